From an optimization exercise on the open Yosys and OpenROAD flow, aimed at small area, a short achievable clock period and few clock cycles; shortcuts taken in it are not production practice. RTL that was checked went through simulation tests only; none was proved equivalent to the original. Runs are listed by start time; runs that overlapped did not see each other's results, and the first one shown may already differ from the original design. Some runs may be left out. An edit can pass the tests and still lose a function that they never use. Only the layout flow was run in runs 1, 3, 9, 10, 12, 16 to 19, 24 to 26 and 41; the RTL was not checked for function there. Power is estimated from default activity; no workload was simulated.

==> flow/design.v <==
module k_rom (
    input  logic [5:0] kSel,
    output logic [31:0] kBus
);
    always_comb begin
        case (kSel)
                00: kBus = 32'h428a2f98;
                01: kBus = 32'h71374491;
                02: kBus = 32'hb5c0fbcf;
                03: kBus = 32'he9b5dba5;
                04: kBus = 32'h3956c25b;
                05: kBus = 32'h59f111f1;
                06: kBus = 32'h923f82a4;
                07: kBus = 32'hab1c5ed5;
                08: kBus = 32'hd807aa98;
                09: kBus = 32'h12835b01;
                10: kBus = 32'h243185be;
                11: kBus = 32'h550c7dc3;
                12: kBus = 32'h72be5d74;
                13: kBus = 32'h80deb1fe;
                14: kBus = 32'h9bdc06a7;
                15: kBus = 32'hc19bf174;
                16: kBus = 32'he49b69c1;
                17: kBus = 32'hefbe4786;
                18: kBus = 32'h0fc19dc6;
                19: kBus = 32'h240ca1cc;
                20: kBus = 32'h2de92c6f;
                21: kBus = 32'h4a7484aa;
                22: kBus = 32'h5cb0a9dc;
                23: kBus = 32'h76f988da;
                24: kBus = 32'h983e5152;
                25: kBus = 32'ha831c66d;
                26: kBus = 32'hb00327c8;
                27: kBus = 32'hbf597fc7;
                28: kBus = 32'hc6e00bf3;
                29: kBus = 32'hd5a79147;
                30: kBus = 32'h06ca6351;
                31: kBus = 32'h14292967;
                32: kBus = 32'h27b70a85;
                33: kBus = 32'h2e1b2138;
                34: kBus = 32'h4d2c6dfc;
                35: kBus = 32'h53380d13;
                36: kBus = 32'h650a7354;
                37: kBus = 32'h766a0abb;
                38: kBus = 32'h81c2c92e;
                39: kBus = 32'h92722c85;
                40: kBus = 32'ha2bfe8a1;
                41: kBus = 32'ha81a664b;
                42: kBus = 32'hc24b8b70;
                43: kBus = 32'hc76c51a3;
                44: kBus = 32'hd192e819;
                45: kBus = 32'hd6990624;
                46: kBus = 32'hf40e3585;
                47: kBus = 32'h106aa070;
                48: kBus = 32'h19a4c116;
                49: kBus = 32'h1e376c08;
                50: kBus = 32'h2748774c;
                51: kBus = 32'h34b0bcb5;
                52: kBus = 32'h391c0cb3;
                53: kBus = 32'h4ed8aa4a;
                54: kBus = 32'h5b9cca4f;
                55: kBus = 32'h682e6ff3;
                56: kBus = 32'h748f82ee;
                57: kBus = 32'h78a5636f;
                58: kBus = 32'h84c87814;
                59: kBus = 32'h8cc70208;
                60: kBus = 32'h90befffa;
                61: kBus = 32'ha4506ceb;
                62: kBus = 32'hbef9a3f7;
                63: kBus = 32'hc67178f2;
            default: kBus = 32'h00000000;
        endcase
    end
endmodule: k_rom
module w_ram_half (
    input  logic        clk,
    input  logic        we,
    input  logic [4:0]  waddr,
    input  logic [31:0] wdata,
    input  logic [4:0]  raddr1,
    output logic [31:0] rdata1,
    input  logic [4:0]  raddr2,
    output logic [31:0] rdata2
);
    logic [31:0] mem [0:31];
    always_ff @(posedge clk) begin
        if (we) begin
            mem[waddr] <= wdata;
        end
    end
    assign rdata1 = mem[raddr1];  
    assign rdata2 = mem[raddr2];  
endmodule
module msg_ram (
    input  logic        clk,
    input  logic        we,
    input  logic [9:0]  waddr,
    input  logic [7:0]  wdata,
    input  logic [7:0]  raddr,
    output logic [31:0] rdata
);
    logic [7:0] mem [0:255]; 
    logic [7:0] raddr_aligned;
    always_ff @(posedge clk) begin
        if (we) begin
            mem[waddr[7:0]] <= wdata;
        end
    end
    assign raddr_aligned = {raddr[5:0], 2'b00};  
    assign rdata = {mem[raddr_aligned], mem[raddr_aligned+1], mem[raddr_aligned+2], mem[raddr_aligned+3]};
endmodule: msg_ram
module compression_loop_parity (
    input  logic        clk,             
    input  logic        rst_n,           
    input  logic        enable,          
    input  logic        start,           
    input  logic [31:0] word_data,       
    input  logic        word_valid,      
    output logic        busy,             
    output logic        req_word,        
    output logic        load_done,       
    input  logic [255:0]    prev_hash,
    input  logic            hash_ack,        
    output logic [255:0]    hash_out,       
    output logic            hash_valid      
);
    typedef enum logic [3:0] {
        IDLE,
        LOAD_SCHEDULE,
        EXTEND_SCHEDULE,
        COMPRESS,
        FINALIZE
    } state_t;
    state_t state, next_state;
    logic [5:0] kSel;
    logic [31:0] kBus;
    k_rom k (
        .kSel(kSel),
        .kBus(kBus)
    );
    logic [4:0] write_addr_e;      
    logic [31:0] write_data_e;      
    logic [4:0] read_addr1_e;       
    logic [31:0] read_data1_e;      
    logic [4:0] read_addr2_e;       
    logic [31:0] read_data2_e;      
    logic enable_write_e;          
    w_ram_half w_e (
        .clk(clk),
        .we(enable_write_e),
        .waddr(write_addr_e),
        .wdata((state == LOAD_SCHEDULE) ? word_data : write_data_e),
        .raddr1(read_addr1_e),
        .rdata1(read_data1_e),
        .raddr2(read_addr2_e),
        .rdata2(read_data2_e)
    );
    logic [4:0] write_addr_o;      
    logic [31:0] write_data_o;      
    logic [4:0] read_addr1_o;       
    logic [31:0] read_data1_o;      
    logic [4:0] read_addr2_o;       
    logic [31:0] read_data2_o;      
    logic enable_write_o;          
    w_ram_half w_o (
        .clk(clk),
        .we(enable_write_o),
        .waddr(write_addr_o),
        .wdata((state == LOAD_SCHEDULE) ? word_data : write_data_o),
        .raddr1(read_addr1_o),
        .rdata1(read_data1_o),
        .raddr2(read_addr2_o),
        .rdata2(read_data2_o)
    );
    logic [31:0] a, b, c, d, e, f, g, h;
    logic [31:0] h0, h1, h2, h3, h4, h5, h6, h7;  
    logic [6:0]  schedule_counter;
    logic [6:0]  round_counter;
    logic [2:0]  extend_phase;
    logic [31:0] temp1, temp2;
    logic [31:0] extend_W [0:3];     
    logic hash_saved;  
    logic delay_save;  
    function automatic logic [31:0] ch(input logic [31:0] x, input logic [31:0] y, input logic [31:0] z);
        ch = (x & y) ^ (~x & z);
    endfunction
    function automatic logic [31:0] maj(input logic [31:0] x, input logic [31:0] y, input logic [31:0] z);
        maj = (x & y) ^ (x & z) ^ (y & z);
    endfunction
    function automatic logic [31:0] sigma0(input logic [31:0] x);
        sigma0 = {x[1:0], x[31:2]} ^ {x[12:0], x[31:13]} ^ {x[21:0], x[31:22]};
    endfunction
    function automatic logic [31:0] sigma1(input logic [31:0] x);
        sigma1 = {x[5:0], x[31:6]} ^ {x[10:0], x[31:11]} ^ {x[24:0], x[31:25]};
    endfunction
    function automatic logic [31:0] sigma_0(input logic [31:0] x);
        sigma_0 = {x[6:0], x[31:7]} ^ {x[17:0], x[31:18]} ^ (x >> 3);
    endfunction
    function automatic logic [31:0] sigma_1(input logic [31:0] x);
        sigma_1 = {x[16:0], x[31:17]} ^ {x[18:0], x[31:19]} ^ (x >> 10);
    endfunction
    always_ff @(posedge clk or negedge rst_n) begin
        if (!rst_n) begin
            state <= IDLE;
            busy <= 1'b0;
            hash_valid <= 1'b0;
            schedule_counter <= 7'b0;
            round_counter <= 7'b0;
            kSel <= 6'b0;
            extend_phase <= 3'b0;
            hash_out <= 256'b0; 
            hash_saved <= 1'b0;
            delay_save <= 1'b0;
            h0 <= 32'b0;
            h1 <= 32'b0;
            h2 <= 32'b0;
            h3 <= 32'b0;
            h4 <= 32'b0;
            h5 <= 32'b0;
            h6 <= 32'b0;
            h7 <= 32'b0;
            a <= 32'b0;
            b <= 32'b0;
            c <= 32'b0;
            d <= 32'b0;
            e <= 32'b0;
            f <= 32'b0;
            g <= 32'b0;
            h <= 32'b0;
        end else begin
            state <= next_state;
            case (state)
                IDLE: begin
                    if (start) begin
                        busy <= 1'b1;
                        hash_valid <= 1'b0;
                        schedule_counter <= 7'b0;
                        round_counter <= 7'b0;
                        kSel <= 6'b0;
                        extend_phase <= 3'b0;
                        hash_out <= 256'b0;
                        hash_saved <= 1'b0; 
                        delay_save <= 1'b0;
                    end
                end
                LOAD_SCHEDULE: begin
                    if (schedule_counter < 16) begin    
                        delay_save <= 1'b1;
                        if (word_valid && delay_save) begin
                            schedule_counter <= schedule_counter + 1;
                        end
                    end 
                end
                EXTEND_SCHEDULE: begin
                    delay_save <= 1'b0;  
                    extend_phase <= extend_phase + 1;
                    case (extend_phase)
                        0: begin
                            if (schedule_counter[0] == 1'b0) begin
                                extend_W[0] <= read_data1_e;
                                extend_W[1] <= read_data1_o;
                                extend_W[2] <= read_data2_o;
                                extend_W[3] <= read_data2_e;
                            end else begin
                                extend_W[0] <= read_data1_o;
                                extend_W[1] <= read_data1_e;
                                extend_W[2] <= read_data2_e;
                                extend_W[3] <= read_data2_o;
                            end 
                        end
                        1: begin
                            schedule_counter <= schedule_counter + 1;
                            extend_phase <= 3'b0;
                        end
                    endcase
                end
                COMPRESS: begin
                    if (hash_ack == 1'b1 && hash_saved == 1'b0) begin
                        h0 <= prev_hash[255:224];
                        h1 <= prev_hash[223:192];
                        h2 <= prev_hash[191:160];
                        h3 <= prev_hash[159:128];
                        h4 <= prev_hash[127:96];
                        h5 <= prev_hash[95:64];
                        h6 <= prev_hash[63:32];
                        h7 <= prev_hash[31:0];
                        hash_saved <= 1'b1;
                    end else if (hash_saved == 1'b1) begin
                        if (round_counter == 0) begin
                            a <= h0;
                            b <= h1;
                            c <= h2;
                            d <= h3;
                            e <= h4;
                            f <= h5;
                            g <= h6;
                            h <= h7;
                            round_counter <= round_counter + 1;
                        end else if (round_counter >= 65) begin
                            busy <= 1'b0;
                        end else begin                      
                            if (round_counter <= 64) begin
                                h <= g;
                                g <= f;
                                f <= e;
                                e <= d + temp1;
                                d <= c;
                                c <= b;
                                b <= a;
                                a <= temp1 + temp2;
                                kSel <= kSel + 1;
                            end
                            round_counter <= round_counter + 1;
                        end
                    end
                end
                FINALIZE: begin
                    hash_out <= {h0+a, h1+b, h2+c, h3+d, h4+e, h5+f, h6+g, h7+h};
                    hash_valid <= 1'b1;
                    busy <= 1'b0;
                end
                default: begin
                    state <= IDLE;
                end
            endcase
        end
    end
    assign load_done = (state == LOAD_SCHEDULE && schedule_counter >= 16) ? 1'b1 : 1'b0;
    assign req_word = (state == LOAD_SCHEDULE && schedule_counter < 16) ? 1'b1 : 1'b0;
    always_comb begin
        temp1 = 32'b0;
        temp2 = 32'b0;
        if (state == COMPRESS) begin
            if (round_counter[0] == 1'b1) begin
                temp1 = h + sigma1(e) + ch(e, f, g) + kBus + read_data1_e;
                temp2 = sigma0(a) + maj(a, b, c);
            end else begin
                temp1 = h + sigma1(e) + ch(e, f, g) + kBus + read_data1_o;
                temp2 = sigma0(a) + maj(a, b, c);
            end
        end
    end
    always_comb begin
        enable_write_e = 1'b0;
        write_data_e = 32'b0;
        write_addr_e = 5'b0;
        read_addr1_e = 5'b0;
        read_addr2_e = 5'b0;
        enable_write_o = 1'b0;
        write_data_o = 32'b0;
        write_addr_o = 5'b0;
        read_addr1_o = 5'b0;
        read_addr2_o = 5'b0;
        if (state == LOAD_SCHEDULE) begin
            if (word_valid && delay_save) begin
                if (schedule_counter[0] == 1'b0) begin
                    enable_write_e = 1'b1;
                    write_data_e = word_data;
                    write_addr_e = {2'b00, schedule_counter[3:1]};
                end else begin
                    enable_write_o = 1'b1;
                    write_data_o = word_data;
                    write_addr_o = {2'b00, schedule_counter[3:1]};
                end
            end
        end else if (state == EXTEND_SCHEDULE) begin
            case (extend_phase)
                0: begin
                    if (schedule_counter[0] == 1'b0) begin
                        read_addr1_e = schedule_counter[5:1]-1; 
                        read_addr1_o = schedule_counter[5:1]-4;
                        read_addr2_o = schedule_counter[5:1]-8; 
                        read_addr2_e = schedule_counter[5:1]-8;  
                    end else begin
                        read_addr1_o = schedule_counter[5:1]-1; 
                        read_addr1_e = schedule_counter[5:1]-3;
                        read_addr2_e = schedule_counter[5:1]-7; 
                        read_addr2_o = schedule_counter[5:1]-8;  
                    end
                end
                1: begin
                    if (schedule_counter[0] == 1'b0) begin
                        enable_write_e = 1'b1;
                        write_data_e = sigma_1(extend_W[0]) + extend_W[1] + sigma_0(extend_W[2]) + extend_W[3];
                        write_addr_e = schedule_counter[5:1];
                    end else begin
                        enable_write_o = 1'b1;
                        write_data_o = sigma_1(extend_W[0]) + extend_W[1] + sigma_0(extend_W[2]) + extend_W[3];
                        write_addr_o = schedule_counter[5:1];
                    end
                end
                default: begin
                    read_addr1_e = 5'b0;
                    read_addr1_o = 5'b0;
                    read_addr2_e = 5'b0;
                    read_addr2_o = 5'b0;
                end
            endcase
        end else if (state == COMPRESS) begin
            if (round_counter[0] == 1'b1) begin
                read_addr1_e = round_counter[5:1];
            end else begin
                read_addr1_o = round_counter[5:1] - 1;
            end
        end
    end
    always_comb begin
        next_state = state;
        case (state)
            IDLE: begin
                if (start && enable) next_state = LOAD_SCHEDULE;
            end
            LOAD_SCHEDULE: begin
                if (schedule_counter == 16) next_state = EXTEND_SCHEDULE;
            end
            EXTEND_SCHEDULE: begin
                if (schedule_counter == 64) next_state = COMPRESS;
            end
            COMPRESS: begin
                if (round_counter == 65) next_state = FINALIZE;  
            end
            FINALIZE: begin
                next_state = IDLE;
            end
            default: begin
                next_state = IDLE;  
            end
        endcase
    end
endmodule
module message_controller (
    input  logic        clk,             
    input  logic        rst_n,           
    input  logic [7:0]  data_in,         
    input  logic        data_valid,      
    input  logic        end_of_file,     
    input  logic        busy,            
    input  logic [3:0]  word_address,    
    input  logic        req_word,        
    input  logic        cont,            
    input  logic        enable,          
    output logic [31:0] word_data,       
    output logic        word_valid,      
    output logic [3:0]  num_blocks,      
    output logic        ready,           
    output logic        done             
);
    typedef enum {
        IDLE,
        RECEIVE,
        PADDING,
        LENGTH_APPEND,
        CALCULATE_BLOCKS,
        READY,
        PROVIDE_DATA
    } state_t;
    state_t state, next_state;
    logic [12:0]    bit_count;          
    logic [12:0]    temp_msgLen;        
    logic [9:0]     byte_count;         
    logic           padding_phase;      
    logic [2:0]     length_phase;       
    logic [3:0]     block_section;      
    logic [7:0] write_data;        
    logic [7:0] read_addr;          
    logic [31:0] read_data;         
    logic enable_write;          
    logic delay_out;
    msg_ram memory_buffer (
        .clk(clk),
        .we(enable_write),
        .waddr(byte_count),
        .wdata(write_data),
        .raddr(read_addr),
        .rdata(read_data)
    );
    always_ff @(posedge clk or negedge rst_n) begin
        if (!rst_n) begin
            state <= IDLE;
            bit_count <= 13'b0;
            temp_msgLen <= 13'b0;
            byte_count <= 10'b0;
            padding_phase <= 1'b0;
            length_phase <= 3'b0;
            num_blocks <= 4'b0;
            done <= 1'b0;
            block_section <= 4'b0;
            word_valid <= 1'b0;
        end else begin
            state <= next_state;
            case (state)
                IDLE: begin
                    bit_count <= 13'b0;
                    temp_msgLen <= 13'b0;
                    byte_count <= 10'b0;
                    padding_phase <= 1'b0;
                    length_phase <= 3'b0;
                    num_blocks <= 4'b0;
                    done <= 1'b0;
                    block_section <= 4'b0;
                    word_valid <= 1'b0;
                end
                RECEIVE: begin
                    if (data_valid) begin
                        bit_count <= bit_count + 8;
                        byte_count <= byte_count + 1;
                    end
                end
                PADDING: begin
                    if (padding_phase == 0) begin
                        bit_count <= bit_count + 8;
                        byte_count <= byte_count + 1;
                        padding_phase <= 1;
                        temp_msgLen <= bit_count;
                    end else begin
                        if ((byte_count % 64) != 56) begin
                            bit_count <= bit_count + 8;
                            byte_count <= byte_count + 1;
                        end
                    end
                end
                LENGTH_APPEND: begin
                    bit_count <= bit_count + 8;
                    byte_count <= byte_count + 1;
                    length_phase <= length_phase + 1;
                end
                CALCULATE_BLOCKS: begin
                    num_blocks <= (byte_count >> 6) - 1;
                end
                READY: begin
                    done <= 1'b1;
                    padding_phase <= 1'b0;
                    block_section <= 4'b0;
                end
                PROVIDE_DATA: begin
                    word_valid <= 1'b0;
                    delay_out <= 1'b0;
                    if (req_word) begin
                        if (delay_out) begin
                            block_section <= (block_section <= 4'b1111) ? block_section + 1 : block_section;
                        end
                        delay_out <= 1'b1;
                        word_valid <= req_word;
                    end 
                end
            endcase
        end
    end
    assign ready = (state == IDLE) && !busy;
    always_comb begin
        enable_write = 1'b0;
        write_data = 8'b0;
        word_data = 32'b0;
        read_addr = 8'b0;
        case (state)
            RECEIVE: begin
                enable_write = 1'b1;
                write_data = data_in;
            end
            PADDING: begin
                enable_write = 1'b1;
                if (padding_phase == 0)
                    write_data = 8'h80;
                else
                    write_data = 8'h00;
                end
            LENGTH_APPEND: begin
                enable_write = 1'b1;
                if (length_phase == 6)
                    write_data = {3'b000, temp_msgLen[12:8]};
                else if (length_phase == 7)
                    write_data = temp_msgLen[7:0];      
                else
                    write_data = 8'h00;
            end
            PROVIDE_DATA: begin
                read_addr = {word_address[3:0], block_section};
                if (word_valid) begin
                    word_data = read_data;
                end 
            end
        endcase
    end
    always_comb begin
        next_state = state;
        case (state)
            IDLE: begin
                if (data_valid && enable) next_state = RECEIVE;
                if (end_of_file) next_state = PADDING;
            end
            RECEIVE: begin
                if (end_of_file) next_state = PADDING;
            end
            PADDING: begin
                if (padding_phase > 0 && (byte_count % 64) == 56)
                    next_state = LENGTH_APPEND;
            end
            LENGTH_APPEND: begin
                if (length_phase == 7) next_state = CALCULATE_BLOCKS;
            end
            CALCULATE_BLOCKS: begin
                next_state = READY;
            end
            READY: begin
                if (!busy) next_state = PROVIDE_DATA;
            end
            PROVIDE_DATA: begin
                if ((block_section >= 4'b1111) && done && !req_word) begin
                    if (cont) begin
                        next_state = READY;
                    end else begin
                        next_state = IDLE;
                    end
                end 
            end
        endcase
    end
endmodule
module sha256_reduced 
#(
    parameter num_loops = 4  
)
(
    input  logic        clk,
    input  logic        rst_n,           
    input  logic        enable,          
    input  logic [7:0]  data_in,         
    input  logic        data_valid,      
    input  logic        end_of_file,     
    output logic        ready,           
    output logic [31:0] hash_out,       
    output logic        hash_valid       
);
    logic [3:0]     num_blocks;         
    logic [3:0]     block_count;        
    logic [255:0]   internal_hash;      
    logic           hash_ready;         
    logic [2:0]     hash_counter;       
    logic           mc_done;            
    logic           compression_busy;   
    logic [31:0]    word_data;          
    logic           word_valid;         
    logic [3:0]     word_address;       
    logic           req_word;           
    logic [num_loops-1:0]   cl_start;                
    logic [num_loops-1:0]   cl_compression_busy;                 
    logic                   cl_req_word [num_loops];             
    logic                   cl_load_done [num_loops];             
    logic [num_loops-1:0]   cl_hash_ack;                         
    logic [255:0]           cl_internal_hash [num_loops];        
    logic [255:0]           cl_hash_out [num_loops];             
    logic [255:0]           cl_output_hash;                      
    logic                   cl_hash_valid [num_loops];           
    logic          cont;                 
    logic [3:0] cl_block_count;          
    logic [num_loops-1:0] cl_select;     
    logic cl_init_hash;                  
    logic cl_finalize;                 
    message_controller mc (
        .clk(clk),
        .rst_n(rst_n),
        .data_in(data_in),
        .data_valid(data_valid),
        .end_of_file(end_of_file),
        .busy(compression_busy),
        .word_address(word_address),
        .req_word(req_word),
        .cont(cont),
        .word_data(word_data),
        .word_valid(word_valid),
        .num_blocks(num_blocks),
        .ready(ready),
        .done(mc_done),
        .enable(enable)
    );
    genvar i;
    generate
        for (i = 0; i < num_loops; i++) begin : compression_loop
            compression_loop_parity cl (
                .clk(clk),
                .rst_n(rst_n),
                .enable(enable),
                .start(cl_start[i]),
                .word_data(word_data),
                .word_valid(word_valid),
                .busy(cl_compression_busy[i]),
                .req_word(cl_req_word[i]),
                .load_done(cl_load_done[i]),
                .prev_hash(cl_internal_hash[i]),
                .hash_ack(cl_hash_ack[i]),
                .hash_out(cl_hash_out[i]),
                .hash_valid(cl_hash_valid[i])
            );
        end
    endgenerate
    typedef enum {
        IDLE,
        ITERATE,
        SINGLE,
        FINALIZE
    } state_t;
    state_t state;
    task automatic clSequence(input logic [1:0] select);
        if (compression_busy || cl_finalize) begin
            cl_start <= 4'b0;  
        end else begin
            cl_start <= 4'b0001 << select;  
        end
        if (cl_load_done[select] && cl_block_count != block_count) begin
            cl_select <= {cl_select[num_loops-2:0], cl_select[num_loops-1]};  
            cl_block_count <= cl_block_count + 1;  
        end else if (cl_hash_valid[0]) begin
            cl_init_hash <= 1'b1;  
        end 
        if (cl_block_count == block_count && cl_compression_busy == 4'b0) begin
            cl_finalize <= 1'b1;  
            cl_start <= 4'b0;
        end else begin
            cl_finalize <= 1'b0;  
        end
    endtask
    always_ff @(posedge clk or negedge rst_n) begin
        if (!rst_n) begin
            state <= IDLE;
            cl_block_count <= 4'b0;  
            cl_start <= 4'b0;  
            cl_select <= 4'b1;  
            hash_ready <= 1'b0;  
            cl_init_hash <= 1'b0;  
            cl_finalize <= 1'b0;  
            block_count <= 4'b0;  
            internal_hash <= 256'h6a09e667bb67ae853c6ef372a54ff53a510e527f9b05688c1f83d9ab5be0cd19;  
        end else begin
            case (state)
                IDLE: begin
                    state <= IDLE;
                    cl_block_count <= 4'b0;  
                    cl_start <= 4'b0;  
                    cl_select <= 4'b1;  
                    hash_ready <= 1'b0;  
                    cl_init_hash <= 1'b0;  
                    cl_finalize <= 1'b0;  
                    block_count <= num_blocks;  
                    internal_hash <= 256'h6a09e667bb67ae853c6ef372a54ff53a510e527f9b05688c1f83d9ab5be0cd19;  
                    if (enable && mc_done && block_count != 4'b0) begin
                        state <= ITERATE;                                
                    end else if (enable && mc_done && block_count == 4'b0) begin
                        state <= SINGLE;  
                        block_count <= 4'b1;  
                    end else begin
                        state <= IDLE;  
                    end
                end
                ITERATE: begin
                    if (cl_finalize) begin
                        state <= FINALIZE;
                        case (cl_select)
                            4'b0001: internal_hash <= cl_internal_hash[1];  
                            4'b0010: internal_hash <= cl_internal_hash[2];  
                            4'b0100: internal_hash <= cl_internal_hash[3];  
                            4'b1000: internal_hash <= cl_internal_hash[0];  
                            default: cl_start <= 4'b0;  
                        endcase
                    end else if (cl_block_count <= block_count) begin
                        if (cl_compression_busy == 4'b1111 && cl_load_done[num_loops-1] == 1'b1 && cl_block_count != block_count) begin
                            cl_select <= 4'b1;
                            cl_start <= 4'b0;
                            cl_block_count <= cl_block_count + 1;  
                        end else begin
                            case (cl_select)
                                4'b0001: clSequence(2'b00);  
                                4'b0010: clSequence(2'b01);
                                4'b0100: clSequence(2'b10);
                                4'b1000: clSequence(2'b11);
                                default: cl_start <= 4'b0;  
                            endcase
                        end
                    end 
                end
                SINGLE: begin
                    if (cl_finalize) begin
                        state <= FINALIZE;
                        internal_hash <= cl_internal_hash[1];  
                    end else begin
                        cl_start <= 4'b0001;  
                        cl_select <= 4'b0001;  
                        if (cl_load_done[0] && cl_block_count != block_count) begin
                            cl_block_count <= cl_block_count + 1;  
                        end
                        if (cl_block_count == block_count && cl_compression_busy == 4'b0) begin
                            cl_finalize <= 1'b1;  
                            cl_start <= 4'b0;
                        end else begin
                            cl_finalize <= 1'b0;  
                        end
                    end
                end
                FINALIZE: begin
                    hash_ready <= 1'b1;  
                    if (hash_counter == 3'b111) begin
                        state <= IDLE;  
                    end 
                end
                default: state <= IDLE;  
            endcase
        end   
    end
    always_comb begin
        word_address = cl_block_count;
        case (cl_select)
            4'b0001: begin
                req_word = cl_req_word[0];
            end
            4'b0010: begin
                req_word = cl_req_word[1];
            end
            4'b0100: begin
                req_word = cl_req_word[2];
            end
            4'b1000: begin
                req_word = cl_req_word[3];
            end
            default: begin
                word_address = 4'b0;  
                req_word = 1'b0;  
            end
        endcase
    end
    always_comb begin
        cl_internal_hash[0] = (cl_init_hash) ? cl_output_hash : internal_hash;
        cl_hash_ack[0] = (cl_init_hash) ? cl_hash_valid[num_loops-1] : 1'b1;  
        for (int j = 1; j < num_loops; j++) begin
            cl_internal_hash[j] = cl_hash_out[j-1];
            cl_hash_ack[j] = cl_hash_valid[j-1];
        end
    end
    assign cl_output_hash = cl_hash_out[num_loops-1];
    assign compression_busy = &cl_compression_busy;
    assign cont = ((cl_block_count < block_count) ? 1'b1 : 1'b0);  
    always_ff @(posedge clk or negedge rst_n) begin
        if (!rst_n) begin
            hash_counter <= 3'b0;
        end else if (hash_valid) begin
            if (hash_counter < 3'b111) begin
                hash_counter <= hash_counter + 1;
            end 
        end else begin
            hash_counter <= 3'b0;  
        end   
    end
    assign hash_valid = (hash_counter <= 3'b111 && enable && hash_ready) ? 1'b1 : 1'b0;
    assign hash_out = hash_valid ? internal_hash[255 - 32*hash_counter -: 32] : 32'b0;
endmodule
==> flow/run.sh <==
#!/bin/bash
# synth_recipe.tcl (not shown) runs the flow's synth.tcl, then flattens the netlist and writes it again
# the make line also repeats each setting of config.mk as NAME=value (left out here)
make -C /OpenROAD-flow-scripts/flow DESIGN_CONFIG=/design/flow/config.mk WORK_HOME=/design/flow/orfs CLKGATE_MAP_FILE= SYNTH_SCRIPT=/design/flow/synth_recipe.tcl finish
==> flow/config.mk <==
export PLATFORM = sky130hd
export DESIGN_NAME = sha256_reduced
export DESIGN_NICKNAME = sha256_reduced
export VERILOG_FILES = /design/flow/design.v
export SDC_FILE = /design/flow/constraint.sdc
export NUM_CORES = 8
export LEC_CHECK = 0
export CAP_MARGIN = 20
export CORE_MARGIN = 2
export CORE_UTILIZATION = 40
export SLEW_MARGIN = 20
export SYNTH_MEMORY_MAX_BITS = 4096
==> flow/constraint.sdc <==
create_clock -name core_clock -period 15.0 [get_ports {clk}]
set_input_delay 3.0000 -clock core_clock [delete_from_list [all_inputs] [get_ports {clk}]]
set_output_delay 3.0000 -clock core_clock [all_outputs]
set_load 0.01 [all_outputs]
==> results of run 1 <==
## logic make-up (layout without fill, tap and decap cells)
family / count (synthesis) / count (layout) / share of synthesized area
adder cells (fa/ha/maj): 2548 / 2548 / 0.0464
other: 0 / 566 / 0
AND/OR/NAND/NOR: 24900 / 24900 / 0.139
multiplexers: 4411 / 4411 / 0.0814
AO/OA/AOI/OAI: 15600 / 15600 / 0.136
XOR/XNOR: 2559 / 2559 / 0.0293
flip-flops: 14300 / 14300 / 0.537
buffers and inverters: 6434 / 5931 / 0.0316
## cell usage after synthesis, drive strengths merged, types with 220 or more instances
| library cell | instances | area share |
|---|---|---|
| dfrtp | 3383 | 0.11 |
| o21ai | 3507 | 0.023 |
| xor2 | 669 | 0.0077 |
| a31oi | 1947 | 0.016 |
| fa | 544 | 0.014 |
| inv | 1077 | 0.0053 |
| edfxtp | 10800 | 0.42 |
| mux2 | 1592 | 0.023 |
| o221ai | 342 | 0.0039 |
| a221oi | 542 | 0.0062 |
| o22ai | 555 | 0.0045 |
| nor3 | 852 | 0.0056 |
| o211ai | 771 | 0.0076 |
| nand3 | 3052 | 0.020 |
| a211oi | 1395 | 0.014 |
| nand2 | 13300 | 0.065 |
| nor2 | 4685 | 0.023 |
| a21o | 393 | 0.0039 |
| o21bai | 336 | 0.0033 |
| ha | 1829 | 0.030 |
| and2 | 659 | 0.0054 |
| a311oi | 1646 | 0.019 |
| mux2i | 1526 | 0.020 |
| clkbuf | 4757 | 0.023 |
| a21oi | 2632 | 0.017 |
| mux4 | 1293 | 0.038 |
| o21a | 220 | 0.0022 |
| and3 | 1064 | 0.0087 |
| buf | 582 | 0.0029 |
| xnor2 | 1888 | 0.022 |
| nand2b | 365 | 0.0030 |
## sequential cells by signal (all words and copies together), names as in the netlist, 256 cells and up
name,count
compression_loop.cl.w_e.mem,4096
compression_loop.cl.w_o.mem,4096
mc.memory_buffer.mem,2048
compression_loop.cl.hash_out,1024
compression_loop.cl.extend_W,512
internal_hash,256
## metrics by stage
step	utilization	total power [W]	instances
after global placement	0.418	0.0776	92800
after floorplan	-	0.0653	70700
final	0.447	0.118	96300
after detailed placement	0.419	0.0777	92800
after CTS	0.445	0.117	95700
after global routing	0.446	0.121	96000
## path summary, 6_finish.rpt
check | from | to | slack, ps
worst max register to register | compression_loop[0].cl.schedule_counter[0] | compression_loop[0].cl.a[31] | 2290
worst max-delay path | compression_loop[0].cl.schedule_counter[0] | compression_loop[0].cl.a[31] | 2290
min in group asynchronous | rst_n | compression_loop[3].cl.schedule_counter[1] | 1560
worst min-delay path | compression_loop[3].cl.hash_out[159] | compression_loop[3].cl.hash_out[159] | 480
max in group asynchronous | rst_n | compression_loop[1].cl.b[26] | 9310
worst min register to register | compression_loop[3].cl.hash_out[159] | compression_loop[3].cl.hash_out[159] | 480
## metal layers
metal | share of wire | vias up
li1 | - | 259000
met1 | 0.38 | 306000
met2 | 0.41 | 40800
met3 | 0.14 | 8110
met4 | 0.073 | 140
met5 | 0.00047 | -
## tightest hold or removal path, stage by stage, from the launching register on
cell and delay, ps:
dfrtp_1 340, nand2_1 40, o21ai_0 60
## area by class of cell
class / count / share of cell area
clock inverters: 859 / 0.0100
well taps: 25500 / 0.0374
repair buffers: 1958 / 0.0198
flip-flops and latches: 14300 / 0.482
multi-input cells: 50000 / 0.394
inverters: 1095 / 0.00484
diodes: 566 / 0.00166
clock buffers: 2019 / 0.0501
## power groups by stage
stage                     combinational [W]  clock (W)  sequential [W]
after global routing                 0.0341     0.0414          0.0460
after global placement               0.0310          0          0.0466
after CTS                            0.0312     0.0399          0.0458
final                                0.0325     0.0397          0.0460
after detailed placement             0.0311          0          0.0466
after floorplan                      0.0199          0          0.0454
==> impl_metrics.ini, run 1 <==
[detailed_routing]
dr.pass1.iters = 13
num_vias = 615000
ant_nets = 0
dr.first_iter.drc_count = 91200
drt-vias-per-instance = 6.39
avgRoutedWirePerCell_um = 33.7
drcViolationCount = 0
wl_mm = 3240

[cts]
clock-root-buffer = clkbuf_16
cts_sinks = 14300
htreeDepth = 7
cts_tree = yes
cts_buffers = 1580
ctsHoldBuffers = 0
cts_resized = 0
post_cts_buffers = 0
clock_latency_ps = 1490
clk_transition_reported_paths_ps = 70
clock_path_buffers = 6

[worst_setup_path]
path_buf_inv = 2
cp-start-kind = register
path_max_fanout = 62
crit_arrival_ps = 13980
reg2reg_depth = 40
critPathSlowestCell = dfrtp_4
required_ps = 16270
path_class = register to register
max_stage_delay_ps = 930
crit_family = compound AO/OA/AOI/OAI gates
crit_path_end_kind = register
cp.depth = 40
crit_path_frequent_cell = a21oi_1

[final_layout]
layout.cells.most_common = nand2_1
final_cell_mix = nand2_1, edfxtp_1, nor2_1, dfrtp_1, o21ai_0
area_growth_pct = 11.4
design_area_mm2 = 0.853
seq_area_mm2 = 0.411
drive_above_1_share = 0.120
multiInputGateArea_mm2 = 0.336
fin_nets = 71300
n_fill_cell = 175000

[floorplan]
io_pins = 47
dieArea_mm2 = 1.93
num_rows = 508
die_y_mm = 1.39
initial_utilization = 0.401
fp.dieW_mm = 1.39
core_area_mm2 = 1.91

[logic_synthesis]
synth.distinct_cells = 125
yosys_register_bits = 14300
synth_ff_type = edfxtp_1
syn_area_per_cell_um2 = 10.8
async_reset_ff_frac = 0.247
synth-edff-count = 10800
yosysWarnings = 13
synth_area_mm2 = 0.766
synthCells = 70700
seq_area_frac_synth = 0.537
syn_nets = 73100

[grt]
grt_busiest_layer = met2
antenna_found_initial = 287
overflow = 0
globalRouteMet1Util = 0.422
grt_pass1_vias = 567000
grt_start_max_net_pins = 201
met2_usage = 0.451
grt.total_usage = 0.323
grt_pass1_wl_mm = 4460
grtUsageMet3 = 0.119

[sta]
hold_ws_ps = 478
rsz0062_at_grt = false
finalSetupViolCount = 0
period_needed_ps = 12710
fin_tns_setup_ps = 0
clock-skew-final_ps = 147
clock.fmax_mhz = 78.6
slew-limit-headroom = 0.0553
hold_viol_final = 0
worst_slew_pin_slew_ps = 1410
setup_slack_ps = 2290
post-route-period-util = 0.848
drv_slew = 0

[place]
placed_area_mm2 = 0.800
dp_slack_ps = 2700
hpwl_mm = 2100
portBuffers = 46
place_congestion = 1.06

[power_and_ir_drop]
powerDensity_mw_per_mm2 = 139
swShare = 0.349
leakage_nw = 315
p_sw_w = 0.0412
clockPowerShare = 0.336
combPwrFrac = 0.275
ir_worst_vdd_v = 0.000423
seqPwrFrac = 0.389
power.internal_w = 0.0769

[run_status]
status = no timing/DRC/antenna violations

[hold_path]
hold_class = register to register
holdPathStages = 2

[run]
drv_cap = 0
==> inputs of run 2 (changes only) <==
==> flow/design.v (replaced) <==
module k_rom (
    input  logic [5:0] kSel,
    output logic [31:0] kBus
);
    always_comb begin
        case (kSel)
                00: kBus = 32'h428a2f98;
                01: kBus = 32'h71374491;
                02: kBus = 32'hb5c0fbcf;
                03: kBus = 32'he9b5dba5;
                04: kBus = 32'h3956c25b;
                05: kBus = 32'h59f111f1;
                06: kBus = 32'h923f82a4;
                07: kBus = 32'hab1c5ed5;
                08: kBus = 32'hd807aa98;
                09: kBus = 32'h12835b01;
                10: kBus = 32'h243185be;
                11: kBus = 32'h550c7dc3;
                12: kBus = 32'h72be5d74;
                13: kBus = 32'h80deb1fe;
                14: kBus = 32'h9bdc06a7;
                15: kBus = 32'hc19bf174;
                16: kBus = 32'he49b69c1;
                17: kBus = 32'hefbe4786;
                18: kBus = 32'h0fc19dc6;
                19: kBus = 32'h240ca1cc;
                20: kBus = 32'h2de92c6f;
                21: kBus = 32'h4a7484aa;
                22: kBus = 32'h5cb0a9dc;
                23: kBus = 32'h76f988da;
                24: kBus = 32'h983e5152;
                25: kBus = 32'ha831c66d;
                26: kBus = 32'hb00327c8;
                27: kBus = 32'hbf597fc7;
                28: kBus = 32'hc6e00bf3;
                29: kBus = 32'hd5a79147;
                30: kBus = 32'h06ca6351;
                31: kBus = 32'h14292967;
                32: kBus = 32'h27b70a85;
                33: kBus = 32'h2e1b2138;
                34: kBus = 32'h4d2c6dfc;
                35: kBus = 32'h53380d13;
                36: kBus = 32'h650a7354;
                37: kBus = 32'h766a0abb;
                38: kBus = 32'h81c2c92e;
                39: kBus = 32'h92722c85;
                40: kBus = 32'ha2bfe8a1;
                41: kBus = 32'ha81a664b;
                42: kBus = 32'hc24b8b70;
                43: kBus = 32'hc76c51a3;
                44: kBus = 32'hd192e819;
                45: kBus = 32'hd6990624;
                46: kBus = 32'hf40e3585;
                47: kBus = 32'h106aa070;
                48: kBus = 32'h19a4c116;
                49: kBus = 32'h1e376c08;
                50: kBus = 32'h2748774c;
                51: kBus = 32'h34b0bcb5;
                52: kBus = 32'h391c0cb3;
                53: kBus = 32'h4ed8aa4a;
                54: kBus = 32'h5b9cca4f;
                55: kBus = 32'h682e6ff3;
                56: kBus = 32'h748f82ee;
                57: kBus = 32'h78a5636f;
                58: kBus = 32'h84c87814;
                59: kBus = 32'h8cc70208;
                60: kBus = 32'h90befffa;
                61: kBus = 32'ha4506ceb;
                62: kBus = 32'hbef9a3f7;
                63: kBus = 32'hc67178f2;
            default: kBus = 32'h00000000;
        endcase
    end
endmodule: k_rom
module sha256_reduced (
    input  logic        clk,
    input  logic        rst_n,
    input  logic        enable,
    input  logic [7:0]  data_in,
    input  logic        data_valid,
    input  logic        end_of_file,
    output logic        ready,
    output logic [31:0] hash_out,
    output logic        hash_valid
);
    localparam int FD = 13;    
    function automatic logic [31:0] rotr(input logic [31:0] x, input int n);
        rotr = (x >> n) | (x << (32 - n));
    endfunction
    function automatic logic [31:0] bsig0(input logic [31:0] x);
        bsig0 = rotr(x, 2) ^ rotr(x, 13) ^ rotr(x, 22);
    endfunction
    function automatic logic [31:0] bsig1(input logic [31:0] x);
        bsig1 = rotr(x, 6) ^ rotr(x, 11) ^ rotr(x, 25);
    endfunction
    function automatic logic [31:0] ssig0(input logic [31:0] x);
        ssig0 = rotr(x, 7) ^ rotr(x, 18) ^ (x >> 3);
    endfunction
    function automatic logic [31:0] ssig1(input logic [31:0] x);
        ssig1 = rotr(x, 17) ^ rotr(x, 19) ^ (x >> 10);
    endfunction
    logic        started;     
    logic        rx;          
    logic        eof_done;    
    logic        pad80;       
    logic [1:0]  bc;          
    logic [7:0]  nbytes;      
    logic [23:0] asm_q;
    assign ready = ~started;
    wire start  = ~started & data_valid & enable;
    wire byte_v = rx & data_valid;
    wire push   = byte_v & ((bc == 2'd3) | end_of_file);
    logic [31:0] wdata;
    always_comb begin
        case (bc)
            2'd0:    wdata = {data_in, 8'h80, 16'h0000};
            2'd1:    wdata = {asm_q[7:0], data_in, 8'h80, 8'h00};
            2'd2:    wdata = {asm_q[15:0], data_in, 8'h80};
            default: wdata = {asm_q, data_in};
        endcase
    end
    always_ff @(posedge clk) begin
        if (byte_v) asm_q <= {asm_q[15:0], data_in};
    end
    logic [FD-1:0][31:0] fq;
    logic [FD-1:0]       occ;      
    logic                fne;      
    logic                pop;
    always_ff @(posedge clk) begin
        if (push) fq <= {fq[FD-2:0], wdata};
    end
    logic [31:0] fhead;
    always_comb begin
        fhead = '0;
        for (int i = 0; i < FD; i++) fhead |= fq[i] & {32{occ[i]}};
    end
    always_ff @(posedge clk or negedge rst_n) begin
        if (!rst_n) begin
            occ <= '0;
            fne <= 1'b0;
        end else if (push & ~pop) begin
            occ <= {occ[FD-2:0], ~fne};
            fne <= 1'b1;
        end else if (pop & ~push) begin
            occ <= {1'b0, occ[FD-1:1]};
            fne <= ~occ[0];
        end
    end
    localparam logic [1:0] P_IDLE = 2'd0, P_RUN = 2'd1, P_OUT = 2'd2, P_DONE = 2'd3;
    logic [1:0]  ph;
    logic [6:0]  st;
    logic        zero_op;    
    logic        pad14;      
    logic        lastblk;    
    logic [31:0] a, b, c, d, e, f, g, h;
    logic [31:0] dl;         
    logic [3:0][31:0] xa, xe;   
    logic [15:0][31:0] w;
    logic [7:0]  osel;
    wire run     = (ph == P_RUN);
    wire srcm    = (st <= 7'd14) | (st == 7'd64);
    wire needm   = (st <= 7'd14) | ((st == 7'd64) & ~lastblk);
    wire adv     = run & ~(needm & ~fne & ~eof_done);
    wire ffstep  = adv & ((st >= 7'd62) | (st == 7'd0));
    wire bound   = (st == 7'd0);
    assign pop = adv & srcm & fne;
    logic [31:0] padword;
    always_comb begin
        if (pad80)                       padword = 32'h80000000;
        else if ((st == 7'd14) & pad14)  padword = {21'b0, nbytes, 3'b000};
        else                             padword = 32'h0;
    end
    wire [31:0] mval = fne ? fhead : padword;
    wire [31:0] wsch = ssig1(w[14]) + w[9] + ssig0(w[1]) + w[0];
    wire [31:0] wnew = srcm ? mval : wsch;
    logic [31:0] kbus;
    k_rom krom (.kSel(st[5:0]), .kBus(kbus));
    wire [31:0] ch  = (e & f) ^ (~e & g);
    wire [31:0] maj = (a & b) ^ (a & c) ^ (b & c);
    wire [31:0] t1  = dl + bsig1(e) + ch;
    wire [31:0] t2  = bsig0(a) + maj;
    wire [31:0] an  = t1 + t2;
    wire [31:0] en  = d + t1;
    wire [31:0] suma = xa[0] + (zero_op ? 32'h0 : a);
    wire [31:0] sume = xe[0] + (zero_op ? 32'h0 : e);
    wire [31:0] hsrc = bound ? xe[1] : g;
    always_ff @(posedge clk) begin
        if (adv) begin
            w  <= {wnew, w[15:1]};
            dl <= hsrc + kbus + w[15];
            if (bound) begin
                a <= suma;  b <= xa[3]; c <= xa[2]; d <= xa[1];
                e <= sume;  f <= xe[3]; g <= xe[2]; h <= xe[1];
            end else begin
                a <= an;    b <= a;     c <= b;     d <= c;
                e <= en;    f <= e;     g <= f;     h <= g;
            end
        end
    end
    always_ff @(posedge clk or negedge rst_n) begin
        if (!rst_n) begin
            xa <= {32'h3c6ef372, 32'ha54ff53a, 32'h6a09e667, 32'hbb67ae85};
            xe <= {32'h1f83d9ab, 32'h5be0cd19, 32'h510e527f, 32'h9b05688c};
        end else if (ffstep) begin
            xa <= {suma, xa[3:1]};
            xe <= {sume, xe[3:1]};
        end
    end
    always_ff @(posedge clk or negedge rst_n) begin
        if (!rst_n) begin
            started    <= 1'b0;
            rx         <= 1'b0;
            eof_done   <= 1'b0;
            pad80      <= 1'b0;
            bc         <= 2'd0;
            nbytes     <= 8'd0;
            ph         <= P_IDLE;
            st         <= 7'd0;
            zero_op    <= 1'b0;
            pad14      <= 1'b0;
            lastblk    <= 1'b0;
            osel       <= 8'd0;
            hash_valid <= 1'b0;
        end else begin
            if (start) begin
                started <= 1'b1;
                ph      <= P_RUN;
                st      <= 7'd64;
                zero_op <= 1'b1;
                if (end_of_file) begin
                    eof_done <= 1'b1;
                    pad80    <= 1'b1;
                end else begin
                    rx <= 1'b1;
                end
            end
            if (byte_v) begin
                bc     <= bc + 2'd1;
                nbytes <= nbytes + 8'd1;
                if (end_of_file) begin
                    rx       <= 1'b0;
                    eof_done <= 1'b1;
                    pad80    <= (bc == 2'd3);
                end
            end
            if (adv) begin
                st <= (st == 7'd64) ? 7'd0 : st + 7'd1;
                if (srcm & ~fne & pad80) pad80 <= 1'b0;
                if (st == 7'd13) pad14 <= ~fne & ~pad80;
                if ((st == 7'd14) & ~fne & pad14) lastblk <= 1'b1;
                if (bound) begin
                    zero_op <= 1'b0;
                    if (lastblk) begin
                        ph         <= P_OUT;
                        osel       <= 8'd1;
                        hash_valid <= 1'b1;
                    end
                end
            end
            if (ph == P_OUT) begin
                osel <= {osel[6:0], 1'b0};
                if (osel[7]) begin
                    ph         <= P_DONE;
                    hash_valid <= 1'b0;
                end
            end
        end
    end
    always_comb begin
        hash_out = ({32{osel[0]}} & a) | ({32{osel[1]}} & b) |
                   ({32{osel[2]}} & c) | ({32{osel[3]}} & d) |
                   ({32{osel[4]}} & e) | ({32{osel[5]}} & f) |
                   ({32{osel[6]}} & g) | ({32{osel[7]}} & h);
    end
endmodule
==> run 2 against run 1 <==
- routed wire length is 93% lower
- clock skew shrank 84 ps
- hold slack got worse by 80 ps
- critical path depth shrank 18
- die area is 90% lower
- synthesized cell count down 91%
- critical endpoint is now dl[31]
- highest routed layer unchanged
==> impl_metrics.ini, run 2 <==
[grt]
grt_pass1_vias = 49000
grt_start_max_net_pins = 195
overflow = 0
grt.total_usage = 0.229
antenna_found_initial = 6
grt_pass1_wl_mm = 335

[floorplan]
die_y_um = 444
fp.dieW_um = 444
num_rows = 161
initial_utilization = 0.402
dieArea_mm2 = 0.197
io_pins = 47
core_area_mm2 = 0.192

[logic_synthesis]
synth-edff-count = 1240
yosysWarnings = 2
yosysTopAreaCell = edfxtp_1
synth.distinct_cells = 91
synth_ff_type = edfxtp_1
synth_common_cells = edfxtp_1, nand2_1, inv_1
seq_area_frac_synth = 0.582
syn_area_per_cell_um2 = 12.3
synth_area_mm2 = 0.0774
synth_top_area_share = 0.481
yosys_register_bits = 1545
syn_nets = 6693
synth_most_common_cell = edfxtp_1
synthTopCellsByArea = edfxtp_1, dfrtp_1, dfstp_2
synthCells = 6282
async_reset_ff_frac = 0.197

[sta]
worst_slew_pin_slew_ps = 1240
fin_tns_setup_ps = 0
slew-limit-headroom = 0.162
finalSetupViolCount = 0
post-route-period-util = 0.517
rsz0062_at_grt = false
drv_slew = 0
clock.fmax_mhz = 129
clock-skew-final_ps = 62.7
period_needed_ps = 7750
hold_viol_final = 0

[run_status]
status = no timing/DRC/antenna violations

[final_layout]
area_growth_pct = 11.1
final_cell_mix = edfxtp_1, nand2_1, inv_1, o21ai_0, xnor2_1
layout.cells.most_common = edfxtp_1
fin_nets = 6637
regMostFlops = w
largest_reg_flops = 512
design_area_mm2 = 0.0860
n_fill_cell = 17400
top_regs = w (512), fq (416)
drive_above_1_share = 0.121

[detailed_routing]
ant_nets = 0
dr.first_iter.drc_count = 5890
avgRoutedWirePerCell_um = 25.6
drt-vias-per-instance = 5.72
num_vias = 50800
dr.pass1.iters = 6
wl_mm = 228
drcViolationCount = 0

[place]
hpwl_mm = 159
placed_area_mm2 = 0.0803
portBuffers = 46
place_congestion = 0.943

[worst_setup_path]
cp-start-kind = register
path_max_fanout = 104
reg2reg_depth = 22
crit_arrival_ps = 8350
crit_path_end_kind = register
required_ps = 15600
path_class = register to register

[cts]
ctsHoldBuffers = 0
clock_path_buffers = 3
post_cts_buffers = 0
clock-root-buffer = clkbuf_16
cts_resized = 0
cts_tree = yes
cts_buffers = 166
clk_transition_reported_paths_ps = 60
cts_sinks = 1545
htreeDepth = 4
clock_latency_ps = 860

[hold_path]
holdPathStages = 0
hold_class = register to register

[run]
drv_cap = 0
==> run 2: logic make-up (layout without fill, tap and decap cells) <==
kind of cell | count (synthesis) | after routing | share of synthesized area
AO/OA/AOI/OAI | 1386 | 1386 | 0.120
XOR/XNOR | 446 | 446 | 0.0505
adder cells (fa/ha/maj) | 400 | 400 | 0.0802
buffers and inverters | 763 | 849 | 0.0380
flip-flops | 1545 | 1545 | 0.582
multiplexers | 324 | 324 | 0.0471
other | 0 | 1 | 0
AND/OR/NAND/NOR | 1418 | 1418 | 0.0821
==> run 2: worst paths after layout <==
check | startpoint | endpoint | slack (ps)
max | st[0] | dl[31] | 7250
min | w[389] | w[357] | 400
min in group asynchronous | rst_n | xa[126] | 2080
max in group asynchronous | rst_n | xe[71] | 10780
max reg2reg | st[0] | dl[31] | 7250
min reg2reg | w[389] | w[357] | 400
==> run 2: per-layer routing <==
layer | wire, um | global-route usage | vias to the layer above
met5 | 13 | 0 | -
met4 | 5470 | 0.0595 | 2
met3 | 18400 | 0.0425 | 346
met2 | 101000 | 0.342 | 2049
met1 | 103000 | 0.341 | 25800
li1 | - | - | 22700
==> run 2: stage by stage <==
stage                     std cells  utilization  worst slack (ps)  hold slack [ps]
final                          8895        0.447              7250              399
after global routing           8894        0.447              6730              414
after CTS                      8894        0.447              7340              404
after detailed placement       8584        0.418              7340              405
after global placement         8584        0.418              7360              400
after floorplan                6282            -              2510              400
==> run 2: area by class of cell <==
cell class                 count  area [um^2]  area share
clock inverter                91         1170      0.0136
clock buffer                 219         4450      0.0518
tap                         2526         3160      0.0368
sequential                  1545        45000       0.524
multi-input combinational   3974        29500       0.343
antenna                        1         2.50   0.0000291
timing repair buffer         127         1120      0.0131
inverter                     412         1550      0.0181
==> run 2: critical path, stage by stage, from the launching register on <==
cell and delay, ps:
dfrtp_1 690, clkinv_1 440, ha_1 660, nand2_1 330
nor4_2 210, buf_4 640, buf_12 480, mux2i_1 400
fa_1 470, inv_1 70, ha_1 180, inv_1 70
fa_1 460, nor2b_1 120, o21ai_0 100, a21boi_0 410
o21a_1 240, a311oi_1 210, nor3_1 410, nor3_1 130
o41ai_1 360, a21oi_1 130, xnor2_1 130
Testbench counts for the RTL of run 2, summed over its fixed seeds: cycles 20,321.
Power of run 2 is not shown: default switching activity piles up to over one toggle a cycle in this logic, so the estimate is an artifact.
==> inputs of run 3 (changes only) <==
--- a/flow/design.v
+++ b/flow/design.v
@@ -85,3 +85,4 @@
 );
-    localparam int FD = 13;    
+    localparam int FD = 14;    
+    localparam int TH = 12;    
     function automatic logic [31:0] rotr(input logic [31:0] x, input int n);
@@ -101,2 +102,22 @@
     endfunction
+    function automatic logic [31:0] csum(input logic [31:0] x, input logic [31:0] y, input logic [31:0] z);
+        csum = x ^ y ^ z;
+    endfunction
+    function automatic logic [31:0] ccar(input logic [31:0] x, input logic [31:0] y, input logic [31:0] z);
+        ccar = {((x[30:0] & y[30:0]) | (x[30:0] & z[30:0]) | (y[30:0] & z[30:0])), 1'b0};
+    endfunction
+    logic       iv, ie, ien;
+    logic [7:0] id;
+    always_ff @(posedge clk or negedge rst_n) begin
+        if (!rst_n) begin
+            iv  <= 1'b0;
+            ie  <= 1'b0;
+            ien <= 1'b0;
+        end else begin
+            iv  <= data_valid;
+            ie  <= end_of_file;
+            ien <= enable;
+        end
+    end
+    always_ff @(posedge clk) id <= data_in;
     logic        started;     
@@ -109,5 +130,5 @@
     assign ready = ~started;
-    wire start  = ~started & data_valid & enable;
-    wire byte_v = rx & data_valid;
-    wire push   = byte_v & ((bc == 2'd3) | end_of_file);
+    wire start  = ~started & iv & ien;
+    wire byte_v = rx & iv;
+    wire push   = byte_v & ((bc == 2'd3) | ie);
     logic [31:0] wdata;
@@ -115,6 +136,6 @@
         case (bc)
-            2'd0:    wdata = {data_in, 8'h80, 16'h0000};
-            2'd1:    wdata = {asm_q[7:0], data_in, 8'h80, 8'h00};
-            2'd2:    wdata = {asm_q[15:0], data_in, 8'h80};
-            default: wdata = {asm_q, data_in};
+            2'd0:    wdata = {id, 8'h80, 16'h0000};
+            2'd1:    wdata = {asm_q[7:0], id, 8'h80, 8'h00};
+            2'd2:    wdata = {asm_q[15:0], id, 8'h80};
+            default: wdata = {asm_q, id};
         endcase
@@ -122,3 +143,3 @@
     always_ff @(posedge clk) begin
-        if (byte_v) asm_q <= {asm_q[15:0], data_in};
+        if (byte_v) asm_q <= {asm_q[15:0], id};
     end
@@ -151,2 +172,6 @@
     logic [6:0]  st;
+    logic        bnd;        
+    logic        srcm;       
+    logic        nm;         
+    logic        ffq;        
     logic        zero_op;    
@@ -154,3 +179,5 @@
     logic        lastblk;    
+    logic [1:0]  stl;        
     logic [31:0] a, b, c, d, e, f, g, h;
+    logic [31:0] kq;         
     logic [31:0] dl;         
@@ -159,9 +186,14 @@
     logic [7:0]  osel;
-    wire run     = (ph == P_RUN);
-    wire srcm    = (st <= 7'd14) | (st == 7'd64);
-    wire needm   = (st <= 7'd14) | ((st == 7'd64) & ~lastblk);
-    wire adv     = run & ~(needm & ~fne & ~eof_done);
-    wire ffstep  = adv & ((st >= 7'd62) | (st == 7'd0));
-    wire bound   = (st == 7'd0);
+    logic [31:0] hout;
+    logic        hv;
+    wire run      = (ph == P_RUN);
+    wire avail    = fne | eof_done;
+    wire stalling = (stl != 2'd0);
+    wire stall    = stalling | (run & nm & ~avail);
+    wire adv      = run & ~stall;
+    wire ffstep   = adv & ffq;
+    wire ld_r     = adv & ~bnd;
+    wire ld_b     = adv & bnd;
     assign pop = adv & srcm & fne;
+    wire [6:0] st_next = (st == 7'd64) ? 7'd0 : st + 7'd1;
     logic [31:0] padword;
@@ -173,33 +205,62 @@
     wire [31:0] mval = fne ? fhead : padword;
-    wire [31:0] wsch = ssig1(w[14]) + w[9] + ssig0(w[1]) + w[0];
+    wire [31:0] ws1  = ssig1(w[14]);
+    wire [31:0] ws0  = ssig0(w[1]);
+    wire [31:0] wx1  = csum(ws1, w[9], ws0);
+    wire [31:0] wy1  = ccar(ws1, w[9], ws0);
+    wire [31:0] wx2  = csum(wx1, wy1, w[0]);
+    wire [31:0] wy2  = ccar(wx1, wy1, w[0]);
+    wire [31:0] wsch = wx2 + wy2;
     wire [31:0] wnew = srcm ? mval : wsch;
-    logic [31:0] kbus;
-    k_rom krom (.kSel(st[5:0]), .kBus(kbus));
-    wire [31:0] ch  = (e & f) ^ (~e & g);
-    wire [31:0] maj = (a & b) ^ (a & c) ^ (b & c);
-    wire [31:0] t1  = dl + bsig1(e) + ch;
-    wire [31:0] t2  = bsig0(a) + maj;
-    wire [31:0] an  = t1 + t2;
-    wire [31:0] en  = d + t1;
-    wire [31:0] suma = xa[0] + (zero_op ? 32'h0 : a);
-    wire [31:0] sume = xe[0] + (zero_op ? 32'h0 : e);
-    wire [31:0] hsrc = bound ? xe[1] : g;
+    logic [31:0] knext;
+    k_rom krom (.kSel(st_next[5:0]), .kBus(knext));
+    wire [31:0] s1  = bsig1(e);
+    wire [31:0] s0  = bsig0(a);
+    wire [31:0] ch  = (e & f) | (~e & g);
+    wire [31:0] maj = (a & b) | (c & (a | b));
+    wire [31:0] ax1 = csum(dl, ch, maj);
+    wire [31:0] ay1 = ccar(dl, ch, maj);
+    wire [31:0] ax2 = csum(ax1, ay1, s0);
+    wire [31:0] ay2 = ccar(ax1, ay1, s0);
+    wire [31:0] ax3 = csum(ax2, ay2, s1);
+    wire [31:0] ay3 = ccar(ax2, ay2, s1);
+    wire [31:0] an  = ax3 + ay3;
+    wire [31:0] ex1 = csum(dl, ch, s1);
+    wire [31:0] ey1 = ccar(dl, ch, s1);
+    wire [31:0] ex2 = csum(ex1, ey1, d);
+    wire [31:0] ey2 = ccar(ex1, ey1, d);
+    wire [31:0] en  = ex2 + ey2;
+    wire [31:0] hsrc = bnd ? xe[1] : g;
+    wire [31:0] px1  = csum(hsrc, kq, w[15]);
+    wire [31:0] py1  = ccar(hsrc, kq, w[15]);
+    logic [31:0] iva, ive;
+    always_comb begin
+        case (st)
+            7'd62:   begin iva = 32'ha54ff53a; ive = 32'h5be0cd19; end
+            7'd63:   begin iva = 32'h3c6ef372; ive = 32'h1f83d9ab; end
+            7'd64:   begin iva = 32'hbb67ae85; ive = 32'h9b05688c; end
+            default: begin iva = 32'h6a09e667; ive = 32'h510e527f; end
+        endcase
+    end
+    wire [31:0] suma = zero_op ? iva : xa[0] + a;
+    wire [31:0] sume = zero_op ? ive : xe[0] + e;
+    wire [31:0] a_alt = ld_b ? suma : d;
+    wire [31:0] e_alt = ld_b ? sume : h;
     always_ff @(posedge clk) begin
+        w <= {(adv ? wnew  : w[12]), w[15:13],
+              (adv ? w[12] : w[8]),  w[11:9],
+              (adv ? w[8]  : w[4]),  w[7:5],
+              (adv ? w[4]  : w[0]),  w[3:1]};
+        a <= ld_r ? an : a_alt;
+        b <= ld_b ? xa[3] : a;
+        c <= ld_b ? xa[2] : b;
+        d <= ld_b ? xa[1] : c;
+        e <= ld_r ? en : e_alt;
+        f <= ld_b ? xe[3] : e;
+        g <= ld_b ? xe[2] : f;
+        h <= ld_b ? xe[1] : g;
         if (adv) begin
-            w  <= {wnew, w[15:1]};
-            dl <= hsrc + kbus + w[15];
-            if (bound) begin
-                a <= suma;  b <= xa[3]; c <= xa[2]; d <= xa[1];
-                e <= sume;  f <= xe[3]; g <= xe[2]; h <= xe[1];
-            end else begin
-                a <= an;    b <= a;     c <= b;     d <= c;
-                e <= en;    f <= e;     g <= f;     h <= g;
-            end
+            kq  <= knext;
+            dl  <= px1 + py1;
         end
-    end
-    always_ff @(posedge clk or negedge rst_n) begin
-        if (!rst_n) begin
-            xa <= {32'h3c6ef372, 32'ha54ff53a, 32'h6a09e667, 32'hbb67ae85};
-            xe <= {32'h1f83d9ab, 32'h5be0cd19, 32'h510e527f, 32'h9b05688c};
-        end else if (ffstep) begin
+        if (ffstep) begin
             xa <= {suma, xa[3:1]};
@@ -208,17 +269,29 @@
     end
+    always_ff @(posedge clk) begin
+        hout <= ({32{osel[0] | osel[2]}} & a) | ({32{osel[1] | osel[3]}} & c) |
+                ({32{osel[4] | osel[6]}} & e) | ({32{osel[5] | osel[7]}} & g);
+    end
+    assign hash_out   = hout;
+    assign hash_valid = hv;
+    wire thr = |occ[FD-1:TH-1];
     always_ff @(posedge clk or negedge rst_n) begin
         if (!rst_n) begin
-            started    <= 1'b0;
-            rx         <= 1'b0;
-            eof_done   <= 1'b0;
-            pad80      <= 1'b0;
-            bc         <= 2'd0;
-            nbytes     <= 8'd0;
-            ph         <= P_IDLE;
-            st         <= 7'd0;
-            zero_op    <= 1'b0;
-            pad14      <= 1'b0;
-            lastblk    <= 1'b0;
-            osel       <= 8'd0;
-            hash_valid <= 1'b0;
+            started  <= 1'b0;
+            rx       <= 1'b0;
+            eof_done <= 1'b0;
+            pad80    <= 1'b0;
+            bc       <= 2'd0;
+            nbytes   <= 8'd0;
+            ph       <= P_IDLE;
+            st       <= 7'd0;
+            bnd      <= 1'b0;
+            srcm     <= 1'b0;
+            nm       <= 1'b0;
+            ffq      <= 1'b0;
+            zero_op  <= 1'b0;
+            pad14    <= 1'b0;
+            lastblk  <= 1'b0;
+            stl      <= 2'd0;
+            osel     <= 8'd0;
+            hv       <= 1'b0;
         end else begin
@@ -226,6 +299,3 @@
                 started <= 1'b1;
-                ph      <= P_RUN;
-                st      <= 7'd64;
-                zero_op <= 1'b1;
-                if (end_of_file) begin
+                if (ie) begin
                     eof_done <= 1'b1;
@@ -239,3 +309,3 @@
                 nbytes <= nbytes + 8'd1;
-                if (end_of_file) begin
+                if (ie) begin
                     rx       <= 1'b0;
@@ -245,4 +315,18 @@
             end
+            if ((ph == P_IDLE) & started & (thr | eof_done)) begin
+                ph      <= P_RUN;
+                st      <= 7'd62;
+                bnd     <= 1'b0;
+                srcm    <= 1'b0;
+                nm      <= 1'b0;
+                ffq     <= 1'b1;
+                zero_op <= 1'b1;
+            end
+            stl <= stall ? stl + 2'd1 : 2'd0;
             if (adv) begin
-                st <= (st == 7'd64) ? 7'd0 : st + 7'd1;
+                st   <= st_next;
+                bnd  <= (st_next == 7'd0);
+                srcm <= (st_next <= 7'd14) | (st_next == 7'd64);
+                nm   <= (st_next <= 7'd14) | ((st_next == 7'd64) & ~lastblk);
+                ffq  <= (st_next >= 7'd62) | (st_next == 7'd0);
                 if (srcm & ~fne & pad80) pad80 <= 1'b0;
@@ -250,8 +334,7 @@
                 if ((st == 7'd14) & ~fne & pad14) lastblk <= 1'b1;
-                if (bound) begin
+                if (bnd) begin
                     zero_op <= 1'b0;
                     if (lastblk) begin
-                        ph         <= P_OUT;
-                        osel       <= 8'd1;
-                        hash_valid <= 1'b1;
+                        ph   <= P_OUT;
+                        osel <= 8'd1;
                     end
@@ -261,15 +344,7 @@
                 osel <= {osel[6:0], 1'b0};
-                if (osel[7]) begin
-                    ph         <= P_DONE;
-                    hash_valid <= 1'b0;
-                end
+                if (osel[7]) ph <= P_DONE;
             end
+            hv <= |osel;
         end
     end
-    always_comb begin
-        hash_out = ({32{osel[0]}} & a) | ({32{osel[1]}} & b) |
-                   ({32{osel[2]}} & c) | ({32{osel[3]}} & d) |
-                   ({32{osel[4]}} & e) | ({32{osel[5]}} & f) |
-                   ({32{osel[6]}} & g) | ({32{osel[7]}} & h);
-    end
 endmodule
==> run 3 against run 2 <==
- still clean on timing, DRC and antenna
- via count fell by 2.6%
- hold slack got worse by 89 ps
- clock skew rose by 5.2 ps
- die area fell by 5.8%
- critical path type unchanged
- critical endpoint is now a[31]
- largest cell class unchanged
==> impl_metrics.ini, run 3 <==
[sta]
period_needed_ps = 5810
hold_viol_final = 0
clock.fmax_mhz = 172
finalSetupViolCount = 0
clock-skew-final_ps = 67.8
rsz0062_at_grt = false
fin_tns_setup_ps = 0
setup_slack_ps = 9190
post-route-period-util = 0.387
hold_ws_ps = 309
worst_slew_pin_slew_ps = 1260
drv_slew = 0
slew-limit-headroom = 0.159

[floorplan]
initial_utilization = 0.403
fp.dieW_um = 431
die_y_um = 431
dieArea_mm2 = 0.186
io_pins = 47
core_area_mm2 = 0.181
num_rows = 156

[final_layout]
fin_nets = 6857
drive_above_1_share = 0.0675
regMostFlops = w
largest_reg_flops = 512
final_util = 0.451
top_regs = w (512), fq (448)
area_growth_pct = 12.1
final_cell_mix = nand2_1, dfxtp_1, edfxtp_1, o21ai_0, xnor2_1
layout.cells.most_common = nand2_1

[worst_setup_path]
cp-start-kind = register
required_ps = 15640
crit_path_end_kind = register
path_class = register to register
crit_arrival_ps = 6450
path_max_fanout = 7

[grt]
grt_start_max_net_pins = 223
antenna_found_initial = 3
grt.total_usage = 0.233
overflow = 0
grt_pass1_vias = 48000
grt_pass1_wl_mm = 322

[cts]
cts_sinks = 1659
clock_path_buffers = 3
post_cts_buffers = 0
ctsHoldBuffers = 0
clock-root-buffer = clkbuf_16
clk_transition_reported_paths_ps = 60
htreeDepth = 4
cts_tree = yes
cts_resized = 0
clock_latency_ps = 830
cts_buffers = 171

[detailed_routing]
dr.pass1.iters = 6
avgRoutedWirePerCell_um = 24.6
drcViolationCount = 0
drt-vias-per-instance = 5.56
dr.first_iter.drc_count = 5192
wl_mm = 219
ant_nets = 0
num_vias = 49500

[place]
dp_slack_ps = 9280
portBuffers = 46
hpwl_mm = 156
place_congestion = 0.979

[logic_synthesis]
seq_area_frac_synth = 0.568
synth_top_area_share = 0.326
synth_most_common_cell = nand2_1
async_reset_ff_frac = 0.0356
yosysTopAreaCell = edfxtp_1
synth_area_mm2 = 0.0729
synth.distinct_cells = 95
yosys_register_bits = 1659
synth_common_cells = nand2_1, dfxtp_1, edfxtp_1
synth-edff-count = 792
syn_nets = 6904
syn_area_per_cell_um2 = 11.3
yosysWarnings = 2
synth_ff_type = dfxtp_1
synthCells = 6427
synthTopCellsByArea = edfxtp_1, dfxtp_1, fa_1

[hold_path]
hold_class = register to register

[run]
drv_cap = 0

[run_status]
status = no timing/DRC/antenna violations
==> run 3: critical path: stages (launching register included) <==
cell and delay [ps]:
dfxtp_1 550, mux2i_1 350, inv_1 100, fa_1 370, inv_1 90, fa_1 440, fa_1 520, inv_1 50
ha_1 230, inv_1 90, fa_1 190, nor2b_1 70, o31a_1 280, o31ai_1 450, a31oi_1 300, o21ai_0 580
a31oi_1 330, o21ai_0 310, xnor2_1 110, mux2i_1 150, o21ai_1 70
==> run 3: cell families (layout without fill, tap and decap cells) <==
family                     after synthesis  count (layout)  synth area share
AOI/OAI and AO/OA                     1425            1425             0.131
xor gates and xnor gates               417             417            0.0501
adders and majority gates              467             467             0.106
buffers and inverters                  589             692            0.0305
DFF                                   1659            1659             0.568
muxes                                   93              93            0.0135
other                                    0               3                 0
and+or+nand+nor                       1777            1777             0.101
==> run 3: path summary, 6_finish.rpt <==
| path | slack, ps | cells past startpoint | endpoint | from |
|---|---|---|---|---|
| min | 310 | 0 | w[387] | w[419] |
| max | 9190 | 20 | a[31] | e[0] |
| max reg2reg | 9190 | 20 | a[31] | e[0] |
| min reg2reg | 310 | 0 | w[387] | w[419] |
| max in group asynchronous | 11800 | 2 | bnd | rst_n |
| min in group asynchronous | 1980 | 1 | ie | rst_n |
==> run 3: routing by layer <==
layer / global-route usage / wire length [um] / share of wire / vias up
li1: - / - / - / 22600
met1: 0.320 / 94600 / 0.43 / 24600
met2: 0.369 / 101000 / 0.46 / 1924
met3: 0.0338 / 14300 / 0.065 / 378
met4: 0.0961 / 9520 / 0.043 / 2
met5: 0 / 13 / 0.000059 / -
==> run 3: area by class of cell <==
type,count,area [um^2]
multi-input cells,4179,29400
flip-flops and latches,1659,41400
well taps,2370,2970
clock inverters,89,1040
inverters,244,923
diodes,3,7.51
repair buffers,125,1120
fillers,16500,99300
clock buffers,234,4800
==> run 3: stage by stage <==
| step | cell area, um^2 | std cells |
|---|---|---|
| after floorplan | 72900 | 6427 |
| after global placement | 75800 | 8575 |
| after detailed placement | 75800 | 8575 |
| after CTS | 81600 | 8898 |
| after global routing | 81700 | 8900 |
| final | 81700 | 8903 |
Power of run 3 is left out for the same reason.
==> inputs of run 4 (changes only) <==
--- a/flow/design.v
+++ b/flow/design.v
@@ -86,3 +86,3 @@
     localparam int FD = 14;    
-    localparam int TH = 12;    
+    localparam int NB = 46;    
     function automatic logic [31:0] rotr(input logic [31:0] x, input int n);
@@ -185,3 +185,3 @@
     logic [15:0][31:0] w;
-    logic [7:0]  osel;
+    logic [7:1]  osel;
     logic [31:0] hout;
@@ -269,5 +269,7 @@
     end
+    wire fin = ld_b & lastblk;
     always_ff @(posedge clk) begin
-        hout <= ({32{osel[0] | osel[2]}} & a) | ({32{osel[1] | osel[3]}} & c) |
-                ({32{osel[4] | osel[6]}} & e) | ({32{osel[5] | osel[7]}} & g);
+        hout <= ({32{fin}} & suma) |
+                ({32{osel[1] | osel[3]}} & b) | ({32{osel[2]}} & d) |
+                ({32{osel[4] | osel[6]}} & h) | ({32{osel[5] | osel[7]}} & f);
     end
@@ -275,3 +277,3 @@
     assign hash_valid = hv;
-    wire thr = |occ[FD-1:TH-1];
+    wire thr = (nbytes >= 8'(NB));
     always_ff @(posedge clk or negedge rst_n) begin
@@ -294,3 +296,3 @@
             stl      <= 2'd0;
-            osel     <= 8'd0;
+            osel     <= 7'd0;
             hv       <= 1'b0;
@@ -336,13 +338,8 @@
                     zero_op <= 1'b0;
-                    if (lastblk) begin
-                        ph   <= P_OUT;
-                        osel <= 8'd1;
-                    end
+                    if (lastblk) ph <= P_OUT;
                 end
             end
-            if (ph == P_OUT) begin
-                osel <= {osel[6:0], 1'b0};
-                if (osel[7]) ph <= P_DONE;
-            end
-            hv <= |osel;
+            osel <= {osel[6:1], fin};
+            if (osel[7]) ph <= P_DONE;
+            hv <= fin | (|osel);
         end
==> flow/flow/run.sh (new file) <==
#!/bin/bash
# Standard synthesis, then the standard flow's own layout with a larger setup margin for
# timing repair, so that repair keeps working past the constraint's period.
set -euo pipefail
bash standard.sh synth > synth.log 2>&1
bash standard.sh SETUP_SLACK_MARGIN=10.4 TNS_END_PERCENT=100 finish > layout.log 2>&1
==> flow/standard.sh (new file) <==
#!/bin/bash
# synth_recipe.tcl (not shown) runs the flow's synth.tcl, then flattens the netlist and writes it again
# the make line also repeats each setting of config.mk as NAME=value (left out here)
make -C /OpenROAD-flow-scripts/flow DESIGN_CONFIG=/design/flow/config.mk WORK_HOME=/design/flow/orfs CLKGATE_MAP_FILE= SYNTH_SCRIPT=/design/flow/synth_recipe.tcl "${@:-finish}"
removed: flow/run.sh
==> run 4 against run 3 <==
- hold slack about the same
- routed wire length grew 1.5%
- clock-buffer cell count shrank 11
- first-iteration DRC count up 12%
- maximum frequency increased by 23%
- highest routed layer unchanged
- sequential share of layout area fell by 0.85 points
- setup slack better by 1100 ps
- cell count increased by 0.84%
- final area rose by 2.1%
==> impl_metrics.ini, run 4 <==
[run_status]
status = no timing/DRC/antenna violations

[worst_setup_path]
path_buf_inv = 1
max_stage_delay_ps = 550
crit_family = compound AO/OA/AOI/OAI gates
critPathSlowestCell = fa_2
path_max_fanout = 5
path_cells = mux2i_4 -> fa_1 -> fa_2 -> fa_1 -> inv_2 -> ha_4 -> a211o_1 -> a21o_1 -> o2111a_2 -> nor2_4 -> a221oi_4 -> a221oi_2 -> a22oi_1 -> a21oi_1 -> a31oi_1 -> a2111oi_1
crit_path_frequent_cell = fa_1
crit_path_end_kind = register
crit_arrival_ps = 5410
required_ps = 15680
path_class = register to register
cp-start-kind = register
cp.depth = 16
critPathLaunch = e[2]
reg2reg_depth = 16
reg2reg_slack_ps = 10270
r2r_start = e[2]

[hold_path]
hp-start = w[382]
holdPathStages = 0
hold_class = register to register

[run]
drv_cap = 0

[sta]
finalSetupViolCount = 0
drv_slew = 0
rsz0062_at_grt = true
hold_viol_final = 0
clock-skew-final_ps = 58.6
period_needed_ps = 4730
slew-limit-headroom = 0.202
worst_slew_pin_slew_ps = 1200
clock.fmax_mhz = 211
fin_tns_setup_ps = 0
post-route-period-util = 0.316

[place]
place_congestion = 0.977
portBuffers = 46
hpwl_mm = 155

[logic_synthesis]
yosys_register_bits = 1658
synth-edff-count = 792
synth_area_mm2 = 0.0732
synth_top_area_share = 0.325
yosysWarnings = 2
synth_common_cells = nand2_1, dfxtp_1, edfxtp_1
synth_most_common_cell = nand2_1
syn_nets = 6940
synthCells = 6464
synth.distinct_cells = 94
synthTopCellsByArea = edfxtp_1, dfxtp_1, fa_1
async_reset_ff_frac = 0.0350
yosysTopAreaCell = edfxtp_1
seq_area_frac_synth = 0.566
syn_area_per_cell_um2 = 11.3
synth_ff_type = dfxtp_1

[detailed_routing]
dr.pass1.iters = 6
ant_nets = 0
wl_mm = 223
num_vias = 50700
dr.first_iter.drc_count = 5824
drt-vias-per-instance = 5.65
avgRoutedWirePerCell_um = 24.8
drcViolationCount = 0

[floorplan]
io_pins = 47
num_rows = 156
die_y_um = 432
initial_utilization = 0.404
dieArea_mm2 = 0.186
fp.dieW_um = 432
core_area_mm2 = 0.181

[cts]
cts_buffers = 173
cts_sinks = 1658
clock_latency_ps = 830
htreeDepth = 4
clk_transition_reported_paths_ps = 70
clock-root-buffer = clkbuf_16
clock_path_buffers = 3
cts_tree = yes
ctsHoldBuffers = 0

[final_layout]
area_growth_pct = 14.0
seq_area_mm2 = 0.0416
fin_nets = 6935
multiInputGateArea_mm2 = 0.0304
largest_reg_flops = 512
drive_above_1_share = 0.106
top_regs = w (512), fq (448)
layout.cells.most_common = nand2_1
n_fill_cell = 16400
regMostFlops = w
final_cell_mix = nand2_1, edfxtp_1, dfxtp_1, o21ai_0, a21oi_1

[grt]
grt_start_max_net_pins = 221
grt.total_usage = 0.235
overflow = 0
antenna_found_initial = 2
grt_pass1_wl_mm = 326
grt_pass1_vias = 48600
[run 4: cells by family after synthesis]
kind of cell | after synthesis | synth area share
simple gates | 1771 | 0.0998
flops | 1658 | 0.566
compound gates | 1444 | 0.133
buf+inv | 609 | 0.0316
fa+ha+maj | 466 | 0.105
xor+xnor | 420 | 0.0503
mux | 96 | 0.0143
[run 4: metrics by stage]
| step | area [um^2] | worst slack [ps] | util | cells | hold slack [ps] |
|---|---|---|---|---|---|
| detailed placement | 75900 | 9430 | 0.419 | 8590 | 312 |
| global route | 83400 | 10130 | 0.460 | 8975 | 311 |
| floorplan | 73300 | 6190 | - | 6464 | 310 |
| CTS | 82600 | 10230 | 0.455 | 8940 | 305 |
| finish | 83400 | 10270 | 0.460 | 8978 | 309 |
| global placement | 75900 | 9460 | 0.419 | 8590 | 310 |
[run 4: path summary, 6_finish.rpt]
| path | endpoint |
|---|---|
| worst min-delay path | w[350] |
| worst min register to register | w[350] |
| max in group asynchronous | bnd |
| worst max-delay path | a[30] |
| worst max register to register | a[30] |
| min in group asynchronous | bc[0] |
[run 4: timing repair]
action / in CTS / in global routing
resized for setup: 207 / 141
endpoints found under the setup margin: 168 / 184
cloned: 0 / 1
pin swaps: 32 / 60
buffers inserted: 29 / 33
[run 4: layer usage]
| metal | part of all wire | up-vias | track usage |
|---|---|---|---|
| li1 | - | 22800 | - |
| met1 | 0.44 | 25200 | 0.335 |
| met5 | 0.000040 | - | 0 |
| met2 | 0.44 | 2298 | 0.360 |
| met4 | 0.037 | 2 | 0.0816 |
| met3 | 0.084 | 407 | 0.0418 |
[run 4: final cells by class]
cell class / count / area share
Inverter: 252 / 0.0115
Clock inverter: 98 / 0.0137
Antenna cell: 3 / 0.0000900
Timing Repair Buffer: 176 / 0.0183
Tap cell: 2370 / 0.0356
Sequential cell: 1658 / 0.499
Multi-Input combinational cell: 4198 / 0.365
Clock buffer: 223 / 0.0575
Testbench counts for the RTL of run 4, summed over its fixed seeds: cycles 20,631.
Power of run 4 is left out for the same reason.
==> inputs of run 5 (changes only) <==
==> flow/run.sh (new file) <==
#!/bin/bash
# synth_recipe.tcl (not shown) runs the flow's synth.tcl, then flattens the netlist and writes it again
# the make line also repeats each setting of config.mk as NAME=value (left out here)
make -C /OpenROAD-flow-scripts/flow DESIGN_CONFIG=/design/flow/config.mk WORK_HOME=/design/flow/orfs CLKGATE_MAP_FILE= SYNTH_SCRIPT=/design/flow/synth_recipe.tcl finish
removed: flow/flow/run.sh
removed: flow/standard.sh
==> run 5 against run 4 <==
- still clean on timing, DRC and antenna
- non-clock buffer count shrank 61
- sequential cell count unchanged
- utilization is 0.91 points lower
- routed wire length is 0.15% lower
- clock-buffer cell count grew 23
- synthesized area is the same
- critical path type unchanged
- largest cell class unchanged
==> impl_metrics.ini, run 5 <==
[sta]
hold_viol_final = 0
drv_slew = 0
period_needed_ps = 5750
finalSetupViolCount = 0
worst_slew_pin_slew_ps = 1150
post-route-period-util = 0.383
slew-limit-headroom = 0.230
rsz0062_at_grt = false
clock-skew-final_ps = 80.9
fin_tns_setup_ps = 0
clock.fmax_mhz = 174

[logic_synthesis]
async_reset_ff_frac = 0.0350
synth_ff_type = dfxtp_1
synth_common_cells = nand2_1, dfxtp_1, edfxtp_1
synth_most_common_cell = nand2_1
syn_area_per_cell_um2 = 11.3
seq_area_frac_synth = 0.566
synth-edff-count = 792
yosys_register_bits = 1658
synth_area_mm2 = 0.0732
synth_top_area_share = 0.325
synthCells = 6464
yosysTopAreaCell = edfxtp_1
yosysWarnings = 2
syn_nets = 6940
synthTopCellsByArea = edfxtp_1, dfxtp_1, fa_1
synth.distinct_cells = 94

[worst_setup_path]
crit_family = adder cells
crit_path_frequent_cell = fa_1
reg2reg_slack_ps = 9250
required_ps = 15680
r2r_end = a[31]
critPathSlowestCell = dfxtp_1
max_stage_delay_ps = 550
cp-start-kind = register
path_max_fanout = 6
crit_arrival_ps = 6430
path_cells = mux2i_1 -> fa_1 -> fa_1 -> fa_1 -> inv_1 -> ha_1 -> inv_1 -> fa_1 -> nor2b_1 -> o31a_1 -> o221ai_1 -> a21oi_1 -> nor3_1 -> o21ai_0 -> a41oi_1 -> xnor2_1 -> nor3_1 -> a221o_1
path_class = register to register
path_buf_inv = 2
reg2reg_depth = 18
r2r_start = e[1]
crit_path_end_kind = register

[final_layout]
seq_area_mm2 = 0.0414
top_regs = w (512), fq (448)
drive_above_1_share = 0.0655
largest_reg_flops = 512
fin_nets = 6873
n_fill_cell = 16600
layout.cells.most_common = nand2_1
area_growth_pct = 11.7
regMostFlops = w
multiInputGateArea_mm2 = 0.0296
final_cell_mix = nand2_1, dfxtp_1, edfxtp_1, o21ai_0, a21oi_1

[cts]
ctsHoldBuffers = 0
post_cts_buffers = 0
cts_buffers = 173
cts_tree = yes
clock-root-buffer = clkbuf_16
clk_transition_reported_paths_ps = 60
htreeDepth = 4
clock_path_buffers = 3
clock_latency_ps = 850
cts_resized = 0
cts_sinks = 1658

[detailed_routing]
dr.pass1.iters = 6
wl_mm = 222
dr.first_iter.drc_count = 5268
num_vias = 49500
drcViolationCount = 0
drt-vias-per-instance = 5.55
ant_nets = 0
avgRoutedWirePerCell_um = 24.9

[run]
drv_cap = 0

[hold_path]
hold_end = w[330]
holdPathStages = 0
hp-start = w[362]
hold_class = register to register

[place]
portBuffers = 46
hpwl_mm = 158
place_congestion = 0.954

[grt]
overflow = 0
grt_pass1_wl_mm = 327
grt.total_usage = 0.237
grt_start_max_net_pins = 196
antenna_found_initial = 6
grt_pass1_vias = 48300

[floorplan]
core_area_mm2 = 0.181
io_pins = 47
initial_utilization = 0.404
num_rows = 156
fp.dieW_um = 432
dieArea_mm2 = 0.186
die_y_um = 432

[run_status]
status = no timing/DRC/antenna violations
[run 5: cell type report]
| cell class | instances | area share |
|---|---|---|
| diodes | 3 | 0.0000918 |
| clock buffers | 246 | 0.0594 |
| clock inverters | 82 | 0.0120 |
| inverters | 252 | 0.0117 |
| multi-input cells | 4197 | 0.362 |
| flip-flops and latches | 1658 | 0.507 |
| well taps | 2370 | 0.0363 |
| repair buffers | 115 | 0.0124 |
[run 5: metrics by stage]
step | cells | area [um^2] | hold WS, ps | setup WS (ps) | util
after floorplan | 6464 | 73200 | 310 | 210 | -
after global placement | 8590 | 75900 | 310 | 9460 | 0.418
after detailed placement | 8591 | 75900 | 312 | 9360 | 0.418
after CTS | 8919 | 81700 | 301 | 9290 | 0.451
after global routing | 8920 | 81700 | 303 | 9000 | 0.451
final | 8923 | 81700 | 291 | 9250 | 0.451
[run 5: worst register-to-register path, stage by stage, from the launching register on]
cell      delay, ps
dfxtp_1         550
mux2i_1         410
fa_1            510
fa_1            530
fa_1            440
inv_1            70
ha_1            200
inv_1            80
fa_1            440
nor2b_1         230
o31a_1          230
o221ai_1        290
a21oi_1         410
nor3_1          180
o21ai_0         340
a41oi_1         190
xnor2_1         180
nor3_1           60
a221o_1         280
[run 5: how the worst max path moves through the flow]
stage / from / end / cells after the start / slack (ps)
detailed placement: e[1] / a[31] / 18 / 9360
floorplan: bc[0] / occ[10] / 10 / 210
global route: e[1] / a[31] / 18 / 9000
CTS: e[1] / a[31] / 18 / 9290
global placement: e[0] / a[31] / 20 / 9460
finish: e[1] / a[31] / 18 / 9250
[run 5: per-layer routing]
| metal | up-vias | GRT usage | wire length, um | share of wire |
|---|---|---|---|---|
| met5 | - | 0 | 37 | 0.00017 |
| met4 | 6 | 0.0809 | 7550 | 0.034 |
| li1 | 22700 | - | - | - |
| met2 | 1982 | 0.361 | 99000 | 0.45 |
| met1 | 24500 | 0.342 | 99500 | 0.45 |
| met3 | 351 | 0.0381 | 16100 | 0.073 |
[run 5: kinds of logic after synthesis]
kind of cell    Yosys count  synth area share
compound gates         1444             0.133
xor+xnor                420            0.0503
fa+ha+maj               466             0.105
buf+inv                 609            0.0316
flops                  1658             0.566
mux                      96            0.0143
simple gates           1771            0.0998
Power of run 5 is left out for the same reason.
==> inputs of run 6 (changes only) <==
==> flow/flow/run.sh (new file) <==
#!/bin/bash
# Standard synthesis, then the standard flow's own layout with a larger setup margin for
# timing repair, so that repair keeps working past the constraint's period.
set -euo pipefail
bash standard.sh synth > synth.log 2>&1
bash standard.sh SETUP_SLACK_MARGIN=10.4 TNS_END_PERCENT=100 finish > layout.log 2>&1
==> flow/standard.sh (new file) <==
#!/bin/bash
# synth_recipe.tcl (not shown) runs the flow's synth.tcl, then flattens the netlist and writes it again
# the make line also repeats each setting of config.mk as NAME=value (left out here)
make -C /OpenROAD-flow-scripts/flow DESIGN_CONFIG=/design/flow/config.mk WORK_HOME=/design/flow/orfs CLKGATE_MAP_FILE= SYNTH_SCRIPT=/design/flow/synth_recipe.tcl "${@:-finish}"
--- a/flow/config.mk
+++ b/flow/config.mk
@@ -9,3 +9,5 @@
 export CORE_MARGIN = 2
-export CORE_UTILIZATION = 40
+export CORE_UTILIZATION = 55
+export CTS_CLUSTER_DIAMETER = 100
+export CTS_CLUSTER_SIZE = 25
 export SLEW_MARGIN = 20
removed: flow/run.sh
==> run 6 against run 5 <==
- still clean on timing, DRC and antenna
- sequential cell count unchanged
- cell count decreased by 8.2%
- hold slack improved by 32 ps
- setup slack improved by 1100 ps
- maximum frequency increased by 25%
- clock skew decreased by 19 ps
- synthesized cell count unchanged
- utilization increased by 15 points
- sequential share of layout area increased by 1.7 points
- largest cell class unchanged
==> impl_metrics.ini, run 6 <==
[run_status]
status = no timing/DRC/antenna violations

[detailed_routing]
num_vias = 49500
drt-vias-per-instance = 6.04
avgRoutedWirePerCell_um = 26.8
ant_nets = 0
wl_mm = 219
dr.pass1.iters = 8
drcViolationCount = 0
dr.first_iter.drc_count = 5227

[worst_setup_path]
path_class = register to register
path_max_fanout = 3
required_ps = 15600
crit_family = adder cells
path_buf_inv = 2
cp-start-kind = register
cp.depth = 18
critPathSlowestCell = fa_2
max_stage_delay_ps = 550
crit_arrival_ps = 5210
path_cells = mux2i_4 -> fa_1 -> fa_2 -> fa_1 -> inv_1 -> ha_2 -> inv_2 -> fa_2 -> nor2b_4 -> o31a_1 -> o221ai_4 -> a21oi_4 -> nor3_4 -> o21ai_2 -> a41oi_2 -> xnor2_1 -> nor3_1 -> a221o_1
crit_path_end_kind = register
reg2reg_slack_ps = 10390
reg2reg_depth = 18

[sta]
hold_viol_final = 0
post-route-period-util = 0.307
finalSetupViolCount = 0
drv_slew = 0
hold_ws_ps = 323
clock-skew-final_ps = 61.6
worst_slew_pin_slew_ps = 1080
setup_slack_ps = 10390
period_needed_ps = 4610
rsz0062_at_grt = true
slew-limit-headroom = 0.274
fin_tns_setup_ps = 0
clock.fmax_mhz = 217

[floorplan]
initial_utilization = 0.555
fp.dieW_um = 369
core_area_mm2 = 0.132
num_rows = 133
dieArea_mm2 = 0.136
io_pins = 47
die_y_um = 369

[cts]
clk_transition_reported_paths_ps = 100
clock_latency_ps = 750
cts_sinks = 1658
cts_buffers = 79
clock_path_buffers = 3
htreeDepth = 3
ctsHoldBuffers = 0
cts_tree = yes
clock-root-buffer = clkbuf_16

[hold_path]
hold_class = register to register
holdPathStages = 0

[final_layout]
largest_reg_flops = 512
regMostFlops = w
top_regs = w (512), fq (448)
final_cell_mix = nand2_1, edfxtp_1, dfxtp_1, o21ai_0, a21oi_1
design_area_mm2 = 0.0795
drive_above_1_share = 0.0867
layout.cells.most_common = nand2_1
fin_nets = 6855
area_growth_pct = 8.59

[logic_synthesis]
seq_area_frac_synth = 0.566
syn_nets = 6940
syn_area_per_cell_um2 = 11.3
yosysTopAreaCell = edfxtp_1
yosys_register_bits = 1658
synthCells = 6464
async_reset_ff_frac = 0.0350
synth_most_common_cell = nand2_1
synth_top_area_share = 0.325
synth.distinct_cells = 94
synth_common_cells = nand2_1, dfxtp_1, edfxtp_1
synth-edff-count = 792
synth_ff_type = dfxtp_1
yosysWarnings = 2
synth_area_mm2 = 0.0732
synthTopCellsByArea = edfxtp_1, dfxtp_1, fa_1

[grt]
grt_pass1_wl_mm = 320
grt.total_usage = 0.320
antenna_found_initial = 0
grt_start_max_net_pins = 181
overflow = 0
grt_pass1_vias = 47900

[place]
portBuffers = 46
dp_slack_ps = 9330
hpwl_mm = 157
place_congestion = 0.986
placed_area_mm2 = 0.0752

[run]
drv_cap = 0
## run 6: cell families (layout without fill, tap and decap cells)
group | Yosys count | in the layout | share of synthesized area
simple gates | 1771 | 1771 | 0.0998
fa+ha+maj | 466 | 466 | 0.105
mux | 96 | 96 | 0.0143
buf+inv | 609 | 580 | 0.0316
xor+xnor | 420 | 420 | 0.0503
flops | 1658 | 1658 | 0.566
compound gates | 1444 | 1444 | 0.133
other cells | 0 | 3 | 0
## run 6: layout make-up
cell class	count	area [um^2]
well taps	1755	2200
clock buffers	122	2170
inverters	252	956
diodes	3	7.51
clock inverters	15	284
flip-flops and latches	1658	41600
multi-input cells	4197	30600
repair buffers	191	1620
fillers	10800	52300
## run 6: what timing repair did
item                       CTS  global route
pin swaps                   46            46
buffers inserted            37            34
setup endpoints to repair  107            43
resized for setup          262           113
## run 6: worst reg2reg max path, cell delays in order (launching register included)
cell and delay (ps):
dfxtp_4 380, mux2i_4 290, fa_1 480, fa_2 550, fa_1 390, inv_1 80, ha_2 190, inv_2 40
fa_2 370, nor2b_4 140, o31a_1 230, o221ai_4 200, a21oi_4 260, nor3_4 70, o21ai_2 170, a41oi_2 120
xnor2_1 170, nor3_1 60, a221o_1 270
## run 6: layer usage
metal  share of wire  global-route usage
met1            0.41               0.424
met2            0.48               0.535
met3           0.057              0.0323
met4           0.052               0.139
met5               0                   0
## run 6: worst paths after layout
kind                         from  endpoint
setup / recovery             e[1]     a[31]
hold / removal             w[210]    w[178]
setup reg to reg             e[1]     a[31]
hold reg to reg            w[210]    w[178]
max in group asynchronous   rst_n       bnd
min in group asynchronous   rst_n     bc[0]
## run 6: per-stage QoR
stage          instances   util
6_report            8193  0.603
5_1_grt             8190  0.603
4_1_cts             8155  0.597
3_5_place_dp        7981  0.570
3_3_place_gp        7981  0.570
2_1_floorplan       6464      -
Power of run 6 is left out for the same reason.
==> inputs of run 7 (changes only) <==
--- a/flow/design.v
+++ b/flow/design.v
@@ -108,2 +108,27 @@
     endfunction
+    function automatic logic [63:0] comp42(input logic [31:0] x1, input logic [31:0] x2,
+                                           input logic [31:0] x3, input logic [31:0] x4);
+        logic [31:0] p, t, co, ss, cc;
+        p  = x1 ^ x2;
+        t  = p ^ (x3 ^ x4);
+        co = {(p[30:0] & x3[30:0]) | (~p[30:0] & x1[30:0]), 1'b0};
+        ss = t ^ co;
+        cc = {(t[30:0] & co[30:0]) | (~t[30:0] & x4[30:0]), 1'b0};
+        comp42 = {ss, cc};
+    endfunction
+    function automatic logic [31:0] skadd(input logic [31:0] x, input logic [31:0] y);
+        logic [31:0] gg, pp, g2, p2;
+        gg = x & y; pp = x ^ y;
+        for (int k = 1; k < 32; k = k * 2) begin
+            g2 = gg; p2 = pp;
+            for (int i = 0; i < 32; i++) begin
+                if ((i / k) % 2 == 1) begin
+                    g2[i] = gg[i] | (pp[i] & gg[(i / k) * k - 1]);
+                    p2[i] = pp[i] & pp[(i / k) * k - 1];
+                end
+            end
+            gg = g2; pp = p2;
+        end
+        skadd = (x ^ y) ^ {gg[30:0], 1'b0};
+    endfunction
     logic       iv, ie, ien;
@@ -129,3 +154,4 @@
     logic [23:0] asm_q;
-    assign ready = ~started;
+    logic        nrdy;        
+    assign ready = ~nrdy;
     wire start  = ~started & iv & ien;
@@ -207,10 +233,7 @@
     wire [31:0] ws0  = ssig0(w[1]);
-    wire [31:0] wx1  = csum(ws1, w[9], ws0);
-    wire [31:0] wy1  = ccar(ws1, w[9], ws0);
-    wire [31:0] wx2  = csum(wx1, wy1, w[0]);
-    wire [31:0] wy2  = ccar(wx1, wy1, w[0]);
-    wire [31:0] wsch = wx2 + wy2;
+    wire [63:0] wc   = comp42(w[9], w[0], ws0, ws1);
+    wire [31:0] wsch = wc[63:32] + wc[31:0];
     wire [31:0] wnew = srcm ? mval : wsch;
     logic [31:0] knext;
-    k_rom krom (.kSel(st_next[5:0]), .kBus(knext));
+    k_rom krom (.kSel(adv ? st_next[5:0] : st[5:0]), .kBus(knext));
     wire [31:0] s1  = bsig1(e);
@@ -219,14 +242,8 @@
     wire [31:0] maj = (a & b) | (c & (a | b));
-    wire [31:0] ax1 = csum(dl, ch, maj);
-    wire [31:0] ay1 = ccar(dl, ch, maj);
-    wire [31:0] ax2 = csum(ax1, ay1, s0);
-    wire [31:0] ay2 = ccar(ax1, ay1, s0);
-    wire [31:0] ax3 = csum(ax2, ay2, s1);
-    wire [31:0] ay3 = ccar(ax2, ay2, s1);
-    wire [31:0] an  = ax3 + ay3;
-    wire [31:0] ex1 = csum(dl, ch, s1);
-    wire [31:0] ey1 = ccar(dl, ch, s1);
-    wire [31:0] ex2 = csum(ex1, ey1, d);
-    wire [31:0] ey2 = ccar(ex1, ey1, d);
-    wire [31:0] en  = ex2 + ey2;
+    wire [63:0] ac  = comp42(dl, maj, ch, s0);
+    wire [31:0] ax3 = csum(ac[63:32], ac[31:0], s1);
+    wire [31:0] ay3 = ccar(ac[63:32], ac[31:0], s1);
+    wire [31:0] an  = skadd(ax3, ay3);
+    wire [63:0] ec  = comp42(dl, d, ch, s1);
+    wire [31:0] en  = skadd(ec[63:32], ec[31:0]);
     wire [31:0] hsrc = bnd ? xe[1] : g;
@@ -260,4 +277,4 @@
         h <= ld_b ? xe[1] : g;
+        kq <= knext;
         if (adv) begin
-            kq  <= knext;
             dl  <= px1 + py1;
@@ -281,2 +298,3 @@
             started  <= 1'b0;
+            nrdy     <= 1'b0;
             rx       <= 1'b0;
@@ -301,2 +319,3 @@
                 started <= 1'b1;
+                nrdy    <= 1'b1;
                 if (ie) begin
==> flow/flow/run.sh (replaced) <==
#!/bin/bash
# Standard synthesis, then the standard flow's own layout with two changes: timing repair
# gets a larger setup margin, so that it keeps working past the constraint's
# period, and the port buffers are plain buffers (sky130_fd_sc_hd__buf_2)
# instead of the delay cells that buffer_ports picks by default.
set -euo pipefail
bash standard.sh synth > synth.log 2>&1
bash standard.sh SETUP_SLACK_MARGIN=10.7 TNS_END_PERCENT=100 \
  "BUFFER_PORTS_ARGS=-buffer_cell sky130_fd_sc_hd__buf_2" finish > layout.log 2>&1
--- a/flow/config.mk
+++ b/flow/config.mk
@@ -12,2 +12,3 @@
 export CTS_CLUSTER_SIZE = 25
+export GPL_TIMING_DRIVEN = 1
 export SLEW_MARGIN = 20
==> run 7 against run 6 <==
- sequential share of layout area shrank 0.83 points
- non-clock buffer count increased by 5
- critical path type unchanged
- still clean
- critical path depth rose by 3
- routed wire length up 1.4%
- critical endpoint is now a[17]
- utilization decreased by 0.27 points
- cell count increased by 3.9%
- maximum frequency up 2.6%
- via count rose by 3.7%
==> impl_metrics.ini, run 7 <==
[final_layout]
fin_nets = 6984
layout.cells.most_common = nand2_1
drive_above_1_share = 0.0979
n_fill_cell = 11100
final_util = 0.600
regMostFlops = w
largest_reg_flops = 512
area_growth_pct = 8.44
top_regs = w (512), fq (448)
final_cell_mix = nand2_1, dfxtp_1, edfxtp_1, xnor2_1, nor2_1

[floorplan]
core_area_mm2 = 0.133
io_pins = 47
dieArea_mm2 = 0.137
initial_utilization = 0.553
num_rows = 134
fp.dieW_um = 370
die_y_um = 370

[cts]
cts_sinks = 1658
cts_tree = yes
clock_path_buffers = 3
clock_latency_ps = 760
cts_buffers = 79
clock-root-buffer = clkbuf_16
clk_transition_reported_paths_ps = 110
htreeDepth = 3

[logic_synthesis]
synth-edff-count = 760
async_reset_ff_frac = 0.0350
yosysWarnings = 2
synth_most_common_cell = nand2_1
synthTopCellsByArea = edfxtp_1, dfxtp_1, nand2_1
yosysTopAreaCell = edfxtp_1
seq_area_frac_synth = 0.557
synth_top_area_share = 0.309
synth_common_cells = nand2_1, dfxtp_1, edfxtp_1
synthCells = 6762
synth_ff_type = dfxtp_1
synth.distinct_cells = 102
yosys_register_bits = 1658
synth_area_mm2 = 0.0738
syn_area_per_cell_um2 = 10.9
syn_nets = 7059

[detailed_routing]
avgRoutedWirePerCell_um = 26.1
drt-vias-per-instance = 6.02
ant_nets = 0
drcViolationCount = 0
num_vias = 51300
dr.pass1.iters = 6
dr.first_iter.drc_count = 5521
wl_mm = 222

[grt]
globalRouteMet1Util = 0.437
grt_pass1_wl_mm = 324
antenna_found_initial = 3
grt.total_usage = 0.319
grt_start_max_net_pins = 203
grt_busiest_layer = met2
grt_pass1_vias = 48600
grtUsageMet3 = 0.0410
met2_usage = 0.513
overflow = 0

[sta]
rsz0062_at_grt = true
post-route-period-util = 0.299
worst_slew_pin_slew_ps = 1120
slew-limit-headroom = 0.252
period_needed_ps = 4490
hold_ws_ps = 307
clock.fmax_mhz = 223
drv_slew = 0
clock-skew-final_ps = 39.1
fin_tns_setup_ps = 0
finalSetupViolCount = 0
hold_viol_final = 0

[worst_setup_path]
path_max_fanout = 3
path_class = register to register
max_stage_delay_ps = 460
cp-start-kind = register
crit_path_end_kind = register
crit_arrival_ps = 5110
critPathLaunch = e[3]
crit_path_frequent_cell = xor2_1
r2r_start = e[3]
path_cells = mux2_4 -> xor2_2 -> xor2_1 -> xnor2_1 -> xor2_1 -> fa_1 -> inv_2 -> ha_4 -> a21oi_4 -> a211o_1 -> nand2_1 -> o21bai_1 -> nand3b_1 -> a21oi_2 -> o21bai_1 -> a21o_1 -> fa_2 -> xor2_1 -> nor2_1 -> a211oi_2 -> a21o_1
required_ps = 15620
critPathSlowestCell = fa_1

[place]
place_congestion = 0.985
hpwl_mm = 157
portBuffers = 46

[run]
drv_cap = 0

[hold_path]
hold_class = register to register
hp-start = w[75]

[run_status]
status = no timing/DRC/antenna violations
run 7: what timing repair did:
item,4_1_cts,5_1_grt
hold buffers,0,0
buffers inserted,57,20
gates resized for setup,252,120
pin swaps,62,44
setup endpoints to repair,162,285
cloned,3,1
run 7: final cells by class:
| class | count | area (um^2) | area share |
|---|---|---|---|
| Multi-Input combinational cell | 4575 | 32000 | 0.400 |
| Antenna cell | 2 | 5.00 | 0.0000626 |
| Clock inverter | 14 | 249 | 0.00311 |
| Clock buffer | 120 | 2130 | 0.0266 |
| Sequential cell | 1658 | 41200 | 0.516 |
| Tap cell | 1768 | 2210 | 0.0277 |
| Inverter | 177 | 682 | 0.00852 |
| Timing Repair Buffer | 196 | 1510 | 0.0189 |
run 7: final timing paths:
kind | endpoint | slack (ps) | depth (start not counted)
worst max-delay path | a[17] | 10510 | 21
worst max register to register | a[17] | 10510 | 21
max in group asynchronous | bnd | 11790 | 1
worst min register to register | w[43] | 310 | 0
worst min-delay path | w[43] | 310 | 0
min in group asynchronous | iv | 2390 | 1
run 7: worst max-delay path: cells and delay by family (launching register included):
| kind | cells | cell delay, ps |
|---|---|---|
| AO/OA/AOI/OAI | 8 | 1220 |
| adder cells (fa/ha/maj) | 3 | 1020 |
| XOR/XNOR | 5 | 1010 |
| flip-flops | 1 | 360 |
| AND/OR/NAND/NOR | 3 | 360 |
| multiplexers | 1 | 320 |
| buffers and inverters | 1 | 80 |
run 7: routing by layer:
metal	wire length (um)	up-vias
met1	94600	25200
met4	11200	2
met5	12	-
met3	13800	403
met2	102000	1972
li1	-	23600
run 7: logic make-up after synthesis:
family	synth area share
buf+inv	0.0284
xor+xnor	0.0890
flops	0.557
mux	0.0149
compound gates	0.128
simple gates	0.111
fa+ha+maj	0.0720
run 7: through the flow:
| stage | cells | setup slack [ps] | instance area (um^2) |
|---|---|---|---|
| floorplan | 6762 | 6190 | 73900 |
| global placement | 8293 | 9890 | 75500 |
| detailed placement | 8293 | 9840 | 75500 |
| CTS | 8487 | 10570 | 79300 |
| global route | 8508 | 10300 | 80000 |
| finish | 8510 | 10510 | 80000 |
Testbench counts for the RTL of run 7, summed over its fixed seeds: cycles 20,631.
Power of run 7 is left out for the same reason.
==> inputs of run 8 (changes only) <==
--- a/flow/flow/run.sh
+++ b/flow/flow/run.sh
@@ -7,3 +7,3 @@
 bash standard.sh synth > synth.log 2>&1
-bash standard.sh SETUP_SLACK_MARGIN=10.7 TNS_END_PERCENT=100 \
+bash standard.sh SETUP_SLACK_MARGIN=11.0 TNS_END_PERCENT=100 \
   "BUFFER_PORTS_ARGS=-buffer_cell sky130_fd_sc_hd__buf_2" finish > layout.log 2>&1
--- a/flow/config.mk
+++ b/flow/config.mk
@@ -12,3 +12,2 @@
 export CTS_CLUSTER_SIZE = 25
-export GPL_TIMING_DRIVEN = 1
 export SLEW_MARGIN = 20
==> run 8 against run 7 <==
- highest routed layer is now met4
- first-iteration DRC count rose by 1.0%
- hold slack worse by 1.2 ps
- synthesized area unchanged
- routed wire length is 1.1% higher
==> impl_metrics.ini, run 8 <==
[run_status]
status = no timing/DRC/antenna violations

[floorplan]
initial_utilization = 0.553
io_pins = 47
core_area_mm2 = 0.133
num_rows = 134
die_y_um = 370
dieArea_mm2 = 0.137
fp.dieW_um = 370

[sta]
slew-limit-headroom = 0.253
post-route-period-util = 0.298
finalSetupViolCount = 0
rsz0062_at_grt = true
fin_tns_setup_ps = 0
clock-skew-final_ps = 39.0
period_needed_ps = 4460
worst_slew_pin_slew_ps = 1120
hold_ws_ps = 306
hold_viol_final = 0
drv_slew = 0
clock.fmax_mhz = 224

[cts]
cts_buffers = 79
clock_path_buffers = 3
cts_tree = yes
ctsHoldBuffers = 0
clock_latency_ps = 760
cts_sinks = 1658
clk_transition_reported_paths_ps = 110
htreeDepth = 3
clock-root-buffer = clkbuf_16

[logic_synthesis]
synth.distinct_cells = 102
yosys_register_bits = 1658
seq_area_frac_synth = 0.557
syn_area_per_cell_um2 = 10.9
synth_common_cells = nand2_1, dfxtp_1, edfxtp_1
syn_nets = 7059
async_reset_ff_frac = 0.0350
synth_ff_type = dfxtp_1
synth-edff-count = 760
yosysWarnings = 2
synthTopCellsByArea = edfxtp_1, dfxtp_1, nand2_1
synth_most_common_cell = nand2_1
synth_top_area_share = 0.309
synthCells = 6762
synth_area_mm2 = 0.0738
yosysTopAreaCell = edfxtp_1

[detailed_routing]
wl_mm = 225
drt-met1-wl_mm = 95.3
dr.first_iter.drc_count = 5576
topRoutingLayerUsed = met4
drcViolationCount = 0
ant_nets = 0
drt-vias-per-instance = 6.03
avgRoutedWirePerCell_um = 26.3
dr.pass1.iters = 6
route.met2.wl_mm = 104
num_vias = 51600
wl_met3_mm = 14.1

[run]
drv_cap = 0

[final_layout]
drive_above_1_share = 0.125
area_growth_pct = 10.4
largest_reg_flops = 512
layout.cells.most_common = nand2_1
regMostFlops = w
n_fill_cell = 11000
fin_nets = 7030
top_regs = w (512), fq (448)
final_cell_mix = nand2_1, edfxtp_1, dfxtp_1, xnor2_1, nor2_1
num_antenna_cells = 0

[grt]
antenna_found_initial = 3
grt_pass1_vias = 48900
overflow = 0
grt.total_usage = 0.321
grt_pass1_wl_mm = 326
grt_start_max_net_pins = 203

[worst_setup_path]
required_ps = 15620
path_class = register to register
crit_arrival_ps = 5090
cp-start-kind = register
crit_path_end_kind = register
path_max_fanout = 3

[place]
hpwl_mm = 157
place_congestion = 0.985
portBuffers = 46

[hold_path]
hold_class = register to register
-- run 8: critical path, stage by stage (launching register included) --
cell and delay [ps]:
dfxtp_4 360, mux2_4 340, xor2_4 170, xor2_2 170
xnor2_1 230, xor2_1 130, fa_1 560, inv_2 50
ha_4 250, a21oi_4 130, a211o_1 240, nand2_2 110
o21bai_4 160, nand3b_1 130, a21oi_2 170, o21bai_1 100
a21o_1 200, fa_2 350, xor2_1 150, nor2_1 120
a211oi_2 60, a21o_1 160
-- run 8: final timing paths --
kind                        from    end  slack, ps  cells past startpoint
setup / recovery            e[3]  a[17]      10540                     21
hold reg to reg            w[75]  w[43]        310                      0
max in group asynchronous  rst_n    bnd      11790                      1
setup reg to reg            e[3]  a[17]      10540                     21
hold / removal             w[75]  w[43]        310                      0
min in group asynchronous  rst_n     iv       2390                      1
-- run 8: cells by family after synthesis --
kind of cell,count (synthesis),share of synthesized area
adders and majority gates,405,0.0720
DFF,1658,0.557
xor gates and xnor gates,717,0.0890
buffers and inverters,532,0.0284
muxes,102,0.0149
AOI/OAI and AO/OA,1396,0.128
and+or+nand+nor,1952,0.111
-- run 8: area by class of cell --
| cell class | instances | area [um^2] | share of cell area |
|---|---|---|---|
| Clock buffer | 120 | 2130 | 0.0262 |
| Clock inverter | 14 | 249 | 0.00306 |
| Inverter | 177 | 689 | 0.00847 |
| Multi-Input combinational cell | 4576 | 32800 | 0.403 |
| Sequential cell | 1658 | 41300 | 0.507 |
| Tap cell | 1768 | 2210 | 0.0272 |
| Timing Repair Buffer | 241 | 2070 | 0.0254 |
-- run 8: routing by layer --
layer | global-route usage | vias up
met5 | 0 | -
li1 | - | 23700
met4 | 0.138 | 0
met2 | 0.517 | 2000
met3 | 0.0408 | 408
met1 | 0.438 | 25500
-- run 8: stage by stage --
stage	std cells	cell area (um^2)	worst slack, ps	utilization
after floorplan	6762	73900	6190	-
after global placement	8293	75500	9890	0.566
after detailed placement	8293	75500	9840	0.566
after CTS	8515	80100	10580	0.601
after global routing	8554	81400	10300	0.611
final	8554	81400	10540	0.611
-- run 8: repair_timing --
item,4_1_cts,5_1_grt
pin swaps,94,77
resized for setup,386,207
gates cloned,4,4
setup buffers,84,35
setup endpoints to repair,459,510
Power of run 8 is left out for the same reason.
==> inputs of run 9 (changes only) <==
--- a/flow/design.v
+++ b/flow/design.v
@@ -224,2 +224,13 @@
     wire [6:0] st_next = (st == 7'd64) ? 7'd0 : st + 7'd1;
+    logic       ldr_q, ldb_q;
+    wire        init_go  = (ph == P_IDLE) & started & (thr | eof_done);
+    wire        fin      = ld_b & lastblk;
+    wire        run_n    = init_go | (run & ~fin);
+    wire [1:0]  stl_n    = stall ? stl + 2'd1 : 2'd0;
+    wire        nm_n     = init_go ? 1'b0 :
+                           adv ? ((st_next <= 7'd14) | ((st_next == 7'd64) & ~lastblk)) : nm;
+    wire        bnd_n    = init_go ? 1'b0 : adv ? (st_next == 7'd0) : bnd;
+    wire        fne_n    = (push & ~pop) ? 1'b1 : (pop & ~push) ? ~occ[0] : fne;
+    wire        eofd_n   = eof_done | (start & ie) | (byte_v & ie);
+    wire        adv_n    = run_n & (stl_n == 2'd0) & ~(nm_n & ~fne_n & ~eofd_n);
     logic [31:0] padword;
@@ -242,5 +253,10 @@
     wire [31:0] maj = (a & b) | (c & (a | b));
-    wire [63:0] ac  = comp42(dl, maj, ch, s0);
-    wire [31:0] ax3 = csum(ac[63:32], ac[31:0], s1);
-    wire [31:0] ay3 = ccar(ac[63:32], ac[31:0], s1);
+    wire [31:0] adl  = ldr_q ? dl : (ldb_q ? (zero_op ? iva : xa[0]) : d);
+    wire [31:0] amaj = ldr_q ? maj : ((ldb_q & ~zero_op) ? a : 32'h0);
+    wire [31:0] ach  = ch & {32{ldr_q}};
+    wire [31:0] as0  = s0 & {32{ldr_q}};
+    wire [31:0] as1  = s1 & {32{ldr_q}};
+    wire [63:0] ac  = comp42(adl, amaj, ach, as0);
+    wire [31:0] ax3 = csum(ac[63:32], ac[31:0], as1);
+    wire [31:0] ay3 = ccar(ac[63:32], ac[31:0], as1);
     wire [31:0] an  = skadd(ax3, ay3);
@@ -262,3 +278,2 @@
     wire [31:0] sume = zero_op ? ive : xe[0] + e;
-    wire [31:0] a_alt = ld_b ? suma : d;
     wire [31:0] e_alt = ld_b ? sume : h;
@@ -269,3 +284,3 @@
               (adv ? w[4]  : w[0]),  w[3:1]};
-        a <= ld_r ? an : a_alt;
+        a <= an;
         b <= ld_b ? xa[3] : a;
@@ -286,3 +301,2 @@
     end
-    wire fin = ld_b & lastblk;
     always_ff @(posedge clk) begin
@@ -314,2 +328,4 @@
             stl      <= 2'd0;
+            ldr_q    <= 1'b0;
+            ldb_q    <= 1'b0;
             osel     <= 7'd0;
@@ -336,3 +352,3 @@
             end
-            if ((ph == P_IDLE) & started & (thr | eof_done)) begin
+            if (init_go) begin
                 ph      <= P_RUN;
@@ -345,3 +361,5 @@
             end
-            stl <= stall ? stl + 2'd1 : 2'd0;
+            stl <= stl_n;
+            ldr_q <= adv_n & ~bnd_n;
+            ldb_q <= adv_n & bnd_n;
             if (adv) begin
--- a/flow/flow/run.sh
+++ b/flow/flow/run.sh
@@ -7,3 +7,3 @@
 bash standard.sh synth > synth.log 2>&1
-bash standard.sh SETUP_SLACK_MARGIN=11.0 TNS_END_PERCENT=100 \
+bash standard.sh SETUP_SLACK_MARGIN=10.7 TNS_END_PERCENT=100 \
   "BUFFER_PORTS_ARGS=-buffer_cell sky130_fd_sc_hd__buf_2" finish > layout.log 2>&1
==> run 9 against run 8 <==
- cell count up 1.5%
- critical path depth up 1
- synthesized cell count up 2.0%
- critical path type unchanged
- still clean
- register-to-register slack worse by 920 ps
==> impl_metrics.ini, run 9 <==
[run_status]
status = no timing/DRC/antenna violations

[sta]
worst_slew_pin_slew_ps = 1120
clock.fmax_mhz = 186
hold_viol_final = 0
slew-limit-headroom = 0.252
clock-skew-final_ps = 45.6
hold_ws_ps = 315
rsz0062_at_grt = true
finalSetupViolCount = 0
fin_tns_setup_ps = 0
post-route-period-util = 0.359
period_needed_ps = 5380
drv_slew = 0

[logic_synthesis]
synth_area_mm2 = 0.0750
synthTopCellsByArea = edfxtp_1, dfxtp_1, nand2_1
yosysWarnings = 2
syn_area_per_cell_um2 = 10.9
seq_area_frac_synth = 0.548
synth_common_cells = nand2_1, dfxtp_1, edfxtp_1
yosys_register_bits = 1660
synth.distinct_cells = 101
synth_most_common_cell = nand2_1
synth-edff-count = 760
synth_ff_type = dfxtp_1
async_reset_ff_frac = 0.0361
yosysTopAreaCell = edfxtp_1
synthCells = 6896
syn_nets = 7198
synth_top_area_share = 0.304

[detailed_routing]
dr.first_iter.drc_count = 5707
avgRoutedWirePerCell_um = 26.6
dr.pass1.iters = 7
num_vias = 52700
wl_mm = 231
drt-vias-per-instance = 6.07
ant_nets = 0
drcViolationCount = 0

[final_layout]
regMostFlops = w
final_cell_mix = nand2_1, dfxtp_1, edfxtp_1, xnor2_1, o21ai_0
largest_reg_flops = 512
n_fill_cell = 11200
design_area_mm2 = 0.0819
drive_above_1_share = 0.101
fin_nets = 7143
top_regs = w (512), fq (448)
layout.cells.most_common = nand2_1
area_growth_pct = 9.09
final_util = 0.604

[cts]
cts_tree = yes
clock-root-buffer = clkbuf_16
cts_buffers = 79
htreeDepth = 3
clock_latency_ps = 760
clk_transition_reported_paths_ps = 110
clock_path_buffers = 3
cts_sinks = 1660

[hold_path]
hold_class = register to register
hp-start = w[423]

[grt]
grt_pass1_vias = 50000
grt_start_max_net_pins = 195
antenna_found_initial = 7
grt_pass1_wl_mm = 336
overflow = 0
grt.total_usage = 0.323

[worst_setup_path]
path_class = register to register
cp-start-kind = register
critPathLaunch = st[1]
crit_arrival_ps = 6050
r2r_start = st[1]
crit_path_end_kind = register
path_max_fanout = 8
required_ps = 15670

[place]
place_congestion = 0.997
portBuffers = 46
hpwl_mm = 162
placed_area_mm2 = 0.0770

[floorplan]
io_pins = 47
num_rows = 135
initial_utilization = 0.554
dieArea_mm2 = 0.139
core_area_mm2 = 0.135
die_y_um = 373
fp.dieW_um = 373

[run]
drv_cap = 0
run 9: worst max-delay path, stage by stage (launching register included):
cell,delay [ps]
dfrtp_2,480
inv_2,110
ha_4,140
nand4bb_4,150
or3_4,550
a311oi_2,320
or3_1,160
and2_4,150
nor2_2,40
maj3_2,320
a22o_1,230
fa_1,610
ha_4,230
a211oi_4,240
o21a_2,220
o21ai_4,100
a21oi_4,260
o21ai_4,100
a21oi_4,190
o21ai_2,90
or3_4,350
a31oi_4,160
xnor2_1,120
run 9: worst paths after layout:
check / slack [ps] / end / depth (start not counted)
max: 9620 / a[31] / 22
min: 320 / w[391] / 0
max reg2reg: 9620 / a[31] / 22
min reg2reg: 320 / w[391] / 0
max in group asynchronous: 11700 / ldr_q / 2
min in group asynchronous: 2110 / ie / 1
run 9: area by class of cell:
class / instances / area, um^2 / area share
Tap cell: 1781 / 2230 / 0.0272
Timing Repair Buffer: 237 / 2040 / 0.0249
Inverter: 136 / 524 / 0.00640
Clock buffer: 123 / 2170 / 0.0265
Clock inverter: 17 / 292 / 0.00356
Multi-Input combinational cell: 4727 / 33400 / 0.408
Sequential cell: 1660 / 41200 / 0.504
Antenna cell: 5 / 12.5 / 0.000153
run 9: cell families (layout without fill, tap and decap cells):
| group | count (synthesis) | count (layout) | synth area share |
|---|---|---|---|
| xor gates and xnor gates | 748 | 748 | 0.0910 |
| AOI/OAI and AO/OA | 1476 | 1476 | 0.133 |
| buffers and inverters | 509 | 513 | 0.0269 |
| DFF | 1660 | 1660 | 0.548 |
| other | 0 | 5 | 0 |
| adders and majority gates | 441 | 441 | 0.0758 |
| muxes | 116 | 116 | 0.0166 |
| and+or+nand+nor | 1946 | 1946 | 0.108 |
run 9: metrics by stage:
| stage | std cells | worst slack [ps] |
|---|---|---|
| 2_1_floorplan | 6896 | 6390 |
| 3_3_place_gp | 8437 | 8270 |
| 3_5_place_dp | 8437 | 8080 |
| 4_1_cts | 8654 | 9670 |
| 5_1_grt | 8685 | 9440 |
| 6_report | 8686 | 9620 |
run 9: what timing repair did:
action                                  in CTS  in global routing
hold buffers                                 0                  0
pin swaps                                   62                 65
setup buffers                               74                 25
endpoints found under the setup margin     285                272
gates cloned                                 3                  2
gates resized for setup                    223                 96
endpoints found under the hold margin        0                  0
run 9: per-layer routing:
metal,global-route usage,vias up,routed length [um]
met4,0.149,0,12300
li1,-,24300,-
met3,0.0376,470,14800
met5,0,-,0
met1,0.435,25800,96100
met2,0.526,2156,108000
Power of run 9 is left out for the same reason.
==> inputs of run 10 (changes only) <==
--- a/flow/design.v
+++ b/flow/design.v
@@ -253,3 +253,3 @@
     wire [31:0] maj = (a & b) | (c & (a | b));
-    wire [31:0] adl  = ldr_q ? dl : (ldb_q ? (zero_op ? iva : xa[0]) : d);
+    wire [31:0] adl  = ldr_q ? dl : (ldb_q ? (zero_op ? 32'h6a09e667 : xa[0]) : d);
     wire [31:0] amaj = ldr_q ? maj : ((ldb_q & ~zero_op) ? a : 32'h0);
==> run 10 against run 9 <==
- hold slack got worse by 3.8 ps
- clock skew increased by 9.4 ps
- die area decreased by 0.92%
- setup slack improved by 570 ps
- via count decreased by 0.71%
- cell count decreased by 1.0%
- critical path depth decreased by 3
- synthesized area decreased by 0.93%
- sequential share of layout area about the same
- critical path type unchanged
- critical endpoint is now a[30]
- largest cell class unchanged
==> impl_metrics.ini, run 10 <==
[floorplan]
core_area_mm2 = 0.134
initial_utilization = 0.556
dieArea_mm2 = 0.138
num_rows = 134
fp.dieW_um = 372
die_y_um = 372
io_pins = 47

[final_layout]
largest_reg_flops = 512
final_cell_mix = nand2_1, dfxtp_1, edfxtp_1, xnor2_1, nor2_1
drive_above_1_share = 0.112
n_fill_cell = 11000
regMostFlops = w
area_growth_pct = 10.1
top_regs = w (512), fq (448)
layout.cells.most_common = nand2_1
design_area_mm2 = 0.0819
final_util = 0.612
fin_nets = 7066

[logic_synthesis]
synth.distinct_cells = 87
synthCells = 6783
synth-edff-count = 760
synth_common_cells = nand2_1, dfxtp_1, edfxtp_1
synthTopCellsByArea = edfxtp_1, dfxtp_1, nand2_1
synth_area_mm2 = 0.0744
syn_area_per_cell_um2 = 11.0
yosysWarnings = 2
synth_ff_type = dfxtp_1
async_reset_ff_frac = 0.0361
yosys_register_bits = 1660
synth_most_common_cell = nand2_1
yosysTopAreaCell = edfxtp_1
syn_nets = 7084
seq_area_frac_synth = 0.553
synth_top_area_share = 0.307

[hold_path]
hold_class = register to register
hold_end = w[387]
hp-start = w[419]
holdPathStages = 0

[worst_setup_path]
max_stage_delay_ps = 730
path_cells = xor2_1 -> xnor2_1 -> xnor2_1 -> nand2_1 -> xnor2_1 -> xnor2_1 -> fa_1 -> inv_1 -> ha_1 -> and3_4 -> and3_4 -> nand3_4 -> a2111oi_4 -> o21ai_2 -> nor2_2 -> o41ai_2 -> o21bai_1 -> buf_4 -> xor2_1
r2r_start = a[10]
crit_path_end_kind = register
required_ps = 15650
cp-start-kind = register
crit_path_frequent_cell = xnor2_1
r2r_end = a[30]
reg2reg_slack_ps = 10190
crit_family = XOR/XNOR gates
path_max_fanout = 7
crit_arrival_ps = 5460
reg2reg_depth = 19
path_buf_inv = 2
path_class = register to register
critPathSlowestCell = dfxtp_1

[detailed_routing]
drcViolationCount = 0
avgRoutedWirePerCell_um = 26.8
ant_nets = 0
dr.first_iter.drc_count = 5776
drt-vias-per-instance = 6.09
dr.pass1.iters = 9
num_vias = 52400
wl_mm = 231

[sta]
worst_slew_pin_slew_ps = 1160
setup_slack_ps = 10190
clock.fmax_mhz = 208
period_needed_ps = 4810
fin_tns_setup_ps = 0
drv_slew = 0
slew-limit-headroom = 0.220
clock-skew-final_ps = 55.0
hold_viol_final = 0
post-route-period-util = 0.320
finalSetupViolCount = 0
rsz0062_at_grt = true

[grt]
grt.total_usage = 0.327
met2_usage = 0.526
grt_pass1_wl_mm = 333
grtUsageMet3 = 0.0398
grt_busiest_layer = met2
grt_start_max_net_pins = 96
antenna_found_initial = 7
globalRouteMet1Util = 0.448
grt_pass1_vias = 49400
overflow = 0

[cts]
cts_tree = yes
clock_latency_ps = 740
clock_path_buffers = 3
cts_buffers = 79
clock-root-buffer = clkbuf_16
ctsHoldBuffers = 0
cts_sinks = 1660
htreeDepth = 3
clk_transition_reported_paths_ps = 100

[place]
dp_slack_ps = 9220
placed_area_mm2 = 0.0763
hpwl_mm = 162
place_congestion = 0.986
portBuffers = 46

[run]
drv_cap = 0

[run_status]
status = no timing/DRC/antenna violations
==> run 10: final cells by class <==
type | count | area [um^2] | area share
Sequential cell | 1660 | 41300 | 0.504
Multi-Input combinational cell | 4641 | 33000 | 0.403
Timing Repair Buffer | 270 | 2460 | 0.0301
Tap cell | 1768 | 2210 | 0.0270
Clock buffer | 126 | 2180 | 0.0267
Inverter | 113 | 457 | 0.00558
Clock inverter | 16 | 264 | 0.00323
Antenna cell | 2 | 5.00 | 0.0000611
==> run 10: repair_timing <==
action,CTS,global route
setup endpoints to repair,180,105
buffers inserted,91,50
resized for setup,263,149
gates cloned,10,2
endpoints found under the hold margin,0,0
pin swaps,73,88
==> run 10: cells by family after synthesis <==
logic type,share of synthesized area
AOI/OAI and AO/OA,0.129
adders and majority gates,0.0762
xor gates and xnor gates,0.0955
DFF,0.553
and+or+nand+nor,0.109
muxes,0.0130
buffers and inverters,0.0248
==> run 10: worst max path at each step <==
stage / endpoint / cells after the start / from
after floorplan: ldb_q / 10 / bc[1]
after global placement: a[31] / 19 / ldr_q
after detailed placement: a[31] / 19 / ldr_q
after global routing: a[30] / 23 / ldb_q
final: a[30] / 19 / a[10]
after CTS: a[31] / 23 / ldb_q
==> run 10: per-stage QoR <==
stage          cells  hold WS, ps
2_1_floorplan   6783          310
3_3_place_gp    8299          310
3_5_place_dp    8299          312
4_1_cts         8542          303
5_1_grt         8594          313
6_report        8596          312
==> run 10: layer usage <==
layer | wire, um | part of all wire | vias to the layer above
li1 | - | - | 24000
met1 | 97500 | 0.42 | 25800
met2 | 106000 | 0.46 | 2157
met3 | 15700 | 0.068 | 468
met4 | 11800 | 0.051 | 2
met5 | 13 | 0.000056 | -
Power of run 10 is left out for the same reason.
==> inputs of run 11 (changes only) <==
--- a/flow/design.v
+++ b/flow/design.v
@@ -224,13 +224,2 @@
     wire [6:0] st_next = (st == 7'd64) ? 7'd0 : st + 7'd1;
-    logic       ldr_q, ldb_q;
-    wire        init_go  = (ph == P_IDLE) & started & (thr | eof_done);
-    wire        fin      = ld_b & lastblk;
-    wire        run_n    = init_go | (run & ~fin);
-    wire [1:0]  stl_n    = stall ? stl + 2'd1 : 2'd0;
-    wire        nm_n     = init_go ? 1'b0 :
-                           adv ? ((st_next <= 7'd14) | ((st_next == 7'd64) & ~lastblk)) : nm;
-    wire        bnd_n    = init_go ? 1'b0 : adv ? (st_next == 7'd0) : bnd;
-    wire        fne_n    = (push & ~pop) ? 1'b1 : (pop & ~push) ? ~occ[0] : fne;
-    wire        eofd_n   = eof_done | (start & ie) | (byte_v & ie);
-    wire        adv_n    = run_n & (stl_n == 2'd0) & ~(nm_n & ~fne_n & ~eofd_n);
     logic [31:0] padword;
@@ -253,10 +242,5 @@
     wire [31:0] maj = (a & b) | (c & (a | b));
-    wire [31:0] adl  = ldr_q ? dl : (ldb_q ? (zero_op ? 32'h6a09e667 : xa[0]) : d);
-    wire [31:0] amaj = ldr_q ? maj : ((ldb_q & ~zero_op) ? a : 32'h0);
-    wire [31:0] ach  = ch & {32{ldr_q}};
-    wire [31:0] as0  = s0 & {32{ldr_q}};
-    wire [31:0] as1  = s1 & {32{ldr_q}};
-    wire [63:0] ac  = comp42(adl, amaj, ach, as0);
-    wire [31:0] ax3 = csum(ac[63:32], ac[31:0], as1);
-    wire [31:0] ay3 = ccar(ac[63:32], ac[31:0], as1);
+    wire [63:0] ac  = comp42(dl, maj, ch, s0);
+    wire [31:0] ax3 = csum(ac[63:32], ac[31:0], s1);
+    wire [31:0] ay3 = ccar(ac[63:32], ac[31:0], s1);
     wire [31:0] an  = skadd(ax3, ay3);
@@ -278,2 +262,3 @@
     wire [31:0] sume = zero_op ? ive : xe[0] + e;
+    wire [31:0] a_alt = ld_b ? suma : d;
     wire [31:0] e_alt = ld_b ? sume : h;
@@ -284,3 +269,3 @@
               (adv ? w[4]  : w[0]),  w[3:1]};
-        a <= an;
+        a <= ld_r ? an : a_alt;
         b <= ld_b ? xa[3] : a;
@@ -301,2 +286,3 @@
     end
+    wire fin = ld_b & lastblk;
     always_ff @(posedge clk) begin
@@ -328,4 +314,2 @@
             stl      <= 2'd0;
-            ldr_q    <= 1'b0;
-            ldb_q    <= 1'b0;
             osel     <= 7'd0;
@@ -352,3 +336,3 @@
             end
-            if (init_go) begin
+            if ((ph == P_IDLE) & started & (thr | eof_done)) begin
                 ph      <= P_RUN;
@@ -361,5 +345,3 @@
             end
-            stl <= stl_n;
-            ldr_q <= adv_n & ~bnd_n;
-            ldb_q <= adv_n & bnd_n;
+            stl <= stall ? stl + 2'd1 : 2'd0;
             if (adv) begin
==> run 11 against run 10 <==
- first-iteration DRC count is 4.4% lower
- cell count is 1.0% lower
- critical path depth is 2 higher
- clock-buffer cell count is 6 lower
- critical path type unchanged
- still clean on timing, DRC and antenna
- hold slack worse by 4.4 ps
- final area is 2.3% lower
==> impl_metrics.ini, run 11 <==
[run]
drv_cap = 0

[sta]
finalSetupViolCount = 0
period_needed_ps = 4490
fin_tns_setup_ps = 0
clock-skew-final_ps = 39.1
clock.fmax_mhz = 223
drv_slew = 0
rsz0062_at_grt = true
worst_slew_pin_slew_ps = 1120
post-route-period-util = 0.299
hold_viol_final = 0
slew-limit-headroom = 0.252

[floorplan]
initial_utilization = 0.553
die_y_um = 370
dieArea_mm2 = 0.137
core_area_mm2 = 0.133
io_pins = 47
num_rows = 134
fp.dieW_um = 370

[logic_synthesis]
async_reset_ff_frac = 0.0350
yosysTopAreaCell = edfxtp_1
synth_top_area_share = 0.309
syn_nets = 7059
syn_area_per_cell_um2 = 10.9
yosysWarnings = 2
synthTopCellsByArea = edfxtp_1, dfxtp_1, nand2_1
synth_common_cells = nand2_1, dfxtp_1, edfxtp_1
synthCells = 6762
seq_area_frac_synth = 0.557
yosys_register_bits = 1658
synth_ff_type = dfxtp_1
synth_area_mm2 = 0.0738
synth.distinct_cells = 102
synth-edff-count = 760
synth_most_common_cell = nand2_1

[grt]
grt_pass1_wl_mm = 324
antenna_found_initial = 3
grt.total_usage = 0.319
grt_pass1_vias = 48600
overflow = 0
grt_start_max_net_pins = 203

[final_layout]
multiInputGateArea_mm2 = 0.0320
n_fill_cell = 11100
area_growth_pct = 8.44
regMostFlops = w
seq_area_mm2 = 0.0412
largest_reg_flops = 512
final_cell_mix = nand2_1, dfxtp_1, edfxtp_1, xnor2_1, nor2_1
top_regs = w (512), fq (448)
fin_nets = 6984
drive_above_1_share = 0.0979
layout.cells.most_common = nand2_1

[worst_setup_path]
crit_path_end_kind = register
path_max_fanout = 3
r2r_end = a[17]
r2r_start = e[3]
crit_end = a[17]
reg2reg_depth = 21
critPathLaunch = e[3]
crit_arrival_ps = 5110
reg2reg_slack_ps = 10510
path_class = register to register
required_ps = 15620
cp-start-kind = register

[place]
portBuffers = 46
place_congestion = 0.985
hpwl_mm = 157

[detailed_routing]
drt-vias-per-instance = 6.02
wl_mm = 222
num_vias = 51300
dr.pass1.iters = 6
drcViolationCount = 0
dr.first_iter.drc_count = 5521
ant_nets = 0
avgRoutedWirePerCell_um = 26.1

[cts]
clock_latency_ps = 760
clk_transition_reported_paths_ps = 110
cts_buffers = 79
htreeDepth = 3
clock_path_buffers = 3
clock-root-buffer = clkbuf_16
cts_tree = yes
cts_sinks = 1658

[hold_path]
hold_class = register to register

[run_status]
status = no timing/DRC/antenna violations
-- run 11: area by class of cell --
class,instances,share of cell area
flip-flops and latches,1658,0.516
multi-input cells,4575,0.400
well taps,1768,0.0277
clock buffers,120,0.0266
repair buffers,196,0.0189
inverters,177,0.00852
clock inverters,14,0.00311
diodes,2,0.0000626
-- run 11: kinds of logic after synthesis --
group | synth area share
compound gates | 0.128
simple gates | 0.111
buf+inv | 0.0284
flops | 0.557
fa+ha+maj | 0.0720
xor+xnor | 0.0890
mux | 0.0149
-- run 11: worst min path at each step --
stage            from      to  slack, ps  cells after the start
6_report        w[75]   w[43]        310                      0
5_1_grt         w[75]   w[43]        320                      0
4_1_cts         w[75]   w[43]        310                      0
3_5_place_dp   w[244]  w[212]        310                      0
3_3_place_gp   w[432]  w[400]        310                      0
2_1_floorplan  w[160]  w[128]        310                      0
-- run 11: worst max-delay path: stages (launching register included) --
cell and delay, ps:
dfxtp_4 360, mux2_4 320, xor2_2 180, xor2_1 280
xnor2_1 180, xor2_1 220, fa_1 460, inv_2 80
ha_4 220, a21oi_4 130, a211o_1 220, nand2_1 90
o21bai_1 180, nand3b_1 140, a21oi_2 190, o21bai_1 100
a21o_1 180, fa_2 340, xor2_1 150, nor2_1 130
a211oi_2 50, a21o_1 170
-- run 11: metal layers --
layer / part of all wire / vias to the layer above / GRT usage
met1: 0.43 / 25200 / 0.437
li1: - / 23600 / -
met2: 0.46 / 1972 / 0.513
met4: 0.051 / 2 / 0.137
met5: 0.000054 / - / 0
met3: 0.062 / 403 / 0.0410
-- run 11: metrics by stage --
step / area (um^2) / utilization / hold slack (ps) / std cells / setup WS (ps)
3_3_place_gp: 75500 / 0.566 / 310 / 8293 / 9890
6_report: 80000 / 0.600 / 307 / 8510 / 10510
4_1_cts: 79300 / 0.595 / 313 / 8487 / 10570
3_5_place_dp: 75500 / 0.566 / 312 / 8293 / 9840
2_1_floorplan: 73900 / - / 310 / 6762 / 6190
5_1_grt: 80000 / 0.600 / 325 / 8508 / 10300
-- run 11: timing repair --
| item | 4_1_cts | 5_1_grt |
|---|---|---|
| cloned | 3 | 1 |
| setup buffers | 57 | 20 |
| hold buffers | 0 | 0 |
| resized for setup | 252 | 120 |
| pin swaps | 62 | 44 |
| endpoints found under the setup margin | 162 | 285 |
Testbench counts for the RTL of run 11, summed over its fixed seeds: cycles 20,631.
Power of run 11 is left out for the same reason.
==> inputs of run 12 (changes only) <==
--- a/flow/design.v
+++ b/flow/design.v
@@ -86,3 +86,3 @@
     localparam int FD = 14;    
-    localparam int NB = 46;    
+    localparam int NB = 45;    
     function automatic logic [31:0] rotr(input logic [31:0] x, input int n);
@@ -133,16 +133,6 @@
     endfunction
-    logic       iv, ie, ien;
-    logic [7:0] id;
-    always_ff @(posedge clk or negedge rst_n) begin
-        if (!rst_n) begin
-            iv  <= 1'b0;
-            ie  <= 1'b0;
-            ien <= 1'b0;
-        end else begin
-            iv  <= data_valid;
-            ie  <= end_of_file;
-            ien <= enable;
-        end
-    end
-    always_ff @(posedge clk) id <= data_in;
+    wire       iv  = data_valid;
+    wire       ie  = end_of_file;
+    wire       ien = enable;
+    wire [7:0] id  = data_in;
     logic        started;     
@@ -158,3 +148,5 @@
     wire byte_v = rx & iv;
-    wire push   = byte_v & ((bc == 2'd3) | ie);
+    wire wrd    = byte_v & ((bc == 2'd3) | ie);    
+    logic byp;                                      
+    wire push   = wrd & ~byp;                       
     logic [31:0] wdata;
@@ -215,3 +207,3 @@
     wire run      = (ph == P_RUN);
-    wire avail    = fne | eof_done;
+    wire avail    = fne | eof_done | wrd;
     wire stalling = (stl != 2'd0);
@@ -223,2 +215,3 @@
     assign pop = adv & srcm & fne;
+    assign byp = adv & srcm & ~fne & wrd;
     wire [6:0] st_next = (st == 7'd64) ? 7'd0 : st + 7'd1;
@@ -230,3 +223,3 @@
     end
-    wire [31:0] mval = fne ? fhead : padword;
+    wire [31:0] mval = fne ? fhead : wrd ? wdata : padword;
     wire [31:0] ws1  = ssig1(w[14]);
@@ -352,5 +345,5 @@
                 ffq  <= (st_next >= 7'd62) | (st_next == 7'd0);
-                if (srcm & ~fne & pad80) pad80 <= 1'b0;
-                if (st == 7'd13) pad14 <= ~fne & ~pad80;
-                if ((st == 7'd14) & ~fne & pad14) lastblk <= 1'b1;
+                if (srcm & ~fne & ~wrd & pad80) pad80 <= 1'b0;
+                if (st == 7'd13) pad14 <= ~fne & ~wrd & ~pad80;
+                if ((st == 7'd14) & ~fne & ~wrd & pad14) lastblk <= 1'b1;
                 if (bnd) begin
==> run 12 against run 11 <==
- non-clock buffer count increased by 600
- via count is 11% higher
- synthesized cell count fell by 0.16%
- clock skew increased by 26 ps
- clock-buffer cell count is 2 higher
- sequential share of layout area is 7.9 points lower
- sequential cell count decreased by 11
- largest cell class unchanged
==> impl_metrics.ini, run 12 <==
[place]
portBuffers = 46
place_congestion = 0.930
hpwl_mm = 156

[hold_path]
hold_end = w[135]
hold_class = register to register
hp-start = w[167]
holdPathStages = 0

[sta]
fin_tns_setup_ps = 0
hold_viol_final = 0
clock-skew-final_ps = 65.0
clock.fmax_mhz = 195
finalSetupViolCount = 0
drv_slew = 0
worst_slew_pin_slew_ps = 1060
period_needed_ps = 5140
rsz0062_at_grt = true
post-route-period-util = 0.343
slew-limit-headroom = 0.289

[detailed_routing]
drcViolationCount = 0
num_vias = 57100
dr.first_iter.drc_count = 6830
ant_nets = 0
avgRoutedWirePerCell_um = 29.7
wl_mm = 270
drt-vias-per-instance = 6.27
dr.pass1.iters = 6

[grt]
overflow = 0
grt.total_usage = 0.379
grt_pass1_wl_mm = 375
grt_start_max_net_pins = 71
antenna_found_initial = 5
grt_pass1_vias = 54100

[final_layout]
n_fill_cell = 9416
seq_area_mm2 = 0.0410
largest_reg_flops = 512
layout.cells.most_common = nand2_1
regMostFlops = w
top_regs = w (512), fq (448)
final_cell_mix = nand2_1, edfxtp_1, dfxtp_1, xnor2_1, nor2_1
multiInputGateArea_mm2 = 0.0346
area_growth_pct = 27.8
drive_above_1_share = 0.237
fin_nets = 7578

[logic_synthesis]
synth_most_common_cell = nand2_1
synth_top_area_share = 0.310
yosysWarnings = 2
async_reset_ff_frac = 0.0334
yosysTopAreaCell = edfxtp_1
synth.distinct_cells = 96
syn_nets = 7049
synthTopCellsByArea = edfxtp_1, dfxtp_1, nand2_1
synthCells = 6751
syn_area_per_cell_um2 = 10.9
synth_ff_type = dfxtp_1
synth_area_mm2 = 0.0735
synth_common_cells = nand2_1, dfxtp_1, edfxtp_1
synth-edff-count = 760
yosys_register_bits = 1647
seq_area_frac_synth = 0.556

[floorplan]
core_area_mm2 = 0.133
dieArea_mm2 = 0.137
initial_utilization = 0.552
num_rows = 134
io_pins = 47
fp.dieW_um = 370
die_y_um = 370

[cts]
cts_tree = yes
clock_path_buffers = 3
cts_sinks = 1647
clock-root-buffer = clkbuf_16
cts_buffers = 78
htreeDepth = 3
clock_latency_ps = 760
clk_transition_reported_paths_ps = 100

[worst_setup_path]
cp-start-kind = input pin
path_class = input pin to register
path_max_fanout = 11
r2r_end = a[28]
required_ps = 15630
crit_path_end_kind = register
crit_arrival_ps = 5770
r2r_start = f[13]
reg2reg_slack_ps = 10370
reg2reg_depth = 21

[run_status]
status = no timing/DRC/antenna violations

[run]
drv_cap = 0
-- run 12: cell types whose count changed after synthesis, moves of 9 or more --
cell and change:
o31ai_1 -11, a22o_1 +9, inv_1 -14, o311ai_0 +10
o21ai_0 +25, nand2b_1 +19, a21oi_1 +12, a211oi_1 -16
nor2_1 -11, o21a_1 +15, nand2_1 -9
-- run 12: kinds of logic (layout without fill, tap and decap cells) --
logic type	Yosys count	in the layout	synth area share
AO/OA/AOI/OAI	1410	1410	0.129
other	0	2	0
adder cells (fa/ha/maj)	400	400	0.0716
multiplexers	102	102	0.0150
AND/OR/NAND/NOR	1957	1963	0.112
buffers and inverters	516	1095	0.0274
flip-flops	1647	1647	0.556
XOR/XNOR	719	719	0.0895
-- run 12: worst max path at each step --
stage                   end  slack, ps        start
floorplan               fne       1770  end_of_file
global placement    xa[125]       7660   data_valid
detailed placement  xa[124]       7580   data_valid
CTS                  kq[10]       9970  end_of_file
global route         kq[16]       9770  end_of_file
finish               kq[16]       9860  end_of_file
-- run 12: per-stage QoR --
step	setup WS [ps]	instance area (um^2)	util	instances	hold slack, ps
finish	9860	94000	0.706	9106	306
global route	9770	93900	0.706	9104	313
CTS	9970	90400	0.679	8956	307
detailed placement	7580	75400	0.566	8296	312
global placement	7660	75400	0.566	8295	310
floorplan	1770	73600	-	6751	310
-- run 12: layer usage --
layer / vias up / part of all wire / GRT usage
li1: 25000 / - / -
met1: 28000 / 0.37 / 0.470
met2: 3200 / 0.46 / 0.615
met3: 923 / 0.083 / 0.0585
met4: 4 / 0.087 / 0.254
met5: - / 0.000081 / 0
-- run 12: worst max-delay path, stage by stage --
cell and delay (ps):
buf_8 100, o211a_4 270, o311ai_4 350, buf_6 180
buf_12 100, buf_16 100, buf_4 110, or2_4 180
xor2_4 90, buf_4 190, clkbuf_16 180, nor2_2 400
o221ai_1 240, o21ai_1 170, a31oi_1 70
-- run 12: cell type report --
| type | instances | area share |
|---|---|---|
| timing repair inverter | 3 | 0.000280 |
| inverter | 160 | 0.00706 |
| antenna | 2 | 0.0000533 |
| sequential | 1647 | 0.437 |
| timing repair buffer | 796 | 0.139 |
| clock buffer | 122 | 0.0228 |
| clock inverter | 14 | 0.00245 |
| tap | 1768 | 0.0235 |
| multi-input combinational | 4594 | 0.369 |
-- run 12: repair_timing --
action                                  in CTS  in global routing
gates cloned                               196                 31
endpoints found under the setup margin    1162               1137
pin swaps                                  284                188
endpoints found under the hold margin        0                  0
gates resized for setup                   1148                485
buffers inserted                           328                117
hold buffers                                 0                  0
Power of run 12 is left out for the same reason.
==> inputs of run 13 (changes only) <==
--- a/flow/design.v
+++ b/flow/design.v
@@ -86,3 +86,3 @@
     localparam int FD = 14;    
-    localparam int NB = 45;    
+    localparam int NB = 46;    
     function automatic logic [31:0] rotr(input logic [31:0] x, input int n);
@@ -133,6 +133,16 @@
     endfunction
-    wire       iv  = data_valid;
-    wire       ie  = end_of_file;
-    wire       ien = enable;
-    wire [7:0] id  = data_in;
+    logic       iv, ie, ien;
+    logic [7:0] id;
+    always_ff @(posedge clk or negedge rst_n) begin
+        if (!rst_n) begin
+            iv  <= 1'b0;
+            ie  <= 1'b0;
+            ien <= 1'b0;
+        end else begin
+            iv  <= data_valid;
+            ie  <= end_of_file;
+            ien <= enable;
+        end
+    end
+    always_ff @(posedge clk) id <= data_in;
     logic        started;     
@@ -148,5 +158,3 @@
     wire byte_v = rx & iv;
-    wire wrd    = byte_v & ((bc == 2'd3) | ie);    
-    logic byp;                                      
-    wire push   = wrd & ~byp;                       
+    wire push   = byte_v & ((bc == 2'd3) | ie);
     logic [31:0] wdata;
@@ -207,3 +215,3 @@
     wire run      = (ph == P_RUN);
-    wire avail    = fne | eof_done | wrd;
+    wire avail    = fne | eof_done;
     wire stalling = (stl != 2'd0);
@@ -215,3 +223,2 @@
     assign pop = adv & srcm & fne;
-    assign byp = adv & srcm & ~fne & wrd;
     wire [6:0] st_next = (st == 7'd64) ? 7'd0 : st + 7'd1;
@@ -223,3 +230,3 @@
     end
-    wire [31:0] mval = fne ? fhead : wrd ? wdata : padword;
+    wire [31:0] mval = fne ? fhead : padword;
     wire [31:0] ws1  = ssig1(w[14]);
@@ -345,5 +352,5 @@
                 ffq  <= (st_next >= 7'd62) | (st_next == 7'd0);
-                if (srcm & ~fne & ~wrd & pad80) pad80 <= 1'b0;
-                if (st == 7'd13) pad14 <= ~fne & ~wrd & ~pad80;
-                if ((st == 7'd14) & ~fne & ~wrd & pad14) lastblk <= 1'b1;
+                if (srcm & ~fne & pad80) pad80 <= 1'b0;
+                if (st == 7'd13) pad14 <= ~fne & ~pad80;
+                if ((st == 7'd14) & ~fne & pad14) lastblk <= 1'b1;
                 if (bnd) begin
--- a/flow/config.mk
+++ b/flow/config.mk
@@ -9,3 +9,3 @@
 export CORE_MARGIN = 2
-export CORE_UTILIZATION = 55
+export CORE_UTILIZATION = 65
 export CTS_CLUSTER_DIAMETER = 100
==> run 13 against run 12 <==
- setup slack better by 630 ps
- first-iteration DRC count down 4.5%
- clock skew down 25 ps
- die area down 15%
- final area down 16%
- still clean
- critical endpoint is now a[15]
- synthesized area up 0.34%
==> impl_metrics.ini, run 13 <==
[run_status]
status = no timing/DRC/antenna violations

[sta]
hold_viol_final = 0
worst_slew_pin_slew_ps = 1120
period_needed_ps = 4510
post-route-period-util = 0.301
slew-limit-headroom = 0.248
clock-skew-final_ps = 40.4
hold_ws_ps = 313
fin_tns_setup_ps = 0
rsz0062_at_grt = true
clock.fmax_mhz = 222
drv_slew = 0
finalSetupViolCount = 0

[logic_synthesis]
synth.distinct_cells = 102
synth-edff-count = 760
synth_common_cells = nand2_1, dfxtp_1, edfxtp_1
synth_most_common_cell = nand2_1
yosysTopAreaCell = edfxtp_1
synth_ff_type = dfxtp_1
yosysWarnings = 2
seq_area_frac_synth = 0.557
synthTopCellsByArea = edfxtp_1, dfxtp_1, nand2_1
synthCells = 6762
syn_area_per_cell_um2 = 10.9
syn_nets = 7059
synth_top_area_share = 0.309
yosys_register_bits = 1658
synth_area_mm2 = 0.0738
async_reset_ff_frac = 0.0350

[detailed_routing]
num_vias = 52200
avgRoutedWirePerCell_um = 26.3
dr.pass1.iters = 8
drcViolationCount = 0
wl_mm = 217
ant_nets = 0
drt-vias-per-instance = 6.34
dr.first_iter.drc_count = 6523

[floorplan]
core_area_mm2 = 0.112
dieArea_mm2 = 0.116
fp.dieW_um = 341
num_rows = 123
die_y_um = 341
initial_utilization = 0.656
io_pins = 47

[grt]
antenna_found_initial = 6
overflow = 0
grt.total_usage = 0.367
grt_busiest_layer = met2
grt_pass1_vias = 49300
met2_usage = 0.572
grtUsageMet3 = 0.0553
grt_pass1_wl_mm = 317
grt_start_max_net_pins = 182
globalRouteMet1Util = 0.499

[final_layout]
regMostFlops = w
layout.cells.most_common = nand2_1
final_cell_count_no_fill = 8226
fin_nets = 6965
drive_above_1_share = 0.0911
top_regs = w (512), fq (448)
largest_reg_flops = 512
area_growth_pct = 7.60
final_util = 0.706
final_cell_mix = nand2_1, dfxtp_1, edfxtp_1, xnor2_1, nor2_1

[place]
place_inst = 8018
hpwl_mm = 150
portBuffers = 46
place_congestion = 0.995

[worst_setup_path]
path_max_fanout = 6
crit_path_end_kind = register
cp-start-kind = register
crit_arrival_ps = 5110
path_class = register to register
required_ps = 15600

[cts]
clock_path_buffers = 3
cts_tree = yes
cts_sinks = 1658
clk_transition_reported_paths_ps = 110
htreeDepth = 3
cts_buffers = 78
clock_latency_ps = 730
clock-root-buffer = clkbuf_16
ctsHoldBuffers = 0

[hold_path]
hold_class = register to register

[run]
drv_cap = 0
-- run 13: cell count changes after synthesis, sizes merged, moves of 13 or more --
cell	before	now
nand2b	45	26
a211oi	31	48
o21ai	335	319
inv	159	174
o21a	48	33
o31ai	15	28
-- run 13: cell families after synthesis --
logic type	count (synthesis)	synth area share
mux	102	0.0149
compound gates	1396	0.128
fa+ha+maj	405	0.0720
buf+inv	532	0.0284
flops	1658	0.557
xor+xnor	717	0.0890
simple gates	1952	0.111
-- run 13: metal layers --
metal	vias up	wire (um)
met1	25500	86000
met3	527	19100
li1	23600	-
met4	0	13900
met2	2587	97700
met5	-	0
-- run 13: critical path: stages (launching register included) --
cell and delay (ps):
dfxtp_1 750, xnor2_2 260, xnor2_1 260, xor2_1 220, fa_1 460, inv_2 90
ha_4 220, a21oi_4 120, a211o_1 240, nand2_1 90, o21bai_1 190, nand3b_1 150
a21oi_2 200, o21bai_2 80, buf_4 140, buf_6 110, buf_6 100, buf_6 100
buf_6 100, xor2_2 140, a221o_1 320
-- run 13: final timing paths --
kind                          end  slack, ps   start  cells past startpoint
min reg2reg                w[409]        310  w[441]                      0
min                        w[409]        310  w[441]                      0
min in group asynchronous   bc[0]       2100   rst_n                      1
max in group asynchronous     bnd      11660   rst_n                      2
max reg2reg                 a[15]      10490   a[25]                     20
max                         a[15]      10490   a[25]                     20
-- run 13: layout make-up --
cell class	count	area, um^2
Fill cell	8073	33100
Inverter	177	677
Tap cell	1500	1880
Multi-Input combinational cell	4574	31700
Antenna cell	5	12.5
Sequential cell	1658	41200
Clock inverter	11	204
Clock buffer	122	2180
Timing Repair Buffer	179	1460
-- run 13: through the flow --
stage                     area [um^2]  setup slack, ps
after CTS                       78700            10560
final                           79400            10490
after detailed placement        75100             9820
after global routing            79400            10300
after global placement          75100             9890
after floorplan                 73900             6190
-- run 13: what timing repair did --
action	CTS	global route
setup endpoints to repair	282	143
resized for setup	222	107
setup buffers	52	13
hold endpoints to repair	0	0
cloned	3	2
pin swaps	54	41
Testbench counts for the RTL of run 13, summed over its fixed seeds: cycles 20,631.
Power of run 13 is left out for the same reason.
==> inputs of run 14 (changes only) <==
--- a/flow/design.v
+++ b/flow/design.v
@@ -86,3 +86,3 @@
     localparam int FD = 14;    
-    localparam int NB = 46;    
+    localparam int NB = 45;    
     function automatic logic [31:0] rotr(input logic [31:0] x, input int n);
@@ -158,3 +158,5 @@
     wire byte_v = rx & iv;
-    wire push   = byte_v & ((bc == 2'd3) | ie);
+    wire wrd    = byte_v & ((bc == 2'd3) | ie);    
+    logic byp;                                      
+    wire push   = wrd & ~byp;                       
     logic [31:0] wdata;
@@ -215,3 +217,3 @@
     wire run      = (ph == P_RUN);
-    wire avail    = fne | eof_done;
+    wire avail    = fne | eof_done | wrd;
     wire stalling = (stl != 2'd0);
@@ -223,2 +225,3 @@
     assign pop = adv & srcm & fne;
+    assign byp = adv & srcm & ~fne & wrd;
     wire [6:0] st_next = (st == 7'd64) ? 7'd0 : st + 7'd1;
@@ -230,3 +233,3 @@
     end
-    wire [31:0] mval = fne ? fhead : padword;
+    wire [31:0] mval = fne ? fhead : wrd ? wdata : padword;
     wire [31:0] ws1  = ssig1(w[14]);
@@ -352,5 +355,5 @@
                 ffq  <= (st_next >= 7'd62) | (st_next == 7'd0);
-                if (srcm & ~fne & pad80) pad80 <= 1'b0;
-                if (st == 7'd13) pad14 <= ~fne & ~pad80;
-                if ((st == 7'd14) & ~fne & pad14) lastblk <= 1'b1;
+                if (srcm & ~fne & ~wrd & pad80) pad80 <= 1'b0;
+                if (st == 7'd13) pad14 <= ~fne & ~wrd & ~pad80;
+                if ((st == 7'd14) & ~fne & ~wrd & pad14) lastblk <= 1'b1;
                 if (bnd) begin
--- a/flow/config.mk
+++ b/flow/config.mk
@@ -9,3 +9,3 @@
 export CORE_MARGIN = 2
-export CORE_UTILIZATION = 65
+export CORE_UTILIZATION = 55
 export CTS_CLUSTER_DIAMETER = 100
==> run 14 against run 13 <==
- still clean
- synthesized cell count shrank 0.37%
- critical path type is now register to output pin
- sequential cell count is the same
- maximum frequency grew 0.32%
- critical path depth shrank 18
- hold slack lost 0.80 ps
- die area grew 18%
==> impl_metrics.ini, run 14 <==
[grt]
grt_pass1_vias = 48800
grt.total_usage = 0.330
overflow = 0
grt_start_max_net_pins = 200
grt_pass1_wl_mm = 332
antenna_found_initial = 3

[logic_synthesis]
yosys_register_bits = 1658
synth.distinct_cells = 95
synth_top_area_share = 0.310
synth_most_common_cell = nand2_1
yosysWarnings = 2
syn_area_per_cell_um2 = 10.9
synth_ff_type = dfxtp_1
synthCells = 6737
yosysTopAreaCell = edfxtp_1
synthTopCellsByArea = edfxtp_1, dfxtp_1, nand2_1
synth_area_mm2 = 0.0735
seq_area_frac_synth = 0.559
synth-edff-count = 760
synth_common_cells = nand2_1, dfxtp_1, edfxtp_1
async_reset_ff_frac = 0.0350
syn_nets = 7035

[place]
portBuffers = 46
hpwl_mm = 161
place_congestion = 0.994

[sta]
slew-limit-headroom = 0.193
period_needed_ps = 4500
rsz0062_at_grt = true
finalSetupViolCount = 0
clock.fmax_mhz = 222
drv_slew = 0
clock-skew-final_ps = 51.9
fin_tns_setup_ps = 0
hold_viol_final = 0
worst_slew_pin_slew_ps = 1210
post-route-period-util = 0.300

[hold_path]
hold_class = register to register

[cts]
clock-root-buffer = clkbuf_16
clk_transition_reported_paths_ps = 100
cts_sinks = 1658
htreeDepth = 3
cts_buffers = 78
cts_tree = yes
clock_latency_ps = 760
ctsHoldBuffers = 0
clock_path_buffers = 3

[detailed_routing]
num_vias = 51700
avgRoutedWirePerCell_um = 27.1
wl_mm = 230
dr.first_iter.drc_count = 5353
ant_nets = 0
drcViolationCount = 0
drt-vias-per-instance = 6.09
dr.pass1.iters = 6

[floorplan]
dieArea_mm2 = 0.137
num_rows = 134
fp.dieW_um = 370
core_area_mm2 = 0.133
die_y_um = 370
initial_utilization = 0.552
io_pins = 47

[final_layout]
largest_reg_flops = 512
layout.cells.most_common = nand2_1
fin_nets = 6964
top_regs = w (512), fq (448)
regMostFlops = w
final_cell_mix = nand2_1, edfxtp_1, dfxtp_1, xnor2_1, nor2_1
drive_above_1_share = 0.108
area_growth_pct = 9.01

[worst_setup_path]
critPathSlowestCell = dfrtp_1
crit_arrival_ps = 1500
path_max_fanout = 2
path_cells = clkinvlp_4 -> buf_6
cp-start-kind = register
required_ps = 12000
max_stage_delay_ps = 400
crit_path_end_kind = output pin
path_class = register to output pin

[run]
drv_cap = 0

[run_status]
status = no timing/DRC/antenna violations
==> run 14: cell count changes in the layout (fill, tap and decap cells not counted), sizes merged, moves of 16 or more <==
| cell | change |
|---|---|
| a211oi | -17 |
| buf | +24 |
| nor2 | -24 |
| nand2 | -18 |
| nand3 | +24 |
| a21o | +16 |
==> run 14: cells by family after synthesis <==
family	Yosys count	share of synthesized area
compound gates	1400	0.127
xor+xnor	723	0.0902
fa+ha+maj	400	0.0716
buf+inv	518	0.0274
flops	1658	0.559
mux	97	0.0141
simple gates	1941	0.110
==> run 14: routing by layer <==
metal | global-route usage | vias to the layer above | part of all wire
met5 | 0 | - | 0
met4 | 0.164 | 0 | 0.059
met3 | 0.0369 | 415 | 0.060
met2 | 0.525 | 2000 | 0.46
met1 | 0.450 | 25700 | 0.42
li1 | - | 23500 | -
==> run 14: final timing paths <==
path / cells after the start / slack, ps / startpoint / endpoint
setup / recovery: 2 / 10500 / nrdy / ready
hold / removal: 0 / 310 / w[82] / w[50]
setup reg to reg: 18 / 10600 / e[10] / a[31]
hold reg to reg: 0 / 310 / w[82] / w[50]
max in group asynchronous: 2 / 11790 / rst_n / bnd
min in group asynchronous: 2 / 2420 / rst_n / ien
==> run 14: final cells by class <==
class	count	area, um^2
flip-flops and latches	1658	41300
multi-input cells	4561	31900
repair buffers	204	1710
clock inverters	13	225
diodes	1	2.50
well taps	1768	2210
fillers	11100	53000
clock buffers	117	2120
inverters	163	634
==> run 14: critical path: cells and delay by family, from the launching register on <==
family	cells	cell delay, ps
flip-flops	1	400
buffers and inverters	2	350
==> run 14: stage by stage <==
stage / instance area (um^2) / util / cells / setup WS (ps) / hold WS [ps]
final: 80100 / 0.602 / 8485 / 10500 / 312
after global placement: 75300 / 0.566 / 8268 / 9610 / 310
after floorplan: 73700 / - / 6737 / 4120 / 310
after detailed placement: 75300 / 0.566 / 8268 / 9680 / 312
after global routing: 80100 / 0.602 / 8484 / 10470 / 325
after CTS: 78900 / 0.593 / 8445 / 10480 / 315
==> run 14: repair_timing <==
action / CTS / global route
resized for setup: 245 / 229
hold endpoints to repair: 0 / 0
pin swaps: 17 / 58
setup buffers: 45 / 38
cloned: 2 / 1
endpoints found under the setup margin: 698 / 172
Testbench counts for the RTL of run 14, summed over its fixed seeds: cycles 20,554.
Power of run 14 is left out for the same reason.
==> inputs of run 15 (changes only) <==
--- a/flow/config.mk
+++ b/flow/config.mk
@@ -9,3 +9,3 @@
 export CORE_MARGIN = 2
-export CORE_UTILIZATION = 55
+export CORE_UTILIZATION = 65
 export CTS_CLUSTER_DIAMETER = 100
==> run 15 against run 14 <==
- sequential share of layout area is 0.11 points higher
- setup slack better by 100 ps
- synthesized cell count stayed put
- global-route usage is 3.0 points higher
- non-clock buffer count is 4 higher
- highest routed layer is now met5
- maximum frequency is 2.3% higher
- cell count is 3.0% lower
- clock-buffer cell count is 11 higher
- first-iteration DRC count is 13% higher
- via count is 0.78% higher
- final area is 0.24% lower
==> impl_metrics.ini, run 15 <==
[floorplan]
io_pins = 47
initial_utilization = 0.654
dieArea_mm2 = 0.116
num_rows = 123
core_area_mm2 = 0.112
die_y_um = 340
fp.dieW_um = 340

[sta]
post-route-period-util = 0.293
period_needed_ps = 4400
rsz0062_at_grt = true
clock-skew-final_ps = 37.4
fin_tns_setup_ps = 0
finalSetupViolCount = 0
slew-limit-headroom = 0.266
setup_slack_ps = 10600
clock.fmax_mhz = 227
hold_viol_final = 0
worst_slew_pin_slew_ps = 1100
drv_slew = 0

[worst_setup_path]
cp-start-kind = register
crit_family = flip-flops
max_stage_delay_ps = 400
required_ps = 12000
crit_path_end_kind = output pin
crit_arrival_ps = 1400
path_buf_inv = 2
critPathSlowestCell = dfrtp_1
path_cells = clkinvlp_4 -> buf_6
path_max_fanout = 2
path_class = register to output pin

[cts]
cts_tree = yes
clock-root-buffer = clkbuf_16
htreeDepth = 3
ctsHoldBuffers = 0
clk_transition_reported_paths_ps = 110
clock_latency_ps = 700
cts_buffers = 79
clock_path_buffers = 3
cts_sinks = 1658

[detailed_routing]
wl_mm = 214
drcViolationCount = 0
avgRoutedWirePerCell_um = 26.0
ant_nets = 0
drt-vias-per-instance = 6.33
dr.pass1.iters = 9
dr.first_iter.drc_count = 6042
num_vias = 52100

[logic_synthesis]
muxShareOfSynthArea = 0.0141
synth_ff_type = dfxtp_1
synth-xor-area-share = 0.0902
synthTopCellsByArea = edfxtp_1, dfxtp_1, nand2_1
synth_top_area_share = 0.310
synth_fa_ha_area_frac = 0.0716
async_reset_ff_frac = 0.0350
yosysWarnings = 2
synthSimpleGateAreaFrac = 0.110
syn_area_per_cell_um2 = 10.9
synth_top_family_by_area = compound AO/OA/AOI/OAI gates
yosysTopAreaCell = edfxtp_1
seq_area_frac_synth = 0.559
synth.distinct_cells = 95
syn_nets = 7035
synth_common_cells = nand2_1, dfxtp_1, edfxtp_1
synth_area_mm2 = 0.0735
synth-compound-area-share = 0.127
synth-edff-count = 760
synthCells = 6737
synth_most_common_cell = nand2_1
yosys_register_bits = 1658

[final_layout]
seq_area_mm2 = 0.0413
drive_above_1_share = 0.107
top_regs = w (512), fq (448)
n_fill_cell = 8097
layout.cells.most_common = nand2_1
regMostFlops = w
fin_nets = 6970
final_cell_count_no_fill = 8232
final_cell_mix = nand2_1, edfxtp_1, dfxtp_1, xnor2_1
multiInputGateArea_mm2 = 0.0320
area_growth_pct = 8.74
largest_reg_flops = 512

[run_status]
status = no timing/DRC/antenna violations

[run]
drv_cap = 0

[grt]
overflow = 0
grt.total_usage = 0.360
grt_start_max_net_pins = 213
grt_pass1_vias = 49200
grt_pass1_wl_mm = 313
antenna_found_initial = 4

[place]
place_inst = 7998
place_congestion = 0.965
dp_slack_ps = 8990
portBuffers = 46
hpwl_mm = 150

[hold_path]
hold_class = register to register
[run 15: cell counts after synthesis]
No cell type changed its count.
[run 15: repair_timing]
item	CTS	global route
setup buffers	53	36
gates cloned	2	2
resized for setup	245	240
setup endpoints to repair	835	520
pin swaps	29	73
[run 15: final timing paths]
check / end / cells after the start / from / slack [ps]
hold / removal: w[60] / 0 / w[92] / 310
setup reg to reg: a[30] / 18 / a[7] / 10610
min in group asynchronous: iv / 1 / rst_n / 2230
setup / recovery: ready / 2 / nrdy / 10600
max in group asynchronous: bnd / 2 / rst_n / 11530
hold reg to reg: w[60] / 0 / w[92] / 310
[run 15: layer usage]
layer	GRT usage	wire (um)	vias to the layer above
met1	0.476	83800	25400
met3	0.0398	16500	572
met5	0	24	-
li1	-	-	23600
met4	0.206	14500	4
met2	0.581	99400	2563
[run 15: layout make-up]
class | instances | share of cell area
multi-input cells | 4562 | 0.400
repair buffers | 208 | 0.0225
clock buffers | 128 | 0.0276
inverters | 163 | 0.00800
diodes | 2 | 0.0000626
well taps | 1500 | 0.0235
clock inverters | 11 | 0.00177
flip-flops and latches | 1658 | 0.516
[run 15: cells by family after synthesis]
family,Yosys count
simple gates,1941
fa+ha+maj,400
compound gates,1400
buf+inv,518
xor+xnor,723
flops,1658
mux,97
[run 15: per-stage QoR]
step	utilization	hold WS (ps)	cell area (um^2)
after CTS	0.700	325	78700
final	0.712	312	79900
after global placement	0.667	310	74900
after detailed placement	0.667	312	74900
after global routing	0.711	331	79900
after floorplan	-	310	73700
Power of run 15 is left out for the same reason.
==> inputs of run 16 (changes only) <==
--- a/flow/design.v
+++ b/flow/design.v
@@ -209,3 +209,2 @@
     logic [31:0] a, b, c, d, e, f, g, h;
-    logic [31:0] kq;         
     logic [31:0] dl;         
@@ -239,4 +238,4 @@
     wire [31:0] wnew = srcm ? mval : wsch;
-    logic [31:0] knext;
-    k_rom krom (.kSel(adv ? st_next[5:0] : st[5:0]), .kBus(knext));
+    logic [31:0] kq;         
+    k_rom krom (.kSel(st[5:0]), .kBus(kq));
     wire [31:0] s1  = bsig1(e);
@@ -280,3 +279,2 @@
         h <= ld_b ? xe[1] : g;
-        kq <= knext;
         if (adv) begin
==> run 16 against run 15 <==
- maximum frequency is 14% lower
- register-to-register slack worse by 730 ps
- clock skew is 37 ps higher
- synthesized area is 0.55% lower
- critical endpoint is now dl[29]
==> impl_metrics.ini, run 16 <==
[detailed_routing]
drcViolationCount = 0
wl_met3_mm = 27.5
ant_nets = 0
route.met2.wl_mm = 94.5
drt-met1-wl_mm = 90.5
avgRoutedWirePerCell_um = 26.6
wl_mm = 223
dr.first_iter.drc_count = 7575
topRoutingLayerUsed = met5
drt-vias-per-instance = 6.42
dr.pass1.iters = 8
num_vias = 53700

[grt]
antenna_found_initial = 14
grt.total_usage = 0.378
grt_start_max_net_pins = 218
overflow = 0
grt_pass1_wl_mm = 325
grt_pass1_vias = 49700

[sta]
hold_viol_final = 0
clock-skew-final_ps = 74.5
clock.fmax_mhz = 195
fin_tns_setup_ps = 0
post-route-period-util = 0.341
finalSetupViolCount = 0
slew-limit-headroom = 0.222
worst_slew_pin_slew_ps = 1170
rsz0062_at_grt = true
period_needed_ps = 5120
drv_slew = 0

[worst_setup_path]
reg2reg_depth = 24
required_ps = 15490
crit_arrival_ps = 5610
critPathLaunch = st[0]
path_class = register to register
r2r_start = st[0]
crit_path_end_kind = register
path_max_fanout = 7
cp-start-kind = register

[hold_path]
holdPathStages = 0
hold_class = register to register
hp-start = w[67]

[cts]
cts_tree = yes
ctsHoldBuffers = 0
clk_transition_reported_paths_ps = 100
cts_buffers = 76
htreeDepth = 3
clock_path_buffers = 3
cts_sinks = 1626
clock_latency_ps = 730
clock-root-buffer = clkbuf_16

[logic_synthesis]
synth-edff-count = 760
synthTopCellsByArea = edfxtp_1, dfxtp_1, nand2_1
seq_area_frac_synth = 0.553
yosys_register_bits = 1626
syn_area_per_cell_um2 = 10.7
synth_top_area_share = 0.312
synth_common_cells = nand2_1, dfxtp_1, edfxtp_1
synth.distinct_cells = 84
yosysTopAreaCell = edfxtp_1
yosysWarnings = 2
synth_area_mm2 = 0.0731
synth_most_common_cell = nand2_1
syn_nets = 7115
synthCells = 6819
async_reset_ff_frac = 0.0357
synth_ff_type = dfxtp_1

[final_layout]
final_cell_mix = nand2_1, edfxtp_1, dfxtp_1, xnor2_1, nor2_1
seq_area_mm2 = 0.0406
multiInputGateArea_mm2 = 0.0322
n_fill_cell = 8021
largest_reg_flops = 512
layout.cells.most_common = nand2_1
area_growth_pct = 10.0
fin_nets = 7104
regMostFlops = w
drive_above_1_share = 0.110
top_regs = w (512), fq (448)

[floorplan]
io_pins = 47
dieArea_mm2 = 0.115
initial_utilization = 0.653
die_y_um = 339
core_area_mm2 = 0.112
num_rows = 123
fp.dieW_um = 339

[place]
hpwl_mm = 153
place_congestion = 0.961
portBuffers = 46

[run]
drv_cap = 0

[run_status]
status = no timing/DRC/antenna violations
[run 16: layout make-up]
class	instances	area share
diodes	8	0.000249
clock buffers	115	0.0257
clock inverters	13	0.00286
inverters	251	0.0123
multi-input cells	4599	0.401
flip-flops and latches	1626	0.505
well taps	1500	0.0233
repair buffers	254	0.0299
[run 16: critical path, stage by stage, from the launching register on]
cell	delay, ps
dfrtp_1	400
buf_12	160
inv_16	50
buf_12	120
ha_4	170
buf_12	140
nor2_4	140
nor2_4	70
nor2_2	120
a31oi_2	50
a211oi_2	270
a311oi_2	90
fa_1	590
inv_2	50
fa_2	350
nor2b_1	110
o21a_1	200
o21ai_4	90
a211oi_4	310
a31oi_2	150
o31a_1	310
o311a_4	410
o41ai_2	300
a21oi_1	120
xnor2_1	130
[run 16: per-layer routing]
layer / up-vias / global-route usage
met5: - / 0
met4: 12 / 0.148
met3: 534 / 0.0790
met2: 3235 / 0.549
met1: 26100 / 0.557
li1: 23800 / -
[run 16: final timing paths]
kind	endpoint	slack [ps]
setup / recovery	dl[29]	9880
hold / removal	w[35]	310
setup reg to reg	dl[29]	9880
hold reg to reg	w[35]	310
max in group asynchronous	occ[4]	11950
min in group asynchronous	st[1]	2360
[run 16: cells by family after synthesis]
| family | count (synthesis) | share of synthesized area |
|---|---|---|
| xor gates and xnor gates | 716 | 0.0895 |
| AOI/OAI and AO/OA | 1417 | 0.128 |
| adders and majority gates | 388 | 0.0703 |
| muxes | 103 | 0.0152 |
| and+or+nand+nor | 1973 | 0.112 |
| buffers and inverters | 596 | 0.0308 |
| DFF | 1626 | 0.553 |
[run 16: what timing repair did]
item                       in CTS  in global routing
pin swaps                      81                 74
resized for setup             328                168
setup endpoints to repair     631                250
setup buffers                  97                 40
gates cloned                    9                  0
[run 16: through the flow]
stage          cell area (um^2)  setup slack, ps  hold WS [ps]   util  instances
2_1_floorplan             73400             4350           310      -       6819
3_3_place_gp              74600             8890           309  0.666       8084
3_5_place_dp              74600             8720           312  0.666       8084
4_1_cts                   79300             9980           299  0.708       8318
5_1_grt                   80400             9700           317  0.718       8358
6_report                  80400             9880           308  0.718       8366
Power of run 16 is left out for the same reason.
==> inputs of run 17 (changes only) <==
--- a/flow/design.v
+++ b/flow/design.v
@@ -244,6 +244,6 @@
     wire [31:0] maj = (a & b) | (c & (a | b));
-    wire [63:0] ac  = comp42(dl, maj, ch, s0);
-    wire [31:0] ax3 = csum(ac[63:32], ac[31:0], s1);
-    wire [31:0] ay3 = ccar(ac[63:32], ac[31:0], s1);
-    wire [31:0] an  = skadd(ax3, ay3);
+    wire [31:0] ax1 = csum(dl, maj, ch);
+    wire [31:0] ay1 = ccar(dl, maj, ch);
+    wire [63:0] ac  = comp42(ax1, ay1, s0, s1);
+    wire [31:0] an  = skadd(ac[63:32], ac[31:0]);
     wire [63:0] ec  = comp42(dl, d, ch, s1);
==> run 17 against run 16 <==
- hold slack better by 6.9 ps
- synthesized area up 0.51%
- cell count about the same
- critical path depth down 4
- setup slack worse by 2.5 ps
- first-iteration DRC count down 8.8%
- routed wire length up 0.54%
- non-clock buffer count up 4
- sequential share of layout area down 0.17 points
- global-route usage up 0.061 points
- critical path type unchanged
- largest cell class unchanged
==> impl_metrics.ini, run 17 <==
[run_status]
status = no timing/DRC/antenna violations

[sta]
clock-skew-final_ps = 43.2
clock.fmax_mhz = 195
period_needed_ps = 5120
setup_slack_ps = 9880
drv_slew = 0
worst_slew_pin_slew_ps = 1140
rsz0062_at_grt = true
fin_tns_setup_ps = 0
slew-limit-headroom = 0.236
post-route-period-util = 0.342
hold_viol_final = 0
finalSetupViolCount = 0

[detailed_routing]
dr.first_iter.drc_count = 6906
avgRoutedWirePerCell_um = 26.7
num_vias = 53800
topRoutingLayerUsed = met5
drcViolationCount = 0
drt-met1-wl_mm = 93.4
wl_met3_mm = 26.5
wl_mm = 224
dr.pass1.iters = 6
drt-vias-per-instance = 6.43
ant_nets = 0
route.met2.wl_mm = 95.5

[grt]
grt.total_usage = 0.378
grt_pass1_vias = 50000
grt_start_max_net_pins = 168
antenna_found_initial = 12
grt_pass1_wl_mm = 326
overflow = 0

[cts]
clock_latency_ps = 720
cts_sinks = 1626
clock_path_buffers = 3
cts_tree = yes
htreeDepth = 3
clk_transition_reported_paths_ps = 90
ctsHoldBuffers = 0
clock-root-buffer = clkbuf_16
cts_buffers = 77

[logic_synthesis]
syn_nets = 7120
synth_area_mm2 = 0.0735
async_reset_ff_frac = 0.0357
synth_most_common_cell = nand2_1
synth.distinct_cells = 91
synth_ff_type = dfxtp_1
yosysWarnings = 2
synth-edff-count = 760
yosys_register_bits = 1626
synth_top_area_share = 0.311
seq_area_frac_synth = 0.550
yosysTopAreaCell = edfxtp_1
synth_common_cells = nand2_1, dfxtp_1, edfxtp_1
synthTopCellsByArea = edfxtp_1, dfxtp_1, nand2_1
synthCells = 6824
syn_area_per_cell_um2 = 10.8

[final_layout]
final_cell_mix = nand2_1, edfxtp_1, dfxtp_1, xnor2_1, o21ai_0
top_regs = w (512), fq (448)
fin_nets = 7115
layout.cells.most_common = nand2_1
drive_above_1_share = 0.111
largest_reg_flops = 512
area_growth_pct = 9.94
design_area_mm2 = 0.0808
regMostFlops = w

[worst_setup_path]
max_stage_delay_ps = 480
path_class = register to register
path_cells = buf_12 -> buf_4 -> ha_4 -> buf_4 -> nor2_2 -> o21ai_0 -> a211oi_2 -> a21oi_1 -> fa_1 -> ha_4 -> o21a_1 -> o21ai_1 -> a21oi_2 -> o211ai_1 -> a21oi_2 -> a21oi_4 -> o211ai_1 -> buf_4 -> a2111o_1 -> o211ai_1
crit_arrival_ps = 5680
r2r_end = dl[31]
r2r_start = st[1]
cp.depth = 20
path_buf_inv = 4
crit_family = compound AO/OA/AOI/OAI gates
critPathLaunch = st[1]
crit_path_end_kind = register
path_max_fanout = 9
cp-start-kind = register
reg2reg_slack_ps = 9880
critPathSlowestCell = a211oi_2
reg2reg_depth = 20
crit_end = dl[31]
required_ps = 15560

[floorplan]
die_y_um = 340
fp.dieW_um = 340
num_rows = 123
dieArea_mm2 = 0.116
io_pins = 47
initial_utilization = 0.654
core_area_mm2 = 0.112

[place]
hpwl_mm = 154
place_congestion = 1.00
dp_slack_ps = 8330
placed_area_mm2 = 0.0749
portBuffers = 46

[hold_path]
hold_class = register to register

[run]
drv_cap = 0
[run 17: cell count changes in the layout (fill, tap and decap cells not counted), moves of 20 or more]
cell and delta:
a21o_1 +41, nand2_1 +28, nor2_1 -54, o21ai_1 +20
xnor2_1 +66
[run 17: stage by stage]
step / utilization / hold slack (ps) / instances
3_5_place_dp: 0.667 / 312 / 8098
2_1_floorplan: - / 310 / 6824
3_3_place_gp: 0.667 / 310 / 8097
6_report: 0.719 / 315 / 8371
4_1_cts: 0.709 / 321 / 8315
5_1_grt: 0.719 / 313 / 8370
[run 17: metal layers]
layer | track usage | up-vias
met1 | 0.563 | 26500
met4 | 0.122 | 4
met2 | 0.551 | 3001
met5 | 0 | -
li1 | - | 23900
met3 | 0.0856 | 441
[run 17: final cells by class]
class	instances	area, um^2
timing repair buffer	258	2380
multi-input combinational	4612	32600
clock buffer	114	2070
timing repair inverter	1	8.76
inverter	243	952
clock inverter	16	241
tap	1500	1880
fill	7957	31600
sequential	1626	40600
antenna	1	2.50
[run 17: cells by family (layout without fill, tap and decap cells)]
family                   count (synthesis)  count (layout)  synth area share
AND/OR/NAND/NOR                       1913            1915             0.109
flip-flops                            1626            1626             0.550
AO/OA/AOI/OAI                         1425            1425             0.129
XOR/XNOR                               778             778            0.0957
buffers and inverters                  588             632            0.0304
adder cells (fa/ha/maj)                393             393            0.0708
multiplexers                           101             101            0.0148
other                                    0               1                 0
[run 17: worst register-to-register path, delay by kind of cell (launching register included)]
kind	cells	cell delay, ps
buf+inv	4	680
fa+ha+maj	3	970
flops	1	440
simple gates	1	350
compound gates	12	2550
[run 17: worst min-delay path by stage]
stage / start / end / slack, ps / cells after the start
after floorplan: w[160] / w[128] / 310 / 0
after global placement: w[429] / w[397] / 310 / 0
after detailed placement: w[186] / w[154] / 310 / 0
after CTS: w[339] / w[307] / 320 / 0
after global routing: w[339] / w[307] / 310 / 0
final: w[339] / w[307] / 310 / 0
[run 17: timing repair]
action                                  in CTS  in global routing
gates resized for setup                    421                156
setup buffers                               76                 55
endpoints found under the setup margin     787                131
cloned                                      11                  0
pin swaps                                  100                 90
Power of run 17 is left out for the same reason.
==> inputs of run 18 (changes only) <==
--- a/flow/design.v
+++ b/flow/design.v
@@ -209,2 +209,3 @@
     logic [31:0] a, b, c, d, e, f, g, h;
+    logic [31:0] kq;         
     logic [31:0] dl;         
@@ -238,4 +239,4 @@
     wire [31:0] wnew = srcm ? mval : wsch;
-    logic [31:0] kq;         
-    k_rom krom (.kSel(st[5:0]), .kBus(kq));
+    logic [31:0] knext;
+    k_rom krom (.kSel(adv ? st_next[5:0] : st[5:0]), .kBus(knext));
     wire [31:0] s1  = bsig1(e);
@@ -279,2 +280,3 @@
         h <= ld_b ? xe[1] : g;
+        kq <= knext;
         if (adv) begin
==> run 18 against run 17 <==
- now fails the layout checks on slew limit
- hold slack gained 5.3 ps
- final area is 0.18% lower
- first-iteration DRC count down 3.8%
- cell count down 0.25%
- maximum frequency increased by 10%
- via count down 0.49%
- synthesized area rose by 0.98%
- critical path type unchanged
- largest cell class unchanged
==> impl_metrics.ini, run 18 <==
[final_layout]
n_fill_cell = 7974
top_regs = w (512), fq (448)
multiInputGateArea_mm2 = 0.0325
area_growth_pct = 8.68
final_cell_mix = nand2_1, dfxtp_1, edfxtp_1, xnor2_1, o21ai_0
seq_area_mm2 = 0.0413
fin_nets = 7085
largest_reg_flops = 512
drive_above_1_share = 0.0969
layout.cells.most_common = nand2_1
regMostFlops = w

[floorplan]
core_area_mm2 = 0.113
initial_utilization = 0.658
io_pins = 47
fp.dieW_um = 342
dieArea_mm2 = 0.117
num_rows = 123
die_y_um = 342

[logic_synthesis]
synth.distinct_cells = 99
yosysTopAreaCell = edfxtp_1
syn_area_per_cell_um2 = 10.9
synth_top_family_by_area = compound AO/OA/AOI/OAI gates
async_reset_ff_frac = 0.0350
synth_area_mm2 = 0.0742
yosysWarnings = 2
syn_nets = 7118
synthTopCellsByArea = edfxtp_1, dfxtp_1, nand2_1
yosys_register_bits = 1658
synth_top_area_share = 0.308
synthCells = 6820
synth-edff-count = 760
seq_area_frac_synth = 0.554
synthSimpleGateAreaFrac = 0.107
synth-xor-area-share = 0.0942
synth_ff_type = dfxtp_1
synth_fa_ha_area_frac = 0.0713
synth-compound-area-share = 0.131
muxShareOfSynthArea = 0.0154
synth_most_common_cell = nand2_1
synth_common_cells = nand2_1, dfxtp_1, edfxtp_1

[detailed_routing]
wl_mm = 224
avgRoutedWirePerCell_um = 26.8
drcViolationCount = 0
num_vias = 53600
drt-vias-per-instance = 6.42
dr.first_iter.drc_count = 6646
ant_nets = 0
dr.pass1.iters = 9

[worst_setup_path]
path_class = register to register
crit_arrival_ps = 5230
crit_path_end_kind = register
required_ps = 15580
path_max_fanout = 5
cp-start-kind = register

[grt]
antenna_found_initial = 9
grt_pass1_wl_mm = 328
grt_start_max_net_pins = 209
grt.total_usage = 0.378
grt_pass1_vias = 50400
overflow = 0

[sta]
post-route-period-util = 0.310
hold_viol_final = 0
clock-skew-final_ps = 36.7
period_needed_ps = 4650
worst_slew_pin_slew_ps = 1890
hold_ws_ps = 320
finalSetupViolCount = 0
fin_tns_setup_ps = 0
clock.fmax_mhz = 215
slew-limit-headroom = -0.258
rsz0062_at_grt = true
drv_slew = 129

[hold_path]
hold_class = register to register

[cts]
clock_latency_ps = 710
clock-root-buffer = clkbuf_16
cts_buffers = 78
cts_sinks = 1658
clk_transition_reported_paths_ps = 100
cts_tree = yes
htreeDepth = 3
ctsHoldBuffers = 0
clock_path_buffers = 3

[run_status]
so.violations = slew limit
status = failed layout checks

[run]
drv_cap = 0

[place]
hpwl_mm = 156
portBuffers = 46
place_congestion = 1.04
run 18: cell types whose count changed after synthesis, moves of 28 or more:
cell and change:
o21ai_1 -28, a21oi_1 -33, o21ai_0 +39, dfxtp_1 +32, inv_1 -67
run 18: final cells by class:
class,instances,share of cell area
antenna,5,0.000155
clock buffer,130,0.0277
clock inverter,8,0.00183
inverter,178,0.00875
multi-input combinational,4633,0.403
sequential,1658,0.512
tap,1500,0.0233
timing repair buffer,238,0.0240
run 18: worst max-delay path, cell delays in order (launching register included):
cell       delay, ps
dfxtp_4          380
mux2i_4          280
fa_2             520
xnor2_2          220
xnor2_2          160
xor2_1           200
xor2_1           220
inv_1             60
ha_1             270
o211ai_1          90
o211a_1          310
o2bb2ai_4        270
nand4_1          300
a21oi_2          320
o2111a_1         260
nor3_1            70
nor3_1           210
mux2i_1          120
a221o_1          260
run 18: what timing repair did:
action | 4_1_cts | 5_1_grt
buffers inserted | 63 | 44
pin swaps | 51 | 74
endpoints found under the setup margin | 528 | 100
gates resized for setup | 232 | 160
cloned | 3 | 1
run 18: metal layers:
metal | up-vias | track usage | wire length [um]
met5 | - | 0 | 22
met4 | 4 | 0.171 | 12300
met3 | 549 | 0.0821 | 25700
met2 | 2999 | 0.553 | 95300
met1 | 26100 | 0.543 | 90800
li1 | 24000 | - | -
run 18: kinds of logic after synthesis:
logic type | count (synthesis)
AOI/OAI and AO/OA | 1448
xor gates and xnor gates | 755
adders and majority gates | 402
buffers and inverters | 529
DFF | 1658
muxes | 108
and+or+nand+nor | 1920
run 18: final timing paths:
| kind | start | endpoint | slack (ps) | cells after the start |
|---|---|---|---|---|
| max reg2reg | e[4] | a[31] | 10350 | 18 |
| min in group asynchronous | rst_n | ien | 2510 | 2 |
| min | w[215] | w[183] | 320 | 0 |
| max in group asynchronous | rst_n | bnd | 11720 | 2 |
| max | e[4] | a[31] | 10350 | 18 |
| min reg2reg | w[215] | w[183] | 320 | 0 |
run 18: metrics by stage:
stage	instance area, um^2	setup WS (ps)	utilization	std cells
final	80600	10350	0.715	8350
after global routing	80600	10220	0.715	8345
after CTS	79600	10520	0.706	8300
after detailed placement	75800	9500	0.672	8096
after global placement	75800	9610	0.672	8096
after floorplan	74400	4490	-	6820
Power of run 18 is left out for the same reason.
==> inputs of run 19 (changes only) <==
--- a/flow/design.v
+++ b/flow/design.v
@@ -154,4 +154,4 @@
     logic [23:0] asm_q;
-    logic        nrdy;        
-    assign ready = ~nrdy;
+    logic        rdy_q;       
+    assign ready = rdy_q;
     wire start  = ~started & iv & ien;
@@ -297,2 +297,6 @@
     assign hash_valid = hv;
+    always_ff @(posedge clk) begin
+        rdy_q <= ~(started | start);
+        hv    <= fin | (|osel);
+    end
     wire thr = (nbytes >= 8'(NB));
@@ -301,3 +305,2 @@
             started  <= 1'b0;
-            nrdy     <= 1'b0;
             rx       <= 1'b0;
@@ -318,3 +321,2 @@
             osel     <= 7'd0;
-            hv       <= 1'b0;
         end else begin
@@ -322,3 +324,2 @@
                 started <= 1'b1;
-                nrdy    <= 1'b1;
                 if (ie) begin
@@ -365,3 +366,2 @@
             if (osel[7]) ph <= P_DONE;
-            hv <= fin | (|osel);
         end
==> run 19 against run 18 <==
- the run now finishes clean
- cell count decreased by 1.1%
- maximum frequency increased by 2.0%
- sequential share of layout area increased by 0.80 points
- hold slack about the same
- routed wire length decreased by 4.7%
- clock skew increased by 6.9 ps
- final area decreased by 1.6%
- synthesized cell count decreased by 0.21%
- non-clock buffer count decreased by 61
- setup slack improved by 90 ps
- first-iteration DRC count decreased by 13%
- utilization decreased by 1.1 points
- critical path type unchanged
==> impl_metrics.ini, run 19 <==
[run_status]
status = no timing/DRC/antenna violations

[detailed_routing]
wl_mm = 213
drcViolationCount = 0
drt-vias-per-instance = 6.34
avgRoutedWirePerCell_um = 25.8
num_vias = 52400
ant_nets = 0
dr.pass1.iters = 8
dr.first_iter.drc_count = 5773

[logic_synthesis]
synthCells = 6806
synth-xor-area-share = 0.0954
synth_most_common_cell = nand2_1
async_reset_ff_frac = 0.0344
yosys_register_bits = 1659
yosysTopAreaCell = edfxtp_1
synth_top_area_share = 0.308
seq_area_frac_synth = 0.555
muxShareOfSynthArea = 0.0143
synth_area_mm2 = 0.0740
synth.distinct_cells = 86
syn_nets = 7104
synthSimpleGateAreaFrac = 0.107
synth_top_family_by_area = compound AO/OA/AOI/OAI gates
synth-compound-area-share = 0.129
synth_ff_type = dfxtp_1
synth_common_cells = nand2_1, dfxtp_1, edfxtp_1
synth_fa_ha_area_frac = 0.0716
synth-edff-count = 760
synthTopCellsByArea = edfxtp_1, dfxtp_1, nand2_1
yosysWarnings = 2
syn_area_per_cell_um2 = 10.9

[place]
portBuffers = 46
hpwl_mm = 150
place_congestion = 0.977

[grt]
grt.total_usage = 0.360
grt_pass1_vias = 49200
grt_pass1_wl_mm = 313
grt_start_max_net_pins = 218
antenna_found_initial = 4
overflow = 0

[final_layout]
n_fill_cell = 8339
largest_reg_flops = 512
multiInputGateArea_mm2 = 0.0318
area_growth_pct = 7.21
seq_area_mm2 = 0.0412
drive_above_1_share = 0.0786
regMostFlops = w
layout.cells.most_common = nand2_1
fin_nets = 7005
final_cell_mix = nand2_1, dfxtp_1, edfxtp_1, xnor2_1, o21ai_0
top_regs = w (512), fq (448)

[floorplan]
die_y_um = 341
core_area_mm2 = 0.113
dieArea_mm2 = 0.117
num_rows = 123
initial_utilization = 0.657
io_pins = 47
fp.dieW_um = 341

[sta]
hold_viol_final = 0
worst_slew_pin_slew_ps = 1210
period_needed_ps = 4560
finalSetupViolCount = 0
fin_tns_setup_ps = 0
clock.fmax_mhz = 219
slew-limit-headroom = 0.195
drv_slew = 0
post-route-period-util = 0.304
clock-skew-final_ps = 43.6
rsz0062_at_grt = true

[cts]
ctsHoldBuffers = 0
clock-root-buffer = clkbuf_16
clock_path_buffers = 3
clk_transition_reported_paths_ps = 100
clock_latency_ps = 720
cts_tree = yes
htreeDepth = 3
cts_buffers = 77
cts_sinks = 1659

[worst_setup_path]
critPathSlowestCell = fa_1
path_max_fanout = 5
cp-start-kind = register
required_ps = 15610
crit_path_end_kind = register
max_stage_delay_ps = 500
path_class = register to register
crit_arrival_ps = 5170
path_cells = mux2i_4 -> fa_1 -> xnor2_2 -> xnor2_2 -> xor2_1 -> xor2_1 -> inv_1 -> ha_4 -> and3_4 -> a2111o_1 -> nor4_4 -> o21ai_4 -> a21o_1 -> fa_2 -> nor3b_2 -> a221o_1

[run]
drv_cap = 0

[hold_path]
hold_class = register to register
[run 19: changes by cell type in the layout (fill, tap and decap cells not counted), moves of 14 or more]
cell / change
a21oi_1: +35
a31oi_1: -14
buf_4: -53
dfxtp_4: -14
nand2_1: -14
nor2b_1: -15
xnor2_1: +20
[run 19: repair_timing]
item | in CTS | in global routing
pin swaps | 41 | 43
gates resized for setup | 182 | 93
cloned | 4 | 2
setup endpoints to repair | 593 | 118
setup buffers | 32 | 21
[run 19: critical path: cells and delay by family (launching register included)]
family          cells  cell delay (ps)
compound gates      4             1150
buf+inv             1              110
flops               1              370
xor+xnor            4              820
mux                 1              270
fa+ha+maj           3             1150
simple gates        3              580
[run 19: path summary, 6_finish.rpt]
check                            start  endpoint  slack [ps]  cells after the start
worst max-delay path              e[4]     a[16]       10440                     16
worst min-delay path            w[430]    w[398]         320                      0
worst max register to register    e[4]     a[16]       10440                     16
worst min register to register  w[430]    w[398]         320                      0
max in group asynchronous        rst_n       bnd       11820                      2
min in group asynchronous        rst_n     bc[1]        2430                      2
[run 19: metal layers]
layer | routed length [um] | vias up | GRT usage
met3 | 17600 | 572 | 0.0424
met1 | 84400 | 25400 | 0.488
li1 | - | 23700 | -
met4 | 14000 | 4 | 0.190
met5 | 26 | - | 0
met2 | 97500 | 2664 | 0.575
[run 19: cells by family after synthesis]
family                     count (synthesis)
DFF                                     1659
and+or+nand+nor                         1909
buffers and inverters                    536
muxes                                    101
AOI/OAI and AO/OA                       1431
adders and majority gates                403
xor gates and xnor gates                 767
[run 19: stage by stage]
step,util,area [um^2],worst slack (ps),std cells,hold WS [ps]
5_1_grt,0.704,79300,10280,8256,321
6_report,0.704,79300,10440,8261,320
3_5_place_dp,0.670,75400,9650,8068,312
4_1_cts,0.699,78700,10460,8232,305
3_3_place_gp,0.670,75400,9710,8068,310
2_1_floorplan,-,74200,4250,6806,310
[run 19: layout make-up]
type / count / area share
well taps: 1500 / 0.0237
repair buffers: 177 / 0.0178
multi-input cells: 4613 / 0.401
diodes: 5 / 0.000158
clock inverters: 11 / 0.00240
clock buffers: 117 / 0.0266
inverters: 179 / 0.00863
flip-flops and latches: 1659 / 0.520
Power of run 19 is left out for the same reason.
==> inputs of run 20 (changes only) <==
--- a/flow/design.v
+++ b/flow/design.v
@@ -154,4 +154,4 @@
     logic [23:0] asm_q;
-    logic        rdy_q;       
-    assign ready = rdy_q;
+    logic        nrdy;        
+    assign ready = ~nrdy;
     wire start  = ~started & iv & ien;
@@ -245,6 +245,6 @@
     wire [31:0] maj = (a & b) | (c & (a | b));
-    wire [31:0] ax1 = csum(dl, maj, ch);
-    wire [31:0] ay1 = ccar(dl, maj, ch);
-    wire [63:0] ac  = comp42(ax1, ay1, s0, s1);
-    wire [31:0] an  = skadd(ac[63:32], ac[31:0]);
+    wire [63:0] ac  = comp42(dl, maj, ch, s0);
+    wire [31:0] ax3 = csum(ac[63:32], ac[31:0], s1);
+    wire [31:0] ay3 = ccar(ac[63:32], ac[31:0], s1);
+    wire [31:0] an  = skadd(ax3, ay3);
     wire [63:0] ec  = comp42(dl, d, ch, s1);
@@ -297,6 +297,2 @@
     assign hash_valid = hv;
-    always_ff @(posedge clk) begin
-        rdy_q <= ~(started | start);
-        hv    <= fin | (|osel);
-    end
     wire thr = (nbytes >= 8'(NB));
@@ -305,2 +301,3 @@
             started  <= 1'b0;
+            nrdy     <= 1'b0;
             rx       <= 1'b0;
@@ -321,2 +318,3 @@
             osel     <= 7'd0;
+            hv       <= 1'b0;
         end else begin
@@ -324,2 +322,3 @@
                 started <= 1'b1;
+                nrdy    <= 1'b1;
                 if (ie) begin
@@ -366,2 +365,3 @@
             if (osel[7]) ph <= P_DONE;
+            hv <= fin | (|osel);
         end
--- a/flow/flow/run.sh
+++ b/flow/flow/run.sh
@@ -7,3 +7,3 @@
 bash standard.sh synth > synth.log 2>&1
-bash standard.sh SETUP_SLACK_MARGIN=10.7 TNS_END_PERCENT=100 \
+bash standard.sh SETUP_SLACK_MARGIN=10.7 TNS_END_PERCENT=100 SKIP_BUFFER_REMOVAL=1 \
   "BUFFER_PORTS_ARGS=-buffer_cell sky130_fd_sc_hd__buf_2" finish > layout.log 2>&1
==> run 20 against run 19 <==
- register-to-register slack improved by 170 ps
- first-iteration DRC count increased by 4.7%
- synthesized area decreased by 0.67%
- maximum frequency increased by 3.7%
- sequential share of layout area decreased by 0.34 points
- largest cell class unchanged
==> impl_metrics.ini, run 20 <==
[worst_setup_path]
path_cells = clkinvlp_4 -> buf_6
cp-start-kind = register
critPathSlowestCell = dfrtp_1
max_stage_delay_ps = 400
required_ps = 12000
crit_path_end_kind = output pin
crit_family = flip-flops
reg2reg_depth = 18
path_class = register to output pin
path_max_fanout = 2
path_buf_inv = 2
crit_arrival_ps = 1400
cp.depth = 2

[logic_synthesis]
yosys_register_bits = 1658
synth_area_mm2 = 0.0735
synth-edff-count = 760
yosysTopAreaCell = edfxtp_1
synthCells = 6737
synth_most_common_cell = nand2_1
synth.distinct_cells = 95
synthTopCellsByArea = edfxtp_1, dfxtp_1, nand2_1
synth_common_cells = nand2_1, dfxtp_1, edfxtp_1
seq_area_frac_synth = 0.559
syn_area_per_cell_um2 = 10.9
synth_top_area_share = 0.310
async_reset_ff_frac = 0.0350
yosysWarnings = 2
syn_nets = 7035
synth_ff_type = dfxtp_1

[place]
place_congestion = 0.965
portBuffers = 46
hpwl_mm = 150

[cts]
clock_latency_ps = 700
cts_tree = yes
htreeDepth = 3
clock_path_buffers = 3
cts_buffers = 79
clk_transition_reported_paths_ps = 110
cts_sinks = 1658
clock-root-buffer = clkbuf_16

[floorplan]
core_area_mm2 = 0.112
dieArea_mm2 = 0.116
initial_utilization = 0.654
die_y_um = 340
io_pins = 47
num_rows = 123
fp.dieW_um = 340

[grt]
grt_pass1_vias = 49200
grt.total_usage = 0.360
overflow = 0
antenna_found_initial = 4
grt_pass1_wl_mm = 313
grt_start_max_net_pins = 213

[detailed_routing]
drt-vias-per-instance = 6.33
num_vias = 52100
avgRoutedWirePerCell_um = 26.0
dr.pass1.iters = 9
drcViolationCount = 0
dr.first_iter.drc_count = 6042
ant_nets = 0
wl_mm = 214

[sta]
slew-limit-headroom = 0.266
finalSetupViolCount = 0
period_needed_ps = 4400
hold_viol_final = 0
fin_tns_setup_ps = 0
clock.fmax_mhz = 227
drv_slew = 0
worst_slew_pin_slew_ps = 1100
rsz0062_at_grt = true
post-route-period-util = 0.293
clock-skew-final_ps = 37.4

[final_layout]
fin_nets = 6970
n_fill_cell = 8097
area_growth_pct = 8.74
drive_above_1_share = 0.107
final_cell_mix = nand2_1, edfxtp_1, dfxtp_1, xnor2_1
layout.cells.most_common = nand2_1
regMostFlops = w
top_regs = w (512), fq (448)
largest_reg_flops = 512

[hold_path]
holdPathStages = 0
hold_class = register to register

[run]
drv_cap = 0

[run_status]
status = no timing/DRC/antenna violations
[run 20: kinds of logic after synthesis]
| group | Yosys count | synth area share |
|---|---|---|
| compound gates | 1400 | 0.127 |
| mux | 97 | 0.0141 |
| buf+inv | 518 | 0.0274 |
| flops | 1658 | 0.559 |
| fa+ha+maj | 400 | 0.0716 |
| xor+xnor | 723 | 0.0902 |
| simple gates | 1941 | 0.110 |
[run 20: metrics by stage]
stage	hold slack (ps)	util	worst slack (ps)	instances	instance area, um^2
floorplan	310	-	4120	6737	73700
global placement	310	0.667	9120	7998	74900
detailed placement	312	0.667	8990	7998	74900
CTS	325	0.700	10580	8192	78700
global route	331	0.711	10550	8230	79900
finish	312	0.712	10600	8232	79900
[run 20: layout make-up]
cell class / count / area (um^2) / area share
flip-flops and latches: 1658 / 41300 / 0.516
multi-input cells: 4562 / 32000 / 0.400
well taps: 1500 / 1880 / 0.0235
clock buffers: 128 / 2210 / 0.0276
clock inverters: 11 / 141 / 0.00177
repair buffers: 208 / 1800 / 0.0225
diodes: 2 / 5.00 / 0.0000626
inverters: 163 / 639 / 0.00800
[run 20: repair_timing]
item / CTS / global route
resized for setup: 245 / 240
hold buffers: 0 / 0
setup buffers: 53 / 36
hold endpoints to repair: 0 / 0
gates cloned: 2 / 2
pin swaps: 29 / 73
endpoints found under the setup margin: 835 / 520
[run 20: worst register-to-register path: cells and delay by family, from the launching register on]
family                   cells  cell delay, ps
AO/OA/AOI/OAI                7            1350
buffers and inverters        2             260
flip-flops                   1             420
adder cells (fa/ha/maj)      2             630
XOR/XNOR                     5            1270
AND/OR/NAND/NOR              2             390
[run 20: layer usage]
| metal | vias up | share of wire | global-route usage | wire length [um] |
|---|---|---|---|---|
| li1 | 23600 | - | - | - |
| met1 | 25400 | 0.39 | 0.476 | 83800 |
| met2 | 2563 | 0.46 | 0.581 | 99400 |
| met3 | 572 | 0.077 | 0.0398 | 16500 |
| met4 | 4 | 0.068 | 0.206 | 14500 |
| met5 | - | 0.00011 | 0 | 24 |
[run 20: path summary, 6_finish.rpt]
| check | start | slack (ps) | endpoint |
|---|---|---|---|
| setup / recovery | nrdy | 10600 | ready |
| hold / removal | w[92] | 310 | w[60] |
| setup reg to reg | a[7] | 10610 | a[30] |
| hold reg to reg | w[92] | 310 | w[60] |
| max in group asynchronous | rst_n | 11530 | bnd |
| min in group asynchronous | rst_n | 2230 | iv |
Testbench counts for the RTL of run 20, summed over its fixed seeds: cycles 20,554.
Power of run 20 is left out for the same reason.
==> inputs of run 21 (changes only) <==
--- a/flow/design.v
+++ b/flow/design.v
@@ -154,4 +154,4 @@
     logic [23:0] asm_q;
-    logic        nrdy;        
-    assign ready = ~nrdy;
+    logic        rdy_q;       
+    assign ready = rdy_q;
     wire start  = ~started & iv & ien;
@@ -297,2 +297,6 @@
     assign hash_valid = hv;
+    always_ff @(posedge clk) begin
+        rdy_q <= ~(started | start);
+        hv    <= fin | (|osel);
+    end
     wire thr = (nbytes >= 8'(NB));
@@ -301,3 +305,2 @@
             started  <= 1'b0;
-            nrdy     <= 1'b0;
             rx       <= 1'b0;
@@ -318,3 +321,2 @@
             osel     <= 7'd0;
-            hv       <= 1'b0;
         end else begin
@@ -322,3 +324,2 @@
                 started <= 1'b1;
-                nrdy    <= 1'b1;
                 if (ie) begin
@@ -365,3 +366,2 @@
             if (osel[7]) ph <= P_DONE;
-            hv <= fin | (|osel);
         end
--- a/flow/flow/run.sh
+++ b/flow/flow/run.sh
@@ -7,3 +7,3 @@
 bash standard.sh synth > synth.log 2>&1
-bash standard.sh SETUP_SLACK_MARGIN=10.7 TNS_END_PERCENT=100 SKIP_BUFFER_REMOVAL=1 \
+bash standard.sh SETUP_SLACK_MARGIN=10.7 TNS_END_PERCENT=100 \
   "BUFFER_PORTS_ARGS=-buffer_cell sky130_fd_sc_hd__buf_2" finish > layout.log 2>&1
==> run 21 against run 20 <==
- clock-buffer cell count down 8
- sequential cell count rose by 1
- via count grew 1.2%
- synthesized area rose by 0.48%
- final area hardly changed
- first-iteration DRC count shrank 0.91%
- register-to-register slack improved by 60 ps
- synthesized cell count is 1.5% higher
- die area rose by 0.47%
- setup slack better by 75 ps
- hold slack improved by 12 ps
- critical endpoint is now a[29]
- largest cell class unchanged
==> impl_metrics.ini, run 21 <==
[run_status]
status = no timing/DRC/antenna violations

[logic_synthesis]
syn_area_per_cell_um2 = 10.8
async_reset_ff_frac = 0.0344
synth_common_cells = nand2_1, dfxtp_1, edfxtp_1
synth_most_common_cell = nand2_1
synth.distinct_cells = 95
yosysTopAreaCell = edfxtp_1
syn_nets = 7133
synth_area_mm2 = 0.0739
synth_top_area_share = 0.309
synthTopCellsByArea = edfxtp_1, dfxtp_1, nand2_1
seq_area_frac_synth = 0.557
yosys_register_bits = 1659
yosysWarnings = 2
synthCells = 6835
synth-edff-count = 760
synth_ff_type = dfxtp_1

[hold_path]
hold_class = register to register
holdPathStages = 0
hp-start = w[331]
hold_end = w[299]

[sta]
clock-skew-final_ps = 34.2
post-route-period-util = 0.288
drv_slew = 0
finalSetupViolCount = 0
worst_slew_pin_slew_ps = 1160
fin_tns_setup_ps = 0
slew-limit-headroom = 0.222
hold_viol_final = 0
hold_ws_ps = 324
period_needed_ps = 4330
clock.fmax_mhz = 231
rsz0062_at_grt = true

[detailed_routing]
avgRoutedWirePerCell_um = 25.8
num_vias = 52700
drcViolationCount = 0
drt-vias-per-instance = 6.33
dr.pass1.iters = 6
dr.first_iter.drc_count = 5987
ant_nets = 0
wl_mm = 214

[cts]
cts_buffers = 77
clock_latency_ps = 720
cts_tree = yes
cts_sinks = 1659
ctsHoldBuffers = 0
htreeDepth = 3
clk_transition_reported_paths_ps = 100
clock-root-buffer = clkbuf_16
clock_path_buffers = 3

[place]
hpwl_mm = 150
portBuffers = 46
place_congestion = 0.966

[worst_setup_path]
path_max_fanout = 3
crit_path_end_kind = register
path_buf_inv = 1
max_stage_delay_ps = 520
crit_family = compound AO/OA/AOI/OAI gates
reg2reg_slack_ps = 10670
path_class = register to register
required_ps = 15590
r2r_end = a[29]
cp-start-kind = register
critPathSlowestCell = fa_2
path_cells = buf_6 -> mux2_4 -> maj3_2 -> xnor2_1 -> xnor2_1 -> fa_2 -> ha_4 -> o21ai_2 -> o211ai_1 -> nand2_1 -> o21ai_4 -> o211ai_1 -> nand2b_1 -> a21oi_2 -> xor2_1 -> nor3_1 -> a221o_1
crit_arrival_ps = 4920
reg2reg_depth = 17
r2r_start = e[3]

[grt]
grt_pass1_wl_mm = 313
antenna_found_initial = 2
overflow = 0
grt.total_usage = 0.361
grt_pass1_vias = 49300
grt_start_max_net_pins = 190

[floorplan]
io_pins = 47
dieArea_mm2 = 0.116
num_rows = 123
die_y_um = 341
initial_utilization = 0.656
fp.dieW_um = 341
core_area_mm2 = 0.113

[final_layout]
seq_area_mm2 = 0.0413
top_regs = w (512), fq (448)
layout.cells.most_common = nand2_1
multiInputGateArea_mm2 = 0.0323
drive_above_1_share = 0.102
area_growth_pct = 8.32
fin_nets = 7064
final_cell_mix = nand2_1, dfxtp_1, edfxtp_1, xnor2_1, nor2_1
regMostFlops = w
largest_reg_flops = 512
n_fill_cell = 8230

[run]
drv_cap = 0
-- run 21: final cells by class --
cell class / instances / share of cell area
flip-flops and latches: 1659 / 0.516
multi-input cells: 4662 / 0.404
clock buffers: 120 / 0.0265
well taps: 1500 / 0.0235
repair buffers: 208 / 0.0202
inverters: 158 / 0.00783
clock inverters: 12 / 0.00191
diodes: 2 / 0.0000626
-- run 21: what timing repair did --
item                                    4_1_cts  5_1_grt
gates cloned                                  2        1
endpoints found under the setup margin      748      267
pin swaps                                    26       77
resized for setup                           204      233
buffers inserted                             34       60
-- run 21: worst max-delay path by stage --
stage,startpoint,endpoint,slack (ps),cells after the start
4_1_cts,e[12],a[29],10640,17
3_5_place_dp,bc[1],fq[289],9020,10
5_1_grt,w[468],w[503],10590,14
6_report,e[3],a[29],10670,17
2_1_floorplan,bc[1],fne,4340,13
3_3_place_gp,bc[1],fq[289],9110,10
-- run 21: metrics by stage --
step,setup WS (ps),cells,area [um^2],util
detailed placement,9020,8090,75200,0.667
global route,10590,8319,80000,0.710
floorplan,4340,6835,74000,-
finish,10670,8321,80000,0.710
global placement,9110,8090,75200,0.667
CTS,10640,8258,78500,0.697
-- run 21: routing by layer --
metal,vias up,track usage,wire (um)
li1,23900,-,-
met1,25600,0.489,85200
met2,2723,0.569,97000
met3,488,0.0458,18100
met4,2,0.197,14000
met5,-,0,15
-- run 21: kinds of logic after synthesis --
family                   after synthesis  share of synthesized area
flip-flops                          1659                      0.557
AO/OA/AOI/OAI                       1437                      0.129
AND/OR/NAND/NOR                     2011                      0.114
XOR/XNOR                             718                     0.0888
multiplexers                          95                     0.0138
buffers and inverters                516                     0.0270
adder cells (fa/ha/maj)              399                     0.0711
Testbench counts for the RTL of run 21, summed over its fixed seeds: cycles 20,554.
Power of run 21 is left out for the same reason.
==> inputs of run 22 (changes only) <==
--- a/flow/flow/run.sh
+++ b/flow/flow/run.sh
@@ -7,3 +7,3 @@
 bash standard.sh synth > synth.log 2>&1
-bash standard.sh SETUP_SLACK_MARGIN=10.7 TNS_END_PERCENT=100 \
+bash standard.sh SETUP_SLACK_MARGIN=10.9 TNS_END_PERCENT=100 \
   "BUFFER_PORTS_ARGS=-buffer_cell sky130_fd_sc_hd__buf_2" finish > layout.log 2>&1
==> run 22 against run 21 <==
- final area is 1.6% higher
- setup slack better by 19 ps
- synthesized area stayed put
==> impl_metrics.ini, run 22 <==
[logic_synthesis]
synthTopCellsByArea = edfxtp_1, dfxtp_1, nand2_1
synth-edff-count = 760
syn_area_per_cell_um2 = 10.8
yosys_register_bits = 1659
seq_area_frac_synth = 0.557
synth_common_cells = nand2_1, dfxtp_1, edfxtp_1
async_reset_ff_frac = 0.0344
synth_ff_type = dfxtp_1
synth_most_common_cell = nand2_1
yosysWarnings = 2
synth_area_mm2 = 0.0739
synth.distinct_cells = 95
synth_top_area_share = 0.309
synthCells = 6835
syn_nets = 7133
yosysTopAreaCell = edfxtp_1

[sta]
clock.fmax_mhz = 232
post-route-period-util = 0.287
worst_slew_pin_slew_ps = 1140
fin_tns_setup_ps = 0
hold_viol_final = 0
drv_slew = 0
hold_ws_ps = 322
finalSetupViolCount = 0
slew-limit-headroom = 0.241
rsz0062_at_grt = true
setup_slack_ps = 10690
period_needed_ps = 4310
clock-skew-final_ps = 30.8

[detailed_routing]
topRoutingLayerUsed = met5
wl_mm = 217
drt-vias-per-instance = 6.34
dr.first_iter.drc_count = 6201
num_vias = 52900
route.met2.wl_mm = 98.5
wl_met3_mm = 18.8
avgRoutedWirePerCell_um = 26.0
ant_nets = 0
dr.pass1.iters = 6
drcViolationCount = 0
drt-met1-wl_mm = 85.2

[grt]
grt_pass1_vias = 49700
grt.total_usage = 0.365
grt_pass1_wl_mm = 316
grt_start_max_net_pins = 190
antenna_found_initial = 2
overflow = 0

[place]
hpwl_mm = 150
portBuffers = 46
dp_slack_ps = 9020
place_congestion = 0.966
place_inst = 8090

[worst_setup_path]
path_cells = buf_4 -> xnor2_1 -> xor2_1 -> xnor2_1 -> fa_1 -> inv_2 -> ha_4 -> nand4_1 -> nor4_4 -> buf_4 -> nand3b_1 -> o21ai_4 -> buf_12 -> o211ai_1 -> nand2b_1 -> a21oi_2 -> xor2_1 -> nor3_1 -> a221o_1
path_max_fanout = 5
required_ps = 15600
crit_path_end_kind = register
cp-start-kind = register
reg2reg_depth = 19
crit_arrival_ps = 4900
critPathSlowestCell = fa_1
path_class = register to register
max_stage_delay_ps = 560

[cts]
clock_latency_ps = 720
clock-root-buffer = clkbuf_16
cts_buffers = 77
cts_tree = yes
htreeDepth = 3
cts_sinks = 1659
clk_transition_reported_paths_ps = 100
clock_path_buffers = 3

[floorplan]
dieArea_mm2 = 0.116
initial_utilization = 0.656
core_area_mm2 = 0.113
die_y_um = 341
num_rows = 123
fp.dieW_um = 341
io_pins = 47

[final_layout]
drive_above_1_share = 0.127
top_regs = w (512), fq (448)
final_cell_mix = nand2_1, edfxtp_1, dfxtp_1, xnor2_1, nor2_1
layout.cells.most_common = nand2_1
largest_reg_flops = 512
fin_nets = 7088
regMostFlops = w
final_cell_count_no_fill = 8345
area_growth_pct = 10.0

[run_status]
status = no timing/DRC/antenna violations

[run]
drv_cap = 0

[hold_path]
holdPathStages = 0
hold_class = register to register
-- run 22: cell counts after synthesis --
No cell type changed its count.
-- run 22: critical path, delay by kind of cell, from the launching register on --
family	cells	cell delay (ps)
xor gates and xnor gates	4	770
adders and majority gates	2	830
and+or+nand+nor	5	810
AOI/OAI and AO/OA	4	610
DFF	1	510
buffers and inverters	4	660
-- run 22: layout make-up --
class,instances,area (um^2)
repair buffers,231,2000
fillers,7969,31400
flip-flops and latches,1659,41400
inverters,158,638
diodes,2,5.00
clock buffers,120,2120
well taps,1500,1880
multi-input cells,4663,33100
clock inverters,12,153
-- run 22: metrics by stage --
stage,utilization,area [um^2]
4_1_cts,0.706,79600
3_3_place_gp,0.667,75200
2_1_floorplan,-,74000
5_1_grt,0.721,81200
6_report,0.721,81300
3_5_place_dp,0.667,75200
-- run 22: routing by layer --
layer  up-vias  global-route usage
li1      23900                   -
met4         2               0.195
met5         -                   0
met3       546              0.0469
met2      2688               0.578
met1     25800               0.493
-- run 22: logic make-up (layout without fill, tap and decap cells) --
group,count (synthesis),after routing,synth area share
AO/OA/AOI/OAI,1437,1437,0.129
buffers and inverters,516,521,0.0270
other,0,2,0
multiplexers,95,95,0.0138
adder cells (fa/ha/maj),399,399,0.0711
AND/OR/NAND/NOR,2011,2014,0.114
flip-flops,1659,1659,0.557
XOR/XNOR,718,718,0.0888
-- run 22: worst paths after layout --
kind	startpoint	end	slack [ps]
worst min-delay path	w[88]	w[56]	320
worst max register to register	a[25]	a[29]	10690
worst max-delay path	a[25]	a[29]	10690
worst min register to register	w[88]	w[56]	320
max in group asynchronous	rst_n	bnd	11830
min in group asynchronous	rst_n	ien	2460
-- run 22: repair_timing --
| item | CTS | global route |
|---|---|---|
| gates resized for setup | 385 | 306 |
| hold buffers | 0 | 0 |
| cloned | 4 | 0 |
| setup buffers | 71 | 46 |
| pin swaps | 64 | 103 |
| setup endpoints to repair | 939 | 238 |
Power of run 22 is left out for the same reason.
==> inputs of run 23 (changes only) <==
--- a/flow/flow/run.sh
+++ b/flow/flow/run.sh
@@ -7,3 +7,3 @@
 bash standard.sh synth > synth.log 2>&1
-bash standard.sh SETUP_SLACK_MARGIN=10.9 TNS_END_PERCENT=100 \
+bash standard.sh SETUP_SLACK_MARGIN=10.7 TNS_END_PERCENT=100 \
   "BUFFER_PORTS_ARGS=-buffer_cell sky130_fd_sc_hd__buf_2" finish > layout.log 2>&1
--- a/flow/config.mk
+++ b/flow/config.mk
@@ -9,3 +9,3 @@
 export CORE_MARGIN = 2
-export CORE_UTILIZATION = 65
+export CORE_UTILIZATION = 70
 export CTS_CLUSTER_DIAMETER = 100
==> run 23 against run 22 <==
- still clean on timing, DRC and antenna
- global-route usage up 3.0 points
- synthesized area did not move
- synthesized cell count is the same
- non-clock buffer count shrank 21
- hold slack worse by 1.0 ps
- critical path type unchanged
- largest cell class unchanged
==> impl_metrics.ini, run 23 <==
[worst_setup_path]
path_max_fanout = 6
reg2reg_slack_ps = 10500
required_ps = 15600
critPathLaunch = a[19]
crit_arrival_ps = 5090
cp-start-kind = register
path_class = register to register
crit_path_end_kind = register
reg2reg_depth = 17
crit_end = a[31]
r2r_start = a[19]
r2r_end = a[31]

[place]
place_congestion = 0.988
portBuffers = 46
hpwl_mm = 149

[final_layout]
regMostFlops = w
area_growth_pct = 8.68
final_util = 0.765
largest_reg_flops = 512
drive_above_1_share = 0.108
final_cell_mix = nand2_1, edfxtp_1, dfxtp_1, xnor2_1, nor2_1
fin_nets = 7066
top_regs = w (512), fq (448)
layout.cells.most_common = nand2_1

[grt]
overflow = 0
grt.total_usage = 0.394
grt_start_max_net_pins = 169
grt_pass1_wl_mm = 317
antenna_found_initial = 4
grt_pass1_vias = 50800

[floorplan]
dieArea_mm2 = 0.108
num_rows = 119
initial_utilization = 0.704
die_y_um = 329
fp.dieW_um = 329
io_pins = 47
core_area_mm2 = 0.105

[cts]
clock_latency_ps = 710
clock_path_buffers = 3
htreeDepth = 3
clk_transition_reported_paths_ps = 110
cts_tree = yes
cts_sinks = 1659
cts_buffers = 77
ctsHoldBuffers = 0
clock-root-buffer = clkbuf_16

[sta]
finalSetupViolCount = 0
clock-skew-final_ps = 39.4
slew-limit-headroom = 0.156
clock.fmax_mhz = 222
rsz0062_at_grt = true
worst_slew_pin_slew_ps = 1270
fin_tns_setup_ps = 0
post-route-period-util = 0.300
hold_viol_final = 0
drv_slew = 0
period_needed_ps = 4500

[logic_synthesis]
yosysTopAreaCell = edfxtp_1
synth_common_cells = nand2_1, dfxtp_1, edfxtp_1
synthCells = 6835
seq_area_frac_synth = 0.557
synth-edff-count = 760
synth_ff_type = dfxtp_1
synth_area_mm2 = 0.0739
synth_most_common_cell = nand2_1
synth.distinct_cells = 95
syn_nets = 7133
async_reset_ff_frac = 0.0344
synth_top_area_share = 0.309
synthTopCellsByArea = edfxtp_1, dfxtp_1, nand2_1
syn_area_per_cell_um2 = 10.8
yosysWarnings = 2
yosys_register_bits = 1659

[run_status]
status = no timing/DRC/antenna violations

[detailed_routing]
avgRoutedWirePerCell_um = 26.6
dr.pass1.iters = 10
wl_mm = 219
num_vias = 53800
ant_nets = 0
dr.first_iter.drc_count = 7415
drcViolationCount = 0
drt-vias-per-instance = 6.55

[hold_path]
hold_class = register to register
holdPathStages = 0

[run]
drv_cap = 0
run 23: how the worst min path moves through the flow:
stage / from / to / slack [ps]
floorplan: w[160] / w[128] / 310
global placement: w[438] / w[406] / 310
detailed placement: w[187] / w[155] / 310
CTS: w[209] / w[177] / 320
global route: w[360] / w[328] / 320
finish: w[376] / w[344] / 320
run 23: final cells by class:
| type | count | area (um^2) |
|---|---|---|
| Antenna cell | 2 | 5.00 |
| Clock buffer | 122 | 2150 |
| Clock inverter | 8 | 100 |
| Fill cell | 6628 | 24700 |
| Inverter | 158 | 604 |
| Multi-Input combinational cell | 4662 | 32600 |
| Sequential cell | 1659 | 41300 |
| Tap cell | 1391 | 1740 |
| Timing Repair Buffer | 210 | 1780 |
run 23: repair_timing:
action	CTS	global route
pin swaps	37	83
gates resized for setup	218	273
endpoints found under the setup margin	454	175
buffers inserted	49	53
gates cloned	6	0
run 23: metrics by stage:
stage	hold slack (ps)	setup slack, ps	area (um^2)	cells
2_1_floorplan	310	4340	74000	6835
3_3_place_gp	310	9290	75000	7972
3_5_place_dp	312	9180	75000	7972
4_1_cts	317	10590	78700	8157
5_1_grt	321	10430	80300	8210
6_report	321	10500	80300	8212
run 23: routing by layer:
layer	vias to the layer above	routed length [um]	track usage
met5	-	27	0
met4	4	18000	0.270
met3	720	21000	0.0639
met2	3086	97800	0.607
met1	26100	81700	0.517
li1	23900	-	-
run 23: cell families (layout without fill, tap and decap cells):
family / Yosys count / in the layout / synth area share
adders and majority gates: 399 / 399 / 0.0711
xor gates and xnor gates: 718 / 718 / 0.0888
and+or+nand+nor: 2011 / 2013 / 0.114
AOI/OAI and AO/OA: 1437 / 1437 / 0.129
buffers and inverters: 516 / 498 / 0.0270
DFF: 1659 / 1659 / 0.557
other: 0 / 2 / 0
muxes: 95 / 95 / 0.0138
run 23: worst max-delay path: stages (launching register included):
cell      delay [ps]
dfxtp_4          400
maj3_2           370
maj3_2           370
xnor2_2          230
xnor2_2          150
fa_2             460
ha_1             330
nand4_1          220
nor4_4           320
buf_4            200
nand2_4           60
o21ai_4          270
o211ai_1         200
buf_4            180
a21oi_4          140
a21oi_2           70
xnor2_1          120
o31ai_1          270
Power of run 23 is left out for the same reason.
==> inputs of run 24 (changes only) <==
--- a/flow/design.v
+++ b/flow/design.v
@@ -227,2 +227,17 @@
     wire [6:0] st_next = (st == 7'd64) ? 7'd0 : st + 7'd1;
+    logic       advq, ldrq, ldbq, ffsq;
+    wire        init_go = (ph == P_IDLE) & started & (thr | eof_done);
+    wire        fin     = ld_b & lastblk;
+    wire        run_n   = init_go | (run & ~fin);
+    wire [1:0]  stl_n   = stall ? stl + 2'd1 : 2'd0;
+    wire        nm_n    = init_go ? 1'b0 :
+                          adv ? ((st_next <= 7'd14) | ((st_next == 7'd64) & ~lastblk)) : nm;
+    wire        bnd_n   = init_go ? 1'b0 : adv ? (st_next == 7'd0) : bnd;
+    wire        ffq_n   = init_go ? 1'b1 : adv ? ((st_next >= 7'd62) | (st_next == 7'd0)) : ffq;
+    wire        fne_n   = (push & ~pop) ? 1'b1 : (pop & ~push) ? ~occ[0] : fne;
+    wire        eofd_n  = eof_done | (start & ie) | (byte_v & ie);
+    wire        rx_n    = (start & ~ie) | (rx & ~(byte_v & ie));
+    wire [1:0]  bc_n    = byte_v ? bc + 2'd1 : bc;
+    wire        wrd_n   = rx_n & data_valid & ((bc_n == 2'd3) | end_of_file);
+    wire        adv_n   = run_n & (stl_n == 2'd0) & ~(nm_n & ~fne_n & ~eofd_n & ~wrd_n);
     logic [31:0] padword;
@@ -265,22 +280,22 @@
     wire [31:0] sume = zero_op ? ive : xe[0] + e;
-    wire [31:0] a_alt = ld_b ? suma : d;
-    wire [31:0] e_alt = ld_b ? sume : h;
+    wire [31:0] a_alt = ldbq ? suma : d;
+    wire [31:0] e_alt = ldbq ? sume : h;
     always_ff @(posedge clk) begin
-        w <= {(adv ? wnew  : w[12]), w[15:13],
-              (adv ? w[12] : w[8]),  w[11:9],
-              (adv ? w[8]  : w[4]),  w[7:5],
-              (adv ? w[4]  : w[0]),  w[3:1]};
-        a <= ld_r ? an : a_alt;
-        b <= ld_b ? xa[3] : a;
-        c <= ld_b ? xa[2] : b;
-        d <= ld_b ? xa[1] : c;
-        e <= ld_r ? en : e_alt;
-        f <= ld_b ? xe[3] : e;
-        g <= ld_b ? xe[2] : f;
-        h <= ld_b ? xe[1] : g;
+        w <= {(advq ? wnew  : w[12]), w[15:13],
+              (advq ? w[12] : w[8]),  w[11:9],
+              (advq ? w[8]  : w[4]),  w[7:5],
+              (advq ? w[4]  : w[0]),  w[3:1]};
+        a <= ldrq ? an : a_alt;
+        b <= ldbq ? xa[3] : a;
+        c <= ldbq ? xa[2] : b;
+        d <= ldbq ? xa[1] : c;
+        e <= ldrq ? en : e_alt;
+        f <= ldbq ? xe[3] : e;
+        g <= ldbq ? xe[2] : f;
+        h <= ldbq ? xe[1] : g;
         kq <= knext;
-        if (adv) begin
+        if (advq) begin
             dl  <= px1 + py1;
         end
-        if (ffstep) begin
+        if (ffsq) begin
             xa <= {suma, xa[3:1]};
@@ -289,3 +304,2 @@
     end
-    wire fin = ld_b & lastblk;
     always_ff @(posedge clk) begin
@@ -320,2 +334,6 @@
             stl      <= 2'd0;
+            advq     <= 1'b0;
+            ldrq     <= 1'b0;
+            ldbq     <= 1'b0;
+            ffsq     <= 1'b0;
             osel     <= 7'd0;
@@ -340,3 +358,3 @@
             end
-            if ((ph == P_IDLE) & started & (thr | eof_done)) begin
+            if (init_go) begin
                 ph      <= P_RUN;
@@ -349,3 +367,7 @@
             end
-            stl <= stall ? stl + 2'd1 : 2'd0;
+            stl  <= stl_n;
+            advq <= adv_n;
+            ldrq <= adv_n & ~bnd_n;
+            ldbq <= adv_n & bnd_n;
+            ffsq <= adv_n & ffq_n;
             if (adv) begin
--- a/flow/config.mk
+++ b/flow/config.mk
@@ -9,3 +9,3 @@
 export CORE_MARGIN = 2
-export CORE_UTILIZATION = 70
+export CORE_UTILIZATION = 65
 export CTS_CLUSTER_DIAMETER = 100
==> run 24 against run 23 <==
- clock skew grew 1.5 ps
- routed wire length shrank 5.1%
- highest routed layer unchanged
- critical endpoint unchanged
- utilization shrank 5.6 points
- synthesized area shrank 0.35%
- cell count shrank 6.7%
- critical path depth grew 1
- non-clock buffer count shrank 7
- largest cell class unchanged
- maximum frequency grew 1.6%
- final area shrank 0.77%
- still clean
- synthesized cell count shrank 10%
- sequential cell count grew 4
- global-route usage shrank 4.3 points
==> impl_metrics.ini, run 24 <==
[run_status]
status = no timing/DRC/antenna violations

[final_layout]
fin_nets = 6408
drive_above_1_share = 0.154
layout.cells.most_common = dfxtp_1
design_area_mm2 = 0.0797
final_cell_count_no_fill = 7662
final_cell_mix = dfxtp_1, edfxtp_1, xnor2_1, nand2_1, nor2_1
area_growth_pct = 8.22
top_regs = w (512), fq (448)
n_fill_cell = 7929
regMostFlops = w
largest_reg_flops = 512

[sta]
clock-skew-final_ps = 40.9
clock.fmax_mhz = 226
drv_slew = 0
finalSetupViolCount = 0
worst_slew_pin_slew_ps = 1120
slew-limit-headroom = 0.253
hold_viol_final = 0
post-route-period-util = 0.295
period_needed_ps = 4430
fin_tns_setup_ps = 0
rsz0062_at_grt = true

[worst_setup_path]
r2r_start = f[1]
r2r_end = a[31]
crit_arrival_ps = 4970
path_class = register to register
path_max_fanout = 3
reg2reg_depth = 18
required_ps = 15540
cp-start-kind = register
crit_path_end_kind = register
reg2reg_slack_ps = 10570

[floorplan]
initial_utilization = 0.655
io_pins = 47
die_y_um = 340
dieArea_mm2 = 0.116
core_area_mm2 = 0.112
num_rows = 123
fp.dieW_um = 340

[logic_synthesis]
syn_area_per_cell_um2 = 12.0
synth-edff-count = 760
synthTopCellsByArea = edfxtp_1, dfxtp_1, xnor2_1
synth_area_mm2 = 0.0736
synth.distinct_cells = 95
yosysTopAreaCell = edfxtp_1
yosys_register_bits = 1663
syn_nets = 6443
seq_area_frac_synth = 0.560
async_reset_ff_frac = 0.0367
synth_ff_type = dfxtp_1
synthCells = 6144
synth_most_common_cell = dfxtp_1
synth_top_area_share = 0.310
synth_common_cells = dfxtp_1, edfxtp_1, xnor2_1
yosysWarnings = 2

[cts]
clock-root-buffer = clkbuf_16
ctsHoldBuffers = 0
htreeDepth = 3
cts_tree = yes
clock_latency_ps = 720
clk_transition_reported_paths_ps = 100
clock_path_buffers = 3
cts_sinks = 1663
cts_buffers = 78

[hold_path]
hold_end = w[53]
hold_class = register to register
hp-start = w[85]
holdPathStages = 0

[detailed_routing]
num_vias = 49000
drt-vias-per-instance = 6.40
dr.first_iter.drc_count = 5348
dr.pass1.iters = 7
drcViolationCount = 0
ant_nets = 0
avgRoutedWirePerCell_um = 27.1
wl_mm = 207

[place]
portBuffers = 46
place_congestion = 0.983
placed_area_mm2 = 0.0751
hpwl_mm = 148
place_inst = 7442

[grt]
grt_start_max_net_pins = 99
grt_pass1_wl_mm = 304
grt_pass1_vias = 46800
overflow = 0
antenna_found_initial = 2
grt.total_usage = 0.352

[run]
drv_cap = 0
## run 24: cell count changes in the layout (fill, tap and decap cells not counted), moves of 10 or more
cell / change
a21o_1: -19
a21oi_1: -35
a21oi_2: -11
buf_4: +11
inv_1: +10
mux2_2: +291
mux2i_1: +18
nand2_1: -911
nand3_1: +19
nand4_1: -11
o211ai_1: +20
o21a_1: +10
o21ai_0: -21
xnor2_1: +20
## run 24: through the flow
| step | util | setup slack, ps | hold WS [ps] |
|---|---|---|---|
| detailed placement | 0.669 | 9090 | 312 |
| finish | 0.709 | 10570 | 314 |
| global placement | 0.669 | 9220 | 309 |
| CTS | 0.703 | 10670 | 318 |
| global route | 0.709 | 10380 | 324 |
| floorplan | - | 5330 | 310 |
## run 24: layout make-up
cell class / instances / area (um^2) / share of cell area
clock buffer: 119 / 2130 / 0.0267
tap: 1500 / 1880 / 0.0236
clock inverter: 12 / 205 / 0.00258
multi-input combinational: 3992 / 31900 / 0.400
inverter: 169 / 644 / 0.00809
sequential: 1663 / 41400 / 0.520
timing repair inverter: 2 / 12.5 / 0.000157
antenna: 2 / 5.00 / 0.0000628
timing repair buffer: 203 / 1520 / 0.0191
## run 24: layer usage
| layer | global-route usage | share of wire |
|---|---|---|
| met3 | 0.0470 | 0.074 |
| met1 | 0.475 | 0.40 |
| met5 | 0 | 0.000043 |
| met2 | 0.555 | 0.46 |
| met4 | 0.194 | 0.067 |
## run 24: how the worst max path moves through the flow
| stage | cells after the start | end | start |
|---|---|---|---|
| finish | 18 | a[31] | f[1] |
| global route | 18 | a[28] | e[3] |
| CTS | 18 | a[31] | e[13] |
| detailed placement | 9 | fq[369] | bc[1] |
| global placement | 9 | fq[337] | bc[1] |
| floorplan | 17 | ldrq | bc[1] |
## run 24: timing repair
item | CTS | global route
gates cloned | 2 | 1
gates resized for setup | 259 | 122
setup buffers | 59 | 25
endpoints found under the setup margin | 437 | 144
pin swaps | 62 | 44
## run 24: worst max-delay path, cell delays in order (launching register included)
cell and delay, ps:
dfxtp_2 360, and2_4 170, nor3_4 270, nor2_4 70, xnor2_2 150, maj3_2 320, fa_1 520, inv_1 80
ha_4 270, a211oi_2 70, o211a_1 300, or4b_4 620, a21oi_4 210, nand4b_1 190, and2_4 190, a211oi_4 60
o21bai_1 170, xnor2_1 130, a22oi_1 90
## run 24: kinds of logic (layout without fill, tap and decap cells)
group / Yosys count / after routing / share of synthesized area
buffers and inverters: 489 / 505 / 0.0258
DFF: 1663 / 1663 / 0.560
and+or+nand+nor: 1085 / 1085 / 0.0664
muxes: 399 / 399 / 0.0600
other: 0 / 2 / 0
AOI/OAI and AO/OA: 1382 / 1382 / 0.126
adders and majority gates: 400 / 400 / 0.0716
xor gates and xnor gates: 726 / 726 / 0.0904
Power of run 24 is left out for the same reason.
==> inputs of run 25 (changes only) <==
--- a/flow/config.mk
+++ b/flow/config.mk
@@ -9,3 +9,3 @@
 export CORE_MARGIN = 2
-export CORE_UTILIZATION = 65
+export CORE_UTILIZATION = 55
 export CTS_CLUSTER_DIAMETER = 100
==> run 25 against run 24 <==
- sequential cell count is the same
- critical path depth is the same
- final area grew 0.87%
- still clean on timing, DRC and antenna
- clock skew shrank 5.6 ps
- via count shrank 1.3%
- largest cell class unchanged
- synthesized area is the same
- first-iteration DRC count shrank 7.5%
- setup slack gained 5.9 ps
- routed wire length grew 4.4%
- non-clock buffer count grew 15
==> impl_metrics.ini, run 25 <==
[final_layout]
fin_nets = 6422
top_regs = w (512), fq (448)
final_cell_mix = edfxtp_1, dfxtp_1, xnor2_1, nand2_1, mux2_2
layout.cells.most_common = edfxtp_1
drive_above_1_share = 0.164
largest_reg_flops = 512
area_growth_pct = 9.16
design_area_mm2 = 0.0803
regMostFlops = w

[worst_setup_path]
crit_end = a[30]
path_class = register to register
r2r_start = e[13]
path_max_fanout = 3
crit_arrival_ps = 5040
critPathLaunch = e[13]
crit_path_end_kind = register
cp-start-kind = register
reg2reg_depth = 18
r2r_end = a[30]
reg2reg_slack_ps = 10580
required_ps = 15620

[sta]
clock-skew-final_ps = 35.3
worst_slew_pin_slew_ps = 1120
clock.fmax_mhz = 226
rsz0062_at_grt = true
drv_slew = 0
hold_viol_final = 0
post-route-period-util = 0.295
finalSetupViolCount = 0
period_needed_ps = 4420
slew-limit-headroom = 0.250
fin_tns_setup_ps = 0

[logic_synthesis]
synth_area_mm2 = 0.0736
synth-edff-count = 760
synth_common_cells = dfxtp_1, edfxtp_1, xnor2_1
synth_top_family_by_area = compound AO/OA/AOI/OAI gates
synthCells = 6144
synthSimpleGateAreaFrac = 0.0664
async_reset_ff_frac = 0.0367
synth-xor-area-share = 0.0904
synth_top_area_share = 0.310
synth_fa_ha_area_frac = 0.0716
synth-compound-area-share = 0.126
seq_area_frac_synth = 0.560
muxShareOfSynthArea = 0.0600
synth.distinct_cells = 95
syn_area_per_cell_um2 = 12.0
syn_nets = 6443
synth_ff_type = dfxtp_1
yosys_register_bits = 1663
yosysTopAreaCell = edfxtp_1
synthTopCellsByArea = edfxtp_1, dfxtp_1, xnor2_1
synth_most_common_cell = dfxtp_1
yosysWarnings = 2

[floorplan]
num_rows = 134
die_y_um = 370
core_area_mm2 = 0.133
io_pins = 47
fp.dieW_um = 370
dieArea_mm2 = 0.137
initial_utilization = 0.553

[place]
portBuffers = 46
place_congestion = 0.980
placed_area_mm2 = 0.0755
hpwl_mm = 156

[detailed_routing]
avgRoutedWirePerCell_um = 27.3
dr.pass1.iters = 8
dr.first_iter.drc_count = 4948
drt-vias-per-instance = 6.09
ant_nets = 0
drcViolationCount = 0
wl_mm = 217
num_vias = 48400

[cts]
htreeDepth = 3
clock_latency_ps = 730
clock_path_buffers = 3
clk_transition_reported_paths_ps = 110
cts_buffers = 78
clock-root-buffer = clkbuf_16
cts_tree = yes
cts_sinks = 1663

[hold_path]
hold_class = register to register

[grt]
grt_pass1_wl_mm = 314
antenna_found_initial = 7
overflow = 0
grt_start_max_net_pins = 88
grt_pass1_vias = 46000
grt.total_usage = 0.311

[run]
drv_cap = 0

[run_status]
status = no timing/DRC/antenna violations
-- run 25: cell counts after synthesis --
Identical to the previous run, type by type.
-- run 25: repair_timing --
item / CTS / global route
hold endpoints to repair: 0 / 0
gates cloned: 1 / 1
hold buffers: 0 / 0
pin swaps: 66 / 52
setup endpoints to repair: 255 / 220
gates resized for setup: 274 / 165
buffers inserted: 55 / 37
-- run 25: final cells by class --
cell class,count,area (um^2)
Antenna cell,2,5.00
Clock buffer,117,2180
Clock inverter,12,160
Fill cell,10900,52800
Inverter,169,647
Multi-Input combinational cell,3993,32100
Sequential cell,1663,41400
Tap cell,1768,2210
Timing Repair Buffer,218,1660
-- run 25: how the worst min path moves through the flow --
stage	startpoint	cells past startpoint	to
after floorplan	w[160]	0	w[128]
after global placement	w[122]	0	w[90]
after detailed placement	w[180]	0	w[148]
after CTS	w[446]	0	w[414]
after global routing	w[434]	0	w[402]
final	w[439]	0	w[407]
-- run 25: logic make-up after synthesis --
group                      count (synthesis)
AOI/OAI and AO/OA                       1382
and+or+nand+nor                         1085
buffers and inverters                    489
muxes                                    399
adders and majority gates                400
DFF                                     1663
xor gates and xnor gates                 726
-- run 25: per-layer routing --
metal,vias up,wire (um),track usage
li1,22200,-,-
met1,24000,93500,0.436
met2,1780,99000,0.489
met3,397,12400,0.0341
met4,2,11600,0.143
met5,-,11,0
-- run 25: metrics by stage --
stage	std cells	hold WS, ps	setup slack, ps	utilization
6_report	7942	314	10580	0.604
5_1_grt	7940	322	10420	0.604
4_1_cts	7901	318	10630	0.596
3_5_place_dp	7716	312	9880	0.567
3_3_place_gp	7716	310	9920	0.567
2_1_floorplan	6144	310	5330	-
-- run 25: worst max-delay path, stage by stage (launching register included) --
cell and delay [ps]:
dfxtp_4 360, mux2_4 320, and2_4 190, nor2_4 110, xnor2_2 90, maj3_2 310
fa_1 520, inv_2 50, ha_4 250, and4_4 230, nand4_1 130, or4b_4 610
a21oi_4 220, nand4b_1 200, and2_4 200, a211oi_4 60, buf_4 140, xnor2_2 120
a22oi_1 210
Power of run 25 is left out for the same reason.
==> inputs of run 26 (changes only) <==
--- a/flow/config.mk
+++ b/flow/config.mk
@@ -9,3 +9,3 @@
 export CORE_MARGIN = 2
-export CORE_UTILIZATION = 55
+export CORE_UTILIZATION = 60
 export CTS_CLUSTER_DIAMETER = 100
==> run 26 against run 25 <==
- still clean on timing, DRC and antenna
- first-iteration DRC count rose by 7.9%
- synthesized area did not move
- non-clock buffer count fell by 18
- register-to-register slack improved by 20 ps
- critical path depth rose by 1
- routed wire length fell by 1.8%
- clock-buffer cell count rose by 1
- cell count fell by 2.0%
- critical path type unchanged
- largest cell class unchanged
==> impl_metrics.ini, run 26 <==
[final_layout]
design_area_mm2 = 0.0798
top_regs = w (512), fq (448)
drive_above_1_share = 0.157
fin_nets = 6404
regMostFlops = w
layout.cells.most_common = edfxtp_1
final_cell_mix = edfxtp_1, dfxtp_1, xnor2_1, nand2_1, nor2_1
area_growth_pct = 8.46
largest_reg_flops = 512

[floorplan]
dieArea_mm2 = 0.125
initial_utilization = 0.605
fp.dieW_um = 354
die_y_um = 354
io_pins = 47
core_area_mm2 = 0.122
num_rows = 128

[cts]
cts_tree = yes
clock_path_buffers = 3
htreeDepth = 3
cts_sinks = 1663
cts_buffers = 78
clock_latency_ps = 730
clk_transition_reported_paths_ps = 100
clock-root-buffer = clkbuf_16

[logic_synthesis]
seq_area_frac_synth = 0.560
synthCells = 6144
yosysWarnings = 2
synthTopCellsByArea = edfxtp_1, dfxtp_1, xnor2_1
synth.distinct_cells = 95
yosys_register_bits = 1663
synth_common_cells = dfxtp_1, edfxtp_1, xnor2_1
synth_top_area_share = 0.310
synth_most_common_cell = dfxtp_1
synth_area_mm2 = 0.0736
yosysTopAreaCell = edfxtp_1
syn_nets = 6443
async_reset_ff_frac = 0.0367
syn_area_per_cell_um2 = 12.0
synth-edff-count = 760
synth_ff_type = dfxtp_1

[worst_setup_path]
crit_arrival_ps = 4940
required_ps = 15540
cp-start-kind = register
reg2reg_depth = 19
path_max_fanout = 4
path_class = register to register
crit_path_end_kind = register

[grt]
grt_start_max_net_pins = 168
grt_pass1_wl_mm = 308
grt.total_usage = 0.331
overflow = 0
grt_pass1_vias = 46200
antenna_found_initial = 5

[sta]
slew-limit-headroom = 0.238
post-route-period-util = 0.294
fin_tns_setup_ps = 0
hold_viol_final = 0
clock.fmax_mhz = 227
rsz0062_at_grt = true
period_needed_ps = 4400
clock-skew-final_ps = 46.0
drv_slew = 0
worst_slew_pin_slew_ps = 1140
finalSetupViolCount = 0

[place]
placed_area_mm2 = 0.0753
portBuffers = 46
hpwl_mm = 151
place_congestion = 0.949

[detailed_routing]
drcViolationCount = 0
avgRoutedWirePerCell_um = 27.3
drt-vias-per-instance = 6.25
num_vias = 48600
wl_mm = 213
ant_nets = 0
dr.pass1.iters = 6
dr.first_iter.drc_count = 5339

[run]
drv_cap = 0

[hold_path]
hold_class = register to register
holdPathStages = 0

[run_status]
status = no timing/DRC/antenna violations
-- run 26: cell counts after synthesis --
Identical to the previous run, type by type.
-- run 26: final cells by class --
| type | count | area [um^2] |
|---|---|---|
| repair inverters | 1 | 5.00 |
| inverters | 169 | 641 |
| diodes | 2 | 5.00 |
| clock buffers | 118 | 2120 |
| clock inverters | 14 | 234 |
| multi-input cells | 3992 | 31900 |
| well taps | 1625 | 2030 |
| flip-flops and latches | 1663 | 41400 |
| fillers | 9305 | 41900 |
| repair buffers | 200 | 1490 |
-- run 26: worst paths after layout --
| kind | start | endpoint | slack, ps |
|---|---|---|---|
| max in group asynchronous | rst_n | ldbq | 11800 |
| worst max-delay path | e[3] | a[29] | 10600 |
| min in group asynchronous | rst_n | osel[6] | 2450 |
| worst min register to register | w[90] | w[58] | 310 |
| worst min-delay path | w[90] | w[58] | 310 |
| worst max register to register | e[3] | a[29] | 10600 |
-- run 26: timing repair --
item | in CTS | in global routing
buffers inserted | 55 | 33
hold buffers | 0 | 0
gates cloned | 2 | 0
resized for setup | 258 | 134
endpoints found under the setup margin | 444 | 227
pin swaps | 69 | 57
-- run 26: logic make-up after synthesis --
group | Yosys count | synth area share
DFF | 1663 | 0.560
muxes | 399 | 0.0600
and+or+nand+nor | 1085 | 0.0664
xor gates and xnor gates | 726 | 0.0904
adders and majority gates | 400 | 0.0716
AOI/OAI and AO/OA | 1382 | 0.126
buffers and inverters | 489 | 0.0258
-- run 26: layer usage --
metal	GRT usage	wire length, um
met1	0.455	88600
met3	0.0348	13500
met5	0	13
met2	0.532	98700
met4	0.156	11800
-- run 26: through the flow --
stage          worst slack [ps]  hold WS, ps  instances   util
4_1_cts                   10680          319       7749  0.649
5_1_grt                   10390          325       7782  0.656
6_report                  10600          309       7784  0.656
3_5_place_dp               9830          312       7560  0.618
2_1_floorplan              5330          310       6144      -
3_3_place_gp               9970          310       7560  0.618
-- run 26: worst max-delay path, stage by stage (launching register included) --
cell      delay [ps]
dfxtp_4          380
and2_4           170
o21a_2           250
nor2_4           150
xor2_2           200
buf_4            150
xnor2_2           60
fa_1             520
inv_2             50
ha_4             260
o211ai_1          90
o211a_1          290
or4b_4           630
a21oi_4          170
nand4b_1         180
and2_4           190
a21o_1           130
a31oi_1          100
xor2_1           170
o21ai_0           80
Power of run 26 is left out for the same reason.
==> inputs of run 27 (changes only) <==
==> flow/design.v: back to that of run 21 <==
--- a/flow/config.mk
+++ b/flow/config.mk
@@ -7,8 +7,8 @@
 export LEC_CHECK = 0
-export CAP_MARGIN = 20
+export CAP_MARGIN = 5
 export CORE_MARGIN = 2
-export CORE_UTILIZATION = 60
+export CORE_UTILIZATION = 65
 export CTS_CLUSTER_DIAMETER = 100
 export CTS_CLUSTER_SIZE = 25
-export SLEW_MARGIN = 20
+export SLEW_MARGIN = 5
 export SYNTH_MEMORY_MAX_BITS = 4096
==> run 27 against run 26 <==
- sequential cell count down 4
- routed wire length increased by 0.81%
- die area shrank 7.3%
- first-iteration DRC count up 12%
- still clean on timing, DRC and antenna
- global-route usage increased by 2.9 points
- non-clock buffer count rose by 8
- clock skew down 12 ps
- highest routed layer unchanged
- synthesized cell count increased by 11%
- utilization rose by 5.4 points
==> impl_metrics.ini, run 27 <==
[run]
drv_cap = 0

[sta]
fin_tns_setup_ps = 0
worst_slew_pin_slew_ps = 1160
finalSetupViolCount = 0
drv_slew = 0
clock-skew-final_ps = 34.2
post-route-period-util = 0.288
rsz0062_at_grt = true
hold_viol_final = 0
clock.fmax_mhz = 231
slew-limit-headroom = 0.222
period_needed_ps = 4330

[logic_synthesis]
synth-edff-count = 760
yosysWarnings = 2
yosys_register_bits = 1659
syn_area_per_cell_um2 = 10.8
syn_nets = 7133
synthTopCellsByArea = edfxtp_1, dfxtp_1, nand2_1
synth_common_cells = nand2_1, dfxtp_1, edfxtp_1
synth_top_area_share = 0.309
synth_area_mm2 = 0.0739
synth.distinct_cells = 95
async_reset_ff_frac = 0.0344
synth_most_common_cell = nand2_1
synthCells = 6835
synth_ff_type = dfxtp_1
yosysTopAreaCell = edfxtp_1
seq_area_frac_synth = 0.557

[final_layout]
drive_above_1_share = 0.102
area_growth_pct = 8.32
multiInputGateArea_mm2 = 0.0323
fin_nets = 7064
layout.cells.most_common = nand2_1
final_cell_mix = nand2_1, dfxtp_1, edfxtp_1, xnor2_1, nor2_1
seq_area_mm2 = 0.0413
regMostFlops = w
largest_reg_flops = 512
n_fill_cell = 8230
top_regs = w (512), fq (448)

[place]
portBuffers = 46
hpwl_mm = 150
place_congestion = 0.966

[cts]
htreeDepth = 3
clock-root-buffer = clkbuf_16
clock_latency_ps = 720
clock_path_buffers = 3
cts_sinks = 1659
cts_buffers = 77
clk_transition_reported_paths_ps = 100
cts_tree = yes

[worst_setup_path]
required_ps = 15590
reg2reg_depth = 17
reg2reg_slack_ps = 10670
max_stage_delay_ps = 520
cp-start-kind = register
path_buf_inv = 1
critPathSlowestCell = fa_2
cp.depth = 17
crit_arrival_ps = 4920
r2r_start = e[3]
path_cells = buf_6 -> mux2_4 -> maj3_2 -> xnor2_1 -> xnor2_1 -> fa_2 -> ha_4 -> o21ai_2 -> o211ai_1 -> nand2_1 -> o21ai_4 -> o211ai_1 -> nand2b_1 -> a21oi_2 -> xor2_1 -> nor3_1 -> a221o_1
crit_family = compound AO/OA/AOI/OAI gates
crit_path_end_kind = register
r2r_end = a[29]
critPathLaunch = e[3]
crit_end = a[29]
path_max_fanout = 3
path_class = register to register

[detailed_routing]
wl_mm = 214
drt-vias-per-instance = 6.33
drcViolationCount = 0
num_vias = 52700
dr.first_iter.drc_count = 5987
avgRoutedWirePerCell_um = 25.8
ant_nets = 0
dr.pass1.iters = 6

[floorplan]
dieArea_mm2 = 0.116
die_y_um = 341
initial_utilization = 0.656
fp.dieW_um = 341
num_rows = 123
io_pins = 47
core_area_mm2 = 0.113

[grt]
grt_pass1_vias = 49300
grt_start_max_net_pins = 190
grt.total_usage = 0.361
antenna_found_initial = 2
overflow = 0
grt_pass1_wl_mm = 313

[run_status]
status = no timing/DRC/antenna violations

[hold_path]
hold_class = register to register
holdPathStages = 0
run 27: cell types whose count changed in the layout (fill, tap and decap cells not counted), moves of 11 or more:
cell	previous run	this run
a21o_1	56	76
a21oi_1	251	293
dfxtp_1	753	770
dfxtp_2	60	45
mux2_2	327	36
mux2i_1	60	43
nand2_1	352	1263
nand3_1	100	80
nand4_1	34	45
o211ai_1	57	37
o21ai_0	281	308
xnor2_1	433	414
run 27: logic make-up after synthesis:
family,count (synthesis),share of synthesized area
flops,1659,0.557
fa+ha+maj,399,0.0711
mux,95,0.0138
compound gates,1437,0.129
buf+inv,516,0.0270
xor+xnor,718,0.0888
simple gates,2011,0.114
run 27: worst min path at each step:
stage	from	endpoint	slack, ps
5_1_grt	w[422]	w[390]	320
3_5_place_dp	w[169]	w[137]	310
6_report	w[331]	w[299]	320
3_3_place_gp	w[170]	w[138]	310
4_1_cts	w[422]	w[390]	320
2_1_floorplan	w[160]	w[128]	310
run 27: worst register-to-register path: stages, from the launching register on:
cell,delay [ps]
dfxtp_2,330
buf_6,110
mux2_4,350
maj3_2,360
xnor2_1,150
xnor2_1,290
fa_2,520
ha_4,290
o21ai_2,50
o211ai_1,330
nand2_1,190
o21ai_4,330
o211ai_1,220
nand2b_1,150
a21oi_2,70
xor2_1,150
nor3_1,60
a221o_1,280
run 27: layout make-up:
cell class | count | area share
sequential | 1659 | 0.516
multi-input combinational | 4662 | 0.404
clock buffer | 120 | 0.0265
tap | 1500 | 0.0235
timing repair buffer | 208 | 0.0202
inverter | 158 | 0.00783
clock inverter | 12 | 0.00191
antenna | 2 | 0.0000626
run 27: what timing repair did:
action                                  4_1_cts  5_1_grt
gates cloned                                  2        1
resized for setup                           204      233
pin swaps                                    26       77
endpoints found under the setup margin      748      267
hold buffers                                  0        0
buffers inserted                             34       60
run 27: metrics by stage:
step	util	hold slack (ps)	std cells	worst slack, ps	area, um^2
floorplan	-	310	6835	4340	74000
CTS	0.697	325	8258	10640	78500
global placement	0.667	310	8090	9110	75200
detailed placement	0.667	312	8090	9020	75200
global route	0.710	323	8319	10590	80000
finish	0.710	324	8321	10670	80000
run 27: metal layers:
metal	share of wire	wire (um)	GRT usage
met1	0.40	85200	0.489
met2	0.45	97000	0.569
met3	0.084	18100	0.0458
met4	0.065	14000	0.197
met5	0.000070	15	0
Testbench counts for the RTL of run 27, summed over its fixed seeds: cycles 20,554.
Power of run 27 is left out for the same reason.
==> inputs of run 28 (changes only) <==
--- a/flow/config.mk
+++ b/flow/config.mk
@@ -7,8 +7,9 @@
 export LEC_CHECK = 0
-export CAP_MARGIN = 5
+export CAP_MARGIN = 20
 export CORE_MARGIN = 2
 export CORE_UTILIZATION = 65
-export CTS_CLUSTER_DIAMETER = 100
-export CTS_CLUSTER_SIZE = 25
-export SLEW_MARGIN = 5
+export CTS_BUF_LIST = sky130_fd_sc_hd__clkbuf_8 sky130_fd_sc_hd__clkbuf_16
+export CTS_CLUSTER_DIAMETER = 80
+export CTS_CLUSTER_SIZE = 20
+export SLEW_MARGIN = 20
 export SYNTH_MEMORY_MAX_BITS = 4096
==> run 28 against run 27 <==
- setup slack worse by 25 ps
- first-iteration DRC count up 2.4%
- sequential cell count is the same
- synthesized area unchanged
- via count up 0.54%
- routed wire length rose by 0.59%
- global-route usage increased by 0.34 points
- critical path depth grew 1
==> impl_metrics.ini, run 28 <==
[worst_setup_path]
reg2reg_slack_ps = 10650
path_class = register to register
required_ps = 15580
path_max_fanout = 3
reg2reg_depth = 18
r2r_start = e[1]
crit_path_end_kind = register
r2r_end = a[17]
cp-start-kind = register
crit_arrival_ps = 4930

[hold_path]
holdPathStages = 0
hold_class = register to register
hp-start = w[89]
hold_end = w[57]

[sta]
hold_viol_final = 0
drv_slew = 0
period_needed_ps = 4350
slew-limit-headroom = 0.168
worst_slew_pin_slew_ps = 1250
fin_tns_setup_ps = 0
clock.fmax_mhz = 230
finalSetupViolCount = 0
clock-skew-final_ps = 58.6
post-route-period-util = 0.290
rsz0062_at_grt = true

[place]
hpwl_mm = 150
place_congestion = 0.966
portBuffers = 46

[floorplan]
initial_utilization = 0.656
fp.dieW_um = 341
num_rows = 123
die_y_um = 341
dieArea_mm2 = 0.116
io_pins = 47
core_area_mm2 = 0.113

[cts]
clock-root-buffer = clkbuf_16
htreeDepth = 3
clock_path_buffers = 3
cts_sinks = 1659
cts_tree = yes
cts_buffers = 95
clock_latency_ps = 750
clk_transition_reported_paths_ps = 90

[detailed_routing]
dr.first_iter.drc_count = 6130
wl_mm = 216
drcViolationCount = 0
dr.pass1.iters = 8
num_vias = 53000
avgRoutedWirePerCell_um = 25.8
drt-vias-per-instance = 6.34
ant_nets = 0

[final_layout]
area_growth_pct = 9.25
final_cell_mix = nand2_1, dfxtp_1, edfxtp_1, xnor2_1, nor2_1
drive_above_1_share = 0.106
regMostFlops = w
fin_nets = 7083
top_regs = w (512), fq (448)
layout.cells.most_common = nand2_1
largest_reg_flops = 512
n_fill_cell = 8067

[logic_synthesis]
yosysWarnings = 2
async_reset_ff_frac = 0.0344
synthCells = 6835
seq_area_frac_synth = 0.557
syn_nets = 7133
syn_area_per_cell_um2 = 10.8
synthTopCellsByArea = edfxtp_1, dfxtp_1, nand2_1
synth_top_area_share = 0.309
synth_most_common_cell = nand2_1
synth_area_mm2 = 0.0739
synth-edff-count = 760
synth_ff_type = dfxtp_1
synth.distinct_cells = 95
yosys_register_bits = 1659
yosysTopAreaCell = edfxtp_1
synth_common_cells = nand2_1, dfxtp_1, edfxtp_1

[grt]
antenna_found_initial = 1
grtUsageMet3 = 0.0516
grt_pass1_wl_mm = 316
grt.total_usage = 0.364
globalRouteMet1Util = 0.490
grt_start_max_net_pins = 190
grt_busiest_layer = met2
grt_pass1_vias = 49800
overflow = 0
met2_usage = 0.574

[run_status]
status = no timing/DRC/antenna violations

[run]
drv_cap = 0
run 28: stage by stage:
stage / util / hold slack, ps / area [um^2] / setup slack, ps / instances
finish: 0.716 / 313 / 80700 / 10650 / 8352
global placement: 0.667 / 310 / 75200 / 9110 / 8090
global route: 0.716 / 318 / 80700 / 10530 / 8349
detailed placement: 0.667 / 312 / 75200 / 9020 / 8090
floorplan: - / 310 / 74000 / 4340 / 6835
CTS: 0.705 / 318 / 79400 / 10630 / 8304
run 28: cell type report:
type,instances,area (um^2),area share
tap,1500,1880,0.0233
multi-input combinational,4663,32400,0.402
inverter,158,629,0.00780
antenna,3,7.51,0.0000930
sequential,1659,41300,0.512
timing repair buffer,208,1630,0.0202
clock buffer,98,2430,0.0301
clock inverter,63,415,0.00515
run 28: worst max-delay path by stage:
stage,startpoint,endpoint,slack [ps]
detailed placement,bc[1],fq[289],9020
global route,a[9],a[23],10530
global placement,bc[1],fq[289],9110
floorplan,bc[1],fne,4340
CTS,e[25],a[29],10630
finish,e[1],a[17],10650
run 28: what timing repair did:
action / 4_1_cts / 5_1_grt
gates resized for setup: 236 / 218
cloned: 3 / 1
pin swaps: 39 / 83
hold buffers: 0 / 0
buffers inserted: 50 / 44
endpoints found under the setup margin: 738 / 195
run 28: routing by layer:
layer / part of all wire / vias up
li1: - / 23900
met3: 0.080 / 521
met4: 0.066 / 0
met2: 0.45 / 2590
met5: 0 / -
met1: 0.40 / 25900
run 28: cells by family (layout without fill, tap and decap cells):
kind of cell | count (synthesis) | after routing | share of synthesized area
simple gates | 2011 | 2014 | 0.114
flops | 1659 | 1659 | 0.557
compound gates | 1437 | 1437 | 0.129
xor+xnor | 718 | 718 | 0.0888
buf+inv | 516 | 527 | 0.0270
fa+ha+maj | 399 | 399 | 0.0711
mux | 95 | 95 | 0.0138
other cells | 0 | 3 | 0
run 28: critical path, stage by stage, from the launching register on:
cell,delay (ps)
dfxtp_4,370
and2_4,150
o21a_1,200
nor2_2,150
buf_6,130
xnor2_4,60
maj3_2,320
fa_1,590
inv_2,60
ha_4,250
a211oi_4,240
o211ai_1,200
a21oi_2,310
o21ai_4,130
a21o_1,230
fa_2,340
xnor2_1,140
nor3_1,60
a221o_1,280
Power of run 28 is left out for the same reason.
==> inputs of run 29 (changes only) <==
--- a/flow/design.v
+++ b/flow/design.v
@@ -299,3 +299,6 @@
         rdy_q <= ~(started | start);
-        hv    <= fin | (|osel);
+    end
+    always_ff @(posedge clk or negedge rst_n) begin
+        if (!rst_n) hv <= 1'b0;
+        else        hv <= fin | (|osel);
     end
--- a/flow/config.mk
+++ b/flow/config.mk
@@ -10,5 +10,4 @@
 export CORE_UTILIZATION = 65
-export CTS_BUF_LIST = sky130_fd_sc_hd__clkbuf_8 sky130_fd_sc_hd__clkbuf_16
-export CTS_CLUSTER_DIAMETER = 80
-export CTS_CLUSTER_SIZE = 20
+export CTS_CLUSTER_DIAMETER = 100
+export CTS_CLUSTER_SIZE = 25
 export SLEW_MARGIN = 20
==> run 29 against run 28 <==
- final area down 0.59%
- critical path depth grew 1
- hold slack gained 1.0 ps
- largest cell class unchanged
- clock-buffer cell count grew 20
- setup slack hardly changed
- highest routed layer is now met5
- non-clock buffer count shrank 1
- via count is 0.28% higher
==> impl_metrics.ini, run 29 <==
[run_status]
status = no timing/DRC/antenna violations

[logic_synthesis]
synth_common_cells = nand2_1, dfxtp_1, edfxtp_1
syn_nets = 7133
async_reset_ff_frac = 0.0350
synth_ff_type = dfxtp_1
seq_area_frac_synth = 0.557
synth-edff-count = 760
yosysTopAreaCell = edfxtp_1
yosysWarnings = 2
syn_area_per_cell_um2 = 10.8
synthTopCellsByArea = edfxtp_1, dfxtp_1, nand2_1
synth_most_common_cell = nand2_1
synth_area_mm2 = 0.0739
yosys_register_bits = 1659
synth_top_area_share = 0.309
synthCells = 6835
synth.distinct_cells = 95

[final_layout]
design_area_mm2 = 0.0802
multiInputGateArea_mm2 = 0.0324
fin_nets = 7066
n_fill_cell = 8051
final_cell_mix = nand2_1, edfxtp_1, dfxtp_1, xnor2_1, nor2_1
top_regs = w (512), fq (448)
layout.cells.most_common = nand2_1
area_growth_pct = 8.60
regMostFlops = w
largest_reg_flops = 512
drive_above_1_share = 0.104
seq_area_mm2 = 0.0413

[run]
drv_cap = 0

[sta]
clock-skew-final_ps = 41.4
worst_slew_pin_slew_ps = 1100
post-route-period-util = 0.290
drv_slew = 0
rsz0062_at_grt = true
finalSetupViolCount = 0
period_needed_ps = 4350
slew-limit-headroom = 0.264
hold_ws_ps = 314
fin_tns_setup_ps = 0
clock.fmax_mhz = 230
hold_viol_final = 0

[place]
placed_area_mm2 = 0.0752
hpwl_mm = 154
place_congestion = 0.978
portBuffers = 46

[detailed_routing]
wl_mm = 221
num_vias = 53100
dr.first_iter.drc_count = 6655
ant_nets = 0
drcViolationCount = 0
avgRoutedWirePerCell_um = 26.6
drt-vias-per-instance = 6.39
dr.pass1.iters = 6

[cts]
cts_tree = yes
ctsHoldBuffers = 0
clock_latency_ps = 730
cts_sinks = 1659
clock_path_buffers = 3
cts_buffers = 78
htreeDepth = 3
clock-root-buffer = clkbuf_16
clk_transition_reported_paths_ps = 110

[floorplan]
io_pins = 47
dieArea_mm2 = 0.116
die_y_um = 341
core_area_mm2 = 0.113
initial_utilization = 0.656
num_rows = 123
fp.dieW_um = 341

[worst_setup_path]
required_ps = 15600
crit_path_end_kind = register
path_max_fanout = 4
crit_arrival_ps = 4950
path_class = register to register
cp-start-kind = register

[grt]
grt_pass1_vias = 49700
grt_pass1_wl_mm = 321
antenna_found_initial = 3
overflow = 0
grt_start_max_net_pins = 98
grt.total_usage = 0.372

[hold_path]
hold_class = register to register
## run 29: cell types whose count changed after synthesis, sizes merged
cell	delta
buf	-1
clkbuf	+1
dfxtp	-1
dfrtp	+1
## run 29: critical path, stage by stage (launching register included)
cell and delay, ps:
dfxtp_4 380, and2_4 150, nor3_4 290, nor2_4 70
xnor2_2 150, maj3_2 310, fa_1 590, inv_2 60
ha_4 230, a211oi_4 240, o211ai_1 230, nand2_1 200
o21ai_4 80, buf_12 140, o211ai_1 300, nand2b_1 160
a21oi_2 170, xor2_1 150, nor3_1 60, a221o_1 280
## run 29: area by class of cell
class	instances	area share
diodes	2	0.0000624
clock buffers	118	0.0265
clock inverters	11	0.00223
inverters	158	0.00780
multi-input cells	4664	0.404
flip-flops and latches	1659	0.515
well taps	1500	0.0234
repair buffers	207	0.0208
## run 29: per-stage QoR
| stage | utilization | worst slack, ps | instances |
|---|---|---|---|
| floorplan | - | 4340 | 6835 |
| global placement | 0.668 | 9030 | 8095 |
| detailed placement | 0.668 | 8970 | 8095 |
| CTS | 0.700 | 10610 | 8271 |
| global route | 0.712 | 10510 | 8317 |
| finish | 0.712 | 10650 | 8319 |
## run 29: logic make-up (layout without fill, tap and decap cells)
group | Yosys count | in the layout | share of synthesized area
and+or+nand+nor | 2011 | 2015 | 0.114
DFF | 1659 | 1659 | 0.557
AOI/OAI and AO/OA | 1437 | 1437 | 0.129
xor gates and xnor gates | 718 | 718 | 0.0888
buffers and inverters | 516 | 494 | 0.0269
adders and majority gates | 399 | 399 | 0.0711
muxes | 95 | 95 | 0.0138
other | 0 | 2 | 0
## run 29: worst paths after layout
path / depth (start not counted) / slack (ps) / startpoint / end
worst max-delay path: 19 / 10650 / e[1] / a[29]
worst min-delay path: 0 / 310 / w[416] / w[384]
worst max register to register: 19 / 10650 / e[1] / a[29]
worst min register to register: 0 / 310 / w[416] / w[384]
max in group asynchronous: 2 / 11700 / rst_n / osel[2]
min in group asynchronous: 2 / 2510 / rst_n / bc[1]
## run 29: repair_timing
action,4_1_cts,5_1_grt
gates resized for setup,241,219
pin swaps,36,71
buffers inserted,42,44
gates cloned,5,2
setup endpoints to repair,806,155
## run 29: per-layer routing
layer | GRT usage | share of wire | up-vias
met3 | 0.0512 | 0.086 | 549
met2 | 0.582 | 0.46 | 2751
met5 | 0 | 0.00021 | -
met1 | 0.502 | 0.39 | 25900
li1 | - | - | 23900
met4 | 0.209 | 0.068 | 6
Testbench counts for the RTL of run 29, summed over its fixed seeds: cycles 20,554.
Power of run 29 is left out for the same reason.
==> inputs of run 30 (changes only) <==
--- a/flow/config.mk
+++ b/flow/config.mk
@@ -12,2 +12,3 @@
 export CTS_CLUSTER_SIZE = 25
+export PLACE_DENSITY = 0.8
 export SLEW_MARGIN = 20
==> run 30 against run 29 <==
- still clean
- hold slack lost 8.0 ps
- critical path depth fell by 4
- clock-buffer cell count is 13 higher
- synthesized area stayed put
- cell count is essentially flat
- first-iteration DRC count fell by 5.3%
- utilization shrank 0.16 points
- global-route usage decreased by 1.7 points
==> impl_metrics.ini, run 30 <==
[run_status]
status = no timing/DRC/antenna violations

[final_layout]
fin_nets = 7059
layout.cells.most_common = nand2_1
area_growth_pct = 8.36
drive_above_1_share = 0.0993
seq_area_mm2 = 0.0413
multiInputGateArea_mm2 = 0.0323
final_cell_count_no_fill = 8321
regMostFlops = w
final_cell_mix = nand2_1, dfxtp_1, edfxtp_1, xnor2_1, nor2_1
n_fill_cell = 7900
top_regs = w (512), fq (448)
largest_reg_flops = 512

[sta]
clock.fmax_mhz = 231
drv_slew = 0
slew-limit-headroom = 0.283
fin_tns_setup_ps = 0
hold_viol_final = 0
period_needed_ps = 4330
post-route-period-util = 0.289
rsz0062_at_grt = true
worst_slew_pin_slew_ps = 1080
clock-skew-final_ps = 36.4
finalSetupViolCount = 0

[place]
place_inst = 8090
portBuffers = 46
place_congestion = 0.964
hpwl_mm = 147

[worst_setup_path]
path_max_fanout = 6
path_class = register to register
path_buf_inv = 2
crit_path_frequent_cell = a21o_1
crit_family = compound AO/OA/AOI/OAI gates
critPathSlowestCell = dfrtp_4
r2r_end = dl[28]
reg2reg_slack_ps = 10670
r2r_start = bnd
crit_path_end_kind = register
max_stage_delay_ps = 570
crit_arrival_ps = 4790
required_ps = 15450
path_cells = buf_16 -> buf_4 -> mux2_2 -> fa_2 -> ha_2 -> a21o_1 -> a21o_1 -> a211oi_2 -> a21bo_2 -> a222oi_1 -> a31oi_2 -> o31a_1 -> a21o_1 -> a21oi_2 -> xnor2_1
cp-start-kind = register
reg2reg_depth = 15

[logic_synthesis]
seq_area_frac_synth = 0.557
synthCells = 6835
synth_common_cells = nand2_1, dfxtp_1, edfxtp_1
synthTopCellsByArea = edfxtp_1, dfxtp_1, nand2_1
yosysTopAreaCell = edfxtp_1
syn_nets = 7133
synth-edff-count = 760
synth_ff_type = dfxtp_1
synth_top_area_share = 0.309
synth_most_common_cell = nand2_1
syn_area_per_cell_um2 = 10.8
async_reset_ff_frac = 0.0350
yosys_register_bits = 1659
synth_area_mm2 = 0.0739
yosysWarnings = 2
synth.distinct_cells = 95

[grt]
met2_usage = 0.558
grt_start_max_net_pins = 220
grt_pass1_wl_mm = 311
antenna_found_initial = 4
overflow = 0
grtUsageMet3 = 0.0501
globalRouteMet1Util = 0.464
grt_pass1_vias = 50500
grt_busiest_layer = met2
grt.total_usage = 0.354

[hold_path]
hp-start = w[162]
hold_class = register to register
hold_end = w[130]
holdPathStages = 0

[cts]
clock_path_buffers = 3
clock_latency_ps = 710
clock-root-buffer = clkbuf_16
cts_tree = yes
cts_sinks = 1659
cts_buffers = 78
clk_transition_reported_paths_ps = 90
htreeDepth = 3

[floorplan]
io_pins = 47
die_y_um = 341
initial_utilization = 0.656
core_area_mm2 = 0.113
dieArea_mm2 = 0.116
fp.dieW_um = 341
num_rows = 123

[detailed_routing]
drt-vias-per-instance = 6.38
avgRoutedWirePerCell_um = 25.4
dr.pass1.iters = 13
num_vias = 53100
ant_nets = 0
wl_mm = 211
drcViolationCount = 0
dr.first_iter.drc_count = 6302

[run]
drv_cap = 0
-- run 30: cell types whose count changed in the layout (fill, tap and decap cells not counted), sizes merged --
cell / change
xor2: +1
clkbuf: +15
buf: -9
and2: -2
inv: -1
clkinvlp: -1
bufbuf: +1
clkinv: -2
-- run 30: kinds of logic (layout without fill, tap and decap cells) --
family,Yosys count,after routing,share of synthesized area
multiplexers,95,95,0.0138
adder cells (fa/ha/maj),399,399,0.0711
AND/OR/NAND/NOR,2011,2013,0.114
AO/OA/AOI/OAI,1437,1437,0.129
flip-flops,1659,1659,0.557
other,0,2,0
buffers and inverters,516,497,0.0269
XOR/XNOR,718,719,0.0888
-- run 30: per-stage QoR --
| stage | setup slack [ps] | util | hold WS [ps] | area (um^2) |
|---|---|---|---|---|
| after floorplan | 4340 | - | 310 | 74000 |
| after global placement | 9140 | 0.668 | 309 | 75200 |
| after detailed placement | 8970 | 0.668 | 312 | 75200 |
| after CTS | 10600 | 0.698 | 317 | 78600 |
| after global routing | 10550 | 0.710 | 320 | 80000 |
| final | 10670 | 0.711 | 306 | 80000 |
-- run 30: worst max path at each step --
stage / start / end / cells past startpoint
after global placement: bc[1] / fq[215] / 10
after detailed placement: bc[1] / fq[183] / 10
final: bnd / dl[28] / 15
after floorplan: bc[1] / fne / 13
after global routing: e[21] / a[29] / 18
after CTS: e[22] / a[29] / 17
-- run 30: layout make-up --
cell class	instances	share of cell area
Sequential cell	1659	0.516
Multi-Input combinational cell	4663	0.404
Clock buffer	131	0.0275
Tap cell	1500	0.0234
Timing Repair Buffer	201	0.0206
Inverter	158	0.00766
Clock inverter	7	0.00147
Antenna cell	2	0.0000625
-- run 30: metal layers --
metal	vias to the layer above	share of wire
met1	25500	0.38
met2	3018	0.45
li1	23900	-
met5	-	0.00013
met4	4	0.077
met3	662	0.092
-- run 30: timing repair --
item                       4_1_cts  5_1_grt
cloned                           5        2
buffers inserted                34       49
pin swaps                       28       71
gates resized for setup        181      244
hold buffers                     0        0
setup endpoints to repair      724      154
-- run 30: worst register-to-register path, stage by stage (launching register included) --
cell and delay [ps]:
dfrtp_4 570, buf_16 180, buf_4 130, mux2_2 300, fa_2 410, ha_2 200, a21o_1 180, a21o_1 200
a211oi_2 210, a21bo_2 290, a222oi_1 450, a31oi_2 210, o31a_1 350, a21o_1 190, a21oi_2 150, xnor2_1 80
Power of run 30 is left out for the same reason.
==> inputs of run 31 (changes only) <==
--- a/flow/design.v
+++ b/flow/design.v
@@ -86,3 +86,3 @@
     localparam int FD = 14;    
-    localparam int NB = 45;    
+    localparam int NB = 1;
     function automatic logic [31:0] rotr(input logic [31:0] x, input int n);
--- a/flow/config.mk
+++ b/flow/config.mk
@@ -12,3 +12,2 @@
 export CTS_CLUSTER_SIZE = 25
-export PLACE_DENSITY = 0.8
 export SLEW_MARGIN = 20
==> run 31 against run 30 <==
- die area is 0.14% higher
- via count is 0.84% higher
- maximum frequency is 2.5% lower
- hold slack better by 8.9 ps
- setup slack worse by 110 ps
- clock-buffer cell count is 9 lower
- sequential share of layout area is 0.53 points lower
- cell count is 0.22% lower
- synthesized cell count is 0.66% lower
- routed wire length is 5.6% higher
- final area is 1.1% higher
- utilization is 0.82 points higher
- still clean
==> impl_metrics.ini, run 31 <==
[sta]
period_needed_ps = 4440
finalSetupViolCount = 0
post-route-period-util = 0.296
fin_tns_setup_ps = 0
worst_slew_pin_slew_ps = 1190
slew-limit-headroom = 0.207
hold_viol_final = 0
hold_ws_ps = 315
clock-skew-final_ps = 38.7
clock.fmax_mhz = 225
drv_slew = 0
rsz0062_at_grt = true

[place]
place_congestion = 1.01
portBuffers = 46
placed_area_mm2 = 0.0754
hpwl_mm = 155

[logic_synthesis]
synthCells = 6790
yosysTopAreaCell = edfxtp_1
yosysWarnings = 2
syn_nets = 7088
synth_most_common_cell = nand2_1
synth.distinct_cells = 106
syn_area_per_cell_um2 = 10.9
yosys_register_bits = 1659
synth_top_area_share = 0.309
synth-edff-count = 760
async_reset_ff_frac = 0.0350
synth_common_cells = nand2_1, dfxtp_1, edfxtp_1
seq_area_frac_synth = 0.556
synthTopCellsByArea = edfxtp_1, dfxtp_1, nand2_1
synth_area_mm2 = 0.0740
synth_ff_type = dfxtp_1

[hold_path]
hold_class = register to register

[detailed_routing]
drt-vias-per-instance = 6.45
dr.first_iter.drc_count = 6864
drcViolationCount = 0
num_vias = 53600
avgRoutedWirePerCell_um = 26.9
dr.pass1.iters = 7
wl_mm = 223
ant_nets = 0

[final_layout]
final_util = 0.719
largest_reg_flops = 512
layout.cells.most_common = nand2_1
area_growth_pct = 9.45
drive_above_1_share = 0.116
design_area_mm2 = 0.0810
final_cell_mix = nand2_1, edfxtp_1, dfxtp_1, xnor2_1, nor2_1
fin_nets = 7039
top_regs = w (512), fq (448)
regMostFlops = w

[grt]
overflow = 0
grt_busiest_layer = met1
grt_start_max_net_pins = 200
met2_usage = 0.540
grtUsageMet3 = 0.0802
grt_pass1_vias = 49500
grt.total_usage = 0.375
grt_pass1_wl_mm = 324
antenna_found_initial = 8
globalRouteMet1Util = 0.544

[run_status]
status = no timing/DRC/antenna violations

[worst_setup_path]
path_class = register to register
crit_arrival_ps = 5090
crit_path_end_kind = register
required_ps = 15650
path_max_fanout = 6
cp-start-kind = register

[cts]
cts_buffers = 78
clock_path_buffers = 3
clk_transition_reported_paths_ps = 110
cts_tree = yes
htreeDepth = 3
clock_latency_ps = 720
cts_sinks = 1659
clock-root-buffer = clkbuf_16

[floorplan]
fp.dieW_um = 341
num_rows = 123
die_y_um = 341
core_area_mm2 = 0.113
dieArea_mm2 = 0.117
io_pins = 47
initial_utilization = 0.657

[run]
drv_cap = 0
-- run 31: changes by cell type in the layout (fill, tap and decap cells not counted), sizes merged, moves of 10 or more --
cell,delta
a21oi,-34
o21a,+10
o221ai,-10
nand2,-26
xnor2,+12
xor2,-16
buf,+23
nand3,-10
clkbuf,-12
nor2,-14
-- run 31: per-layer routing --
metal | up-vias | part of all wire
met5 | - | 0.00022
met4 | 2 | 0.055
met3 | 542 | 0.12
met2 | 3021 | 0.42
met1 | 26200 | 0.41
li1 | 23800 | -
-- run 31: layout make-up --
type	instances	area [um^2]
antenna	4	10.0
clock buffer	122	2120
clock inverter	16	200
fill	7991	31700
inverter	163	638
multi-input combinational	4614	32800
sequential	1659	41300
tap	1500	1880
timing repair buffer	225	1990
-- run 31: metrics by stage --
step	std cells	worst slack (ps)
5_1_grt	8299	10480
2_1_floorplan	6790	4270
4_1_cts	8264	10700
6_report	8303	10560
3_3_place_gp	8051	8940
3_5_place_dp	8051	8760
-- run 31: path summary, 6_finish.rpt --
path                       depth (start not counted)  slack [ps]     end  startpoint
max in group asynchronous                          2       11760     bnd       rst_n
min                                                0         320  w[405]      w[437]
min in group asynchronous                          2        2510      ie       rst_n
max                                               16       10560   a[31]       a[17]
min reg2reg                                        0         320  w[405]      w[437]
max reg2reg                                       16       10560   a[31]       a[17]
-- run 31: cells by family (layout without fill, tap and decap cells) --
group | count (synthesis) | after routing | synth area share
flip-flops | 1659 | 1659 | 0.556
multiplexers | 96 | 96 | 0.0140
AO/OA/AOI/OAI | 1425 | 1426 | 0.130
buffers and inverters | 519 | 526 | 0.0270
AND/OR/NAND/NOR | 1972 | 1973 | 0.112
adder cells (fa/ha/maj) | 402 | 402 | 0.0715
other | 0 | 4 | 0
XOR/XNOR | 717 | 717 | 0.0891
-- run 31: timing repair --
action | 4_1_cts | 5_1_grt
hold buffers | 0 | 0
cloned | 7 | 2
gates resized for setup | 308 | 209
endpoints found under the setup margin | 911 | 229
pin swaps | 62 | 75
setup buffers | 68 | 33
-- run 31: critical path, stage by stage, from the launching register on --
cell and delay [ps]:
dfxtp_1 610, xor2_1 170, xnor2_2 420, xnor2_1 190
xnor2_1 120, fa_1 540, ha_1 310, o211ai_1 110
o21ai_2 340, o211a_4 310, o211ai_1 140, nand2_2 130
a41oi_2 150, a211o_1 330, nor4b_2 260, a31oi_1 60
a31oi_1 160
Testbench counts for the RTL of run 31, summed over its fixed seeds: cycles 20,365.
Power of run 31 is left out for the same reason.
==> inputs of run 32 (changes only) <==
--- a/flow/config.mk
+++ b/flow/config.mk
@@ -12,2 +12,3 @@
 export CTS_CLUSTER_SIZE = 25
+export PLACE_DENSITY = 0.8
 export SLEW_MARGIN = 20
==> run 32 against run 31 <==
- still clean on timing, DRC and antenna
- cell count shrank 0.11%
- sequential share of layout area about the same
- first-iteration DRC count up 8.4%
- setup slack worse by 5.0 ps
- sequential cell count unchanged
- clock skew rose by 1.5 ps
- register-to-register slack about the same
- routed wire length shrank 0.52%
- critical path depth rose by 1
- die area did not move
- via count is 0.58% higher
- largest cell class unchanged
==> impl_metrics.ini, run 32 <==
[run_status]
status = no timing/DRC/antenna violations

[grt]
grt.total_usage = 0.372
grt_pass1_wl_mm = 324
grt_start_max_net_pins = 187
antenna_found_initial = 10
overflow = 0
grt_pass1_vias = 50800

[hold_path]
hold_class = register to register

[final_layout]
final_cell_count_no_fill = 8294
layout.cells.most_common = nand2_1
drive_above_1_share = 0.112
fin_nets = 7033
top_regs = w (512), fq (448)
largest_reg_flops = 512
area_growth_pct = 9.33
regMostFlops = w
n_fill_cell = 7778
final_cell_mix = nand2_1, dfxtp_1, edfxtp_1, xnor2_1, nor2_1

[sta]
clock.fmax_mhz = 225
hold_viol_final = 0
period_needed_ps = 4450
rsz0062_at_grt = true
finalSetupViolCount = 0
slew-limit-headroom = 0.255
post-route-period-util = 0.297
clock-skew-final_ps = 40.2
fin_tns_setup_ps = 0
drv_slew = 0
worst_slew_pin_slew_ps = 1120

[logic_synthesis]
synth_top_area_share = 0.309
synthCells = 6790
synth_common_cells = nand2_1, dfxtp_1, edfxtp_1
synth_ff_type = dfxtp_1
yosys_register_bits = 1659
async_reset_ff_frac = 0.0350
synth_area_mm2 = 0.0740
synth.distinct_cells = 106
yosysWarnings = 2
seq_area_frac_synth = 0.556
synth_most_common_cell = nand2_1
syn_area_per_cell_um2 = 10.9
synthTopCellsByArea = edfxtp_1, dfxtp_1, nand2_1
yosysTopAreaCell = edfxtp_1
synth-edff-count = 760
syn_nets = 7088

[floorplan]
initial_utilization = 0.657
fp.dieW_um = 341
num_rows = 123
io_pins = 47
core_area_mm2 = 0.113
die_y_um = 341
dieArea_mm2 = 0.117

[place]
hpwl_mm = 151
place_inst = 8053
place_congestion = 1.00
portBuffers = 46

[worst_setup_path]
critPathSlowestCell = a221o_2
max_stage_delay_ps = 460
crit_path_frequent_cell = xnor2_1
crit_arrival_ps = 5050
crit_path_end_kind = register
path_max_fanout = 5
required_ps = 15600
cp-start-kind = register
path_cells = buf_4 -> xnor2_1 -> xnor2_1 -> inv_1 -> xnor2_1 -> xnor2_1 -> ha_1 -> a21o_1 -> a22oi_2 -> a21o_1 -> a21boi_4 -> a221o_2 -> a31oi_4 -> nor3_2 -> o311ai_1 -> o41ai_1 -> a221o_1
path_class = register to register

[detailed_routing]
dr.first_iter.drc_count = 7443
wl_mm = 222
drcViolationCount = 0
avgRoutedWirePerCell_um = 26.8
num_vias = 53900
drt-vias-per-instance = 6.50
ant_nets = 0
dr.pass1.iters = 7

[cts]
htreeDepth = 3
clock_latency_ps = 730
clock-root-buffer = clkbuf_16
cts_tree = yes
ctsHoldBuffers = 0
clock_path_buffers = 3
cts_buffers = 78
clk_transition_reported_paths_ps = 100
cts_sinks = 1659

[run]
drv_cap = 0
## run 32: worst paths after layout
path                            start  endpoint  slack (ps)  cells after the start
worst max-delay path            e[12]     e[31]       10550                     17
worst min-delay path            w[78]     w[46]         320                      0
worst max register to register  e[12]     e[31]       10550                     17
worst min register to register  w[78]     w[46]         320                      0
max in group asynchronous       rst_n       bnd       11740                      2
min in group asynchronous       rst_n       ien        2500                      2
## run 32: layout make-up
cell class | count | area, um^2 | share of cell area
repair buffers | 218 | 2000 | 0.0247
well taps | 1500 | 1880 | 0.0232
diodes | 5 | 12.5 | 0.000155
flip-flops and latches | 1659 | 41300 | 0.511
clock buffers | 121 | 2150 | 0.0266
clock inverters | 13 | 238 | 0.00294
multi-input cells | 4615 | 32700 | 0.404
inverters | 163 | 624 | 0.00772
## run 32: critical path, delay by kind of cell, from the launching register on
| family | cells | cell delay (ps) |
|---|---|---|
| xor gates and xnor gates | 4 | 970 |
| and+or+nand+nor | 1 | 110 |
| adders and majority gates | 1 | 230 |
| DFF | 1 | 370 |
| buffers and inverters | 2 | 360 |
| AOI/OAI and AO/OA | 9 | 2290 |
## run 32: per-stage QoR
step	hold WS [ps]	util	worst slack, ps	cell area, um^2
finish	324	0.718	10550	80900
global route	336	0.718	10470	80900
CTS	330	0.708	10700	79800
detailed placement	312	0.669	9030	75400
global placement	310	0.669	9120	75400
floorplan	310	-	4270	74100
## run 32: cell families (layout without fill, tap and decap cells)
family | after synthesis | after routing | synth area share
other cells | 0 | 5 | 0
simple gates | 1972 | 1975 | 0.112
mux | 96 | 96 | 0.0140
buf+inv | 519 | 515 | 0.0270
compound gates | 1425 | 1425 | 0.130
fa+ha+maj | 402 | 402 | 0.0715
flops | 1659 | 1659 | 0.556
xor+xnor | 717 | 717 | 0.0891
## run 32: repair_timing
| action | 4_1_cts | 5_1_grt |
|---|---|---|
| endpoints found under the setup margin | 732 | 522 |
| buffers inserted | 59 | 33 |
| cloned | 7 | 3 |
| pin swaps | 56 | 74 |
| gates resized for setup | 342 | 173 |
## run 32: layer usage
metal | GRT usage | part of all wire | up-vias
met4 | 0.140 | 0.047 | 10
li1 | - | - | 23800
met3 | 0.108 | 0.14 | 581
met2 | 0.541 | 0.42 | 3466
met5 | 0 | 0.00027 | -
met1 | 0.529 | 0.39 | 26000
Power of run 32 is left out for the same reason.
==> inputs of run 33 (changes only) <==
--- a/flow/config.mk
+++ b/flow/config.mk
@@ -9,6 +9,5 @@
 export CORE_MARGIN = 2
-export CORE_UTILIZATION = 65
+export CORE_UTILIZATION = 60
 export CTS_CLUSTER_DIAMETER = 100
 export CTS_CLUSTER_SIZE = 25
-export PLACE_DENSITY = 0.8
 export SLEW_MARGIN = 20
==> run 33 against run 32 <==
- still clean on timing, DRC and antenna
- first-iteration DRC count shrank 11%
- non-clock buffer count grew 23
- via count shrank 1.3%
- global-route usage shrank 1.4 points
- synthesized area is the same
- die area grew 8.2%
- critical endpoint is now a[27]
- largest cell class unchanged
- highest routed layer unchanged
==> impl_metrics.ini, run 33 <==
[place]
portBuffers = 46
hpwl_mm = 157
place_congestion = 0.961

[logic_synthesis]
synth_top_area_share = 0.309
synth_area_mm2 = 0.0740
synth_most_common_cell = nand2_1
synth-edff-count = 760
synth_common_cells = nand2_1, dfxtp_1, edfxtp_1
seq_area_frac_synth = 0.556
yosysWarnings = 2
synth.distinct_cells = 106
async_reset_ff_frac = 0.0350
yosys_register_bits = 1659
syn_area_per_cell_um2 = 10.9
synthCells = 6790
synthTopCellsByArea = edfxtp_1, dfxtp_1, nand2_1
syn_nets = 7088
synth_ff_type = dfxtp_1
yosysTopAreaCell = edfxtp_1

[detailed_routing]
drcViolationCount = 0
topRoutingLayerUsed = met5
num_vias = 53200
avgRoutedWirePerCell_um = 27.2
ant_nets = 0
wl_mm = 230
wl_met3_mm = 24.5
drt-vias-per-instance = 6.30
dr.pass1.iters = 9
drt-met1-wl_mm = 96.0
dr.first_iter.drc_count = 6656
route.met2.wl_mm = 98.5

[cts]
clk_transition_reported_paths_ps = 110
clock_path_buffers = 3
cts_sinks = 1659
ctsHoldBuffers = 0
clock_latency_ps = 740
htreeDepth = 3
clock-root-buffer = clkbuf_16
cts_buffers = 78
cts_tree = yes

[hold_path]
hold_class = register to register
holdPathStages = 0

[grt]
grt_pass1_vias = 49800
grt_pass1_wl_mm = 333
grt_start_max_net_pins = 99
overflow = 0
grt.total_usage = 0.358
antenna_found_initial = 6

[worst_setup_path]
cp-start-kind = register
crit_path_end_kind = register
path_class = register to register
reg2reg_depth = 17
path_max_fanout = 6
required_ps = 15600
crit_arrival_ps = 4930

[sta]
drv_slew = 0
worst_slew_pin_slew_ps = 1080
period_needed_ps = 4330
rsz0062_at_grt = true
post-route-period-util = 0.288
hold_viol_final = 0
clock-skew-final_ps = 43.1
fin_tns_setup_ps = 0
finalSetupViolCount = 0
clock.fmax_mhz = 231
slew-limit-headroom = 0.273

[floorplan]
dieArea_mm2 = 0.126
initial_utilization = 0.606
num_rows = 128
fp.dieW_um = 355
die_y_um = 355
io_pins = 47
core_area_mm2 = 0.122

[final_layout]
n_fill_cell = 9500
layout.cells.most_common = nand2_1
drive_above_1_share = 0.117
largest_reg_flops = 512
regMostFlops = w
fin_nets = 7054
seq_area_mm2 = 0.0413
multiInputGateArea_mm2 = 0.0327
top_regs = w (512), fq (448)
area_growth_pct = 9.80
final_cell_mix = nand2_1, edfxtp_1, dfxtp_1, xnor2_1, nor2_1

[run_status]
status = no timing/DRC/antenna violations

[run]
drv_cap = 0
[run 33: cell count changes in the layout (fill, tap and decap cells not counted), moves of 7 or more]
cell     delta
dfxtp_2     +7
maj3_1      -8
maj3_2      +8
buf_4      +26
dfxtp_1    -14
o21ai_1     +7
dfxtp_4     +7
[run 33: cell families after synthesis]
family                   share of synthesized area
adder cells (fa/ha/maj)                     0.0715
AO/OA/AOI/OAI                                0.130
flip-flops                                   0.556
XOR/XNOR                                    0.0891
AND/OR/NAND/NOR                              0.112
buffers and inverters                       0.0270
multiplexers                                0.0140
[run 33: worst paths after layout]
kind,startpoint,end,slack (ps)
min in group asynchronous,rst_n,ien,2080
max in group asynchronous,rst_n,bnd,11680
worst max-delay path,a[19],a[27],10670
worst max register to register,a[19],a[27],10670
worst min register to register,w[88],w[56],310
worst min-delay path,w[88],w[56],310
[run 33: per-stage QoR]
stage	setup WS (ps)	instances	utilization	cell area, um^2	hold slack, ps
2_1_floorplan	4270	6790	-	74100	310
3_3_place_gp	8990	8179	0.619	75600	310
3_5_place_dp	8970	8179	0.619	75600	312
4_1_cts	10700	8403	0.656	80100	319
5_1_grt	10530	8437	0.665	81200	332
6_report	10670	8442	0.666	81200	313
[run 33: worst max-delay path, cell delays in order (launching register included)]
cell and delay [ps]:
dfxtp_1 570, xor2_1 170, xnor2_2 410, xnor2_1 160, xnor2_1 160, fa_1 510, inv_1 40, ha_1 320
o21a_1 210, o21a_1 230, o211a_4 210, o211ai_1 210, nand2_2 120, buf_4 160, a21o_1 190, a211o_1 290
nand3b_1 130, a31oi_1 90
[run 33: layout make-up]
| class | instances | share of cell area |
|---|---|---|
| sequential | 1659 | 0.509 |
| multi-input combinational | 4613 | 0.402 |
| clock buffer | 126 | 0.0270 |
| tap | 1625 | 0.0250 |
| clock inverter | 10 | 0.00146 |
| antenna | 5 | 0.000154 |
| inverter | 163 | 0.00796 |
| timing repair buffer | 241 | 0.0273 |
[run 33: what timing repair did]
action / 4_1_cts / 5_1_grt
setup endpoints to repair: 759 / 223
pin swaps: 58 / 79
setup buffers: 77 / 33
resized for setup: 326 / 193
gates cloned: 11 / 1
[run 33: routing by layer]
metal  up-vias  GRT usage
met5         -          0
met4         6      0.141
met3       449     0.0775
met2      2574      0.528
met1     26300      0.516
li1      23900          -
Power of run 33 is left out for the same reason.
==> inputs of run 34 (changes only) <==
--- a/flow/flow/run.sh
+++ b/flow/flow/run.sh
@@ -7,3 +7,3 @@
 bash standard.sh synth > synth.log 2>&1
-bash standard.sh SETUP_SLACK_MARGIN=10.7 TNS_END_PERCENT=100 \
+bash standard.sh SETUP_SLACK_MARGIN=10.6 TNS_END_PERCENT=100 \
   "BUFFER_PORTS_ARGS=-buffer_cell sky130_fd_sc_hd__buf_2" finish > layout.log 2>&1
--- a/flow/config.mk
+++ b/flow/config.mk
@@ -9,3 +9,3 @@
 export CORE_MARGIN = 2
-export CORE_UTILIZATION = 60
+export CORE_UTILIZATION = 65
 export CTS_CLUSTER_DIAMETER = 100
==> run 34 against run 33 <==
- via count up 0.67%
- routed wire length is 3.5% lower
- hold slack improved by 12 ps
- maximum frequency fell by 2.7%
- sequential share of layout area is 0.57 points higher
- first-iteration DRC count up 6.9%
- cell count fell by 2.0%
- global-route usage increased by 1.6 points
- non-clock buffer count shrank 48
- critical endpoint is now a[29]
==> impl_metrics.ini, run 34 <==
[cts]
cts_sinks = 1659
htreeDepth = 3
clock_latency_ps = 730
clock-root-buffer = clkbuf_16
ctsHoldBuffers = 0
clk_transition_reported_paths_ps = 100
cts_tree = yes
clock_path_buffers = 3
cts_buffers = 79

[final_layout]
final_cell_count_no_fill = 8271
largest_reg_flops = 512
top_regs = w (512), fq (448)
seq_area_mm2 = 0.0413
n_fill_cell = 8086
layout.cells.most_common = nand2_1
fin_nets = 7006
multiInputGateArea_mm2 = 0.0324
drive_above_1_share = 0.104
final_cell_mix = nand2_1, dfxtp_1, edfxtp_1, xnor2_1, nor2_1
regMostFlops = w
area_growth_pct = 8.52

[logic_synthesis]
synthCells = 6790
muxShareOfSynthArea = 0.0140
synthTopCellsByArea = edfxtp_1, dfxtp_1, nand2_1
synth_fa_ha_area_frac = 0.0715
synth_ff_type = dfxtp_1
synth_most_common_cell = nand2_1
seq_area_frac_synth = 0.556
synth_area_mm2 = 0.0740
synth-xor-area-share = 0.0891
synth_top_area_share = 0.309
yosysWarnings = 2
synth.distinct_cells = 106
synth-compound-area-share = 0.130
syn_area_per_cell_um2 = 10.9
yosysTopAreaCell = edfxtp_1
synth_top_family_by_area = compound AO/OA/AOI/OAI gates
syn_nets = 7088
synth-edff-count = 760
synthSimpleGateAreaFrac = 0.112
async_reset_ff_frac = 0.0350
yosys_register_bits = 1659
synth_common_cells = nand2_1, dfxtp_1, edfxtp_1

[sta]
setup_slack_ps = 10550
worst_slew_pin_slew_ps = 1260
slew-limit-headroom = 0.159
hold_viol_final = 0
finalSetupViolCount = 0
clock-skew-final_ps = 42.9
period_needed_ps = 4450
fin_tns_setup_ps = 0
drv_slew = 0
rsz0062_at_grt = true
clock.fmax_mhz = 225
post-route-period-util = 0.296

[worst_setup_path]
reg2reg_depth = 19
path_max_fanout = 4
cp-start-kind = register
path_class = register to register
path_buf_inv = 2
r2r_end = a[29]
path_cells = mux2_4 -> xor2_4 -> xor2_2 -> xnor2_1 -> xor2_1 -> fa_1 -> inv_2 -> ha_4 -> o211ai_1 -> o21ai_1 -> buf_4 -> o211a_4 -> o211ai_1 -> nand2_1 -> a41oi_2 -> nand2b_1 -> a21oi_2 -> xor2_1 -> o31ai_1
crit_path_end_kind = register
critPathSlowestCell = fa_1
reg2reg_slack_ps = 10550
r2r_start = f[3]
crit_family = compound AO/OA/AOI/OAI gates
cp.depth = 19
crit_arrival_ps = 5060
max_stage_delay_ps = 570
required_ps = 15620

[floorplan]
dieArea_mm2 = 0.117
core_area_mm2 = 0.113
fp.dieW_um = 341
num_rows = 123
die_y_um = 341
io_pins = 47
initial_utilization = 0.657

[detailed_routing]
dr.pass1.iters = 6
wl_mm = 222
avgRoutedWirePerCell_um = 26.8
num_vias = 53500
drt-vias-per-instance = 6.47
dr.first_iter.drc_count = 7114
ant_nets = 0
drcViolationCount = 0

[grt]
antenna_found_initial = 11
overflow = 0
grt.total_usage = 0.373
grt_start_max_net_pins = 204
grt_pass1_vias = 49600
grt_pass1_wl_mm = 324

[place]
portBuffers = 46
place_inst = 8052
dp_slack_ps = 9590
place_congestion = 0.983
hpwl_mm = 155

[hold_path]
holdPathStages = 0
hold_end = w[410]
hp-start = w[442]
hold_class = register to register

[run_status]
status = no timing/DRC/antenna violations

[run]
drv_cap = 0
-- run 34: cell counts after synthesis --
Identical to the previous run, type by type.
-- run 34: logic make-up after synthesis --
family,Yosys count
compound gates,1425
xor+xnor,717
fa+ha+maj,402
buf+inv,519
flops,1659
mux,96
simple gates,1972
-- run 34: timing repair --
item | CTS | global route
setup endpoints to repair | 594 | 69
gates cloned | 4 | 1
pin swaps | 23 | 79
buffers inserted | 27 | 42
resized for setup | 228 | 206
-- run 34: per-layer routing --
layer  GRT usage  up-vias  wire length, um
li1            -    23700                -
met1       0.546    26200            90400
met2       0.547     3108            94700
met3      0.0724      524            25300
met4       0.159        6            11300
met5           0        -               35
-- run 34: worst reg2reg max path, stage by stage, from the launching register on --
cell and delay [ps]:
dfxtp_1 390, mux2_4 320, xor2_4 170, xor2_2 200
xnor2_1 150, xor2_1 180, fa_1 570, inv_2 50
ha_4 220, o211ai_1 240, o21ai_1 110, buf_4 170
o211a_4 320, o211ai_1 190, nand2_1 130, a41oi_2 290
nand2b_1 140, a21oi_2 160, xor2_1 80, o31ai_1 300
-- run 34: worst max-delay path by stage --
stage / from / end
detailed placement: bc[1] / fq[364]
CTS: e[3] / a[31]
global placement: e[10] / a[31]
global route: f[3] / a[29]
finish: f[3] / a[29]
floorplan: bc[1] / occ[9]
-- run 34: stage by stage --
stage / hold WS (ps) / instance area [um^2] / util
finish: 324 / 80300 / 0.713
global route: 331 / 80300 / 0.713
CTS: 318 / 79000 / 0.702
detailed placement: 312 / 75400 / 0.669
global placement: 310 / 75400 / 0.669
floorplan: 310 / 74100 / -
-- run 34: layout make-up --
class / instances / share of cell area
clock inverter: 12 / 0.00228
tap: 1500 / 0.0234
multi-input combinational: 4612 / 0.404
antenna: 2 / 0.0000624
inverter: 163 / 0.00793
sequential: 1659 / 0.515
clock buffer: 130 / 0.0282
timing repair buffer: 193 / 0.0199
Power of run 34 is left out for the same reason.
==> inputs of run 35 (changes only) <==
--- a/flow/config.mk
+++ b/flow/config.mk
@@ -9,3 +9,3 @@
 export CORE_MARGIN = 2
-export CORE_UTILIZATION = 65
+export CORE_UTILIZATION = 60
 export CTS_CLUSTER_DIAMETER = 100
==> run 35 against run 34 <==
- still clean
- clock skew decreased by 12 ps
- register-to-register slack worse by 40 ps
- synthesized cell count unchanged
- clock-buffer cell count shrank 5
- sequential cell count unchanged
- via count is 0.81% lower
- setup slack got worse by 42 ps
- non-clock buffer count grew 19
- critical path type unchanged
- critical endpoint is now dl[31]
==> impl_metrics.ini, run 35 <==
[worst_setup_path]
path_class = register to register
path_buf_inv = 2
crit_family = compound AO/OA/AOI/OAI gates
required_ps = 15480
path_max_fanout = 26
critPathSlowestCell = dfrtp_4
path_cells = buf_4 -> buf_16 -> mux2_2 -> fa_1 -> ha_1 -> nand2_1 -> a211oi_1 -> o31ai_4 -> a32o_2 -> a211oi_4 -> o31a_1 -> o211ai_1 -> o21ai_0 -> a21oi_1 -> xnor2_1
cp-start-kind = register
crit_path_end_kind = register
max_stage_delay_ps = 510
crit_arrival_ps = 4970

[grt]
grt_pass1_wl_mm = 326
grt_start_max_net_pins = 169
grt.total_usage = 0.349
antenna_found_initial = 9
grt_pass1_vias = 48900
overflow = 0

[final_layout]
fin_nets = 7027
drive_above_1_share = 0.106
area_growth_pct = 9.02
layout.cells.most_common = nand2_1
final_util = 0.661
final_cell_mix = nand2_1, dfxtp_1, edfxtp_1, xnor2_1, nor2_1
seq_area_mm2 = 0.0413
top_regs = w (512), fq (448)
num_antenna_cells = 0
n_fill_cell = 9564
multiInputGateArea_mm2 = 0.0325
regMostFlops = w
largest_reg_flops = 512

[sta]
fin_tns_setup_ps = 0
slew-limit-headroom = 0.147
hold_viol_final = 0
clock.fmax_mhz = 223
rsz0062_at_grt = true
hold_ws_ps = 320
post-route-period-util = 0.299
worst_slew_pin_slew_ps = 1280
period_needed_ps = 4490
setup_slack_ps = 10510
finalSetupViolCount = 0
drv_slew = 0
clock-skew-final_ps = 31.2

[detailed_routing]
route.met2.wl_mm = 94.3
topRoutingLayerUsed = met5
wl_mm = 227
dr.pass1.iters = 6
dr.first_iter.drc_count = 7464
drt-vias-per-instance = 6.31
num_vias = 53100
wl_met3_mm = 25.5
avgRoutedWirePerCell_um = 27.0
ant_nets = 0
drt-met1-wl_mm = 98.9
drcViolationCount = 0

[logic_synthesis]
async_reset_ff_frac = 0.0350
synth_top_area_share = 0.309
seq_area_frac_synth = 0.556
synth_most_common_cell = nand2_1
muxShareOfSynthArea = 0.0140
synth-edff-count = 760
yosysWarnings = 2
synth-xor-area-share = 0.0891
syn_area_per_cell_um2 = 10.9
synth.distinct_cells = 106
yosysTopAreaCell = edfxtp_1
synthTopCellsByArea = edfxtp_1, dfxtp_1, nand2_1
synth_fa_ha_area_frac = 0.0715
syn_nets = 7088
synth-compound-area-share = 0.130
synth_area_mm2 = 0.0740
synth_top_family_by_area = compound AO/OA/AOI/OAI gates
synthSimpleGateAreaFrac = 0.112
synthCells = 6790
synth_ff_type = dfxtp_1
synth_common_cells = nand2_1, dfxtp_1, edfxtp_1
yosys_register_bits = 1659

[cts]
cts_tree = yes
cts_sinks = 1659
clk_transition_reported_paths_ps = 110
htreeDepth = 3
clock_latency_ps = 730
clock_path_buffers = 3
clock-root-buffer = clkbuf_16
cts_buffers = 79

[floorplan]
die_y_um = 355
num_rows = 128
dieArea_mm2 = 0.126
io_pins = 47
core_area_mm2 = 0.122
initial_utilization = 0.606
fp.dieW_um = 355

[run]
drv_cap = 0

[place]
hpwl_mm = 159
portBuffers = 46
dp_slack_ps = 9400
place_congestion = 0.988

[hold_path]
hold_class = register to register

[run_status]
status = no timing/DRC/antenna violations
[run 35: cell type report]
class,instances,area share
Inverter,163,0.00791
Timing Repair Buffer,212,0.0224
Sequential cell,1659,0.512
Clock buffer,125,0.0269
Tap cell,1625,0.0252
Clock inverter,15,0.00290
Multi-Input combinational cell,4614,0.403
[run 35: path summary, 6_finish.rpt]
path | from | endpoint | slack [ps] | cells past startpoint
worst min-delay path | w[76] | w[44] | 320 | 0
min in group asynchronous | rst_n | ien | 2470 | 2
max in group asynchronous | rst_n | bnd | 11830 | 2
worst min register to register | w[76] | w[44] | 320 | 0
worst max register to register | bnd | dl[31] | 10510 | 15
worst max-delay path | bnd | dl[31] | 10510 | 15
[run 35: repair_timing]
action | 4_1_cts | 5_1_grt
setup buffers | 28 | 47
pin swaps | 22 | 76
endpoints found under the setup margin | 663 | 432
hold buffers | 0 | 0
cloned | 2 | 4
gates resized for setup | 201 | 247
[run 35: layer usage]
layer	track usage	up-vias
li1	-	23800
met2	0.495	2791
met3	0.0734	431
met4	0.111	18
met5	0	-
met1	0.535	26100
[run 35: cells by family (layout without fill, tap and decap cells)]
| kind of cell | count (synthesis) | count (layout) |
|---|---|---|
| DFF | 1659 | 1659 |
| buffers and inverters | 519 | 515 |
| AOI/OAI and AO/OA | 1425 | 1425 |
| muxes | 96 | 96 |
| xor gates and xnor gates | 717 | 717 |
| and+or+nand+nor | 1972 | 1974 |
| adders and majority gates | 402 | 402 |
[run 35: stage by stage]
stage	cell area [um^2]	std cells
after floorplan	74100	6790
after global placement	75700	8192
after detailed placement	75700	8192
after CTS	79100	8362
after global routing	80600	8413
final	80600	8413
Power of run 35 is left out for the same reason.
==> inputs of run 36 (changes only) <==
--- a/flow/flow/run.sh
+++ b/flow/flow/run.sh
@@ -7,3 +7,3 @@
 bash standard.sh synth > synth.log 2>&1
-bash standard.sh SETUP_SLACK_MARGIN=10.6 TNS_END_PERCENT=100 \
+bash standard.sh SETUP_SLACK_MARGIN=10.7 TNS_END_PERCENT=100 \
   "BUFFER_PORTS_ARGS=-buffer_cell sky130_fd_sc_hd__buf_2" finish > layout.log 2>&1
--- a/flow/config.mk
+++ b/flow/config.mk
@@ -9,3 +9,3 @@
 export CORE_MARGIN = 2
-export CORE_UTILIZATION = 60
+export CORE_UTILIZATION = 62
 export CTS_CLUSTER_DIAMETER = 100
==> run 36 against run 35 <==
- final area up 0.56%
- still clean
- setup slack improved by 79 ps
- synthesized area unchanged
- critical endpoint is now a[31]
==> impl_metrics.ini, run 36 <==
[final_layout]
n_fill_cell = 8838
regMostFlops = w
fin_nets = 7051
drive_above_1_share = 0.119
top_regs = w (512), fq (448)
largest_reg_flops = 512
seq_area_mm2 = 0.0413
num_antenna_cells = 0
multiInputGateArea_mm2 = 0.0328
area_growth_pct = 9.64
final_cell_mix = nand2_1, edfxtp_1, dfxtp_1, xnor2_1, nor2_1
layout.cells.most_common = nand2_1

[detailed_routing]
drt-vias-per-instance = 6.35
num_vias = 53000
dr.first_iter.drc_count = 6047
avgRoutedWirePerCell_um = 26.8
ant_nets = 0
dr.pass1.iters = 6
drcViolationCount = 0
wl_mm = 224

[sta]
finalSetupViolCount = 0
post-route-period-util = 0.294
fin_tns_setup_ps = 0
drv_slew = 0
hold_ws_ps = 304
slew-limit-headroom = 0.148
clock-skew-final_ps = 47.6
rsz0062_at_grt = true
period_needed_ps = 4410
clock.fmax_mhz = 227
hold_viol_final = 0
worst_slew_pin_slew_ps = 1280

[floorplan]
die_y_um = 349
io_pins = 47
initial_utilization = 0.626
num_rows = 126
core_area_mm2 = 0.118
fp.dieW_um = 349
dieArea_mm2 = 0.122

[cts]
htreeDepth = 3
ctsHoldBuffers = 0
clk_transition_reported_paths_ps = 110
cts_tree = yes
cts_buffers = 79
clock_latency_ps = 720
clock-root-buffer = clkbuf_16
clock_path_buffers = 3
cts_sinks = 1659

[logic_synthesis]
async_reset_ff_frac = 0.0350
synth_most_common_cell = nand2_1
synth_common_cells = nand2_1, dfxtp_1, edfxtp_1
synth_area_mm2 = 0.0740
syn_area_per_cell_um2 = 10.9
yosys_register_bits = 1659
synth_ff_type = dfxtp_1
synth_top_area_share = 0.309
seq_area_frac_synth = 0.556
synth.distinct_cells = 106
synth-edff-count = 760
syn_nets = 7088
yosysWarnings = 2
yosysTopAreaCell = edfxtp_1
synthCells = 6790
synthTopCellsByArea = edfxtp_1, dfxtp_1, nand2_1

[hold_path]
hold_class = register to register
holdPathStages = 0

[run_status]
status = no timing/DRC/antenna violations

[place]
hpwl_mm = 155
place_congestion = 0.971
portBuffers = 46

[worst_setup_path]
reg2reg_slack_ps = 10590
critPathSlowestCell = fa_2
cp.depth = 15
crit_arrival_ps = 4970
crit_family = XOR/XNOR gates
path_cells = buf_4 -> maj3_1 -> maj3_2 -> xor2_1 -> xnor2_1 -> fa_2 -> xnor2_1 -> xnor2_2 -> xnor2_1 -> xnor2_1 -> xnor2_2 -> mux2i_1 -> nor2_1 -> a221oi_2 -> a31oi_1
max_stage_delay_ps = 490
path_max_fanout = 5
crit_path_end_kind = register
reg2reg_depth = 15
crit_path_frequent_cell = xnor2_1
cp-start-kind = register
required_ps = 15560
path_buf_inv = 1
path_class = register to register

[grt]
grt.total_usage = 0.360
grt_pass1_wl_mm = 325
grt_pass1_vias = 49400
overflow = 0
grt_start_max_net_pins = 204
antenna_found_initial = 12

[run]
drv_cap = 0
-- run 36: changes by cell type in the layout (fill, tap and decap cells not counted), sizes merged --
cell,before,now
bufinv,2,0
bufbuf,0,4
clkbuf,130,129
and2,39,37
buf,207,231
inv,170,165
clkinv,5,11
-- run 36: final cells by class --
class                      instances  share of cell area
sequential                      1659               0.509
clock buffer                     126              0.0270
tap                             1536              0.0237
inverter                         163             0.00779
timing repair buffer             238              0.0257
multi-input combinational       4612               0.404
clock inverter                    14             0.00253
-- run 36: worst register-to-register path: stages, from the launching register on --
cell	delay, ps
dfxtp_1	410
buf_4	240
maj3_1	400
maj3_2	370
xor2_1	180
xnor2_1	190
fa_2	490
xnor2_1	200
xnor2_2	490
xnor2_1	170
xnor2_1	180
xnor2_2	310
mux2i_1	240
nor2_1	70
a221oi_2	200
a31oi_1	120
-- run 36: cells by family (layout without fill, tap and decap cells) --
family	after synthesis	after routing	share of synthesized area
and+or+nand+nor	1972	1972	0.112
muxes	96	96	0.0140
adders and majority gates	402	402	0.0715
buffers and inverters	519	541	0.0270
DFF	1659	1659	0.556
AOI/OAI and AO/OA	1425	1425	0.130
xor gates and xnor gates	717	717	0.0891
-- run 36: final timing paths --
check                      endpoint    from
max                           a[31]   a[29]
min                          w[300]  w[332]
max reg2reg                   a[31]   a[29]
min reg2reg                  w[300]  w[332]
max in group asynchronous       bnd   rst_n
min in group asynchronous       ien   rst_n
-- run 36: metal layers --
metal,track usage,routed length (um),vias up
met3,0.0812,23300,451
li1,-,-,23800
met5,0,88,-
met2,0.529,96500,2647
met1,0.514,92600,26000
met4,0.158,11200,14
-- run 36: per-stage QoR --
stage	instances	util	cell area (um^2)	setup slack, ps
after floorplan	6790	-	74100	4270
after global routing	8348	0.686	81100	10550
after detailed placement	8088	0.638	75400	8730
after CTS	8288	0.672	79500	10640
after global placement	8088	0.638	75400	8650
final	8348	0.686	81100	10590
-- run 36: what timing repair did --
action | in CTS | in global routing
pin swaps | 35 | 89
cloned | 4 | 1
endpoints found under the setup margin | 812 | 279
buffers inserted | 56 | 59
resized for setup | 291 | 273
Power of run 36 is left out for the same reason.
==> inputs of run 37 (changes only) <==
--- a/flow/config.mk
+++ b/flow/config.mk
@@ -9,3 +9,3 @@
 export CORE_MARGIN = 2
-export CORE_UTILIZATION = 62
+export CORE_UTILIZATION = 57
 export CTS_CLUSTER_DIAMETER = 100
==> run 37 against run 36 <==
- cell count is 2.3% higher
- final area is 0.33% lower
- synthesized area stayed put
- first-iteration DRC count is 8.8% higher
- register-to-register slack hardly changed
- die area is 8.7% higher
- setup slack better by 13 ps
- critical endpoint is now a[26]
- via count is 0.43% lower
- still clean on timing, DRC and antenna
- non-clock buffer count is 18 lower
- clock skew is 6.1 ps lower
- hold slack better by 16 ps
- critical path type unchanged
==> impl_metrics.ini, run 37 <==
[final_layout]
top_regs = w (512), fq (448)
design_area_mm2 = 0.0808
drive_above_1_share = 0.111
fin_nets = 7033
regMostFlops = w
layout.cells.most_common = nand2_1
final_cell_mix = nand2_1, dfxtp_1, edfxtp_1, xnor2_1, nor2_1
final_cell_count_no_fill = 8536
largest_reg_flops = 512
n_fill_cell = 10500
area_growth_pct = 9.28

[logic_synthesis]
syn_nets = 7088
synthCells = 6790
synthTopCellsByArea = edfxtp_1, dfxtp_1, nand2_1
yosys_register_bits = 1659
seq_area_frac_synth = 0.556
synth-edff-count = 760
synth_top_area_share = 0.309
synth_ff_type = dfxtp_1
yosysWarnings = 2
synth_area_mm2 = 0.0740
async_reset_ff_frac = 0.0350
syn_area_per_cell_um2 = 10.9
synth_common_cells = nand2_1, dfxtp_1, edfxtp_1
yosysTopAreaCell = edfxtp_1
synth.distinct_cells = 106
synth_most_common_cell = nand2_1

[worst_setup_path]
path_class = register to register
cp-start-kind = register
crit_arrival_ps = 5030
path_max_fanout = 6
crit_path_end_kind = register
required_ps = 15640

[detailed_routing]
avgRoutedWirePerCell_um = 26.9
drt-vias-per-instance = 6.18
ant_nets = 0
dr.pass1.iters = 5
num_vias = 52800
wl_mm = 230
dr.first_iter.drc_count = 6579
drcViolationCount = 0

[sta]
drv_slew = 0
clock.fmax_mhz = 227
slew-limit-headroom = 0.206
rsz0062_at_grt = true
finalSetupViolCount = 0
clock-skew-final_ps = 41.5
post-route-period-util = 0.293
fin_tns_setup_ps = 0
worst_slew_pin_slew_ps = 1190
hold_viol_final = 0
period_needed_ps = 4400

[grt]
antenna_found_initial = 12
grt_pass1_wl_mm = 333
overflow = 0
grt.total_usage = 0.341
grt_pass1_vias = 48900
grt_start_max_net_pins = 146

[run]
drv_cap = 0

[floorplan]
fp.dieW_um = 364
core_area_mm2 = 0.129
io_pins = 47
dieArea_mm2 = 0.133
die_y_um = 364
num_rows = 132
initial_utilization = 0.573

[run_status]
status = no timing/DRC/antenna violations

[cts]
cts_sinks = 1659
clock_latency_ps = 730
clock-root-buffer = clkbuf_16
htreeDepth = 3
ctsHoldBuffers = 0
clk_transition_reported_paths_ps = 110
cts_buffers = 78
cts_tree = yes
clock_path_buffers = 3

[hold_path]
hold_class = register to register

[place]
place_congestion = 0.974
place_inst = 8303
placed_area_mm2 = 0.0757
portBuffers = 46
hpwl_mm = 161
## run 37: cell counts after synthesis
Identical to the previous run, type by type.
## run 37: stage by stage
| stage | util | setup WS [ps] | hold slack [ps] |
|---|---|---|---|
| 2_1_floorplan | - | 4270 | 310 |
| 3_3_place_gp | 0.586 | 9750 | 310 |
| 3_5_place_dp | 0.586 | 9750 | 312 |
| 4_1_cts | 0.618 | 10610 | 320 |
| 5_1_grt | 0.626 | 10430 | 324 |
| 6_report | 0.626 | 10600 | 319 |
## run 37: cell families (layout without fill, tap and decap cells)
group | after synthesis | after routing | share of synthesized area
AO/OA/AOI/OAI | 1425 | 1425 | 0.130
XOR/XNOR | 717 | 717 | 0.0891
adder cells (fa/ha/maj) | 402 | 402 | 0.0715
buffers and inverters | 519 | 518 | 0.0270
flip-flops | 1659 | 1659 | 0.556
multiplexers | 96 | 96 | 0.0140
other | 0 | 4 | 0
AND/OR/NAND/NOR | 1972 | 1973 | 0.112
## run 37: final cells by class
class / instances / area, um^2 / share of cell area
inverters: 163 / 629 / 0.00779
diodes: 4 / 10.0 / 0.000124
multi-input cells: 4613 / 32600 / 0.403
well taps: 1742 / 2180 / 0.0270
clock buffers: 124 / 2150 / 0.0265
flip-flops and latches: 1659 / 41300 / 0.511
repair buffers: 220 / 1810 / 0.0224
clock inverters: 11 / 154 / 0.00190
## run 37: worst max-delay path, stage by stage, from the launching register on
cell      delay, ps
dfxtp_1         440
maj3_1          480
xnor2_1         200
maj3_2          360
fa_1            540
inv_1            60
ha_4            240
a21o_1          190
a31o_2          250
a221o_1         300
a21oi_2         160
nand2_2         130
buf_4           170
buf_6           110
a21o_1          190
xor2_1          140
o21ai_1         130
o211ai_1        110
o21a_1          150
## run 37: routing by layer
metal | vias up | wire [um] | share of wire | track usage
li1 | 23800 | - | - | -
met1 | 26100 | 102000 | 0.44 | 0.516
met2 | 2432 | 97500 | 0.42 | 0.499
met3 | 367 | 21400 | 0.093 | 0.0507
met4 | 6 | 9150 | 0.040 | 0.119
met5 | - | 40 | 0.00017 | 0
## run 37: worst paths after layout
kind / start / slack [ps] / cells past startpoint / to
worst max-delay path: a[20] / 10600 / 18 / a[26]
worst min-delay path: w[119] / 320 / 0 / w[87]
worst max register to register: a[20] / 10600 / 18 / a[26]
worst min register to register: w[119] / 320 / 0 / w[87]
max in group asynchronous: rst_n / 11780 / 2 / bnd
min in group asynchronous: rst_n / 2500 / 2 / ien
## run 37: timing repair
item | 4_1_cts | 5_1_grt
cloned | 4 | 0
resized for setup | 327 | 170
setup endpoints to repair | 799 | 628
buffers inserted | 56 | 34
pin swaps | 51 | 71
Power of run 37 is left out for the same reason.
==> inputs of run 38 (changes only) <==
--- a/flow/design.v
+++ b/flow/design.v
@@ -227,2 +227,17 @@
     wire [6:0] st_next = (st == 7'd64) ? 7'd0 : st + 7'd1;
+    logic       advq, ldrq, ldbq, ffsq;
+    wire        init_go = (ph == P_IDLE) & started & (thr | eof_done);
+    wire        fin     = ld_b & lastblk;
+    wire        run_n   = init_go | (run & ~fin);
+    wire [1:0]  stl_n   = stall ? stl + 2'd1 : 2'd0;
+    wire        nm_n    = init_go ? 1'b0 :
+                          adv ? ((st_next <= 7'd14) | ((st_next == 7'd64) & ~lastblk)) : nm;
+    wire        bnd_n   = init_go ? 1'b0 : adv ? (st_next == 7'd0) : bnd;
+    wire        ffq_n   = init_go ? 1'b1 : adv ? ((st_next >= 7'd62) | (st_next == 7'd0)) : ffq;
+    wire        fne_n   = (push & ~pop) ? 1'b1 : (pop & ~push) ? ~occ[0] : fne;
+    wire        eofd_n  = eof_done | (start & ie) | (byte_v & ie);
+    wire        rx_n    = (start & ~ie) | (rx & ~(byte_v & ie));
+    wire [1:0]  bc_n    = byte_v ? bc + 2'd1 : bc;
+    wire        wrd_n   = rx_n & data_valid & ((bc_n == 2'd3) | end_of_file);
+    wire        adv_n   = run_n & (stl_n == 2'd0) & ~(nm_n & ~fne_n & ~eofd_n & ~wrd_n);
     logic [31:0] padword;
@@ -265,22 +280,22 @@
     wire [31:0] sume = zero_op ? ive : xe[0] + e;
-    wire [31:0] a_alt = ld_b ? suma : d;
-    wire [31:0] e_alt = ld_b ? sume : h;
+    wire [31:0] a_alt = ldbq ? suma : d;
+    wire [31:0] e_alt = ldbq ? sume : h;
     always_ff @(posedge clk) begin
-        w <= {(adv ? wnew  : w[12]), w[15:13],
-              (adv ? w[12] : w[8]),  w[11:9],
-              (adv ? w[8]  : w[4]),  w[7:5],
-              (adv ? w[4]  : w[0]),  w[3:1]};
-        a <= ld_r ? an : a_alt;
-        b <= ld_b ? xa[3] : a;
-        c <= ld_b ? xa[2] : b;
-        d <= ld_b ? xa[1] : c;
-        e <= ld_r ? en : e_alt;
-        f <= ld_b ? xe[3] : e;
-        g <= ld_b ? xe[2] : f;
-        h <= ld_b ? xe[1] : g;
+        w <= {(advq ? wnew  : w[12]), w[15:13],
+              (advq ? w[12] : w[8]),  w[11:9],
+              (advq ? w[8]  : w[4]),  w[7:5],
+              (advq ? w[4]  : w[0]),  w[3:1]};
+        a <= ldrq ? an : a_alt;
+        b <= ldbq ? xa[3] : a;
+        c <= ldbq ? xa[2] : b;
+        d <= ldbq ? xa[1] : c;
+        e <= ldrq ? en : e_alt;
+        f <= ldbq ? xe[3] : e;
+        g <= ldbq ? xe[2] : f;
+        h <= ldbq ? xe[1] : g;
         kq <= knext;
-        if (adv) begin
+        if (advq) begin
             dl  <= px1 + py1;
         end
-        if (ffstep) begin
+        if (ffsq) begin
             xa <= {suma, xa[3:1]};
@@ -289,3 +304,2 @@
     end
-    wire fin = ld_b & lastblk;
     always_ff @(posedge clk) begin
@@ -323,2 +337,6 @@
             stl      <= 2'd0;
+            advq     <= 1'b0;
+            ldrq     <= 1'b0;
+            ldbq     <= 1'b0;
+            ffsq     <= 1'b0;
             osel     <= 7'd0;
@@ -343,3 +361,3 @@
             end
-            if ((ph == P_IDLE) & started & (thr | eof_done)) begin
+            if (init_go) begin
                 ph      <= P_RUN;
@@ -352,3 +370,7 @@
             end
-            stl <= stall ? stl + 2'd1 : 2'd0;
+            stl  <= stl_n;
+            advq <= adv_n;
+            ldrq <= adv_n & ~bnd_n;
+            ldbq <= adv_n & bnd_n;
+            ffsq <= adv_n & ffq_n;
             if (adv) begin
--- a/flow/config.mk
+++ b/flow/config.mk
@@ -9,3 +9,3 @@
 export CORE_MARGIN = 2
-export CORE_UTILIZATION = 57
+export CORE_UTILIZATION = 60
 export CTS_CLUSTER_DIAMETER = 100
==> run 38 against run 37 <==
- hold slack improved by 2.0 ps
- via count shrank 7.4%
- sequential share of layout area grew 0.91 points
- first-iteration DRC count down 18%
- synthesized cell count decreased by 9.0%
- routed wire length fell by 8.2%
- global-route usage is 1.2 points lower
- cell count down 8.9%
- critical path depth decreased by 2
- clock-buffer cell count decreased by 8
==> impl_metrics.ini, run 38 <==
[run_status]
status = no timing/DRC/antenna violations

[detailed_routing]
dr.pass1.iters = 6
wl_mm = 211
avgRoutedWirePerCell_um = 27.1
ant_nets = 0
num_vias = 48800
drt-vias-per-instance = 6.28
dr.first_iter.drc_count = 5412
drcViolationCount = 0

[sta]
finalSetupViolCount = 0
clock-skew-final_ps = 47.8
hold_viol_final = 0
post-route-period-util = 0.290
period_needed_ps = 4340
drv_slew = 0
fin_tns_setup_ps = 0
worst_slew_pin_slew_ps = 1150
slew-limit-headroom = 0.232
rsz0062_at_grt = true
clock.fmax_mhz = 230
hold_ws_ps = 321

[worst_setup_path]
crit_path_end_kind = register
required_ps = 15630
reg2reg_depth = 16
path_cells = mux2_2 -> xor2_2 -> xor2_2 -> maj3_1 -> fa_1 -> ha_4 -> a21o_1 -> a21o_1 -> a21oi_2 -> o22a_1 -> o31ai_4 -> nand3_2 -> a31oi_1 -> and2_4 -> or4_1 -> o2111a_1
crit_arrival_ps = 4980
path_class = register to register
critPathSlowestCell = fa_1
path_max_fanout = 6
cp-start-kind = register
max_stage_delay_ps = 490

[cts]
clock-root-buffer = clkbuf_16
htreeDepth = 3
cts_buffers = 77
clk_transition_reported_paths_ps = 100
cts_sinks = 1663
clock_latency_ps = 750
clock_path_buffers = 3
cts_tree = yes

[grt]
grt_pass1_wl_mm = 308
grt.total_usage = 0.329
grt_start_max_net_pins = 213
grt_pass1_vias = 46800
antenna_found_initial = 4
overflow = 0

[floorplan]
fp.dieW_um = 355
dieArea_mm2 = 0.126
io_pins = 47
num_rows = 128
core_area_mm2 = 0.122
initial_utilization = 0.605
die_y_um = 355

[logic_synthesis]
yosysTopAreaCell = edfxtp_1
syn_nets = 6477
synth-xor-area-share = 0.0896
yosys_register_bits = 1663
synth_common_cells = dfxtp_1, edfxtp_1, xnor2_1
synthTopCellsByArea = edfxtp_1, dfxtp_1, xnor2_1
synth-edff-count = 760
synth_ff_type = dfxtp_1
synth_top_family_by_area = compound AO/OA/AOI/OAI gates
synth-compound-area-share = 0.128
muxShareOfSynthArea = 0.0604
yosysWarnings = 2
seq_area_frac_synth = 0.559
syn_area_per_cell_um2 = 11.9
synthSimpleGateAreaFrac = 0.0659
synth_top_area_share = 0.309
synth_most_common_cell = dfxtp_1
async_reset_ff_frac = 0.0373
synth.distinct_cells = 90
synth_fa_ha_area_frac = 0.0714
synth_area_mm2 = 0.0738
synthCells = 6178

[final_layout]
final_cell_mix = dfxtp_1, edfxtp_1, xnor2_1, nand2_1, mux2_2
area_growth_pct = 7.84
layout.cells.most_common = dfxtp_1
top_regs = w (512), fq (448)
final_util = 0.653
n_fill_cell = 9370
largest_reg_flops = 512
regMostFlops = w
fin_nets = 6404
num_antenna_cells = 0
drive_above_1_share = 0.144

[place]
portBuffers = 46
place_congestion = 0.968
hpwl_mm = 149

[hold_path]
holdPathStages = 0
hold_class = register to register

[run]
drv_cap = 0
-- run 38: cells by family (layout without fill, tap and decap cells) --
group	Yosys count	count (layout)
xor+xnor	722	722
simple gates	1076	1076
mux	404	404
fa+ha+maj	400	400
compound gates	1412	1412
flops	1663	1663
buf+inv	501	476
-- run 38: what timing repair did --
action / in CTS / in global routing
hold buffers: 0 / 0
gates resized for setup: 187 / 147
setup endpoints to repair: 56 / 47
cloned: 1 / 0
setup buffers: 27 / 23
pin swaps: 31 / 40
-- run 38: worst max-delay path: cells and delay by family (launching register included) --
family	cells	cell delay, ps
adder cells (fa/ha/maj)	3	1180
multiplexers	1	400
XOR/XNOR	2	350
flip-flops	1	410
AND/OR/NAND/NOR	3	750
AO/OA/AOI/OAI	7	1130
-- run 38: final timing paths --
| path | startpoint | end | slack, ps |
|---|---|---|---|
| min reg2reg | w[365] | w[333] | 320 |
| max | e[11] | a[31] | 10660 |
| min in group asynchronous | rst_n | occ[13] | 2420 |
| min | w[365] | w[333] | 320 |
| max reg2reg | e[11] | a[31] | 10660 |
| max in group asynchronous | rst_n | ldbq | 11810 |
-- run 38: stage by stage --
stage | cell area [um^2] | setup WS, ps | std cells
after global placement | 75500 | 10040 | 7599
after floorplan | 73900 | 5160 | 6178
final | 79600 | 10660 | 7778
after global routing | 79600 | 10490 | 7778
after CTS | 78700 | 10610 | 7754
after detailed placement | 75500 | 9950 | 7599
-- run 38: final cells by class --
type	instances	area (um^2)	share of cell area
flip-flops and latches	1663	41400	0.520
multi-input cells	4014	31900	0.401
clock buffers	116	2110	0.0266
well taps	1625	2030	0.0256
repair buffers	165	1240	0.0156
inverters	184	694	0.00873
clock inverters	11	189	0.00237
-- run 38: per-layer routing --
metal / global-route usage / wire [um] / vias to the layer above
li1: - / - / 22200
met1: 0.454 / 88400 / 24200
met2: 0.529 / 97600 / 2050
met3: 0.0330 / 13500 / 415
met4: 0.150 / 11200 / 0
met5: 0 / 0 / -
Testbench counts for the RTL of run 38, summed over its fixed seeds: cycles 20,365.
Power of run 38 is left out for the same reason.
==> inputs of run 39 (changes only) <==
--- a/flow/config.mk
+++ b/flow/config.mk
@@ -9,3 +9,3 @@
 export CORE_MARGIN = 2
-export CORE_UTILIZATION = 60
+export CORE_UTILIZATION = 65
 export CTS_CLUSTER_DIAMETER = 100
==> run 39 against run 38 <==
- critical path depth is 2 higher
- routed wire length is 1.1% lower
- highest routed layer is now met5
- via count increased by 1.3%
- sequential cell count is the same
- die area down 7.6%
- first-iteration DRC count rose by 4.3%
- clock skew decreased by 12 ps
==> impl_metrics.ini, run 39 <==
[final_layout]
final_util = 0.708
top_regs = w (512), fq (448)
multiInputGateArea_mm2 = 0.0320
largest_reg_flops = 512
regMostFlops = w
fin_nets = 6416
layout.cells.most_common = dfxtp_1
drive_above_1_share = 0.146
final_cell_mix = dfxtp_1, edfxtp_1, xnor2_1, nand2_1, mux2_2
seq_area_mm2 = 0.0414
area_growth_pct = 7.97
n_fill_cell = 8000

[grt]
overflow = 0
grt_start_max_net_pins = 156
grt_pass1_wl_mm = 304
grt.total_usage = 0.351
antenna_found_initial = 5
grt_pass1_vias = 47000

[cts]
clock_latency_ps = 730
cts_sinks = 1663
cts_tree = yes
clock_path_buffers = 3
ctsHoldBuffers = 0
clock-root-buffer = clkbuf_16
clk_transition_reported_paths_ps = 100
cts_buffers = 78
htreeDepth = 3

[logic_synthesis]
syn_nets = 6477
synth_most_common_cell = dfxtp_1
yosys_register_bits = 1663
synth.distinct_cells = 90
synthCells = 6178
synthTopCellsByArea = edfxtp_1, dfxtp_1, xnor2_1
synth_top_area_share = 0.309
yosysWarnings = 2
synth_common_cells = dfxtp_1, edfxtp_1, xnor2_1
synth_ff_type = dfxtp_1
synth_area_mm2 = 0.0738
async_reset_ff_frac = 0.0373
synth-edff-count = 760
seq_area_frac_synth = 0.559
syn_area_per_cell_um2 = 11.9
yosysTopAreaCell = edfxtp_1

[hold_path]
holdPathStages = 0
hp-start = w[121]
hold_end = w[89]
hold_class = register to register

[sta]
rsz0062_at_grt = true
fin_tns_setup_ps = 0
worst_slew_pin_slew_ps = 1160
finalSetupViolCount = 0
slew-limit-headroom = 0.229
drv_slew = 0
hold_viol_final = 0
period_needed_ps = 4270
post-route-period-util = 0.284
hold_ws_ps = 316
clock-skew-final_ps = 35.7
setup_slack_ps = 10730
clock.fmax_mhz = 234

[detailed_routing]
topRoutingLayerUsed = met5
wl_mm = 208
drcViolationCount = 0
drt-vias-per-instance = 6.45
avgRoutedWirePerCell_um = 27.2
wl_met3_mm = 15.8
drt-met1-wl_mm = 83.9
num_vias = 49500
route.met2.wl_mm = 94.9
dr.first_iter.drc_count = 5644
dr.pass1.iters = 8
ant_nets = 0

[worst_setup_path]
r2r_end = a[31]
path_class = register to register
crit_path_frequent_cell = xnor2_1
r2r_start = f[12]
required_ps = 15610
path_cells = mux2i_4 -> xnor2_1 -> xnor2_1 -> nor2_1 -> nand2b_1 -> xnor2_1 -> fa_2 -> ha_1 -> a21o_1 -> a21o_1 -> a21oi_2 -> o22a_1 -> o31ai_4 -> nand3_2 -> a31oi_1 -> and2_1 -> or4_1 -> o2111a_1
path_buf_inv = 0
reg2reg_depth = 18
crit_family = compound AO/OA/AOI/OAI gates
critPathSlowestCell = dfxtp_1
path_max_fanout = 3
crit_path_end_kind = register
max_stage_delay_ps = 570
cp-start-kind = register
crit_arrival_ps = 4880
reg2reg_slack_ps = 10730

[place]
portBuffers = 46
place_congestion = 0.989
hpwl_mm = 147
dp_slack_ps = 9950

[floorplan]
die_y_um = 341
num_rows = 123
initial_utilization = 0.656
fp.dieW_um = 341
core_area_mm2 = 0.112
io_pins = 47
dieArea_mm2 = 0.116

[run]
drv_cap = 0

[run_status]
status = no timing/DRC/antenna violations
[run 39: cell counts after synthesis]
Identical to the previous run, type by type.
[run 39: per-layer routing]
metal  GRT usage  vias up
met5           0        -
met4       0.193        6
met2       0.555     2470
met3      0.0393      517
li1            -    22200
met1       0.479    24200
[run 39: repair_timing]
item	4_1_cts	5_1_grt
pin swaps	12	54
gates cloned	1	2
hold endpoints to repair	0	0
gates resized for setup	114	238
endpoints found under the setup margin	341	327
setup buffers	10	48
[run 39: cells by family (layout without fill, tap and decap cells)]
family / count (synthesis) / after routing / synth area share
other: 0 / 4 / 0
muxes: 404 / 404 / 0.0604
and+or+nand+nor: 1076 / 1076 / 0.0659
AOI/OAI and AO/OA: 1412 / 1412 / 0.128
buffers and inverters: 501 / 491 / 0.0260
adders and majority gates: 400 / 400 / 0.0714
xor gates and xnor gates: 722 / 722 / 0.0896
DFF: 1663 / 1663 / 0.559
[run 39: worst max path at each step]
stage | startpoint | depth (start not counted) | endpoint
after floorplan | bc[1] | 17 | ffsq
after global placement | e[3] | 18 | a[31]
after detailed placement | e[3] | 18 | a[31]
after CTS | e[20] | 17 | a[31]
after global routing | w[39] | 19 | w[511]
final | f[12] | 18 | a[31]
[run 39: cell type report]
type                    count  area share
repair inverters            2    0.000126
flip-flops and latches   1663       0.520
clock buffers             119      0.0270
inverters                 184     0.00875
well taps                1500      0.0236
repair buffers            174      0.0163
multi-input cells        4014       0.401
clock inverters            12     0.00311
diodes                      4    0.000126
[run 39: worst register-to-register path, cell delays in order (launching register included)]
cell      delay (ps)
dfxtp_1          570
mux2i_4          160
xnor2_1          270
xnor2_1          170
nor2_1            90
nand2b_1         170
xnor2_1          210
fa_2             470
ha_1             200
a21o_1           180
a21o_1           180
a21oi_2          190
o22a_1           220
o31ai_4          130
nand3_2          110
a31oi_1           90
and2_1           170
or4_1            460
o2111a_1         150
[run 39: metrics by stage]
stage	cells	area, um^2
after detailed placement	7476	75300
after global routing	7668	79600
after global placement	7476	75300
after CTS	7618	78200
final	7672	79700
after floorplan	6178	73900
Power of run 39 is left out for the same reason.
==> inputs of run 40 (changes only) <==
--- a/flow/design.v
+++ b/flow/design.v
@@ -216,2 +216,3 @@
     logic        hv;
+    logic        advq, ldrq, ldbq, ffsq;    
     wire run      = (ph == P_RUN);
@@ -224,8 +225,7 @@
     wire ld_b     = adv & bnd;
-    assign pop = adv & srcm & fne;
-    assign byp = adv & srcm & ~fne & wrd;
+    assign pop = advq & srcm & fne;
+    assign byp = advq & srcm & ~fne & wrd;
     wire [6:0] st_next = (st == 7'd64) ? 7'd0 : st + 7'd1;
-    logic       advq, ldrq, ldbq, ffsq;
     wire        init_go = (ph == P_IDLE) & started & (thr | eof_done);
-    wire        fin     = ld_b & lastblk;
+    wire        fin     = ldbq & lastblk;
     wire        run_n   = init_go | (run & ~fin);
@@ -255,3 +255,3 @@
     logic [31:0] knext;
-    k_rom krom (.kSel(adv ? st_next[5:0] : st[5:0]), .kBus(knext));
+    k_rom krom (.kSel(advq ? st_next[5:0] : st[5:0]), .kBus(knext));
     wire [31:0] s1  = bsig1(e);
==> run 40 against run 39 <==
- still clean
- maximum frequency decreased by 0.26%
- sequential share of layout area grew 0.095 points
- clock skew down 2.0 ps
- die area about the same
- first-iteration DRC count is 13% lower
- synthesized cell count down 0.87%
- routed wire length fell by 2.3%
- sequential cell count stayed put
- hold slack improved by 1.8 ps
- critical endpoint is now a[28]
==> impl_metrics.ini, run 40 <==
[run_status]
status = no timing/DRC/antenna violations

[worst_setup_path]
path_class = register to register
required_ps = 15600
r2r_end = a[28]
path_cells = maj3_1 -> maj3_1 -> maj3_1 -> fa_1 -> ha_1 -> a21o_1 -> a21o_1 -> a21oi_2 -> o21ai_4 -> a41oi_4 -> buf_4 -> o21bai_2 -> a21oi_1 -> xnor2_1 -> a22o_1
critPathSlowestCell = fa_1
reg2reg_slack_ps = 10720
path_max_fanout = 6
r2r_start = a[10]
crit_arrival_ps = 4880
max_stage_delay_ps = 460
crit_path_end_kind = register
crit_path_frequent_cell = maj3_1
reg2reg_depth = 15
cp-start-kind = register

[sta]
hold_viol_final = 0
fin_tns_setup_ps = 0
finalSetupViolCount = 0
clock.fmax_mhz = 234
period_needed_ps = 4280
post-route-period-util = 0.285
clock-skew-final_ps = 33.7
worst_slew_pin_slew_ps = 1160
slew-limit-headroom = 0.224
rsz0062_at_grt = true
drv_slew = 0

[grt]
grt_pass1_wl_mm = 299
grt.total_usage = 0.344
overflow = 0
grt_start_max_net_pins = 90
grt_pass1_vias = 46500
antenna_found_initial = 5

[final_layout]
drive_above_1_share = 0.146
n_fill_cell = 7864
final_cell_count_no_fill = 7628
area_growth_pct = 7.81
multiInputGateArea_mm2 = 0.0319
fin_nets = 6378
design_area_mm2 = 0.0794
largest_reg_flops = 512
seq_area_mm2 = 0.0414
final_cell_mix = dfxtp_1, edfxtp_1, xnor2_1, nand2_1, mux2_2
top_regs = w (512), fq (448)
final_util = 0.706
regMostFlops = w
layout.cells.most_common = dfxtp_1

[cts]
clock-root-buffer = clkbuf_16
clock_path_buffers = 3
clock_latency_ps = 720
clk_transition_reported_paths_ps = 110
cts_tree = yes
cts_sinks = 1663
htreeDepth = 3
cts_buffers = 79

[detailed_routing]
wl_mm = 204
dr.first_iter.drc_count = 4906
num_vias = 48600
drcViolationCount = 0
dr.pass1.iters = 9
drt-vias-per-instance = 6.38
avgRoutedWirePerCell_um = 26.7
ant_nets = 0

[place]
place_inst = 7423
portBuffers = 46
placed_area_mm2 = 0.0753
place_congestion = 0.997
hpwl_mm = 145

[logic_synthesis]
async_reset_ff_frac = 0.0373
synth_common_cells = dfxtp_1, edfxtp_1, xnor2_1
synth-edff-count = 760
syn_area_per_cell_um2 = 12.0
synthTopCellsByArea = edfxtp_1, dfxtp_1, xnor2_1
synthCells = 6124
synth_ff_type = dfxtp_1
synth_area_mm2 = 0.0737
seq_area_frac_synth = 0.559
synth_most_common_cell = dfxtp_1
yosysTopAreaCell = edfxtp_1
yosys_register_bits = 1663
synth_top_area_share = 0.310
synth.distinct_cells = 97
syn_nets = 6426
yosysWarnings = 2

[hold_path]
hp-start = w[160]
hold_end = w[128]
hold_class = register to register
holdPathStages = 0

[floorplan]
die_y_um = 341
io_pins = 47
num_rows = 123
core_area_mm2 = 0.112
dieArea_mm2 = 0.116
fp.dieW_um = 341
initial_utilization = 0.655

[run]
drv_cap = 0
==> run 40: changes by cell type after synthesis, sizes merged, moves of 12 or more <==
cell | before | now
a21oi | 278 | 249
a221oi | 64 | 83
a31oi | 54 | 30
inv | 182 | 164
a22o | 55 | 43
nand2 | 355 | 343
nor2b | 36 | 50
==> run 40: through the flow <==
stage               hold slack, ps  setup slack [ps]
CTS                            323             10630
global route                   327             10520
global placement               310              9620
floorplan                      310              5550
finish                         318             10720
detailed placement             312              9650
==> run 40: final cells by class <==
cell class              count  share of cell area
diodes                      1           0.0000315
clock buffers             119              0.0269
clock inverters            13             0.00244
inverters                 166             0.00795
multi-input cells        3980               0.401
flip-flops and latches   1663               0.521
well taps                1500              0.0236
repair buffers            186              0.0174
==> run 40: cells by family (layout without fill, tap and decap cells) <==
kind of cell,count (synthesis),after routing,share of synthesized area
xor gates and xnor gates,726,726,0.0902
AOI/OAI and AO/OA,1381,1381,0.126
and+or+nand+nor,1064,1064,0.0663
muxes,408,408,0.0615
adders and majority gates,401,401,0.0717
DFF,1663,1663,0.559
other,0,1,0
buffers and inverters,481,484,0.0248
==> run 40: worst max-delay path by stage <==
stage | endpoint | slack [ps] | from
floorplan | ffsq | 5550 | advq
global placement | kq[0] | 9620 | advq
detailed placement | kq[15] | 9650 | advq
CTS | dl[31] | 10630 | bnd
global route | a[31] | 10520 | b[0]
finish | a[28] | 10720 | a[10]
==> run 40: what timing repair did <==
item / 4_1_cts / 5_1_grt
setup endpoints to repair: 174 / 154
hold buffers: 0 / 0
buffers inserted: 31 / 40
gates cloned: 0 / 1
gates resized for setup: 158 / 156
pin swaps: 27 / 63
==> run 40: worst max-delay path, delay by kind of cell, from the launching register on <==
family	cells	cell delay, ps
DFF	1	400
adders and majority gates	5	2080
xor gates and xnor gates	1	90
buffers and inverters	1	170
AOI/OAI and AO/OA	8	1430
==> run 40: layer usage <==
layer | vias to the layer above | part of all wire | track usage
met3 | 445 | 0.075 | 0.0422
met2 | 2211 | 0.46 | 0.552
met4 | 0 | 0.058 | 0.166
met1 | 23900 | 0.40 | 0.468
met5 | - | 0 | 0
li1 | 22100 | - | -
Testbench counts for the RTL of run 40, summed over its fixed seeds: cycles 20,365.
Power of run 40 is left out for the same reason.
==> inputs of run 41 (changes only) <==
--- a/flow/design.v
+++ b/flow/design.v
@@ -118,2 +118,15 @@
     endfunction
+    function automatic logic [31:0] ksadd(input logic [31:0] x, input logic [31:0] y);
+        logic [31:0] gg, pp, g2, p2;
+        gg = x & y; pp = x ^ y;
+        for (int k = 1; k < 32; k = k * 2) begin
+            g2 = gg; p2 = pp;
+            for (int i = k; i < 32; i++) begin
+                g2[i] = gg[i] | (pp[i] & gg[i-k]);
+                p2[i] = pp[i] & pp[i-k];
+            end
+            gg = g2; pp = p2;
+        end
+        ksadd = (x ^ y) ^ {gg[30:0], 1'b0};
+    endfunction
     function automatic logic [31:0] skadd(input logic [31:0] x, input logic [31:0] y);
@@ -263,3 +276,3 @@
     wire [31:0] ay3 = ccar(ac[63:32], ac[31:0], s1);
-    wire [31:0] an  = skadd(ax3, ay3);
+    wire [31:0] an  = ksadd(ax3, ay3);
     wire [63:0] ec  = comp42(dl, d, ch, s1);
==> run 41 against run 40 <==
- utilization decreased by 0.21 points
- clock-buffer cell count decreased by 3
- sequential share of layout area decreased by 0.53 points
- clock skew grew 5.5 ps
- final area grew 1.1%
- maximum frequency shrank 2.1%
- critical path type unchanged
==> impl_metrics.ini, run 41 <==
[run_status]
status = no timing/DRC/antenna violations

[hold_path]
hp-start = w[75]
hold_class = register to register

[sta]
slew-limit-headroom = 0.169
finalSetupViolCount = 0
drv_slew = 0
hold_viol_final = 0
fin_tns_setup_ps = 0
post-route-period-util = 0.291
rsz0062_at_grt = true
clock.fmax_mhz = 229
clock-skew-final_ps = 39.2
worst_slew_pin_slew_ps = 1240
period_needed_ps = 4370

[logic_synthesis]
synthTopCellsByArea = edfxtp_1, dfxtp_1, xnor2_1
synth_common_cells = dfxtp_1, edfxtp_1, xnor2_1
syn_nets = 6586
yosysTopAreaCell = edfxtp_1
synth_most_common_cell = dfxtp_1
synth_ff_type = dfxtp_1
async_reset_ff_frac = 0.0373
syn_area_per_cell_um2 = 11.9
synth-edff-count = 760
synthCells = 6287
seq_area_frac_synth = 0.552
yosys_register_bits = 1663
yosysWarnings = 2
synth_area_mm2 = 0.0746
synth.distinct_cells = 108
synth_top_area_share = 0.306

[grt]
grt_start_max_net_pins = 91
grt.total_usage = 0.359
grt_pass1_vias = 48500
antenna_found_initial = 5
overflow = 0
grt_pass1_wl_mm = 313

[place]
place_inst = 7587
hpwl_mm = 153
place_congestion = 1.01
portBuffers = 46
placed_area_mm2 = 0.0761

[cts]
clock-root-buffer = clkbuf_16
cts_sinks = 1663
cts_tree = yes
clk_transition_reported_paths_ps = 100
clock_latency_ps = 740
cts_buffers = 78
htreeDepth = 3
clock_path_buffers = 3

[floorplan]
core_area_mm2 = 0.114
fp.dieW_um = 343
io_pins = 47
dieArea_mm2 = 0.118
die_y_um = 343
num_rows = 124
initial_utilization = 0.654

[final_layout]
top_regs = w (512), fq (448)
n_fill_cell = 8065
seq_area_mm2 = 0.0414
final_cell_mix = dfxtp_1, edfxtp_1, xnor2_1, nand2_1, mux2_2
area_growth_pct = 7.62
drive_above_1_share = 0.147
largest_reg_flops = 512
final_cell_count_no_fill = 7775
fin_nets = 6511
layout.cells.most_common = dfxtp_1
regMostFlops = w
design_area_mm2 = 0.0803
multiInputGateArea_mm2 = 0.0329

[worst_setup_path]
cp-start-kind = register
crit_arrival_ps = 4920
critPathLaunch = e[29]
path_class = register to register
r2r_start = e[29]
required_ps = 15550
crit_path_end_kind = register
path_max_fanout = 6

[detailed_routing]
ant_nets = 0
drt-vias-per-instance = 6.52
wl_mm = 214
num_vias = 50700
drcViolationCount = 0
dr.pass1.iters = 6
dr.first_iter.drc_count = 5941
avgRoutedWirePerCell_um = 27.6

[run]
drv_cap = 0
==> run 41: cells by family (layout without fill, tap and decap cells) <==
group,after synthesis,after routing,share of synthesized area
adder cells (fa/ha/maj),392,392,0.0692
flip-flops,1663,1663,0.552
multiplexers,399,399,0.0597
buffers and inverters,485,459,0.0253
XOR/XNOR,721,721,0.0891
other,0,2,0
AO/OA/AOI/OAI,1463,1463,0.132
AND/OR/NAND/NOR,1164,1164,0.0720
==> run 41: cell type report <==
type / count / area share
well taps: 1512 / 0.0236
diodes: 2 / 0.0000623
inverters: 158 / 0.00743
flip-flops and latches: 1663 / 0.515
clock buffers: 116 / 0.0261
clock inverters: 13 / 0.00279
multi-input cells: 4139 / 0.409
repair buffers: 172 / 0.0154
==> run 41: through the flow <==
step                setup WS (ps)   util  hold slack [ps]
floorplan                    5650      -              310
global placement             9700  0.667              310
detailed placement           9640  0.667              312
CTS                         10620  0.695              321
global route                10530  0.704              333
finish                      10630  0.704              321
==> run 41: routing by layer <==
metal  vias up  wire length, um  track usage
li1      22700                -            -
met2      2559            97400        0.569
met1     24900            85800        0.484
met4         6            14600        0.194
met3       551            16600       0.0463
met5         -               35            0
==> run 41: timing repair <==
action | 4_1_cts | 5_1_grt
hold buffers | 0 | 0
setup endpoints to repair | 123 | 194
pin swaps | 22 | 43
gates resized for setup | 197 | 171
cloned | 0 | 1
setup buffers | 18 | 38
==> run 41: final timing paths <==
kind / slack (ps) / end / cells past startpoint
worst max-delay path: 10630 / a[31] / 13
worst min-delay path: 320 / w[43] / 0
worst max register to register: 10630 / a[31] / 13
worst min register to register: 320 / w[43] / 0
max in group asynchronous: 11810 / ldrq / 2
min in group asynchronous: 2150 / occ[7] / 1
==> run 41: critical path, cell delays in order, from the launching register on <==
cell and delay (ps):
dfxtp_1 700, mux2_2 430, nand2_1 120, nor2b_1 240, xnor2_1 150, maj3_1 410, fa_1 610, xnor2_1 450
xnor2_2 220, xnor2_1 300, xnor2_1 200, xnor2_2 160, xnor2_1 140, a32oi_1 70
Power of run 41 is left out for the same reason.

afterwards: timing with drivers on the ports:
The flow's constraints put no driver on any port. The routed layouts listed below were extracted and timed again, unchanged, in two steps. Step 1, drivers: a clkbuf_16 drives clk and a buf_2 each remaining input, both assumed. Step 2 times the ports against the registers' clock, not the clock port: input delays grow and output delays shrink by t, the midpoint of the rising clock arrivals with the driver on. Slacks: ideal / step 1 / step 2; pairs: ideal / step 1.
run | t, ns | setup WS [ns] | worst setup path at the end
run 1 | 1.598 | 2.285 / 2.285 / 2.285 | register to register
run 2 | 0.924 | 7.252 / 7.252 / 7.252 | register to register
run 3 | 0.882 | 9.189 / 9.189 / 9.189 | register to register
run 4 | 0.884 | 10.265 / 10.265 / 10.265 | register to register
run 5 | 0.902 | 9.250 / 9.250 / 9.250 | register to register
run 6 | 0.798 | 10.393 / 10.374 / 10.393 | register to register
run 7 | 0.805 | 10.508 / 10.508 / 10.508 | register to register
run 8 | 0.809 | 10.535 / 10.535 / 10.535 | register to register
run 9 | 0.808 | 9.619 / 9.619 / 9.619 | register to register
run 10 | 0.798 | 10.193 / 10.193 / 10.193 | register to register
run 11 | 0.805 | 10.508 / 10.508 / 10.508 | register to register
run 12 | 0.815 | 9.861 / 9.905 / 9.091 | input to register
run 13 | 0.786 | 10.486 / 10.486 / 10.486 | register to register
run 14 | 0.811 | 10.500 / 10.420 / 10.596 | register to register
run 15 | 0.765 | 10.600 / 10.519 / 10.612 | register to register
run 16 | 0.772 | 9.879 / 9.879 / 9.879 | register to register
run 17 | 0.780 | 9.876 / 9.876 / 9.876 | register to register
run 18 | 0.760 | 10.349 / 10.349 / 10.349 | register to register
run 19 | 0.782 | 10.439 / 10.439 / 10.439 | register to register
run 20 | 0.765 | 10.600 / 10.519 / 10.612 | register to register
run 21 | 0.780 | 10.675 / 10.643 / 10.675 | register to register
run 22 | 0.782 | 10.693 / 10.693 / 10.693 | register to register
run 23 | 0.762 | 10.503 / 10.503 / 10.503 | register to register
run 24 | 0.773 | 10.574 / 10.574 / 10.574 | register to register
run 25 | 0.794 | 10.580 / 10.580 / 10.580 | register to register
run 26 | 0.784 | 10.597 / 10.597 / 10.597 | register to register
run 27 | 0.780 | 10.675 / 10.643 / 10.675 | register to register
run 28 | 0.799 | 10.649 / 10.649 / 10.649 | register to register
run 29 | 0.790 | 10.650 / 10.639 / 10.650 | register to register
run 30 | 0.764 | 10.666 / 10.666 / 10.666 | register to register
run 31 | 0.786 | 10.557 / 10.557 / 10.557 | register to register
run 32 | 0.780 | 10.552 / 10.552 / 10.552 | register to register
run 33 | 0.796 | 10.674 / 10.644 / 10.674 | register to register
run 34 | 0.778 | 10.555 / 10.545 / 10.555 | register to register
run 35 | 0.782 | 10.512 / 10.512 / 10.512 | register to register
run 36 | 0.770 | 10.591 / 10.575 / 10.591 | register to register
run 37 | 0.782 | 10.604 / 10.592 / 10.604 | register to register
run 38 | 0.798 | 10.657 / 10.657 / 10.542 | input to register
run 39 | 0.788 | 10.734 / 10.686 / 10.685 | input to register
run 40 | 0.778 | 10.723 / 10.695 / 10.723 | register to register
run 41 | 0.795 | 10.633 / 10.632 / 10.618 | input to register
The setup slack of run 12, which loses most, moves by +0.044 ns with the drivers and by -0.770 ns with both steps.
